What follows belongs to an exercise in optimizing a design on an open flow for small area and a short achievable clock period; a production flow would make more cautious choices.
Only simulation tests tie the RTL to the original design; equivalence was not proved.
Runs are listed by start time; runs that overlapped did not see each other's results, and the first one shown may already differ from the original design.
The series may have gaps, and a smaller design here may also do less where the tests do not look.
No activity file was given, so power comes from the tool's default toggle rates.

===== design/flow/config.mk =====
export PLATFORM = sky130hd
export DESIGN_NAME = fpu
export DESIGN_NICKNAME = fpu
export VERILOG_FILES = /design/flow/design.v
export SDC_FILE = /design/flow/constraint.sdc
export NUM_CORES = 4
export LEC_CHECK = 0
export CAP_MARGIN = 20
export CORE_MARGIN = 2
export CORE_UTILIZATION = 40
export SLEW_MARGIN = 20

===== design/flow/constraint.sdc =====
create_clock -name core_clock -period 8.5 [get_ports {clk}]
set_input_delay 1.7000 -clock core_clock [delete_from_list [all_inputs] [get_ports {clk}]]
set_output_delay 1.7000 -clock core_clock [all_outputs]
set_load 0.01 [all_outputs]

===== design/flow/design.v =====
module fpu_lzc (
    input  wire [47:0] data_in,
    output reg  [5:0]  count        
);
    always @(*) begin
        casez (data_in)
            48'b1???????????????????????????????????????????????: count = 6'd0;
            48'b01??????????????????????????????????????????????: count = 6'd1;
            48'b001?????????????????????????????????????????????: count = 6'd2;
            48'b0001????????????????????????????????????????????: count = 6'd3;
            48'b00001???????????????????????????????????????????: count = 6'd4;
            48'b000001??????????????????????????????????????????: count = 6'd5;
            48'b0000001?????????????????????????????????????????: count = 6'd6;
            48'b00000001????????????????????????????????????????: count = 6'd7;
            48'b000000001???????????????????????????????????????: count = 6'd8;
            48'b0000000001??????????????????????????????????????: count = 6'd9;
            48'b00000000001?????????????????????????????????????: count = 6'd10;
            48'b000000000001????????????????????????????????????: count = 6'd11;
            48'b0000000000001???????????????????????????????????: count = 6'd12;
            48'b00000000000001??????????????????????????????????: count = 6'd13;
            48'b000000000000001?????????????????????????????????: count = 6'd14;
            48'b0000000000000001????????????????????????????????: count = 6'd15;
            48'b00000000000000001???????????????????????????????: count = 6'd16;
            48'b000000000000000001??????????????????????????????: count = 6'd17;
            48'b0000000000000000001?????????????????????????????: count = 6'd18;
            48'b00000000000000000001????????????????????????????: count = 6'd19;
            48'b000000000000000000001???????????????????????????: count = 6'd20;
            48'b0000000000000000000001??????????????????????????: count = 6'd21;
            48'b00000000000000000000001?????????????????????????: count = 6'd22;
            48'b000000000000000000000001????????????????????????: count = 6'd23;
            48'b0000000000000000000000001???????????????????????: count = 6'd24;
            48'b00000000000000000000000001??????????????????????: count = 6'd25;
            48'b000000000000000000000000001?????????????????????: count = 6'd26;
            48'b0000000000000000000000000001????????????????????: count = 6'd27;
            48'b00000000000000000000000000001???????????????????: count = 6'd28;
            48'b000000000000000000000000000001??????????????????: count = 6'd29;
            48'b0000000000000000000000000000001?????????????????: count = 6'd30;
            48'b00000000000000000000000000000001????????????????: count = 6'd31;
            48'b000000000000000000000000000000001???????????????: count = 6'd32;
            48'b0000000000000000000000000000000001??????????????: count = 6'd33;
            48'b00000000000000000000000000000000001?????????????: count = 6'd34;
            48'b000000000000000000000000000000000001????????????: count = 6'd35;
            48'b0000000000000000000000000000000000001???????????: count = 6'd36;
            48'b00000000000000000000000000000000000001??????????: count = 6'd37;
            48'b000000000000000000000000000000000000001?????????: count = 6'd38;
            48'b0000000000000000000000000000000000000001????????: count = 6'd39;
            48'b00000000000000000000000000000000000000001???????: count = 6'd40;
            48'b000000000000000000000000000000000000000001??????: count = 6'd41;
            48'b0000000000000000000000000000000000000000001?????: count = 6'd42;
            48'b00000000000000000000000000000000000000000001????: count = 6'd43;
            48'b000000000000000000000000000000000000000000001???: count = 6'd44;
            48'b0000000000000000000000000000000000000000000001??: count = 6'd45;
            48'b00000000000000000000000000000000000000000000001?: count = 6'd46;
            48'b000000000000000000000000000000000000000000000001: count = 6'd47;
            48'b000000000000000000000000000000000000000000000000: count = 6'd48;   
            default: count = 6'd0;
        endcase
    end
endmodule
module fpu_unpack (
    input  wire [31:0] ieee_in,
    output wire        sign,
    output wire [7:0]  exponent,
    output wire [23:0] significand,     
    output wire        is_zero,
    output wire        is_inf,
    output wire        is_nan,
    output wire        is_qnan,         
    output wire        is_snan,         
    output wire        is_subnormal
);
    assign sign     = ieee_in[31];
    assign exponent = ieee_in[30:23];
    wire [22:0] fraction = ieee_in[22:0];
    assign is_zero = (exponent == 8'd0) && (fraction == 23'd0);
    assign is_inf = (exponent == 8'd255) && (fraction == 23'd0);
    assign is_nan = (exponent == 8'd255) && (fraction != 23'd0);
    assign is_qnan = is_nan && fraction[22];
    assign is_snan = is_nan && ~fraction[22];
    assign is_subnormal = (exponent == 8'd0) && (fraction != 23'd0);
    assign significand = is_subnormal ? {1'b0, fraction} :
                         is_zero      ? 24'd0 :
                         is_nan       ? {1'b1, fraction} :
                         is_inf       ? 24'd0 :
                                        {1'b1, fraction};   
endmodule
module fpu_classify (
    input  wire [31:0] x_in,
    input  wire [31:0] y_in,
    input  wire [31:0] z_in,
    output wire        xs,
    output wire [7:0]  xe,
    output wire [23:0] xm,
    output wire        x_zero,
    output wire        x_inf,
    output wire        x_nan,
    output wire        x_qnan,
    output wire        x_snan,
    output wire        x_subnormal,
    output wire        ys,
    output wire [7:0]  ye,
    output wire [23:0] ym,
    output wire        y_zero,
    output wire        y_inf,
    output wire        y_nan,
    output wire        y_qnan,
    output wire        y_snan,
    output wire        y_subnormal,
    output wire        zs,
    output wire [7:0]  ze,
    output wire [23:0] zm,
    output wire        z_zero,
    output wire        z_inf,
    output wire        z_nan,
    output wire        z_qnan,
    output wire        z_snan,
    output wire        z_subnormal
);
    fpu_unpack unpack_x (
        .ieee_in     (x_in),
        .sign        (xs),
        .exponent    (xe),
        .significand (xm),
        .is_zero     (x_zero),
        .is_inf      (x_inf),
        .is_nan      (x_nan),
        .is_qnan     (x_qnan),
        .is_snan     (x_snan),
        .is_subnormal(x_subnormal)
    );
    fpu_unpack unpack_y (
        .ieee_in     (y_in),
        .sign        (ys),
        .exponent    (ye),
        .significand (ym),
        .is_zero     (y_zero),
        .is_inf      (y_inf),
        .is_nan      (y_nan),
        .is_qnan     (y_qnan),
        .is_snan     (y_snan),
        .is_subnormal(y_subnormal)
    );
    fpu_unpack unpack_z (
        .ieee_in     (z_in),
        .sign        (zs),
        .exponent    (ze),
        .significand (zm),
        .is_zero     (z_zero),
        .is_inf      (z_inf),
        .is_nan      (z_nan),
        .is_qnan     (z_qnan),
        .is_snan     (z_snan),
        .is_subnormal(z_subnormal)
    );
endmodule
module fpu_sign_logic (
    input  wire       xs,           
    input  wire       ys,           
    input  wire       zs,           
    input  wire [2:0] op_type,      
    output reg        prod_sign,    
    output reg        result_sign   
);
    localparam OP_ADD    = 3'b000;
    localparam OP_SUB    = 3'b001;
    localparam OP_MUL    = 3'b010;
    localparam OP_FMA    = 3'b011;   
    localparam OP_FMS    = 3'b100;   
    localparam OP_FNMADD = 3'b101;   
    localparam OP_FNMSUB = 3'b110;   
    always @(*) begin
        prod_sign = xs ^ ys;
    end
    always @(*) begin
        case (op_type)
            OP_ADD: begin
                result_sign = xs;   
            end
            OP_SUB: begin
                result_sign = xs;   
            end
            OP_MUL: begin
                result_sign = xs ^ ys;
            end
            OP_FMA: begin
                result_sign = prod_sign;   
            end
            OP_FMS: begin
                result_sign = prod_sign;   
            end
            OP_FNMADD: begin
                result_sign = ~prod_sign;   
            end
            OP_FNMSUB: begin
                result_sign = ~prod_sign;   
            end
            default: begin
                result_sign = 1'b0;
            end
        endcase
    end
endmodule
module fpu_multiplier (
    input  wire [23:0] multiplicand,   
    input  wire [23:0] multiplier,     
    output wire [47:0] product         
);
    assign product = multiplicand * multiplier;
endmodule
module fpu_addend_align (
    input  wire [47:0] product,          
    input  wire [8:0]  product_exp,      
    input  wire [23:0] addend,           
    input  wire [7:0]  addend_exp,       
    input  wire        addend_sign,      
    input  wire        prod_sign,        
    input  wire [2:0]  op_type,          
    output reg  [47:0] addend_aligned,   
    output reg  [8:0]  result_exp,       
    output reg         effective_sub,    
    output wire        sticky             
);
    localparam OP_ADD    = 3'b000;
    localparam OP_SUB    = 3'b001;
    localparam OP_MUL    = 3'b010;
    localparam OP_FMA    = 3'b011;
    localparam OP_FMS    = 3'b100;
    localparam OP_FNMADD = 3'b101;
    localparam OP_FNMSUB = 3'b110;
    wire signed [9:0] exp_diff;
    wire [8:0] abs_exp_diff;
    wire product_larger;
    assign exp_diff = $signed({1'b0, product_exp}) - $signed({1'b0, addend_exp});
    assign product_larger = (exp_diff >= 0);
    assign abs_exp_diff = product_larger ? exp_diff[8:0] : -exp_diff[8:0];
    always @(*) begin
        case (op_type)
            OP_ADD:    effective_sub = (addend_sign != prod_sign);
            OP_SUB:    effective_sub = (addend_sign == prod_sign);
            OP_FMA:    effective_sub = (addend_sign != prod_sign);
            OP_FMS:    effective_sub = (addend_sign == prod_sign);
            OP_FNMADD: effective_sub = (addend_sign == prod_sign);
            OP_FNMSUB: effective_sub = (addend_sign != prod_sign);
            default:   effective_sub = 1'b0;
        endcase
    end
    reg [71:0] extended_addend;   
    reg [71:0] shifted_addend;
    reg [71:0] sticky_bits;       
    always @(*) begin
        extended_addend = {addend, 48'd0};
        if (abs_exp_diff >= 9'd72) begin
            shifted_addend = 72'd0;
            sticky_bits = |addend;   
        end
        else begin
            shifted_addend = extended_addend >> abs_exp_diff;
            if (abs_exp_diff > 0) begin
                sticky_bits = extended_addend & ((72'd1 << abs_exp_diff) - 1);
            end
            else begin
                sticky_bits = 72'd0;
            end
        end
        addend_aligned = shifted_addend[71:24];
        result_exp = product_larger ? product_exp : {1'b0, addend_exp};
    end
    assign sticky = |sticky_bits;
endmodule
module fpu_adder (
    input  wire [47:0] operand_a,       
    input  wire [47:0] operand_b,       
    input  wire        effective_sub,   
    input  wire        sticky_in,       
    output reg  [48:0] sum,             
    output reg         result_sign,     
    output wire        guard,           
    output wire        round,           
    output wire        sticky           
);
    reg [48:0] extended_a;
    reg [48:0] extended_b;
    reg [48:0] raw_sum;
    always @(*) begin
        extended_a = {1'b0, operand_a};
        extended_b = {1'b0, operand_b};
        if (effective_sub) begin
            raw_sum = extended_a - extended_b;
            if (raw_sum[48]) begin   
                raw_sum = -raw_sum;
                result_sign = 1'b1;
            end
            else begin
                result_sign = 1'b0;
            end
        end
        else begin
            raw_sum = extended_a + extended_b;
            result_sign = 1'b0;   
        end
        sum = raw_sum;
    end
    assign guard = sum[2];
    assign round = sum[1];
    assign sticky = sum[0] | sticky_in;
endmodule
module fpu_lza (
    input  wire [47:0] operand_a,      
    input  wire [47:0] operand_b,      
    input  wire        cin,            
    input  wire        is_sub,         
    output wire [5:0]  lza_count,      
    output wire        lza_error       
);
    wire [47:0] p;    
    wire [47:0] g;    
    wire [47:0] k;    
    wire [47:0] pp1;   
    wire [47:0] gm1;   
    wire [47:0] km1;   
    wire [48:0] f;     
    assign p = operand_a ^ operand_b;
    assign g = operand_a & operand_b;
    assign k = ~operand_a & ~operand_b;
    assign pp1 = {is_sub, p[47:1]};
    assign gm1 = {g[46:0], cin};
    assign km1 = {k[46:0], ~cin};
    assign f[48] = ~is_sub & p[47];
    assign f[47:0] = (pp1 & (g & ~km1 | k & ~gm1)) |
                     (~pp1 & (k & ~km1 | g & ~gm1));
    wire        f_msb_is_one;
    wire [47:0] f_lower;
    wire [5:0]  lzc_lower;
    assign f_msb_is_one = f[48];
    assign f_lower = f[47:0];
    fpu_lzc lzc_inst (
        .data_in (f_lower),
        .count   (lzc_lower)
    );
    assign lza_count = f_msb_is_one ? 6'd0 : (lzc_lower + 6'd1);
    assign lza_error = 1'b0;   
endmodule
module fpu_norm_shift (
    input  wire [48:0] sum,             
    input  wire [5:0]  lza_count,       
    input  wire [8:0]  sum_exp,         
    input  wire        effective_sub,   
    output reg  [47:0] shifted_sum,     
    output reg  [8:0]  norm_exp,        
    output reg         overflow,        
    output reg         underflow        
);
    reg [5:0] shift_amount;
    reg shift_right;
    always @(*) begin
        if (sum[48]) begin
            shift_right = 1'b1;
            shift_amount = 6'd1;
        end
        else if (effective_sub && (lza_count > 0)) begin
            shift_right = 1'b0;
            shift_amount = lza_count;
        end
        else begin
            shift_right = 1'b0;
            shift_amount = 6'd0;
        end
    end
    always @(*) begin
        if (shift_right) begin
            shifted_sum = sum[48:1];   
            norm_exp = sum_exp + 9'd1;
        end
        else if (shift_amount > 0) begin
            if (shift_amount >= 6'd48) begin
                shifted_sum = 48'd0;
                norm_exp = 9'd0;
            end
            else begin
                shifted_sum = sum[47:0] << shift_amount;
                norm_exp = sum_exp - {3'd0, shift_amount};
            end
        end
        else begin
            shifted_sum = sum[47:0];
            norm_exp = sum_exp;
        end
    end
    always @(*) begin
        overflow = (norm_exp >= 9'd255);
        underflow = (norm_exp[8] == 1'b1) || (norm_exp == 9'd0);
    end
endmodule
module fpu_rounder (
    input  wire [47:0] mantissa,       
    input  wire [8:0]  exponent,       
    input  wire        sign,           
    input  wire        guard,          
    input  wire        round,          
    input  wire        sticky,         
    input  wire [2:0]  rm,             
    output reg  [22:0] mantissa_rounded,   
    output reg  [7:0]  exponent_rounded,   
    output wire        inexact,            
    output wire        overflow            
);
    localparam RNE = 3'b000;   
    localparam RTZ = 3'b001;   
    localparam RDN = 3'b010;   
    localparam RUP = 3'b011;   
    localparam RMM = 3'b100;   
    wire lsb = mantissa[24];   
    reg round_up;
    always @(*) begin
        case (rm)
            RNE: begin
                round_up = guard & (round | sticky | lsb);
            end
            RTZ: begin
                round_up = 1'b0;
            end
            RDN: begin
                round_up = sign & (guard | round | sticky);
            end
            RUP: begin
                round_up = ~sign & (guard | round | sticky);
            end
            RMM: begin
                round_up = guard;
            end
            default: begin
                round_up = 1'b0;
            end
        endcase
    end
    reg [24:0] mantissa_inc;   
    reg [23:0] mantissa_pre_round;
    always @(*) begin
        mantissa_pre_round = mantissa[47:24];
        mantissa_inc = 25'd0;
        if (round_up) begin
            mantissa_inc = {1'b0, mantissa_pre_round} + 25'd1;
            if (mantissa_inc[24]) begin
                mantissa_rounded = mantissa_inc[23:1];
                exponent_rounded = exponent[7:0] + 8'd1;
            end
            else begin
                mantissa_rounded = mantissa_inc[22:0];
                exponent_rounded = exponent[7:0];
            end
        end
        else begin
            mantissa_rounded = mantissa_pre_round[22:0];
            exponent_rounded = exponent[7:0];
        end
    end
    assign inexact = guard | round | sticky;
    assign overflow = (exponent_rounded == 8'd255);
endmodule
module fpu_pack (
    input  wire        sign,
    input  wire [7:0]  exponent,
    input  wire [22:0] mantissa,       
    output wire [31:0] ieee_out
);
    assign ieee_out = {sign, exponent, mantissa};
endmodule
module fpu_special_case (
    input  wire [31:0] normal_result,
    input  wire        normal_sign,
    input  wire        x_nan,
    input  wire        y_nan,
    input  wire        z_nan,
    input  wire        x_snan,
    input  wire        y_snan,
    input  wire        z_snan,
    input  wire        x_inf,
    input  wire        y_inf,
    input  wire        z_inf,
    input  wire        x_zero,
    input  wire        y_zero,
    input  wire        z_zero,
    input  wire        overflow,
    input  wire        underflow,
    input  wire        invalid_op,
    input  wire [2:0]  op_type,
    input  wire [2:0]  rm,             
    output reg  [31:0] result
);
    localparam QNAN_POS    = 32'h7FC00000;   
    localparam QNAN_NEG    = 32'hFFC00000;   
    localparam INF_POS     = 32'h7F800000;   
    localparam INF_NEG     = 32'hFF800000;   
    localparam ZERO_POS    = 32'h00000000;   
    localparam ZERO_NEG    = 32'h80000000;   
    localparam MAX_NORMAL  = 32'h7F7FFFFF;   
    localparam MIN_NORMAL  = 32'h00800000;   
    localparam OP_ADD    = 3'b000;
    localparam OP_SUB    = 3'b001;
    localparam OP_MUL    = 3'b010;
    localparam OP_FMA    = 3'b011;
    localparam OP_FMS    = 3'b100;
    localparam RNE = 3'b000;
    localparam RTZ = 3'b001;
    localparam RDN = 3'b010;
    localparam RUP = 3'b011;
    localparam RMM = 3'b100;
    always @(*) begin
        if (x_snan || y_snan || z_snan) begin
            result = QNAN_POS;
        end
        else if (x_nan) begin
            result = {1'b0, 8'hFF, 1'b1, 22'd0};   
        end
        else if (y_nan) begin
            result = {1'b0, 8'hFF, 1'b1, 22'd0};
        end
        else if (z_nan) begin
            result = {1'b0, 8'hFF, 1'b1, 22'd0};
        end
        else if (invalid_op) begin
            result = QNAN_POS;
        end
        else if (x_inf || y_inf || z_inf) begin
            case (op_type)
                OP_MUL: begin
                    if (x_zero || y_zero)
                        result = QNAN_POS;   
                    else
                        result = normal_sign ? INF_NEG : INF_POS;
                end
                OP_ADD, OP_SUB: begin
                    if (x_inf && y_inf && (x_nan != y_nan))
                        result = QNAN_POS;   
                    else
                        result = normal_sign ? INF_NEG : INF_POS;
                end
                OP_FMA, OP_FMS: begin
                    if ((x_zero && y_inf) || (x_inf && y_zero))
                        result = QNAN_POS;   
                    else
                        result = normal_sign ? INF_NEG : INF_POS;
                end
                default: result = normal_sign ? INF_NEG : INF_POS;
            endcase
        end
        else if (overflow) begin
            case (rm)
                RTZ: result = normal_sign ? {1'b1, MAX_NORMAL[30:0]} : MAX_NORMAL;
                RDN: result = normal_sign ? INF_NEG : MAX_NORMAL;
                RUP: result = normal_sign ? {1'b1, MAX_NORMAL[30:0]} : INF_POS;
                default: result = normal_sign ? INF_NEG : INF_POS;   
            endcase
        end
        else if (underflow) begin
            result = normal_sign ? ZERO_NEG : ZERO_POS;
        end
        else begin
            result = normal_result;
        end
    end
endmodule
module fpu_exception_flags (
    input  wire        result_overflow,
    input  wire        result_underflow,
    input  wire        result_inexact,
    input  wire        result_invalid,
    input  wire        x_nan,
    input  wire        y_nan,
    input  wire        z_nan,
    input  wire        x_snan,
    input  wire        y_snan,
    input  wire        z_snan,
    input  wire        x_inf,
    input  wire        y_inf,
    input  wire        z_inf,
    input  wire        x_zero,
    input  wire        y_zero,
    input  wire        z_zero,
    input  wire [2:0]  op_type,   
    output reg  [4:0]  flags      
);
    localparam NV = 4;   
    localparam DZ = 3;   
    localparam OF = 2;   
    localparam UF = 1;   
    localparam NX = 0;   
    localparam OP_ADD = 3'b000;
    localparam OP_SUB = 3'b001;
    localparam OP_MUL = 3'b010;
    localparam OP_FMA = 3'b011;
    localparam OP_FMS = 3'b100;
    reg invalid_op;
    always @(*) begin
        invalid_op = 1'b0;
        if (x_snan || y_snan || z_snan)
            invalid_op = 1'b1;
        case (op_type)
            OP_ADD, OP_SUB: begin
                if (x_inf && y_inf)
                    invalid_op = 1'b1;
            end
            OP_MUL: begin
                if ((x_zero && y_inf) || (x_inf && y_zero))
                    invalid_op = 1'b1;
            end
            OP_FMA, OP_FMS: begin
                if ((x_zero && y_inf) || (x_inf && y_zero))
                    invalid_op = 1'b1;
            end
            default: invalid_op = 1'b0;
        endcase
        if (result_invalid)
            invalid_op = 1'b1;
    end
    always @(*) begin
        flags = 5'b00000;
        flags[NV] = invalid_op;
        flags[DZ] = 1'b0;
        flags[OF] = result_overflow;
        flags[UF] = result_underflow;
        flags[NX] = result_inexact || result_overflow || result_underflow;
    end
endmodule
module fpu_fma (
    input  wire        clk,
    input  wire        rst_n,
    input  wire [31:0] x_in,           
    input  wire [31:0] y_in,           
    input  wire [31:0] z_in,           
    input  wire [2:0]  op_type,        
    input  wire [2:0]  rm,             
    input  wire        start,          
    output reg  [31:0] result,
    output reg  [4:0]  flags,          
    output reg         valid           
);
    localparam OP_ADD    = 3'b000;
    localparam OP_SUB    = 3'b001;
    localparam OP_MUL    = 3'b010;
    localparam OP_FMA    = 3'b011;
    localparam OP_FMS    = 3'b100;
    localparam OP_FNMADD = 3'b101;
    localparam OP_FNMSUB = 3'b110;
    reg [31:0] x_s1, y_s1, z_s1;
    reg [2:0]  op_s1, rm_s1;
    reg        valid_s1;
    wire       xs, ys, zs;
    wire [7:0] xe, ye, ze;
    wire [23:0] xm, ym, zm;
    wire x_zero, y_zero, z_zero;
    wire x_inf, y_inf, z_inf;
    wire x_nan, y_nan, z_nan;
    wire x_qnan, y_qnan, z_qnan;
    wire x_snan, y_snan, z_snan;
    wire x_subnormal, y_subnormal, z_subnormal;
    fpu_classify classify (
        .x_in(x_s1), .y_in(y_s1), .z_in(z_s1),
        .xs(xs), .xe(xe), .xm(xm),
        .x_zero(x_zero), .x_inf(x_inf), .x_nan(x_nan),
        .x_qnan(x_qnan), .x_snan(x_snan), .x_subnormal(x_subnormal),
        .ys(ys), .ye(ye), .ym(ym),
        .y_zero(y_zero), .y_inf(y_inf), .y_nan(y_nan),
        .y_qnan(y_qnan), .y_snan(y_snan), .y_subnormal(y_subnormal),
        .zs(zs), .ze(ze), .zm(zm),
        .z_zero(z_zero), .z_inf(z_inf), .z_nan(z_nan),
        .z_qnan(z_qnan), .z_snan(z_snan), .z_subnormal(z_subnormal)
    );
    wire prod_sign_s1, result_sign_s1;
    fpu_sign_logic sign_logic (
        .xs(xs), .ys(ys), .zs(zs),
        .op_type(op_s1),
        .prod_sign(prod_sign_s1),
        .result_sign(result_sign_s1)
    );
    always @(posedge clk or negedge rst_n) begin
        if (!rst_n) begin
            x_s1 <= 32'd0;
            y_s1 <= 32'd0;
            z_s1 <= 32'd0;
            op_s1 <= 3'd0;
            rm_s1 <= 3'd0;
            valid_s1 <= 1'b0;
        end else begin
            x_s1 <= x_in;
            y_s1 <= y_in;
            z_s1 <= z_in;
            op_s1 <= op_type;
            rm_s1 <= rm;
            valid_s1 <= start;
        end
    end
    reg [47:0] product_s2;
    reg [8:0]  prod_exp_s2;
    reg        prod_sign_s2, result_sign_s2;
    reg [23:0] zm_s2;
    reg [7:0]  ze_s2;
    reg        zs_s2;
    reg [2:0]  op_s2, rm_s2;
    reg        valid_s2;
    reg x_zero_s2, y_zero_s2, z_zero_s2;
    reg x_inf_s2, y_inf_s2, z_inf_s2;
    reg x_nan_s2, y_nan_s2, z_nan_s2;
    reg x_snan_s2, y_snan_s2, z_snan_s2;
    wire [47:0] mult_product;
    fpu_multiplier mult (
        .multiplicand(xm),
        .multiplier(ym),
        .product(mult_product)
    );
    always @(posedge clk or negedge rst_n) begin
        if (!rst_n) begin
            product_s2 <= 48'd0;
            prod_exp_s2 <= 9'd0;
            prod_sign_s2 <= 1'b0;
            result_sign_s2 <= 1'b0;
            zm_s2 <= 24'd0;
            ze_s2 <= 8'd0;
            zs_s2 <= 1'b0;
            op_s2 <= 3'd0;
            rm_s2 <= 3'd0;
            valid_s2 <= 1'b0;
            x_zero_s2 <= 1'b0; y_zero_s2 <= 1'b0; z_zero_s2 <= 1'b0;
            x_inf_s2 <= 1'b0; y_inf_s2 <= 1'b0; z_inf_s2 <= 1'b0;
            x_nan_s2 <= 1'b0; y_nan_s2 <= 1'b0; z_nan_s2 <= 1'b0;
            x_snan_s2 <= 1'b0; y_snan_s2 <= 1'b0; z_snan_s2 <= 1'b0;
        end else begin
            product_s2 <= mult_product;
            prod_exp_s2 <= {1'b0, xe} + {1'b0, ye} - 9'd127;
            prod_sign_s2 <= prod_sign_s1;
            result_sign_s2 <= result_sign_s1;
            zm_s2 <= zm;
            ze_s2 <= ze;
            zs_s2 <= zs;
            op_s2 <= op_s1;
            rm_s2 <= rm_s1;
            valid_s2 <= valid_s1;
            x_zero_s2 <= x_zero; y_zero_s2 <= y_zero; z_zero_s2 <= z_zero;
            x_inf_s2 <= x_inf; y_inf_s2 <= y_inf; z_inf_s2 <= z_inf;
            x_nan_s2 <= x_nan; y_nan_s2 <= y_nan; z_nan_s2 <= z_nan;
            x_snan_s2 <= x_snan; y_snan_s2 <= y_snan; z_snan_s2 <= z_snan;
        end
    end
    reg [47:0] product_s3;
    reg [47:0] addend_aligned_s3;
    reg [8:0]  result_exp_s3;
    reg        effective_sub_s3;
    reg        sticky_s3;
    reg        prod_sign_s3, result_sign_s3;
    reg [2:0]  op_s3, rm_s3;
    reg        valid_s3;
    reg x_zero_s3, y_zero_s3, z_zero_s3;
    reg x_inf_s3, y_inf_s3, z_inf_s3;
    reg x_nan_s3, y_nan_s3, z_nan_s3;
    reg x_snan_s3, y_snan_s3, z_snan_s3;
    wire [47:0] aligned_addend;
    wire [8:0]  align_exp;
    wire        eff_sub;
    wire        align_sticky;
    fpu_addend_align aligner (
        .product(product_s2),
        .product_exp(prod_exp_s2),
        .addend(zm_s2),
        .addend_exp(ze_s2),
        .addend_sign(zs_s2),
        .prod_sign(prod_sign_s2),
        .op_type(op_s2),
        .addend_aligned(aligned_addend),
        .result_exp(align_exp),
        .effective_sub(eff_sub),
        .sticky(align_sticky)
    );
    always @(posedge clk or negedge rst_n) begin
        if (!rst_n) begin
            product_s3 <= 48'd0;
            addend_aligned_s3 <= 48'd0;
            result_exp_s3 <= 9'd0;
            effective_sub_s3 <= 1'b0;
            sticky_s3 <= 1'b0;
            prod_sign_s3 <= 1'b0;
            result_sign_s3 <= 1'b0;
            op_s3 <= 3'd0;
            rm_s3 <= 3'd0;
            valid_s3 <= 1'b0;
            x_zero_s3 <= 1'b0; y_zero_s3 <= 1'b0; z_zero_s3 <= 1'b0;
            x_inf_s3 <= 1'b0; y_inf_s3 <= 1'b0; z_inf_s3 <= 1'b0;
            x_nan_s3 <= 1'b0; y_nan_s3 <= 1'b0; z_nan_s3 <= 1'b0;
            x_snan_s3 <= 1'b0; y_snan_s3 <= 1'b0; z_snan_s3 <= 1'b0;
        end else begin
            product_s3 <= product_s2;
            addend_aligned_s3 <= aligned_addend;
            result_exp_s3 <= align_exp;
            effective_sub_s3 <= eff_sub;
            sticky_s3 <= align_sticky;
            prod_sign_s3 <= prod_sign_s2;
            result_sign_s3 <= result_sign_s2;
            op_s3 <= op_s2;
            rm_s3 <= rm_s2;
            valid_s3 <= valid_s2;
            x_zero_s3 <= x_zero_s2; y_zero_s3 <= y_zero_s2; z_zero_s3 <= z_zero_s2;
            x_inf_s3 <= x_inf_s2; y_inf_s3 <= y_inf_s2; z_inf_s3 <= z_inf_s2;
            x_nan_s3 <= x_nan_s2; y_nan_s3 <= y_nan_s2; z_nan_s3 <= z_nan_s2;
            x_snan_s3 <= x_snan_s2; y_snan_s3 <= y_snan_s2; z_snan_s3 <= z_snan_s2;
        end
    end
    reg [48:0] sum_s4;
    reg [5:0]  lza_count_s4;
    reg [8:0]  result_exp_s4;
    reg        sum_sign_s4;
    reg        guard_s4, round_s4, sticky_s4;
    reg        effective_sub_s4;
    reg [2:0]  rm_s4;
    reg        valid_s4;
    reg x_zero_s4, y_zero_s4, z_zero_s4;
    reg x_inf_s4, y_inf_s4, z_inf_s4;
    reg x_nan_s4, y_nan_s4, z_nan_s4;
    reg x_snan_s4, y_snan_s4, z_snan_s4;
    wire [48:0] adder_sum;
    wire        adder_sign;
    wire        g_bit, r_bit, s_bit;
    fpu_adder adder (
        .operand_a(product_s3),
        .operand_b(addend_aligned_s3),
        .effective_sub(effective_sub_s3),
        .sticky_in(sticky_s3),
        .sum(adder_sum),
        .result_sign(adder_sign),
        .guard(g_bit),
        .round(r_bit),
        .sticky(s_bit)
    );
    wire [5:0] lza_pred;
    fpu_lza lza (
        .operand_a(product_s3),
        .operand_b(addend_aligned_s3),
        .cin(effective_sub_s3),
        .is_sub(effective_sub_s3),
        .lza_count(lza_pred),
        .lza_error()
    );
    always @(posedge clk or negedge rst_n) begin
        if (!rst_n) begin
            sum_s4 <= 49'd0;
            lza_count_s4 <= 6'd0;
            result_exp_s4 <= 9'd0;
            sum_sign_s4 <= 1'b0;
            guard_s4 <= 1'b0;
            round_s4 <= 1'b0;
            sticky_s4 <= 1'b0;
            effective_sub_s4 <= 1'b0;
            rm_s4 <= 3'd0;
            valid_s4 <= 1'b0;
            x_zero_s4 <= 1'b0; y_zero_s4 <= 1'b0; z_zero_s4 <= 1'b0;
            x_inf_s4 <= 1'b0; y_inf_s4 <= 1'b0; z_inf_s4 <= 1'b0;
            x_nan_s4 <= 1'b0; y_nan_s4 <= 1'b0; z_nan_s4 <= 1'b0;
            x_snan_s4 <= 1'b0; y_snan_s4 <= 1'b0; z_snan_s4 <= 1'b0;
        end else begin
            sum_s4 <= adder_sum;
            lza_count_s4 <= lza_pred;
            result_exp_s4 <= result_exp_s3;
            sum_sign_s4 <= ((op_s3 == 3'b000) || (op_s3 == 3'b001)) ? adder_sign : (adder_sign ^ result_sign_s3);
            guard_s4 <= g_bit;
            round_s4 <= r_bit;
            sticky_s4 <= s_bit;
            effective_sub_s4 <= effective_sub_s3;
            rm_s4 <= rm_s3;
            valid_s4 <= valid_s3;
            x_zero_s4 <= x_zero_s3; y_zero_s4 <= y_zero_s3; z_zero_s4 <= z_zero_s3;
            x_inf_s4 <= x_inf_s3; y_inf_s4 <= y_inf_s3; z_inf_s4 <= z_inf_s3;
            x_nan_s4 <= x_nan_s3; y_nan_s4 <= y_nan_s3; z_nan_s4 <= z_nan_s3;
            x_snan_s4 <= x_snan_s3; y_snan_s4 <= y_snan_s3; z_snan_s4 <= z_snan_s3;
        end
    end
    reg [47:0] norm_sum_s5;
    reg [8:0]  norm_exp_s5;
    reg        norm_sign_s5;
    reg        overflow_s5, underflow_s5;
    reg        guard_s5, round_s5, sticky_s5;
    reg [2:0]  rm_s5;
    reg        valid_s5;
    reg x_zero_s5, y_zero_s5, z_zero_s5;
    reg x_inf_s5, y_inf_s5, z_inf_s5;
    reg x_nan_s5, y_nan_s5, z_nan_s5;
    reg x_snan_s5, y_snan_s5, z_snan_s5;
    wire [47:0] shifted_sum;
    wire [8:0]  shifted_exp;
    wire        of_flag, uf_flag;
    fpu_norm_shift normalizer (
        .sum(sum_s4),
        .lza_count(lza_count_s4),
        .sum_exp(result_exp_s4),
        .effective_sub(effective_sub_s4),
        .shifted_sum(shifted_sum),
        .norm_exp(shifted_exp),
        .overflow(of_flag),
        .underflow(uf_flag)
    );
    always @(posedge clk or negedge rst_n) begin
        if (!rst_n) begin
            norm_sum_s5 <= 48'd0;
            norm_exp_s5 <= 9'd0;
            norm_sign_s5 <= 1'b0;
            overflow_s5 <= 1'b0;
            underflow_s5 <= 1'b0;
            guard_s5 <= 1'b0;
            round_s5 <= 1'b0;
            sticky_s5 <= 1'b0;
            rm_s5 <= 3'd0;
            valid_s5 <= 1'b0;
            x_zero_s5 <= 1'b0; y_zero_s5 <= 1'b0; z_zero_s5 <= 1'b0;
            x_inf_s5 <= 1'b0; y_inf_s5 <= 1'b0; z_inf_s5 <= 1'b0;
            x_nan_s5 <= 1'b0; y_nan_s5 <= 1'b0; z_nan_s5 <= 1'b0;
            x_snan_s5 <= 1'b0; y_snan_s5 <= 1'b0; z_snan_s5 <= 1'b0;
        end else begin
            norm_sum_s5 <= shifted_sum;
            norm_exp_s5 <= shifted_exp;
            norm_sign_s5 <= sum_sign_s4;
            overflow_s5 <= of_flag;
            underflow_s5 <= uf_flag;
            guard_s5 <= guard_s4;
            round_s5 <= round_s4;
            sticky_s5 <= sticky_s4;
            rm_s5 <= rm_s4;
            valid_s5 <= valid_s4;
            x_zero_s5 <= x_zero_s4; y_zero_s5 <= y_zero_s4; z_zero_s5 <= z_zero_s4;
            x_inf_s5 <= x_inf_s4; y_inf_s5 <= y_inf_s4; z_inf_s5 <= z_inf_s4;
            x_nan_s5 <= x_nan_s4; y_nan_s5 <= y_nan_s4; z_nan_s5 <= z_nan_s4;
            x_snan_s5 <= x_snan_s4; y_snan_s5 <= y_snan_s4; z_snan_s5 <= z_snan_s4;
        end
    end
    wire [22:0] rounded_mantissa;
    wire [7:0]  rounded_exp;
    wire        inexact_flag, overflow_flag;
    fpu_rounder rounder (
        .mantissa(norm_sum_s5),
        .exponent(norm_exp_s5),
        .sign(norm_sign_s5),
        .guard(guard_s5),
        .round(round_s5),
        .sticky(sticky_s5),
        .rm(rm_s5),
        .mantissa_rounded(rounded_mantissa),
        .exponent_rounded(rounded_exp),
        .inexact(inexact_flag),
        .overflow(overflow_flag)
    );
    wire [31:0] packed_result;
    fpu_pack packer (
        .sign(norm_sign_s5),
        .exponent(rounded_exp),
        .mantissa(rounded_mantissa),
        .ieee_out(packed_result)
    );
    wire [31:0] final_result;
    fpu_special_case special (
        .normal_result(packed_result),
        .normal_sign(norm_sign_s5),
        .x_nan(x_nan_s5), .y_nan(y_nan_s5), .z_nan(z_nan_s5),
        .x_snan(x_snan_s5), .y_snan(y_snan_s5), .z_snan(z_snan_s5),
        .x_inf(x_inf_s5), .y_inf(y_inf_s5), .z_inf(z_inf_s5),
        .x_zero(x_zero_s5), .y_zero(y_zero_s5), .z_zero(z_zero_s5),
        .overflow(overflow_s5 | overflow_flag),
        .underflow(underflow_s5),
        .invalid_op(1'b0),   
        .op_type(3'b0),
        .rm(rm_s5),
        .result(final_result)
    );
    wire [4:0] exception_flags;
    fpu_exception_flags exc_flags (
        .result_overflow(overflow_s5 | overflow_flag),
        .result_underflow(underflow_s5),
        .result_inexact(inexact_flag),
        .result_invalid(1'b0),
        .x_nan(x_nan_s5), .y_nan(y_nan_s5), .z_nan(z_nan_s5),
        .x_snan(x_snan_s5), .y_snan(y_snan_s5), .z_snan(z_snan_s5),
        .x_inf(x_inf_s5), .y_inf(y_inf_s5), .z_inf(z_inf_s5),
        .x_zero(x_zero_s5), .y_zero(y_zero_s5), .z_zero(z_zero_s5),
        .op_type(3'b0),
        .flags(exception_flags)
    );
    always @(posedge clk or negedge rst_n) begin
        if (!rst_n) begin
            result <= 32'd0;
            flags <= 5'd0;
            valid <= 1'b0;
        end else begin
            result <= final_result;
            flags <= exception_flags;
            valid <= valid_s5;
        end
    end
endmodule
module fpu (
    input  wire        clk,
    input  wire        rst_n,
    input  wire [31:0] rs1_data,       
    input  wire [31:0] rs2_data,       
    input  wire [31:0] rs3_data,       
    input  wire [6:0]  funct7,         
    input  wire [2:0]  funct3,         
    input  wire        fp_op,          
    input  wire [2:0]  frm,            
    output wire [31:0] result,
    output wire [4:0]  flags,          
    output wire        ready,          
    output wire [2:0]  latency         
);
    wire [4:0] fp_opcode = funct7[6:2];
    wire [1:0] fma_variant = funct7[1:0];
    localparam FP_ADD     = 5'b00000;
    localparam FP_SUB     = 5'b00001;
    localparam FP_MUL     = 5'b00010;
    localparam FP_MADD    = 5'b10000;   
    wire is_add    = (fp_opcode == FP_ADD);
    wire is_sub    = (fp_opcode == FP_SUB);
    wire is_mul    = (fp_opcode == FP_MUL);
    wire is_fmadd  = (fp_opcode == FP_MADD) && (fma_variant == 2'b00);
    wire is_fmsub  = (fp_opcode == FP_MADD) && (fma_variant == 2'b01);
    wire is_fnmadd = (fp_opcode == FP_MADD) && (fma_variant == 2'b10);
    wire is_fnmsub = (fp_opcode == FP_MADD) && (fma_variant == 2'b11);
    reg [2:0] op_type;
    localparam OP_ADD    = 3'b000;
    localparam OP_SUB    = 3'b001;
    localparam OP_MUL    = 3'b010;
    localparam OP_FMA    = 3'b011;
    localparam OP_FMS    = 3'b100;
    localparam OP_FNMADD = 3'b101;
    localparam OP_FNMSUB = 3'b110;
    always @(*) begin
        if (is_add)         op_type = OP_ADD;
        else if (is_sub)    op_type = OP_SUB;
        else if (is_mul)    op_type = OP_MUL;
        else if (is_fmadd)  op_type = OP_FMA;
        else if (is_fmsub)  op_type = OP_FMS;
        else if (is_fnmadd) op_type = OP_FNMADD;
        else if (is_fnmsub) op_type = OP_FNMSUB;
        else                op_type = OP_ADD;   
    end
    wire [2:0] rounding_mode;
    assign rounding_mode = (funct3 == 3'b111) ? frm : funct3;
    wire [31:0] x_operand;
    wire [31:0] y_operand;
    wire [31:0] z_operand;
    wire [31:0] one_point_zero = 32'h3F800000;   
    assign x_operand = (is_add | is_sub) ? one_point_zero : rs1_data;
    assign y_operand = (is_add | is_sub) ? rs1_data : rs2_data;
    assign z_operand = (is_add | is_sub) ? rs2_data :
                       (is_fmadd | is_fmsub | is_fnmadd | is_fnmsub) ? rs3_data :
                       32'h00000000;   
    wire [31:0] fma_result;
    wire [4:0]  fma_flags;
    wire        fma_valid;
    fpu_fma fma_unit (
        .clk      (clk),
        .rst_n    (rst_n),
        .x_in     (x_operand),
        .y_in     (y_operand),
        .z_in     (z_operand),
        .op_type  (op_type),
        .rm       (rounding_mode),
        .start    (fp_op),
        .result   (fma_result),
        .flags    (fma_flags),
        .valid    (fma_valid)
    );
    assign result = fma_result;
    assign flags  = fma_flags;
    assign ready  = fma_valid;
    assign latency = (is_add | is_sub) ? 3'd4 :
                     (is_mul)          ? 3'd5 :
                                         3'd6;
endmodule

===== design/flow/run.sh =====
#!/bin/bash
# synth_recipe.tcl (not shown) runs the flow's synth.tcl, then flattens the netlist and writes it again
# the make line also repeats each setting of config.mk as NAME=value (left out here)
make -C /OpenROAD-flow-scripts/flow DESIGN_CONFIG=/design/flow/config.mk WORK_HOME=/design/flow/orfs CLKGATE_MAP_FILE= SYNTH_SCRIPT=/design/flow/synth_recipe.tcl finish

==> summary.txt, run 1 <==
=================================================================================================
Crit path top cell by count ........................................................ sky130_fd_sc_hd__fa_1
Largest net degree at the start of global routing ..................................          143
Antenna violation net count after detailed routing .................................            0
Final wirelength ...................................................................    154000 um
Worst clock skew on the final layout ...............................................    0.0236 ns
Number of sinks handled by clock tree synthesis ....................................          502
Cells on Worst Hold Path ...........................................................            0
Share of the core filled with cells ................................................        44.5%
Relative slew slack ................................................................        20.6%
Overall fraction of global-route tracks in use .....................................        23.6%
Syn Nets ...........................................................................         6552
Final HPWL from detailed placement .................................................    122000 um
Die Span Y .........................................................................       360 um
Total number of vias ...............................................................        40600
Peak fanout along the critical path ................................................           10
Final period util ..................................................................        95.8%
Library cell occupying the most area in the post-synthesis netlist ................. sky130_fd_sc_hd__dfrtp_1
Transition time at the pin with the least slew margin ..............................      1.18 ns
Effective utilization at floorplan .................................................        40.3%
Cell with the largest stage delay on the worst path ................................ sky130_fd_sc_hd__fa_1
Flop and latch count out of synthesis ..............................................          502
Critical path's largest stage delay ................................................      0.57 ns
Num rows ...........................................................................          130
Post-synth top flop ................................................................ sky130_fd_sc_hd__dfrtp_1
Reg clk slew, reported paths .......................................................      0.07 ns
Netlist Area Pre-Place .............................................................   0.0507 mm2
Maximum root-to-sink buffer count ..................................................            3
Endpoints failing hold .............................................................            0
Setup slack after placement ........................................................   -0.0937 ns
# port buffers .....................................................................          150
Wire length of the first global-routing pass .......................................    240000 um
Area share of the leading cell type in the synthesized netlist .....................        24.8%
Number of global-route vias before repair ..........................................        40800
Clock tree from TritonCTS ..........................................................          yes
R2r endpoint ....................................................................... fma_unit.product_s2[43]
Cell at the root of the clock tree ................................................. sky130_fd_sc_hd__clkbuf_16
Maximum operating frequency ........................................................      123 MHz
Post-layout worst setup margin .....................................................     0.359 ns
Unrepaired setup endpoints after global routing ....................................        false
Fill cell instance count of the final layout .......................................        12200
Setup Viol. Count Final ............................................................            0
Worst path arrival time ............................................................      8.70 ns
R2R Setup Slk ......................................................................      0.36 ns
HP Start ........................................................................... fma_unit.result_exp_s3[6]
Cts hold-fix bufs ..................................................................            0
Share of synthesized flip-flops with an asynchronous set or reset ..................         100%
Path category of the worst min-delay check ......................................... flop to flop
Startpoint of the worst register-to-register path .................................. fma_unit.x_s1[5]
Critical path startpoint category ..................................................         flop
Part of the Yosys area used for sequential elements ................................        24.8%
Fraction of layout instances using a drive strength above 1 ........................        5.87%
Full die area ......................................................................    0.130 mm2
Final setup TNS ....................................................................         0 ns
Antenna violations before repair ...................................................            2
Outcome ............................................................................  no timing/DRC/antenna violations
Yosys warnings .....................................................................           10
Post-synthesis area per instance ...................................................     9.05 um2
Number of synthesized flops with an enable pin .....................................            0
# H-tree levels ....................................................................            2
Core Box Area ......................................................................    0.126 mm2
Count of final max-slew check failures .............................................            0
Area growth syn-to-layout ..........................................................        10.5%
Post-synthesis instance total ......................................................         5598
Hold Path Sink ..................................................................... fma_unit.result_exp_s4[6]
Inserted Clock Buffers .............................................................           53
Final Wtd Congestion ...............................................................        0.934
Cells taking the most area after synthesis ......................................... sky130_fd_sc_hd__dfrtp_1, sky130_fd_sc_hd__fa_1, sky130_fd_sc_hd__ha_1
Final Cell Area ....................................................................   0.0560 mm2
Residual DRC count .................................................................            0
Total congestion overflow after global routing .....................................            0
Setup crit end kind ................................................................         flop
Worst EP required ..................................................................      9.06 ns
Number of top-level design ports ...................................................          153
Placed Area ........................................................................   0.0541 mm2
Number of violations reported at the end of detailed-routing iteration 0 ...........         2954
# Max-Cap Violations ...............................................................            0
X dimension of the die .............................................................       360 um
Clock period minus final worst setup slack .........................................      8.14 ns
Worst r2r path cells ...............................................................           28
Clock insertion delay at the later pin of the skew report ..........................      0.65 ns
DR WL/cell .........................................................................      21.1 um
Vias/cell ..........................................................................         5.55
Layout net count ...................................................................         6571
Crit path kind ..................................................................... flop to flop
Number of distinct library cell variants in the gate-level netlist after synthesis .          107
Drt first pass iters ...............................................................            8
=================================================================================================
==> flip-flops by register name (all words and copies together), names as in the netlist, 24 cells and up <==
register and count:
fma_unit.z_s1 32, fma_unit.product_s2 48, fma_unit.zm_s2 24, fma_unit.addend_aligned_s3 48, fma_unit.x_s1 32, fma_unit.norm_sum_s5 24, fma_unit.result 32, fma_unit.product_s3 48
fma_unit.y_s1 32, fma_unit.sum_s4 49
==> layout by cell type, fill, tap and decap left out, types with 43 or more instances in the layout <==
cell type,n
sky130_fd_sc_hd__xor2_1,55
sky130_fd_sc_hd__o21ai_0,187
sky130_fd_sc_hd__nor4_1,57
sky130_fd_sc_hd__and2_1,323
sky130_fd_sc_hd__inv_1,770
sky130_fd_sc_hd__ha_1,355
sky130_fd_sc_hd__buf_4,103
sky130_fd_sc_hd__clkdlybuf4s50_1,149
sky130_fd_sc_hd__mux2i_1,204
sky130_fd_sc_hd__nand3_1,90
sky130_fd_sc_hd__xnor2_1,131
sky130_fd_sc_hd__nand2_1,545
sky130_fd_sc_hd__nand4_1,43
sky130_fd_sc_hd__mux2_2,45
sky130_fd_sc_hd__nor3_1,82
sky130_fd_sc_hd__a21o_1,54
sky130_fd_sc_hd__a31oi_1,53
sky130_fd_sc_hd__nor2b_1,55
sky130_fd_sc_hd__a211oi_1,50
sky130_fd_sc_hd__dfrtp_1,500
sky130_fd_sc_hd__fa_1,487
sky130_fd_sc_hd__a21oi_1,261
sky130_fd_sc_hd__a221oi_1,48
sky130_fd_sc_hd__nor2_1,279
sky130_fd_sc_hd__clkbuf_16,53
==> per-layer routing <==
layer	wire length, um	global-route usage [%]	vias to the layer above
met2	71300	38.3	1229
met5	0	0	-
met3	9070	3.61	267
li1	-	-	18800
met4	6450	8.77	0
met1	67200	31.9	20300
==> how the worst max path moves through the flow <==
| stage | slack [ns] | from | cells after the start | endpoint |
|---|---|---|---|---|
| final | 0.36 | fma_unit.x_s1[5] | 28 | fma_unit.product_s2[43] |
| after detailed placement | -0.09 | fma_unit.x_s1[5] | 28 | fma_unit.product_s2[47] |
| after CTS | 0.005 | fma_unit.x_s1[5] | 28 | fma_unit.product_s2[47] |
| after global placement | 0.01 | fma_unit.x_s1[5] | 28 | fma_unit.product_s2[47] |
| after floorplan | 0.73 | fma_unit.x_s1[5] | 27 | fma_unit.product_s2[47] |
| after global routing | 0.01 | fma_unit.x_s1[5] | 28 | fma_unit.product_s2[43] |
==> through the flow <==
stage	hold WS, ns	instances
after floorplan	0.331	5598
after global placement	0.332	7211
after detailed placement	0.335	7211
after CTS	0.344	7307
after global routing	0.350	7308
final	0.339	7310
==> Yosys cell counts (all sizes together), types with 55 or more instances <==
library cell / count
dfrtp: 502
ha: 355
fa: 487
nand2: 545
xnor2: 135
xor2: 58
nand3: 92
mux2i: 205
and2: 325
nor2b: 55
nor3: 86
o21ai: 198
a21oi: 265
nor2: 279
clkbuf: 253
nor4: 66
inv: 772
==> what timing repair did <==
item                                   CTS  global route
endpoints found under the hold margin    0             0
gates resized for setup                  1             5
pin swaps                                0             2
buffers inserted                         0             1
setup endpoints to repair                2             4
==> layout make-up <==
type | instances | area [um2] | share of cell area, %
tap | 1650 | 2060 | 3.69
sequential | 502 | 12600 | 22.4
clock inverter | 28 | 438 | 0.782
multi-input combinational | 4026 | 34200 | 61.1
clock buffer | 68 | 1460 | 2.61
timing repair buffer | 255 | 2320 | 4.14
inverter | 779 | 2920 | 5.22
antenna | 2 | 5.00 | 0.00894
==> cell families after synthesis <==
logic type	count (synthesis)	synth area share (%)
adder cells (fa/ha/maj)	842	28.0
AO/OA/AOI/OAI	1073	14.3
buffers and inverters	1070	8.01
multiplexers	251	5.09
AND/OR/NAND/NOR	1665	16.5
flip-flops	502	24.8
XOR/XNOR	193	3.33
other	2	0.0148
==> worst max-delay path, delay by kind of cell, from the launching register on <==
family / cells / cell delay (ns)
AO/OA/AOI/OAI: 9 / 1.86
AND/OR/NAND/NOR: 6 / 1.46
XOR/XNOR: 1 / 0.16
adder cells (fa/ha/maj): 8 / 3.63
flip-flops: 1 / 0.38
buffers and inverters: 4 / 0.57
Power of run 1 is not shown: default switching activity piles up to over one toggle a cycle in this logic, so the estimate is an artifact.
==> inputs of run 2 (changes only) <==
==> design/flow/design.v (replaced) <==
module fpu_lzc (
    input  wire [47:0] data_in,
    output reg  [5:0]  count
);
    function [4:0] lz16;
        input [15:0] v;
        integer n;
        begin
            lz16 = 5'd16;
            for (n = 0; n < 16; n = n + 1)
                if (v[n]) lz16 = 5'd15 - n[4:0];
        end
    endfunction
    wire [4:0] c2 = lz16(data_in[47:32]);
    wire [4:0] c1 = lz16(data_in[31:16]);
    wire [4:0] c0 = lz16(data_in[15:0]);
    always @(*) begin
        if (!c2[4])      count = {2'b00, c2[3:0]};
        else if (!c1[4]) count = {2'b01, c1[3:0]};
        else             count = {1'b1, 1'b0, 4'd0} + {1'b0, c0};
    end
endmodule
module fpu_mul_a (
    input  wire [23:0] a,
    input  wire [23:0] b,
    output wire [95:0] rows
);
  wire [25:0] yb = {2'b00, b};
  wire [26:0] ye = {yb, 1'b0};
  wire [11:0] one, two, neg;
  genvar j;
  generate for (j = 0; j < 12; j = j + 1) begin : enc
    assign one[j] = ye[2*j+1] ^ ye[2*j];
    assign two[j] = (ye[2*j+2] & ~ye[2*j+1] & ~ye[2*j]) | (~ye[2*j+2] & ye[2*j+1] & ye[2*j]);
    assign neg[j] = ye[2*j+2];
  end endgenerate
  wire [24:0] ax = {1'b0, a};
  wire [24:0] a2 = {a, 1'b0};
  wire [24:0] pp0 = (({25{one[0]}} & ax) | ({25{two[0]}} & a2)) ^ {25{neg[0]}};
  wire [24:0] pp1 = (({25{one[1]}} & ax) | ({25{two[1]}} & a2)) ^ {25{neg[1]}};
  wire [24:0] pp2 = (({25{one[2]}} & ax) | ({25{two[2]}} & a2)) ^ {25{neg[2]}};
  wire [24:0] pp3 = (({25{one[3]}} & ax) | ({25{two[3]}} & a2)) ^ {25{neg[3]}};
  wire [24:0] pp4 = (({25{one[4]}} & ax) | ({25{two[4]}} & a2)) ^ {25{neg[4]}};
  wire [24:0] pp5 = (({25{one[5]}} & ax) | ({25{two[5]}} & a2)) ^ {25{neg[5]}};
  wire [24:0] pp6 = (({25{one[6]}} & ax) | ({25{two[6]}} & a2)) ^ {25{neg[6]}};
  wire [24:0] pp7 = (({25{one[7]}} & ax) | ({25{two[7]}} & a2)) ^ {25{neg[7]}};
  wire [24:0] pp8 = (({25{one[8]}} & ax) | ({25{two[8]}} & a2)) ^ {25{neg[8]}};
  wire [24:0] pp9 = (({25{one[9]}} & ax) | ({25{two[9]}} & a2)) ^ {25{neg[9]}};
  wire [24:0] pp10 = (({25{one[10]}} & ax) | ({25{two[10]}} & a2)) ^ {25{neg[10]}};
  wire [24:0] pp11 = (({25{one[11]}} & ax) | ({25{two[11]}} & a2)) ^ {25{neg[11]}};
  wire t1 = ~neg[0] ^ pp1[23];
  wire t2 = ~neg[0] & pp1[23];
  wire t3 = pp1[24] ^ pp2[22];
  wire t4 = pp1[24] & pp2[22];
  wire t5 = pp0[16] ^ pp1[14];
  wire t6 = pp0[16] & pp1[14];
  wire t7 = pp0[17] ^ pp1[15];
  wire t8 = pp0[17] & pp1[15];
  wire t9 = pp0[18] ^ pp1[16] ^ pp2[14];
  wire t10 = (pp0[18] & pp1[16]) | (pp0[18] & pp2[14]) | (pp1[16] & pp2[14]);
  wire t11 = pp3[12] ^ pp4[10];
  wire t12 = pp3[12] & pp4[10];
  wire t13 = pp0[19] ^ pp1[17] ^ pp2[15];
  wire t14 = (pp0[19] & pp1[17]) | (pp0[19] & pp2[15]) | (pp1[17] & pp2[15]);
  wire t15 = pp3[13] ^ pp4[11];
  wire t16 = pp3[13] & pp4[11];
  wire t17 = pp0[20] ^ pp1[18] ^ pp2[16];
  wire t18 = (pp0[20] & pp1[18]) | (pp0[20] & pp2[16]) | (pp1[18] & pp2[16]);
  wire t19 = pp3[14] ^ pp4[12] ^ pp5[10];
  wire t20 = (pp3[14] & pp4[12]) | (pp3[14] & pp5[10]) | (pp4[12] & pp5[10]);
  wire t21 = pp6[8] ^ pp7[6];
  wire t22 = pp6[8] & pp7[6];
  wire t23 = pp0[21] ^ pp1[19] ^ pp2[17];
  wire t24 = (pp0[21] & pp1[19]) | (pp0[21] & pp2[17]) | (pp1[19] & pp2[17]);
  wire t25 = pp3[15] ^ pp4[13] ^ pp5[11];
  wire t26 = (pp3[15] & pp4[13]) | (pp3[15] & pp5[11]) | (pp4[13] & pp5[11]);
  wire t27 = pp6[9] ^ pp7[7];
  wire t28 = pp6[9] & pp7[7];
  wire t29 = pp0[22] ^ pp1[20] ^ pp2[18];
  wire t30 = (pp0[22] & pp1[20]) | (pp0[22] & pp2[18]) | (pp1[20] & pp2[18]);
  wire t31 = pp3[16] ^ pp4[14] ^ pp5[12];
  wire t32 = (pp3[16] & pp4[14]) | (pp3[16] & pp5[12]) | (pp4[14] & pp5[12]);
  wire t33 = pp6[10] ^ pp7[8] ^ pp8[6];
  wire t34 = (pp6[10] & pp7[8]) | (pp6[10] & pp8[6]) | (pp7[8] & pp8[6]);
  wire t35 = pp9[4] ^ pp10[2];
  wire t36 = pp9[4] & pp10[2];
  wire t37 = pp0[23] ^ pp1[21] ^ pp2[19];
  wire t38 = (pp0[23] & pp1[21]) | (pp0[23] & pp2[19]) | (pp1[21] & pp2[19]);
  wire t39 = pp3[17] ^ pp4[15] ^ pp5[13];
  wire t40 = (pp3[17] & pp4[15]) | (pp3[17] & pp5[13]) | (pp4[15] & pp5[13]);
  wire t41 = pp6[11] ^ pp7[9] ^ pp8[7];
  wire t42 = (pp6[11] & pp7[9]) | (pp6[11] & pp8[7]) | (pp7[9] & pp8[7]);
  wire t43 = pp9[5] ^ pp10[3];
  wire t44 = pp9[5] & pp10[3];
  wire t45 = pp0[24] ^ pp1[22] ^ pp2[20];
  wire t46 = (pp0[24] & pp1[22]) | (pp0[24] & pp2[20]) | (pp1[22] & pp2[20]);
  wire t47 = pp3[18] ^ pp4[16] ^ pp5[14];
  wire t48 = (pp3[18] & pp4[16]) | (pp3[18] & pp5[14]) | (pp4[16] & pp5[14]);
  wire t49 = pp6[12] ^ pp7[10] ^ pp8[8];
  wire t50 = (pp6[12] & pp7[10]) | (pp6[12] & pp8[8]) | (pp7[10] & pp8[8]);
  wire t51 = pp9[6] ^ pp10[4] ^ pp11[2];
  wire t52 = (pp9[6] & pp10[4]) | (pp9[6] & pp11[2]) | (pp10[4] & pp11[2]);
  wire t53 = t1 ^ pp2[21] ^ pp3[19];
  wire t54 = (t1 & pp2[21]) | (t1 & pp3[19]) | (pp2[21] & pp3[19]);
  wire t55 = pp4[17] ^ pp5[15] ^ pp6[13];
  wire t56 = (pp4[17] & pp5[15]) | (pp4[17] & pp6[13]) | (pp5[15] & pp6[13]);
  wire t57 = pp7[11] ^ pp8[9] ^ pp9[7];
  wire t58 = (pp7[11] & pp8[9]) | (pp7[11] & pp9[7]) | (pp8[9] & pp9[7]);
  wire t59 = pp10[5] ^ pp11[3] ^ (b[23] & a[1]);
  wire t60 = (pp10[5] & pp11[3]) | (pp10[5] & (b[23] & a[1])) | (pp11[3] & (b[23] & a[1]));
  wire t61 = t3 ^ pp3[20] ^ pp4[18];
  wire t62 = (t3 & pp3[20]) | (t3 & pp4[18]) | (pp3[20] & pp4[18]);
  wire t63 = pp5[16] ^ pp6[14] ^ pp7[12];
  wire t64 = (pp5[16] & pp6[14]) | (pp5[16] & pp7[12]) | (pp6[14] & pp7[12]);
  wire t65 = pp8[10] ^ pp9[8] ^ pp10[6];
  wire t66 = (pp8[10] & pp9[8]) | (pp8[10] & pp10[6]) | (pp9[8] & pp10[6]);
  wire t67 = pp11[4] ^ (b[23] & a[2]) ^ 1'b1;
  wire t68 = (pp11[4] & (b[23] & a[2])) | (pp11[4] & 1'b1) | ((b[23] & a[2]) & 1'b1);
  wire t69 = ~neg[1] ^ pp2[23] ^ pp3[21];
  wire t70 = (~neg[1] & pp2[23]) | (~neg[1] & pp3[21]) | (pp2[23] & pp3[21]);
  wire t71 = pp4[19] ^ pp5[17] ^ pp6[15];
  wire t72 = (pp4[19] & pp5[17]) | (pp4[19] & pp6[15]) | (pp5[17] & pp6[15]);
  wire t73 = pp7[13] ^ pp8[11] ^ pp9[9];
  wire t74 = (pp7[13] & pp8[11]) | (pp7[13] & pp9[9]) | (pp8[11] & pp9[9]);
  wire t75 = pp10[7] ^ pp11[5] ^ (b[23] & a[3]);
  wire t76 = (pp10[7] & pp11[5]) | (pp10[7] & (b[23] & a[3])) | (pp11[5] & (b[23] & a[3]));
  wire t77 = pp2[24] ^ pp3[22] ^ pp4[20];
  wire t78 = (pp2[24] & pp3[22]) | (pp2[24] & pp4[20]) | (pp3[22] & pp4[20]);
  wire t79 = pp5[18] ^ pp6[16] ^ pp7[14];
  wire t80 = (pp5[18] & pp6[16]) | (pp5[18] & pp7[14]) | (pp6[16] & pp7[14]);
  wire t81 = pp8[12] ^ pp9[10] ^ pp10[8];
  wire t82 = (pp8[12] & pp9[10]) | (pp8[12] & pp10[8]) | (pp9[10] & pp10[8]);
  wire t83 = pp11[6] ^ (b[23] & a[4]);
  wire t84 = pp11[6] & (b[23] & a[4]);
  wire t85 = ~neg[2] ^ pp3[23] ^ pp4[21];
  wire t86 = (~neg[2] & pp3[23]) | (~neg[2] & pp4[21]) | (pp3[23] & pp4[21]);
  wire t87 = pp5[19] ^ pp6[17] ^ pp7[15];
  wire t88 = (pp5[19] & pp6[17]) | (pp5[19] & pp7[15]) | (pp6[17] & pp7[15]);
  wire t89 = pp8[13] ^ pp9[11] ^ pp10[9];
  wire t90 = (pp8[13] & pp9[11]) | (pp8[13] & pp10[9]) | (pp9[11] & pp10[9]);
  wire t91 = pp3[24] ^ pp4[22] ^ pp5[20];
  wire t92 = (pp3[24] & pp4[22]) | (pp3[24] & pp5[20]) | (pp4[22] & pp5[20]);
  wire t93 = pp6[18] ^ pp7[16] ^ pp8[14];
  wire t94 = (pp6[18] & pp7[16]) | (pp6[18] & pp8[14]) | (pp7[16] & pp8[14]);
  wire t95 = pp9[12] ^ pp10[10];
  wire t96 = pp9[12] & pp10[10];
  wire t97 = ~neg[3] ^ pp4[23] ^ pp5[21];
  wire t98 = (~neg[3] & pp4[23]) | (~neg[3] & pp5[21]) | (pp4[23] & pp5[21]);
  wire t99 = pp6[19] ^ pp7[17] ^ pp8[15];
  wire t100 = (pp6[19] & pp7[17]) | (pp6[19] & pp8[15]) | (pp7[17] & pp8[15]);
  wire t101 = pp4[24] ^ pp5[22] ^ pp6[20];
  wire t102 = (pp4[24] & pp5[22]) | (pp4[24] & pp6[20]) | (pp5[22] & pp6[20]);
  wire t103 = pp7[18] ^ pp8[16];
  wire t104 = pp7[18] & pp8[16];
  wire t105 = ~neg[4] ^ pp5[23] ^ pp6[21];
  wire t106 = (~neg[4] & pp5[23]) | (~neg[4] & pp6[21]) | (pp5[23] & pp6[21]);
  wire t107 = pp5[24] ^ pp6[22];
  wire t108 = pp5[24] & pp6[22];
  wire t109 = pp0[10] ^ pp1[8];
  wire t110 = pp0[10] & pp1[8];
  wire t111 = pp0[11] ^ pp1[9];
  wire t112 = pp0[11] & pp1[9];
  wire t113 = pp0[12] ^ pp1[10] ^ pp2[8];
  wire t114 = (pp0[12] & pp1[10]) | (pp0[12] & pp2[8]) | (pp1[10] & pp2[8]);
  wire t115 = pp3[6] ^ pp4[4];
  wire t116 = pp3[6] & pp4[4];
  wire t117 = pp0[13] ^ pp1[11] ^ pp2[9];
  wire t118 = (pp0[13] & pp1[11]) | (pp0[13] & pp2[9]) | (pp1[11] & pp2[9]);
  wire t119 = pp3[7] ^ pp4[5];
  wire t120 = pp3[7] & pp4[5];
  wire t121 = pp0[14] ^ pp1[12] ^ pp2[10];
  wire t122 = (pp0[14] & pp1[12]) | (pp0[14] & pp2[10]) | (pp1[12] & pp2[10]);
  wire t123 = pp3[8] ^ pp4[6] ^ pp5[4];
  wire t124 = (pp3[8] & pp4[6]) | (pp3[8] & pp5[4]) | (pp4[6] & pp5[4]);
  wire t125 = pp6[2] ^ pp7[0];
  wire t126 = pp6[2] & pp7[0];
  wire t127 = pp0[15] ^ pp1[13] ^ pp2[11];
  wire t128 = (pp0[15] & pp1[13]) | (pp0[15] & pp2[11]) | (pp1[13] & pp2[11]);
  wire t129 = pp3[9] ^ pp4[7] ^ pp5[5];
  wire t130 = (pp3[9] & pp4[7]) | (pp3[9] & pp5[5]) | (pp4[7] & pp5[5]);
  wire t131 = pp6[3] ^ pp7[1];
  wire t132 = pp6[3] & pp7[1];
  wire t133 = t5 ^ pp2[12] ^ pp3[10];
  wire t134 = (t5 & pp2[12]) | (t5 & pp3[10]) | (pp2[12] & pp3[10]);
  wire t135 = pp4[8] ^ pp5[6] ^ pp6[4];
  wire t136 = (pp4[8] & pp5[6]) | (pp4[8] & pp6[4]) | (pp5[6] & pp6[4]);
  wire t137 = pp7[2] ^ pp8[0] ^ neg[8];
  wire t138 = (pp7[2] & pp8[0]) | (pp7[2] & neg[8]) | (pp8[0] & neg[8]);
  wire t139 = t7 ^ pp2[13] ^ pp3[11];
  wire t140 = (t7 & pp2[13]) | (t7 & pp3[11]) | (pp2[13] & pp3[11]);
  wire t141 = pp4[9] ^ pp5[7] ^ pp6[5];
  wire t142 = (pp4[9] & pp5[7]) | (pp4[9] & pp6[5]) | (pp5[7] & pp6[5]);
  wire t143 = pp7[3] ^ pp8[1] ^ t6;
  wire t144 = (pp7[3] & pp8[1]) | (pp7[3] & t6) | (pp8[1] & t6);
  wire t145 = t9 ^ t11 ^ pp5[8];
  wire t146 = (t9 & t11) | (t9 & pp5[8]) | (t11 & pp5[8]);
  wire t147 = pp6[6] ^ pp7[4] ^ pp8[2];
  wire t148 = (pp6[6] & pp7[4]) | (pp6[6] & pp8[2]) | (pp7[4] & pp8[2]);
  wire t149 = pp9[0] ^ neg[9] ^ t8;
  wire t150 = (pp9[0] & neg[9]) | (pp9[0] & t8) | (neg[9] & t8);
  wire t151 = t13 ^ t15 ^ pp5[9];
  wire t152 = (t13 & t15) | (t13 & pp5[9]) | (t15 & pp5[9]);
  wire t153 = pp6[7] ^ pp7[5] ^ pp8[3];
  wire t154 = (pp6[7] & pp7[5]) | (pp6[7] & pp8[3]) | (pp7[5] & pp8[3]);
  wire t155 = pp9[1] ^ t10 ^ t12;
  wire t156 = (pp9[1] & t10) | (pp9[1] & t12) | (t10 & t12);
  wire t157 = t17 ^ t19 ^ t21;
  wire t158 = (t17 & t19) | (t17 & t21) | (t19 & t21);
  wire t159 = pp8[4] ^ pp9[2] ^ pp10[0];
  wire t160 = (pp8[4] & pp9[2]) | (pp8[4] & pp10[0]) | (pp9[2] & pp10[0]);
  wire t161 = neg[10] ^ t14 ^ t16;
  wire t162 = (neg[10] & t14) | (neg[10] & t16) | (t14 & t16);
  wire t163 = t23 ^ t25 ^ t27;
  wire t164 = (t23 & t25) | (t23 & t27) | (t25 & t27);
  wire t165 = pp8[5] ^ pp9[3] ^ pp10[1];
  wire t166 = (pp8[5] & pp9[3]) | (pp8[5] & pp10[1]) | (pp9[3] & pp10[1]);
  wire t167 = t18 ^ t20 ^ t22;
  wire t168 = (t18 & t20) | (t18 & t22) | (t20 & t22);
  wire t169 = t29 ^ t31 ^ t33;
  wire t170 = (t29 & t31) | (t29 & t33) | (t31 & t33);
  wire t171 = t35 ^ pp11[0] ^ neg[11];
  wire t172 = (t35 & pp11[0]) | (t35 & neg[11]) | (pp11[0] & neg[11]);
  wire t173 = t24 ^ t26 ^ t28;
  wire t174 = (t24 & t26) | (t24 & t28) | (t26 & t28);
  wire t175 = t37 ^ t39 ^ t41;
  wire t176 = (t37 & t39) | (t37 & t41) | (t39 & t41);
  wire t177 = t43 ^ pp11[1] ^ t30;
  wire t178 = (t43 & pp11[1]) | (t43 & t30) | (pp11[1] & t30);
  wire t179 = t32 ^ t34 ^ t36;
  wire t180 = (t32 & t34) | (t32 & t36) | (t34 & t36);
  wire t181 = t45 ^ t47 ^ t49;
  wire t182 = (t45 & t47) | (t45 & t49) | (t47 & t49);
  wire t183 = t51 ^ (b[23] & a[0]) ^ t38;
  wire t184 = (t51 & (b[23] & a[0])) | (t51 & t38) | ((b[23] & a[0]) & t38);
  wire t185 = t40 ^ t42 ^ t44;
  wire t186 = (t40 & t42) | (t40 & t44) | (t42 & t44);
  wire t187 = t53 ^ t55 ^ t57;
  wire t188 = (t53 & t55) | (t53 & t57) | (t55 & t57);
  wire t189 = t59 ^ 1'b1 ^ t46;
  wire t190 = (t59 & 1'b1) | (t59 & t46) | (1'b1 & t46);
  wire t191 = t48 ^ t50 ^ t52;
  wire t192 = (t48 & t50) | (t48 & t52) | (t50 & t52);
  wire t193 = t61 ^ t63 ^ t65;
  wire t194 = (t61 & t63) | (t61 & t65) | (t63 & t65);
  wire t195 = t67 ^ t2 ^ t54;
  wire t196 = (t67 & t2) | (t67 & t54) | (t2 & t54);
  wire t197 = t56 ^ t58 ^ t60;
  wire t198 = (t56 & t58) | (t56 & t60) | (t58 & t60);
  wire t199 = t69 ^ t71 ^ t73;
  wire t200 = (t69 & t71) | (t69 & t73) | (t71 & t73);
  wire t201 = t75 ^ t4 ^ t62;
  wire t202 = (t75 & t4) | (t75 & t62) | (t4 & t62);
  wire t203 = t64 ^ t66 ^ t68;
  wire t204 = (t64 & t66) | (t64 & t68) | (t66 & t68);
  wire t205 = t77 ^ t79 ^ t81;
  wire t206 = (t77 & t79) | (t77 & t81) | (t79 & t81);
  wire t207 = t83 ^ 1'b1 ^ t70;
  wire t208 = (t83 & 1'b1) | (t83 & t70) | (1'b1 & t70);
  wire t209 = t72 ^ t74 ^ t76;
  wire t210 = (t72 & t74) | (t72 & t76) | (t74 & t76);
  wire t211 = t85 ^ t87 ^ t89;
  wire t212 = (t85 & t87) | (t85 & t89) | (t87 & t89);
  wire t213 = pp11[7] ^ (b[23] & a[5]) ^ t78;
  wire t214 = (pp11[7] & (b[23] & a[5])) | (pp11[7] & t78) | ((b[23] & a[5]) & t78);
  wire t215 = t80 ^ t82 ^ t84;
  wire t216 = (t80 & t82) | (t80 & t84) | (t82 & t84);
  wire t217 = t91 ^ t93 ^ t95;
  wire t218 = (t91 & t93) | (t91 & t95) | (t93 & t95);
  wire t219 = pp11[8] ^ (b[23] & a[6]) ^ 1'b1;
  wire t220 = (pp11[8] & (b[23] & a[6])) | (pp11[8] & 1'b1) | ((b[23] & a[6]) & 1'b1);
  wire t221 = t86 ^ t88 ^ t90;
  wire t222 = (t86 & t88) | (t86 & t90) | (t88 & t90);
  wire t223 = t97 ^ t99 ^ pp9[13];
  wire t224 = (t97 & t99) | (t97 & pp9[13]) | (t99 & pp9[13]);
  wire t225 = pp10[11] ^ pp11[9] ^ (b[23] & a[7]);
  wire t226 = (pp10[11] & pp11[9]) | (pp10[11] & (b[23] & a[7])) | (pp11[9] & (b[23] & a[7]));
  wire t227 = t92 ^ t94 ^ t96;
  wire t228 = (t92 & t94) | (t92 & t96) | (t94 & t96);
  wire t229 = t101 ^ t103 ^ pp9[14];
  wire t230 = (t101 & t103) | (t101 & pp9[14]) | (t103 & pp9[14]);
  wire t231 = pp10[12] ^ pp11[10] ^ (b[23] & a[8]);
  wire t232 = (pp10[12] & pp11[10]) | (pp10[12] & (b[23] & a[8])) | (pp11[10] & (b[23] & a[8]));
  wire t233 = 1'b1 ^ t98 ^ t100;
  wire t234 = (1'b1 & t98) | (1'b1 & t100) | (t98 & t100);
  wire t235 = t105 ^ pp7[19] ^ pp8[17];
  wire t236 = (t105 & pp7[19]) | (t105 & pp8[17]) | (pp7[19] & pp8[17]);
  wire t237 = pp9[15] ^ pp10[13] ^ pp11[11];
  wire t238 = (pp9[15] & pp10[13]) | (pp9[15] & pp11[11]) | (pp10[13] & pp11[11]);
  wire t239 = (b[23] & a[9]) ^ t102 ^ t104;
  wire t240 = ((b[23] & a[9]) & t102) | ((b[23] & a[9]) & t104) | (t102 & t104);
  wire t241 = t107 ^ pp7[20] ^ pp8[18];
  wire t242 = (t107 & pp7[20]) | (t107 & pp8[18]) | (pp7[20] & pp8[18]);
  wire t243 = pp9[16] ^ pp10[14] ^ pp11[12];
  wire t244 = (pp9[16] & pp10[14]) | (pp9[16] & pp11[12]) | (pp10[14] & pp11[12]);
  wire t245 = (b[23] & a[10]) ^ 1'b1 ^ t106;
  wire t246 = ((b[23] & a[10]) & 1'b1) | ((b[23] & a[10]) & t106) | (1'b1 & t106);
  wire t247 = ~neg[5] ^ pp6[23] ^ pp7[21];
  wire t248 = (~neg[5] & pp6[23]) | (~neg[5] & pp7[21]) | (pp6[23] & pp7[21]);
  wire t249 = pp8[19] ^ pp9[17] ^ pp10[15];
  wire t250 = (pp8[19] & pp9[17]) | (pp8[19] & pp10[15]) | (pp9[17] & pp10[15]);
  wire t251 = pp11[13] ^ (b[23] & a[11]) ^ t108;
  wire t252 = (pp11[13] & (b[23] & a[11])) | (pp11[13] & t108) | ((b[23] & a[11]) & t108);
  wire t253 = pp6[24] ^ pp7[22] ^ pp8[20];
  wire t254 = (pp6[24] & pp7[22]) | (pp6[24] & pp8[20]) | (pp7[22] & pp8[20]);
  wire t255 = pp9[18] ^ pp10[16] ^ pp11[14];
  wire t256 = (pp9[18] & pp10[16]) | (pp9[18] & pp11[14]) | (pp10[16] & pp11[14]);
  wire t257 = (b[23] & a[12]) ^ 1'b1;
  wire t258 = (b[23] & a[12]) & 1'b1;
  wire t259 = ~neg[6] ^ pp7[23] ^ pp8[21];
  wire t260 = (~neg[6] & pp7[23]) | (~neg[6] & pp8[21]) | (pp7[23] & pp8[21]);
  wire t261 = pp9[19] ^ pp10[17] ^ pp11[15];
  wire t262 = (pp9[19] & pp10[17]) | (pp9[19] & pp11[15]) | (pp10[17] & pp11[15]);
  wire t263 = pp7[24] ^ pp8[22] ^ pp9[20];
  wire t264 = (pp7[24] & pp8[22]) | (pp7[24] & pp9[20]) | (pp8[22] & pp9[20]);
  wire t265 = pp10[18] ^ pp11[16];
  wire t266 = pp10[18] & pp11[16];
  wire t267 = ~neg[7] ^ pp8[23] ^ pp9[21];
  wire t268 = (~neg[7] & pp8[23]) | (~neg[7] & pp9[21]) | (pp8[23] & pp9[21]);
  wire t269 = pp8[24] ^ pp9[22];
  wire t270 = pp8[24] & pp9[22];
  wire t271 = pp0[6] ^ pp1[4];
  wire t272 = pp0[6] & pp1[4];
  wire t273 = pp0[7] ^ pp1[5];
  wire t274 = pp0[7] & pp1[5];
  wire t275 = pp0[8] ^ pp1[6] ^ pp2[4];
  wire t276 = (pp0[8] & pp1[6]) | (pp0[8] & pp2[4]) | (pp1[6] & pp2[4]);
  wire t277 = pp3[2] ^ pp4[0];
  wire t278 = pp3[2] & pp4[0];
  wire t279 = pp0[9] ^ pp1[7] ^ pp2[5];
  wire t280 = (pp0[9] & pp1[7]) | (pp0[9] & pp2[5]) | (pp1[7] & pp2[5]);
  wire t281 = pp3[3] ^ pp4[1];
  wire t282 = pp3[3] & pp4[1];
  wire t283 = t109 ^ pp2[6] ^ pp3[4];
  wire t284 = (t109 & pp2[6]) | (t109 & pp3[4]) | (pp2[6] & pp3[4]);
  wire t285 = pp4[2] ^ pp5[0] ^ neg[5];
  wire t286 = (pp4[2] & pp5[0]) | (pp4[2] & neg[5]) | (pp5[0] & neg[5]);
  wire t287 = t111 ^ pp2[7] ^ pp3[5];
  wire t288 = (t111 & pp2[7]) | (t111 & pp3[5]) | (pp2[7] & pp3[5]);
  wire t289 = pp4[3] ^ pp5[1] ^ t110;
  wire t290 = (pp4[3] & pp5[1]) | (pp4[3] & t110) | (pp5[1] & t110);
  wire t291 = t113 ^ t115 ^ pp5[2];
  wire t292 = (t113 & t115) | (t113 & pp5[2]) | (t115 & pp5[2]);
  wire t293 = pp6[0] ^ neg[6] ^ t112;
  wire t294 = (pp6[0] & neg[6]) | (pp6[0] & t112) | (neg[6] & t112);
  wire t295 = t117 ^ t119 ^ pp5[3];
  wire t296 = (t117 & t119) | (t117 & pp5[3]) | (t119 & pp5[3]);
  wire t297 = pp6[1] ^ t114 ^ t116;
  wire t298 = (pp6[1] & t114) | (pp6[1] & t116) | (t114 & t116);
  wire t299 = t121 ^ t123 ^ t125;
  wire t300 = (t121 & t123) | (t121 & t125) | (t123 & t125);
  wire t301 = neg[7] ^ t118 ^ t120;
  wire t302 = (neg[7] & t118) | (neg[7] & t120) | (t118 & t120);
  wire t303 = t127 ^ t129 ^ t131;
  wire t304 = (t127 & t129) | (t127 & t131) | (t129 & t131);
  wire t305 = t122 ^ t124 ^ t126;
  wire t306 = (t122 & t124) | (t122 & t126) | (t124 & t126);
  wire t307 = t133 ^ t135 ^ t137;
  wire t308 = (t133 & t135) | (t133 & t137) | (t135 & t137);
  wire t309 = t128 ^ t130 ^ t132;
  wire t310 = (t128 & t130) | (t128 & t132) | (t130 & t132);
  wire t311 = t139 ^ t141 ^ t143;
  wire t312 = (t139 & t141) | (t139 & t143) | (t141 & t143);
  wire t313 = t134 ^ t136 ^ t138;
  wire t314 = (t134 & t136) | (t134 & t138) | (t136 & t138);
  wire t315 = t145 ^ t147 ^ t149;
  wire t316 = (t145 & t147) | (t145 & t149) | (t147 & t149);
  wire t317 = t140 ^ t142 ^ t144;
  wire t318 = (t140 & t142) | (t140 & t144) | (t142 & t144);
  wire t319 = t151 ^ t153 ^ t155;
  wire t320 = (t151 & t153) | (t151 & t155) | (t153 & t155);
  wire t321 = t146 ^ t148 ^ t150;
  wire t322 = (t146 & t148) | (t146 & t150) | (t148 & t150);
  wire t323 = t157 ^ t159 ^ t161;
  wire t324 = (t157 & t159) | (t157 & t161) | (t159 & t161);
  wire t325 = t152 ^ t154 ^ t156;
  wire t326 = (t152 & t154) | (t152 & t156) | (t154 & t156);
  wire t327 = t163 ^ t165 ^ t167;
  wire t328 = (t163 & t165) | (t163 & t167) | (t165 & t167);
  wire t329 = t158 ^ t160 ^ t162;
  wire t330 = (t158 & t160) | (t158 & t162) | (t160 & t162);
  wire t331 = t169 ^ t171 ^ t173;
  wire t332 = (t169 & t171) | (t169 & t173) | (t171 & t173);
  wire t333 = t164 ^ t166 ^ t168;
  wire t334 = (t164 & t166) | (t164 & t168) | (t166 & t168);
  wire t335 = t175 ^ t177 ^ t179;
  wire t336 = (t175 & t177) | (t175 & t179) | (t177 & t179);
  wire t337 = t170 ^ t172 ^ t174;
  wire t338 = (t170 & t172) | (t170 & t174) | (t172 & t174);
  wire t339 = t181 ^ t183 ^ t185;
  wire t340 = (t181 & t183) | (t181 & t185) | (t183 & t185);
  wire t341 = t176 ^ t178 ^ t180;
  wire t342 = (t176 & t178) | (t176 & t180) | (t178 & t180);
  wire t343 = t187 ^ t189 ^ t191;
  wire t344 = (t187 & t189) | (t187 & t191) | (t189 & t191);
  wire t345 = t182 ^ t184 ^ t186;
  wire t346 = (t182 & t184) | (t182 & t186) | (t184 & t186);
  wire t347 = t193 ^ t195 ^ t197;
  wire t348 = (t193 & t195) | (t193 & t197) | (t195 & t197);
  wire t349 = t188 ^ t190 ^ t192;
  wire t350 = (t188 & t190) | (t188 & t192) | (t190 & t192);
  wire t351 = t199 ^ t201 ^ t203;
  wire t352 = (t199 & t201) | (t199 & t203) | (t201 & t203);
  wire t353 = t194 ^ t196 ^ t198;
  wire t354 = (t194 & t196) | (t194 & t198) | (t196 & t198);
  wire t355 = t205 ^ t207 ^ t209;
  wire t356 = (t205 & t207) | (t205 & t209) | (t207 & t209);
  wire t357 = t200 ^ t202 ^ t204;
  wire t358 = (t200 & t202) | (t200 & t204) | (t202 & t204);
  wire t359 = t211 ^ t213 ^ t215;
  wire t360 = (t211 & t213) | (t211 & t215) | (t213 & t215);
  wire t361 = t206 ^ t208 ^ t210;
  wire t362 = (t206 & t208) | (t206 & t210) | (t208 & t210);
  wire t363 = t217 ^ t219 ^ t221;
  wire t364 = (t217 & t219) | (t217 & t221) | (t219 & t221);
  wire t365 = t212 ^ t214 ^ t216;
  wire t366 = (t212 & t214) | (t212 & t216) | (t214 & t216);
  wire t367 = t223 ^ t225 ^ t227;
  wire t368 = (t223 & t225) | (t223 & t227) | (t225 & t227);
  wire t369 = t218 ^ t220 ^ t222;
  wire t370 = (t218 & t220) | (t218 & t222) | (t220 & t222);
  wire t371 = t229 ^ t231 ^ t233;
  wire t372 = (t229 & t231) | (t229 & t233) | (t231 & t233);
  wire t373 = t224 ^ t226 ^ t228;
  wire t374 = (t224 & t226) | (t224 & t228) | (t226 & t228);
  wire t375 = t235 ^ t237 ^ t239;
  wire t376 = (t235 & t237) | (t235 & t239) | (t237 & t239);
  wire t377 = t230 ^ t232 ^ t234;
  wire t378 = (t230 & t232) | (t230 & t234) | (t232 & t234);
  wire t379 = t241 ^ t243 ^ t245;
  wire t380 = (t241 & t243) | (t241 & t245) | (t243 & t245);
  wire t381 = t236 ^ t238 ^ t240;
  wire t382 = (t236 & t238) | (t236 & t240) | (t238 & t240);
  wire t383 = t247 ^ t249 ^ t251;
  wire t384 = (t247 & t249) | (t247 & t251) | (t249 & t251);
  wire t385 = t242 ^ t244 ^ t246;
  wire t386 = (t242 & t244) | (t242 & t246) | (t244 & t246);
  wire t387 = t253 ^ t255 ^ t257;
  wire t388 = (t253 & t255) | (t253 & t257) | (t255 & t257);
  wire t389 = t248 ^ t250 ^ t252;
  wire t390 = (t248 & t250) | (t248 & t252) | (t250 & t252);
  wire t391 = t259 ^ t261 ^ (b[23] & a[13]);
  wire t392 = (t259 & t261) | (t259 & (b[23] & a[13])) | (t261 & (b[23] & a[13]));
  wire t393 = t254 ^ t256 ^ t258;
  wire t394 = (t254 & t256) | (t254 & t258) | (t256 & t258);
  wire t395 = t263 ^ t265 ^ (b[23] & a[14]);
  wire t396 = (t263 & t265) | (t263 & (b[23] & a[14])) | (t265 & (b[23] & a[14]));
  wire t397 = 1'b1 ^ t260 ^ t262;
  wire t398 = (1'b1 & t260) | (1'b1 & t262) | (t260 & t262);
  wire t399 = t267 ^ pp10[19] ^ pp11[17];
  wire t400 = (t267 & pp10[19]) | (t267 & pp11[17]) | (pp10[19] & pp11[17]);
  wire t401 = (b[23] & a[15]) ^ t264 ^ t266;
  wire t402 = ((b[23] & a[15]) & t264) | ((b[23] & a[15]) & t266) | (t264 & t266);
  wire t403 = t269 ^ pp10[20] ^ pp11[18];
  wire t404 = (t269 & pp10[20]) | (t269 & pp11[18]) | (pp10[20] & pp11[18]);
  wire t405 = (b[23] & a[16]) ^ 1'b1 ^ t268;
  wire t406 = ((b[23] & a[16]) & 1'b1) | ((b[23] & a[16]) & t268) | (1'b1 & t268);
  wire t407 = ~neg[8] ^ pp9[23] ^ pp10[21];
  wire t408 = (~neg[8] & pp9[23]) | (~neg[8] & pp10[21]) | (pp9[23] & pp10[21]);
  wire t409 = pp11[19] ^ (b[23] & a[17]) ^ t270;
  wire t410 = (pp11[19] & (b[23] & a[17])) | (pp11[19] & t270) | ((b[23] & a[17]) & t270);
  wire t411 = pp9[24] ^ pp10[22] ^ pp11[20];
  wire t412 = (pp9[24] & pp10[22]) | (pp9[24] & pp11[20]) | (pp10[22] & pp11[20]);
  wire t413 = (b[23] & a[18]) ^ 1'b1;
  wire t414 = (b[23] & a[18]) & 1'b1;
  wire t415 = ~neg[9] ^ pp10[23] ^ pp11[21];
  wire t416 = (~neg[9] & pp10[23]) | (~neg[9] & pp11[21]) | (pp10[23] & pp11[21]);
  wire t417 = pp10[24] ^ pp11[22];
  wire t418 = pp10[24] & pp11[22];
  wire t419 = pp0[4] ^ pp1[2];
  wire t420 = pp0[4] & pp1[2];
  wire t421 = pp0[5] ^ pp1[3];
  wire t422 = pp0[5] & pp1[3];
  wire t423 = t271 ^ pp2[2] ^ pp3[0];
  wire t424 = (t271 & pp2[2]) | (t271 & pp3[0]) | (pp2[2] & pp3[0]);
  wire t425 = t273 ^ pp2[3] ^ pp3[1];
  wire t426 = (t273 & pp2[3]) | (t273 & pp3[1]) | (pp2[3] & pp3[1]);
  wire t427 = t275 ^ t277 ^ neg[4];
  wire t428 = (t275 & t277) | (t275 & neg[4]) | (t277 & neg[4]);
  wire t429 = t279 ^ t281 ^ t276;
  wire t430 = (t279 & t281) | (t279 & t276) | (t281 & t276);
  wire t431 = t283 ^ t285 ^ t280;
  wire t432 = (t283 & t285) | (t283 & t280) | (t285 & t280);
  wire t433 = t287 ^ t289 ^ t284;
  wire t434 = (t287 & t289) | (t287 & t284) | (t289 & t284);
  wire t435 = t291 ^ t293 ^ t288;
  wire t436 = (t291 & t293) | (t291 & t288) | (t293 & t288);
  wire t437 = t295 ^ t297 ^ t292;
  wire t438 = (t295 & t297) | (t295 & t292) | (t297 & t292);
  wire t439 = t299 ^ t301 ^ t296;
  wire t440 = (t299 & t301) | (t299 & t296) | (t301 & t296);
  wire t441 = t303 ^ t305 ^ t300;
  wire t442 = (t303 & t305) | (t303 & t300) | (t305 & t300);
  wire t443 = t307 ^ t309 ^ t304;
  wire t444 = (t307 & t309) | (t307 & t304) | (t309 & t304);
  wire t445 = t311 ^ t313 ^ t308;
  wire t446 = (t311 & t313) | (t311 & t308) | (t313 & t308);
  wire t447 = t315 ^ t317 ^ t312;
  wire t448 = (t315 & t317) | (t315 & t312) | (t317 & t312);
  wire t449 = t319 ^ t321 ^ t316;
  wire t450 = (t319 & t321) | (t319 & t316) | (t321 & t316);
  wire t451 = t323 ^ t325 ^ t320;
  wire t452 = (t323 & t325) | (t323 & t320) | (t325 & t320);
  wire t453 = t327 ^ t329 ^ t324;
  wire t454 = (t327 & t329) | (t327 & t324) | (t329 & t324);
  wire t455 = t331 ^ t333 ^ t328;
  wire t456 = (t331 & t333) | (t331 & t328) | (t333 & t328);
  wire t457 = t335 ^ t337 ^ t332;
  wire t458 = (t335 & t337) | (t335 & t332) | (t337 & t332);
  wire t459 = t339 ^ t341 ^ t336;
  wire t460 = (t339 & t341) | (t339 & t336) | (t341 & t336);
  wire t461 = t343 ^ t345 ^ t340;
  wire t462 = (t343 & t345) | (t343 & t340) | (t345 & t340);
  wire t463 = t347 ^ t349 ^ t344;
  wire t464 = (t347 & t349) | (t347 & t344) | (t349 & t344);
  wire t465 = t351 ^ t353 ^ t348;
  wire t466 = (t351 & t353) | (t351 & t348) | (t353 & t348);
  wire t467 = t355 ^ t357 ^ t352;
  wire t468 = (t355 & t357) | (t355 & t352) | (t357 & t352);
  wire t469 = t359 ^ t361 ^ t356;
  wire t470 = (t359 & t361) | (t359 & t356) | (t361 & t356);
  wire t471 = t363 ^ t365 ^ t360;
  wire t472 = (t363 & t365) | (t363 & t360) | (t365 & t360);
  wire t473 = t367 ^ t369 ^ t364;
  wire t474 = (t367 & t369) | (t367 & t364) | (t369 & t364);
  wire t475 = t371 ^ t373 ^ t368;
  wire t476 = (t371 & t373) | (t371 & t368) | (t373 & t368);
  wire t477 = t375 ^ t377 ^ t372;
  wire t478 = (t375 & t377) | (t375 & t372) | (t377 & t372);
  wire t479 = t379 ^ t381 ^ t376;
  wire t480 = (t379 & t381) | (t379 & t376) | (t381 & t376);
  wire t481 = t383 ^ t385 ^ t380;
  wire t482 = (t383 & t385) | (t383 & t380) | (t385 & t380);
  wire t483 = t387 ^ t389 ^ t384;
  wire t484 = (t387 & t389) | (t387 & t384) | (t389 & t384);
  wire t485 = t391 ^ t393 ^ t388;
  wire t486 = (t391 & t393) | (t391 & t388) | (t393 & t388);
  wire t487 = t395 ^ t397 ^ t392;
  wire t488 = (t395 & t397) | (t395 & t392) | (t397 & t392);
  wire t489 = t399 ^ t401 ^ t396;
  wire t490 = (t399 & t401) | (t399 & t396) | (t401 & t396);
  wire t491 = t403 ^ t405 ^ t400;
  wire t492 = (t403 & t405) | (t403 & t400) | (t405 & t400);
  wire t493 = t407 ^ t409 ^ t404;
  wire t494 = (t407 & t409) | (t407 & t404) | (t409 & t404);
  wire t495 = t411 ^ t413 ^ t408;
  wire t496 = (t411 & t413) | (t411 & t408) | (t413 & t408);
  wire t497 = t415 ^ (b[23] & a[19]) ^ t412;
  wire t498 = (t415 & (b[23] & a[19])) | (t415 & t412) | ((b[23] & a[19]) & t412);
  wire t499 = t417 ^ (b[23] & a[20]) ^ 1'b1;
  wire t500 = (t417 & (b[23] & a[20])) | (t417 & 1'b1) | ((b[23] & a[20]) & 1'b1);
  wire t501 = ~neg[10] ^ pp11[23] ^ (b[23] & a[21]);
  wire t502 = (~neg[10] & pp11[23]) | (~neg[10] & (b[23] & a[21])) | (pp11[23] & (b[23] & a[21]));
  wire t503 = pp11[24] ^ (b[23] & a[22]);
  wire t504 = pp11[24] & (b[23] & a[22]);
  wire t505 = pp0[2] ^ pp1[0];
  wire t506 = pp0[2] & pp1[0];
  wire t507 = pp0[3] ^ pp1[1];
  wire t508 = pp0[3] & pp1[1];
  wire t509 = t419 ^ pp2[0] ^ neg[2];
  wire t510 = (t419 & pp2[0]) | (t419 & neg[2]) | (pp2[0] & neg[2]);
  wire t511 = t421 ^ pp2[1] ^ t420;
  wire t512 = (t421 & pp2[1]) | (t421 & t420) | (pp2[1] & t420);
  wire t513 = t423 ^ neg[3] ^ t422;
  wire t514 = (t423 & neg[3]) | (t423 & t422) | (neg[3] & t422);
  wire t515 = t425 ^ t272 ^ t424;
  wire t516 = (t425 & t272) | (t425 & t424) | (t272 & t424);
  wire t517 = t427 ^ t274 ^ t426;
  wire t518 = (t427 & t274) | (t427 & t426) | (t274 & t426);
  wire t519 = t429 ^ t278 ^ t428;
  wire t520 = (t429 & t278) | (t429 & t428) | (t278 & t428);
  wire t521 = t431 ^ t282 ^ t430;
  wire t522 = (t431 & t282) | (t431 & t430) | (t282 & t430);
  wire t523 = t433 ^ t286 ^ t432;
  wire t524 = (t433 & t286) | (t433 & t432) | (t286 & t432);
  wire t525 = t435 ^ t290 ^ t434;
  wire t526 = (t435 & t290) | (t435 & t434) | (t290 & t434);
  wire t527 = t437 ^ t294 ^ t436;
  wire t528 = (t437 & t294) | (t437 & t436) | (t294 & t436);
  wire t529 = t439 ^ t298 ^ t438;
  wire t530 = (t439 & t298) | (t439 & t438) | (t298 & t438);
  wire t531 = t441 ^ t302 ^ t440;
  wire t532 = (t441 & t302) | (t441 & t440) | (t302 & t440);
  wire t533 = t443 ^ t306 ^ t442;
  wire t534 = (t443 & t306) | (t443 & t442) | (t306 & t442);
  wire t535 = t445 ^ t310 ^ t444;
  wire t536 = (t445 & t310) | (t445 & t444) | (t310 & t444);
  wire t537 = t447 ^ t314 ^ t446;
  wire t538 = (t447 & t314) | (t447 & t446) | (t314 & t446);
  wire t539 = t449 ^ t318 ^ t448;
  wire t540 = (t449 & t318) | (t449 & t448) | (t318 & t448);
  wire t541 = t451 ^ t322 ^ t450;
  wire t542 = (t451 & t322) | (t451 & t450) | (t322 & t450);
  wire t543 = t453 ^ t326 ^ t452;
  wire t544 = (t453 & t326) | (t453 & t452) | (t326 & t452);
  wire t545 = t455 ^ t330 ^ t454;
  wire t546 = (t455 & t330) | (t455 & t454) | (t330 & t454);
  wire t547 = t457 ^ t334 ^ t456;
  wire t548 = (t457 & t334) | (t457 & t456) | (t334 & t456);
  wire t549 = t459 ^ t338 ^ t458;
  wire t550 = (t459 & t338) | (t459 & t458) | (t338 & t458);
  wire t551 = t461 ^ t342 ^ t460;
  wire t552 = (t461 & t342) | (t461 & t460) | (t342 & t460);
  wire t553 = t463 ^ t346 ^ t462;
  wire t554 = (t463 & t346) | (t463 & t462) | (t346 & t462);
  wire t555 = t465 ^ t350 ^ t464;
  wire t556 = (t465 & t350) | (t465 & t464) | (t350 & t464);
  wire t557 = t467 ^ t354 ^ t466;
  wire t558 = (t467 & t354) | (t467 & t466) | (t354 & t466);
  wire t559 = t469 ^ t358 ^ t468;
  wire t560 = (t469 & t358) | (t469 & t468) | (t358 & t468);
  wire t561 = t471 ^ t362 ^ t470;
  wire t562 = (t471 & t362) | (t471 & t470) | (t362 & t470);
  wire t563 = t473 ^ t366 ^ t472;
  wire t564 = (t473 & t366) | (t473 & t472) | (t366 & t472);
  wire t565 = t475 ^ t370 ^ t474;
  wire t566 = (t475 & t370) | (t475 & t474) | (t370 & t474);
  wire t567 = t477 ^ t374 ^ t476;
  wire t568 = (t477 & t374) | (t477 & t476) | (t374 & t476);
  wire t569 = t479 ^ t378 ^ t478;
  wire t570 = (t479 & t378) | (t479 & t478) | (t378 & t478);
  wire t571 = t481 ^ t382 ^ t480;
  wire t572 = (t481 & t382) | (t481 & t480) | (t382 & t480);
  wire t573 = t483 ^ t386 ^ t482;
  wire t574 = (t483 & t386) | (t483 & t482) | (t386 & t482);
  wire t575 = t485 ^ t390 ^ t484;
  wire t576 = (t485 & t390) | (t485 & t484) | (t390 & t484);
  wire t577 = t487 ^ t394 ^ t486;
  wire t578 = (t487 & t394) | (t487 & t486) | (t394 & t486);
  wire t579 = t489 ^ t398 ^ t488;
  wire t580 = (t489 & t398) | (t489 & t488) | (t398 & t488);
  wire t581 = t491 ^ t402 ^ t490;
  wire t582 = (t491 & t402) | (t491 & t490) | (t402 & t490);
  wire t583 = t493 ^ t406 ^ t492;
  wire t584 = (t493 & t406) | (t493 & t492) | (t406 & t492);
  wire t585 = t495 ^ t410 ^ t494;
  wire t586 = (t495 & t410) | (t495 & t494) | (t410 & t494);
  wire t587 = t497 ^ t414 ^ t496;
  wire t588 = (t497 & t414) | (t497 & t496) | (t414 & t496);
  wire t589 = t499 ^ t416 ^ t498;
  wire t590 = (t499 & t416) | (t499 & t498) | (t416 & t498);
  wire t591 = t501 ^ t418 ^ t500;
  wire t592 = (t501 & t418) | (t501 & t500) | (t418 & t500);
  wire t593 = t503 ^ 1'b1 ^ t502;
  wire t594 = (t503 & 1'b1) | (t503 & t502) | (1'b1 & t502);
  wire t595 = ~neg[11] ^ (b[23] & a[23]) ^ t504;
  wire t596 = (~neg[11] & (b[23] & a[23])) | (~neg[11] & t504) | ((b[23] & a[23]) & t504);
  assign rows[47:0] = {t595, t593, t591, t589, t587, t585, t583, t581, t579, t577, t575, t573, t571, t569, t567, t565, t563, t561, t559, t557, t555, t553, t551, t549, t547, t545, t543, t541, t539, t537, t535, t533, t531, t529, t527, t525, t523, t521, t519, t517, t515, t513, t511, t509, t507, t505, pp0[1], pp0[0]};
  assign rows[95:48] = {t594, t592, t590, t588, t586, t584, t582, t580, t578, t576, t574, t572, t570, t568, t566, t564, t562, t560, t558, t556, t554, t552, t550, t548, t546, t544, t542, t540, t538, t536, t534, t532, t530, t528, t526, t524, t522, t520, t518, t516, t514, t512, t510, t508, t506, neg[1], 1'b0, neg[0]};
endmodule
module fpu_mul_b (
    input  wire [95:0] rows,
    output wire [47:0] p
);
  wire [47:0] r0 = {rows[47], rows[46], rows[45], rows[44], rows[43], rows[42], rows[41], rows[40], rows[39], rows[38], rows[37], rows[36], rows[35], rows[34], rows[33], rows[32], rows[31], rows[30], rows[29], rows[28], rows[27], rows[26], rows[25], rows[24], rows[23], rows[22], rows[21], rows[20], rows[19], rows[18], rows[17], rows[16], rows[15], rows[14], rows[13], rows[12], rows[11], rows[10], rows[9], rows[8], rows[7], rows[6], rows[5], rows[4], rows[3], rows[2], rows[1], rows[0]};
  wire [47:0] r1 = {rows[95], rows[94], rows[93], rows[92], rows[91], rows[90], rows[89], rows[88], rows[87], rows[86], rows[85], rows[84], rows[83], rows[82], rows[81], rows[80], rows[79], rows[78], rows[77], rows[76], rows[75], rows[74], rows[73], rows[72], rows[71], rows[70], rows[69], rows[68], rows[67], rows[66], rows[65], rows[64], rows[63], rows[62], rows[61], rows[60], rows[59], rows[58], rows[57], rows[56], rows[55], rows[54], rows[53], rows[52], rows[51], rows[50], 1'b0, rows[48]};
  assign p = r0 + r1;
endmodule
module fpu_adder (
    input  wire [47:0] a,
    input  wire [47:0] b,
    input  wire        sub,
    output wire [48:0] sum,
    output wire        neg
);
    wire [47:0] bb = sub ? ~b : b;
    wire [47:0] t  = a ^ bb;
    wire [47:0] gl [0:6];
    wire [47:0] pl [0:6];
    assign gl[0] = a & bb;
    assign pl[0] = t;
    genvar l, i;
    generate
        for (l = 0; l < 6; l = l + 1) begin : lvl
            for (i = 0; i < 48; i = i + 1) begin : bit_
                if ((i >> l) & 1) begin : comb
                    localparam integer J = ((i >> l) << l) - 1;
                    assign gl[l+1][i] = gl[l][i] | (pl[l][i] & gl[l][J]);
                    assign pl[l+1][i] = pl[l][i] & pl[l][J];
                end else begin : pass
                    assign gl[l+1][i] = gl[l][i];
                    assign pl[l+1][i] = pl[l][i];
                end
            end
        end
    endgenerate
    wire [47:0] G = gl[6];
    wire [47:0] P = pl[6];
    wire gall = G[47];
    wire pall = P[47];
    wire cin = sub & gall;
    wire [47:0] c = {G[46:0] | (P[46:0] & {47{cin}}), cin};
    wire inv = sub & ~gall;
    assign sum = {~sub & gall, t ^ c ^ {48{inv}}};
    assign neg = inv & ~pall;
endmodule
module fpu_lza (
    input  wire [47:0] a,
    input  wire [47:0] b,
    output wire [5:0]  count
);
    wire [47:0] p = a ^ b;
    wire [47:0] g = a & b;
    wire [47:0] k = ~a & ~b;
    wire [47:0] pp1 = {1'b1, p[47:1]};
    wire [47:0] gm1 = {g[46:0], 1'b1};
    wire [47:0] km1 = {k[46:0], 1'b0};
    wire [47:0] f = (pp1 & (g & ~km1 | k & ~gm1)) |
                    (~pp1 & (k & ~km1 | g & ~gm1));
    wire [5:0] lz;
    fpu_lzc lzc (.data_in(f), .count(lz));
    assign count = lz + 6'd1;
endmodule
module fpu_norm_shift (
    input  wire [48:0] sum,
    input  wire [5:0]  lza,       
    input  wire        es,
    input  wire [8:0]  exp_in,
    output reg  [23:0] mant,
    output reg  [8:0]  exp_out
);
    wire [47:0] shl = sum[47:0] << lza;
    always @(*) begin
        if (sum[48]) begin
            mant    = sum[48:25];
            exp_out = exp_in + 9'd1;
        end else if (es) begin
            if (lza >= 6'd48) begin
                mant    = 24'd0;
                exp_out = 9'd0;
            end else begin
                mant    = shl[47:24];
                exp_out = exp_in - {3'd0, lza};
            end
        end else begin
            mant    = sum[47:24];
            exp_out = exp_in;
        end
    end
endmodule
module fpu_rounder (
    input  wire [23:0] mant,      
    input  wire [7:0]  exp_in,
    input  wire        of5,
    input  wire        uf5,
    input  wire        g,         
    input  wire        rs,        
    input  wire        sign,
    input  wire [2:0]  rm,
    input  wire        any_nan,
    input  wire        any_inf,
    input  wire        nv,
    output reg  [31:0] result,
    output wire [3:0]  flags      
);
    wire lsb = mant[0];
    reg  rup;
    always @(*) begin
        case (rm)
            3'b000:  rup = g & (rs | lsb);
            3'b010:  rup = sign & (g | rs);
            3'b011:  rup = ~sign & (g | rs);
            3'b100:  rup = g;
            default: rup = 1'b0;
        endcase
    end
    wire [23:0] inc  = mant + 24'd1;
    wire [22:0] mr   = rup ? inc[22:0] : mant[22:0];
    wire [7:0]  er   = exp_in + {7'd0, rup & (&mant)};
    wire        of   = of5 | (er == 8'hFF);
    always @(*) begin
        if (any_nan)
            result = 32'h7FC00000;
        else if (any_inf)
            result = {sign, 8'hFF, 23'd0};
        else if (of) begin
            case (rm)
                3'b001:  result = {sign, 31'h7F7FFFFF};
                3'b010:  result = sign ? 32'hFF800000 : 32'h7F7FFFFF;
                3'b011:  result = sign ? 32'hFF7FFFFF : 32'h7F800000;
                default: result = {sign, 31'h7F800000};
            endcase
        end
        else if (uf5)
            result = {sign, 31'd0};
        else
            result = {sign, er, mr};
    end
    assign flags = {nv, of, uf5, g | rs | of | uf5};
endmodule
module fpu (
    input  wire        clk,
    input  wire        rst_n,
    input  wire [31:0] rs1_data,
    input  wire [31:0] rs2_data,
    input  wire [31:0] rs3_data,
    input  wire [6:0]  funct7,
    input  wire [2:0]  funct3,
    input  wire        fp_op,
    input  wire [2:0]  frm,
    output reg  [31:0] result,
    output wire [4:0]  flags,
    output wire        ready,
    output wire [2:0]  latency
);
    wire [4:0] opc    = funct7[6:2];
    wire is_add       = (opc == 5'b00000);
    wire is_sub       = (opc == 5'b00001);
    wire is_mul       = (opc == 5'b00010);
    wire is_fma       = (opc == 5'b10000);
    wire addsub       = is_add | is_sub;
    assign latency = addsub ? 3'd4 : is_mul ? 3'd5 : 3'd6;
    wire [7:0] e1 = rs1_data[30:23];
    wire [7:0] e2 = rs2_data[30:23];
    wire [7:0] e3 = rs3_data[30:23];
    wire f1nz = |rs1_data[22:0];
    wire f2nz = |rs2_data[22:0];
    wire f3nz = |rs3_data[22:0];
    wire e1z = (e1 == 8'd0), e1m = (e1 == 8'hFF);
    wire e2z = (e2 == 8'd0), e2m = (e2 == 8'hFF);
    wire e3z = (e3 == 8'd0), e3m = (e3 == 8'hFF);
    wire h1 = ~e1z & (~e1m | f1nz);
    wire h2 = ~e2z & (~e2m | f2nz);
    wire h3 = ~e3z & (~e3m | f3nz);
    wire nan1 = e1m & f1nz, inf1 = e1m & ~f1nz, snan1 = nan1 & ~rs1_data[22];
    wire nan2 = e2m & f2nz, inf2 = e2m & ~f2nz, snan2 = nan2 & ~rs2_data[22];
    wire nan3 = e3m & f3nz, inf3 = e3m & ~f3nz, snan3 = nan3 & ~rs3_data[22];
    wire [23:0] mx_d = addsub ? 24'h800000 : {h1, rs1_data[22:0]};
    wire [23:0] my_d = addsub ? {h1, rs1_data[22:0]} : {h2, rs2_data[22:0]};
    wire [23:0] mz_d = addsub ? {h2, rs2_data[22:0]} :
                       is_fma ? {h3, rs3_data[22:0]} : 24'd0;
    wire [7:0]  ze_d = addsub ? e2 : is_fma ? e3 : 8'd0;
    wire [8:0]  pe_d = addsub ? {1'b0, e1} : ({1'b0, e1} + {1'b0, e2} - 9'd127);
    wire xnan = ~addsub & nan1;
    wire ynan = addsub ? nan1 : nan2;
    wire znan = addsub ? nan2 : is_fma & nan3;
    wire xinf = ~addsub & inf1;
    wire yinf = addsub ? inf1 : inf2;
    wire zinf = addsub ? inf2 : is_fma & inf3;
    wire xsnan = ~addsub & snan1;
    wire ysnan = addsub ? snan1 : snan2;
    wire zsnan = addsub ? snan2 : is_fma & snan3;
    wire nan_d = xnan | ynan | znan;
    wire inf_d = xinf | yinf | zinf;
    wire nv_d  = xsnan | ysnan | zsnan | (xinf & yinf);
    wire s1 = rs1_data[31], s2 = rs2_data[31], s3 = rs3_data[31];
    wire ps = addsub ? s1 : (s1 ^ s2);
    wire zs = addsub ? s2 : (is_fma & s3);
    wire inv_es = is_sub | (is_fma & (funct7[1:0] == 2'b01 || funct7[1:0] == 2'b10));
    wire es_d = ~is_mul & (zs ^ ps ^ inv_es);
    wire sx_d = (is_mul | is_fma) & (ps ^ (is_fma & funct7[1]));
    wire [2:0] rm_d = (funct3 == 3'b111) ? frm : funct3;
    reg [5:0] vld;
    always @(posedge clk or negedge rst_n) begin
        if (!rst_n) vld <= 6'd0;
        else        vld <= {vld[4:0], fp_op};
    end
    assign ready = vld[5];
    reg [23:0] mx_1, my_1, mz_1;
    reg [8:0]  pe_1;
    reg [7:0]  ze_1;
    reg        es_1, sx_1, nan_1, inf_1, nv_1;
    reg [2:0]  rm_1;
    always @(posedge clk) begin
        mx_1 <= mx_d; my_1 <= my_d; mz_1 <= mz_d;
        pe_1 <= pe_d; ze_1 <= ze_d;
        es_1 <= es_d; sx_1 <= sx_d;
        nan_1 <= nan_d; inf_1 <= inf_d; nv_1 <= nv_d;
        rm_1 <= rm_d;
    end
    wire [95:0] rows;
    fpu_mul_a mul_a (.a(mx_1), .b(my_1), .rows(rows));
    wire [9:0] diff = {1'b0, pe_1} - {2'b00, ze_1};
    wire       pl   = ~diff[9];
    wire [8:0] dabs = pl ? diff[8:0] : (9'd0 - diff[8:0]);
    wire [8:0] re_d = pl ? pe_1 : {1'b0, ze_1};
    wire [6:0] d7_d = (dabs >= 9'd72) ? 7'd72 : dabs[6:0];
    reg [95:0] rows_2;
    reg [23:0] mz_2;
    reg [6:0]  d7_2;
    reg [8:0]  re_2;
    reg        es_2, sx_2, nan_2, inf_2, nv_2;
    reg [2:0]  rm_2;
    always @(posedge clk) begin
        rows_2 <= rows; mz_2 <= mz_1; d7_2 <= d7_d; re_2 <= re_d;
        es_2 <= es_1; sx_2 <= sx_1; nan_2 <= nan_1; inf_2 <= inf_1; nv_2 <= nv_1;
        rm_2 <= rm_1;
    end
    wire [47:0] prod;
    fpu_mul_b mul_b (.rows(rows_2), .p(prod));
    wire [71:0] ext  = {mz_2, 48'd0};
    wire [71:0] shft = ext >> d7_2;
    wire [71:0] smsk = ext & ((72'd1 << d7_2) - 72'd1);
    wire [47:0] al_d = shft[71:24];
    wire        st_d = |smsk;
    reg [47:0] p_3, a_3;
    reg        st_3;
    reg [8:0]  re_3;
    reg        es_3, sx_3, nan_3, inf_3, nv_3;
    reg [2:0]  rm_3;
    always @(posedge clk) begin
        p_3 <= prod; a_3 <= al_d; st_3 <= st_d; re_3 <= re_2;
        es_3 <= es_2; sx_3 <= sx_2; nan_3 <= nan_2; inf_3 <= inf_2; nv_3 <= nv_2;
        rm_3 <= rm_2;
    end
    wire [48:0] sum_d;
    wire        as_d;
    fpu_adder adder (.a(p_3), .b(a_3), .sub(es_3), .sum(sum_d), .neg(as_d));
    wire [5:0] lza_d;
    fpu_lza lza (.a(p_3), .b(a_3), .count(lza_d));
    reg [48:0] s_4;
    reg [5:0]  lza_4;
    reg        st_4, es_4, sg_4;
    reg [8:0]  re_4;
    reg        nan_4, inf_4, nv_4;
    reg [2:0]  rm_4;
    always @(posedge clk) begin
        s_4 <= sum_d; lza_4 <= lza_d; st_4 <= st_3; es_4 <= es_3;
        sg_4 <= as_d ^ sx_3; re_4 <= re_3;
        nan_4 <= nan_3; inf_4 <= inf_3; nv_4 <= nv_3; rm_4 <= rm_3;
    end
    wire [23:0] m_d;
    wire [8:0]  ne_d;
    fpu_norm_shift norm (.sum(s_4), .lza(lza_4), .es(es_4), .exp_in(re_4),
                         .mant(m_d), .exp_out(ne_d));
    wire of5_d = (ne_d >= 9'd255);
    wire uf5_d = ne_d[8] | (ne_d == 9'd0);
    reg [23:0] m_5;
    reg [7:0]  ne_5;
    reg        of_5, uf_5, g_5, rs_5, sg_5, nan_5, inf_5, nv_5;
    reg [2:0]  rm_5;
    always @(posedge clk) begin
        m_5 <= m_d; ne_5 <= ne_d[7:0]; of_5 <= of5_d; uf_5 <= uf5_d;
        g_5 <= s_4[2]; rs_5 <= s_4[1] | s_4[0] | st_4;
        sg_5 <= sg_4; nan_5 <= nan_4; inf_5 <= inf_4; nv_5 <= nv_4; rm_5 <= rm_4;
    end
    wire [31:0] res_d;
    wire [3:0]  flg_d;
    fpu_rounder rnd (.mant(m_5), .exp_in(ne_5), .of5(of_5), .uf5(uf_5),
                     .g(g_5), .rs(rs_5), .sign(sg_5), .rm(rm_5),
                     .any_nan(nan_5), .any_inf(inf_5), .nv(nv_5),
                     .result(res_d), .flags(flg_d));
    reg [3:0] flg_6;
    always @(posedge clk) begin
        result <= res_d;
        flg_6  <= flg_d;
    end
    assign flags = {flg_6[3], 1'b0, flg_6[2:0]};
endmodule
==> run 2 against run 1 <==
Via count is 2.8% higher. Design area is 9.4% lower. Critical path type is now input pin to output pin. Sequential share of layout area is 2.1 points lower. Worst hold slack worse by 0.018 ns. Still clean. Critical endpoint is now latency[0].
==> summary.txt, run 2 <==
=================================================================================================
Unrepaired setup endpoints after global routing ....................................        false
PostCTS Resize Cnt .................................................................            0
Global-route track usage on met2 ...................................................        39.1%
Worst clock skew on the final layout ...............................................    0.0441 ns
Most frequent standard cell in the layout excluding fill and tap cells ............. sky130_fd_sc_hd__nand2_1
Antenna violation net count after detailed routing .................................            0
Residual DRC count .................................................................            0
Fraction of layout instances using a drive strength above 1 ........................        6.13%
Number of synthesized flops with an enable pin .....................................            0
Highest-utilization routing layer at the global route stage ........................         met2
Startpoint of the worst register-to-register path ..................................      my_1[5]
Clock tree from TritonCTS ..........................................................          yes
Cts hold-fix bufs ..................................................................            0
Flop and latch count out of synthesis ..............................................          512
GR met3 Demand/Resource ............................................................        2.65%
Number of sinks handled by clock tree synthesis ....................................          512
Full die area ......................................................................    0.119 mm2
Largest register FFs ...............................................................           95
Final instance count without filler cells ..........................................         7355
# Max-Cap Violations ...............................................................            0
HP Start ...........................................................................      re_3[7]
Maximum operating frequency ........................................................      183 MHz
Final period util ..................................................................        64.3%
Critical Path Start ................................................................    funct7[2]
Setup crit end kind ................................................................   output pin
Critical path startpoint category ..................................................    input pin
Most frequent cells in the layout .................................................. sky130_fd_sc_hd__nand2_1, sky130_fd_sc_hd__nor2_1, sky130_fd_sc_hd__o21ai_0
Antenna violations before repair ...................................................            2
Layout net count ...................................................................         6424
Num rows ...........................................................................          124
Worst path arrival time ............................................................      3.76 ns
Reg clk slew, reported paths .......................................................      0.06 ns
Yosys warnings .....................................................................            5
Largest net degree at the start of global routing ..................................           86
Total number of vias ...............................................................        41700
Effective utilization at floorplan .................................................        40.5%
Leak pwr ...........................................................................      20.7 nW
Post-synthesis area per instance ...................................................     7.73 um2
Relative slew slack ................................................................        28.7%
P_sw ...............................................................................    0.00852 W
Path category of the worst min-delay check ......................................... flop to flop
Global-route met1 utilization ......................................................        31.6%
Maximum ir drop on the vdd rail ....................................................       188 uV
DR WL/cell .........................................................................      19.3 um
Part of the Yosys area used for sequential elements ................................        22.2%
Library cell occupying the most area in the post-synthesis netlist ................. sky130_fd_sc_hd__dfxtp_1
Crit path kind ..................................................................... input pin to output pin
X dimension of the die .............................................................       345 um
Fraction of power spent switching nets .............................................        45.9%
Worst EP required ..................................................................      6.80 ns
Endpoints failing hold .............................................................            0
Power per Cell Area ................................................................   366 mW/mm2
Total power consumption of the routed design .......................................     0.0186 W
Number of instances in the placed design ...........................................         7244
# port buffers .....................................................................          150
Total congestion overflow after global routing .....................................            0
# H-tree levels ....................................................................            2
Share of total power in combinational logic ........................................        63.0%
Fill cell instance count of the final layout .......................................        11500
Final wirelength ...................................................................    142000 um
Clock insertion delay at the later pin of the skew report ..........................      0.67 ns
Maximum root-to-sink buffer count ..................................................            3
Final setup TNS ....................................................................         0 ns
Most common cell in the synthesized netlist ........................................ sky130_fd_sc_hd__nand2_1
Overall fraction of global-route tracks in use .....................................        23.4%
Internal power contribution ........................................................     0.0100 W
Netlist Area Pre-Place .............................................................   0.0464 mm2
Number of top-level design ports ...................................................          153
Top flop regs ...................................................................... rows_2 x95, s_4 x49
Number of distinct library cell variants in the gate-level netlist after synthesis .           94
Cells taking the most area after synthesis ......................................... sky130_fd_sc_hd__dfxtp_1, sky130_fd_sc_hd__fa_1, sky130_fd_sc_hd__ha_1
Post-synth top flop ................................................................ sky130_fd_sc_hd__dfxtp_1
Final HPWL from detailed placement .................................................    106000 um
Core Box Area ......................................................................    0.115 mm2
Outcome ............................................................................  no timing/DRC/antenna violations
Die Span Y .........................................................................       345 um
Most common library cells after synthesis .......................................... sky130_fd_sc_hd__nand2_1, sky130_fd_sc_hd__nor2_1, sky130_fd_sc_hd__o21ai_0, sky130_fd_sc_hd__dfxtp_1, sky130_fd_sc_hd__inv_1
Inserted Clock Buffers .............................................................           57
Cell at the root of the clock tree ................................................. sky130_fd_sc_hd__clkbuf_16
Transition time at the pin with the least slew margin ..............................      1.07 ns
Number of global-route vias before repair ..........................................        38700
Number of violations reported at the end of detailed-routing iteration 0 ...........         3916
Clock period minus final worst setup slack .........................................      5.46 ns
Largest register by flop count .....................................................       rows_2
Part of the power in the clock network .............................................        14.9%
Post-synthesis instance total ......................................................         6001
Peak fanout along the critical path ................................................            4
Share of synthesized flip-flops with an asynchronous set or reset ..................        1.17%
Area growth syn-to-layout ..........................................................        9.35%
Drt first pass iters ...............................................................            6
Syn Nets ...........................................................................         6634
Count of final max-slew check failures .............................................            0
Vias/cell ..........................................................................         5.68
Final Wtd Congestion ...............................................................        0.920
Setup Buffers After CTS ............................................................            0
Sequential share of power ..........................................................        22.1%
Area share of the leading cell type in the synthesized netlist .....................        21.8%
Setup Viol. Count Final ............................................................            0
Wire length of the first global-routing pass .......................................    221000 um
=================================================================================================
run 2: worst paths after layout:
| kind | endpoint | slack [ns] | cells after the start |
|---|---|---|---|
| max in group asynchronous | vld[1] | 7.00 | 1 |
| worst max-delay path | latency[0] | 3.04 | 4 |
| worst min-delay path | re_4[7] | 0.32 | 0 |
| worst max register to register | rows_2[26] | 3.27 | 16 |
| min in group asynchronous | vld[5] | 1.30 | 1 |
| worst min register to register | re_4[7] | 0.32 | 0 |
run 2: final cells by class:
cell class	instances	area [um2]	share of cell area (%)
Antenna cell	3	7.51	0.0148
Clock buffer	66	1530	3.02
Clock inverter	42	637	1.26
Inverter	490	1840	3.62
Multi-Input combinational cell	4501	32400	63.9
Sequential cell	512	10300	20.4
Tap cell	1512	1890	3.73
Timing Repair Buffer	229	2090	4.13
run 2: cells by family after synthesis:
family	after synthesis	share of synthesized area, %
adder cells (fa/ha/maj)	581	19.4
multiplexers	158	5.02
flip-flops	512	22.2
AO/OA/AOI/OAI	1765	24.0
XOR/XNOR	300	5.66
AND/OR/NAND/NOR	1695	15.7
buffers and inverters	988	8.09
other	2	0.0162
run 2: metrics by stage:
stage	hold WS (ns)	util (%)	area, um2	worst slack (ns)
3_3_place_gp	0.310	42.4	48600	3.07
5_1_grt	0.327	44.3	50700	2.88
3_5_place_dp	0.312	42.4	48600	3.07
4_1_cts	0.322	44.2	50700	3.06
6_report	0.321	44.3	50700	3.04
2_1_floorplan	0.310	-	46400	3.76
run 2: power groups by stage:
stage / Combinational (W) / Clock (W) / Sequential (W)
2_1_floorplan: 0.00853 / 0 / 0.00378
3_3_place_gp: 0.0114 / 0 / 0.00413
3_5_place_dp: 0.0116 / 0 / 0.00413
4_1_cts: 0.0116 / 0.00284 / 0.00408
5_1_grt: 0.0130 / 0.00294 / 0.00417
6_report: 0.0117 / 0.00277 / 0.00410
run 2: worst max-delay path: stages:
cell                              delay (ns)
sky130_fd_sc_hd__clkdlybuf4s50_1        0.45
sky130_fd_sc_hd__or3_1                  0.44
sky130_fd_sc_hd__nor3b_1                0.52
sky130_fd_sc_hd__clkdlybuf4s50_1        0.65
run 2: routing by layer:
metal / share of wire (%) / up-vias
met1: 45 / 19900
met2: 47 / 1315
met5: 0.0092 / -
met3: 5.5 / 243
met4: 3.3 / 2
li1: - / 20300
==> inputs of run 3 (changes only) <==
--- a/design/flow/config.mk
+++ b/design/flow/config.mk
@@ -5,7 +5,9 @@
 export SDC_FILE = /design/flow/constraint.sdc
 export NUM_CORES = 4
 export LEC_CHECK = 0
+export ABC_CLOCK_PERIOD_IN_PS = 3500
 export CAP_MARGIN = 20
 export CORE_MARGIN = 2
 export CORE_UTILIZATION = 40
+export SETUP_SLACK_MARGIN = 5
 export SLEW_MARGIN = 20
==> run 3 against run 2 <==
Still clean on timing, DRC and antenna. Synthesized cell count is the same. Combinational power grew 15%. Utilization grew 6.8 points. Worst hold slack gained 0.0019 ns. Die area is the same. Highest routed layer is now met4.
==> summary.txt, run 3 <==
=================================================================================================
Synthesized-area fraction occupied by ao, oa, aoi and oai cells ....................        24.0%
Maximum ir drop on the vdd rail ....................................................       226 uV
Path category of the worst min-delay check ......................................... flop to flop
Post-synth top flop ................................................................ sky130_fd_sc_hd__dfxtp_1
Antenna violations before repair ...................................................            3
Total number of vias ...............................................................        45400
Setup Viol. Count Final ............................................................            0
Count of final max-slew check failures .............................................            0
X dimension of the die .............................................................       345 um
Worst clock skew on the final layout ...............................................    0.0479 ns
Inserted Clock Buffers .............................................................           56
Relative slew slack ................................................................        28.1%
Number of top-level design ports ...................................................          153
Maximum operating frequency ........................................................      230 MHz
Critical path's largest stage delay ................................................      0.39 ns
Total congestion overflow after global routing .....................................            0
Multiplexer area fraction after synthesis ..........................................        5.02%
Worst r2r path cells ...............................................................           16
Clock insertion delay at the later pin of the skew report ..........................      0.67 ns
Most frequent standard cell in the layout excluding fill and tap cells ............. sky130_fd_sc_hd__nand2_1
Post-synthesis area per instance ...................................................     7.73 um2
Fill cell instance count of the final layout .......................................        10500
Drt first pass iters ...............................................................            6
# H-tree levels ....................................................................            2
Core Box Area ......................................................................    0.115 mm2
Final HPWL from detailed placement .................................................    106000 um
Critical path startpoint category ..................................................    input pin
Final setup TNS ....................................................................         0 ns
Number of sinks handled by clock tree synthesis ....................................          512
Full die area ......................................................................    0.119 mm2
Post-layout worst setup margin .....................................................      4.16 ns
Worst EP required ..................................................................      6.80 ns
Setup slack after placement ........................................................      3.33 ns
Power per Cell Area ................................................................   343 mW/mm2
Part of the Yosys area used for sequential elements ................................        22.2%
Syn Nets ...........................................................................         6634
# port buffers .....................................................................          150
Largest family of logic cells by synthesized area .................................. compound AO/OA/AOI/OAI gates
Number of violations reported at the end of detailed-routing iteration 0 ...........         4955
Antenna cell count .................................................................            0
Die Span Y .........................................................................       345 um
Netlist Area Pre-Place .............................................................   0.0464 mm2
Most common library cells after synthesis .......................................... sky130_fd_sc_hd__nand2_1, sky130_fd_sc_hd__nor2_1, sky130_fd_sc_hd__o21ai_0, sky130_fd_sc_hd__dfxtp_1, sky130_fd_sc_hd__inv_1
Cells on Worst Hold Path ...........................................................            0
Fraction of layout instances using a drive strength above 1 ........................        19.5%
Yosys warnings .....................................................................            5
Antenna violation net count after detailed routing .................................            0
Worst path arrival time ............................................................      2.64 ns
DR WL/cell .........................................................................      22.0 um
Transition time at the pin with the least slew margin ..............................      1.08 ns
Layout net count ...................................................................         6779
Post-synthesis instance total ......................................................         6001
Cell with the largest stage delay on the worst path ................................ sky130_fd_sc_hd__or3_4
Effective utilization at floorplan .................................................        40.5%
# Max-Cap Violations ...............................................................            0
Leak pwr ...........................................................................      24.1 nW
Number of global-route vias before repair ..........................................        41800
Final period util ..................................................................        51.1%
Simple logic cell fraction of the synthesized area .................................        15.7%
Residual DRC count .................................................................            0
Number of synthesized flops with an enable pin .....................................            0
Area growth syn-to-layout ..........................................................        26.2%
Parity-gate share of the synthesized area counting xor and xnor cells ..............        5.66%
Top flop regs ...................................................................... rows_2 x95, s_4 x49
Endpoints failing hold .............................................................            0
Number of distinct library cell variants in the gate-level netlist after synthesis .           94
Final wirelength ...................................................................    170000 um
Share of the core filled with cells ................................................        51.1%
Overall fraction of global-route tracks in use .....................................        26.4%
Num rows ...........................................................................          124
Library cell occupying the most area in the post-synthesis netlist ................. sky130_fd_sc_hd__dfxtp_1
Setup crit end kind ................................................................   output pin
Cell at the root of the clock tree ................................................. sky130_fd_sc_hd__clkbuf_16
Area share of the leading cell type in the synthesized netlist .....................        21.8%
Cells along the critical path ...................................................... buf_8 -> or3_4 -> nor3b_4 -> buf_6 -> buf_6
Clock period minus final worst setup slack .........................................      4.34 ns
Largest register by flop count .....................................................       rows_2
Most frequent cells in the layout .................................................. sky130_fd_sc_hd__nand2_1, sky130_fd_sc_hd__nor2_1, sky130_fd_sc_hd__dfxtp_1
Reg clk slew, reported paths .......................................................      0.06 ns
Crit path top cell by count ........................................................ sky130_fd_sc_hd__buf_6
Final Wtd Congestion ...............................................................        0.931
Maximum root-to-sink buffer count ..................................................            3
Clock tree from TritonCTS ..........................................................          yes
Vias/cell ..........................................................................         5.90
R2R Setup Slk ......................................................................      4.39 ns
Largest net degree at the start of global routing ..................................           65
Peak fanout along the critical path ................................................            3
Crit path kind ..................................................................... input pin to output pin
Flop and latch count out of synthesis ..............................................          512
Most common cell in the synthesized netlist ........................................ sky130_fd_sc_hd__nand2_1
Cts hold-fix bufs ..................................................................            0
Wire length of the first global-routing pass .......................................    246000 um
Synth Area in Adders ...............................................................        19.4%
Outcome ............................................................................  no timing/DRC/antenna violations
Share of synthesized flip-flops with an asynchronous set or reset ..................        1.17%
Cells taking the most area after synthesis ......................................... sky130_fd_sc_hd__dfxtp_1, sky130_fd_sc_hd__fa_1, sky130_fd_sc_hd__ha_1
Unrepaired setup endpoints after global routing ....................................         true
Largest register FFs ...............................................................           95
=================================================================================================
run 3: cell counts after synthesis:
Identical to the previous run, type by type.
run 3: cell families (layout without fill, tap and decap cells):
kind of cell / count (synthesis) / in the layout
XOR/XNOR: 300 / 300
other: 2 / 2
multiplexers: 158 / 158
flip-flops: 512 / 512
AND/OR/NAND/NOR: 1695 / 1703
AO/OA/AOI/OAI: 1765 / 1765
adder cells (fa/ha/maj): 581 / 581
buffers and inverters: 988 / 1172
run 3: final timing paths:
check / startpoint / end
worst max-delay path: funct7[2] / latency[0]
worst min-delay path: mz_1[3] / mz_2[3]
worst max register to register: my_1[5] / rows_2[21]
worst min register to register: mz_1[3] / mz_2[3]
max in group asynchronous: rst_n / vld[0]
min in group asynchronous: rst_n / vld[1]
run 3: stage by stage:
step | power, W | hold WS [ns] | std cells | cell area, um2
after floorplan | 0.0125 | 0.310 | 6001 | 47500
after global placement | 0.0156 | 0.310 | 7242 | 48800
after detailed placement | 0.0158 | 0.312 | 7242 | 48800
after CTS | 0.0192 | 0.320 | 7583 | 55700
after global routing | 0.0217 | 0.326 | 7705 | 58600
final | 0.0201 | 0.323 | 7705 | 58600
run 3: layout make-up:
cell class | instances | area [um2] | area share, %
Clock buffer | 70 | 1560 | 2.67
Multi-Input combinational cell | 4509 | 34600 | 59.1
Sequential cell | 512 | 10400 | 17.8
Timing Repair Buffer | 577 | 7710 | 13.2
Clock inverter | 35 | 473 | 0.807
Inverter | 490 | 1900 | 3.25
Tap cell | 1512 | 1890 | 3.23
run 3: report_power, final:
group / switching, W / internal (W) / leakage, nW
logic: 0.00739 / 0.00606 / 18.9
clock network: 0.00109 / 0.00152 / 0.977
registers: 0.000709 / 0.00335 / 4.30
run 3: repair_timing:
item | CTS | global route
buffers inserted | 179 | 89
gates resized for setup | 597 | 405
endpoints found under the setup margin | 162 | 154
pin swaps | 120 | 167
cloned | 57 | 33
run 3: critical path, delay by kind of cell:
kind | cells | cell delay (ns)
simple gates | 2 | 0.62
buf+inv | 3 | 0.32
run 3: per-layer routing:
metal / track usage, % / share of wire [%] / up-vias
met5: 0 / 0 / -
met4: 14.0 / 7.2 / 0
met3: 4.22 / 8.0 / 622
met2: 43.1 / 45 / 2250
met1: 33.5 / 39 / 21500
li1: - / - / 21100
==> inputs of run 4 (changes only) <==
--- a/design/flow/design.v
+++ b/design/flow/design.v
@@ -22,18 +22,12 @@
 endmodule
 module fpu_mul_a (
     input  wire [23:0] a,
-    input  wire [23:0] b,
-    output wire [95:0] rows
+    input  wire [36:0] benc,    
+    output wire [143:0] rows
 );
-  wire [25:0] yb = {2'b00, b};
-  wire [26:0] ye = {yb, 1'b0};
-  wire [11:0] one, two, neg;
-  genvar j;
-  generate for (j = 0; j < 12; j = j + 1) begin : enc
-    assign one[j] = ye[2*j+1] ^ ye[2*j];
-    assign two[j] = (ye[2*j+2] & ~ye[2*j+1] & ~ye[2*j]) | (~ye[2*j+2] & ye[2*j+1] & ye[2*j]);
-    assign neg[j] = ye[2*j+2];
-  end endgenerate
+  wire [11:0] one = benc[11:0];
+  wire [11:0] two = benc[23:12];
+  wire [11:0] neg = benc[35:24];
   wire [24:0] ax = {1'b0, a};
   wire [24:0] a2 = {a, 1'b0};
   wire [24:0] pp0 = (({25{one[0]}} & ax) | ({25{two[0]}} & a2)) ^ {25{neg[0]}};
@@ -106,32 +100,32 @@
   wire t56 = (pp4[17] & pp5[15]) | (pp4[17] & pp6[13]) | (pp5[15] & pp6[13]);
   wire t57 = pp7[11] ^ pp8[9] ^ pp9[7];
   wire t58 = (pp7[11] & pp8[9]) | (pp7[11] & pp9[7]) | (pp8[9] & pp9[7]);
-  wire t59 = pp10[5] ^ pp11[3] ^ (b[23] & a[1]);
-  wire t60 = (pp10[5] & pp11[3]) | (pp10[5] & (b[23] & a[1])) | (pp11[3] & (b[23] & a[1]));
+  wire t59 = pp10[5] ^ pp11[3] ^ (benc[36] & a[1]);
+  wire t60 = (pp10[5] & pp11[3]) | (pp10[5] & (benc[36] & a[1])) | (pp11[3] & (benc[36] & a[1]));
   wire t61 = t3 ^ pp3[20] ^ pp4[18];
   wire t62 = (t3 & pp3[20]) | (t3 & pp4[18]) | (pp3[20] & pp4[18]);
   wire t63 = pp5[16] ^ pp6[14] ^ pp7[12];
   wire t64 = (pp5[16] & pp6[14]) | (pp5[16] & pp7[12]) | (pp6[14] & pp7[12]);
   wire t65 = pp8[10] ^ pp9[8] ^ pp10[6];
   wire t66 = (pp8[10] & pp9[8]) | (pp8[10] & pp10[6]) | (pp9[8] & pp10[6]);
-  wire t67 = pp11[4] ^ (b[23] & a[2]) ^ 1'b1;
-  wire t68 = (pp11[4] & (b[23] & a[2])) | (pp11[4] & 1'b1) | ((b[23] & a[2]) & 1'b1);
+  wire t67 = pp11[4] ^ (benc[36] & a[2]) ^ 1'b1;
+  wire t68 = (pp11[4] & (benc[36] & a[2])) | (pp11[4] & 1'b1) | ((benc[36] & a[2]) & 1'b1);
   wire t69 = ~neg[1] ^ pp2[23] ^ pp3[21];
   wire t70 = (~neg[1] & pp2[23]) | (~neg[1] & pp3[21]) | (pp2[23] & pp3[21]);
   wire t71 = pp4[19] ^ pp5[17] ^ pp6[15];
   wire t72 = (pp4[19] & pp5[17]) | (pp4[19] & pp6[15]) | (pp5[17] & pp6[15]);
   wire t73 = pp7[13] ^ pp8[11] ^ pp9[9];
   wire t74 = (pp7[13] & pp8[11]) | (pp7[13] & pp9[9]) | (pp8[11] & pp9[9]);
-  wire t75 = pp10[7] ^ pp11[5] ^ (b[23] & a[3]);
-  wire t76 = (pp10[7] & pp11[5]) | (pp10[7] & (b[23] & a[3])) | (pp11[5] & (b[23] & a[3]));
+  wire t75 = pp10[7] ^ pp11[5] ^ (benc[36] & a[3]);
+  wire t76 = (pp10[7] & pp11[5]) | (pp10[7] & (benc[36] & a[3])) | (pp11[5] & (benc[36] & a[3]));
   wire t77 = pp2[24] ^ pp3[22] ^ pp4[20];
   wire t78 = (pp2[24] & pp3[22]) | (pp2[24] & pp4[20]) | (pp3[22] & pp4[20]);
   wire t79 = pp5[18] ^ pp6[16] ^ pp7[14];
   wire t80 = (pp5[18] & pp6[16]) | (pp5[18] & pp7[14]) | (pp6[16] & pp7[14]);
   wire t81 = pp8[12] ^ pp9[10] ^ pp10[8];
   wire t82 = (pp8[12] & pp9[10]) | (pp8[12] & pp10[8]) | (pp9[10] & pp10[8]);
-  wire t83 = pp11[6] ^ (b[23] & a[4]);
-  wire t84 = pp11[6] & (b[23] & a[4]);
+  wire t83 = pp11[6] ^ (benc[36] & a[4]);
+  wire t84 = pp11[6] & (benc[36] & a[4]);
   wire t85 = ~neg[2] ^ pp3[23] ^ pp4[21];
   wire t86 = (~neg[2] & pp3[23]) | (~neg[2] & pp4[21]) | (pp3[23] & pp4[21]);
   wire t87 = pp5[19] ^ pp6[17] ^ pp7[15];
@@ -230,8 +224,8 @@
   wire t180 = (t32 & t34) | (t32 & t36) | (t34 & t36);
   wire t181 = t45 ^ t47 ^ t49;
   wire t182 = (t45 & t47) | (t45 & t49) | (t47 & t49);
-  wire t183 = t51 ^ (b[23] & a[0]) ^ t38;
-  wire t184 = (t51 & (b[23] & a[0])) | (t51 & t38) | ((b[23] & a[0]) & t38);
+  wire t183 = t51 ^ (benc[36] & a[0]) ^ t38;
+  wire t184 = (t51 & (benc[36] & a[0])) | (t51 & t38) | ((benc[36] & a[0]) & t38);
   wire t185 = t40 ^ t42 ^ t44;
   wire t186 = (t40 & t42) | (t40 & t44) | (t42 & t44);
   wire t187 = t53 ^ t55 ^ t57;
@@ -260,52 +254,52 @@
   wire t210 = (t72 & t74) | (t72 & t76) | (t74 & t76);
   wire t211 = t85 ^ t87 ^ t89;
   wire t212 = (t85 & t87) | (t85 & t89) | (t87 & t89);
-  wire t213 = pp11[7] ^ (b[23] & a[5]) ^ t78;
-  wire t214 = (pp11[7] & (b[23] & a[5])) | (pp11[7] & t78) | ((b[23] & a[5]) & t78);
+  wire t213 = pp11[7] ^ (benc[36] & a[5]) ^ t78;
+  wire t214 = (pp11[7] & (benc[36] & a[5])) | (pp11[7] & t78) | ((benc[36] & a[5]) & t78);
   wire t215 = t80 ^ t82 ^ t84;
   wire t216 = (t80 & t82) | (t80 & t84) | (t82 & t84);
   wire t217 = t91 ^ t93 ^ t95;
   wire t218 = (t91 & t93) | (t91 & t95) | (t93 & t95);
-  wire t219 = pp11[8] ^ (b[23] & a[6]) ^ 1'b1;
-  wire t220 = (pp11[8] & (b[23] & a[6])) | (pp11[8] & 1'b1) | ((b[23] & a[6]) & 1'b1);
+  wire t219 = pp11[8] ^ (benc[36] & a[6]) ^ 1'b1;
+  wire t220 = (pp11[8] & (benc[36] & a[6])) | (pp11[8] & 1'b1) | ((benc[36] & a[6]) & 1'b1);
   wire t221 = t86 ^ t88 ^ t90;
   wire t222 = (t86 & t88) | (t86 & t90) | (t88 & t90);
   wire t223 = t97 ^ t99 ^ pp9[13];
   wire t224 = (t97 & t99) | (t97 & pp9[13]) | (t99 & pp9[13]);
-  wire t225 = pp10[11] ^ pp11[9] ^ (b[23] & a[7]);
-  wire t226 = (pp10[11] & pp11[9]) | (pp10[11] & (b[23] & a[7])) | (pp11[9] & (b[23] & a[7]));
+  wire t225 = pp10[11] ^ pp11[9] ^ (benc[36] & a[7]);
+  wire t226 = (pp10[11] & pp11[9]) | (pp10[11] & (benc[36] & a[7])) | (pp11[9] & (benc[36] & a[7]));
   wire t227 = t92 ^ t94 ^ t96;
   wire t228 = (t92 & t94) | (t92 & t96) | (t94 & t96);
   wire t229 = t101 ^ t103 ^ pp9[14];
   wire t230 = (t101 & t103) | (t101 & pp9[14]) | (t103 & pp9[14]);
-  wire t231 = pp10[12] ^ pp11[10] ^ (b[23] & a[8]);
-  wire t232 = (pp10[12] & pp11[10]) | (pp10[12] & (b[23] & a[8])) | (pp11[10] & (b[23] & a[8]));
+  wire t231 = pp10[12] ^ pp11[10] ^ (benc[36] & a[8]);
+  wire t232 = (pp10[12] & pp11[10]) | (pp10[12] & (benc[36] & a[8])) | (pp11[10] & (benc[36] & a[8]));
   wire t233 = 1'b1 ^ t98 ^ t100;
   wire t234 = (1'b1 & t98) | (1'b1 & t100) | (t98 & t100);
   wire t235 = t105 ^ pp7[19] ^ pp8[17];
   wire t236 = (t105 & pp7[19]) | (t105 & pp8[17]) | (pp7[19] & pp8[17]);
   wire t237 = pp9[15] ^ pp10[13] ^ pp11[11];
   wire t238 = (pp9[15] & pp10[13]) | (pp9[15] & pp11[11]) | (pp10[13] & pp11[11]);
-  wire t239 = (b[23] & a[9]) ^ t102 ^ t104;
-  wire t240 = ((b[23] & a[9]) & t102) | ((b[23] & a[9]) & t104) | (t102 & t104);
+  wire t239 = (benc[36] & a[9]) ^ t102 ^ t104;
+  wire t240 = ((benc[36] & a[9]) & t102) | ((benc[36] & a[9]) & t104) | (t102 & t104);
   wire t241 = t107 ^ pp7[20] ^ pp8[18];
   wire t242 = (t107 & pp7[20]) | (t107 & pp8[18]) | (pp7[20] & pp8[18]);
   wire t243 = pp9[16] ^ pp10[14] ^ pp11[12];
   wire t244 = (pp9[16] & pp10[14]) | (pp9[16] & pp11[12]) | (pp10[14] & pp11[12]);
-  wire t245 = (b[23] & a[10]) ^ 1'b1 ^ t106;
-  wire t246 = ((b[23] & a[10]) & 1'b1) | ((b[23] & a[10]) & t106) | (1'b1 & t106);
+  wire t245 = (benc[36] & a[10]) ^ 1'b1 ^ t106;
+  wire t246 = ((benc[36] & a[10]) & 1'b1) | ((benc[36] & a[10]) & t106) | (1'b1 & t106);
   wire t247 = ~neg[5] ^ pp6[23] ^ pp7[21];
   wire t248 = (~neg[5] & pp6[23]) | (~neg[5] & pp7[21]) | (pp6[23] & pp7[21]);
   wire t249 = pp8[19] ^ pp9[17] ^ pp10[15];
   wire t250 = (pp8[19] & pp9[17]) | (pp8[19] & pp10[15]) | (pp9[17] & pp10[15]);
-  wire t251 = pp11[13] ^ (b[23] & a[11]) ^ t108;
-  wire t252 = (pp11[13] & (b[23] & a[11])) | (pp11[13] & t108) | ((b[23] & a[11]) & t108);
+  wire t251 = pp11[13] ^ (benc[36] & a[11]) ^ t108;
+  wire t252 = (pp11[13] & (benc[36] & a[11])) | (pp11[13] & t108) | ((benc[36] & a[11]) & t108);
   wire t253 = pp6[24] ^ pp7[22] ^ pp8[20];
   wire t254 = (pp6[24] & pp7[22]) | (pp6[24] & pp8[20]) | (pp7[22] & pp8[20]);
   wire t255 = pp9[18] ^ pp10[16] ^ pp11[14];
   wire t256 = (pp9[18] & pp10[16]) | (pp9[18] & pp11[14]) | (pp10[16] & pp11[14]);
-  wire t257 = (b[23] & a[12]) ^ 1'b1;
-  wire t258 = (b[23] & a[12]) & 1'b1;
+  wire t257 = (benc[36] & a[12]) ^ 1'b1;
+  wire t258 = (benc[36] & a[12]) & 1'b1;
   wire t259 = ~neg[6] ^ pp7[23] ^ pp8[21];
   wire t260 = (~neg[6] & pp7[23]) | (~neg[6] & pp8[21]) | (pp7[23] & pp8[21]);
   wire t261 = pp9[19] ^ pp10[17] ^ pp11[15];
@@ -438,30 +432,30 @@
   wire t388 = (t253 & t255) | (t253 & t257) | (t255 & t257);
   wire t389 = t248 ^ t250 ^ t252;
   wire t390 = (t248 & t250) | (t248 & t252) | (t250 & t252);
-  wire t391 = t259 ^ t261 ^ (b[23] & a[13]);
-  wire t392 = (t259 & t261) | (t259 & (b[23] & a[13])) | (t261 & (b[23] & a[13]));
+  wire t391 = t259 ^ t261 ^ (benc[36] & a[13]);
+  wire t392 = (t259 & t261) | (t259 & (benc[36] & a[13])) | (t261 & (benc[36] & a[13]));
   wire t393 = t254 ^ t256 ^ t258;
   wire t394 = (t254 & t256) | (t254 & t258) | (t256 & t258);
-  wire t395 = t263 ^ t265 ^ (b[23] & a[14]);
-  wire t396 = (t263 & t265) | (t263 & (b[23] & a[14])) | (t265 & (b[23] & a[14]));
+  wire t395 = t263 ^ t265 ^ (benc[36] & a[14]);
+  wire t396 = (t263 & t265) | (t263 & (benc[36] & a[14])) | (t265 & (benc[36] & a[14]));
   wire t397 = 1'b1 ^ t260 ^ t262;
   wire t398 = (1'b1 & t260) | (1'b1 & t262) | (t260 & t262);
   wire t399 = t267 ^ pp10[19] ^ pp11[17];
   wire t400 = (t267 & pp10[19]) | (t267 & pp11[17]) | (pp10[19] & pp11[17]);
-  wire t401 = (b[23] & a[15]) ^ t264 ^ t266;
-  wire t402 = ((b[23] & a[15]) & t264) | ((b[23] & a[15]) & t266) | (t264 & t266);
+  wire t401 = (benc[36] & a[15]) ^ t264 ^ t266;
+  wire t402 = ((benc[36] & a[15]) & t264) | ((benc[36] & a[15]) & t266) | (t264 & t266);
   wire t403 = t269 ^ pp10[20] ^ pp11[18];
   wire t404 = (t269 & pp10[20]) | (t269 & pp11[18]) | (pp10[20] & pp11[18]);
-  wire t405 = (b[23] & a[16]) ^ 1'b1 ^ t268;
-  wire t406 = ((b[23] & a[16]) & 1'b1) | ((b[23] & a[16]) & t268) | (1'b1 & t268);
+  wire t405 = (benc[36] & a[16]) ^ 1'b1 ^ t268;
+  wire t406 = ((benc[36] & a[16]) & 1'b1) | ((benc[36] & a[16]) & t268) | (1'b1 & t268);
   wire t407 = ~neg[8] ^ pp9[23] ^ pp10[21];
   wire t408 = (~neg[8] & pp9[23]) | (~neg[8] & pp10[21]) | (pp9[23] & pp10[21]);
-  wire t409 = pp11[19] ^ (b[23] & a[17]) ^ t270;
-  wire t410 = (pp11[19] & (b[23] & a[17])) | (pp11[19] & t270) | ((b[23] & a[17]) & t270);
+  wire t409 = pp11[19] ^ (benc[36] & a[17]) ^ t270;
+  wire t410 = (pp11[19] & (benc[36] & a[17])) | (pp11[19] & t270) | ((benc[36] & a[17]) & t270);
   wire t411 = pp9[24] ^ pp10[22] ^ pp11[20];
   wire t412 = (pp9[24] & pp10[22]) | (pp9[24] & pp11[20]) | (pp10[22] & pp11[20]);
-  wire t413 = (b[23] & a[18]) ^ 1'b1;
-  wire t414 = (b[23] & a[18]) & 1'b1;
+  wire t413 = (benc[36] & a[18]) ^ 1'b1;
+  wire t414 = (benc[36] & a[18]) & 1'b1;
   wire t415 = ~neg[9] ^ pp10[23] ^ pp11[21];
   wire t416 = (~neg[9] & pp10[23]) | (~neg[9] & pp11[21]) | (pp10[23] & pp11[21]);
   wire t417 = pp10[24] ^ pp11[22];
@@ -544,117 +538,132 @@
   wire t494 = (t407 & t409) | (t407 & t404) | (t409 & t404);
   wire t495 = t411 ^ t413 ^ t408;
   wire t496 = (t411 & t413) | (t411 & t408) | (t413 & t408);
-  wire t497 = t415 ^ (b[23] & a[19]) ^ t412;
-  wire t498 = (t415 & (b[23] & a[19])) | (t415 & t412) | ((b[23] & a[19]) & t412);
-  wire t499 = t417 ^ (b[23] & a[20]) ^ 1'b1;
-  wire t500 = (t417 & (b[23] & a[20])) | (t417 & 1'b1) | ((b[23] & a[20]) & 1'b1);
-  wire t501 = ~neg[10] ^ pp11[23] ^ (b[23] & a[21]);
-  wire t502 = (~neg[10] & pp11[23]) | (~neg[10] & (b[23] & a[21])) | (pp11[23] & (b[23] & a[21]));
-  wire t503 = pp11[24] ^ (b[23] & a[22]);
-  wire t504 = pp11[24] & (b[23] & a[22]);
-  wire t505 = pp0[2] ^ pp1[0];
-  wire t506 = pp0[2] & pp1[0];
-  wire t507 = pp0[3] ^ pp1[1];
-  wire t508 = pp0[3] & pp1[1];
-  wire t509 = t419 ^ pp2[0] ^ neg[2];
-  wire t510 = (t419 & pp2[0]) | (t419 & neg[2]) | (pp2[0] & neg[2]);
-  wire t511 = t421 ^ pp2[1] ^ t420;
-  wire t512 = (t421 & pp2[1]) | (t421 & t420) | (pp2[1] & t420);
-  wire t513 = t423 ^ neg[3] ^ t422;
-  wire t514 = (t423 & neg[3]) | (t423 & t422) | (neg[3] & t422);
-  wire t515 = t425 ^ t272 ^ t424;
-  wire t516 = (t425 & t272) | (t425 & t424) | (t272 & t424);
-  wire t517 = t427 ^ t274 ^ t426;
-  wire t518 = (t427 & t274) | (t427 & t426) | (t274 & t426);
-  wire t519 = t429 ^ t278 ^ t428;
-  wire t520 = (t429 & t278) | (t429 & t428) | (t278 & t428);
-  wire t521 = t431 ^ t282 ^ t430;
-  wire t522 = (t431 & t282) | (t431 & t430) | (t282 & t430);
-  wire t523 = t433 ^ t286 ^ t432;
-  wire t524 = (t433 & t286) | (t433 & t432) | (t286 & t432);
-  wire t525 = t435 ^ t290 ^ t434;
-  wire t526 = (t435 & t290) | (t435 & t434) | (t290 & t434);
-  wire t527 = t437 ^ t294 ^ t436;
-  wire t528 = (t437 & t294) | (t437 & t436) | (t294 & t436);
-  wire t529 = t439 ^ t298 ^ t438;
-  wire t530 = (t439 & t298) | (t439 & t438) | (t298 & t438);
-  wire t531 = t441 ^ t302 ^ t440;
-  wire t532 = (t441 & t302) | (t441 & t440) | (t302 & t440);
-  wire t533 = t443 ^ t306 ^ t442;
-  wire t534 = (t443 & t306) | (t443 & t442) | (t306 & t442);
-  wire t535 = t445 ^ t310 ^ t444;
-  wire t536 = (t445 & t310) | (t445 & t444) | (t310 & t444);
-  wire t537 = t447 ^ t314 ^ t446;
-  wire t538 = (t447 & t314) | (t447 & t446) | (t314 & t446);
-  wire t539 = t449 ^ t318 ^ t448;
-  wire t540 = (t449 & t318) | (t449 & t448) | (t318 & t448);
-  wire t541 = t451 ^ t322 ^ t450;
-  wire t542 = (t451 & t322) | (t451 & t450) | (t322 & t450);
-  wire t543 = t453 ^ t326 ^ t452;
-  wire t544 = (t453 & t326) | (t453 & t452) | (t326 & t452);
-  wire t545 = t455 ^ t330 ^ t454;
-  wire t546 = (t455 & t330) | (t455 & t454) | (t330 & t454);
-  wire t547 = t457 ^ t334 ^ t456;
-  wire t548 = (t457 & t334) | (t457 & t456) | (t334 & t456);
-  wire t549 = t459 ^ t338 ^ t458;
-  wire t550 = (t459 & t338) | (t459 & t458) | (t338 & t458);
-  wire t551 = t461 ^ t342 ^ t460;
-  wire t552 = (t461 & t342) | (t461 & t460) | (t342 & t460);
-  wire t553 = t463 ^ t346 ^ t462;
-  wire t554 = (t463 & t346) | (t463 & t462) | (t346 & t462);
-  wire t555 = t465 ^ t350 ^ t464;
-  wire t556 = (t465 & t350) | (t465 & t464) | (t350 & t464);
-  wire t557 = t467 ^ t354 ^ t466;
-  wire t558 = (t467 & t354) | (t467 & t466) | (t354 & t466);
-  wire t559 = t469 ^ t358 ^ t468;
-  wire t560 = (t469 & t358) | (t469 & t468) | (t358 & t468);
-  wire t561 = t471 ^ t362 ^ t470;
-  wire t562 = (t471 & t362) | (t471 & t470) | (t362 & t470);
-  wire t563 = t473 ^ t366 ^ t472;
-  wire t564 = (t473 & t366) | (t473 & t472) | (t366 & t472);
-  wire t565 = t475 ^ t370 ^ t474;
-  wire t566 = (t475 & t370) | (t475 & t474) | (t370 & t474);
-  wire t567 = t477 ^ t374 ^ t476;
-  wire t568 = (t477 & t374) | (t477 & t476) | (t374 & t476);
-  wire t569 = t479 ^ t378 ^ t478;
-  wire t570 = (t479 & t378) | (t479 & t478) | (t378 & t478);
-  wire t571 = t481 ^ t382 ^ t480;
-  wire t572 = (t481 & t382) | (t481 & t480) | (t382 & t480);
-  wire t573 = t483 ^ t386 ^ t482;
-  wire t574 = (t483 & t386) | (t483 & t482) | (t386 & t482);
-  wire t575 = t485 ^ t390 ^ t484;
-  wire t576 = (t485 & t390) | (t485 & t484) | (t390 & t484);
-  wire t577 = t487 ^ t394 ^ t486;
-  wire t578 = (t487 & t394) | (t487 & t486) | (t394 & t486);
-  wire t579 = t489 ^ t398 ^ t488;
-  wire t580 = (t489 & t398) | (t489 & t488) | (t398 & t488);
-  wire t581 = t491 ^ t402 ^ t490;
-  wire t582 = (t491 & t402) | (t491 & t490) | (t402 & t490);
-  wire t583 = t493 ^ t406 ^ t492;
-  wire t584 = (t493 & t406) | (t493 & t492) | (t406 & t492);
-  wire t585 = t495 ^ t410 ^ t494;
-  wire t586 = (t495 & t410) | (t495 & t494) | (t410 & t494);
-  wire t587 = t497 ^ t414 ^ t496;
-  wire t588 = (t497 & t414) | (t497 & t496) | (t414 & t496);
-  wire t589 = t499 ^ t416 ^ t498;
-  wire t590 = (t499 & t416) | (t499 & t498) | (t416 & t498);
-  wire t591 = t501 ^ t418 ^ t500;
-  wire t592 = (t501 & t418) | (t501 & t500) | (t418 & t500);
-  wire t593 = t503 ^ 1'b1 ^ t502;
-  wire t594 = (t503 & 1'b1) | (t503 & t502) | (1'b1 & t502);
-  wire t595 = ~neg[11] ^ (b[23] & a[23]) ^ t504;
-  wire t596 = (~neg[11] & (b[23] & a[23])) | (~neg[11] & t504) | ((b[23] & a[23]) & t504);
-  assign rows[47:0] = {t595, t593, t591, t589, t587, t585, t583, t581, t579, t577, t575, t573, t571, t569, t567, t565, t563, t561, t559, t557, t555, t553, t551, t549, t547, t545, t543, t541, t539, t537, t535, t533, t531, t529, t527, t525, t523, t521, t519, t517, t515, t513, t511, t509, t507, t505, pp0[1], pp0[0]};
-  assign rows[95:48] = {t594, t592, t590, t588, t586, t584, t582, t580, t578, t576, t574, t572, t570, t568, t566, t564, t562, t560, t558, t556, t554, t552, t550, t548, t546, t544, t542, t540, t538, t536, t534, t532, t530, t528, t526, t524, t522, t520, t518, t516, t514, t512, t510, t508, t506, neg[1], 1'b0, neg[0]};
+  wire t497 = t415 ^ (benc[36] & a[19]) ^ t412;
+  wire t498 = (t415 & (benc[36] & a[19])) | (t415 & t412) | ((benc[36] & a[19]) & t412);
+  wire t499 = t417 ^ (benc[36] & a[20]) ^ 1'b1;
+  wire t500 = (t417 & (benc[36] & a[20])) | (t417 & 1'b1) | ((benc[36] & a[20]) & 1'b1);
+  wire t501 = ~neg[10] ^ pp11[23] ^ (benc[36] & a[21]);
+  wire t502 = (~neg[10] & pp11[23]) | (~neg[10] & (benc[36] & a[21])) | (pp11[23] & (benc[36] & a[21]));
+  wire t503 = pp11[24] ^ (benc[36] & a[22]);
+  wire t504 = pp11[24] & (benc[36] & a[22]);
+  assign rows[47:0] = {~neg[11], t503, t501, t499, t497, t495, t493, t491, t489, t487, t485, t483, t481, t479, t477, t475, t473, t471, t469, t467, t465, t463, t461, t459, t457, t455, t453, t451, t449, t447, t445, t443, t441, t439, t437, t435, t433, t431, t429, t427, t425, t423, t421, t419, pp0[3], pp0[2], pp0[1], pp0[0]};
+  assign rows[95:48] = {(benc[36] & a[23]), 1'b1, t418, t416, t414, t410, t406, t402, t398, t394, t390, t386, t382, t378, t374, t370, t366, t362, t358, t354, t350, t346, t342, t338, t334, t330, t326, t322, t318, t314, t310, t306, t302, t298, t294, t290, t286, t282, t278, t274, t272, neg[3], pp2[1], pp2[0], pp1[1], pp1[0], 1'b0, neg[0]};
+  assign rows[143:96] = {t504, t502, t500, t498, t496, t494, t492, t490, t488, t486, t484, t482, t480, t478, t476, t474, t472, t470, t468, t466, t464, t462, t460, t458, t456, t454, t452, t450, t448, t446, t444, t442, t440, t438, t436, t434, t432, t430, t428, t426, t424, t422, t420, neg[2], 1'b0, neg[1], 1'b0, 1'b0};
 endmodule
 module fpu_mul_b (
-    input  wire [95:0] rows,
+    input  wire [143:0] rows,
     output wire [47:0] p
 );
-  wire [47:0] r0 = {rows[47], rows[46], rows[45], rows[44], rows[43], rows[42], rows[41], rows[40], rows[39], rows[38], rows[37], rows[36], rows[35], rows[34], rows[33], rows[32], rows[31], rows[30], rows[29], rows[28], rows[27], rows[26], rows[25], rows[24], rows[23], rows[22], rows[21], rows[20], rows[19], rows[18], rows[17], rows[16], rows[15], rows[14], rows[13], rows[12], rows[11], rows[10], rows[9], rows[8], rows[7], rows[6], rows[5], rows[4], rows[3], rows[2], rows[1], rows[0]};
-  wire [47:0] r1 = {rows[95], rows[94], rows[93], rows[92], rows[91], rows[90], rows[89], rows[88], rows[87], rows[86], rows[85], rows[84], rows[83], rows[82], rows[81], rows[80], rows[79], rows[78], rows[77], rows[76], rows[75], rows[74], rows[73], rows[72], rows[71], rows[70], rows[69], rows[68], rows[67], rows[66], rows[65], rows[64], rows[63], rows[62], rows[61], rows[60], rows[59], rows[58], rows[57], rows[56], rows[55], rows[54], rows[53], rows[52], rows[51], rows[50], 1'b0, rows[48]};
+  wire t1 = rows[2] ^ rows[50];
+  wire t2 = rows[2] & rows[50];
+  wire t3 = rows[3] ^ rows[51];
+  wire t4 = rows[3] & rows[51];
+  wire t5 = rows[4] ^ rows[52] ^ rows[100];
+  wire t6 = (rows[4] & rows[52]) | (rows[4] & rows[100]) | (rows[52] & rows[100]);
+  wire t7 = rows[5] ^ rows[53] ^ rows[101];
+  wire t8 = (rows[5] & rows[53]) | (rows[5] & rows[101]) | (rows[53] & rows[101]);
+  wire t9 = rows[6] ^ rows[54] ^ rows[102];
+  wire t10 = (rows[6] & rows[54]) | (rows[6] & rows[102]) | (rows[54] & rows[102]);
+  wire t11 = rows[7] ^ rows[55] ^ rows[103];
+  wire t12 = (rows[7] & rows[55]) | (rows[7] & rows[103]) | (rows[55] & rows[103]);
+  wire t13 = rows[8] ^ rows[56] ^ rows[104];
+  wire t14 = (rows[8] & rows[56]) | (rows[8] & rows[104]) | (rows[56] & rows[104]);
+  wire t15 = rows[9] ^ rows[57] ^ rows[105];
+  wire t16 = (rows[9] & rows[57]) | (rows[9] & rows[105]) | (rows[57] & rows[105]);
+  wire t17 = rows[10] ^ rows[58] ^ rows[106];
+  wire t18 = (rows[10] & rows[58]) | (rows[10] & rows[106]) | (rows[58] & rows[106]);
+  wire t19 = rows[11] ^ rows[59] ^ rows[107];
+  wire t20 = (rows[11] & rows[59]) | (rows[11] & rows[107]) | (rows[59] & rows[107]);
+  wire t21 = rows[12] ^ rows[60] ^ rows[108];
+  wire t22 = (rows[12] & rows[60]) | (rows[12] & rows[108]) | (rows[60] & rows[108]);
+  wire t23 = rows[13] ^ rows[61] ^ rows[109];
+  wire t24 = (rows[13] & rows[61]) | (rows[13] & rows[109]) | (rows[61] & rows[109]);
+  wire t25 = rows[14] ^ rows[62] ^ rows[110];
+  wire t26 = (rows[14] & rows[62]) | (rows[14] & rows[110]) | (rows[62] & rows[110]);
+  wire t27 = rows[15] ^ rows[63] ^ rows[111];
+  wire t28 = (rows[15] & rows[63]) | (rows[15] & rows[111]) | (rows[63] & rows[111]);
+  wire t29 = rows[16] ^ rows[64] ^ rows[112];
+  wire t30 = (rows[16] & rows[64]) | (rows[16] & rows[112]) | (rows[64] & rows[112]);
+  wire t31 = rows[17] ^ rows[65] ^ rows[113];
+  wire t32 = (rows[17] & rows[65]) | (rows[17] & rows[113]) | (rows[65] & rows[113]);
+  wire t33 = rows[18] ^ rows[66] ^ rows[114];
+  wire t34 = (rows[18] & rows[66]) | (rows[18] & rows[114]) | (rows[66] & rows[114]);
+  wire t35 = rows[19] ^ rows[67] ^ rows[115];
+  wire t36 = (rows[19] & rows[67]) | (rows[19] & rows[115]) | (rows[67] & rows[115]);
+  wire t37 = rows[20] ^ rows[68] ^ rows[116];
+  wire t38 = (rows[20] & rows[68]) | (rows[20] & rows[116]) | (rows[68] & rows[116]);
+  wire t39 = rows[21] ^ rows[69] ^ rows[117];
+  wire t40 = (rows[21] & rows[69]) | (rows[21] & rows[117]) | (rows[69] & rows[117]);
+  wire t41 = rows[22] ^ rows[70] ^ rows[118];
+  wire t42 = (rows[22] & rows[70]) | (rows[22] & rows[118]) | (rows[70] & rows[118]);
+  wire t43 = rows[23] ^ rows[71] ^ rows[119];
+  wire t44 = (rows[23] & rows[71]) | (rows[23] & rows[119]) | (rows[71] & rows[119]);
+  wire t45 = rows[24] ^ rows[72] ^ rows[120];
+  wire t46 = (rows[24] & rows[72]) | (rows[24] & rows[120]) | (rows[72] & rows[120]);
+  wire t47 = rows[25] ^ rows[73] ^ rows[121];
+  wire t48 = (rows[25] & rows[73]) | (rows[25] & rows[121]) | (rows[73] & rows[121]);
+  wire t49 = rows[26] ^ rows[74] ^ rows[122];
+  wire t50 = (rows[26] & rows[74]) | (rows[26] & rows[122]) | (rows[74] & rows[122]);
+  wire t51 = rows[27] ^ rows[75] ^ rows[123];
+  wire t52 = (rows[27] & rows[75]) | (rows[27] & rows[123]) | (rows[75] & rows[123]);
+  wire t53 = rows[28] ^ rows[76] ^ rows[124];
+  wire t54 = (rows[28] & rows[76]) | (rows[28] & rows[124]) | (rows[76] & rows[124]);
+  wire t55 = rows[29] ^ rows[77] ^ rows[125];
+  wire t56 = (rows[29] & rows[77]) | (rows[29] & rows[125]) | (rows[77] & rows[125]);
+  wire t57 = rows[30] ^ rows[78] ^ rows[126];
+  wire t58 = (rows[30] & rows[78]) | (rows[30] & rows[126]) | (rows[78] & rows[126]);
+  wire t59 = rows[31] ^ rows[79] ^ rows[127];
+  wire t60 = (rows[31] & rows[79]) | (rows[31] & rows[127]) | (rows[79] & rows[127]);
+  wire t61 = rows[32] ^ rows[80] ^ rows[128];
+  wire t62 = (rows[32] & rows[80]) | (rows[32] & rows[128]) | (rows[80] & rows[128]);
+  wire t63 = rows[33] ^ rows[81] ^ rows[129];
+  wire t64 = (rows[33] & rows[81]) | (rows[33] & rows[129]) | (rows[81] & rows[129]);
+  wire t65 = rows[34] ^ rows[82] ^ rows[130];
+  wire t66 = (rows[34] & rows[82]) | (rows[34] & rows[130]) | (rows[82] & rows[130]);
+  wire t67 = rows[35] ^ rows[83] ^ rows[131];
+  wire t68 = (rows[35] & rows[83]) | (rows[35] & rows[131]) | (rows[83] & rows[131]);
+  wire t69 = rows[36] ^ rows[84] ^ rows[132];
+  wire t70 = (rows[36] & rows[84]) | (rows[36] & rows[132]) | (rows[84] & rows[132]);
+  wire t71 = rows[37] ^ rows[85] ^ rows[133];
+  wire t72 = (rows[37] & rows[85]) | (rows[37] & rows[133]) | (rows[85] & rows[133]);
+  wire t73 = rows[38] ^ rows[86] ^ rows[134];
+  wire t74 = (rows[38] & rows[86]) | (rows[38] & rows[134]) | (rows[86] & rows[134]);
+  wire t75 = rows[39] ^ rows[87] ^ rows[135];
+  wire t76 = (rows[39] & rows[87]) | (rows[39] & rows[135]) | (rows[87] & rows[135]);
+  wire t77 = rows[40] ^ rows[88] ^ rows[136];
+  wire t78 = (rows[40] & rows[88]) | (rows[40] & rows[136]) | (rows[88] & rows[136]);
+  wire t79 = rows[41] ^ rows[89] ^ rows[137];
+  wire t80 = (rows[41] & rows[89]) | (rows[41] & rows[137]) | (rows[89] & rows[137]);
+  wire t81 = rows[42] ^ rows[90] ^ rows[138];
+  wire t82 = (rows[42] & rows[90]) | (rows[42] & rows[138]) | (rows[90] & rows[138]);
+  wire t83 = rows[43] ^ rows[91] ^ rows[139];
+  wire t84 = (rows[43] & rows[91]) | (rows[43] & rows[139]) | (rows[91] & rows[139]);
+  wire t85 = rows[44] ^ rows[92] ^ rows[140];
+  wire t86 = (rows[44] & rows[92]) | (rows[44] & rows[140]) | (rows[92] & rows[140]);
+  wire t87 = rows[45] ^ rows[93] ^ rows[141];
+  wire t88 = (rows[45] & rows[93]) | (rows[45] & rows[141]) | (rows[93] & rows[141]);
+  wire t89 = rows[46] ^ rows[94] ^ rows[142];
+  wire t90 = (rows[46] & rows[94]) | (rows[46] & rows[142]) | (rows[94] & rows[142]);
+  wire t91 = rows[47] ^ rows[95] ^ rows[143];
+  wire t92 = (rows[47] & rows[95]) | (rows[47] & rows[143]) | (rows[95] & rows[143]);
+  wire [47:0] r0 = {t91, t89, t87, t85, t83, t81, t79, t77, t75, t73, t71, t69, t67, t65, t63, t61, t59, t57, t55, t53, t51, t49, t47, t45, t43, t41, t39, t37, t35, t33, t31, t29, t27, t25, t23, t21, t19, t17, t15, t13, t11, t9, t7, t5, t3, t1, rows[1], rows[0]};
+  wire [47:0] r1 = {t90, t88, t86, t84, t82, t80, t78, t76, t74, t72, t70, t68, t66, t64, t62, t60, t58, t56, t54, t52, t50, t48, t46, t44, t42, t40, t38, t36, t34, t32, t30, t28, t26, t24, t22, t20, t18, t16, t14, t12, t10, t8, t6, t4, t2, rows[98], 1'b0, rows[48]};
   assign p = r0 + r1;
 endmodule
+module fpu_booth_enc (
+    input  wire [23:0] b,
+    output wire [36:0] benc
+);
+  wire [26:0] ye = {2'b00, b, 1'b0};
+  wire [11:0] one, two, neg;
+  genvar j;
+  generate for (j = 0; j < 12; j = j + 1) begin : enc
+    assign one[j] = ye[2*j+1] ^ ye[2*j];
+    assign two[j] = (ye[2*j+2] & ~ye[2*j+1] & ~ye[2*j]) | (~ye[2*j+2] & ye[2*j+1] & ye[2*j]);
+    assign neg[j] = ye[2*j+2];
+  end endgenerate
+  assign benc = {b[23], neg, two, one};
+endmodule
 module fpu_adder (
     input  wire [47:0] a,
     input  wire [47:0] b,
@@ -706,9 +715,7 @@
     wire [47:0] km1 = {k[46:0], 1'b0};
     wire [47:0] f = (pp1 & (g & ~km1 | k & ~gm1)) |
                     (~pp1 & (k & ~km1 | g & ~gm1));
-    wire [5:0] lz;
-    fpu_lzc lzc (.data_in(f), .count(lz));
-    assign count = lz + 6'd1;
+    fpu_lzc lzc (.data_in(f), .count(count));
 endmodule
 module fpu_norm_shift (
     input  wire [48:0] sum,
@@ -718,18 +725,18 @@
     output reg  [23:0] mant,
     output reg  [8:0]  exp_out
 );
-    wire [47:0] shl = sum[47:0] << lza;
+    wire [46:0] shl = sum[46:0] << lza;
     always @(*) begin
         if (sum[48]) begin
             mant    = sum[48:25];
             exp_out = exp_in + 9'd1;
         end else if (es) begin
-            if (lza >= 6'd48) begin
+            if (lza >= 6'd47) begin
                 mant    = 24'd0;
                 exp_out = 9'd0;
             end else begin
-                mant    = shl[47:24];
-                exp_out = exp_in - {3'd0, lza};
+                mant    = shl[46:23];
+                exp_out = exp_in - {3'd0, lza} - 9'd1;
             end
         end else begin
             mant    = sum[47:24];
@@ -855,26 +862,29 @@
         else        vld <= {vld[4:0], fp_op};
     end
     assign ready = vld[5];
-    reg [23:0] mx_1, my_1, mz_1;
+    wire [36:0] benc_d;
+    fpu_booth_enc benc_u (.b(my_d), .benc(benc_d));
+    reg [23:0] mx_1, mz_1;
+    reg [36:0] benc_1;
     reg [8:0]  pe_1;
     reg [7:0]  ze_1;
     reg        es_1, sx_1, nan_1, inf_1, nv_1;
     reg [2:0]  rm_1;
     always @(posedge clk) begin
-        mx_1 <= mx_d; my_1 <= my_d; mz_1 <= mz_d;
+        mx_1 <= mx_d; benc_1 <= benc_d; mz_1 <= mz_d;
         pe_1 <= pe_d; ze_1 <= ze_d;
         es_1 <= es_d; sx_1 <= sx_d;
         nan_1 <= nan_d; inf_1 <= inf_d; nv_1 <= nv_d;
         rm_1 <= rm_d;
     end
-    wire [95:0] rows;
-    fpu_mul_a mul_a (.a(mx_1), .b(my_1), .rows(rows));
+    wire [143:0] rows;
+    fpu_mul_a mul_a (.a(mx_1), .benc(benc_1), .rows(rows));
     wire [9:0] diff = {1'b0, pe_1} - {2'b00, ze_1};
     wire       pl   = ~diff[9];
     wire [8:0] dabs = pl ? diff[8:0] : (9'd0 - diff[8:0]);
     wire [8:0] re_d = pl ? pe_1 : {1'b0, ze_1};
     wire [6:0] d7_d = (dabs >= 9'd72) ? 7'd72 : dabs[6:0];
-    reg [95:0] rows_2;
+    reg [143:0] rows_2;
     reg [23:0] mz_2;
     reg [6:0]  d7_2;
     reg [8:0]  re_2;
==> design/flow/config.mk (replaced) <==
export PLATFORM = sky130hd
export DESIGN_NAME = fpu
export DESIGN_NICKNAME = fpu
export VERILOG_FILES = /design/flow/design.v
export SDC_FILE = /design/flow/constraint.sdc
export NUM_CORES = 4
export LEC_CHECK = 0
export ABC_AREA = 1
export CAP_MARGIN = 20
export CORE_MARGIN = 2
export CORE_UTILIZATION = 40
export SETUP_SLACK_MARGIN = 4.5
export SLEW_MARGIN = 20
==> run 4 against run 3 <==
Still clean on timing, DRC and antenna. Routed wire length decreased by 15%. Worst setup slack gained 0.20 ns. First-iteration DRC count down 34%. Critical path type unchanged.
==> summary.txt, run 4 <==
=================================================================================================
Number of top-level design ports ...................................................          153
Relative slew slack ................................................................        22.6%
Most common library cells after synthesis .......................................... sky130_fd_sc_hd__nand2_1, sky130_fd_sc_hd__inv_1, sky130_fd_sc_hd__dfxtp_1, sky130_fd_sc_hd__xor2_1, sky130_fd_sc_hd__o21ai_0
Final HPWL from detailed placement .................................................    107000 um
Overall fraction of global-route tracks in use .....................................        25.1%
Transition time at the pin with the least slew margin ..............................      1.16 ns
Setup crit end kind ................................................................   output pin
Syn Nets ...........................................................................         6318
Number of instances in the placed design ...........................................         7036
Flop and latch count out of synthesis ..............................................          568
Sequential cell area ...............................................................   0.0114 mm2
Multi-input combinational cell area ................................................   0.0276 mm2
Unrepaired setup endpoints after global routing ....................................         true
Area growth syn-to-layout ..........................................................        12.7%
Largest register by flop count .....................................................       rows_2
Total congestion overflow after global routing .....................................            0
Full die area ......................................................................    0.111 mm2
Effective utilization at floorplan .................................................        40.4%
Cell with the largest stage delay on the worst path ................................ sky130_fd_sc_hd__nor3_4
Number of synthesized flops with an enable pin .....................................            0
Largest register FFs ...............................................................          139
Layout net count ...................................................................         6375
Final period util ..................................................................        48.7%
Endpoints failing hold .............................................................            0
Final instance count without filler cells ..........................................         7194
Antenna violations before repair ...................................................            3
Outcome ............................................................................  no timing/DRC/antenna violations
Number of global-route vias before repair ..........................................        37600
Total number of vias ...............................................................        38700
Cells taking the most area after synthesis ......................................... sky130_fd_sc_hd__dfxtp_1, sky130_fd_sc_hd__fa_1, sky130_fd_sc_hd__nand2_1
Antenna violation net count after detailed routing .................................            0
# port buffers .....................................................................          150
Post-synthesis instance total ......................................................         5686
Drt first pass iters ...............................................................            6
Cell at the root of the clock tree ................................................. sky130_fd_sc_hd__clkbuf_16
Maximum operating frequency ........................................................      242 MHz
Most common cell in the synthesized netlist ........................................ sky130_fd_sc_hd__nand2_1
Vias/cell ..........................................................................         5.38
Final wirelength ...................................................................    144000 um
DR WL/cell .........................................................................      20.0 um
Number of violations reported at the end of detailed-routing iteration 0 ...........         3288
Maximum root-to-sink buffer count ..................................................            3
Setup Viol. Count Final ............................................................            0
Part of the Yosys area used for sequential elements ................................        26.4%
Most frequent standard cell in the layout excluding fill and tap cells ............. sky130_fd_sc_hd__nand2_1
Share of synthesized flip-flops with an asynchronous set or reset ..................        1.06%
Core Box Area ......................................................................    0.107 mm2
Residual DRC count .................................................................            0
Most frequent cells in the layout .................................................. sky130_fd_sc_hd__nand2_1, sky130_fd_sc_hd__inv_1, sky130_fd_sc_hd__dfxtp_1
Area share of the leading cell type in the synthesized netlist .....................        26.0%
Post-synth top flop ................................................................ sky130_fd_sc_hd__dfxtp_1
Yosys warnings .....................................................................            5
Fraction of layout instances using a drive strength above 1 ........................        6.04%
Final setup TNS ....................................................................         0 ns
Clock insertion delay at the later pin of the skew report ..........................      0.67 ns
Netlist Area Pre-Place .............................................................   0.0432 mm2
Worst clock skew on the final layout ...............................................    0.0691 ns
Worst EP required ..................................................................      6.80 ns
Number of sinks handled by clock tree synthesis ....................................          568
Post-synthesis area per instance ...................................................     7.60 um2
Worst hold slack after final layout ................................................     0.325 ns
Wire length of the first global-routing pass .......................................    218000 um
Peak fanout along the critical path ................................................            3
Count of final max-slew check failures .............................................            0
Die Span Y .........................................................................       333 um
Fill cell instance count of the final layout .......................................        10700
# H-tree levels ....................................................................            2
Final Wtd Congestion ...............................................................        0.953
Top flop regs ...................................................................... rows_2 x139, s_4 x49
Clock period minus final worst setup slack .........................................      4.14 ns
Inserted Clock Buffers .............................................................           59
Worst path arrival time ............................................................      2.44 ns
Path category of the worst min-delay check ......................................... flop to flop
Reg clk slew, reported paths .......................................................      0.06 ns
# Max-Cap Violations ...............................................................            0
Number of distinct library cell variants in the gate-level netlist after synthesis .           63
Num rows ...........................................................................          120
X dimension of the die .............................................................       333 um
Cells along the critical path ...................................................... clkdlybuf4s15_1 -> inv_2 -> nor3_4 -> buf_6 -> buf_6
Critical path startpoint category ..................................................    input pin
Clock tree from TritonCTS ..........................................................          yes
Largest net degree at the start of global routing ..................................           89
Critical path's largest stage delay ................................................      0.23 ns
Library cell occupying the most area in the post-synthesis netlist ................. sky130_fd_sc_hd__dfxtp_1
Crit path top cell by count ........................................................ sky130_fd_sc_hd__buf_6
Crit path kind ..................................................................... input pin to output pin
=================================================================================================
-- run 4: changes by cell type in the layout (fill, tap and decap cells not counted), sizes merged, moves of 129 or more --
cell   delta
a21oi   -172
nor2    -242
inv     +390
nand2   +308
o22ai   +277
xor2    +306
o21ai   -129
buf     -273
-- run 4: path summary, 6_finish.rpt --
| path | start | endpoint | slack, ns | cells past startpoint |
|---|---|---|---|---|
| max | funct7[3] | latency[0] | 4.36 | 5 |
| min | inf_2 | inf_3 | 0.32 | 0 |
| max reg2reg | rm_5[0] | result[22] | 4.43 | 25 |
| min reg2reg | inf_2 | inf_3 | 0.32 | 0 |
| max in group asynchronous | rst_n | vld[2] | 6.97 | 1 |
| min in group asynchronous | rst_n | vld[5] | 1.33 | 1 |
-- run 4: layout make-up --
cell class | instances | share of cell area [%]
repair buffers | 252 | 4.92
diodes | 1 | 0.00514
inverters | 885 | 6.94
multi-input cells | 3967 | 56.8
repair inverters | 10 | 0.121
well taps | 1403 | 3.61
flip-flops and latches | 568 | 23.4
clock inverters | 33 | 0.884
clock buffers | 75 | 3.30
-- run 4: layer usage --
metal	up-vias	part of all wire (%)	track usage [%]
li1	18600	-	-
met5	-	0.018	0
met2	1610	44	39.7
met1	18000	42	32.7
met3	445	7.3	4.25
met4	4	6.2	13.7
-- run 4: kinds of logic after synthesis --
family                     after synthesis  share of synthesized area [%]
buffers and inverters                 1152                           10.2
DFF                                    568                           26.4
AOI/OAI and AO/OA                     1206                           16.2
muxes                                   33                          0.770
other                                    2                         0.0174
adders and majority gates              520                           19.4
and+or+nand+nor                       1701                           16.4
xor gates and xnor gates               504                           10.5
-- run 4: through the flow --
step	setup slack [ns]	area, um2	utilization [%]
finish	4.36	48700	45.5
global route	4.16	48700	45.5
CTS	4.36	48100	45.0
detailed placement	3.48	45900	42.8
global placement	3.49	45900	42.8
floorplan	4.53	43200	-
-- run 4: repair_timing --
item / 4_1_cts / 5_1_grt
endpoints found under the setup margin: 98 / 108
gates cloned: 6 / 8
hold buffers: 0 / 0
pin swaps: 6 / 31
buffers inserted: 16 / 19
resized for setup: 49 / 71
-- run 4: worst max-delay path: cells and delay by family --
family	cells	cell delay, ns
AND/OR/NAND/NOR	1	0.23
buffers and inverters	4	0.50
Power of run 4 is not shown: the default activity estimate is doubtful for this run.
==> inputs of run 5 (changes only) <==
--- a/design/flow/config.mk
+++ b/design/flow/config.mk
@@ -8,6 +8,7 @@
 export ABC_AREA = 1
 export CAP_MARGIN = 20
 export CORE_MARGIN = 2
-export CORE_UTILIZATION = 40
+export CORE_UTILIZATION = 60
+export CTS_CLUSTER_SIZE = 30
 export SETUP_SLACK_MARGIN = 4.5
 export SLEW_MARGIN = 20
==> run 5 against run 4 <==
Die area fell by 33%. Register-to-register slack improved by 0.09 ns. Clock-buffer cell count grew 4. Utilization increased by 22 points. Via count up 1.5%. Worst setup slack improved by 0.031 ns. First-iteration DRC count is 20% higher. Critical path depth grew 1. Design area shrank 0.83%. Sequential share of layout area increased by 0.19 points. Global-route usage increased by 11 points. Critical endpoint is now latency[1]. Highest routed layer unchanged.
==> summary.txt, run 5 <==
=================================================================================================
Post-synthesis instance total ......................................................         5686
Number of sinks handled by clock tree synthesis ....................................          568
Most common library cells after synthesis .......................................... sky130_fd_sc_hd__nand2_1, sky130_fd_sc_hd__inv_1, sky130_fd_sc_hd__dfxtp_1, sky130_fd_sc_hd__xor2_1, sky130_fd_sc_hd__o21ai_0
Die Span Y .........................................................................       272 um
Global-route met1 utilization ......................................................        45.5%
Worst EP required ..................................................................      6.80 ns
Highest-utilization routing layer at the global route stage ........................         met2
Global-route track usage on met2 ...................................................        57.6%
Final HPWL from detailed placement .................................................    101000 um
Clock tree from TritonCTS ..........................................................          yes
Reg clk slew, reported paths .......................................................      0.06 ns
Antenna violation net count after detailed routing .................................            0
Worst clock skew on the final layout ...............................................    0.0221 ns
Setup Viol. Count Final ............................................................            0
Peak fanout along the critical path ................................................            3
Worst r2r path cells ...............................................................            8
R2r endpoint .......................................................................  rows_2[118]
HP Start ...........................................................................      re_3[6]
Flop and latch count out of synthesis ..............................................          568
# H-tree levels ....................................................................            2
Critical path's largest stage delay ................................................      0.19 ns
Kind of cell adding the most delay to the critical path ............................ simple AND/OR/NAND/NOR gates
Unrepaired setup endpoints after global routing ....................................         true
Final period util ..................................................................        48.3%
Drt first pass iters ...............................................................            8
Cell at the root of the clock tree ................................................. sky130_fd_sc_hd__clkbuf_16
Cells on Worst Hold Path ...........................................................            0
Total congestion overflow after global routing .....................................            0
Critical Path Start ................................................................    funct7[5]
Path category of the worst min-delay check ......................................... flop to flop
Hold Path Sink .....................................................................      re_4[6]
Number of synthesized flops with an enable pin .....................................            0
Part of the Yosys area used for sequential elements ................................        26.4%
Layout net count ...................................................................         6366
Number of top-level design ports ...................................................          153
Post-layout worst setup margin .....................................................      4.40 ns
Post-synth top flop ................................................................ sky130_fd_sc_hd__dfxtp_1
Endpoints failing hold .............................................................            0
Area growth syn-to-layout ..........................................................        11.7%
Maximum operating frequency ........................................................      244 MHz
Final setup TNS ....................................................................         0 ns
Critical path startpoint category ..................................................    input pin
Relative slew slack ................................................................        17.9%
R2R Setup Slk ......................................................................      4.52 ns
Total number of vias ...............................................................        39300
Maximum root-to-sink buffer count ..................................................            3
CP Buf/Inv Count ...................................................................            2
Most frequent cells in the layout .................................................. sky130_fd_sc_hd__nand2_1, sky130_fd_sc_hd__inv_1, sky130_fd_sc_hd__dfxtp_1
Crit path kind ..................................................................... input pin to output pin
Top flop regs ...................................................................... rows_2 x139, s_4 x49
Clock period minus final worst setup slack .........................................      4.10 ns
Worst path arrival time ............................................................      2.40 ns
Antenna violations before repair ...................................................            9
Area share of the leading cell type in the synthesized netlist .....................        26.0%
Largest register FFs ...............................................................          139
Largest register by flop count .....................................................       rows_2
Overall fraction of global-route tracks in use .....................................        36.1%
Cells taking the most area after synthesis ......................................... sky130_fd_sc_hd__dfxtp_1, sky130_fd_sc_hd__fa_1, sky130_fd_sc_hd__nand2_1
Share of synthesized flip-flops with an asynchronous set or reset ..................        1.06%
Post-synthesis area per instance ...................................................     7.60 um2
Outcome ............................................................................  no timing/DRC/antenna violations
Inserted Clock Buffers .............................................................           60
Syn Nets ...........................................................................         6318
Final Wtd Congestion ...............................................................         1.02
X dimension of the die .............................................................       272 um
Cell with the largest stage delay on the worst path ................................ sky130_fd_sc_hd__nor3_4
Yosys warnings .....................................................................            5
Number of distinct library cell variants in the gate-level netlist after synthesis .           63
Largest net degree at the start of global routing ..................................           62
Most common cell in the synthesized netlist ........................................ sky130_fd_sc_hd__nand2_1
Transition time at the pin with the least slew margin ..............................      1.23 ns
Most frequent standard cell in the layout excluding fill and tap cells ............. sky130_fd_sc_hd__nand2_1
Residual DRC count .................................................................            0
Wire length of the first global-routing pass .......................................    210000 um
Library cell occupying the most area in the post-synthesis netlist ................. sky130_fd_sc_hd__dfxtp_1
Number of violations reported at the end of detailed-routing iteration 0 ...........         3959
Startpoint of the worst register-to-register path ..................................   benc_1[29]
Netlist Area Pre-Place .............................................................   0.0432 mm2
Effective utilization at floorplan .................................................        60.5%
Count of final max-slew check failures .............................................            0
Num rows ...........................................................................           98
Core Box Area ......................................................................   0.0714 mm2
Number of global-route vias before repair ..........................................        37500
Full die area ......................................................................   0.0742 mm2
Setup crit end kind ................................................................   output pin
Cells along the critical path ...................................................... buf_6 -> nor2_4 -> nand2_2 -> nor3_4 -> nor2_2 -> buf_2
DR WL/cell .........................................................................      20.4 um
Clock insertion delay at the later pin of the skew report ..........................      0.65 ns
Fraction of layout instances using a drive strength above 1 ........................        5.89%
# port buffers .....................................................................          150
GR met3 Demand/Resource ............................................................        7.01%
Vias/cell ..........................................................................         5.83
Final wirelength ...................................................................    138000 um
# Max-Cap Violations ...............................................................            0
Setup slack after placement ........................................................      2.76 ns
=================================================================================================
-- run 5: changes by cell type in the layout (fill, tap and decap cells not counted), sizes merged --
cell | previous run | this run
clkbuf | 78 | 82
inv | 871 | 880
bufinv | 7 | 11
diode | 1 | 4
buf | 104 | 101
clkdlybuf4s15 | 2 | 0
clkinv | 24 | 21
bufbuf | 0 | 3
clkinvlp | 26 | 10
-- run 5: how the worst max path moves through the flow --
stage                 end  slack (ns)  cells past startpoint
5_1_grt         result[6]        4.35                     26
2_1_floorplan  latency[1]        4.53                      5
3_3_place_gp   latency[1]        2.77                      7
6_report       latency[1]        4.40                      6
3_5_place_dp   latency[1]        2.76                      7
4_1_cts        latency[1]        4.26                      7
-- run 5: timing repair --
action / 4_1_cts / 5_1_grt
pin swaps: 7 / 23
cloned: 5 / 3
setup buffers: 13 / 33
hold buffers: 0 / 0
endpoints found under the setup margin: 113 / 89
resized for setup: 47 / 79
-- run 5: worst register-to-register path: stages (launching register included) --
cell and delay [ns]:
sky130_fd_sc_hd__dfxtp_1 1.05, sky130_fd_sc_hd__clkinvlp_4 0.20, sky130_fd_sc_hd__buf_4 0.25, sky130_fd_sc_hd__xor2_1 0.20
sky130_fd_sc_hd__fa_1 0.53, sky130_fd_sc_hd__fa_1 0.52, sky130_fd_sc_hd__inv_1 0.05, sky130_fd_sc_hd__fa_1 0.52
sky130_fd_sc_hd__fa_1 0.53
-- run 5: final cells by class --
cell class / instances / area [um2]
clock inverters: 35 / 547
repair buffers: 250 / 2390
repair inverters: 2 / 13.8
inverters: 885 / 3360
diodes: 4 / 10.0
fillers: 6207 / 23100
clock buffers: 79 / 1650
flip-flops and latches: 568 / 11400
multi-input cells: 3967 / 27700
well taps: 950 / 1190
-- run 5: metal layers --
layer	wire (um)	share of wire (%)
met3	12800	9.3
met4	9250	6.7
met5	13	0.0094
met1	54300	39
met2	61200	45
-- run 5: metrics by stage --
step,cell area [um2],util (%),std cells,hold WS (ns)
after global routing,48300,67.6,6739,0.318
after floorplan,43200,-,5686,0.310
after CTS,47700,66.8,6700,0.323
after detailed placement,45200,63.3,6568,0.312
final,48300,67.6,6740,0.319
after global placement,45200,63.3,6568,0.310
-- run 5: kinds of logic (layout without fill, tap and decap cells) --
family                     after synthesis  count (layout)  synth area share (%)
muxes                                   33              33                 0.770
AOI/OAI and AO/OA                     1206            1206                  16.2
adders and majority gates              520             520                  19.4
buffers and inverters                 1152            1251                  10.2
xor gates and xnor gates               504             504                  10.5
and+or+nand+nor                       1701            1702                  16.4
DFF                                    568             568                  26.4
other                                    2               6                0.0174
Power of run 5 is not shown: the default activity estimate is doubtful for this run.
==> inputs of run 6 (changes only) <==
--- a/design/flow/design.v
+++ b/design/flow/design.v
@@ -648,7 +648,7 @@
   wire t92 = (rows[47] & rows[95]) | (rows[47] & rows[143]) | (rows[95] & rows[143]);
   wire [47:0] r0 = {t91, t89, t87, t85, t83, t81, t79, t77, t75, t73, t71, t69, t67, t65, t63, t61, t59, t57, t55, t53, t51, t49, t47, t45, t43, t41, t39, t37, t35, t33, t31, t29, t27, t25, t23, t21, t19, t17, t15, t13, t11, t9, t7, t5, t3, t1, rows[1], rows[0]};
   wire [47:0] r1 = {t90, t88, t86, t84, t82, t80, t78, t76, t74, t72, t70, t68, t66, t64, t62, t60, t58, t56, t54, t52, t50, t48, t46, t44, t42, t40, t38, t36, t34, t32, t30, t28, t26, t24, t22, t20, t18, t16, t14, t12, t10, t8, t6, t4, t2, rows[98], 1'b0, rows[48]};
-  assign p = r0 + r1;
+  fpu_pfx_add #(.N(48)) cpa (.a(r0), .b(r1), .s(p));
 endmodule
 module fpu_booth_enc (
     input  wire [23:0] b,
@@ -671,11 +671,12 @@
     output wire [48:0] sum,
     output wire        neg
 );
-    wire [47:0] bb = sub ? ~b : b;
-    wire [47:0] t  = a ^ bb;
+    wire [47:0] x  = a ^ b;
+    wire [47:0] t  = x ^ {48{sub}};          
+    wire [47:0] g0 = a & (b ^ {48{sub}});    
     wire [47:0] gl [0:6];
     wire [47:0] pl [0:6];
-    assign gl[0] = a & bb;
+    assign gl[0] = g0;
     assign pl[0] = t;
     genvar l, i;
     generate
@@ -696,11 +697,38 @@
     wire [47:0] P = pl[6];
     wire gall = G[47];
     wire pall = P[47];
-    wire cin = sub & gall;
-    wire [47:0] c = {G[46:0] | (P[46:0] & {47{cin}}), cin};
-    wire inv = sub & ~gall;
-    assign sum = {~sub & gall, t ^ c ^ {48{inv}}};
-    assign neg = inv & ~pall;
+    wire eac  = sub & gall;                   
+    wire [47:0] Gm = {G[46:0], 1'b0};
+    wire [47:0] Pm = {P[46:0], 1'b1};
+    wire [47:0] k  = eac ? ~(Gm | Pm) : Gm;
+    assign sum = {~sub & gall, x ^ k};
+    assign neg = sub & ~gall & ~pall;
+endmodule
+module fpu_pfx_add #(parameter N = 48, parameter L = 6) (
+    input  wire [N-1:0] a,
+    input  wire [N-1:0] b,
+    output wire [N-1:0] s
+);
+    wire [N-1:0] gl [0:L];
+    wire [N-1:0] pl [0:L];
+    assign gl[0] = a & b;
+    assign pl[0] = a ^ b;
+    genvar l, i;
+    generate
+        for (l = 0; l < L; l = l + 1) begin : lvl
+            for (i = 0; i < N; i = i + 1) begin : b_
+                if ((i >> l) & 1) begin : c
+                    localparam integer J = ((i >> l) << l) - 1;
+                    assign gl[l+1][i] = gl[l][i] | (pl[l][i] & gl[l][J]);
+                    assign pl[l+1][i] = pl[l][i] & pl[l][J];
+                end else begin : p
+                    assign gl[l+1][i] = gl[l][i];
+                    assign pl[l+1][i] = pl[l][i];
+                end
+            end
+        end
+    endgenerate
+    assign s = pl[0] ^ {gl[L][N-2:0], 1'b0};
 endmodule
 module fpu_lza (
     input  wire [47:0] a,
==> run 6 against run 5 <==
Synthesized cell count increased by 3.9%. Final cell count increased by 2.9%. Critical endpoint unchanged. Still clean. First-iteration DRC count increased by 12%. Critical path type unchanged. Worst setup slack got worse by 0.030 ns. Design area increased by 0.28%.
==> summary.txt, run 6 <==
=================================================================================================
Number of distinct library cell variants in the gate-level netlist after synthesis .           71
Core Box Area ......................................................................   0.0717 mm2
Final setup TNS ....................................................................         0 ns
DR WL/cell .........................................................................      19.5 um
Maximum root-to-sink buffer count ..................................................            3
Setup crit end kind ................................................................   output pin
Unrepaired setup endpoints after global routing ....................................         true
Yosys warnings .....................................................................            6
Effective utilization at floorplan .................................................        60.7%
Most common cell in the synthesized netlist ........................................ sky130_fd_sc_hd__nand2_1
Syn Nets ...........................................................................         6494
Antenna violation net count after detailed routing .................................            0
Num rows ...........................................................................           98
Outcome ............................................................................  no timing/DRC/antenna violations
Final instance count without filler cells ..........................................         6935
Post-synthesis area per instance ...................................................     7.38 um2
Final HPWL from detailed placement .................................................    101000 um
Largest register by flop count .....................................................       rows_2
Number of global-route vias before repair ..........................................        38200
Path category of the worst min-delay check ......................................... flop to flop
Final Wtd Congestion ...............................................................        0.967
Cells on Worst Hold Path ...........................................................            0
Number of sinks handled by clock tree synthesis ....................................          568
Reg clk slew, reported paths .......................................................      0.06 ns
Most frequent standard cell in the layout excluding fill and tap cells ............. sky130_fd_sc_hd__nand2_1
Antenna violations before repair ...................................................            4
Fraction of layout instances using a drive strength above 1 ........................        6.53%
Most common library cells after synthesis .......................................... sky130_fd_sc_hd__nand2_1, sky130_fd_sc_hd__inv_1, sky130_fd_sc_hd__dfxtp_1, sky130_fd_sc_hd__o21ai_0, sky130_fd_sc_hd__xor2_1
Peak fanout along the critical path ................................................            2
Clock insertion delay at the later pin of the skew report ..........................      0.66 ns
Worst clock skew on the final layout ...............................................    0.0351 ns
Largest net degree at the start of global routing ..................................           96
Total congestion overflow after global routing .....................................            0
Inserted Clock Buffers .............................................................           61
Netlist Area Pre-Place .............................................................   0.0436 mm2
Number of synthesized flops with an enable pin .....................................            0
Worst EP required ..................................................................      6.80 ns
Full die area ......................................................................   0.0748 mm2
Overall fraction of global-route tracks in use .....................................        35.6%
Critical path startpoint category ..................................................    input pin
Worst r2r path cells ...............................................................            9
Relative slew slack ................................................................        23.9%
Area growth syn-to-layout ..........................................................        11.1%
Number of violations reported at the end of detailed-routing iteration 0 ...........         4433
Die Span Y .........................................................................       273 um
Top flop regs ...................................................................... rows_2 x139, s_4 x49
Area share of the leading cell type in the synthesized netlist .....................        25.8%
Clock tree from TritonCTS ..........................................................          yes
Maximum operating frequency ........................................................      242 MHz
Vias/cell ..........................................................................         5.78
Layout net count ...................................................................         6523
Residual DRC count .................................................................            0
Transition time at the pin with the least slew margin ..............................      1.14 ns
Crit path kind ..................................................................... input pin to output pin
Setup Viol. Count Final ............................................................            0
Cells taking the most area after synthesis ......................................... sky130_fd_sc_hd__dfxtp_1, sky130_fd_sc_hd__fa_1, sky130_fd_sc_hd__nand2_1
Cell at the root of the clock tree ................................................. sky130_fd_sc_hd__clkbuf_16
Post-synthesis instance total ......................................................         5905
Largest register FFs ...............................................................          139
Worst path arrival time ............................................................      2.44 ns
Endpoints failing hold .............................................................            0
Count of final max-slew check failures .............................................            0
X dimension of the die .............................................................       273 um
Post-synth top flop ................................................................ sky130_fd_sc_hd__dfxtp_1
Flop and latch count out of synthesis ..............................................          568
Drt first pass iters ...............................................................            6
Number of top-level design ports ...................................................          153
Number of instances in the placed design ...........................................         6778
Clock period minus final worst setup slack .........................................      4.14 ns
Final wirelength ...................................................................    135000 um
Most frequent cells in the layout .................................................. sky130_fd_sc_hd__nand2_1, sky130_fd_sc_hd__inv_1, sky130_fd_sc_hd__dfxtp_1
Share of synthesized flip-flops with an asynchronous set or reset ..................        1.06%
Part of the Yosys area used for sequential elements ................................        26.2%
Library cell occupying the most area in the post-synthesis netlist ................. sky130_fd_sc_hd__dfxtp_1
Total number of vias ...............................................................        40100
# Max-Cap Violations ...............................................................            0
# H-tree levels ....................................................................            2
Final period util ..................................................................        48.7%
# port buffers .....................................................................          150
Wire length of the first global-routing pass .......................................    210000 um
=================================================================================================
-- run 6: cell types whose count changed in the layout (fill, tap and decap cells not counted), sizes merged, moves of 8 or more --
cell	previous run	this run
nand2	1021	1255
nand3	171	271
xor2	443	367
a21oi	288	233
ha	269	221
inv	880	926
mux2i	31	21
o211ai	19	11
o21ai	390	382
-- run 6: cell families (layout without fill, tap and decap cells) --
group | Yosys count | count (layout) | share of synthesized area [%]
and+or+nand+nor | 2045 | 2046 | 20.0
buffers and inverters | 1218 | 1296 | 10.9
AOI/OAI and AO/OA | 1137 | 1137 | 15.3
DFF | 568 | 568 | 26.2
adders and majority gates | 477 | 477 | 18.1
xor gates and xnor gates | 435 | 435 | 8.92
muxes | 23 | 23 | 0.534
other | 2 | 3 | 0.0172
-- run 6: worst paths after layout --
path | from | end | slack (ns)
setup / recovery | funct7[5] | latency[1] | 4.36
hold / removal | re_3[2] | re_4[2] | 0.32
setup reg to reg | benc_1[17] | rows_2[28] | 4.57
hold reg to reg | re_3[2] | re_4[2] | 0.32
max in group asynchronous | rst_n | vld[2] | 7.01
min in group asynchronous | rst_n | vld[4] | 1.29
-- run 6: metal layers --
layer,part of all wire [%],vias to the layer above,track usage (%)
li1,-,19200,-
met1,41,18500,45.8
met2,45,1938,57.6
met3,8.2,459,5.82
met4,6.0,2,18.7
met5,0.0089,-,0
-- run 6: area by class of cell --
cell class,instances,area [um2]
clock inverter,37,533
timing repair buffer,242,2300
clock buffer,76,1650
multi-input combinational,4120,27700
tap,950,1190
inverter,936,3560
antenna,1,2.50
fill,6203,23300
sequential,568,11400
timing repair inverter,5,25.0
-- run 6: timing repair --
action                                  in CTS  in global routing
gates resized for setup                     59                 73
gates cloned                                 3                  6
pin swaps                                    6                 12
buffers inserted                            12                 21
endpoints found under the setup margin     110                 92
hold buffers                                 0                  0
-- run 6: stage by stage --
| step | hold slack, ns | setup WS, ns | util [%] | instance area [um2] |
|---|---|---|---|---|
| final | 0.317 | 4.36 | 67.5 | 48400 |
| after global routing | 0.327 | 4.30 | 67.5 | 48400 |
| after CTS | 0.322 | 4.32 | 66.8 | 47900 |
| after detailed placement | 0.312 | 3.32 | 63.4 | 45500 |
| after global placement | 0.310 | 3.37 | 63.4 | 45500 |
| after floorplan | 0.310 | 4.49 | - | 43600 |
-- run 6: worst max-delay path, stage by stage --
cell	delay, ns
sky130_fd_sc_hd__buf_6	0.09
sky130_fd_sc_hd__nor2_4	0.10
sky130_fd_sc_hd__inv_2	0.06
sky130_fd_sc_hd__nor3_4	0.20
sky130_fd_sc_hd__buf_8	0.13
sky130_fd_sc_hd__nor2_4	0.03
sky130_fd_sc_hd__buf_6	0.11
Power of run 6 is not shown: the default activity estimate is doubtful for this run.
==> inputs of run 7 (changes only) <==
==> design/flow/design.v (replaced) <==
module fpu_lzc (
    input  wire [47:0] data_in,
    output reg  [5:0]  count
);
    function [4:0] lz16;
        input [15:0] v;
        integer n;
        begin
            lz16 = 5'd16;
            for (n = 0; n < 16; n = n + 1)
                if (v[n]) lz16 = 5'd15 - n[4:0];
        end
    endfunction
    wire [4:0] c2 = lz16(data_in[47:32]);
    wire [4:0] c1 = lz16(data_in[31:16]);
    wire [4:0] c0 = lz16(data_in[15:0]);
    always @(*) begin
        if (!c2[4])      count = {2'b00, c2[3:0]};
        else if (!c1[4]) count = {2'b01, c1[3:0]};
        else             count = {1'b1, 1'b0, 4'd0} + {1'b0, c0};
    end
endmodule
module fpu_mul_pre (
    input  wire [23:0] a,
    input  wire [23:0] b,
    output wire [25:0] a3,
    output wire [35:0] sel
);
  fpu_pfx_add #(.N(26), .L(5)) add3 (.a({2'b00, a}), .b({1'b0, a, 1'b0}), .s(a3));
  genvar j;
  generate for (j = 0; j < 12; j = j + 1) begin : dig
    assign sel[3*j]   = ~b[2*j+1] &  b[2*j];
    assign sel[3*j+1] =  b[2*j+1] & ~b[2*j];
    assign sel[3*j+2] =  b[2*j+1] &  b[2*j];
  end endgenerate
endmodule
module fpu_mul_a (
    input  wire [23:0] a,
    input  wire [25:0] a3,      
    input  wire [35:0] sel,     
    output wire [95:0] rows
);
  wire [25:0] a1 = {2'b00, a};
  wire [25:0] a2 = {1'b0, a, 1'b0};
  wire [25:0] pp0 = ({26{sel[0]}} & a1) | ({26{sel[1]}} & a2) | ({26{sel[2]}} & a3);
  wire [25:0] pp1 = ({26{sel[3]}} & a1) | ({26{sel[4]}} & a2) | ({26{sel[5]}} & a3);
  wire [25:0] pp2 = ({26{sel[6]}} & a1) | ({26{sel[7]}} & a2) | ({26{sel[8]}} & a3);
  wire [25:0] pp3 = ({26{sel[9]}} & a1) | ({26{sel[10]}} & a2) | ({26{sel[11]}} & a3);
  wire [25:0] pp4 = ({26{sel[12]}} & a1) | ({26{sel[13]}} & a2) | ({26{sel[14]}} & a3);
  wire [25:0] pp5 = ({26{sel[15]}} & a1) | ({26{sel[16]}} & a2) | ({26{sel[17]}} & a3);
  wire [25:0] pp6 = ({26{sel[18]}} & a1) | ({26{sel[19]}} & a2) | ({26{sel[20]}} & a3);
  wire [25:0] pp7 = ({26{sel[21]}} & a1) | ({26{sel[22]}} & a2) | ({26{sel[23]}} & a3);
  wire [25:0] pp8 = ({26{sel[24]}} & a1) | ({26{sel[25]}} & a2) | ({26{sel[26]}} & a3);
  wire [25:0] pp9 = ({26{sel[27]}} & a1) | ({26{sel[28]}} & a2) | ({26{sel[29]}} & a3);
  wire [25:0] pp10 = ({26{sel[30]}} & a1) | ({26{sel[31]}} & a2) | ({26{sel[32]}} & a3);
  wire [25:0] pp11 = ({26{sel[33]}} & a1) | ({26{sel[34]}} & a2) | ({26{sel[35]}} & a3);
  wire t1 = pp0[18] ^ pp1[16];
  wire t2 = pp0[18] & pp1[16];
  wire t3 = pp0[19] ^ pp1[17] ^ pp2[15];
  wire t4 = (pp0[19] & pp1[17]) | (pp0[19] & pp2[15]) | (pp1[17] & pp2[15]);
  wire t5 = pp0[20] ^ pp1[18] ^ pp2[16];
  wire t6 = (pp0[20] & pp1[18]) | (pp0[20] & pp2[16]) | (pp1[18] & pp2[16]);
  wire t7 = pp3[14] ^ pp4[12];
  wire t8 = pp3[14] & pp4[12];
  wire t9 = pp0[21] ^ pp1[19] ^ pp2[17];
  wire t10 = (pp0[21] & pp1[19]) | (pp0[21] & pp2[17]) | (pp1[19] & pp2[17]);
  wire t11 = pp3[15] ^ pp4[13] ^ pp5[11];
  wire t12 = (pp3[15] & pp4[13]) | (pp3[15] & pp5[11]) | (pp4[13] & pp5[11]);
  wire t13 = pp0[22] ^ pp1[20] ^ pp2[18];
  wire t14 = (pp0[22] & pp1[20]) | (pp0[22] & pp2[18]) | (pp1[20] & pp2[18]);
  wire t15 = pp3[16] ^ pp4[14] ^ pp5[12];
  wire t16 = (pp3[16] & pp4[14]) | (pp3[16] & pp5[12]) | (pp4[14] & pp5[12]);
  wire t17 = pp6[10] ^ pp7[8];
  wire t18 = pp6[10] & pp7[8];
  wire t19 = pp0[23] ^ pp1[21] ^ pp2[19];
  wire t20 = (pp0[23] & pp1[21]) | (pp0[23] & pp2[19]) | (pp1[21] & pp2[19]);
  wire t21 = pp3[17] ^ pp4[15] ^ pp5[13];
  wire t22 = (pp3[17] & pp4[15]) | (pp3[17] & pp5[13]) | (pp4[15] & pp5[13]);
  wire t23 = pp6[11] ^ pp7[9] ^ pp8[7];
  wire t24 = (pp6[11] & pp7[9]) | (pp6[11] & pp8[7]) | (pp7[9] & pp8[7]);
  wire t25 = pp0[24] ^ pp1[22] ^ pp2[20];
  wire t26 = (pp0[24] & pp1[22]) | (pp0[24] & pp2[20]) | (pp1[22] & pp2[20]);
  wire t27 = pp3[18] ^ pp4[16] ^ pp5[14];
  wire t28 = (pp3[18] & pp4[16]) | (pp3[18] & pp5[14]) | (pp4[16] & pp5[14]);
  wire t29 = pp6[12] ^ pp7[10] ^ pp8[8];
  wire t30 = (pp6[12] & pp7[10]) | (pp6[12] & pp8[8]) | (pp7[10] & pp8[8]);
  wire t31 = pp0[25] ^ pp1[23] ^ pp2[21];
  wire t32 = (pp0[25] & pp1[23]) | (pp0[25] & pp2[21]) | (pp1[23] & pp2[21]);
  wire t33 = pp3[19] ^ pp4[17] ^ pp5[15];
  wire t34 = (pp3[19] & pp4[17]) | (pp3[19] & pp5[15]) | (pp4[17] & pp5[15]);
  wire t35 = pp6[13] ^ pp7[11] ^ pp8[9];
  wire t36 = (pp6[13] & pp7[11]) | (pp6[13] & pp8[9]) | (pp7[11] & pp8[9]);
  wire t37 = pp1[24] ^ pp2[22] ^ pp3[20];
  wire t38 = (pp1[24] & pp2[22]) | (pp1[24] & pp3[20]) | (pp2[22] & pp3[20]);
  wire t39 = pp4[18] ^ pp5[16] ^ pp6[14];
  wire t40 = (pp4[18] & pp5[16]) | (pp4[18] & pp6[14]) | (pp5[16] & pp6[14]);
  wire t41 = pp7[12] ^ pp8[10];
  wire t42 = pp7[12] & pp8[10];
  wire t43 = pp1[25] ^ pp2[23] ^ pp3[21];
  wire t44 = (pp1[25] & pp2[23]) | (pp1[25] & pp3[21]) | (pp2[23] & pp3[21]);
  wire t45 = pp4[19] ^ pp5[17] ^ pp6[15];
  wire t46 = (pp4[19] & pp5[17]) | (pp4[19] & pp6[15]) | (pp5[17] & pp6[15]);
  wire t47 = pp7[13] ^ pp8[11];
  wire t48 = pp7[13] & pp8[11];
  wire t49 = pp2[24] ^ pp3[22] ^ pp4[20];
  wire t50 = (pp2[24] & pp3[22]) | (pp2[24] & pp4[20]) | (pp3[22] & pp4[20]);
  wire t51 = pp5[18] ^ pp6[16] ^ pp7[14];
  wire t52 = (pp5[18] & pp6[16]) | (pp5[18] & pp7[14]) | (pp6[16] & pp7[14]);
  wire t53 = pp2[25] ^ pp3[23] ^ pp4[21];
  wire t54 = (pp2[25] & pp3[23]) | (pp2[25] & pp4[21]) | (pp3[23] & pp4[21]);
  wire t55 = pp5[19] ^ pp6[17];
  wire t56 = pp5[19] & pp6[17];
  wire t57 = pp3[24] ^ pp4[22] ^ pp5[20];
  wire t58 = (pp3[24] & pp4[22]) | (pp3[24] & pp5[20]) | (pp4[22] & pp5[20]);
  wire t59 = pp3[25] ^ pp4[23];
  wire t60 = pp3[25] & pp4[23];
  wire t61 = pp0[12] ^ pp1[10];
  wire t62 = pp0[12] & pp1[10];
  wire t63 = pp0[13] ^ pp1[11] ^ pp2[9];
  wire t64 = (pp0[13] & pp1[11]) | (pp0[13] & pp2[9]) | (pp1[11] & pp2[9]);
  wire t65 = pp0[14] ^ pp1[12] ^ pp2[10];
  wire t66 = (pp0[14] & pp1[12]) | (pp0[14] & pp2[10]) | (pp1[12] & pp2[10]);
  wire t67 = pp3[8] ^ pp4[6];
  wire t68 = pp3[8] & pp4[6];
  wire t69 = pp0[15] ^ pp1[13] ^ pp2[11];
  wire t70 = (pp0[15] & pp1[13]) | (pp0[15] & pp2[11]) | (pp1[13] & pp2[11]);
  wire t71 = pp3[9] ^ pp4[7] ^ pp5[5];
  wire t72 = (pp3[9] & pp4[7]) | (pp3[9] & pp5[5]) | (pp4[7] & pp5[5]);
  wire t73 = pp0[16] ^ pp1[14] ^ pp2[12];
  wire t74 = (pp0[16] & pp1[14]) | (pp0[16] & pp2[12]) | (pp1[14] & pp2[12]);
  wire t75 = pp3[10] ^ pp4[8] ^ pp5[6];
  wire t76 = (pp3[10] & pp4[8]) | (pp3[10] & pp5[6]) | (pp4[8] & pp5[6]);
  wire t77 = pp6[4] ^ pp7[2];
  wire t78 = pp6[4] & pp7[2];
  wire t79 = pp0[17] ^ pp1[15] ^ pp2[13];
  wire t80 = (pp0[17] & pp1[15]) | (pp0[17] & pp2[13]) | (pp1[15] & pp2[13]);
  wire t81 = pp3[11] ^ pp4[9] ^ pp5[7];
  wire t82 = (pp3[11] & pp4[9]) | (pp3[11] & pp5[7]) | (pp4[9] & pp5[7]);
  wire t83 = pp6[5] ^ pp7[3] ^ pp8[1];
  wire t84 = (pp6[5] & pp7[3]) | (pp6[5] & pp8[1]) | (pp7[3] & pp8[1]);
  wire t85 = t1 ^ pp2[14] ^ pp3[12];
  wire t86 = (t1 & pp2[14]) | (t1 & pp3[12]) | (pp2[14] & pp3[12]);
  wire t87 = pp4[10] ^ pp5[8] ^ pp6[6];
  wire t88 = (pp4[10] & pp5[8]) | (pp4[10] & pp6[6]) | (pp5[8] & pp6[6]);
  wire t89 = pp7[4] ^ pp8[2] ^ pp9[0];
  wire t90 = (pp7[4] & pp8[2]) | (pp7[4] & pp9[0]) | (pp8[2] & pp9[0]);
  wire t91 = t3 ^ pp3[13] ^ pp4[11];
  wire t92 = (t3 & pp3[13]) | (t3 & pp4[11]) | (pp3[13] & pp4[11]);
  wire t93 = pp5[9] ^ pp6[7] ^ pp7[5];
  wire t94 = (pp5[9] & pp6[7]) | (pp5[9] & pp7[5]) | (pp6[7] & pp7[5]);
  wire t95 = pp8[3] ^ pp9[1] ^ t2;
  wire t96 = (pp8[3] & pp9[1]) | (pp8[3] & t2) | (pp9[1] & t2);
  wire t97 = t5 ^ t7 ^ pp5[10];
  wire t98 = (t5 & t7) | (t5 & pp5[10]) | (t7 & pp5[10]);
  wire t99 = pp6[8] ^ pp7[6] ^ pp8[4];
  wire t100 = (pp6[8] & pp7[6]) | (pp6[8] & pp8[4]) | (pp7[6] & pp8[4]);
  wire t101 = pp9[2] ^ pp10[0] ^ t4;
  wire t102 = (pp9[2] & pp10[0]) | (pp9[2] & t4) | (pp10[0] & t4);
  wire t103 = t9 ^ t11 ^ pp6[9];
  wire t104 = (t9 & t11) | (t9 & pp6[9]) | (t11 & pp6[9]);
  wire t105 = pp7[7] ^ pp8[5] ^ pp9[3];
  wire t106 = (pp7[7] & pp8[5]) | (pp7[7] & pp9[3]) | (pp8[5] & pp9[3]);
  wire t107 = pp10[1] ^ t6 ^ t8;
  wire t108 = (pp10[1] & t6) | (pp10[1] & t8) | (t6 & t8);
  wire t109 = t13 ^ t15 ^ t17;
  wire t110 = (t13 & t15) | (t13 & t17) | (t15 & t17);
  wire t111 = pp8[6] ^ pp9[4] ^ pp10[2];
  wire t112 = (pp8[6] & pp9[4]) | (pp8[6] & pp10[2]) | (pp9[4] & pp10[2]);
  wire t113 = pp11[0] ^ t10 ^ t12;
  wire t114 = (pp11[0] & t10) | (pp11[0] & t12) | (t10 & t12);
  wire t115 = t19 ^ t21 ^ t23;
  wire t116 = (t19 & t21) | (t19 & t23) | (t21 & t23);
  wire t117 = pp9[5] ^ pp10[3] ^ pp11[1];
  wire t118 = (pp9[5] & pp10[3]) | (pp9[5] & pp11[1]) | (pp10[3] & pp11[1]);
  wire t119 = t14 ^ t16 ^ t18;
  wire t120 = (t14 & t16) | (t14 & t18) | (t16 & t18);
  wire t121 = t25 ^ t27 ^ t29;
  wire t122 = (t25 & t27) | (t25 & t29) | (t27 & t29);
  wire t123 = pp9[6] ^ pp10[4] ^ pp11[2];
  wire t124 = (pp9[6] & pp10[4]) | (pp9[6] & pp11[2]) | (pp10[4] & pp11[2]);
  wire t125 = t20 ^ t22 ^ t24;
  wire t126 = (t20 & t22) | (t20 & t24) | (t22 & t24);
  wire t127 = t31 ^ t33 ^ t35;
  wire t128 = (t31 & t33) | (t31 & t35) | (t33 & t35);
  wire t129 = pp9[7] ^ pp10[5] ^ pp11[3];
  wire t130 = (pp9[7] & pp10[5]) | (pp9[7] & pp11[3]) | (pp10[5] & pp11[3]);
  wire t131 = t26 ^ t28 ^ t30;
  wire t132 = (t26 & t28) | (t26 & t30) | (t28 & t30);
  wire t133 = t37 ^ t39 ^ t41;
  wire t134 = (t37 & t39) | (t37 & t41) | (t39 & t41);
  wire t135 = pp9[8] ^ pp10[6] ^ pp11[4];
  wire t136 = (pp9[8] & pp10[6]) | (pp9[8] & pp11[4]) | (pp10[6] & pp11[4]);
  wire t137 = t32 ^ t34 ^ t36;
  wire t138 = (t32 & t34) | (t32 & t36) | (t34 & t36);
  wire t139 = t43 ^ t45 ^ t47;
  wire t140 = (t43 & t45) | (t43 & t47) | (t45 & t47);
  wire t141 = pp9[9] ^ pp10[7] ^ pp11[5];
  wire t142 = (pp9[9] & pp10[7]) | (pp9[9] & pp11[5]) | (pp10[7] & pp11[5]);
  wire t143 = t38 ^ t40 ^ t42;
  wire t144 = (t38 & t40) | (t38 & t42) | (t40 & t42);
  wire t145 = t49 ^ t51 ^ pp8[12];
  wire t146 = (t49 & t51) | (t49 & pp8[12]) | (t51 & pp8[12]);
  wire t147 = pp9[10] ^ pp10[8] ^ pp11[6];
  wire t148 = (pp9[10] & pp10[8]) | (pp9[10] & pp11[6]) | (pp10[8] & pp11[6]);
  wire t149 = t44 ^ t46 ^ t48;
  wire t150 = (t44 & t46) | (t44 & t48) | (t46 & t48);
  wire t151 = t53 ^ t55 ^ pp7[15];
  wire t152 = (t53 & t55) | (t53 & pp7[15]) | (t55 & pp7[15]);
  wire t153 = pp8[13] ^ pp9[11] ^ pp10[9];
  wire t154 = (pp8[13] & pp9[11]) | (pp8[13] & pp10[9]) | (pp9[11] & pp10[9]);
  wire t155 = pp11[7] ^ t50 ^ t52;
  wire t156 = (pp11[7] & t50) | (pp11[7] & t52) | (t50 & t52);
  wire t157 = t57 ^ pp6[18] ^ pp7[16];
  wire t158 = (t57 & pp6[18]) | (t57 & pp7[16]) | (pp6[18] & pp7[16]);
  wire t159 = pp8[14] ^ pp9[12] ^ pp10[10];
  wire t160 = (pp8[14] & pp9[12]) | (pp8[14] & pp10[10]) | (pp9[12] & pp10[10]);
  wire t161 = pp11[8] ^ t54 ^ t56;
  wire t162 = (pp11[8] & t54) | (pp11[8] & t56) | (t54 & t56);
  wire t163 = t59 ^ pp5[21] ^ pp6[19];
  wire t164 = (t59 & pp5[21]) | (t59 & pp6[19]) | (pp5[21] & pp6[19]);
  wire t165 = pp7[17] ^ pp8[15] ^ pp9[13];
  wire t166 = (pp7[17] & pp8[15]) | (pp7[17] & pp9[13]) | (pp8[15] & pp9[13]);
  wire t167 = pp10[11] ^ pp11[9] ^ t58;
  wire t168 = (pp10[11] & pp11[9]) | (pp10[11] & t58) | (pp11[9] & t58);
  wire t169 = pp4[24] ^ pp5[22] ^ pp6[20];
  wire t170 = (pp4[24] & pp5[22]) | (pp4[24] & pp6[20]) | (pp5[22] & pp6[20]);
  wire t171 = pp7[18] ^ pp8[16] ^ pp9[14];
  wire t172 = (pp7[18] & pp8[16]) | (pp7[18] & pp9[14]) | (pp8[16] & pp9[14]);
  wire t173 = pp10[12] ^ pp11[10] ^ t60;
  wire t174 = (pp10[12] & pp11[10]) | (pp10[12] & t60) | (pp11[10] & t60);
  wire t175 = pp4[25] ^ pp5[23] ^ pp6[21];
  wire t176 = (pp4[25] & pp5[23]) | (pp4[25] & pp6[21]) | (pp5[23] & pp6[21]);
  wire t177 = pp7[19] ^ pp8[17] ^ pp9[15];
  wire t178 = (pp7[19] & pp8[17]) | (pp7[19] & pp9[15]) | (pp8[17] & pp9[15]);
  wire t179 = pp10[13] ^ pp11[11];
  wire t180 = pp10[13] & pp11[11];
  wire t181 = pp5[24] ^ pp6[22] ^ pp7[20];
  wire t182 = (pp5[24] & pp6[22]) | (pp5[24] & pp7[20]) | (pp6[22] & pp7[20]);
  wire t183 = pp8[18] ^ pp9[16] ^ pp10[14];
  wire t184 = (pp8[18] & pp9[16]) | (pp8[18] & pp10[14]) | (pp9[16] & pp10[14]);
  wire t185 = pp5[25] ^ pp6[23] ^ pp7[21];
  wire t186 = (pp5[25] & pp6[23]) | (pp5[25] & pp7[21]) | (pp6[23] & pp7[21]);
  wire t187 = pp8[19] ^ pp9[17];
  wire t188 = pp8[19] & pp9[17];
  wire t189 = pp6[24] ^ pp7[22] ^ pp8[20];
  wire t190 = (pp6[24] & pp7[22]) | (pp6[24] & pp8[20]) | (pp7[22] & pp8[20]);
  wire t191 = pp6[25] ^ pp7[23];
  wire t192 = pp6[25] & pp7[23];
  wire t193 = pp0[8] ^ pp1[6];
  wire t194 = pp0[8] & pp1[6];
  wire t195 = pp0[9] ^ pp1[7] ^ pp2[5];
  wire t196 = (pp0[9] & pp1[7]) | (pp0[9] & pp2[5]) | (pp1[7] & pp2[5]);
  wire t197 = pp0[10] ^ pp1[8] ^ pp2[6];
  wire t198 = (pp0[10] & pp1[8]) | (pp0[10] & pp2[6]) | (pp1[8] & pp2[6]);
  wire t199 = pp3[4] ^ pp4[2];
  wire t200 = pp3[4] & pp4[2];
  wire t201 = pp0[11] ^ pp1[9] ^ pp2[7];
  wire t202 = (pp0[11] & pp1[9]) | (pp0[11] & pp2[7]) | (pp1[9] & pp2[7]);
  wire t203 = pp3[5] ^ pp4[3] ^ pp5[1];
  wire t204 = (pp3[5] & pp4[3]) | (pp3[5] & pp5[1]) | (pp4[3] & pp5[1]);
  wire t205 = t61 ^ pp2[8] ^ pp3[6];
  wire t206 = (t61 & pp2[8]) | (t61 & pp3[6]) | (pp2[8] & pp3[6]);
  wire t207 = pp4[4] ^ pp5[2] ^ pp6[0];
  wire t208 = (pp4[4] & pp5[2]) | (pp4[4] & pp6[0]) | (pp5[2] & pp6[0]);
  wire t209 = t63 ^ pp3[7] ^ pp4[5];
  wire t210 = (t63 & pp3[7]) | (t63 & pp4[5]) | (pp3[7] & pp4[5]);
  wire t211 = pp5[3] ^ pp6[1] ^ t62;
  wire t212 = (pp5[3] & pp6[1]) | (pp5[3] & t62) | (pp6[1] & t62);
  wire t213 = t65 ^ t67 ^ pp5[4];
  wire t214 = (t65 & t67) | (t65 & pp5[4]) | (t67 & pp5[4]);
  wire t215 = pp6[2] ^ pp7[0] ^ t64;
  wire t216 = (pp6[2] & pp7[0]) | (pp6[2] & t64) | (pp7[0] & t64);
  wire t217 = t69 ^ t71 ^ pp6[3];
  wire t218 = (t69 & t71) | (t69 & pp6[3]) | (t71 & pp6[3]);
  wire t219 = pp7[1] ^ t66 ^ t68;
  wire t220 = (pp7[1] & t66) | (pp7[1] & t68) | (t66 & t68);
  wire t221 = t73 ^ t75 ^ t77;
  wire t222 = (t73 & t75) | (t73 & t77) | (t75 & t77);
  wire t223 = pp8[0] ^ t70 ^ t72;
  wire t224 = (pp8[0] & t70) | (pp8[0] & t72) | (t70 & t72);
  wire t225 = t79 ^ t81 ^ t83;
  wire t226 = (t79 & t81) | (t79 & t83) | (t81 & t83);
  wire t227 = t74 ^ t76 ^ t78;
  wire t228 = (t74 & t76) | (t74 & t78) | (t76 & t78);
  wire t229 = t85 ^ t87 ^ t89;
  wire t230 = (t85 & t87) | (t85 & t89) | (t87 & t89);
  wire t231 = t80 ^ t82 ^ t84;
  wire t232 = (t80 & t82) | (t80 & t84) | (t82 & t84);
  wire t233 = t91 ^ t93 ^ t95;
  wire t234 = (t91 & t93) | (t91 & t95) | (t93 & t95);
  wire t235 = t86 ^ t88 ^ t90;
  wire t236 = (t86 & t88) | (t86 & t90) | (t88 & t90);
  wire t237 = t97 ^ t99 ^ t101;
  wire t238 = (t97 & t99) | (t97 & t101) | (t99 & t101);
  wire t239 = t92 ^ t94 ^ t96;
  wire t240 = (t92 & t94) | (t92 & t96) | (t94 & t96);
  wire t241 = t103 ^ t105 ^ t107;
  wire t242 = (t103 & t105) | (t103 & t107) | (t105 & t107);
  wire t243 = t98 ^ t100 ^ t102;
  wire t244 = (t98 & t100) | (t98 & t102) | (t100 & t102);
  wire t245 = t109 ^ t111 ^ t113;
  wire t246 = (t109 & t111) | (t109 & t113) | (t111 & t113);
  wire t247 = t104 ^ t106 ^ t108;
  wire t248 = (t104 & t106) | (t104 & t108) | (t106 & t108);
  wire t249 = t115 ^ t117 ^ t119;
  wire t250 = (t115 & t117) | (t115 & t119) | (t117 & t119);
  wire t251 = t110 ^ t112 ^ t114;
  wire t252 = (t110 & t112) | (t110 & t114) | (t112 & t114);
  wire t253 = t121 ^ t123 ^ t125;
  wire t254 = (t121 & t123) | (t121 & t125) | (t123 & t125);
  wire t255 = t116 ^ t118 ^ t120;
  wire t256 = (t116 & t118) | (t116 & t120) | (t118 & t120);
  wire t257 = t127 ^ t129 ^ t131;
  wire t258 = (t127 & t129) | (t127 & t131) | (t129 & t131);
  wire t259 = t122 ^ t124 ^ t126;
  wire t260 = (t122 & t124) | (t122 & t126) | (t124 & t126);
  wire t261 = t133 ^ t135 ^ t137;
  wire t262 = (t133 & t135) | (t133 & t137) | (t135 & t137);
  wire t263 = t128 ^ t130 ^ t132;
  wire t264 = (t128 & t130) | (t128 & t132) | (t130 & t132);
  wire t265 = t139 ^ t141 ^ t143;
  wire t266 = (t139 & t141) | (t139 & t143) | (t141 & t143);
  wire t267 = t134 ^ t136 ^ t138;
  wire t268 = (t134 & t136) | (t134 & t138) | (t136 & t138);
  wire t269 = t145 ^ t147 ^ t149;
  wire t270 = (t145 & t147) | (t145 & t149) | (t147 & t149);
  wire t271 = t140 ^ t142 ^ t144;
  wire t272 = (t140 & t142) | (t140 & t144) | (t142 & t144);
  wire t273 = t151 ^ t153 ^ t155;
  wire t274 = (t151 & t153) | (t151 & t155) | (t153 & t155);
  wire t275 = t146 ^ t148 ^ t150;
  wire t276 = (t146 & t148) | (t146 & t150) | (t148 & t150);
  wire t277 = t157 ^ t159 ^ t161;
  wire t278 = (t157 & t159) | (t157 & t161) | (t159 & t161);
  wire t279 = t152 ^ t154 ^ t156;
  wire t280 = (t152 & t154) | (t152 & t156) | (t154 & t156);
  wire t281 = t163 ^ t165 ^ t167;
  wire t282 = (t163 & t165) | (t163 & t167) | (t165 & t167);
  wire t283 = t158 ^ t160 ^ t162;
  wire t284 = (t158 & t160) | (t158 & t162) | (t160 & t162);
  wire t285 = t169 ^ t171 ^ t173;
  wire t286 = (t169 & t171) | (t169 & t173) | (t171 & t173);
  wire t287 = t164 ^ t166 ^ t168;
  wire t288 = (t164 & t166) | (t164 & t168) | (t166 & t168);
  wire t289 = t175 ^ t177 ^ t179;
  wire t290 = (t175 & t177) | (t175 & t179) | (t177 & t179);
  wire t291 = t170 ^ t172 ^ t174;
  wire t292 = (t170 & t172) | (t170 & t174) | (t172 & t174);
  wire t293 = t181 ^ t183 ^ pp11[12];
  wire t294 = (t181 & t183) | (t181 & pp11[12]) | (t183 & pp11[12]);
  wire t295 = t176 ^ t178 ^ t180;
  wire t296 = (t176 & t178) | (t176 & t180) | (t178 & t180);
  wire t297 = t185 ^ t187 ^ pp10[15];
  wire t298 = (t185 & t187) | (t185 & pp10[15]) | (t187 & pp10[15]);
  wire t299 = pp11[13] ^ t182 ^ t184;
  wire t300 = (pp11[13] & t182) | (pp11[13] & t184) | (t182 & t184);
  wire t301 = t189 ^ pp9[18] ^ pp10[16];
  wire t302 = (t189 & pp9[18]) | (t189 & pp10[16]) | (pp9[18] & pp10[16]);
  wire t303 = pp11[14] ^ t186 ^ t188;
  wire t304 = (pp11[14] & t186) | (pp11[14] & t188) | (t186 & t188);
  wire t305 = t191 ^ pp8[21] ^ pp9[19];
  wire t306 = (t191 & pp8[21]) | (t191 & pp9[19]) | (pp8[21] & pp9[19]);
  wire t307 = pp10[17] ^ pp11[15] ^ t190;
  wire t308 = (pp10[17] & pp11[15]) | (pp10[17] & t190) | (pp11[15] & t190);
  wire t309 = pp7[24] ^ pp8[22] ^ pp9[20];
  wire t310 = (pp7[24] & pp8[22]) | (pp7[24] & pp9[20]) | (pp8[22] & pp9[20]);
  wire t311 = pp10[18] ^ pp11[16] ^ t192;
  wire t312 = (pp10[18] & pp11[16]) | (pp10[18] & t192) | (pp11[16] & t192);
  wire t313 = pp7[25] ^ pp8[23] ^ pp9[21];
  wire t314 = (pp7[25] & pp8[23]) | (pp7[25] & pp9[21]) | (pp8[23] & pp9[21]);
  wire t315 = pp10[19] ^ pp11[17];
  wire t316 = pp10[19] & pp11[17];
  wire t317 = pp8[24] ^ pp9[22] ^ pp10[20];
  wire t318 = (pp8[24] & pp9[22]) | (pp8[24] & pp10[20]) | (pp9[22] & pp10[20]);
  wire t319 = pp8[25] ^ pp9[23];
  wire t320 = pp8[25] & pp9[23];
  wire t321 = pp0[6] ^ pp1[4];
  wire t322 = pp0[6] & pp1[4];
  wire t323 = pp0[7] ^ pp1[5] ^ pp2[3];
  wire t324 = (pp0[7] & pp1[5]) | (pp0[7] & pp2[3]) | (pp1[5] & pp2[3]);
  wire t325 = t193 ^ pp2[4] ^ pp3[2];
  wire t326 = (t193 & pp2[4]) | (t193 & pp3[2]) | (pp2[4] & pp3[2]);
  wire t327 = t195 ^ pp3[3] ^ pp4[1];
  wire t328 = (t195 & pp3[3]) | (t195 & pp4[1]) | (pp3[3] & pp4[1]);
  wire t329 = t197 ^ t199 ^ pp5[0];
  wire t330 = (t197 & t199) | (t197 & pp5[0]) | (t199 & pp5[0]);
  wire t331 = t201 ^ t203 ^ t198;
  wire t332 = (t201 & t203) | (t201 & t198) | (t203 & t198);
  wire t333 = t205 ^ t207 ^ t202;
  wire t334 = (t205 & t207) | (t205 & t202) | (t207 & t202);
  wire t335 = t209 ^ t211 ^ t206;
  wire t336 = (t209 & t211) | (t209 & t206) | (t211 & t206);
  wire t337 = t213 ^ t215 ^ t210;
  wire t338 = (t213 & t215) | (t213 & t210) | (t215 & t210);
  wire t339 = t217 ^ t219 ^ t214;
  wire t340 = (t217 & t219) | (t217 & t214) | (t219 & t214);
  wire t341 = t221 ^ t223 ^ t218;
  wire t342 = (t221 & t223) | (t221 & t218) | (t223 & t218);
  wire t343 = t225 ^ t227 ^ t222;
  wire t344 = (t225 & t227) | (t225 & t222) | (t227 & t222);
  wire t345 = t229 ^ t231 ^ t226;
  wire t346 = (t229 & t231) | (t229 & t226) | (t231 & t226);
  wire t347 = t233 ^ t235 ^ t230;
  wire t348 = (t233 & t235) | (t233 & t230) | (t235 & t230);
  wire t349 = t237 ^ t239 ^ t234;
  wire t350 = (t237 & t239) | (t237 & t234) | (t239 & t234);
  wire t351 = t241 ^ t243 ^ t238;
  wire t352 = (t241 & t243) | (t241 & t238) | (t243 & t238);
  wire t353 = t245 ^ t247 ^ t242;
  wire t354 = (t245 & t247) | (t245 & t242) | (t247 & t242);
  wire t355 = t249 ^ t251 ^ t246;
  wire t356 = (t249 & t251) | (t249 & t246) | (t251 & t246);
  wire t357 = t253 ^ t255 ^ t250;
  wire t358 = (t253 & t255) | (t253 & t250) | (t255 & t250);
  wire t359 = t257 ^ t259 ^ t254;
  wire t360 = (t257 & t259) | (t257 & t254) | (t259 & t254);
  wire t361 = t261 ^ t263 ^ t258;
  wire t362 = (t261 & t263) | (t261 & t258) | (t263 & t258);
  wire t363 = t265 ^ t267 ^ t262;
  wire t364 = (t265 & t267) | (t265 & t262) | (t267 & t262);
  wire t365 = t269 ^ t271 ^ t266;
  wire t366 = (t269 & t271) | (t269 & t266) | (t271 & t266);
  wire t367 = t273 ^ t275 ^ t270;
  wire t368 = (t273 & t275) | (t273 & t270) | (t275 & t270);
  wire t369 = t277 ^ t279 ^ t274;
  wire t370 = (t277 & t279) | (t277 & t274) | (t279 & t274);
  wire t371 = t281 ^ t283 ^ t278;
  wire t372 = (t281 & t283) | (t281 & t278) | (t283 & t278);
  wire t373 = t285 ^ t287 ^ t282;
  wire t374 = (t285 & t287) | (t285 & t282) | (t287 & t282);
  wire t375 = t289 ^ t291 ^ t286;
  wire t376 = (t289 & t291) | (t289 & t286) | (t291 & t286);
  wire t377 = t293 ^ t295 ^ t290;
  wire t378 = (t293 & t295) | (t293 & t290) | (t295 & t290);
  wire t379 = t297 ^ t299 ^ t294;
  wire t380 = (t297 & t299) | (t297 & t294) | (t299 & t294);
  wire t381 = t301 ^ t303 ^ t298;
  wire t382 = (t301 & t303) | (t301 & t298) | (t303 & t298);
  wire t383 = t305 ^ t307 ^ t302;
  wire t384 = (t305 & t307) | (t305 & t302) | (t307 & t302);
  wire t385 = t309 ^ t311 ^ t306;
  wire t386 = (t309 & t311) | (t309 & t306) | (t311 & t306);
  wire t387 = t313 ^ t315 ^ t310;
  wire t388 = (t313 & t315) | (t313 & t310) | (t315 & t310);
  wire t389 = t317 ^ pp11[18] ^ t314;
  wire t390 = (t317 & pp11[18]) | (t317 & t314) | (pp11[18] & t314);
  wire t391 = t319 ^ pp10[21] ^ pp11[19];
  wire t392 = (t319 & pp10[21]) | (t319 & pp11[19]) | (pp10[21] & pp11[19]);
  wire t393 = pp9[24] ^ pp10[22] ^ pp11[20];
  wire t394 = (pp9[24] & pp10[22]) | (pp9[24] & pp11[20]) | (pp10[22] & pp11[20]);
  wire t395 = pp9[25] ^ pp10[23];
  wire t396 = pp9[25] & pp10[23];
  wire t397 = pp0[4] ^ pp1[2];
  wire t398 = pp0[4] & pp1[2];
  wire t399 = pp0[5] ^ pp1[3] ^ pp2[1];
  wire t400 = (pp0[5] & pp1[3]) | (pp0[5] & pp2[1]) | (pp1[3] & pp2[1]);
  wire t401 = t321 ^ pp2[2] ^ pp3[0];
  wire t402 = (t321 & pp2[2]) | (t321 & pp3[0]) | (pp2[2] & pp3[0]);
  wire t403 = t323 ^ pp3[1] ^ t322;
  wire t404 = (t323 & pp3[1]) | (t323 & t322) | (pp3[1] & t322);
  wire t405 = t325 ^ pp4[0] ^ t324;
  wire t406 = (t325 & pp4[0]) | (t325 & t324) | (pp4[0] & t324);
  wire t407 = t327 ^ t194 ^ t326;
  wire t408 = (t327 & t194) | (t327 & t326) | (t194 & t326);
  wire t409 = t329 ^ t196 ^ t328;
  wire t410 = (t329 & t196) | (t329 & t328) | (t196 & t328);
  wire t411 = t331 ^ t200 ^ t330;
  wire t412 = (t331 & t200) | (t331 & t330) | (t200 & t330);
  wire t413 = t333 ^ t204 ^ t332;
  wire t414 = (t333 & t204) | (t333 & t332) | (t204 & t332);
  wire t415 = t335 ^ t208 ^ t334;
  wire t416 = (t335 & t208) | (t335 & t334) | (t208 & t334);
  wire t417 = t337 ^ t212 ^ t336;
  wire t418 = (t337 & t212) | (t337 & t336) | (t212 & t336);
  wire t419 = t339 ^ t216 ^ t338;
  wire t420 = (t339 & t216) | (t339 & t338) | (t216 & t338);
  wire t421 = t341 ^ t220 ^ t340;
  wire t422 = (t341 & t220) | (t341 & t340) | (t220 & t340);
  wire t423 = t343 ^ t224 ^ t342;
  wire t424 = (t343 & t224) | (t343 & t342) | (t224 & t342);
  wire t425 = t345 ^ t228 ^ t344;
  wire t426 = (t345 & t228) | (t345 & t344) | (t228 & t344);
  wire t427 = t347 ^ t232 ^ t346;
  wire t428 = (t347 & t232) | (t347 & t346) | (t232 & t346);
  wire t429 = t349 ^ t236 ^ t348;
  wire t430 = (t349 & t236) | (t349 & t348) | (t236 & t348);
  wire t431 = t351 ^ t240 ^ t350;
  wire t432 = (t351 & t240) | (t351 & t350) | (t240 & t350);
  wire t433 = t353 ^ t244 ^ t352;
  wire t434 = (t353 & t244) | (t353 & t352) | (t244 & t352);
  wire t435 = t355 ^ t248 ^ t354;
  wire t436 = (t355 & t248) | (t355 & t354) | (t248 & t354);
  wire t437 = t357 ^ t252 ^ t356;
  wire t438 = (t357 & t252) | (t357 & t356) | (t252 & t356);
  wire t439 = t359 ^ t256 ^ t358;
  wire t440 = (t359 & t256) | (t359 & t358) | (t256 & t358);
  wire t441 = t361 ^ t260 ^ t360;
  wire t442 = (t361 & t260) | (t361 & t360) | (t260 & t360);
  wire t443 = t363 ^ t264 ^ t362;
  wire t444 = (t363 & t264) | (t363 & t362) | (t264 & t362);
  wire t445 = t365 ^ t268 ^ t364;
  wire t446 = (t365 & t268) | (t365 & t364) | (t268 & t364);
  wire t447 = t367 ^ t272 ^ t366;
  wire t448 = (t367 & t272) | (t367 & t366) | (t272 & t366);
  wire t449 = t369 ^ t276 ^ t368;
  wire t450 = (t369 & t276) | (t369 & t368) | (t276 & t368);
  wire t451 = t371 ^ t280 ^ t370;
  wire t452 = (t371 & t280) | (t371 & t370) | (t280 & t370);
  wire t453 = t373 ^ t284 ^ t372;
  wire t454 = (t373 & t284) | (t373 & t372) | (t284 & t372);
  wire t455 = t375 ^ t288 ^ t374;
  wire t456 = (t375 & t288) | (t375 & t374) | (t288 & t374);
  wire t457 = t377 ^ t292 ^ t376;
  wire t458 = (t377 & t292) | (t377 & t376) | (t292 & t376);
  wire t459 = t379 ^ t296 ^ t378;
  wire t460 = (t379 & t296) | (t379 & t378) | (t296 & t378);
  wire t461 = t381 ^ t300 ^ t380;
  wire t462 = (t381 & t300) | (t381 & t380) | (t300 & t380);
  wire t463 = t383 ^ t304 ^ t382;
  wire t464 = (t383 & t304) | (t383 & t382) | (t304 & t382);
  wire t465 = t385 ^ t308 ^ t384;
  wire t466 = (t385 & t308) | (t385 & t384) | (t308 & t384);
  wire t467 = t387 ^ t312 ^ t386;
  wire t468 = (t387 & t312) | (t387 & t386) | (t312 & t386);
  wire t469 = t389 ^ t316 ^ t388;
  wire t470 = (t389 & t316) | (t389 & t388) | (t316 & t388);
  wire t471 = t391 ^ t318 ^ t390;
  wire t472 = (t391 & t318) | (t391 & t390) | (t318 & t390);
  wire t473 = t393 ^ t320 ^ t392;
  wire t474 = (t393 & t320) | (t393 & t392) | (t320 & t392);
  wire t475 = t395 ^ pp11[21] ^ t394;
  wire t476 = (t395 & pp11[21]) | (t395 & t394) | (pp11[21] & t394);
  wire t477 = pp10[24] ^ pp11[22] ^ t396;
  wire t478 = (pp10[24] & pp11[22]) | (pp10[24] & t396) | (pp11[22] & t396);
  wire t479 = pp10[25] ^ pp11[23];
  wire t480 = pp10[25] & pp11[23];
  assign rows[47:0] = {pp11[25], pp11[24], t479, t477, t475, t473, t471, t469, t467, t465, t463, t461, t459, t457, t455, t453, t451, t449, t447, t445, t443, t441, t439, t437, t435, t433, t431, t429, t427, t425, t423, t421, t419, t417, t415, t413, t411, t409, t407, t405, t403, t401, t399, t397, pp0[3], pp0[2], pp0[1], pp0[0]};
  assign rows[95:48] = {1'b0, t480, t478, t476, t474, t472, t470, t468, t466, t464, t462, t460, t458, t456, t454, t452, t450, t448, t446, t444, t442, t440, t438, t436, t434, t432, t430, t428, t426, t424, t422, t420, t418, t416, t414, t412, t410, t408, t406, t404, t402, t400, t398, pp2[0], pp1[1], pp1[0], 1'b0, 1'b0};
endmodule
module fpu_mul_b (
    input  wire [95:0] rows,
    output wire [47:0] p
);
  wire [47:0] r0 = {rows[47], rows[46], rows[45], rows[44], rows[43], rows[42], rows[41], rows[40], rows[39], rows[38], rows[37], rows[36], rows[35], rows[34], rows[33], rows[32], rows[31], rows[30], rows[29], rows[28], rows[27], rows[26], rows[25], rows[24], rows[23], rows[22], rows[21], rows[20], rows[19], rows[18], rows[17], rows[16], rows[15], rows[14], rows[13], rows[12], rows[11], rows[10], rows[9], rows[8], rows[7], rows[6], rows[5], rows[4], rows[3], rows[2], rows[1], rows[0]};
  wire [47:0] r1 = {1'b0, rows[94], rows[93], rows[92], rows[91], rows[90], rows[89], rows[88], rows[87], rows[86], rows[85], rows[84], rows[83], rows[82], rows[81], rows[80], rows[79], rows[78], rows[77], rows[76], rows[75], rows[74], rows[73], rows[72], rows[71], rows[70], rows[69], rows[68], rows[67], rows[66], rows[65], rows[64], rows[63], rows[62], rows[61], rows[60], rows[59], rows[58], rows[57], rows[56], rows[55], rows[54], rows[53], rows[52], rows[51], rows[50], 1'b0, 1'b0};
  fpu_pfx_add #(.N(48), .L(6)) cpa (.a(r0), .b(r1), .s(p));
endmodule
module fpu_adder (
    input  wire [47:0] a,
    input  wire [47:0] b,
    input  wire        sub,
    output wire [48:0] sum,
    output wire        neg
);
    wire [47:0] bb = sub ? ~b : b;
    wire [47:0] t  = a ^ bb;
    wire [47:0] gl [0:6];
    wire [47:0] pl [0:6];
    assign gl[0] = a & bb;
    assign pl[0] = t;
    genvar l, i;
    generate
        for (l = 0; l < 6; l = l + 1) begin : lvl
            for (i = 0; i < 48; i = i + 1) begin : bit_
                if ((i >> l) & 1) begin : comb
                    localparam integer J = ((i >> l) << l) - 1;
                    assign gl[l+1][i] = gl[l][i] | (pl[l][i] & gl[l][J]);
                    assign pl[l+1][i] = pl[l][i] & pl[l][J];
                end else begin : pass
                    assign gl[l+1][i] = gl[l][i];
                    assign pl[l+1][i] = pl[l][i];
                end
            end
        end
    endgenerate
    wire [47:0] G = gl[6];
    wire [47:0] P = pl[6];
    wire gall = G[47];
    wire pall = P[47];
    wire cin = sub & gall;
    wire [47:0] c = {G[46:0] | (P[46:0] & {47{cin}}), cin};
    wire inv = sub & ~gall;
    assign sum = {~sub & gall, t ^ c ^ {48{inv}}};
    assign neg = inv & ~pall;
endmodule
module fpu_pfx_add #(parameter N = 48, parameter L = 6) (
    input  wire [N-1:0] a,
    input  wire [N-1:0] b,
    output wire [N-1:0] s
);
    wire [N-1:0] gl [0:L];
    wire [N-1:0] pl [0:L];
    assign gl[0] = a & b;
    assign pl[0] = a ^ b;
    genvar l, i;
    generate
        for (l = 0; l < L; l = l + 1) begin : lvl
            for (i = 0; i < N; i = i + 1) begin : b_
                if ((i >> l) & 1) begin : c
                    localparam integer J = ((i >> l) << l) - 1;
                    assign gl[l+1][i] = gl[l][i] | (pl[l][i] & gl[l][J]);
                    assign pl[l+1][i] = pl[l][i] & pl[l][J];
                end else begin : p
                    assign gl[l+1][i] = gl[l][i];
                    assign pl[l+1][i] = pl[l][i];
                end
            end
        end
    endgenerate
    assign s = pl[0] ^ {gl[L][N-2:0], 1'b0};
endmodule
module fpu_lza (
    input  wire [47:0] a,
    input  wire [47:0] b,
    output wire [5:0]  count
);
    wire [47:0] p = a ^ b;
    wire [47:0] g = a & b;
    wire [47:0] k = ~a & ~b;
    wire [47:0] pp1 = {1'b1, p[47:1]};
    wire [47:0] gm1 = {g[46:0], 1'b1};
    wire [47:0] km1 = {k[46:0], 1'b0};
    wire [47:0] f = (pp1 & (g & ~km1 | k & ~gm1)) |
                    (~pp1 & (k & ~km1 | g & ~gm1));
    fpu_lzc lzc (.data_in(f), .count(count));
endmodule
module fpu_norm_shift (
    input  wire [48:0] sum,
    input  wire [5:0]  lza,       
    input  wire        es,
    input  wire [8:0]  exp_in,
    output reg  [23:0] mant,
    output reg  [8:0]  exp_out
);
    wire [46:0] shl = sum[46:0] << lza;
    always @(*) begin
        if (sum[48]) begin
            mant    = sum[48:25];
            exp_out = exp_in + 9'd1;
        end else if (es) begin
            if (lza >= 6'd47) begin
                mant    = 24'd0;
                exp_out = 9'd0;
            end else begin
                mant    = shl[46:23];
                exp_out = exp_in - {3'd0, lza} - 9'd1;
            end
        end else begin
            mant    = sum[47:24];
            exp_out = exp_in;
        end
    end
endmodule
module fpu_rounder (
    input  wire [23:0] mant,      
    input  wire [7:0]  exp_in,
    input  wire        of5,
    input  wire        uf5,
    input  wire        g,         
    input  wire        rs,        
    input  wire        sign,
    input  wire [2:0]  rm,
    input  wire        any_nan,
    input  wire        any_inf,
    input  wire        nv,
    output reg  [31:0] result,
    output wire [3:0]  flags      
);
    wire lsb = mant[0];
    reg  rup;
    always @(*) begin
        case (rm)
            3'b000:  rup = g & (rs | lsb);
            3'b010:  rup = sign & (g | rs);
            3'b011:  rup = ~sign & (g | rs);
            3'b100:  rup = g;
            default: rup = 1'b0;
        endcase
    end
    wire [23:0] inc  = mant + 24'd1;
    wire [22:0] mr   = rup ? inc[22:0] : mant[22:0];
    wire [7:0]  er   = exp_in + {7'd0, rup & (&mant)};
    wire        of   = of5 | (er == 8'hFF);
    always @(*) begin
        if (any_nan)
            result = 32'h7FC00000;
        else if (any_inf)
            result = {sign, 8'hFF, 23'd0};
        else if (of) begin
            case (rm)
                3'b001:  result = {sign, 31'h7F7FFFFF};
                3'b010:  result = sign ? 32'hFF800000 : 32'h7F7FFFFF;
                3'b011:  result = sign ? 32'hFF7FFFFF : 32'h7F800000;
                default: result = {sign, 31'h7F800000};
            endcase
        end
        else if (uf5)
            result = {sign, 31'd0};
        else
            result = {sign, er, mr};
    end
    assign flags = {nv, of, uf5, g | rs | of | uf5};
endmodule
module fpu (
    input  wire        clk,
    input  wire        rst_n,
    input  wire [31:0] rs1_data,
    input  wire [31:0] rs2_data,
    input  wire [31:0] rs3_data,
    input  wire [6:0]  funct7,
    input  wire [2:0]  funct3,
    input  wire        fp_op,
    input  wire [2:0]  frm,
    output reg  [31:0] result,
    output wire [4:0]  flags,
    output wire        ready,
    output wire [2:0]  latency
);
    wire [4:0] opc    = funct7[6:2];
    wire is_add       = (opc == 5'b00000);
    wire is_sub       = (opc == 5'b00001);
    wire is_mul       = (opc == 5'b00010);
    wire is_fma       = (opc == 5'b10000);
    wire addsub       = is_add | is_sub;
    assign latency = addsub ? 3'd4 : is_mul ? 3'd5 : 3'd6;
    wire [7:0] e1 = rs1_data[30:23];
    wire [7:0] e2 = rs2_data[30:23];
    wire [7:0] e3 = rs3_data[30:23];
    wire f1nz = |rs1_data[22:0];
    wire f2nz = |rs2_data[22:0];
    wire f3nz = |rs3_data[22:0];
    wire e1z = (e1 == 8'd0), e1m = (e1 == 8'hFF);
    wire e2z = (e2 == 8'd0), e2m = (e2 == 8'hFF);
    wire e3z = (e3 == 8'd0), e3m = (e3 == 8'hFF);
    wire h1 = ~e1z & (~e1m | f1nz);
    wire h2 = ~e2z & (~e2m | f2nz);
    wire h3 = ~e3z & (~e3m | f3nz);
    wire nan1 = e1m & f1nz, inf1 = e1m & ~f1nz, snan1 = nan1 & ~rs1_data[22];
    wire nan2 = e2m & f2nz, inf2 = e2m & ~f2nz, snan2 = nan2 & ~rs2_data[22];
    wire nan3 = e3m & f3nz, inf3 = e3m & ~f3nz, snan3 = nan3 & ~rs3_data[22];
    wire [23:0] mx_d = addsub ? 24'h800000 : {h1, rs1_data[22:0]};
    wire [23:0] my_d = addsub ? {h1, rs1_data[22:0]} : {h2, rs2_data[22:0]};
    wire [23:0] mz_d = addsub ? {h2, rs2_data[22:0]} :
                       is_fma ? {h3, rs3_data[22:0]} : 24'd0;
    wire [7:0]  ze_d = addsub ? e2 : is_fma ? e3 : 8'd0;
    wire [8:0]  pe_d = addsub ? {1'b0, e1} : ({1'b0, e1} + {1'b0, e2} - 9'd127);
    wire xnan = ~addsub & nan1;
    wire ynan = addsub ? nan1 : nan2;
    wire znan = addsub ? nan2 : is_fma & nan3;
    wire xinf = ~addsub & inf1;
    wire yinf = addsub ? inf1 : inf2;
    wire zinf = addsub ? inf2 : is_fma & inf3;
    wire xsnan = ~addsub & snan1;
    wire ysnan = addsub ? snan1 : snan2;
    wire zsnan = addsub ? snan2 : is_fma & snan3;
    wire nan_d = xnan | ynan | znan;
    wire inf_d = xinf | yinf | zinf;
    wire nv_d  = xsnan | ysnan | zsnan | (xinf & yinf);
    wire s1 = rs1_data[31], s2 = rs2_data[31], s3 = rs3_data[31];
    wire ps = addsub ? s1 : (s1 ^ s2);
    wire zs = addsub ? s2 : (is_fma & s3);
    wire inv_es = is_sub | (is_fma & (funct7[1:0] == 2'b01 || funct7[1:0] == 2'b10));
    wire es_d = ~is_mul & (zs ^ ps ^ inv_es);
    wire sx_d = (is_mul | is_fma) & (ps ^ (is_fma & funct7[1]));
    wire [2:0] rm_d = (funct3 == 3'b111) ? frm : funct3;
    reg [5:0] vld;
    always @(posedge clk or negedge rst_n) begin
        if (!rst_n) vld <= 6'd0;
        else        vld <= {vld[4:0], fp_op};
    end
    assign ready = vld[5];
    wire [25:0] a3_m1;
    wire [35:0] sel_d;
    fpu_mul_pre mul_pre (.a({h1, rs1_data[22:0]}), .b(my_d), .a3(a3_m1), .sel(sel_d));
    wire [25:0] a3_d = addsub ? 26'h1800000 : a3_m1;
    reg [23:0] mx_1, mz_1;
    reg [25:0] a3_1;
    reg [35:0] sel_1;
    reg [8:0]  pe_1;
    reg [7:0]  ze_1;
    reg        es_1, sx_1, nan_1, inf_1, nv_1;
    reg [2:0]  rm_1;
    always @(posedge clk) begin
        mx_1 <= mx_d; a3_1 <= a3_d; sel_1 <= sel_d; mz_1 <= mz_d;
        pe_1 <= pe_d; ze_1 <= ze_d;
        es_1 <= es_d; sx_1 <= sx_d;
        nan_1 <= nan_d; inf_1 <= inf_d; nv_1 <= nv_d;
        rm_1 <= rm_d;
    end
    wire [95:0] rows;
    fpu_mul_a mul_a (.a(mx_1), .a3(a3_1), .sel(sel_1), .rows(rows));
    wire [9:0] diff = {1'b0, pe_1} - {2'b00, ze_1};
    wire       pl   = ~diff[9];
    wire [8:0] dabs = pl ? diff[8:0] : (9'd0 - diff[8:0]);
    wire [8:0] re_d = pl ? pe_1 : {1'b0, ze_1};
    wire [6:0] d7_d = (dabs >= 9'd72) ? 7'd72 : dabs[6:0];
    reg [95:0] rows_2;
    reg [23:0] mz_2;
    reg [6:0]  d7_2;
    reg [8:0]  re_2;
    reg        es_2, sx_2, nan_2, inf_2, nv_2;
    reg [2:0]  rm_2;
    always @(posedge clk) begin
        rows_2 <= rows; mz_2 <= mz_1; d7_2 <= d7_d; re_2 <= re_d;
        es_2 <= es_1; sx_2 <= sx_1; nan_2 <= nan_1; inf_2 <= inf_1; nv_2 <= nv_1;
        rm_2 <= rm_1;
    end
    wire [47:0] prod;
    fpu_mul_b mul_b (.rows(rows_2), .p(prod));
    wire [71:0] ext  = {mz_2, 48'd0};
    wire [71:0] shft = ext >> d7_2;
    wire [71:0] smsk = ext & ((72'd1 << d7_2) - 72'd1);
    wire [47:0] al_d = shft[71:24];
    wire        st_d = |smsk;
    reg [47:0] p_3, a_3;
    reg        st_3;
    reg [8:0]  re_3;
    reg        es_3, sx_3, nan_3, inf_3, nv_3;
    reg [2:0]  rm_3;
    always @(posedge clk) begin
        p_3 <= prod; a_3 <= al_d; st_3 <= st_d; re_3 <= re_2;
        es_3 <= es_2; sx_3 <= sx_2; nan_3 <= nan_2; inf_3 <= inf_2; nv_3 <= nv_2;
        rm_3 <= rm_2;
    end
    wire [48:0] sum_d;
    wire        as_d;
    fpu_adder adder (.a(p_3), .b(a_3), .sub(es_3), .sum(sum_d), .neg(as_d));
    wire [5:0] lza_d;
    fpu_lza lza (.a(p_3), .b(a_3), .count(lza_d));
    reg [48:0] s_4;
    reg [5:0]  lza_4;
    reg        st_4, es_4, sg_4;
    reg [8:0]  re_4;
    reg        nan_4, inf_4, nv_4;
    reg [2:0]  rm_4;
    always @(posedge clk) begin
        s_4 <= sum_d; lza_4 <= lza_d; st_4 <= st_3; es_4 <= es_3;
        sg_4 <= as_d ^ sx_3; re_4 <= re_3;
        nan_4 <= nan_3; inf_4 <= inf_3; nv_4 <= nv_3; rm_4 <= rm_3;
    end
    wire [23:0] m_d;
    wire [8:0]  ne_d;
    fpu_norm_shift norm (.sum(s_4), .lza(lza_4), .es(es_4), .exp_in(re_4),
                         .mant(m_d), .exp_out(ne_d));
    wire of5_d = (ne_d >= 9'd255);
    wire uf5_d = ne_d[8] | (ne_d == 9'd0);
    reg [23:0] m_5;
    reg [7:0]  ne_5;
    reg        of_5, uf_5, g_5, rs_5, sg_5, nan_5, inf_5, nv_5;
    reg [2:0]  rm_5;
    always @(posedge clk) begin
        m_5 <= m_d; ne_5 <= ne_d[7:0]; of_5 <= of5_d; uf_5 <= uf5_d;
        g_5 <= s_4[2]; rs_5 <= s_4[1] | s_4[0] | st_4;
        sg_5 <= sg_4; nan_5 <= nan_4; inf_5 <= inf_4; nv_5 <= nv_4; rm_5 <= rm_4;
    end
    wire [31:0] res_d;
    wire [3:0]  flg_d;
    fpu_rounder rnd (.mant(m_5), .exp_in(ne_5), .of5(of_5), .uf5(uf_5),
                     .g(g_5), .rs(rs_5), .sign(sg_5), .rm(rm_5),
                     .any_nan(nan_5), .any_inf(inf_5), .nv(nv_5),
                     .result(res_d), .flags(flg_d));
    reg [3:0] flg_6;
    always @(posedge clk) begin
        result <= res_d;
        flg_6  <= flg_d;
    end
    assign flags = {flg_6[3], 1'b0, flg_6[2:0]};
endmodule
==> run 7 against run 6 <==
Sequential share of layout area fell by 0.38 points. Non-clock buffer count grew 47. Via count up 2.7%. Highest routed layer unchanged. Still clean on timing, DRC and antenna. Final cell count increased by 2.0%. Maximum frequency fell by 2.2%. Largest cell class unchanged.
==> summary.txt, run 7 <==
=================================================================================================
P_sw ...............................................................................    0.00821 W
Sequential share of power ..........................................................        24.6%
Reg clk slew, reported paths .......................................................      0.07 ns
Num rows ...........................................................................           97
Most frequent cells in the layout .................................................. sky130_fd_sc_hd__nand2_1, sky130_fd_sc_hd__inv_1, sky130_fd_sc_hd__dfxtp_1
Critical path startpoint category ..................................................         flop
Path category of the worst min-delay check ......................................... flop to flop
Cells taking the most area after synthesis ......................................... sky130_fd_sc_hd__dfxtp_1, sky130_fd_sc_hd__nand2_1, sky130_fd_sc_hd__fa_1
# port buffers .....................................................................          150
Share of the core filled with cells ................................................        68.2%
Share of total power in combinational logic ........................................        59.2%
Number of sinks handled by clock tree synthesis ....................................          547
Post-synth top flop ................................................................ sky130_fd_sc_hd__dfxtp_1
Residual DRC count .................................................................            0
Wire length of the first global-routing pass .......................................    213000 um
Final setup TNS ....................................................................         0 ns
DR WL/cell .........................................................................      20.0 um
Number of distinct library cell variants in the gate-level netlist after synthesis .           65
Total number of vias ...............................................................        41100
Unrepaired setup endpoints after global routing ....................................         true
Most frequent standard cell in the layout excluding fill and tap cells ............. sky130_fd_sc_hd__nand2_1
CP Buf/Inv Count ...................................................................           21
Drt first pass iters ...............................................................            7
Antenna violations before repair ...................................................            7
Transition time at the pin with the least slew margin ..............................      1.25 ns
Cell with the largest stage delay on the worst path ................................ sky130_fd_sc_hd__dfxtp_2
Crit path kind ..................................................................... flop to flop
Final HPWL from detailed placement .................................................    101000 um
Kind of cell adding the most delay to the critical path ............................ buffers and inverters
Maximum ir drop on the vdd rail ....................................................       399 uV
Die Span Y .........................................................................       269 um
Final Wtd Congestion ...............................................................         1.00
Post-synthesis instance total ......................................................         6022
Number of top-level design ports ...................................................          153
Worst EP required ..................................................................      9.05 ns
Outcome ............................................................................  no timing/DRC/antenna violations
Crit path top cell by count ........................................................ sky130_fd_sc_hd__buf_6
Total congestion overflow after global routing .....................................            0
Startpoint of the worst register-to-register path ..................................      rm_5[1]
Number of global-route vias before repair ..........................................        38300
Number of violations reported at the end of detailed-routing iteration 0 ...........         5074
Leak pwr ...........................................................................      23.0 nW
HP Start ........................................................................... mul_b.cpa.a[1]
Peak fanout along the critical path ................................................            4
Worst clock skew on the final layout ...............................................    0.0689 ns
Antenna violation net count after detailed routing .................................            0
Number of synthesized flops with an enable pin .....................................            0
Core Box Area ......................................................................   0.0698 mm2
R2r endpoint .......................................................................   result[14]
Final wirelength ...................................................................    142000 um
Maximum root-to-sink buffer count ..................................................            3
Part of the power in the clock network .............................................        16.2%
Library cell occupying the most area in the post-synthesis netlist ................. sky130_fd_sc_hd__dfxtp_1
Critical path's largest stage delay ................................................      0.37 ns
Maximum operating frequency ........................................................      237 MHz
Fraction of layout instances using a drive strength above 1 ........................        6.72%
Fraction of power spent switching nets .............................................        48.0%
Cells on Worst Hold Path ...........................................................            0
Most common library cells after synthesis .......................................... sky130_fd_sc_hd__nand2_1, sky130_fd_sc_hd__inv_1, sky130_fd_sc_hd__dfxtp_1, sky130_fd_sc_hd__nand3_1, sky130_fd_sc_hd__nor2_1
Power per Cell Area ................................................................   360 mW/mm2
Vias/cell ..........................................................................         5.82
Flop and latch count out of synthesis ..............................................          547
Endpoints failing hold .............................................................            0
Syn Nets ...........................................................................         6643
Internal power contribution ........................................................    0.00891 W
Clock tree from TritonCTS ..........................................................          yes
Worst path arrival time ............................................................      4.78 ns
Netlist Area Pre-Place .............................................................   0.0421 mm2
Setup Viol. Count Final ............................................................            0
# H-tree levels ....................................................................            2
Area share of the leading cell type in the synthesized netlist .....................        25.7%
Effective utilization at floorplan .................................................        60.4%
Largest register FFs ...............................................................           49
Worst r2r path cells ...............................................................           31
Clock insertion delay at the later pin of the skew report ..........................      0.68 ns
Area growth syn-to-layout ..........................................................        12.9%
Clock period minus final worst setup slack .........................................      4.23 ns
Overall fraction of global-route tracks in use .....................................        38.1%
X dimension of the die .............................................................       269 um
Relative slew slack ................................................................        16.1%
Setup crit end kind ................................................................         flop
Hold Path Sink .....................................................................       p_3[1]
Most common cell in the synthesized netlist ........................................ sky130_fd_sc_hd__nand2_1
Cell at the root of the clock tree ................................................. sky130_fd_sc_hd__clkbuf_16
Largest net degree at the start of global routing ..................................           81
Largest register by flop count .....................................................          s_4
R2R Setup Slk ......................................................................      4.27 ns
Layout net count ...................................................................         6701
Share of synthesized flip-flops with an asynchronous set or reset ..................        1.10%
Count of final max-slew check failures .............................................            0
Post-synthesis area per instance ...................................................     7.00 um2
Full die area ......................................................................   0.0724 mm2
Part of the Yosys area used for sequential elements ................................        26.1%
Inserted Clock Buffers .............................................................           58
Yosys warnings .....................................................................            7
Cts hold-fix bufs ..................................................................            0
# Max-Cap Violations ...............................................................            0
Final period util ..................................................................        49.7%
=================================================================================================
[run 7: final cells by class]
cell class / instances / area (um2)
clock inverters: 28 / 457
well taps: 940 / 1180
multi-input cells: 4321 / 27100
inverters: 862 / 3270
diodes: 6 / 15.0
clock buffers: 81 / 1690
flip-flops and latches: 547 / 11000
repair inverters: 1 / 8.76
repair buffers: 289 / 2800
fillers: 6019 / 22200
[run 7: cells by family (layout without fill, tap and decap cells)]
group	after synthesis	in the layout	share of synthesized area, %
xor gates and xnor gates	167	167	3.49
buffers and inverters	1157	1261	10.5
muxes	25	25	0.594
DFF	547	547	26.1
other	2	8	0.0178
and+or+nand+nor	2572	2575	25.3
adders and majority gates	509	509	19.2
AOI/OAI and AO/OA	1043	1043	14.8
[run 7: power groups by stage]
| stage | combinational (W) | clock, W | sequential [W] |
|---|---|---|---|
| after floorplan | 0.00698 | 0 | 0.00386 |
| final | 0.0101 | 0.00277 | 0.00422 |
| after detailed placement | 0.00955 | 0 | 0.00420 |
| after CTS | 0.00970 | 0.00281 | 0.00415 |
| after global routing | 0.0114 | 0.00291 | 0.00427 |
| after global placement | 0.00938 | 0 | 0.00419 |
[run 7: through the flow]
step / power [W] / instance area (um2) / setup WS [ns] / hold slack (ns) / cells
after floorplan: 0.0108 / 42200 / 4.44 / 0.310 / 6022
after global placement: 0.0136 / 44200 / 3.11 / 0.310 / 6895
final: 0.0171 / 47600 / 4.27 / 0.294 / 7075
after detailed placement: 0.0138 / 44200 / 3.09 / 0.312 / 6895
after CTS: 0.0167 / 46900 / 4.26 / 0.297 / 7048
after global routing: 0.0186 / 47600 / 4.13 / 0.315 / 7070
[run 7: worst reg2reg max path, delay by kind of cell, from the launching register on]
family	cells	cell delay, ns
compound gates	1	0.08
buf+inv	21	2.36
flops	1	0.37
simple gates	9	1.32
[run 7: worst max path at each step]
| stage | startpoint | endpoint | slack [ns] | cells past startpoint |
|---|---|---|---|---|
| final | rm_5[1] | result[14] | 4.27 | 31 |
| after global routing | rm_5[0] | result[19] | 4.13 | 26 |
| after CTS | funct7[5] | latency[1] | 4.26 | 7 |
| after detailed placement | funct7[4] | latency[1] | 3.09 | 6 |
| after global placement | funct7[4] | latency[1] | 3.11 | 6 |
| after floorplan | funct7[4] | latency[1] | 4.44 | 5 |
[run 7: what timing repair did]
item                                    4_1_cts  5_1_grt
hold endpoints to repair                      0        0
endpoints found under the setup margin      201      114
gates resized for setup                      77      140
buffers inserted                             41       18
cloned                                        3        3
pin swaps                                    14       40
[run 7: metal layers]
layer	up-vias	part of all wire [%]	GRT usage [%]	wire (um)
met5	-	0.024	0	34
met4	6	7.6	24.6	10800
met3	617	10	9.05	14600
met2	2282	43	59.8	61600
met1	18800	39	47.0	54700
li1	19500	-	-	-
==> inputs of run 8 (changes only) <==
--- a/design/flow/design.v
+++ b/design/flow/design.v
@@ -654,17 +654,14 @@
 module fpu_rounder (
     input  wire [23:0] mant,      
     input  wire [7:0]  exp_in,
-    input  wire        of5,
-    input  wire        uf5,
+    input  wire        of5,       
     input  wire        g,         
     input  wire        rs,        
     input  wire        sign,
     input  wire [2:0]  rm,
-    input  wire        any_nan,
-    input  wire        any_inf,
-    input  wire        nv,
-    output reg  [31:0] result,
-    output wire [3:0]  flags      
+    output wire [22:0] mant_out,
+    output wire [7:0]  exp_out,
+    output wire        of
 );
     wire lsb = mant[0];
     reg  rup;
@@ -677,10 +674,25 @@
             default: rup = 1'b0;
         endcase
     end
-    wire [23:0] inc  = mant + 24'd1;
-    wire [22:0] mr   = rup ? inc[22:0] : mant[22:0];
-    wire [7:0]  er   = exp_in + {7'd0, rup & (&mant)};
-    wire        of   = of5 | (er == 8'hFF);
+    wire [23:0] inc = mant + 24'd1;
+    assign mant_out = rup ? inc[22:0] : mant[22:0];
+    assign exp_out  = exp_in + {7'd0, rup & (&mant)};
+    assign of       = of5 | (exp_out == 8'hFF);
+endmodule
+module fpu_pack (
+    input  wire [22:0] mant,
+    input  wire [7:0]  exp_in,
+    input  wire        of,
+    input  wire        uf5,
+    input  wire        nx,        
+    input  wire        sign,
+    input  wire [2:0]  rm,
+    input  wire        any_nan,
+    input  wire        any_inf,
+    input  wire        nv,
+    output reg  [31:0] result,
+    output wire [3:0]  flags      
+);
     always @(*) begin
         if (any_nan)
             result = 32'h7FC00000;
@@ -697,9 +709,9 @@
         else if (uf5)
             result = {sign, 31'd0};
         else
-            result = {sign, er, mr};
+            result = {sign, exp_in, mant};
     end
-    assign flags = {nv, of, uf5, g | rs | of | uf5};
+    assign flags = {nv, of, uf5, nx | of | uf5};
 endmodule
 module fpu (
     input  wire        clk,
@@ -844,21 +856,26 @@
                          .mant(m_d), .exp_out(ne_d));
     wire of5_d = (ne_d >= 9'd255);
     wire uf5_d = ne_d[8] | (ne_d == 9'd0);
-    reg [23:0] m_5;
-    reg [7:0]  ne_5;
-    reg        of_5, uf_5, g_5, rs_5, sg_5, nan_5, inf_5, nv_5;
+    wire [22:0] mr_d;
+    wire [7:0]  er_d;
+    wire        of_d;
+    fpu_rounder rnd (.mant(m_d), .exp_in(ne_d[7:0]), .of5(of5_d),
+                     .g(s_4[2]), .rs(s_4[1] | s_4[0] | st_4), .sign(sg_4), .rm(rm_4),
+                     .mant_out(mr_d), .exp_out(er_d), .of(of_d));
+    reg [22:0] mr_5;
+    reg [7:0]  er_5;
+    reg        of_5, uf_5, nx_5, sg_5, nan_5, inf_5, nv_5;
     reg [2:0]  rm_5;
     always @(posedge clk) begin
-        m_5 <= m_d; ne_5 <= ne_d[7:0]; of_5 <= of5_d; uf_5 <= uf5_d;
-        g_5 <= s_4[2]; rs_5 <= s_4[1] | s_4[0] | st_4;
+        mr_5 <= mr_d; er_5 <= er_d; of_5 <= of_d; uf_5 <= uf5_d;
+        nx_5 <= s_4[2] | s_4[1] | s_4[0] | st_4;
         sg_5 <= sg_4; nan_5 <= nan_4; inf_5 <= inf_4; nv_5 <= nv_4; rm_5 <= rm_4;
     end
     wire [31:0] res_d;
     wire [3:0]  flg_d;
-    fpu_rounder rnd (.mant(m_5), .exp_in(ne_5), .of5(of_5), .uf5(uf_5),
-                     .g(g_5), .rs(rs_5), .sign(sg_5), .rm(rm_5),
-                     .any_nan(nan_5), .any_inf(inf_5), .nv(nv_5),
-                     .result(res_d), .flags(flg_d));
+    fpu_pack pack (.mant(mr_5), .exp_in(er_5), .of(of_5), .uf5(uf_5), .nx(nx_5),
+                   .sign(sg_5), .rm(rm_5), .any_nan(nan_5), .any_inf(inf_5), .nv(nv_5),
+                   .result(res_d), .flags(flg_d));
     reg [3:0] flg_6;
     always @(posedge clk) begin
         result <= res_d;
--- a/design/flow/config.mk
+++ b/design/flow/config.mk
@@ -10,5 +10,5 @@
 export CORE_MARGIN = 2
 export CORE_UTILIZATION = 60
 export CTS_CLUSTER_SIZE = 30
-export SETUP_SLACK_MARGIN = 4.5
+export SETUP_SLACK_MARGIN = 4.4
 export SLEW_MARGIN = 20
==> run 8 against run 7 <==
Synthesized cell count increased by 2.6%. Global-route usage decreased by 1.6 points. Sequential cell count decreased by 2. Clock-buffer cell count decreased by 12. Non-clock buffer count decreased by 26. Synthesized area increased by 0.72%. Still clean on timing, DRC and antenna. Register-to-register slack improved by 0.18 ns. Combinational power increased by 4%. Worst hold slack improved by 0.031 ns.
==> summary.txt, run 8 <==
=================================================================================================
Maximum ir drop on the vdd rail ....................................................       338 uV
Wire length of the first global-routing pass .......................................    213000 um
Met2 wire length ...................................................................     60400 um
Worst clock skew on the final layout ...............................................    0.0531 ns
Final instance count without filler cells ..........................................         7191
Inserted Clock Buffers .............................................................           56
Peak fanout along the critical path ................................................           12
Cell at the root of the clock tree ................................................. sky130_fd_sc_hd__clkbuf_16
Post-synthesis area per instance ...................................................     6.87 um2
Number of distinct library cell variants in the gate-level netlist after synthesis .           72
Unrepaired setup endpoints after global routing ....................................         true
Worst path arrival time ............................................................      4.54 ns
HP Start ...........................................................................      re_3[8]
Total congestion overflow after global routing .....................................            0
Maximum root-to-sink buffer count ..................................................            3
Path category of the worst min-delay check ......................................... flop to flop
Largest register by flop count .....................................................          s_4
Part of the Yosys area used for sequential elements ................................        25.8%
Most frequent standard cell in the layout excluding fill and tap cells ............. sky130_fd_sc_hd__nand2_1
DR WL/cell .........................................................................      19.1 um
Fraction of layout instances using a drive strength above 1 ........................        5.76%
Effective utilization at floorplan .................................................        60.6%
Number of violations reported at the end of detailed-routing iteration 0 ...........         5000
Vias/cell ..........................................................................         5.80
Count of final max-slew check failures .............................................            0
Cells along the critical path ...................................................... a22o_1 -> a21oi_1 -> fa_1 -> inv_1 -> fa_1 -> inv_1 -> fa_1 -> inv_1 -> fa_1 -> fa_1
Final Wtd Congestion ...............................................................         1.01
Critical Path Start ................................................................     a3_1[23]
Num rows ...........................................................................           97
Number of instances in the placed design ...........................................         7045
Final setup TNS ....................................................................         0 ns
Antenna violations before repair ...................................................            8
Critical path startpoint category ..................................................         flop
Layout net count ...................................................................         6822
Flop and latch count out of synthesis ..............................................          545
X dimension of the die .............................................................       270 um
Startpoint of the worst register-to-register path ..................................     a3_1[23]
Transition time at the pin with the least slew margin ..............................     0.991 ns
Post-synthesis instance total ......................................................         6179
Critical path's largest stage delay ................................................      0.85 ns
DR WL met3 .........................................................................     14000 um
Drt first pass iters ...............................................................            7
Number of top-level design ports ...................................................          153
Largest net degree at the start of global routing ..................................           72
Leak pwr ...........................................................................      23.0 nW
Clock period minus final worst setup slack .........................................      4.05 ns
Fill cell instance count of the final layout .......................................         6262
Outcome ............................................................................  no timing/DRC/antenna violations
R2R Setup Slk ......................................................................      4.45 ns
Cell with the largest stage delay on the worst path ................................ sky130_fd_sc_hd__dfxtp_1
Full die area ......................................................................   0.0729 mm2
Number of global-route vias before repair ..........................................        39400
Library cell occupying the most area in the post-synthesis netlist ................. sky130_fd_sc_hd__dfxtp_1
Cells taking the most area after synthesis ......................................... sky130_fd_sc_hd__dfxtp_1, sky130_fd_sc_hd__nand2_1, sky130_fd_sc_hd__fa_1
Die Span Y .........................................................................       270 um
Worst EP required ..................................................................      9.00 ns
Clock insertion delay at the later pin of the skew report ..........................      0.66 ns
Maximum operating frequency ........................................................      247 MHz
Netlist Area Pre-Place .............................................................   0.0424 mm2
Reg clk slew, reported paths .......................................................      0.06 ns
Syn Nets ...........................................................................         6799
Crit path kind ..................................................................... flop to flop
Total number of vias ...............................................................        41700
# H-tree levels ....................................................................            2
Largest register FFs ...............................................................           49
# port buffers .....................................................................          150
# Max-Cap Violations ...............................................................            0
Yosys warnings .....................................................................            8
Antenna violation net count after detailed routing .................................            0
Overall fraction of global-route tracks in use .....................................        36.6%
CP Buf/Inv Count ...................................................................            3
Highest metal layer used by the detailed router ....................................         met5
Area share of the leading cell type in the synthesized netlist .....................        25.4%
Most frequent cells in the layout .................................................. sky130_fd_sc_hd__nand2_1, sky130_fd_sc_hd__inv_1, sky130_fd_sc_hd__nand3_1
Final period util ..................................................................        47.6%
Relative slew slack ................................................................        33.9%
Kind of cell adding the most delay to the critical path ............................  adder cells
Setup crit end kind ................................................................         flop
Crit path top cell by count ........................................................ sky130_fd_sc_hd__fa_1
Share of synthesized flip-flops with an asynchronous set or reset ..................        1.10%
Power per Cell Area ................................................................   364 mW/mm2
Post-synth top flop ................................................................ sky130_fd_sc_hd__dfxtp_1
Most common cell in the synthesized netlist ........................................ sky130_fd_sc_hd__nand2_1
Number of sinks handled by clock tree synthesis ....................................          545
Clock tree from TritonCTS ..........................................................          yes
Residual DRC count .................................................................            0
Area growth syn-to-layout ..........................................................        11.1%
Final HPWL from detailed placement .................................................     99100 um
M1 wire length .....................................................................     53600 um
Most common library cells after synthesis .......................................... sky130_fd_sc_hd__nand2_1, sky130_fd_sc_hd__inv_1, sky130_fd_sc_hd__nand3_1, sky130_fd_sc_hd__dfxtp_1, sky130_fd_sc_hd__nor2_1
Final wirelength ...................................................................    137000 um
Endpoints failing hold .............................................................            0
Setup Viol. Count Final ............................................................            0
Core Box Area ......................................................................   0.0700 mm2
Number of synthesized flops with an enable pin .....................................            0
=================================================================================================
==> run 8: cell types whose count changed after synthesis, moves of 9 or more <==
cell and change:
sky130_fd_sc_hd__nor2_2 +9, sky130_fd_sc_hd__o21ai_0 -93, sky130_fd_sc_hd__xor2_1 -23, sky130_fd_sc_hd__nor2_1 +104, sky130_fd_sc_hd__nand2_1 +60, sky130_fd_sc_hd__inv_1 -9
sky130_fd_sc_hd__clkbuf_1 -11, sky130_fd_sc_hd__mux2i_1 -10, sky130_fd_sc_hd__a22oi_1 -12, sky130_fd_sc_hd__a21oi_1 +15, sky130_fd_sc_hd__xnor2_1 -17, sky130_fd_sc_hd__nand3_1 +172
sky130_fd_sc_hd__buf_2 +9
==> run 8: what timing repair did <==
| item | 4_1_cts | 5_1_grt |
|---|---|---|
| cloned | 6 | 6 |
| hold buffers | 0 | 0 |
| setup endpoints to repair | 112 | 72 |
| gates resized for setup | 76 | 66 |
| pin swaps | 8 | 12 |
| endpoints found under the hold margin | 0 | 0 |
| buffers inserted | 9 | 18 |
==> run 8: report_power, final <==
group / internal [W] / switching (W) / total [W]
clock network: 0.00147 / 0.00111 / 0.00258
logic: 0.00390 / 0.00660 / 0.0105
registers: 0.00344 / 0.000628 / 0.00406
==> run 8: path summary, 6_finish.rpt <==
path,to,cells past startpoint
max in group asynchronous,vld[3],1
worst min register to register,re_4[8],0
worst max register to register,mul_b.cpa.a[27],10
worst min-delay path,re_4[8],0
min in group asynchronous,vld[5],1
worst max-delay path,mul_b.cpa.a[27],10
==> run 8: kinds of logic after synthesis <==
group | after synthesis | synth area share (%)
and+or+nand+nor | 2893 | 28.3
buffers and inverters | 1168 | 10.8
AOI/OAI and AO/OA | 922 | 13.2
DFF | 545 | 25.8
adders and majority gates | 508 | 19.1
xor gates and xnor gates | 126 | 2.60
muxes | 15 | 0.354
other | 2 | 0.0177
==> run 8: metrics by stage <==
step                hold WS, ns  utilization [%]  total power [W]  worst slack [ns]  cell area, um2
detailed placement        0.312             63.4           0.0141              2.91           44400
global placement          0.310             63.4           0.0138              2.93           44400
CTS                       0.326             66.6           0.0168              4.41           46700
floorplan                 0.310                -           0.0113              4.41           42400
finish                    0.325             67.3           0.0171              4.45           47200
global route              0.328             67.3           0.0187              4.29           47100
==> run 8: layer usage <==
metal / vias up / global-route usage (%)
met5: - / 0
met1: 18800 / 46.0
met3: 571 / 7.26
met4: 2 / 21.8
li1: 19900 / -
met2: 2436 / 58.1
==> run 8: layout make-up <==
type	instances	area, um2	area share [%]
Multi-Input combinational cell	4471	27200	57.7
Sequential cell	545	11000	23.3
Inverter	863	3300	7.01
Timing Repair Buffer	263	2510	5.33
Clock buffer	69	1540	3.27
Tap cell	940	1180	2.49
Clock inverter	35	420	0.892
Timing Repair inverter	2	21.3	0.0451
Antenna cell	3	7.51	0.0159
==> inputs of run 9 (changes only) <==
--- a/design/flow/design.v
+++ b/design/flow/design.v
@@ -819,11 +819,15 @@
     end
     wire [47:0] prod;
     fpu_mul_b mul_b (.rows(rows_2), .p(prod));
-    wire [71:0] ext  = {mz_2, 48'd0};
-    wire [71:0] shft = ext >> d7_2;
-    wire [71:0] smsk = ext & ((72'd1 << d7_2) - 72'd1);
-    wire [47:0] al_d = shft[71:24];
-    wire        st_d = |smsk;
+    wire [47:0] al_d = d7_2[6] ? 48'd0 : ({mz_2, 24'd0} >> d7_2[5:0]);
+    wire [23:0] orlo;                        
+    assign orlo[0] = mz_2[0];
+    genvar gi;
+    generate for (gi = 1; gi < 24; gi = gi + 1) begin : stk
+        assign orlo[gi] = orlo[gi-1] | mz_2[gi];
+    end endgenerate
+    wire [6:0] d49  = d7_2 - 7'd49;
+    wire       st_d = (d7_2 >= 7'd49) & ((d49 >= 7'd23) ? orlo[23] : orlo[d49[4:0]]);
     reg [47:0] p_3, a_3;
     reg        st_3;
     reg [8:0]  re_3;
--- a/design/flow/config.mk
+++ b/design/flow/config.mk
@@ -9,6 +9,7 @@
 export CAP_MARGIN = 20
 export CORE_MARGIN = 2
 export CORE_UTILIZATION = 60
+export CTS_BUF_LIST = sky130_fd_sc_hd__clkbuf_4 sky130_fd_sc_hd__clkbuf_8
 export CTS_CLUSTER_SIZE = 30
 export SETUP_SLACK_MARGIN = 4.4
 export SLEW_MARGIN = 20
==> run 9 against run 8 <==
Still clean on timing, DRC and antenna. Global-route usage increased by 0.43 points. Non-clock buffer count increased by 5. Register-to-register slack about the same. Synthesized area decreased by 2.5%. Synthesized cell count decreased by 6.1%. Worst hold slack got worse by 0.0073 ns. First-iteration DRC count decreased by 6.8%. Critical path type is now input pin to output pin. Critical endpoint is now latency[1]. Highest routed layer unchanged.
==> summary.txt, run 9 <==
=================================================================================================
Final period util ..................................................................        49.1%
R2R Setup Slk ......................................................................      4.46 ns
Total number of vias ...............................................................        39800
Clock tree from TritonCTS ..........................................................          yes
Core Box Area ......................................................................   0.0685 mm2
Die Span Y .........................................................................       267 um
Number of top-level design ports ...................................................          153
Largest register by flop count .....................................................          s_4
Clock period minus final worst setup slack .........................................      4.18 ns
R2r endpoint ....................................................................... mul_b.cpa.a[27]
Sequential share of power ..........................................................        24.5%
Post-synth top flop ................................................................ sky130_fd_sc_hd__dfxtp_1
Cells on Worst Hold Path ...........................................................            0
Syn Nets ...........................................................................         6423
Most common library cells after synthesis .......................................... sky130_fd_sc_hd__nand2_1, sky130_fd_sc_hd__inv_1, sky130_fd_sc_hd__dfxtp_1, sky130_fd_sc_hd__nand3_1, sky130_fd_sc_hd__nor2_1
# port buffers .....................................................................          150
Most frequent cells in the layout .................................................. sky130_fd_sc_hd__nand2_1, sky130_fd_sc_hd__inv_1, sky130_fd_sc_hd__dfxtp_1
Relative slew slack ................................................................        31.5%
Worst path arrival time ............................................................      2.48 ns
Post-synthesis instance total ......................................................         5799
Drt first pass iters ...............................................................            7
DR WL/cell .........................................................................      19.8 um
Leak pwr ...........................................................................      22.5 nW
Worst r2r path cells ...............................................................           10
Number of distinct library cell variants in the gate-level netlist after synthesis .           73
Share of total power in combinational logic ........................................        60.5%
Final Wtd Congestion ...............................................................         1.00
Cells taking the most area after synthesis ......................................... sky130_fd_sc_hd__dfxtp_1, sky130_fd_sc_hd__nand2_1, sky130_fd_sc_hd__fa_1
Critical path startpoint category ..................................................    input pin
Most frequent standard cell in the layout excluding fill and tap cells ............. sky130_fd_sc_hd__nand2_1
Number of violations reported at the end of detailed-routing iteration 0 ...........         4659
Worst clock skew on the final layout ...............................................    0.0317 ns
Area share of the leading cell type in the synthesized netlist .....................        26.1%
Residual DRC count .................................................................            0
Final setup TNS ....................................................................         0 ns
Maximum operating frequency ........................................................      239 MHz
Number of sinks handled by clock tree synthesis ....................................          545
Total power consumption of the routed design .......................................     0.0172 W
Maximum root-to-sink buffer count ..................................................            3
P_sw ...............................................................................    0.00828 W
HP Start ...........................................................................     mz_1[20]
Area growth syn-to-layout ..........................................................        12.1%
Worst EP required ..................................................................      6.80 ns
Largest net degree at the start of global routing ..................................          107
Power per Cell Area ................................................................   370 mW/mm2
Part of the Yosys area used for sequential elements ................................        26.4%
Overall fraction of global-route tracks in use .....................................        37.0%
X dimension of the die .............................................................       267 um
Startpoint of the worst register-to-register path ..................................     a3_1[23]
Layout net count ...................................................................         6496
Largest register FFs ...............................................................           49
Peak fanout along the critical path ................................................            4
Transition time at the pin with the least slew margin ..............................      1.02 ns
Number of synthesized flops with an enable pin .....................................            0
Setup crit end kind ................................................................   output pin
Clock insertion delay at the later pin of the skew report ..........................      0.69 ns
Antenna violation net count after detailed routing .................................            0
Flop and latch count out of synthesis ..............................................          545
Wire length of the first global-routing pass .......................................    205000 um
Maximum ir drop on the vdd rail ....................................................       380 uV
Hold Path Sink .....................................................................     mz_2[20]
Vias/cell ..........................................................................         5.83
Effective utilization at floorplan .................................................        60.4%
Fraction of layout instances using a drive strength above 1 ........................        7.81%
Full die area ......................................................................   0.0711 mm2
Library cell occupying the most area in the post-synthesis netlist ................. sky130_fd_sc_hd__dfxtp_1
Setup slack after placement ........................................................      3.28 ns
Count of final max-slew check failures .............................................            0
Cts hold-fix bufs ..................................................................            0
Post-synthesis area per instance ...................................................     7.14 um2
Fill cell instance count of the final layout .......................................         5940
Crit path kind ..................................................................... input pin to output pin
Share of synthesized flip-flops with an asynchronous set or reset ..................        1.10%
Final HPWL from detailed placement .................................................     96600 um
Final wirelength ...................................................................    135000 um
Antenna violations before repair ...................................................            6
Yosys warnings .....................................................................            8
# H-tree levels ....................................................................            3
Cell at the root of the clock tree ................................................. sky130_fd_sc_hd__clkbuf_8
Inserted Clock Buffers .............................................................           87
Internal power contribution ........................................................    0.00889 W
Num rows ...........................................................................           96
Netlist Area Pre-Place .............................................................   0.0414 mm2
Reg clk slew, reported paths .......................................................      0.07 ns
Fraction of power spent switching nets .............................................        48.2%
Number of global-route vias before repair ..........................................        37400
Most common cell in the synthesized netlist ........................................ sky130_fd_sc_hd__nand2_1
Path category of the worst min-delay check ......................................... flop to flop
Total congestion overflow after global routing .....................................            0
Post-layout worst setup margin .....................................................      4.32 ns
Part of the power in the clock network .............................................        15.0%
Worst hold slack after final layout ................................................     0.317 ns
Unrepaired setup endpoints after global routing ....................................         true
Endpoints failing hold .............................................................            0
# Max-Cap Violations ...............................................................            0
Outcome ............................................................................  no timing/DRC/antenna violations
Setup Viol. Count Final ............................................................            0
=================================================================================================
==> run 9: cell types whose count changed in the layout (fill, tap and decap cells not counted), sizes merged, moves of 22 or more <==
cell / before / now
nand2: 1683 / 1510
o21ai: 272 / 299
clkbuf: 72 / 130
nor3: 53 / 31
nand3: 586 / 496
inv: 866 / 833
nor2: 489 / 351
xor2: 101 / 128
==> run 9: through the flow <==
step | utilization (%) | cells | instance area (um2)
final | 67.7 | 6827 | 46400
after global routing | 67.7 | 6826 | 46400
after CTS | 66.6 | 6787 | 45600
after detailed placement | 63.3 | 6616 | 43300
after global placement | 63.3 | 6616 | 43300
after floorplan | - | 5799 | 41400
==> run 9: final cells by class <==
class,instances,area (um2),share of cell area [%]
multi-input cells,4125,26300,56.7
repair buffers,268,2680,5.78
clock buffers,124,1630,3.50
clock inverters,35,417,0.898
repair inverters,5,51.3,0.111
well taps,882,1100,2.38
diodes,3,7.51,0.0162
flip-flops and latches,545,11000,23.7
inverters,840,3210,6.92
==> run 9: power by group through the flow <==
stage	clock, W	sequential [W]	combinational, W
5_1_grt	0.00273	0.00424	0.0116
4_1_cts	0.00262	0.00414	0.00989
3_3_place_gp	0	0.00418	0.00956
6_report	0.00257	0.00421	0.0104
2_1_floorplan	0	0.00382	0.00718
3_5_place_dp	0	0.00419	0.00979
==> run 9: worst max-delay path by stage <==
stage                    from  slack [ns]    endpoint
floorplan           funct7[4]        4.36  latency[1]
global placement    funct7[3]        3.33  latency[0]
detailed placement  funct7[3]        3.28  latency[0]
CTS                  lza_4[2]        4.21        of_5
global route         lza_4[0]        4.18        of_5
finish              funct7[6]        4.32  latency[1]
==> run 9: cell families after synthesis <==
group / synth area share (%)
multiplexers: 0.193
adder cells (fa/ha/maj): 19.7
other: 0.0181
AND/OR/NAND/NOR: 25.3
buffers and inverters: 10.6
flip-flops: 26.4
AO/OA/AOI/OAI: 14.1
XOR/XNOR: 3.68
==> run 9: critical path, cell delays in order <==
cell and delay [ns]:
sky130_fd_sc_hd__buf_4 0.14, sky130_fd_sc_hd__nor4_4 0.31, sky130_fd_sc_hd__buf_4 0.18, sky130_fd_sc_hd__nor2_4 0.03, sky130_fd_sc_hd__buf_6 0.11
==> run 9: timing repair <==
action,in CTS,in global routing
setup endpoints to repair,79,76
gates resized for setup,65,107
pin swaps,4,31
buffers inserted,9,29
gates cloned,3,8
==> run 9: per-layer routing <==
metal / GRT usage (%) / vias to the layer above / part of all wire (%)
met1: 45.6 / 18200 / 39
li1: - / 18800 / -
met5: 0 / - / 0.0096
met3: 9.09 / 633 / 10
met2: 58.4 / 2227 / 44
met4: 22.6 / 2 / 7.1
==> inputs of run 10 (changes only) <==
--- a/design/flow/config.mk
+++ b/design/flow/config.mk
@@ -9,7 +9,6 @@
 export CAP_MARGIN = 20
 export CORE_MARGIN = 2
 export CORE_UTILIZATION = 60
-export CTS_BUF_LIST = sky130_fd_sc_hd__clkbuf_4 sky130_fd_sc_hd__clkbuf_8
 export CTS_CLUSTER_SIZE = 30
 export SETUP_SLACK_MARGIN = 4.4
 export SLEW_MARGIN = 20
==> run 10 against run 9 <==
Design area fell by 0.41%. Synthesized area is the same. Final cell count shrank 0.92%. Utilization shrank 0.28 points. Non-clock buffer count down 10. Die area stayed put. First-iteration DRC count shrank 2.9%. Combinational power barely moved. Critical path type unchanged. Critical endpoint unchanged. Largest cell class unchanged. Highest routed layer unchanged.
==> summary.txt, run 10 <==
=================================================================================================
Outcome ............................................................................  no timing/DRC/antenna violations
Post-synthesis instance total ......................................................         5799
Number of global-route vias before repair ..........................................        37500
Residual DRC count .................................................................            0
Post-synthesis area per instance ...................................................     7.14 um2
Number of sinks handled by clock tree synthesis ....................................          545
Cells on Worst Hold Path ...........................................................            0
Antenna violation net count after detailed routing .................................            0
Wire length of the first global-routing pass .......................................    207000 um
Share of synthesized flip-flops with an asynchronous set or reset ..................        1.10%
Cells taking the most area after synthesis ......................................... sky130_fd_sc_hd__dfxtp_1, sky130_fd_sc_hd__nand2_1, sky130_fd_sc_hd__fa_1
Power per Cell Area ................................................................   373 mW/mm2
Post-synth top flop ................................................................ sky130_fd_sc_hd__dfxtp_1
# port buffers .....................................................................          150
Setup crit end kind ................................................................   output pin
Final Cell Area ....................................................................   0.0462 mm2
# Max-Cap Violations ...............................................................            0
Worst r2r path cells ...............................................................           28
Layout net count ...................................................................         6456
Final Wtd Congestion ...............................................................         1.00
Drt first pass iters ...............................................................            7
Count of final max-slew check failures .............................................            0
DR WL/cell .........................................................................      20.0 um
Maximum root-to-sink buffer count ..................................................            3
Part of the Yosys area used for sequential elements ................................        26.4%
Critical path startpoint category ..................................................    input pin
DR WL met3 .........................................................................     13300 um
Number of top-level design ports ...................................................          153
Num rows ...........................................................................           96
Unrepaired setup endpoints after global routing ....................................         true
Total number of vias ...............................................................        39500
Effective utilization at floorplan .................................................        60.4%
Placed Area ........................................................................   0.0433 mm2
Vias/cell ..........................................................................         5.84
Area share of the leading cell type in the synthesized netlist .....................        26.1%
Number of synthesized flops with an enable pin .....................................            0
Kind of cell adding the most delay to the critical path ............................ buffers and inverters
Path category of the worst min-delay check ......................................... flop to flop
Largest register by flop count .....................................................          s_4
Highest metal layer used by the detailed router ....................................         met5
Syn Nets ...........................................................................         6423
Number of violations reported at the end of detailed-routing iteration 0 ...........         4522
Cell with the largest stage delay on the worst path ................................ sky130_fd_sc_hd__nor4_4
Worst path arrival time ............................................................      2.48 ns
Number of distinct library cell variants in the gate-level netlist after synthesis .           73
Most common library cells after synthesis .......................................... sky130_fd_sc_hd__nand2_1, sky130_fd_sc_hd__inv_1, sky130_fd_sc_hd__dfxtp_1, sky130_fd_sc_hd__nand3_1, sky130_fd_sc_hd__nor2_1
Clock tree from TritonCTS ..........................................................          yes
Final setup TNS ....................................................................         0 ns
Peak fanout along the critical path ................................................            3
Library cell occupying the most area in the post-synthesis netlist ................. sky130_fd_sc_hd__dfxtp_1
Yosys warnings .....................................................................            8
Worst clock skew on the final layout ...............................................    0.0263 ns
Fraction of layout instances using a drive strength above 1 ........................        6.56%
Largest register FFs ...............................................................           49
Setup Viol. Count Final ............................................................            0
Most common cell in the synthesized netlist ........................................ sky130_fd_sc_hd__nand2_1
Netlist Area Pre-Place .............................................................   0.0414 mm2
Cts hold-fix bufs ..................................................................            0
Most frequent standard cell in the layout excluding fill and tap cells ............. sky130_fd_sc_hd__nand2_1
Crit path kind ..................................................................... input pin to output pin
Antenna violations before repair ...................................................            5
Die Span Y .........................................................................       267 um
Reg clk slew, reported paths .......................................................      0.07 ns
Transition time at the pin with the least slew margin ..............................      1.05 ns
Met2 wire length ...................................................................     59000 um
Most frequent cells in the layout .................................................. sky130_fd_sc_hd__nand2_1, sky130_fd_sc_hd__inv_1, sky130_fd_sc_hd__dfxtp_1
Flop and latch count out of synthesis ..............................................          545
CP Buf/Inv Count ...................................................................            4
Largest net degree at the start of global routing ..................................          107
Cell at the root of the clock tree ................................................. sky130_fd_sc_hd__clkbuf_16
Final period util ..................................................................        49.2%
Leak pwr ...........................................................................      22.3 nW
Relative slew slack ................................................................        29.8%
Endpoints failing hold .............................................................            0
Critical path's largest stage delay ................................................      0.26 ns
Cell count along the critical path .................................................            6
Maximum ir drop on the vdd rail ....................................................       376 uV
Area growth syn-to-layout ..........................................................        11.6%
M1 wire length .....................................................................     53000 um
Inserted Clock Buffers .............................................................           57
Clock period minus final worst setup slack .........................................      4.18 ns
Worst EP required ..................................................................      6.80 ns
Final wirelength ...................................................................    135000 um
Full die area ......................................................................   0.0711 mm2
Final HPWL from detailed placement .................................................     96600 um
Maximum operating frequency ........................................................      239 MHz
Cells along the critical path ...................................................... buf_2 -> inv_2 -> nor4_4 -> buf_4 -> nor2_4 -> buf_6
Clock insertion delay at the later pin of the skew report ..........................      0.65 ns
# H-tree levels ....................................................................            2
Overall fraction of global-route tracks in use .....................................        37.3%
Total congestion overflow after global routing .....................................            0
Core Box Area ......................................................................   0.0685 mm2
X dimension of the die .............................................................       267 um
=================================================================================================
==> run 10: cell counts after synthesis <==
No cell type changed its count.
==> run 10: logic make-up (layout without fill, tap and decap cells) <==
logic type / after synthesis / count (layout) / share of synthesized area, %
AND/OR/NAND/NOR: 2476 / 2476 / 25.3
buffers and inverters: 1129 / 1210 / 10.6
AO/OA/AOI/OAI: 954 / 954 / 14.1
flip-flops: 545 / 545 / 26.4
adder cells (fa/ha/maj): 512 / 512 / 19.7
XOR/XNOR: 173 / 173 / 3.68
multiplexers: 8 / 8 / 0.193
other: 2 / 4 / 0.0181
==> run 10: repair_timing <==
item | in CTS | in global routing
gates cloned | 5 | 5
pin swaps | 4 | 14
setup endpoints to repair | 80 | 78
buffers inserted | 12 | 17
gates resized for setup | 72 | 76
==> run 10: worst paths after layout <==
path / from / slack, ns / endpoint
worst max-delay path: funct7[3] / 4.32 / latency[1]
worst min-delay path: re_3[7] / 0.33 / re_4[7]
worst max register to register: lza_4[0] / 4.46 / of_5
worst min register to register: re_3[7] / 0.33 / re_4[7]
max in group asynchronous: rst_n / 7.01 / vld[4]
min in group asynchronous: rst_n / 1.29 / vld[2]
==> run 10: where the power goes <==
part | total, W | internal [W] | switching (W) | leakage (nW)
sequential | 0.00420 | 0.00344 | 0.000760 | 4.56
combinational | 0.0103 | 0.00391 | 0.00640 | 16.7
clock | 0.00269 | 0.00158 | 0.00111 | 1.00
==> run 10: cell type report <==
type / instances / area, um2
multi-input combinational: 4125 / 26200
clock inverter: 38 / 489
timing repair inverter: 5 / 51.3
fill: 5959 / 22300
tap: 882 / 1100
antenna: 2 / 5.00
inverter: 840 / 3210
timing repair buffer: 258 / 2580
sequential: 545 / 11000
clock buffer: 69 / 1570
==> run 10: layer usage <==
metal	track usage, %	up-vias
met5	0	-
met4	23.8	6
met3	9.32	622
met2	58.7	2093
met1	45.7	18000
li1	-	18700
==> run 10: per-stage QoR <==
stage          instances  hold slack [ns]  setup WS [ns]  power (W)  util, %
5_1_grt             6763            0.331           4.16     0.0186     67.5
4_1_cts             6740            0.327           4.29     0.0168     66.8
6_report            6764            0.327           4.32     0.0172     67.5
3_5_place_dp        6616            0.312           3.28     0.0140     63.3
2_1_floorplan       5799            0.310           4.36     0.0110        -
3_3_place_gp        6616            0.310           3.33     0.0137     63.3
==> run 10: worst register-to-register path, delay by kind of cell (launching register included) <==
kind	cells	cell delay [ns]
flip-flops	1	0.43
buffers and inverters	4	0.47
AO/OA/AOI/OAI	3	0.45
adder cells (fa/ha/maj)	1	0.25
AND/OR/NAND/NOR	20	2.37
==> inputs of run 11 (changes only) <==
--- a/design/flow/config.mk
+++ b/design/flow/config.mk
@@ -8,7 +8,7 @@
 export ABC_AREA = 1
 export CAP_MARGIN = 20
 export CORE_MARGIN = 2
-export CORE_UTILIZATION = 60
+export CORE_UTILIZATION = 70
 export CTS_CLUSTER_SIZE = 30
 export SETUP_SLACK_MARGIN = 4.4
 export SLEW_MARGIN = 20
==> run 11 against run 10 <==
Still clean on timing, DRC and antenna. Routed wire length is 1.2% higher. Non-clock buffer count is 9 higher. Clock-buffer cell count is 1 lower. Global-route usage is 6.5 points higher. Utilization is 11 points higher. Design area hardly changed. Sequential cell count stayed put. Die area is 14% lower. Power is 1.2% higher. Final cell count is 1.5% lower. Clock skew is 0.021 ns higher.
==> summary.txt, run 11 <==
=================================================================================================
Outcome ............................................................................  no timing/DRC/antenna violations
Maximum ir drop on the vdd rail ....................................................       373 uV
Unrepaired setup endpoints after global routing ....................................         true
Syn Nets ...........................................................................         6423
Total congestion overflow after global routing .....................................            0
Layout net count ...................................................................         6462
Area share of the leading cell type in the synthesized netlist .....................        26.1%
Final period util ..................................................................        48.9%
Number of violations reported at the end of detailed-routing iteration 0 ...........         4750
Critical path startpoint category ..................................................    input pin
# Max-Cap Violations ...............................................................            0
Post-synth top flop ................................................................ sky130_fd_sc_hd__dfxtp_1
Core Box Area ......................................................................   0.0587 mm2
Worst clock skew on the final layout ...............................................    0.0474 ns
Full die area ......................................................................   0.0611 mm2
X dimension of the die .............................................................       247 um
Number of global-route vias before repair ..........................................        39400
Endpoints failing hold .............................................................            0
Antenna violation net count after detailed routing .................................            0
Post-synthesis area per instance ...................................................     7.14 um2
Share of synthesized flip-flops with an asynchronous set or reset ..................        1.10%
Vias/cell ..........................................................................         6.17
Number of synthesized flops with an enable pin .....................................            0
Overall fraction of global-route tracks in use .....................................        43.8%
Path category of the worst min-delay check ......................................... flop to flop
Maximum root-to-sink buffer count ..................................................            3
Post-layout worst setup margin .....................................................      4.35 ns
Inserted Clock Buffers .............................................................           55
Num rows ...........................................................................           89
Setup Viol. Count Final ............................................................            0
Total number of vias ...............................................................        41100
Drt first pass iters ...............................................................           10
Peak fanout along the critical path ................................................            2
Most common library cells after synthesis .......................................... sky130_fd_sc_hd__nand2_1, sky130_fd_sc_hd__inv_1, sky130_fd_sc_hd__dfxtp_1, sky130_fd_sc_hd__nand3_1, sky130_fd_sc_hd__nor2_1
Number of top-level design ports ...................................................          153
Die Span Y .........................................................................       247 um
Antenna violations before repair ...................................................           10
# port buffers .....................................................................          150
Power per Cell Area ................................................................   377 mW/mm2
Final setup TNS ....................................................................         0 ns
DR WL/cell .........................................................................      20.5 um
Worst path arrival time ............................................................      2.45 ns
Final wirelength ...................................................................    137000 um
Setup crit end kind ................................................................   output pin
Clock period minus final worst setup slack .........................................      4.15 ns
Netlist Area Pre-Place .............................................................   0.0414 mm2
Fraction of layout instances using a drive strength above 1 ........................        6.71%
Wire length of the first global-routing pass .......................................    210000 um
Effective utilization at floorplan .................................................        70.5%
Worst EP required ..................................................................      6.80 ns
Leak pwr ...........................................................................      22.4 nW
Final Wtd Congestion ...............................................................         1.03
Clock insertion delay at the later pin of the skew report ..........................      0.66 ns
Final HPWL from detailed placement .................................................     95900 um
Transition time at the pin with the least slew margin ..............................      1.12 ns
Area growth syn-to-layout ..........................................................        11.7%
Cells taking the most area after synthesis ......................................... sky130_fd_sc_hd__dfxtp_1, sky130_fd_sc_hd__nand2_1, sky130_fd_sc_hd__fa_1
Part of the Yosys area used for sequential elements ................................        26.4%
Number of sinks handled by clock tree synthesis ....................................          545
Largest net degree at the start of global routing ..................................          100
Most frequent cells in the layout .................................................. sky130_fd_sc_hd__nand2_1, sky130_fd_sc_hd__inv_1, sky130_fd_sc_hd__dfxtp_1
Cell at the root of the clock tree ................................................. sky130_fd_sc_hd__clkbuf_16
Library cell occupying the most area in the post-synthesis netlist ................. sky130_fd_sc_hd__dfxtp_1
Largest register FFs ...............................................................           49
# H-tree levels ....................................................................            2
Flop and latch count out of synthesis ..............................................          545
Largest register by flop count .....................................................          s_4
Count of final max-slew check failures .............................................            0
Crit path kind ..................................................................... input pin to output pin
Number of distinct library cell variants in the gate-level netlist after synthesis .           73
Setup slack after placement ........................................................      3.26 ns
Reg clk slew, reported paths .......................................................      0.08 ns
Most frequent standard cell in the layout excluding fill and tap cells ............. sky130_fd_sc_hd__nand2_1
Residual DRC count .................................................................            0
Relative slew slack ................................................................        25.5%
Most common cell in the synthesized netlist ........................................ sky130_fd_sc_hd__nand2_1
Clock tree from TritonCTS ..........................................................          yes
Post-synthesis instance total ......................................................         5799
Maximum operating frequency ........................................................      241 MHz
Yosys warnings .....................................................................            8
=================================================================================================
[run 11: cell type report]
cell class,instances,area [um2]
Multi-Input combinational cell,4125,26300
Fill cell,4199,12500
Sequential cell,545,11000
Inverter,840,3220
Timing Repair Buffer,267,2700
Clock buffer,68,1510
Tap cell,773,967
Clock inverter,36,504
Timing Repair inverter,4,40.0
Antenna cell,3,7.51
[run 11: power breakdown]
group / leakage, nW / internal (W) / total, W / switching (W)
sequential: 4.56 / 0.00344 / 0.00419 / 0.000753
combinational: 16.8 / 0.00392 / 0.0106 / 0.00664
clock: 0.974 / 0.00155 / 0.00267 / 0.00112
total: 22.4 / 0.00891 / 0.0174 / 0.00851
[run 11: final timing paths]
kind | from | to | cells after the start | slack [ns]
setup / recovery | funct7[4] | latency[1] | 7 | 4.35
hold / removal | rm_3[1] | rm_4[1] | 0 | 0.32
setup reg to reg | a3_1[13] | mul_b.cpa.a[25] | 10 | 4.41
hold reg to reg | rm_3[1] | rm_4[1] | 0 | 0.32
max in group asynchronous | rst_n | vld[3] | 1 | 6.99
min in group asynchronous | rst_n | vld[2] | 1 | 1.29
[run 11: routing by layer]
| layer | vias up | track usage, % | routed length (um) |
|---|---|---|---|
| li1 | 18700 | - | - |
| met1 | 18600 | 50.7 | 48600 |
| met2 | 2800 | 68.8 | 59800 |
| met3 | 958 | 13.4 | 16200 |
| met4 | 16 | 31.6 | 12000 |
| met5 | - | 0 | 112 |
[run 11: kinds of logic (layout without fill, tap and decap cells)]
group | count (synthesis) | count (layout) | share of synthesized area, %
AOI/OAI and AO/OA | 954 | 954 | 14.1
DFF | 545 | 545 | 26.4
adders and majority gates | 512 | 512 | 19.7
and+or+nand+nor | 2476 | 2476 | 25.3
other | 2 | 5 | 0.0181
muxes | 8 | 8 | 0.193
buffers and inverters | 1129 | 1215 | 10.6
xor gates and xnor gates | 173 | 173 | 3.68
[run 11: repair_timing]
item	4_1_cts	5_1_grt
setup buffers	5	28
pin swaps	4	23
resized for setup	68	91
cloned	4	7
setup endpoints to repair	74	89
hold buffers	0	0
[run 11: through the flow]
stage | instance area, um2 | cells | util (%) | total power (W) | hold slack, ns
after detailed placement | 43200 | 6509 | 73.6 | 0.0139 | 0.312
after CTS | 45500 | 6622 | 77.6 | 0.0168 | 0.325
final | 46200 | 6661 | 78.8 | 0.0174 | 0.324
after global placement | 43200 | 6509 | 73.6 | 0.0135 | 0.310
after global routing | 46200 | 6659 | 78.8 | 0.0187 | 0.331
after floorplan | 41400 | 5799 | - | 0.0110 | 0.310
[run 11: worst max-delay path: stages]
cell                     delay, ns
sky130_fd_sc_hd__buf_6        0.09
sky130_fd_sc_hd__nor2_4       0.10
sky130_fd_sc_hd__inv_2        0.06
sky130_fd_sc_hd__nor3_4       0.23
sky130_fd_sc_hd__buf_12       0.13
sky130_fd_sc_hd__nor2_4       0.03
sky130_fd_sc_hd__buf_6        0.11
==> inputs of run 12 (changes only) <==
--- a/design/flow/config.mk
+++ b/design/flow/config.mk
@@ -8,7 +8,7 @@
 export ABC_AREA = 1
 export CAP_MARGIN = 20
 export CORE_MARGIN = 2
-export CORE_UTILIZATION = 70
+export CORE_UTILIZATION = 60
 export CTS_CLUSTER_SIZE = 30
-export SETUP_SLACK_MARGIN = 4.4
+export SETUP_SLACK_MARGIN = 4.3
 export SLEW_MARGIN = 20
==> run 12 against run 11 <==
Register-to-register slack worse by 0.05 ns. Non-clock buffer count down 28. Design area down 1.0%. Largest cell class unchanged. Global-route usage down 7.4 points. Combinational power about the same. Worst setup slack better by 0.0091 ns. Largest power group unchanged. Critical path type is now flop to flop. Sequential cell count unchanged. Critical path depth up 3. Clock-buffer cell count up 6. Synthesized area unchanged. Synthesized cell count unchanged.
==> summary.txt, run 12 <==
=================================================================================================
# port buffers .....................................................................          150
Power per Cell Area ................................................................   372 mW/mm2
R2R Setup Slk ......................................................................      4.36 ns
Peak fanout along the critical path ................................................           12
Number of top-level design ports ...................................................          153
Maximum operating frequency ........................................................      241 MHz
Most common cell in the synthesized netlist ........................................ sky130_fd_sc_hd__nand2_1
DR WL/cell .........................................................................      19.6 um
Fraction of layout instances using a drive strength above 1 ........................        5.88%
Share of the core filled with cells ................................................        66.8%
Critical Path Start ................................................................     a3_1[16]
Wire length of the first global-routing pass .......................................    203000 um
Count of final max-slew check failures .............................................            0
Cell at the root of the clock tree ................................................. sky130_fd_sc_hd__clkbuf_16
Critical path startpoint category ..................................................         flop
Library cell occupying the most area in the post-synthesis netlist ................. sky130_fd_sc_hd__dfxtp_1
Final Wtd Congestion ...............................................................         1.01
Crit path kind ..................................................................... flop to flop
Residual DRC count .................................................................            0
Worst clock skew on the final layout ...............................................    0.0508 ns
Setup Viol. Count Final ............................................................            0
Critical Path Sink ................................................................. mul_b.cpa.a[28]
Maximum root-to-sink buffer count ..................................................            3
Largest net degree at the start of global routing ..................................          117
Core Box Area ......................................................................   0.0685 mm2
Post-synthesis area per instance ...................................................     7.14 um2
Largest register by flop count .....................................................          s_4
Transition time at the pin with the least slew margin ..............................      1.19 ns
Post-layout worst setup margin .....................................................      4.36 ns
Leak pwr ...........................................................................      22.1 nW
Number of synthesized flops with an enable pin .....................................            0
Final period util ..................................................................        48.8%
Effective utilization at floorplan .................................................        60.4%
Outcome ............................................................................  no timing/DRC/antenna violations
Most frequent standard cell in the layout excluding fill and tap cells ............. sky130_fd_sc_hd__nand2_1
Number of distinct library cell variants in the gate-level netlist after synthesis .           73
Flop and latch count out of synthesis ..............................................          545
Number of violations reported at the end of detailed-routing iteration 0 ...........         4406
Worst EP required ..................................................................      9.00 ns
Share of synthesized flip-flops with an asynchronous set or reset ..................        1.10%
Full die area ......................................................................   0.0711 mm2
R2r endpoint ....................................................................... mul_b.cpa.a[28]
Clock tree from TritonCTS ..........................................................          yes
Vias/cell ..........................................................................         5.79
Antenna violations before repair ...................................................            3
Most frequent cells in the layout .................................................. sky130_fd_sc_hd__nand2_1, sky130_fd_sc_hd__inv_1, sky130_fd_sc_hd__dfxtp_1
Maximum ir drop on the vdd rail ....................................................       445 uV
Inserted Clock Buffers .............................................................           56
Antenna violation net count after detailed routing .................................            0
Netlist Area Pre-Place .............................................................   0.0414 mm2
Overall fraction of global-route tracks in use .....................................        36.4%
Reg clk slew, reported paths .......................................................      0.06 ns
Setup slack after placement ........................................................      3.38 ns
Num rows ...........................................................................           96
Worst r2r path cells ...............................................................           10
Number of sinks handled by clock tree synthesis ....................................          545
Setup crit end kind ................................................................         flop
Endpoints failing hold .............................................................            0
Final wirelength ...................................................................    132000 um
Part of the Yosys area used for sequential elements ................................        26.4%
# Max-Cap Violations ...............................................................            0
Final HPWL from detailed placement .................................................     96300 um
Relative slew slack ................................................................        20.6%
Most common library cells after synthesis .......................................... sky130_fd_sc_hd__nand2_1, sky130_fd_sc_hd__inv_1, sky130_fd_sc_hd__dfxtp_1, sky130_fd_sc_hd__nand3_1, sky130_fd_sc_hd__nor2_1
Area share of the leading cell type in the synthesized netlist .....................        26.1%
Startpoint of the worst register-to-register path ..................................     a3_1[16]
Total congestion overflow after global routing .....................................            0
Worst path arrival time ............................................................      4.64 ns
# H-tree levels ....................................................................            2
Clock insertion delay at the later pin of the skew report ..........................      0.67 ns
Syn Nets ...........................................................................         6423
Clock period minus final worst setup slack .........................................      4.14 ns
Path category of the worst min-delay check ......................................... flop to flop
Layout net count ...................................................................         6435
Area growth syn-to-layout ..........................................................        10.5%
Number of global-route vias before repair ..........................................        36900
Die Span Y .........................................................................       267 um
Final setup TNS ....................................................................         0 ns
Post-synthesis instance total ......................................................         5799
Post-synth top flop ................................................................ sky130_fd_sc_hd__dfxtp_1
X dimension of the die .............................................................       267 um
Yosys warnings .....................................................................            8
Total number of vias ...............................................................        39000
Cells taking the most area after synthesis ......................................... sky130_fd_sc_hd__dfxtp_1, sky130_fd_sc_hd__nand2_1, sky130_fd_sc_hd__fa_1
Unrepaired setup endpoints after global routing ....................................         true
Largest register FFs ...............................................................           49
Drt first pass iters ...............................................................            7
=================================================================================================
run 12: cell count changes in the layout (fill, tap and decap cells not counted), sizes merged:
cell,before,now
inv,831,834
clkinv,28,26
clkbuf,73,78
dlymetal6s2s,5,3
diode,3,1
bufbuf,3,0
buf,116,92
clkdlybuf4s50,138,140
bufinv,9,4
clkinvlp,12,6
run 12: final cells by class:
| type | count | area, um2 |
|---|---|---|
| Clock buffer | 74 | 1580 |
| Antenna cell | 1 | 2.50 |
| Timing Repair Buffer | 239 | 2270 |
| Sequential cell | 545 | 11000 |
| Clock inverter | 26 | 330 |
| Tap cell | 882 | 1100 |
| Inverter | 840 | 3210 |
| Multi-Input combinational cell | 4125 | 26200 |
| Timing Repair inverter | 4 | 43.8 |
| Fill cell | 6139 | 22700 |
run 12: timing repair:
action	4_1_cts	5_1_grt
hold buffers	0	0
pin swaps	3	16
cloned	1	5
setup buffers	3	14
resized for setup	46	76
endpoints found under the setup margin	72	68
run 12: kinds of logic (layout without fill, tap and decap cells):
kind of cell	Yosys count	in the layout	share of synthesized area, %
DFF	545	545	26.4
adders and majority gates	512	512	19.7
and+or+nand+nor	2476	2476	25.3
AOI/OAI and AO/OA	954	954	14.1
xor gates and xnor gates	173	173	3.68
muxes	8	8	0.193
buffers and inverters	1129	1183	10.6
other	2	3	0.0181
run 12: worst min path at each step:
stage,startpoint,endpoint,slack [ns],cells past startpoint
3_5_place_dp,re_3[4],re_4[4],0.31,0
5_1_grt,re_3[5],re_4[5],0.33,0
3_3_place_gp,mz_1[14],mz_2[14],0.31,0
2_1_floorplan,es_1,es_2,0.31,0
6_report,mz_1[23],mz_2[23],0.32,0
4_1_cts,mz_1[23],mz_2[23],0.32,0
run 12: metal layers:
| layer | global-route usage (%) | up-vias | wire (um) | part of all wire (%) |
|---|---|---|---|---|
| met5 | 0 | - | 27 | 0.020 |
| met1 | 45.9 | 17700 | 53000 | 40 |
| met4 | 20.6 | 4 | 8920 | 6.8 |
| met2 | 57.0 | 2106 | 57100 | 43 |
| li1 | - | 18600 | - | - |
| met3 | 8.76 | 543 | 12900 | 9.8 |
run 12: power breakdown:
| part | switching [W] | total (W) | internal [W] |
|---|---|---|---|
| clock network | 0.00108 | 0.00252 | 0.00144 |
| logic | 0.00642 | 0.0103 | 0.00388 |
| registers | 0.000748 | 0.00419 | 0.00344 |
run 12: metrics by stage:
stage | hold slack [ns] | cells | instance area, um2 | total power [W]
after CTS | 0.325 | 6716 | 45300 | 0.0166
after global placement | 0.310 | 6612 | 43300 | 0.0138
after detailed placement | 0.312 | 6612 | 43300 | 0.0140
after global routing | 0.328 | 6735 | 45700 | 0.0184
final | 0.320 | 6736 | 45700 | 0.0170
after floorplan | 0.310 | 5799 | 41400 | 0.0110
run 12: worst max-delay path, cell delays in order (launching register included):
cell and delay (ns):
sky130_fd_sc_hd__dfxtp_1 0.89, sky130_fd_sc_hd__a22o_1 0.25, sky130_fd_sc_hd__a21oi_1 0.05, sky130_fd_sc_hd__fa_1 0.53
sky130_fd_sc_hd__inv_1 0.06, sky130_fd_sc_hd__fa_1 0.49, sky130_fd_sc_hd__inv_1 0.06, sky130_fd_sc_hd__fa_1 0.53
sky130_fd_sc_hd__inv_1 0.07, sky130_fd_sc_hd__fa_1 0.54, sky130_fd_sc_hd__fa_1 0.54
==> inputs of run 13 (changes only) <==
--- a/design/flow/config.mk
+++ b/design/flow/config.mk
@@ -10,5 +10,5 @@
 export CORE_MARGIN = 2
 export CORE_UTILIZATION = 60
 export CTS_CLUSTER_SIZE = 30
-export SETUP_SLACK_MARGIN = 4.3
+export SETUP_SLACK_MARGIN = 4.15
 export SLEW_MARGIN = 20
==> run 13 against run 12 <==
Utilization down 0.28 points. Combinational power hardly changed. Register-to-register slack worse by 0.07 ns. Sequential share of layout area up 0.095 points. First-iteration DRC count fell by 4.5%. Global-route usage increased by 0.22 points. Critical endpoint is now latency[1]. Largest power group unchanged.
==> summary.txt, run 13 <==
=================================================================================================
Die Span Y .........................................................................       267 um
Final setup TNS ....................................................................         0 ns
Effective utilization at floorplan .................................................        60.4%
Final Wtd Congestion ...............................................................         1.01
Residual DRC count .................................................................            0
Area growth syn-to-layout ..........................................................        10.1%
Fraction of layout instances using a drive strength above 1 ........................        5.48%
Critical path startpoint category ..................................................    input pin
Power per Cell Area ................................................................   371 mW/mm2
# port buffers .....................................................................          150
Relative slew slack ................................................................        27.7%
Vias/cell ..........................................................................         5.77
Number of sinks handled by clock tree synthesis ....................................          545
Sequential share of power ..........................................................        24.8%
Inserted Clock Buffers .............................................................           56
Path category of the worst min-delay check ......................................... flop to flop
Part of the power in the clock network .............................................        14.7%
Final Cell Area ....................................................................   0.0456 mm2
Post-synth top flop ................................................................ sky130_fd_sc_hd__dfxtp_1
Final period util ..................................................................        50.4%
Wire length of the first global-routing pass .......................................    203000 um
Number of global-route vias before repair ..........................................        36700
P_sw ...............................................................................    0.00821 W
Cells taking the most area after synthesis ......................................... sky130_fd_sc_hd__dfxtp_1, sky130_fd_sc_hd__nand2_1, sky130_fd_sc_hd__fa_1
Final wirelength ...................................................................    132000 um
Setup crit end kind ................................................................   output pin
# H-tree levels ....................................................................            2
Count of final max-slew check failures .............................................            0
Peak fanout along the critical path ................................................            2
Drt first pass iters ...............................................................            7
Post-synthesis instance total ......................................................         5799
Hold Path Sink .....................................................................      rm_3[2]
Reg clk slew, reported paths .......................................................      0.06 ns
R2r endpoint ....................................................................... mul_b.cpa.a[30]
Maximum root-to-sink buffer count ..................................................            3
DR WL/cell .........................................................................      19.6 um
Setup Viol. Count Final ............................................................            0
Share of synthesized flip-flops with an asynchronous set or reset ..................        1.10%
Number of top-level design ports ...................................................          153
R2R Setup Slk ......................................................................      4.29 ns
Worst EP required ..................................................................      6.80 ns
Largest net degree at the start of global routing ..................................          101
X dimension of the die .............................................................       267 um
Placed Area ........................................................................   0.0433 mm2
Fraction of power spent switching nets .............................................        48.6%
Internal power contribution ........................................................    0.00867 W
Critical path's largest stage delay ................................................      0.19 ns
Largest register by flop count .....................................................          s_4
Largest register FFs ...............................................................           49
Syn Nets ...........................................................................         6423
Worst path arrival time ............................................................      2.58 ns
Worst r2r path cells ...............................................................           10
Clock insertion delay at the later pin of the skew report ..........................      0.63 ns
Transition time at the pin with the least slew margin ..............................      1.07 ns
Cell with the largest stage delay on the worst path ................................ sky130_fd_sc_hd__clkdlybuf4s15_1
Crit path kind ..................................................................... input pin to output pin
Area share of the leading cell type in the synthesized netlist .....................        26.1%
Maximum operating frequency ........................................................      233 MHz
Worst clock skew on the final layout ...............................................    0.0206 ns
Full die area ......................................................................   0.0711 mm2
Overall fraction of global-route tracks in use .....................................        36.6%
Flop and latch count out of synthesis ..............................................          545
Share of total power in combinational logic ........................................        60.6%
Leak pwr ...........................................................................      22.1 nW
Most common library cells after synthesis .......................................... sky130_fd_sc_hd__nand2_1, sky130_fd_sc_hd__inv_1, sky130_fd_sc_hd__dfxtp_1, sky130_fd_sc_hd__nand3_1, sky130_fd_sc_hd__nor2_1
Num rows ...........................................................................           96
Clock tree from TritonCTS ..........................................................          yes
Cells along the critical path ...................................................... clkdlybuf4s15_1 -> nor2_2 -> inv_2 -> nor3_4 -> buf_6 -> nor2_1 -> buf_2
Startpoint of the worst register-to-register path ..................................    sel_1[10]
Worst hold slack after final layout ................................................     0.322 ns
Endpoints failing hold .............................................................            0
Yosys warnings .....................................................................            8
Maximum ir drop on the vdd rail ....................................................       494 uV
Part of the Yosys area used for sequential elements ................................        26.4%
Netlist Area Pre-Place .............................................................   0.0414 mm2
Library cell occupying the most area in the post-synthesis netlist ................. sky130_fd_sc_hd__dfxtp_1
Antenna violation net count after detailed routing .................................            0
Layout net count ...................................................................         6438
Outcome ............................................................................  no timing/DRC/antenna violations
HP Start ...........................................................................      rm_2[2]
Unrepaired setup endpoints after global routing ....................................         true
Post-synthesis area per instance ...................................................     7.14 um2
# Max-Cap Violations ...............................................................            0
Most frequent cells in the layout .................................................. sky130_fd_sc_hd__nand2_1, sky130_fd_sc_hd__inv_1, sky130_fd_sc_hd__dfxtp_1
Cell at the root of the clock tree ................................................. sky130_fd_sc_hd__clkbuf_16
Clock period minus final worst setup slack .........................................      4.28 ns
Most frequent standard cell in the layout excluding fill and tap cells ............. sky130_fd_sc_hd__nand2_1
Total congestion overflow after global routing .....................................            0
Core Box Area ......................................................................   0.0685 mm2
Most common cell in the synthesized netlist ........................................ sky130_fd_sc_hd__nand2_1
Cells on Worst Hold Path ...........................................................            0
Number of distinct library cell variants in the gate-level netlist after synthesis .           73
Number of synthesized flops with an enable pin .....................................            0
Share of the core filled with cells ................................................        66.5%
Total number of vias ...............................................................        38900
Antenna violations before repair ...................................................            3
Final HPWL from detailed placement .................................................     95600 um
Number of violations reported at the end of detailed-routing iteration 0 ...........         4207
=================================================================================================
run 13: worst max-delay path by stage:
stage	depth (start not counted)	from	slack (ns)	to
floorplan	4	funct7[5]	4.15	latency[1]
global placement	5	funct7[5]	3.37	latency[0]
detailed placement	5	funct7[5]	3.25	latency[0]
CTS	7	funct7[5]	4.15	latency[1]
global route	29	lza_4[0]	4.08	of_5
finish	7	funct7[5]	4.22	latency[1]
run 13: critical path: cells and delay by family:
kind | cells | cell delay [ns]
buf+inv | 4 | 0.54
simple gates | 3 | 0.35
run 13: cell type report:
cell class	instances	area (um2)
antenna	2	5.00
clock buffer	70	1550
clock inverter	34	332
fill	6033	22900
inverter	840	3200
multi-input combinational	4125	26100
sequential	545	11000
tap	882	1100
timing repair buffer	245	2310
timing repair inverter	1	7.51
run 13: layer usage:
| layer | GRT usage, % | vias up | share of wire, % |
|---|---|---|---|
| li1 | - | 18700 | - |
| met1 | 45.4 | 17600 | 40 |
| met2 | 57.1 | 2027 | 43 |
| met3 | 9.16 | 582 | 9.9 |
| met4 | 22.8 | 2 | 7.2 |
| met5 | 0 | - | 0.014 |
run 13: per-stage QoR:
stage / power [W] / std cells / setup WS, ns
floorplan: 0.0110 / 5799 / 4.15
global placement: 0.0138 / 6616 / 3.37
detailed placement: 0.0140 / 6616 / 3.25
CTS: 0.0165 / 6729 / 4.15
global route: 0.0183 / 6743 / 4.08
finish: 0.0169 / 6744 / 4.22
run 13: repair_timing:
| item | 4_1_cts | 5_1_grt |
|---|---|---|
| endpoints found under the hold margin | 0 | 0 |
| resized for setup | 40 | 26 |
| pin swaps | 3 | 4 |
| cloned | 2 | 2 |
| hold buffers | 0 | 0 |
| setup endpoints to repair | 65 | 67 |
| setup buffers | 7 | 11 |
run 13: power groups by stage:
stage | Combinational, W | Sequential, W | Clock (W)
3_5_place_dp | 0.00982 | 0.00419 | 0
5_1_grt | 0.0114 | 0.00423 | 0.00262
3_3_place_gp | 0.00963 | 0.00418 | 0
4_1_cts | 0.00990 | 0.00413 | 0.00252
2_1_floorplan | 0.00718 | 0.00382 | 0
6_report | 0.0102 | 0.00419 | 0.00247
run 13: cells by family after synthesis:
group           after synthesis  synth area share (%)
fa+ha+maj                   512                  19.7
xor+xnor                    173                  3.68
buf+inv                    1129                  10.6
mux                           8                 0.193
flops                       545                  26.4
simple gates               2476                  25.3
compound gates              954                  14.1
other cells                   2                0.0181
==> inputs of run 14 (changes only) <==
--- a/design/flow/config.mk
+++ b/design/flow/config.mk
@@ -10,5 +10,5 @@
 export CORE_MARGIN = 2
 export CORE_UTILIZATION = 60
 export CTS_CLUSTER_SIZE = 30
-export SETUP_SLACK_MARGIN = 4.15
+export SETUP_SLACK_MARGIN = 3.9
 export SLEW_MARGIN = 20
==> run 14 against run 13 <==
Synthesized area did not move. Sequential share of layout area hardly changed. Sequential cell count unchanged. Worst hold slack better by 0.0019 ns. First-iteration DRC count up 7.9%. Non-clock buffer count is 11 lower. Final cell count about the same. Still clean. Routed wire length grew 0.26%. Maximum frequency decreased by 4.9%. Critical endpoint is now latency[0]. Combinational power about the same. Critical path depth decreased by 3. Die area did not move.
==> summary.txt, run 14 <==
=================================================================================================
Most frequent standard cell in the layout excluding fill and tap cells ............. sky130_fd_sc_hd__nand2_1
Inserted Clock Buffers .............................................................           56
Part of the Yosys area used for sequential elements ................................        26.4%
Wire length of the first global-routing pass .......................................    205000 um
Transition time at the pin with the least slew margin ..............................      1.19 ns
Layout net count ...................................................................         6428
Fraction of layout instances using a drive strength above 1 ........................        5.33%
Peak fanout along the critical path ................................................            3
Sequential cell area ...............................................................   0.0110 mm2
Number of violations reported at the end of detailed-routing iteration 0 ...........         4540
Count of final max-slew check failures .............................................            0
# Max-Cap Violations ...............................................................            0
Worst clock skew on the final layout ...............................................    0.0233 ns
Share of synthesized flip-flops with an asynchronous set or reset ..................        1.10%
Number of distinct library cell variants in the gate-level netlist after synthesis .           73
Setup Viol. Count Final ............................................................            0
CP Buf/Inv Count ...................................................................            3
Area share of the leading cell type in the synthesized netlist .....................        26.1%
Overall fraction of global-route tracks in use .....................................        36.8%
Worst path arrival time ............................................................      2.80 ns
Drt first pass iters ...............................................................            8
X dimension of the die .............................................................       267 um
Final Wtd Congestion ...............................................................         1.01
Final HPWL from detailed placement .................................................     95800 um
Largest net degree at the start of global routing ..................................          122
Flop and latch count out of synthesis ..............................................          545
Clock insertion delay at the later pin of the skew report ..........................      0.63 ns
Final wirelength ...................................................................    133000 um
Setup slack after placement ........................................................      3.27 ns
Number of synthesized flops with an enable pin .....................................            0
Post-synth top flop ................................................................ sky130_fd_sc_hd__dfxtp_1
Worst EP required ..................................................................      6.80 ns
Antenna violations before repair ...................................................            1
Setup crit end kind ................................................................   output pin
Final period util ..................................................................        53.0%
Maximum root-to-sink buffer count ..................................................            3
Most frequent cells in the layout .................................................. sky130_fd_sc_hd__nand2_1, sky130_fd_sc_hd__inv_1, sky130_fd_sc_hd__dfxtp_1
Final setup TNS ....................................................................         0 ns
Unrepaired setup endpoints after global routing ....................................         true
Yosys warnings .....................................................................            8
Netlist Area Pre-Place .............................................................   0.0414 mm2
Post-layout worst setup margin .....................................................      4.00 ns
Power per Cell Area ................................................................   371 mW/mm2
Most common cell in the synthesized netlist ........................................ sky130_fd_sc_hd__nand2_1
Relative slew slack ................................................................        20.8%
Die Span Y .........................................................................       267 um
Cell with the largest stage delay on the worst path ................................ sky130_fd_sc_hd__clkdlybuf4s50_1
Area growth syn-to-layout ..........................................................        10.1%
Fill cell instance count of the final layout .......................................         6123
Multi-input combinational cell area ................................................   0.0261 mm2
Total congestion overflow after global routing .....................................            0
Largest register FFs ...............................................................           49
P_sw ...............................................................................    0.00813 W
Kind of cell adding the most delay to the critical path ............................ buffers and inverters
Maximum operating frequency ........................................................      222 MHz
Endpoints failing hold .............................................................            0
Internal power contribution ........................................................    0.00879 W
Antenna violation net count after detailed routing .................................            0
DR WL/cell .........................................................................      19.7 um
Num rows ...........................................................................           96
Outcome ............................................................................  no timing/DRC/antenna violations
Path category of the worst min-delay check ......................................... flop to flop
# H-tree levels ....................................................................            2
Leak pwr ...........................................................................      22.0 nW
Core Box Area ......................................................................   0.0685 mm2
Crit path kind ..................................................................... input pin to output pin
Fraction of power spent switching nets .............................................        48.0%
Reg clk slew, reported paths .......................................................      0.06 ns
Post-synthesis area per instance ...................................................     7.14 um2
Largest register by flop count .....................................................          s_4
Clock period minus final worst setup slack .........................................      4.50 ns
Number of top-level design ports ...................................................          153
Part of the power in the clock network .............................................        15.6%
Vias/cell ..........................................................................         5.81
Post-synthesis instance total ......................................................         5799
# port buffers .....................................................................          150
Syn Nets ...........................................................................         6423
Critical path startpoint category ..................................................    input pin
Total number of vias ...............................................................        39200
Library cell occupying the most area in the post-synthesis netlist ................. sky130_fd_sc_hd__dfxtp_1
Share of total power in combinational logic ........................................        59.4%
Residual DRC count .................................................................            0
Number of global-route vias before repair ..........................................        37000
Full die area ......................................................................   0.0711 mm2
Most common library cells after synthesis .......................................... sky130_fd_sc_hd__nand2_1, sky130_fd_sc_hd__inv_1, sky130_fd_sc_hd__dfxtp_1, sky130_fd_sc_hd__nand3_1, sky130_fd_sc_hd__nor2_1
Cells taking the most area after synthesis ......................................... sky130_fd_sc_hd__dfxtp_1, sky130_fd_sc_hd__nand2_1, sky130_fd_sc_hd__fa_1
Maximum ir drop on the vdd rail ....................................................       512 uV
Clock tree from TritonCTS ..........................................................          yes
Effective utilization at floorplan .................................................        60.4%
Critical path's largest stage delay ................................................      0.49 ns
Cells along the critical path ...................................................... clkdlybuf4s50_1 -> nor4_4 -> buf_4 -> buf_2
Cell at the root of the clock tree ................................................. sky130_fd_sc_hd__clkbuf_16
Number of sinks handled by clock tree synthesis ....................................          545
Sequential share of power ..........................................................        25.0%
=================================================================================================
## run 14: cell counts after synthesis
No cell type changed its count.
## run 14: path summary, 6_finish.rpt
| kind | from | to | slack [ns] | cells after the start |
|---|---|---|---|---|
| max | funct7[2] | latency[0] | 4.00 | 4 |
| min | re_3[6] | re_4[6] | 0.32 | 0 |
| max reg2reg | mx_1[20] | mul_b.cpa.a[27] | 4.14 | 10 |
| min reg2reg | re_3[6] | re_4[6] | 0.32 | 0 |
| max in group asynchronous | rst_n | vld[4] | 6.99 | 1 |
| min in group asynchronous | rst_n | vld[5] | 1.30 | 1 |
## run 14: timing repair
item / in CTS / in global routing
cloned: 2 / 2
setup buffers: 5 / 8
pin swaps: 3 / 3
gates resized for setup: 19 / 32
hold buffers: 0 / 0
setup endpoints to repair: 55 / 62
## run 14: cells by family after synthesis
family          Yosys count  share of synthesized area (%)
xor+xnor                173                           3.68
fa+ha+maj               512                           19.7
other cells               2                         0.0181
compound gates          954                           14.1
mux                       8                          0.193
buf+inv                1129                           10.6
flops                   545                           26.4
simple gates           2476                           25.3
## run 14: power by group through the flow
| stage | Combinational (W) | Clock (W) | Sequential, W |
|---|---|---|---|
| 6_report | 0.0101 | 0.00264 | 0.00423 |
| 5_1_grt | 0.0113 | 0.00277 | 0.00426 |
| 4_1_cts | 0.00979 | 0.00268 | 0.00416 |
| 3_5_place_dp | 0.00971 | 0 | 0.00421 |
| 3_3_place_gp | 0.00951 | 0 | 0.00421 |
| 2_1_floorplan | 0.00718 | 0 | 0.00382 |
## run 14: metrics by stage
step	total power, W	area [um2]	utilization, %	hold slack, ns	instances
2_1_floorplan	0.0110	41400	-	0.310	5799
5_1_grt	0.0183	45600	66.6	0.327	6734
4_1_cts	0.0166	45400	66.3	0.321	6724
6_report	0.0169	45600	66.6	0.324	6738
3_3_place_gp	0.0137	43300	63.2	0.310	6611
3_5_place_dp	0.0139	43300	63.2	0.312	6611
## run 14: layout make-up
class | count | area share (%)
antenna | 4 | 0.0220
clock buffer | 70 | 3.39
clock inverter | 36 | 1.03
inverter | 840 | 7.00
multi-input combinational | 4125 | 57.2
sequential | 545 | 24.0
tap | 882 | 2.42
timing repair buffer | 234 | 4.86
timing repair inverter | 2 | 0.0274
## run 14: metal layers
layer  wire length, um  part of all wire (%)  global-route usage (%)  vias to the layer above
met3             13600                    10                    8.51                      585
met2             57300                    43                    57.9                     2138
met4              9020                   6.8                    21.3                        0
met5                 0                     0                       0                        -
met1             52600                    40                    46.3                    17800
li1                  -                     -                       -                    18600
==> inputs of run 15 (changes only) <==
--- a/design/flow/design.v
+++ b/design/flow/design.v
@@ -653,15 +653,12 @@
 endmodule
 module fpu_rounder (
     input  wire [23:0] mant,      
-    input  wire [7:0]  exp_in,
-    input  wire        of5,       
     input  wire        g,         
     input  wire        rs,        
     input  wire        sign,
     input  wire [2:0]  rm,
     output wire [22:0] mant_out,
-    output wire [7:0]  exp_out,
-    output wire        of
+    output wire        carry      
 );
     wire lsb = mant[0];
     reg  rup;
@@ -676,13 +673,13 @@
     end
     wire [23:0] inc = mant + 24'd1;
     assign mant_out = rup ? inc[22:0] : mant[22:0];
-    assign exp_out  = exp_in + {7'd0, rup & (&mant)};
-    assign of       = of5 | (exp_out == 8'hFF);
+    assign carry    = rup & (&mant);
 endmodule
 module fpu_pack (
     input  wire [22:0] mant,
-    input  wire [7:0]  exp_in,
-    input  wire        of,
+    input  wire [7:0]  exp_in,    
+    input  wire        carry,     
+    input  wire        of5,       
     input  wire        uf5,
     input  wire        nx,        
     input  wire        sign,
@@ -693,6 +690,8 @@
     output reg  [31:0] result,
     output wire [3:0]  flags      
 );
+    wire [7:0] er = exp_in + {7'd0, carry};
+    wire       of = of5 | (er == 8'hFF);
     always @(*) begin
         if (any_nan)
             result = 32'h7FC00000;
@@ -709,7 +708,7 @@
         else if (uf5)
             result = {sign, 31'd0};
         else
-            result = {sign, exp_in, mant};
+            result = {sign, er, mant};
     end
     assign flags = {nv, of, uf5, nx | of | uf5};
 endmodule
@@ -861,23 +860,22 @@
     wire of5_d = (ne_d >= 9'd255);
     wire uf5_d = ne_d[8] | (ne_d == 9'd0);
     wire [22:0] mr_d;
-    wire [7:0]  er_d;
-    wire        of_d;
-    fpu_rounder rnd (.mant(m_d), .exp_in(ne_d[7:0]), .of5(of5_d),
+    wire        cy_d;
+    fpu_rounder rnd (.mant(m_d),
                      .g(s_4[2]), .rs(s_4[1] | s_4[0] | st_4), .sign(sg_4), .rm(rm_4),
-                     .mant_out(mr_d), .exp_out(er_d), .of(of_d));
+                     .mant_out(mr_d), .carry(cy_d));
     reg [22:0] mr_5;
-    reg [7:0]  er_5;
-    reg        of_5, uf_5, nx_5, sg_5, nan_5, inf_5, nv_5;
+    reg [7:0]  ne_5;
+    reg        cy_5, of_5, uf_5, nx_5, sg_5, nan_5, inf_5, nv_5;
     reg [2:0]  rm_5;
     always @(posedge clk) begin
-        mr_5 <= mr_d; er_5 <= er_d; of_5 <= of_d; uf_5 <= uf5_d;
+        mr_5 <= mr_d; ne_5 <= ne_d[7:0]; cy_5 <= cy_d; of_5 <= of5_d; uf_5 <= uf5_d;
         nx_5 <= s_4[2] | s_4[1] | s_4[0] | st_4;
         sg_5 <= sg_4; nan_5 <= nan_4; inf_5 <= inf_4; nv_5 <= nv_4; rm_5 <= rm_4;
     end
     wire [31:0] res_d;
     wire [3:0]  flg_d;
-    fpu_pack pack (.mant(mr_5), .exp_in(er_5), .of(of_5), .uf5(uf_5), .nx(nx_5),
+    fpu_pack pack (.mant(mr_5), .exp_in(ne_5), .carry(cy_5), .of5(of_5), .uf5(uf_5), .nx(nx_5),
                    .sign(sg_5), .rm(rm_5), .any_nan(nan_5), .any_inf(inf_5), .nv(nv_5),
                    .result(res_d), .flags(flg_d));
     reg [3:0] flg_6;
--- a/design/flow/config.mk
+++ b/design/flow/config.mk
@@ -10,5 +10,5 @@
 export CORE_MARGIN = 2
 export CORE_UTILIZATION = 60
 export CTS_CLUSTER_SIZE = 30
-export SETUP_SLACK_MARGIN = 3.9
+export SETUP_SLACK_MARGIN = 4.3
 export SLEW_MARGIN = 20
==> run 15 against run 14 <==
Still clean on timing, DRC and antenna. Via count increased by 1.1%. Maximum frequency up 8.0%. Sequential share of layout area shrank 0.084 points. Utilization grew 0.24 points. Register-to-register slack gained 0.19 ns. Synthesized area up 0.34%. Clock-buffer cell count is 5 higher. Critical path depth grew 6. Largest cell class unchanged. Largest power group unchanged.
==> summary.txt, run 15 <==
=================================================================================================
Relative slew slack ................................................................        30.5%
Transition time at the pin with the least slew margin ..............................      1.04 ns
Cells on Worst Hold Path ...........................................................            0
Parity-gate share of the synthesized area counting xor and xnor cells ..............        3.48%
Path category of the worst min-delay check ......................................... flop to flop
Final wirelength ...................................................................    133000 um
Netlist Area Pre-Place .............................................................   0.0415 mm2
Largest register FFs ...............................................................           49
Cts hold-fix bufs ..................................................................            0
# port buffers .....................................................................          150
Cells along the critical path ...................................................... a22o_1 -> a21oi_1 -> fa_1 -> inv_1 -> fa_1 -> inv_1 -> fa_1 -> inv_1 -> fa_1 -> fa_1
Clock insertion delay at the later pin of the skew report ..........................      0.65 ns
Cell at the root of the clock tree ................................................. sky130_fd_sc_hd__clkbuf_16
Cell with the largest stage delay on the worst path ................................ sky130_fd_sc_hd__dfxtp_1
Worst EP required ..................................................................      9.02 ns
Outcome ............................................................................  no timing/DRC/antenna violations
Synth Area in Adders ...............................................................        19.6%
Largest net degree at the start of global routing ..................................           90
Critical path startpoint category ..................................................         flop
Unrepaired setup endpoints after global routing ....................................        false
Peak fanout along the critical path ................................................           12
Most common library cells after synthesis .......................................... sky130_fd_sc_hd__nand2_1, sky130_fd_sc_hd__inv_1, sky130_fd_sc_hd__nand3_1, sky130_fd_sc_hd__dfxtp_1, sky130_fd_sc_hd__nor2_1
Leak pwr ...........................................................................      22.4 nW
Library cell occupying the most area in the post-synthesis netlist ................. sky130_fd_sc_hd__dfxtp_1
Count of final max-slew check failures .............................................            0
Worst r2r path cells ...............................................................           10
Post-synthesis instance total ......................................................         5870
Antenna violations before repair ...................................................            3
Flop and latch count out of synthesis ..............................................          546
Number of violations reported at the end of detailed-routing iteration 0 ...........         4707
Worst hold slack after final layout ................................................     0.324 ns
Post-synth top flop ................................................................ sky130_fd_sc_hd__dfxtp_1
Share of synthesized flip-flops with an asynchronous set or reset ..................        1.10%
X dimension of the die .............................................................       267 um
Sequential cell area ...............................................................   0.0110 mm2
Final period util ..................................................................        49.0%
Effective utilization at floorplan .................................................        60.5%
Fraction of layout instances using a drive strength above 1 ........................        5.10%
Core Box Area ......................................................................   0.0686 mm2
Total number of vias ...............................................................        39600
Power per Cell Area ................................................................   368 mW/mm2
# Max-Cap Violations ...............................................................            0
Maximum operating frequency ........................................................      240 MHz
Highest-utilization routing layer at the global route stage ........................         met2
Number of sinks handled by clock tree synthesis ....................................          546
Reg clk slew, reported paths .......................................................      0.06 ns
Endpoints failing hold .............................................................            0
Syn Nets ...........................................................................         6494
Area share of the leading cell type in the synthesized netlist .....................        26.0%
Global-route met1 utilization ......................................................        46.4%
Post-synthesis area per instance ...................................................     7.07 um2
Final Wtd Congestion ...............................................................         1.02
Final HPWL from detailed placement .................................................     98300 um
Worst path arrival time ............................................................      4.69 ns
Setup slack after placement ........................................................      3.51 ns
Clock tree from TritonCTS ..........................................................          yes
Number of global-route vias before repair ..........................................        37400
# H-tree levels ....................................................................            2
Overall fraction of global-route tracks in use .....................................        37.1%
Most frequent standard cell in the layout excluding fill and tap cells ............. sky130_fd_sc_hd__nand2_1
Inserted Clock Buffers .............................................................           59
Yosys warnings .....................................................................            8
Crit path top cell by count ........................................................ sky130_fd_sc_hd__fa_1
Full die area ......................................................................   0.0713 mm2
Part of the Yosys area used for sequential elements ................................        26.4%
Number of top-level design ports ...................................................          153
Wire length of the first global-routing pass .......................................    206000 um
Vias/cell ..........................................................................         5.77
Critical path's largest stage delay ................................................      0.85 ns
Maximum ir drop on the vdd rail ....................................................       315 uV
Number of synthesized flops with an enable pin .....................................            0
Multiplexer area fraction after synthesis ..........................................       0.265%
Synthesized-area fraction occupied by ao, oa, aoi and oai cells ....................        13.0%
Final setup TNS ....................................................................         0 ns
Maximum root-to-sink buffer count ..................................................            3
Global-route track usage on met2 ...................................................        59.4%
Largest register by flop count .....................................................          s_4
Total congestion overflow after global routing .....................................            0
Setup crit end kind ................................................................         flop
Largest family of logic cells by synthesized area .................................. simple AND/OR/NAND/NOR gates
Crit path kind ..................................................................... flop to flop
GR met3 Demand/Resource ............................................................        8.29%
DR WL/cell .........................................................................      19.4 um
Area growth syn-to-layout ..........................................................        10.4%
Setup Viol. Count Final ............................................................            0
Worst clock skew on the final layout ...............................................    0.0198 ns
Most common cell in the synthesized netlist ........................................ sky130_fd_sc_hd__nand2_1
Post-layout worst setup margin .....................................................      4.33 ns
Most frequent cells in the layout .................................................. sky130_fd_sc_hd__nand2_1, sky130_fd_sc_hd__inv_1, sky130_fd_sc_hd__nand3_1
Fill cell instance count of the final layout .......................................         6046
Antenna violation net count after detailed routing .................................            0
Multi-input combinational cell area ................................................   0.0264 mm2
Residual DRC count .................................................................            0
Clock period minus final worst setup slack .........................................      4.17 ns
Simple logic cell fraction of the synthesized area .................................        27.1%
Number of distinct library cell variants in the gate-level netlist after synthesis .           67
Num rows ...........................................................................           96
Layout net count ...................................................................         6499
Die Span Y .........................................................................       267 um
Drt first pass iters ...............................................................            7
Cells taking the most area after synthesis ......................................... sky130_fd_sc_hd__dfxtp_1, sky130_fd_sc_hd__nand2_1, sky130_fd_sc_hd__fa_1
=================================================================================================
## run 15: cell count changes after synthesis, moves of 7 or more
cell	previous run	this run
sky130_fd_sc_hd__nor2_1	336	309
sky130_fd_sc_hd__nor3_1	30	37
sky130_fd_sc_hd__o21ai_1	36	16
sky130_fd_sc_hd__o21ai_0	255	224
sky130_fd_sc_hd__clkbuf_1	224	234
sky130_fd_sc_hd__inv_1	814	781
sky130_fd_sc_hd__o211ai_1	24	15
sky130_fd_sc_hd__nand2_2	24	6
sky130_fd_sc_hd__nand3b_1	10	21
sky130_fd_sc_hd__nand3_1	486	551
sky130_fd_sc_hd__nand2_1	1482	1617
sky130_fd_sc_hd__a21oi_1	305	287
sky130_fd_sc_hd__nor2_2	8	16
sky130_fd_sc_hd__nand4_1	35	56
## run 15: worst paths after layout
kind,startpoint,end,slack (ns)
worst max-delay path,a3_1[23],mul_b.cpa.a[27],4.33
worst min-delay path,mz_1[0],mz_2[0],0.32
worst max register to register,a3_1[23],mul_b.cpa.a[27],4.33
worst min register to register,mz_1[0],mz_2[0],0.32
max in group asynchronous,rst_n,vld[1],7.00
min in group asynchronous,rst_n,vld[2],1.29
## run 15: metrics by stage
step                      power [W]  instance area [um2]  instances  utilization, %
after floorplan              0.0110                41600       5870               -
after global placement       0.0136                43600       6734            63.5
after detailed placement     0.0139                43600       6734            63.5
after CTS                    0.0167                45800       6853            66.7
after global routing         0.0183                45800       6857            66.8
final                        0.0169                45800       6858            66.8
## run 15: power by group
part           switching, W  internal, W  total (W)
registers          0.000778      0.00343    0.00421
clock network       0.00114      0.00159    0.00273
logic               0.00619      0.00373    0.00992
## run 15: kinds of logic (layout without fill, tap and decap cells)
logic type	Yosys count	in the layout
muxes	11	11
xor gates and xnor gates	165	165
buffers and inverters	1093	1148
other	2	4
adders and majority gates	512	512
and+or+nand+nor	2669	2669
AOI/OAI and AO/OA	872	872
DFF	546	546
## run 15: timing repair
item / in CTS / in global routing
setup endpoints to repair: 56 / 58
gates resized for setup: 33 / 21
pin swaps: 3 / 3
setup buffers: 7 / 2
gates cloned: 1 / 0
## run 15: per-layer routing
| metal | routed length [um] | part of all wire (%) |
|---|---|---|
| met3 | 13200 | 9.9 |
| met2 | 59300 | 44 |
| met5 | 15 | 0.011 |
| met4 | 8290 | 6.2 |
| met1 | 52500 | 39 |
## run 15: final cells by class
cell class / count / area share (%)
Multi-Input combinational cell: 4231 / 57.6
Sequential cell: 546 / 24.0
Inverter: 801 / 6.57
Timing Repair Buffer: 235 / 4.69
Clock buffer: 75 / 3.55
Tap cell: 931 / 2.54
Clock inverter: 36 / 1.05
Timing Repair inverter: 1 / 0.0164
Antenna cell: 2 / 0.0109
## run 15: critical path, delay by kind of cell, from the launching register on
family | cells | cell delay (ns)
fa+ha+maj | 5 | 2.65
flops | 1 | 0.85
compound gates | 2 | 0.32
buf+inv | 3 | 0.19

==> re-timing with driven ports <==
The flow's constraints put no driver on any port. The routed layouts listed below were extracted and timed again, unchanged, in two steps.
Step 1, drivers: a clkbuf_16 drives clk and a buf_2 each remaining input, both assumed.
Step 2 times the ports against the registers' clock, not the clock port: input delays grow and output delays shrink by t, the midpoint of the rising clock arrivals with the driver on.
a / b / c = ideal ports / drivers / drivers and shift; a / b = the first two.
run	shift t [ns]	setup slack, ns	worst register clock-pin slew, ns	worst data-port slew with drivers (ns)
run 1	0.717	0.359 / 0.359 / 0.359	0.07 / 0.07	0.10
run 2	0.718	3.035 / 3.014 / 3.014	0.07 / 0.07	0.06
run 3	0.716	4.160 / 4.120 / 4.120	0.07 / 0.07	0.06
run 4	0.702	4.364 / 4.327 / 4.209	0.07 / 0.07	0.09
run 5	0.704	4.395 / 4.361 / 4.153	0.07 / 0.07	0.08
run 6	0.712	4.365 / 4.334 / 4.150	0.07 / 0.07	0.07
run 7	0.715	4.274 / 4.274 / 3.987	0.07 / 0.07	0.08
run 8	0.700	4.452 / 4.429 / 3.956	0.07 / 0.07	0.06
run 9	0.740	4.324 / 4.291 / 3.924	0.07 / 0.07	0.08
run 10	0.707	4.321 / 4.292 / 3.917	0.08 / 0.08	0.09
run 11	0.705	4.347 / 4.316 / 3.860	0.08 / 0.08	0.08
run 12	0.707	4.356 / 4.348 / 3.915	0.07 / 0.07	0.08
run 13	0.687	4.216 / 4.187 / 3.910	0.07 / 0.07	0.07
run 14	0.689	3.997 / 3.974 / 3.624	0.08 / 0.08	0.08
run 15	0.712	4.331 / 4.331 / 3.864	0.07 / 0.07	0.09
After both steps setup and hold are still met in every run listed. The setup slack of run 8, which loses most, moves by -0.023 ns with the drivers and by -0.496 ns with both steps.
